Context: an optimization exercise on an open-source flow, tuned for small area, a short achievable clock period and few clock cycles per item. The choices shown serve that exercise and are no tape-out recipe. The RTL was checked by simulation tests, not by an equivalence proof against the original design. Runs are listed by start time; runs that overlapped did not see each other's results, and the first one shown may already differ from the original design. The series may have gaps, and a smaller design here may also do less where the tests do not look. Power is estimated from default activity; no workload was simulated.

$ cat flow/run.sh
#!/bin/bash
# synth_recipe.tcl (not shown) runs the flow's synth.tcl, then flattens the netlist and writes it again
# the make line also repeats each setting of config.mk as NAME=value (left out here)
make -C /OpenROAD-flow-scripts/flow DESIGN_CONFIG=/design/flow/config.mk WORK_HOME=/design/flow/orfs CLKGATE_MAP_FILE= SYNTH_SCRIPT=/design/flow/synth_recipe.tcl finish
$ cat flow/config.mk
export PLATFORM = sky130hd
export DESIGN_NAME = data_mover_bram
export DESIGN_NICKNAME = data_mover_bram
export VERILOG_FILES = /design/flow/design.v
export SDC_FILE = /design/flow/constraint.sdc
export NUM_CORES = 8
export LEC_CHECK = 0
export CAP_MARGIN = 20
export CORE_MARGIN = 2
export CORE_UTILIZATION = 40
export SLEW_MARGIN = 20
$ cat flow/constraint.sdc
create_clock -name core_clock -period 10.0 [get_ports {clk}]
set_input_delay 2.0000 -clock core_clock [delete_from_list [all_inputs] [get_ports {clk}]]
set_output_delay 2.0000 -clock core_clock [all_outputs]
set_load 0.01 [all_outputs]
$ cat flow/design.v
`timescale 1ns / 1ps
module fully_connected_core
#(
    parameter IN_DATA_WITDH = 16
)
(
    input                                clk,
    input                                reset_n, 
    input                                i_run, 
    input                                i_valid, 
    input  signed [IN_DATA_WITDH-1:0]    i_node, 
    input  signed [IN_DATA_WITDH-1:0]    i_wegt, 
    output                               o_valid, 
    output signed [IN_DATA_WITDH-1:0]     o_result   
);
reg                              r_valid;
reg signed [IN_DATA_WITDH-1:0] r_result; 
wire signed [IN_DATA_WITDH-1:0] w_result;
always @(posedge clk or negedge reset_n) begin
    if (!reset_n) begin
        r_valid <= 1'b0;  
    end else if (i_run) begin
        r_valid <= 1'b0;  
    end else begin
        r_valid <= i_valid;
    end
end
always @(posedge clk or negedge reset_n) begin
    if (!reset_n) begin
        r_result <= {IN_DATA_WITDH{1'b0}};  
    end else if (i_run) begin
        r_result <= {IN_DATA_WITDH{1'b0}};  
    end else if (i_valid) begin   
        r_result <= r_result + w_result;  
    end
end
assign o_valid  = r_valid;
assign w_result = i_node * i_wegt;
assign o_result = r_result;
endmodule
`timescale 1ns / 1ps
module data_mover_bram
#(
	parameter CNT_BIT = 31,
	parameter DWIDTH = 32,
	parameter AWIDTH = 12,
	parameter MEM_SIZE = 3481,
	parameter IN_DATA_WITDH = 32  
)
(
    input 				clk,
    input 				reset_n,
	input 				i_run,
	input  [CNT_BIT-1:0]	i_num_cnt,
	output   			o_idle,
	output   			o_read,
	output   			o_write,
	output  			o_done,
	output[AWIDTH-1:0] 	addr_b0,
	output 				ce_b0,
	output 				we_b0,
	input [DWIDTH-1:0]  q_b0,
	output[DWIDTH-1:0] 	d_b0,
	output[AWIDTH-1:0] 	addr_b1,
	output 				ce_b1,
	output 				we_b1,
	input [DWIDTH-1:0]  q_b1,
	output[DWIDTH-1:0] 	d_b1,
	output[AWIDTH-1:0] 	addr_b2,
	output 				ce_b2,
	output 				we_b2,
	input [DWIDTH-1:0]  q_b2,
	output[DWIDTH-1:0] 	d_b2,
	output[AWIDTH-1:0] 	addr_b3,
	output 				ce_b3,
	output 				we_b3,
	input [DWIDTH-1:0]  q_b3,
	output[DWIDTH-1:0] 	d_b3,
	output[AWIDTH-1:0] 	addr_b4,
	output 				ce_b4,
	output 				we_b4,
	input [DWIDTH-1:0]  q_b4,
	output[DWIDTH-1:0] 	d_b4,
	output[AWIDTH-1:0] 	addr_b5,
	output 				ce_b5,
	output 				we_b5,
	input [DWIDTH-1:0]  q_b5,
	output[DWIDTH-1:0] 	d_b5,
	output[AWIDTH-1:0] 	addr_b6,
	output 				ce_b6,
	output 				we_b6,
	input [DWIDTH-1:0]  q_b6,
	output[DWIDTH-1:0] 	d_b6,
	output[AWIDTH-1:0] 	addr_b7,
	output 				ce_b7,
	output 				we_b7,
	input [DWIDTH-1:0]  q_b7,
	output[DWIDTH-1:0] 	d_b7,
	output[AWIDTH-1:0] 	addr_b8,
	output 				ce_b8,
	output 				we_b8,
	input [DWIDTH-1:0]  q_b8,
	output[DWIDTH-1:0] 	d_b8,
	output[AWIDTH-1:0] 	addr_b9,
	output 				ce_b9,
	output 				we_b9,
	input [DWIDTH-1:0]  q_b9,
	output[DWIDTH-1:0] 	d_b9,
	output[AWIDTH-1:0] 	addr_b10,
	output 				ce_b10,
	output 				we_b10,
	input [DWIDTH-1:0]  q_b10,
	output[DWIDTH-1:0] 	d_b10,
	output[AWIDTH-1:0] 	addr_b11,
	output 				ce_b11,
	output 				we_b11,
	input [DWIDTH-1:0]  q_b11,
	output[DWIDTH-1:0] 	d_b11,
	output[AWIDTH-1:0] 	addr_b12,
	output 				ce_b12,
	output 				we_b12,
	input [DWIDTH-1:0]  q_b12,
	output[DWIDTH-1:0] 	d_b12,
	output[AWIDTH-1:0] 	addr_b13,
	output 				ce_b13,
	output 				we_b13,
	input [DWIDTH-1:0]  q_b13,
	output[DWIDTH-1:0] 	d_b13,
	output[AWIDTH-1:0] 	addr_b14,
	output 				ce_b14,
	output 				we_b14,
	input [DWIDTH-1:0]  q_b14,
	output[DWIDTH-1:0] 	d_b14,
	output[AWIDTH-1:0] 	addr_b15,
	output 				ce_b15,
	output 				we_b15,
	input [DWIDTH-1:0]  q_b15,
	output[DWIDTH-1:0] 	d_b15,
	output[AWIDTH-1:0] 	addr_b16,
	output 				ce_b16,
	output 				we_b16,
	input [DWIDTH-1:0]  q_b16,
	output[DWIDTH-1:0] 	d_b16,
	output[DWIDTH-1:0]  result_0,
	output[DWIDTH-1:0]  result_1,
	output[DWIDTH-1:0]  result_2,
	output[DWIDTH-1:0]  result_3,
	output[DWIDTH-1:0]  result_4,
	output[DWIDTH-1:0]  result_5,
	output[DWIDTH-1:0]  result_6,
	output[DWIDTH-1:0]  result_7,
	output[DWIDTH-1:0]  result_8,
	output[DWIDTH-1:0]  result_9,
	output[DWIDTH-1:0]  result_10,
	output[DWIDTH-1:0]  result_11,
	output[DWIDTH-1:0]  result_12,
	output[DWIDTH-1:0]  result_13,
	output[DWIDTH-1:0]  result_14,
	output[DWIDTH-1:0]  result_15
    );
localparam S_IDLE	= 2'b00;
localparam S_RUN	= 2'b01;
localparam S_DONE  	= 2'b10;
reg [1:0] c_state_read;  
reg [1:0] n_state_read;  
reg [1:0] c_state_write;  
reg [1:0] n_state_write;  
wire	  is_write_done;
wire	  result_valid;
wire	  is_read_done;
always @(posedge clk or negedge reset_n) begin
    if(!reset_n) begin
		c_state_read <= S_IDLE;
    end else begin
		c_state_read <= n_state_read;
    end
end
always @(posedge clk or negedge reset_n) begin
    if(!reset_n) begin
		c_state_write <= S_IDLE;
    end else begin
		c_state_write <= n_state_write;
    end
end
always @(*) 
begin
	n_state_read = c_state_read;  
	case(c_state_read)
	S_IDLE	: if(i_run)
				n_state_read = S_RUN;
	S_RUN   : if(is_read_done)
				n_state_read = S_DONE;
	S_DONE	: n_state_read 	 = S_IDLE;
	endcase
end 
always @(*) 
begin
	n_state_write = c_state_write;  
	case(c_state_write)
	S_IDLE	: if(i_run)
				n_state_write = S_RUN;
	S_RUN   : if(is_write_done)
				n_state_write = S_DONE;
	S_DONE	: n_state_write   = S_IDLE;
	endcase
end 
assign o_idle 		= (c_state_read == S_IDLE) && (c_state_write == S_IDLE);
assign o_read 		= (c_state_read == S_RUN);
assign o_write 		= (c_state_write == S_RUN);
assign o_done 		= (c_state_write == S_DONE);  
reg [CNT_BIT-1:0] num_cnt;  
always @(posedge clk or negedge reset_n) begin
    if(!reset_n) begin
        num_cnt <= 0;  
    end else if (i_run) begin
        num_cnt <= i_num_cnt;
	end else if (o_done) begin
		num_cnt <= 0;
	end
end
reg [CNT_BIT-1:0] addr_cnt_read;  
reg [CNT_BIT-1:0] addr_cnt_write;
assign is_read_done  = o_read  && (addr_cnt_read == num_cnt-1);
assign is_write_done = o_write && result_valid && (addr_cnt_write == num_cnt-1);  
always @(posedge clk or negedge reset_n) begin
    if(!reset_n) begin
        addr_cnt_read <= 0;  
    end else if (is_read_done) begin
        addr_cnt_read <= 0; 
    end else if (o_read) begin
        addr_cnt_read <= addr_cnt_read + 1;
	end
end
always @(posedge clk or negedge reset_n) begin
    if(!reset_n) begin
        addr_cnt_write <= 0;  
    end else if (is_write_done) begin
        addr_cnt_write <= 0; 
    end else if (o_write && result_valid) begin   
        addr_cnt_write <= addr_cnt_write + 1;
	end
end
assign addr_b0 	= addr_cnt_read;
assign ce_b0 	= o_read;
assign we_b0 	= 1'b0;  
assign d_b0		= {DWIDTH{1'b0}};  
reg 				r_valid;
wire [DWIDTH-1:0] 	mem_data_0;
always @(posedge clk or negedge reset_n) begin
    if(!reset_n) begin
        r_valid <= {DWIDTH{1'b0}};  
    end else begin
		r_valid <= o_read;  
	end
end
assign mem_data_0 = q_b0;  
assign addr_b1 	= addr_cnt_read;
assign ce_b1 	= o_read;
assign we_b1 	= 1'b0;  
assign d_b1		= {DWIDTH{1'b0}};  
wire [DWIDTH-1:0] 	mem_data_1;
assign mem_data_1 = q_b1;
assign addr_b2 	= addr_cnt_read;
assign ce_b2 	= o_read;
assign we_b2 	= 1'b0;  
assign d_b2		= {DWIDTH{1'b0}};  
wire [DWIDTH-1:0] 	mem_data_2;
assign mem_data_2 = q_b2;
assign addr_b3 	= addr_cnt_read;
assign ce_b3 	= o_read;
assign we_b3 	= 1'b0;  
assign d_b3		= {DWIDTH{1'b0}};  
wire [DWIDTH-1:0] 	mem_data_3;
assign mem_data_3 = q_b3;
assign addr_b4 	= addr_cnt_read;
assign ce_b4 	= o_read;
assign we_b4 	= 1'b0;  
assign d_b4		= {DWIDTH{1'b0}};  
wire [DWIDTH-1:0] 	mem_data_4;
assign mem_data_4 = q_b4;
assign addr_b5 	= addr_cnt_read;
assign ce_b5 	= o_read;
assign we_b5 	= 1'b0;  
assign d_b5		= {DWIDTH{1'b0}};  
wire [DWIDTH-1:0] 	mem_data_5;
assign mem_data_5 = q_b5;
assign addr_b6 	= addr_cnt_read;
assign ce_b6 	= o_read;
assign we_b6 	= 1'b0;  
assign d_b6		= {DWIDTH{1'b0}};  
wire [DWIDTH-1:0] 	mem_data_6;
assign mem_data_6 = q_b6;
assign addr_b7 	= addr_cnt_read;
assign ce_b7 	= o_read;
assign we_b7 	= 1'b0;  
assign d_b7		= {DWIDTH{1'b0}};  
wire [DWIDTH-1:0] 	mem_data_7;
assign mem_data_7 = q_b7;
assign addr_b8 	= addr_cnt_read;
assign ce_b8 	= o_read;
assign we_b8 	= 1'b0;  
assign d_b8		= {DWIDTH{1'b0}};  
wire [DWIDTH-1:0] 	mem_data_8;
assign mem_data_8 = q_b8;
assign addr_b9 	= addr_cnt_read;
assign ce_b9 	= o_read;
assign we_b9 	= 1'b0;  
assign d_b9		= {DWIDTH{1'b0}};  
wire [DWIDTH-1:0] 	mem_data_9;
assign mem_data_9 = q_b9;
assign addr_b10 	= addr_cnt_read;
assign ce_b10 	= o_read;
assign we_b10 	= 1'b0;  
assign d_b10		= {DWIDTH{1'b0}};  
wire [DWIDTH-1:0] 	mem_data_10;
assign mem_data_10 = q_b10;
assign addr_b11 	= addr_cnt_read;
assign ce_b11 	= o_read;
assign we_b11 	= 1'b0;  
assign d_b11		= {DWIDTH{1'b0}};  
wire [DWIDTH-1:0] 	mem_data_11;
assign mem_data_11 = q_b11;
assign addr_b12 	= addr_cnt_read;
assign ce_b12 	= o_read;
assign we_b12 	= 1'b0;  
assign d_b12		= {DWIDTH{1'b0}};  
wire [DWIDTH-1:0] 	mem_data_12;
assign mem_data_12 = q_b12;
assign addr_b13 	= addr_cnt_read;
assign ce_b13 	= o_read;
assign we_b13 	= 1'b0;  
assign d_b13		= {DWIDTH{1'b0}};  
wire [DWIDTH-1:0] 	mem_data_13;
assign mem_data_13 = q_b13;
assign addr_b14 	= addr_cnt_read;
assign ce_b14 	= o_read;
assign we_b14 	= 1'b0;  
assign d_b14		= {DWIDTH{1'b0}};  
wire [DWIDTH-1:0] 	mem_data_14;
assign mem_data_14 = q_b14;
assign addr_b15 	= addr_cnt_read;
assign ce_b15 	= o_read;
assign we_b15 	= 1'b0;  
assign d_b15		= {DWIDTH{1'b0}};  
wire [DWIDTH-1:0] 	mem_data_15;
assign mem_data_15 = q_b15;
assign addr_b16 	= addr_cnt_read;
assign ce_b16 	= o_read;
assign we_b16 	= 1'b0;  
assign d_b16		= {DWIDTH{1'b0}};  
wire [DWIDTH-1:0] 	mem_data_16;
assign mem_data_16 = q_b16;
wire	[IN_DATA_WITDH-1:0]	    w_a_0	 	= mem_data_0[(1*IN_DATA_WITDH)-1:(0*IN_DATA_WITDH)];
wire	[IN_DATA_WITDH-1:0]	    w_b_0	 	= mem_data_1[(1*IN_DATA_WITDH)-1:(0*IN_DATA_WITDH)];
wire	[IN_DATA_WITDH-1:0]     w_result_0	;
wire 							w_valid_0 	;
wire	[IN_DATA_WITDH-1:0]	    w_a_1	 	= mem_data_0[(1*IN_DATA_WITDH)-1:(0*IN_DATA_WITDH)];
wire	[IN_DATA_WITDH-1:0]	    w_b_1	 	= mem_data_2[(1*IN_DATA_WITDH)-1:(0*IN_DATA_WITDH)];
wire	[IN_DATA_WITDH-1:0]     w_result_1	;
wire 							w_valid_1 	;
wire	[IN_DATA_WITDH-1:0]	    w_a_2	 	= mem_data_0[(1*IN_DATA_WITDH)-1:(0*IN_DATA_WITDH)];
wire	[IN_DATA_WITDH-1:0]	    w_b_2	 	= mem_data_3[(1*IN_DATA_WITDH)-1:(0*IN_DATA_WITDH)];
wire	[IN_DATA_WITDH-1:0]     w_result_2	;
wire 							w_valid_2 	;
wire	[IN_DATA_WITDH-1:0]	    w_a_3	 	= mem_data_0[(1*IN_DATA_WITDH)-1:(0*IN_DATA_WITDH)];
wire	[IN_DATA_WITDH-1:0]	    w_b_3	 	= mem_data_4[(1*IN_DATA_WITDH)-1:(0*IN_DATA_WITDH)];
wire	[IN_DATA_WITDH-1:0]     w_result_3	;
wire 							w_valid_3 	;
wire	[IN_DATA_WITDH-1:0]	    w_a_4	 	= mem_data_0[(1*IN_DATA_WITDH)-1:(0*IN_DATA_WITDH)];
wire	[IN_DATA_WITDH-1:0]	    w_b_4	 	= mem_data_5[(1*IN_DATA_WITDH)-1:(0*IN_DATA_WITDH)];
wire	[IN_DATA_WITDH-1:0]     w_result_4	;
wire 							w_valid_4 	;
wire	[IN_DATA_WITDH-1:0]	    w_a_5	 	= mem_data_0[(1*IN_DATA_WITDH)-1:(0*IN_DATA_WITDH)];
wire	[IN_DATA_WITDH-1:0]	    w_b_5	 	= mem_data_6[(1*IN_DATA_WITDH)-1:(0*IN_DATA_WITDH)];
wire	[IN_DATA_WITDH-1:0]     w_result_5	;
wire 							w_valid_5 	;
wire	[IN_DATA_WITDH-1:0]	    w_a_6	 	= mem_data_0[(1*IN_DATA_WITDH)-1:(0*IN_DATA_WITDH)];
wire	[IN_DATA_WITDH-1:0]	    w_b_6	 	= mem_data_7[(1*IN_DATA_WITDH)-1:(0*IN_DATA_WITDH)];
wire	[IN_DATA_WITDH-1:0]     w_result_6	;
wire 							w_valid_6 	;
wire	[IN_DATA_WITDH-1:0]	    w_a_7	 	= mem_data_0[(1*IN_DATA_WITDH)-1:(0*IN_DATA_WITDH)];
wire	[IN_DATA_WITDH-1:0]	    w_b_7	 	= mem_data_8[(1*IN_DATA_WITDH)-1:(0*IN_DATA_WITDH)];
wire	[IN_DATA_WITDH-1:0]     w_result_7	;
wire 							w_valid_7 	;
wire	[IN_DATA_WITDH-1:0]	    w_a_8	 	= mem_data_0[(1*IN_DATA_WITDH)-1:(0*IN_DATA_WITDH)];
wire	[IN_DATA_WITDH-1:0]	    w_b_8	 	= mem_data_9[(1*IN_DATA_WITDH)-1:(0*IN_DATA_WITDH)];
wire	[IN_DATA_WITDH-1:0]     w_result_8	;
wire 							w_valid_8 	;
wire	[IN_DATA_WITDH-1:0]	    w_a_9	 	= mem_data_0[(1*IN_DATA_WITDH)-1:(0*IN_DATA_WITDH)];
wire	[IN_DATA_WITDH-1:0]	    w_b_9	 	= mem_data_10[(1*IN_DATA_WITDH)-1:(0*IN_DATA_WITDH)];
wire	[IN_DATA_WITDH-1:0]     w_result_9	;
wire 							w_valid_9 	;
wire	[IN_DATA_WITDH-1:0]	    w_a_10	 	= mem_data_0[(1*IN_DATA_WITDH)-1:(0*IN_DATA_WITDH)];
wire	[IN_DATA_WITDH-1:0]	    w_b_10	 	= mem_data_11[(1*IN_DATA_WITDH)-1:(0*IN_DATA_WITDH)];
wire	[IN_DATA_WITDH-1:0]     w_result_10	;
wire 							w_valid_10 	;
wire	[IN_DATA_WITDH-1:0]	    w_a_11	 	= mem_data_0[(1*IN_DATA_WITDH)-1:(0*IN_DATA_WITDH)];
wire	[IN_DATA_WITDH-1:0]	    w_b_11	 	= mem_data_12[(1*IN_DATA_WITDH)-1:(0*IN_DATA_WITDH)];
wire	[IN_DATA_WITDH-1:0]     w_result_11	;
wire 							w_valid_11 	;
wire	[IN_DATA_WITDH-1:0]	    w_a_12	 	= mem_data_0[(1*IN_DATA_WITDH)-1:(0*IN_DATA_WITDH)];
wire	[IN_DATA_WITDH-1:0]	    w_b_12	 	= mem_data_13[(1*IN_DATA_WITDH)-1:(0*IN_DATA_WITDH)];
wire	[IN_DATA_WITDH-1:0]     w_result_12	;
wire 							w_valid_12 	;
wire	[IN_DATA_WITDH-1:0]	    w_a_13	 	= mem_data_0[(1*IN_DATA_WITDH)-1:(0*IN_DATA_WITDH)];
wire	[IN_DATA_WITDH-1:0]	    w_b_13	 	= mem_data_14[(1*IN_DATA_WITDH)-1:(0*IN_DATA_WITDH)];
wire	[IN_DATA_WITDH-1:0]     w_result_13	;
wire 							w_valid_13 	;
wire	[IN_DATA_WITDH-1:0]	    w_a_14	 	= mem_data_0[(1*IN_DATA_WITDH)-1:(0*IN_DATA_WITDH)];
wire	[IN_DATA_WITDH-1:0]	    w_b_14	 	= mem_data_15[(1*IN_DATA_WITDH)-1:(0*IN_DATA_WITDH)];
wire	[IN_DATA_WITDH-1:0]     w_result_14	;
wire 							w_valid_14 	;
wire	[IN_DATA_WITDH-1:0]	    w_a_15	 	= mem_data_0[(1*IN_DATA_WITDH)-1:(0*IN_DATA_WITDH)];
wire	[IN_DATA_WITDH-1:0]	    w_b_15	 	= mem_data_16[(1*IN_DATA_WITDH)-1:(0*IN_DATA_WITDH)];
wire	[IN_DATA_WITDH-1:0]     w_result_15	;
wire 							w_valid_15 	;
fully_connected_core
#(
	.IN_DATA_WITDH (IN_DATA_WITDH)
)
u_fully_connected_core_8b_0(
    .clk		(clk	 	),
    .reset_n	(reset_n 	),
	.i_run		(i_run		),
	.i_valid	(r_valid 	),
	.i_node		(w_a_0	 	),
	.i_wegt		(w_b_0	 	),
	.o_result	(w_result_0	),
	.o_valid	(w_valid_0	)
);
fully_connected_core
#(
	.IN_DATA_WITDH (IN_DATA_WITDH)
)
u_fully_connected_core_8b_1(
    .clk		(clk	 	),
    .reset_n	(reset_n 	),
	.i_run		(i_run		),
	.i_valid	(r_valid 	),
	.i_node		(w_a_1	 	),
	.i_wegt		(w_b_1	 	),
	.o_result	(w_result_1	),
	.o_valid	(w_valid_1	)
);
fully_connected_core
#(
	.IN_DATA_WITDH (IN_DATA_WITDH)
)
u_fully_connected_core_8b_2(
    .clk		(clk	 	),
    .reset_n	(reset_n 	),
	.i_run		(i_run		),
	.i_valid	(r_valid 	),
	.i_node		(w_a_2	 	),
	.i_wegt		(w_b_2	 	),
	.o_result	(w_result_2	),
	.o_valid	(w_valid_2	)
);
fully_connected_core
#(
	.IN_DATA_WITDH (IN_DATA_WITDH)
)
u_fully_connected_core_8b_3(
    .clk		(clk	 	),
    .reset_n	(reset_n 	),
	.i_run		(i_run		),
	.i_valid	(r_valid 	),
	.i_node		(w_a_3	 	),
	.i_wegt		(w_b_3	 	),
	.o_result	(w_result_3	),
	.o_valid	(w_valid_3	)
);
fully_connected_core
#(
	.IN_DATA_WITDH (IN_DATA_WITDH)
)
u_fully_connected_core_8b_4(
    .clk		(clk	 	),
    .reset_n	(reset_n 	),
	.i_run		(i_run		),
	.i_valid	(r_valid 	),
	.i_node		(w_a_4	 	),
	.i_wegt		(w_b_4	 	),
	.o_result	(w_result_4	),
	.o_valid	(w_valid_4	)
);
fully_connected_core
#(
	.IN_DATA_WITDH (IN_DATA_WITDH)
)
u_fully_connected_core_8b_5(
    .clk		(clk	 	),
    .reset_n	(reset_n 	),
	.i_run		(i_run		),
	.i_valid	(r_valid 	),
	.i_node		(w_a_5	 	),
	.i_wegt		(w_b_5	 	),
	.o_result	(w_result_5	),
	.o_valid	(w_valid_5	)
);
fully_connected_core
#(
	.IN_DATA_WITDH (IN_DATA_WITDH)
)
u_fully_connected_core_8b_6(
    .clk		(clk	 	),
    .reset_n	(reset_n 	),
	.i_run		(i_run		),
	.i_valid	(r_valid 	),
	.i_node		(w_a_6	 	),
	.i_wegt		(w_b_6	 	),
	.o_result	(w_result_6	),
	.o_valid	(w_valid_6	)
);
fully_connected_core
#(
	.IN_DATA_WITDH (IN_DATA_WITDH)
)
u_fully_connected_core_8b_7(
    .clk		(clk	 	),
    .reset_n	(reset_n 	),
	.i_run		(i_run		),
	.i_valid	(r_valid 	),
	.i_node		(w_a_7	 	),
	.i_wegt		(w_b_7	 	),
	.o_result	(w_result_7	),
	.o_valid	(w_valid_7	)
);
fully_connected_core
#(
	.IN_DATA_WITDH (IN_DATA_WITDH)
)
u_fully_connected_core_8b_8(
    .clk		(clk	 	),
    .reset_n	(reset_n 	),
	.i_run		(i_run		),
	.i_valid	(r_valid 	),
	.i_node		(w_a_8	 	),
	.i_wegt		(w_b_8	 	),
	.o_result	(w_result_8	),
	.o_valid	(w_valid_8	)
);
fully_connected_core
#(
	.IN_DATA_WITDH (IN_DATA_WITDH)
)
u_fully_connected_core_8b_9(
    .clk		(clk	 	),
    .reset_n	(reset_n 	),
	.i_run		(i_run		),
	.i_valid	(r_valid 	),
	.i_node		(w_a_9	 	),
	.i_wegt		(w_b_9	 	),
	.o_result	(w_result_9	),
	.o_valid	(w_valid_9	)
);
fully_connected_core
#(
	.IN_DATA_WITDH (IN_DATA_WITDH)
)
u_fully_connected_core_8b_10(
    .clk		(clk	 	),
    .reset_n	(reset_n 	),
	.i_run		(i_run		),
	.i_valid	(r_valid 	),
	.i_node		(w_a_10	 	),
	.i_wegt		(w_b_10 	),
	.o_result	(w_result_10 ),
	.o_valid	(w_valid_10	)
);
fully_connected_core
#(
	.IN_DATA_WITDH (IN_DATA_WITDH)
)
u_fully_connected_core_8b_11(
    .clk		(clk	 	),
    .reset_n	(reset_n 	),
	.i_run		(i_run		),
	.i_valid	(r_valid 	),
	.i_node		(w_a_11	 	),
	.i_wegt		(w_b_11 	),
	.o_result	(w_result_11 ),
	.o_valid	(w_valid_11	)
);
fully_connected_core
#(
	.IN_DATA_WITDH (IN_DATA_WITDH)
)
u_fully_connected_core_8b_12(
    .clk		(clk	 	),
    .reset_n	(reset_n 	),
	.i_run		(i_run		),
	.i_valid	(r_valid 	),
	.i_node		(w_a_12	 	),
	.i_wegt		(w_b_12	 	),
	.o_result	(w_result_12	),
	.o_valid	(w_valid_12	)
);
fully_connected_core
#(
	.IN_DATA_WITDH (IN_DATA_WITDH)
)
u_fully_connected_core_8b_13(
    .clk		(clk	 	),
    .reset_n	(reset_n 	),
	.i_run		(i_run		),
	.i_valid	(r_valid 	),
	.i_node		(w_a_13	 	),
	.i_wegt		(w_b_13	 	),
	.o_result	(w_result_13	),
	.o_valid	(w_valid_13	)
);
fully_connected_core
#(
	.IN_DATA_WITDH (IN_DATA_WITDH)
)
u_fully_connected_core_8b_14(
    .clk		(clk	 	),
    .reset_n	(reset_n 	),
	.i_run		(i_run		),
	.i_valid	(r_valid 	),
	.i_node		(w_a_14	 	),
	.i_wegt		(w_b_14	 	),
	.o_result	(w_result_14),
	.o_valid	(w_valid_14	)
);
fully_connected_core
#(
	.IN_DATA_WITDH (IN_DATA_WITDH)
)
u_fully_connected_core_8b_15(
    .clk		(clk	 	),
    .reset_n	(reset_n 	),
	.i_run		(i_run		),
	.i_valid	(r_valid 	),
	.i_node		(w_a_15	 	),
	.i_wegt		(w_b_15	 	),
	.o_result	(w_result_15),
	.o_valid	(w_valid_15	)
);
assign result_valid = w_valid_0 & w_valid_1 & w_valid_2 & w_valid_3 & w_valid_4 & w_valid_5 & w_valid_6 & w_valid_7 & w_valid_8 & w_valid_9 & w_valid_10 & w_valid_11 & w_valid_12 & w_valid_13 & w_valid_14 & w_valid_15;
assign result_0 	= w_result_0;
assign result_1 	= w_result_1;
assign result_2 	= w_result_2;
assign result_3 	= w_result_3;
assign result_4 	= w_result_4;
assign result_5 	= w_result_5;
assign result_6 	= w_result_6;
assign result_7 	= w_result_7;
assign result_8 	= w_result_8;
assign result_9 	= w_result_9;
assign result_10 	= w_result_10;
assign result_11 	= w_result_11;
assign result_12 	= w_result_12;
assign result_13 	= w_result_13;
assign result_14 	= w_result_14;
assign result_15 	= w_result_15;
endmodule
==> results of run 1 <==
==> Yosys cell counts (13+ instances only) <==
cell,count
inv_1,8369
a21oi_1,360
xor2_1,338
or3_1,22
a21o_1,170
nor2_1,666
a211oi_1,69
nor2b_1,66
clkbuf_1,1685
o21bai_1,49
and2_1,5097
o211ai_1,18
o21a_1,69
xnor2_1,1181
mux2i_1,250
o31ai_1,34
dfrtp_1,611
buf_1,64
nand2b_1,57
buf_4,788
o21ai_0,342
nor3_1,107
nor4_1,13
nand2_1,3768
nand3_1,100
nand4_1,36
a22o_1,19
a31oi_1,23
fa_1,7008
a21boi_0,14
and3_1,42
ha_1,2426
==> cell families (layout without fill, tap and decap cells) <==
kind of cell	after synthesis	in the layout	share of synthesized area [%]
flip-flops	611	611	5.002
AO/OA/AOI/OAI	1290	1290	2.644
buffers and inverters	10920	11090	14.39
AND/OR/NAND/NOR	10050	10050	16.94
other	1	707	0.001227
adder cells (fa/ha/maj)	9434	9434	55.83
multiplexers	251	251	0.8224
XOR/XNOR	1522	1522	4.375
==> metal layers <==
| metal | vias to the layer above | share of wire [%] | track usage (%) |
|---|---|---|---|
| li1 | 97570 | - | - |
| met1 | 117900 | 40 | 35.74 |
| met2 | 8772 | 46 | 44.72 |
| met3 | 1836 | 8.1 | 5.411 |
| met4 | 62 | 6.1 | 14.11 |
| met5 | - | 0.038 | 0 |
==> state kept, by name, summed over array words and instances (netlist names), 2 cells and up <==
| name | cells |
|---|---|
| u_fully_connected_core_8b_3.r_result | 32 |
| u_fully_connected_core_8b_12.r_result | 32 |
| u_fully_connected_core_8b_1.r_result | 32 |
| u_fully_connected_core_8b_6.r_result | 32 |
| num_cnt | 31 |
| u_fully_connected_core_8b_5.r_result | 32 |
| c_state_write | 2 |
| u_fully_connected_core_8b_9.r_result | 32 |
| u_fully_connected_core_8b_13.r_result | 32 |
| c_state_read | 2 |
| u_fully_connected_core_8b_2.r_result | 32 |
| u_fully_connected_core_8b_7.r_result | 32 |
| addr_cnt_read | 31 |
| u_fully_connected_core_8b_11.r_result | 32 |
| u_fully_connected_core_8b_0.r_result | 32 |
| u_fully_connected_core_8b_14.r_result | 32 |
| u_fully_connected_core_8b_10.r_result | 32 |
| u_fully_connected_core_8b_4.r_result | 32 |
| u_fully_connected_core_8b_8.r_result | 32 |
| u_fully_connected_core_8b_15.r_result | 32 |
| addr_cnt_write | 31 |
==> through the flow <==
step                std cells  TNS (ns)
finish                  45130         0
global route            45040         0
CTS                     44980         0
detailed placement      44790   -0.3609
global placement        44790   -0.3227
floorplan               34640         0
==> cell type report <==
| class | count | area (um^2) |
|---|---|---|
| Clock inverter | 62 | 883.3 |
| Tap cell | 10170 | 12730 |
| Sequential cell | 611 | 15290 |
| Clock buffer | 134 | 2964 |
| Timing Repair Buffer | 2525 | 25190 |
| Inverter | 8371 | 31430 |
| Antenna cell | 146 | 365.4 |
| Fill cell | 74200 | 425300 |
| Multi-Input combinational cell | 23110 | 248500 |
==> tightest hold or removal path, delay by kind of cell, from the launching register on <==
family | cells | cell delay, ns
AO/OA/AOI/OAI | 1 | 0.06
flip-flops | 1 | 0.37
AND/OR/NAND/NOR | 1 | 0.05
==> final timing paths <==
path	start	endpoint	slack, ns	cells after the start
hold / removal	u_fully_connected_core_8b_11.r_result[25]	u_fully_connected_core_8b_11.r_result[25]	0.51	2
min in group asynchronous	reset_n	u_fully_connected_core_8b_9.r_result[4]	0.94	1
hold reg to reg	u_fully_connected_core_8b_11.r_result[25]	u_fully_connected_core_8b_11.r_result[25]	0.51	2
setup reg to reg	u_fully_connected_core_8b_15.r_result[19]	u_fully_connected_core_8b_15.r_result[28]	2.24	22
setup / recovery	q_b16[10]	u_fully_connected_core_8b_15.r_result[28]	0.72	26
max in group asynchronous	reset_n	u_fully_connected_core_8b_2.r_result[20]	7.20	3
==> placed cells by master (no fill, tap or decap), drive strengths merged, types with 38 or more instances in the layout <==
cell           netlist  layout
dfrtp              611     611
fa                7008    7008
a21o               170     170
xor2               338     338
buf                862    1243
a21oi              360     360
o21a                69      69
conb                 1     561
o21bai              49      49
o21ai              343     343
nor3               114     114
inv               8370    8380
a211oi              69      69
nand2             3768    3768
and3                43      43
nand3              100     100
ha                2426    2426
nand4               38      38
nor2b               67      67
clkdlybuf4s50        0    1279
nand2b              58      58
mux2i              250     250
and2              5097    5097
nor2               670     670
clkbuf            1685     137
xnor2             1181    1181
diode                0     146
==> impl_metrics.ini, run 1 <==
[outcome]
status = finished clean

[floorplanning]
fp.dieW_um = 878.1
ios = 1876
rows = 321
core_region_area_um2 = 762700
die_area_um2 = 771100
start_util_pct = 40.07
die_h_um = 878.1

[logic_synthesis]
synth_area_per_cell_um2 = 8.969
netlist_area_um2 = 305600
synth_cells = 34080
synth_top_area_share_pct = 45.90
ys_types = 94
synth_edf_count = 0
ys.flop_type = dfrtp_1
ys_warn_count = 2
synth-seq-cells = 611
ys_seq_area_share_pct = 5.002
synth_top_area_cell = fa_1
synth.area.top_cells = fa_1 46%, and2_1 10%, inv_1 10%
async_flop_share_pct = 100.0

[critical_path]
cp.required_ns = 10.78
path_common_cell = fa_1
cp-end-kind = flip-flop
max_stage_delay_ns = 0.99
critPathMaxFanout = 10
path_class = input port to flip-flop
arrival_ns = 10.05
path_buf_inv = 9
startpoint_type = input port
slowest_stage = clkdlybuf4s50_1
cp_top_family = adder cells

[clock_tree]
cts_tree = done
cts_made_buffers = 111
cts.clk_slew.worst_paths_ns = 0.06
cts_hold_buffers = 0
cts_buffer_depth = 4
htree_levels = 3
cts-root-buf = clkbuf_16
clk_latency_ns = 0.97
post_cts_resize_count = 0
cts_num_sinks = 611
post_cts_buffers = 0

[min_path]
hold_class = flip-flop to flip-flop

[routing]
via_per_inst = 5.011
num_vias = 226200
post-route-drc-count = 0
wire_per_inst_um = 23.45
detail-route-antenna-nets = 0
drtIter0Drc = 15660
dr.pass1.iters = 8
wl_um = 1058000

[sta]
max_freq_ghz = 0.1078
finalHoldViolCount = 0
maxSlewHeadroom_pct = 25.10
min_period_ns = 9.276
drv_slew = 0
setup_ws_ns = 0.7237
worst_pin_slew_ns = 1.124
rsz0062_at_grt = no
finalSetupViolCount = 0
fin_skew_ns = 0.06698
min_period_over_period_pct = 92.76
fin_hold_ws_ns = 0.5139

[finish]
area_growth_pct = 10.38
final_nets = 44740
final_area_um2 = 337400
finalCoreUtilization_pct = 44.23
drive_gt1_share_pct = 4.280

[grt]
global_route.usage.total_pct = 27.77
grt_pass1_vias = 248300
grt_pass1_wl_um = 1606000
grt_max_degree = 106
grt-ovfl-total = 0
antenna_found_initial = 209

[placement]
post-dp-hpwl_um = 869000
gp_congestion = 0.9425
buffer_ports.inserted = 1314
placed_cell_area_um2 = 333200
pre_cts_slack_ns = -0.1223

[job]
drv_cap = 0
Testbench counts, summed over its fixed seeds: cycles 50,836, items 50,068.
Power of run 1 is left out: the tool's default activity adds up to more than one toggle a clock period on the data nets, which glitch-free logic cannot reach.
==> run 2, diff against run 1 <==
==> flow/design.v (replaced) <==
`timescale 1ns / 1ps
module fully_connected_core (
    input             clk,
    input             i_clr_pre,   
    input             i_rd_nxt,    
    input      [11:0] i_addr_nxt,  
    output reg        o_ce,        
    output reg [11:0] o_addr,      
    input      [31:0] i_n1,        
    input      [31:0] i_n3,        
    input      [31:0] i_wegt,      
    output     [31:0] o_result
);
reg  [31:0] i_m1;
reg  [31:0] i_m3;
always @(posedge clk) begin
    i_m1 <= i_n1;
    i_m3 <= i_n3;
end
reg [54:0] e_r;
wire [54:0] e_d;
assign e_d[0] = (i_wegt[0] & ~i_wegt[1] & ~i_wegt[2]) | (i_wegt[0] & i_wegt[1] & i_wegt[2]);
assign e_d[1] = (~i_wegt[0] & i_wegt[1] & ~i_wegt[2]) | (~i_wegt[0] & i_wegt[1] & i_wegt[2]);
assign e_d[2] = (i_wegt[0] & i_wegt[1] & ~i_wegt[2]) | (i_wegt[0] & ~i_wegt[1] & i_wegt[2]);
assign e_d[3] = (~i_wegt[0] & ~i_wegt[1] & i_wegt[2]);
assign e_d[4] = i_wegt[2];
assign e_d[5] = (i_wegt[2] & ~i_wegt[3] & ~i_wegt[4] & ~i_wegt[5]) | (~i_wegt[2] & i_wegt[3] & ~i_wegt[4] & ~i_wegt[5]) | (i_wegt[2] & ~i_wegt[3] & i_wegt[4] & i_wegt[5]) | (~i_wegt[2] & i_wegt[3] & i_wegt[4] & i_wegt[5]);
assign e_d[6] = (i_wegt[2] & i_wegt[3] & ~i_wegt[4] & ~i_wegt[5]) | (~i_wegt[2] & ~i_wegt[3] & i_wegt[4] & ~i_wegt[5]) | (i_wegt[2] & i_wegt[3] & ~i_wegt[4] & i_wegt[5]) | (~i_wegt[2] & ~i_wegt[3] & i_wegt[4] & i_wegt[5]);
assign e_d[7] = (i_wegt[2] & ~i_wegt[3] & i_wegt[4] & ~i_wegt[5]) | (~i_wegt[2] & i_wegt[3] & i_wegt[4] & ~i_wegt[5]) | (i_wegt[2] & ~i_wegt[3] & ~i_wegt[4] & i_wegt[5]) | (~i_wegt[2] & i_wegt[3] & ~i_wegt[4] & i_wegt[5]);
assign e_d[8] = (i_wegt[2] & i_wegt[3] & i_wegt[4] & ~i_wegt[5]) | (~i_wegt[2] & ~i_wegt[3] & ~i_wegt[4] & i_wegt[5]);
assign e_d[9] = i_wegt[5];
assign e_d[10] = (i_wegt[5] & ~i_wegt[6] & ~i_wegt[7] & ~i_wegt[8]) | (~i_wegt[5] & i_wegt[6] & ~i_wegt[7] & ~i_wegt[8]) | (i_wegt[5] & ~i_wegt[6] & i_wegt[7] & i_wegt[8]) | (~i_wegt[5] & i_wegt[6] & i_wegt[7] & i_wegt[8]);
assign e_d[11] = (i_wegt[5] & i_wegt[6] & ~i_wegt[7] & ~i_wegt[8]) | (~i_wegt[5] & ~i_wegt[6] & i_wegt[7] & ~i_wegt[8]) | (i_wegt[5] & i_wegt[6] & ~i_wegt[7] & i_wegt[8]) | (~i_wegt[5] & ~i_wegt[6] & i_wegt[7] & i_wegt[8]);
assign e_d[12] = (i_wegt[5] & ~i_wegt[6] & i_wegt[7] & ~i_wegt[8]) | (~i_wegt[5] & i_wegt[6] & i_wegt[7] & ~i_wegt[8]) | (i_wegt[5] & ~i_wegt[6] & ~i_wegt[7] & i_wegt[8]) | (~i_wegt[5] & i_wegt[6] & ~i_wegt[7] & i_wegt[8]);
assign e_d[13] = (i_wegt[5] & i_wegt[6] & i_wegt[7] & ~i_wegt[8]) | (~i_wegt[5] & ~i_wegt[6] & ~i_wegt[7] & i_wegt[8]);
assign e_d[14] = i_wegt[8];
assign e_d[15] = (i_wegt[8] & ~i_wegt[9] & ~i_wegt[10] & ~i_wegt[11]) | (~i_wegt[8] & i_wegt[9] & ~i_wegt[10] & ~i_wegt[11]) | (i_wegt[8] & ~i_wegt[9] & i_wegt[10] & i_wegt[11]) | (~i_wegt[8] & i_wegt[9] & i_wegt[10] & i_wegt[11]);
assign e_d[16] = (i_wegt[8] & i_wegt[9] & ~i_wegt[10] & ~i_wegt[11]) | (~i_wegt[8] & ~i_wegt[9] & i_wegt[10] & ~i_wegt[11]) | (i_wegt[8] & i_wegt[9] & ~i_wegt[10] & i_wegt[11]) | (~i_wegt[8] & ~i_wegt[9] & i_wegt[10] & i_wegt[11]);
assign e_d[17] = (i_wegt[8] & ~i_wegt[9] & i_wegt[10] & ~i_wegt[11]) | (~i_wegt[8] & i_wegt[9] & i_wegt[10] & ~i_wegt[11]) | (i_wegt[8] & ~i_wegt[9] & ~i_wegt[10] & i_wegt[11]) | (~i_wegt[8] & i_wegt[9] & ~i_wegt[10] & i_wegt[11]);
assign e_d[18] = (i_wegt[8] & i_wegt[9] & i_wegt[10] & ~i_wegt[11]) | (~i_wegt[8] & ~i_wegt[9] & ~i_wegt[10] & i_wegt[11]);
assign e_d[19] = i_wegt[11];
assign e_d[20] = (i_wegt[11] & ~i_wegt[12] & ~i_wegt[13] & ~i_wegt[14]) | (~i_wegt[11] & i_wegt[12] & ~i_wegt[13] & ~i_wegt[14]) | (i_wegt[11] & ~i_wegt[12] & i_wegt[13] & i_wegt[14]) | (~i_wegt[11] & i_wegt[12] & i_wegt[13] & i_wegt[14]);
assign e_d[21] = (i_wegt[11] & i_wegt[12] & ~i_wegt[13] & ~i_wegt[14]) | (~i_wegt[11] & ~i_wegt[12] & i_wegt[13] & ~i_wegt[14]) | (i_wegt[11] & i_wegt[12] & ~i_wegt[13] & i_wegt[14]) | (~i_wegt[11] & ~i_wegt[12] & i_wegt[13] & i_wegt[14]);
assign e_d[22] = (i_wegt[11] & ~i_wegt[12] & i_wegt[13] & ~i_wegt[14]) | (~i_wegt[11] & i_wegt[12] & i_wegt[13] & ~i_wegt[14]) | (i_wegt[11] & ~i_wegt[12] & ~i_wegt[13] & i_wegt[14]) | (~i_wegt[11] & i_wegt[12] & ~i_wegt[13] & i_wegt[14]);
assign e_d[23] = (i_wegt[11] & i_wegt[12] & i_wegt[13] & ~i_wegt[14]) | (~i_wegt[11] & ~i_wegt[12] & ~i_wegt[13] & i_wegt[14]);
assign e_d[24] = i_wegt[14];
assign e_d[25] = (i_wegt[14] & ~i_wegt[15] & ~i_wegt[16] & ~i_wegt[17]) | (~i_wegt[14] & i_wegt[15] & ~i_wegt[16] & ~i_wegt[17]) | (i_wegt[14] & ~i_wegt[15] & i_wegt[16] & i_wegt[17]) | (~i_wegt[14] & i_wegt[15] & i_wegt[16] & i_wegt[17]);
assign e_d[26] = (i_wegt[14] & i_wegt[15] & ~i_wegt[16] & ~i_wegt[17]) | (~i_wegt[14] & ~i_wegt[15] & i_wegt[16] & ~i_wegt[17]) | (i_wegt[14] & i_wegt[15] & ~i_wegt[16] & i_wegt[17]) | (~i_wegt[14] & ~i_wegt[15] & i_wegt[16] & i_wegt[17]);
assign e_d[27] = (i_wegt[14] & ~i_wegt[15] & i_wegt[16] & ~i_wegt[17]) | (~i_wegt[14] & i_wegt[15] & i_wegt[16] & ~i_wegt[17]) | (i_wegt[14] & ~i_wegt[15] & ~i_wegt[16] & i_wegt[17]) | (~i_wegt[14] & i_wegt[15] & ~i_wegt[16] & i_wegt[17]);
assign e_d[28] = (i_wegt[14] & i_wegt[15] & i_wegt[16] & ~i_wegt[17]) | (~i_wegt[14] & ~i_wegt[15] & ~i_wegt[16] & i_wegt[17]);
assign e_d[29] = i_wegt[17];
assign e_d[30] = (i_wegt[17] & ~i_wegt[18] & ~i_wegt[19] & ~i_wegt[20]) | (~i_wegt[17] & i_wegt[18] & ~i_wegt[19] & ~i_wegt[20]) | (i_wegt[17] & ~i_wegt[18] & i_wegt[19] & i_wegt[20]) | (~i_wegt[17] & i_wegt[18] & i_wegt[19] & i_wegt[20]);
assign e_d[31] = (i_wegt[17] & i_wegt[18] & ~i_wegt[19] & ~i_wegt[20]) | (~i_wegt[17] & ~i_wegt[18] & i_wegt[19] & ~i_wegt[20]) | (i_wegt[17] & i_wegt[18] & ~i_wegt[19] & i_wegt[20]) | (~i_wegt[17] & ~i_wegt[18] & i_wegt[19] & i_wegt[20]);
assign e_d[32] = (i_wegt[17] & ~i_wegt[18] & i_wegt[19] & ~i_wegt[20]) | (~i_wegt[17] & i_wegt[18] & i_wegt[19] & ~i_wegt[20]) | (i_wegt[17] & ~i_wegt[18] & ~i_wegt[19] & i_wegt[20]) | (~i_wegt[17] & i_wegt[18] & ~i_wegt[19] & i_wegt[20]);
assign e_d[33] = (i_wegt[17] & i_wegt[18] & i_wegt[19] & ~i_wegt[20]) | (~i_wegt[17] & ~i_wegt[18] & ~i_wegt[19] & i_wegt[20]);
assign e_d[34] = i_wegt[20];
assign e_d[35] = (i_wegt[20] & ~i_wegt[21] & ~i_wegt[22] & ~i_wegt[23]) | (~i_wegt[20] & i_wegt[21] & ~i_wegt[22] & ~i_wegt[23]) | (i_wegt[20] & ~i_wegt[21] & i_wegt[22] & i_wegt[23]) | (~i_wegt[20] & i_wegt[21] & i_wegt[22] & i_wegt[23]);
assign e_d[36] = (i_wegt[20] & i_wegt[21] & ~i_wegt[22] & ~i_wegt[23]) | (~i_wegt[20] & ~i_wegt[21] & i_wegt[22] & ~i_wegt[23]) | (i_wegt[20] & i_wegt[21] & ~i_wegt[22] & i_wegt[23]) | (~i_wegt[20] & ~i_wegt[21] & i_wegt[22] & i_wegt[23]);
assign e_d[37] = (i_wegt[20] & ~i_wegt[21] & i_wegt[22] & ~i_wegt[23]) | (~i_wegt[20] & i_wegt[21] & i_wegt[22] & ~i_wegt[23]) | (i_wegt[20] & ~i_wegt[21] & ~i_wegt[22] & i_wegt[23]) | (~i_wegt[20] & i_wegt[21] & ~i_wegt[22] & i_wegt[23]);
assign e_d[38] = (i_wegt[20] & i_wegt[21] & i_wegt[22] & ~i_wegt[23]) | (~i_wegt[20] & ~i_wegt[21] & ~i_wegt[22] & i_wegt[23]);
assign e_d[39] = i_wegt[23];
assign e_d[40] = (i_wegt[23] & ~i_wegt[24] & ~i_wegt[25] & ~i_wegt[26]) | (~i_wegt[23] & i_wegt[24] & ~i_wegt[25] & ~i_wegt[26]) | (i_wegt[23] & ~i_wegt[24] & i_wegt[25] & i_wegt[26]) | (~i_wegt[23] & i_wegt[24] & i_wegt[25] & i_wegt[26]);
assign e_d[41] = (i_wegt[23] & i_wegt[24] & ~i_wegt[25] & ~i_wegt[26]) | (~i_wegt[23] & ~i_wegt[24] & i_wegt[25] & ~i_wegt[26]) | (i_wegt[23] & i_wegt[24] & ~i_wegt[25] & i_wegt[26]) | (~i_wegt[23] & ~i_wegt[24] & i_wegt[25] & i_wegt[26]);
assign e_d[42] = (i_wegt[23] & ~i_wegt[24] & i_wegt[25] & ~i_wegt[26]) | (~i_wegt[23] & i_wegt[24] & i_wegt[25] & ~i_wegt[26]) | (i_wegt[23] & ~i_wegt[24] & ~i_wegt[25] & i_wegt[26]) | (~i_wegt[23] & i_wegt[24] & ~i_wegt[25] & i_wegt[26]);
assign e_d[43] = (i_wegt[23] & i_wegt[24] & i_wegt[25] & ~i_wegt[26]) | (~i_wegt[23] & ~i_wegt[24] & ~i_wegt[25] & i_wegt[26]);
assign e_d[44] = i_wegt[26];
assign e_d[45] = (i_wegt[26] & ~i_wegt[27] & ~i_wegt[28] & ~i_wegt[29]) | (~i_wegt[26] & i_wegt[27] & ~i_wegt[28] & ~i_wegt[29]) | (i_wegt[26] & ~i_wegt[27] & i_wegt[28] & i_wegt[29]) | (~i_wegt[26] & i_wegt[27] & i_wegt[28] & i_wegt[29]);
assign e_d[46] = (i_wegt[26] & i_wegt[27] & ~i_wegt[28] & ~i_wegt[29]) | (~i_wegt[26] & ~i_wegt[27] & i_wegt[28] & ~i_wegt[29]) | (i_wegt[26] & i_wegt[27] & ~i_wegt[28] & i_wegt[29]) | (~i_wegt[26] & ~i_wegt[27] & i_wegt[28] & i_wegt[29]);
assign e_d[47] = (i_wegt[26] & ~i_wegt[27] & i_wegt[28] & ~i_wegt[29]) | (~i_wegt[26] & i_wegt[27] & i_wegt[28] & ~i_wegt[29]) | (i_wegt[26] & ~i_wegt[27] & ~i_wegt[28] & i_wegt[29]) | (~i_wegt[26] & i_wegt[27] & ~i_wegt[28] & i_wegt[29]);
assign e_d[48] = (i_wegt[26] & i_wegt[27] & i_wegt[28] & ~i_wegt[29]) | (~i_wegt[26] & ~i_wegt[27] & ~i_wegt[28] & i_wegt[29]);
assign e_d[49] = i_wegt[29];
assign e_d[50] = (i_wegt[29] & ~i_wegt[30] & ~i_wegt[31] & ~i_wegt[31]) | (~i_wegt[29] & i_wegt[30] & ~i_wegt[31] & ~i_wegt[31]) | (i_wegt[29] & ~i_wegt[30] & i_wegt[31] & i_wegt[31]) | (~i_wegt[29] & i_wegt[30] & i_wegt[31] & i_wegt[31]);
assign e_d[51] = (i_wegt[29] & i_wegt[30] & ~i_wegt[31] & ~i_wegt[31]) | (~i_wegt[29] & ~i_wegt[30] & i_wegt[31] & ~i_wegt[31]) | (i_wegt[29] & i_wegt[30] & ~i_wegt[31] & i_wegt[31]) | (~i_wegt[29] & ~i_wegt[30] & i_wegt[31] & i_wegt[31]);
assign e_d[52] = (i_wegt[29] & ~i_wegt[30] & i_wegt[31] & ~i_wegt[31]) | (~i_wegt[29] & i_wegt[30] & i_wegt[31] & ~i_wegt[31]) | (i_wegt[29] & ~i_wegt[30] & ~i_wegt[31] & i_wegt[31]) | (~i_wegt[29] & i_wegt[30] & ~i_wegt[31] & i_wegt[31]);
assign e_d[53] = (i_wegt[29] & i_wegt[30] & i_wegt[31] & ~i_wegt[31]) | (~i_wegt[29] & ~i_wegt[30] & ~i_wegt[31] & i_wegt[31]);
assign e_d[54] = i_wegt[31];
always @(posedge clk) e_r <= e_d;
wire s0_1 = e_r[0];
wire s0_2 = e_r[1];
wire s0_3 = e_r[2];
wire s0_4 = e_r[3];
wire n0 = e_r[4];
wire s1_1 = e_r[5];
wire s1_2 = e_r[6];
wire s1_3 = e_r[7];
wire s1_4 = e_r[8];
wire n1 = e_r[9];
wire s2_1 = e_r[10];
wire s2_2 = e_r[11];
wire s2_3 = e_r[12];
wire s2_4 = e_r[13];
wire n2 = e_r[14];
wire s3_1 = e_r[15];
wire s3_2 = e_r[16];
wire s3_3 = e_r[17];
wire s3_4 = e_r[18];
wire n3 = e_r[19];
wire s4_1 = e_r[20];
wire s4_2 = e_r[21];
wire s4_3 = e_r[22];
wire s4_4 = e_r[23];
wire n4 = e_r[24];
wire s5_1 = e_r[25];
wire s5_2 = e_r[26];
wire s5_3 = e_r[27];
wire s5_4 = e_r[28];
wire n5 = e_r[29];
wire s6_1 = e_r[30];
wire s6_2 = e_r[31];
wire s6_3 = e_r[32];
wire s6_4 = e_r[33];
wire n6 = e_r[34];
wire s7_1 = e_r[35];
wire s7_2 = e_r[36];
wire s7_3 = e_r[37];
wire s7_4 = e_r[38];
wire n7 = e_r[39];
wire s8_1 = e_r[40];
wire s8_2 = e_r[41];
wire s8_3 = e_r[42];
wire s8_4 = e_r[43];
wire n8 = e_r[44];
wire s9_1 = e_r[45];
wire s9_2 = e_r[46];
wire s9_3 = e_r[47];
wire s9_4 = e_r[48];
wire n9 = e_r[49];
wire s10_1 = e_r[50];
wire s10_2 = e_r[51];
wire s10_3 = e_r[52];
wire s10_4 = e_r[53];
wire n10 = e_r[54];
wire p0_0 = ((s0_1 & i_m1[0]) | (s0_3 & i_m3[0])) ^ n0;
wire p0_1 = ((s0_1 & i_m1[1]) | (s0_2 & i_m1[0]) | (s0_3 & i_m3[1])) ^ n0;
wire p0_2 = ((s0_1 & i_m1[2]) | (s0_2 & i_m1[1]) | (s0_3 & i_m3[2]) | (s0_4 & i_m1[0])) ^ n0;
wire p0_3 = ((s0_1 & i_m1[3]) | (s0_2 & i_m1[2]) | (s0_3 & i_m3[3]) | (s0_4 & i_m1[1])) ^ n0;
wire p0_4 = ((s0_1 & i_m1[4]) | (s0_2 & i_m1[3]) | (s0_3 & i_m3[4]) | (s0_4 & i_m1[2])) ^ n0;
wire p0_5 = ((s0_1 & i_m1[5]) | (s0_2 & i_m1[4]) | (s0_3 & i_m3[5]) | (s0_4 & i_m1[3])) ^ n0;
wire p0_6 = ((s0_1 & i_m1[6]) | (s0_2 & i_m1[5]) | (s0_3 & i_m3[6]) | (s0_4 & i_m1[4])) ^ n0;
wire p0_7 = ((s0_1 & i_m1[7]) | (s0_2 & i_m1[6]) | (s0_3 & i_m3[7]) | (s0_4 & i_m1[5])) ^ n0;
wire p0_8 = ((s0_1 & i_m1[8]) | (s0_2 & i_m1[7]) | (s0_3 & i_m3[8]) | (s0_4 & i_m1[6])) ^ n0;
wire p0_9 = ((s0_1 & i_m1[9]) | (s0_2 & i_m1[8]) | (s0_3 & i_m3[9]) | (s0_4 & i_m1[7])) ^ n0;
wire p0_10 = ((s0_1 & i_m1[10]) | (s0_2 & i_m1[9]) | (s0_3 & i_m3[10]) | (s0_4 & i_m1[8])) ^ n0;
wire p0_11 = ((s0_1 & i_m1[11]) | (s0_2 & i_m1[10]) | (s0_3 & i_m3[11]) | (s0_4 & i_m1[9])) ^ n0;
wire p0_12 = ((s0_1 & i_m1[12]) | (s0_2 & i_m1[11]) | (s0_3 & i_m3[12]) | (s0_4 & i_m1[10])) ^ n0;
wire p0_13 = ((s0_1 & i_m1[13]) | (s0_2 & i_m1[12]) | (s0_3 & i_m3[13]) | (s0_4 & i_m1[11])) ^ n0;
wire p0_14 = ((s0_1 & i_m1[14]) | (s0_2 & i_m1[13]) | (s0_3 & i_m3[14]) | (s0_4 & i_m1[12])) ^ n0;
wire p0_15 = ((s0_1 & i_m1[15]) | (s0_2 & i_m1[14]) | (s0_3 & i_m3[15]) | (s0_4 & i_m1[13])) ^ n0;
wire p0_16 = ((s0_1 & i_m1[16]) | (s0_2 & i_m1[15]) | (s0_3 & i_m3[16]) | (s0_4 & i_m1[14])) ^ n0;
wire p0_17 = ((s0_1 & i_m1[17]) | (s0_2 & i_m1[16]) | (s0_3 & i_m3[17]) | (s0_4 & i_m1[15])) ^ n0;
wire p0_18 = ((s0_1 & i_m1[18]) | (s0_2 & i_m1[17]) | (s0_3 & i_m3[18]) | (s0_4 & i_m1[16])) ^ n0;
wire p0_19 = ((s0_1 & i_m1[19]) | (s0_2 & i_m1[18]) | (s0_3 & i_m3[19]) | (s0_4 & i_m1[17])) ^ n0;
wire p0_20 = ((s0_1 & i_m1[20]) | (s0_2 & i_m1[19]) | (s0_3 & i_m3[20]) | (s0_4 & i_m1[18])) ^ n0;
wire p0_21 = ((s0_1 & i_m1[21]) | (s0_2 & i_m1[20]) | (s0_3 & i_m3[21]) | (s0_4 & i_m1[19])) ^ n0;
wire p0_22 = ((s0_1 & i_m1[22]) | (s0_2 & i_m1[21]) | (s0_3 & i_m3[22]) | (s0_4 & i_m1[20])) ^ n0;
wire p0_23 = ((s0_1 & i_m1[23]) | (s0_2 & i_m1[22]) | (s0_3 & i_m3[23]) | (s0_4 & i_m1[21])) ^ n0;
wire p0_24 = ((s0_1 & i_m1[24]) | (s0_2 & i_m1[23]) | (s0_3 & i_m3[24]) | (s0_4 & i_m1[22])) ^ n0;
wire p0_25 = ((s0_1 & i_m1[25]) | (s0_2 & i_m1[24]) | (s0_3 & i_m3[25]) | (s0_4 & i_m1[23])) ^ n0;
wire p0_26 = ((s0_1 & i_m1[26]) | (s0_2 & i_m1[25]) | (s0_3 & i_m3[26]) | (s0_4 & i_m1[24])) ^ n0;
wire p0_27 = ((s0_1 & i_m1[27]) | (s0_2 & i_m1[26]) | (s0_3 & i_m3[27]) | (s0_4 & i_m1[25])) ^ n0;
wire p0_28 = ((s0_1 & i_m1[28]) | (s0_2 & i_m1[27]) | (s0_3 & i_m3[28]) | (s0_4 & i_m1[26])) ^ n0;
wire p0_29 = ((s0_1 & i_m1[29]) | (s0_2 & i_m1[28]) | (s0_3 & i_m3[29]) | (s0_4 & i_m1[27])) ^ n0;
wire p0_30 = ((s0_1 & i_m1[30]) | (s0_2 & i_m1[29]) | (s0_3 & i_m3[30]) | (s0_4 & i_m1[28])) ^ n0;
wire p0_31 = ((s0_1 & i_m1[31]) | (s0_2 & i_m1[30]) | (s0_3 & i_m3[31]) | (s0_4 & i_m1[29])) ^ n0;
wire p1_3 = ((s1_1 & i_m1[0]) | (s1_3 & i_m3[0])) ^ n1;
wire p1_4 = ((s1_1 & i_m1[1]) | (s1_2 & i_m1[0]) | (s1_3 & i_m3[1])) ^ n1;
wire p1_5 = ((s1_1 & i_m1[2]) | (s1_2 & i_m1[1]) | (s1_3 & i_m3[2]) | (s1_4 & i_m1[0])) ^ n1;
wire p1_6 = ((s1_1 & i_m1[3]) | (s1_2 & i_m1[2]) | (s1_3 & i_m3[3]) | (s1_4 & i_m1[1])) ^ n1;
wire p1_7 = ((s1_1 & i_m1[4]) | (s1_2 & i_m1[3]) | (s1_3 & i_m3[4]) | (s1_4 & i_m1[2])) ^ n1;
wire p1_8 = ((s1_1 & i_m1[5]) | (s1_2 & i_m1[4]) | (s1_3 & i_m3[5]) | (s1_4 & i_m1[3])) ^ n1;
wire p1_9 = ((s1_1 & i_m1[6]) | (s1_2 & i_m1[5]) | (s1_3 & i_m3[6]) | (s1_4 & i_m1[4])) ^ n1;
wire p1_10 = ((s1_1 & i_m1[7]) | (s1_2 & i_m1[6]) | (s1_3 & i_m3[7]) | (s1_4 & i_m1[5])) ^ n1;
wire p1_11 = ((s1_1 & i_m1[8]) | (s1_2 & i_m1[7]) | (s1_3 & i_m3[8]) | (s1_4 & i_m1[6])) ^ n1;
wire p1_12 = ((s1_1 & i_m1[9]) | (s1_2 & i_m1[8]) | (s1_3 & i_m3[9]) | (s1_4 & i_m1[7])) ^ n1;
wire p1_13 = ((s1_1 & i_m1[10]) | (s1_2 & i_m1[9]) | (s1_3 & i_m3[10]) | (s1_4 & i_m1[8])) ^ n1;
wire p1_14 = ((s1_1 & i_m1[11]) | (s1_2 & i_m1[10]) | (s1_3 & i_m3[11]) | (s1_4 & i_m1[9])) ^ n1;
wire p1_15 = ((s1_1 & i_m1[12]) | (s1_2 & i_m1[11]) | (s1_3 & i_m3[12]) | (s1_4 & i_m1[10])) ^ n1;
wire p1_16 = ((s1_1 & i_m1[13]) | (s1_2 & i_m1[12]) | (s1_3 & i_m3[13]) | (s1_4 & i_m1[11])) ^ n1;
wire p1_17 = ((s1_1 & i_m1[14]) | (s1_2 & i_m1[13]) | (s1_3 & i_m3[14]) | (s1_4 & i_m1[12])) ^ n1;
wire p1_18 = ((s1_1 & i_m1[15]) | (s1_2 & i_m1[14]) | (s1_3 & i_m3[15]) | (s1_4 & i_m1[13])) ^ n1;
wire p1_19 = ((s1_1 & i_m1[16]) | (s1_2 & i_m1[15]) | (s1_3 & i_m3[16]) | (s1_4 & i_m1[14])) ^ n1;
wire p1_20 = ((s1_1 & i_m1[17]) | (s1_2 & i_m1[16]) | (s1_3 & i_m3[17]) | (s1_4 & i_m1[15])) ^ n1;
wire p1_21 = ((s1_1 & i_m1[18]) | (s1_2 & i_m1[17]) | (s1_3 & i_m3[18]) | (s1_4 & i_m1[16])) ^ n1;
wire p1_22 = ((s1_1 & i_m1[19]) | (s1_2 & i_m1[18]) | (s1_3 & i_m3[19]) | (s1_4 & i_m1[17])) ^ n1;
wire p1_23 = ((s1_1 & i_m1[20]) | (s1_2 & i_m1[19]) | (s1_3 & i_m3[20]) | (s1_4 & i_m1[18])) ^ n1;
wire p1_24 = ((s1_1 & i_m1[21]) | (s1_2 & i_m1[20]) | (s1_3 & i_m3[21]) | (s1_4 & i_m1[19])) ^ n1;
wire p1_25 = ((s1_1 & i_m1[22]) | (s1_2 & i_m1[21]) | (s1_3 & i_m3[22]) | (s1_4 & i_m1[20])) ^ n1;
wire p1_26 = ((s1_1 & i_m1[23]) | (s1_2 & i_m1[22]) | (s1_3 & i_m3[23]) | (s1_4 & i_m1[21])) ^ n1;
wire p1_27 = ((s1_1 & i_m1[24]) | (s1_2 & i_m1[23]) | (s1_3 & i_m3[24]) | (s1_4 & i_m1[22])) ^ n1;
wire p1_28 = ((s1_1 & i_m1[25]) | (s1_2 & i_m1[24]) | (s1_3 & i_m3[25]) | (s1_4 & i_m1[23])) ^ n1;
wire p1_29 = ((s1_1 & i_m1[26]) | (s1_2 & i_m1[25]) | (s1_3 & i_m3[26]) | (s1_4 & i_m1[24])) ^ n1;
wire p1_30 = ((s1_1 & i_m1[27]) | (s1_2 & i_m1[26]) | (s1_3 & i_m3[27]) | (s1_4 & i_m1[25])) ^ n1;
wire p1_31 = ((s1_1 & i_m1[28]) | (s1_2 & i_m1[27]) | (s1_3 & i_m3[28]) | (s1_4 & i_m1[26])) ^ n1;
wire p2_6 = ((s2_1 & i_m1[0]) | (s2_3 & i_m3[0])) ^ n2;
wire p2_7 = ((s2_1 & i_m1[1]) | (s2_2 & i_m1[0]) | (s2_3 & i_m3[1])) ^ n2;
wire p2_8 = ((s2_1 & i_m1[2]) | (s2_2 & i_m1[1]) | (s2_3 & i_m3[2]) | (s2_4 & i_m1[0])) ^ n2;
wire p2_9 = ((s2_1 & i_m1[3]) | (s2_2 & i_m1[2]) | (s2_3 & i_m3[3]) | (s2_4 & i_m1[1])) ^ n2;
wire p2_10 = ((s2_1 & i_m1[4]) | (s2_2 & i_m1[3]) | (s2_3 & i_m3[4]) | (s2_4 & i_m1[2])) ^ n2;
wire p2_11 = ((s2_1 & i_m1[5]) | (s2_2 & i_m1[4]) | (s2_3 & i_m3[5]) | (s2_4 & i_m1[3])) ^ n2;
wire p2_12 = ((s2_1 & i_m1[6]) | (s2_2 & i_m1[5]) | (s2_3 & i_m3[6]) | (s2_4 & i_m1[4])) ^ n2;
wire p2_13 = ((s2_1 & i_m1[7]) | (s2_2 & i_m1[6]) | (s2_3 & i_m3[7]) | (s2_4 & i_m1[5])) ^ n2;
wire p2_14 = ((s2_1 & i_m1[8]) | (s2_2 & i_m1[7]) | (s2_3 & i_m3[8]) | (s2_4 & i_m1[6])) ^ n2;
wire p2_15 = ((s2_1 & i_m1[9]) | (s2_2 & i_m1[8]) | (s2_3 & i_m3[9]) | (s2_4 & i_m1[7])) ^ n2;
wire p2_16 = ((s2_1 & i_m1[10]) | (s2_2 & i_m1[9]) | (s2_3 & i_m3[10]) | (s2_4 & i_m1[8])) ^ n2;
wire p2_17 = ((s2_1 & i_m1[11]) | (s2_2 & i_m1[10]) | (s2_3 & i_m3[11]) | (s2_4 & i_m1[9])) ^ n2;
wire p2_18 = ((s2_1 & i_m1[12]) | (s2_2 & i_m1[11]) | (s2_3 & i_m3[12]) | (s2_4 & i_m1[10])) ^ n2;
wire p2_19 = ((s2_1 & i_m1[13]) | (s2_2 & i_m1[12]) | (s2_3 & i_m3[13]) | (s2_4 & i_m1[11])) ^ n2;
wire p2_20 = ((s2_1 & i_m1[14]) | (s2_2 & i_m1[13]) | (s2_3 & i_m3[14]) | (s2_4 & i_m1[12])) ^ n2;
wire p2_21 = ((s2_1 & i_m1[15]) | (s2_2 & i_m1[14]) | (s2_3 & i_m3[15]) | (s2_4 & i_m1[13])) ^ n2;
wire p2_22 = ((s2_1 & i_m1[16]) | (s2_2 & i_m1[15]) | (s2_3 & i_m3[16]) | (s2_4 & i_m1[14])) ^ n2;
wire p2_23 = ((s2_1 & i_m1[17]) | (s2_2 & i_m1[16]) | (s2_3 & i_m3[17]) | (s2_4 & i_m1[15])) ^ n2;
wire p2_24 = ((s2_1 & i_m1[18]) | (s2_2 & i_m1[17]) | (s2_3 & i_m3[18]) | (s2_4 & i_m1[16])) ^ n2;
wire p2_25 = ((s2_1 & i_m1[19]) | (s2_2 & i_m1[18]) | (s2_3 & i_m3[19]) | (s2_4 & i_m1[17])) ^ n2;
wire p2_26 = ((s2_1 & i_m1[20]) | (s2_2 & i_m1[19]) | (s2_3 & i_m3[20]) | (s2_4 & i_m1[18])) ^ n2;
wire p2_27 = ((s2_1 & i_m1[21]) | (s2_2 & i_m1[20]) | (s2_3 & i_m3[21]) | (s2_4 & i_m1[19])) ^ n2;
wire p2_28 = ((s2_1 & i_m1[22]) | (s2_2 & i_m1[21]) | (s2_3 & i_m3[22]) | (s2_4 & i_m1[20])) ^ n2;
wire p2_29 = ((s2_1 & i_m1[23]) | (s2_2 & i_m1[22]) | (s2_3 & i_m3[23]) | (s2_4 & i_m1[21])) ^ n2;
wire p2_30 = ((s2_1 & i_m1[24]) | (s2_2 & i_m1[23]) | (s2_3 & i_m3[24]) | (s2_4 & i_m1[22])) ^ n2;
wire p2_31 = ((s2_1 & i_m1[25]) | (s2_2 & i_m1[24]) | (s2_3 & i_m3[25]) | (s2_4 & i_m1[23])) ^ n2;
wire p3_9 = ((s3_1 & i_m1[0]) | (s3_3 & i_m3[0])) ^ n3;
wire p3_10 = ((s3_1 & i_m1[1]) | (s3_2 & i_m1[0]) | (s3_3 & i_m3[1])) ^ n3;
wire p3_11 = ((s3_1 & i_m1[2]) | (s3_2 & i_m1[1]) | (s3_3 & i_m3[2]) | (s3_4 & i_m1[0])) ^ n3;
wire p3_12 = ((s3_1 & i_m1[3]) | (s3_2 & i_m1[2]) | (s3_3 & i_m3[3]) | (s3_4 & i_m1[1])) ^ n3;
wire p3_13 = ((s3_1 & i_m1[4]) | (s3_2 & i_m1[3]) | (s3_3 & i_m3[4]) | (s3_4 & i_m1[2])) ^ n3;
wire p3_14 = ((s3_1 & i_m1[5]) | (s3_2 & i_m1[4]) | (s3_3 & i_m3[5]) | (s3_4 & i_m1[3])) ^ n3;
wire p3_15 = ((s3_1 & i_m1[6]) | (s3_2 & i_m1[5]) | (s3_3 & i_m3[6]) | (s3_4 & i_m1[4])) ^ n3;
wire p3_16 = ((s3_1 & i_m1[7]) | (s3_2 & i_m1[6]) | (s3_3 & i_m3[7]) | (s3_4 & i_m1[5])) ^ n3;
wire p3_17 = ((s3_1 & i_m1[8]) | (s3_2 & i_m1[7]) | (s3_3 & i_m3[8]) | (s3_4 & i_m1[6])) ^ n3;
wire p3_18 = ((s3_1 & i_m1[9]) | (s3_2 & i_m1[8]) | (s3_3 & i_m3[9]) | (s3_4 & i_m1[7])) ^ n3;
wire p3_19 = ((s3_1 & i_m1[10]) | (s3_2 & i_m1[9]) | (s3_3 & i_m3[10]) | (s3_4 & i_m1[8])) ^ n3;
wire p3_20 = ((s3_1 & i_m1[11]) | (s3_2 & i_m1[10]) | (s3_3 & i_m3[11]) | (s3_4 & i_m1[9])) ^ n3;
wire p3_21 = ((s3_1 & i_m1[12]) | (s3_2 & i_m1[11]) | (s3_3 & i_m3[12]) | (s3_4 & i_m1[10])) ^ n3;
wire p3_22 = ((s3_1 & i_m1[13]) | (s3_2 & i_m1[12]) | (s3_3 & i_m3[13]) | (s3_4 & i_m1[11])) ^ n3;
wire p3_23 = ((s3_1 & i_m1[14]) | (s3_2 & i_m1[13]) | (s3_3 & i_m3[14]) | (s3_4 & i_m1[12])) ^ n3;
wire p3_24 = ((s3_1 & i_m1[15]) | (s3_2 & i_m1[14]) | (s3_3 & i_m3[15]) | (s3_4 & i_m1[13])) ^ n3;
wire p3_25 = ((s3_1 & i_m1[16]) | (s3_2 & i_m1[15]) | (s3_3 & i_m3[16]) | (s3_4 & i_m1[14])) ^ n3;
wire p3_26 = ((s3_1 & i_m1[17]) | (s3_2 & i_m1[16]) | (s3_3 & i_m3[17]) | (s3_4 & i_m1[15])) ^ n3;
wire p3_27 = ((s3_1 & i_m1[18]) | (s3_2 & i_m1[17]) | (s3_3 & i_m3[18]) | (s3_4 & i_m1[16])) ^ n3;
wire p3_28 = ((s3_1 & i_m1[19]) | (s3_2 & i_m1[18]) | (s3_3 & i_m3[19]) | (s3_4 & i_m1[17])) ^ n3;
wire p3_29 = ((s3_1 & i_m1[20]) | (s3_2 & i_m1[19]) | (s3_3 & i_m3[20]) | (s3_4 & i_m1[18])) ^ n3;
wire p3_30 = ((s3_1 & i_m1[21]) | (s3_2 & i_m1[20]) | (s3_3 & i_m3[21]) | (s3_4 & i_m1[19])) ^ n3;
wire p3_31 = ((s3_1 & i_m1[22]) | (s3_2 & i_m1[21]) | (s3_3 & i_m3[22]) | (s3_4 & i_m1[20])) ^ n3;
wire p4_12 = ((s4_1 & i_m1[0]) | (s4_3 & i_m3[0])) ^ n4;
wire p4_13 = ((s4_1 & i_m1[1]) | (s4_2 & i_m1[0]) | (s4_3 & i_m3[1])) ^ n4;
wire p4_14 = ((s4_1 & i_m1[2]) | (s4_2 & i_m1[1]) | (s4_3 & i_m3[2]) | (s4_4 & i_m1[0])) ^ n4;
wire p4_15 = ((s4_1 & i_m1[3]) | (s4_2 & i_m1[2]) | (s4_3 & i_m3[3]) | (s4_4 & i_m1[1])) ^ n4;
wire p4_16 = ((s4_1 & i_m1[4]) | (s4_2 & i_m1[3]) | (s4_3 & i_m3[4]) | (s4_4 & i_m1[2])) ^ n4;
wire p4_17 = ((s4_1 & i_m1[5]) | (s4_2 & i_m1[4]) | (s4_3 & i_m3[5]) | (s4_4 & i_m1[3])) ^ n4;
wire p4_18 = ((s4_1 & i_m1[6]) | (s4_2 & i_m1[5]) | (s4_3 & i_m3[6]) | (s4_4 & i_m1[4])) ^ n4;
wire p4_19 = ((s4_1 & i_m1[7]) | (s4_2 & i_m1[6]) | (s4_3 & i_m3[7]) | (s4_4 & i_m1[5])) ^ n4;
wire p4_20 = ((s4_1 & i_m1[8]) | (s4_2 & i_m1[7]) | (s4_3 & i_m3[8]) | (s4_4 & i_m1[6])) ^ n4;
wire p4_21 = ((s4_1 & i_m1[9]) | (s4_2 & i_m1[8]) | (s4_3 & i_m3[9]) | (s4_4 & i_m1[7])) ^ n4;
wire p4_22 = ((s4_1 & i_m1[10]) | (s4_2 & i_m1[9]) | (s4_3 & i_m3[10]) | (s4_4 & i_m1[8])) ^ n4;
wire p4_23 = ((s4_1 & i_m1[11]) | (s4_2 & i_m1[10]) | (s4_3 & i_m3[11]) | (s4_4 & i_m1[9])) ^ n4;
wire p4_24 = ((s4_1 & i_m1[12]) | (s4_2 & i_m1[11]) | (s4_3 & i_m3[12]) | (s4_4 & i_m1[10])) ^ n4;
wire p4_25 = ((s4_1 & i_m1[13]) | (s4_2 & i_m1[12]) | (s4_3 & i_m3[13]) | (s4_4 & i_m1[11])) ^ n4;
wire p4_26 = ((s4_1 & i_m1[14]) | (s4_2 & i_m1[13]) | (s4_3 & i_m3[14]) | (s4_4 & i_m1[12])) ^ n4;
wire p4_27 = ((s4_1 & i_m1[15]) | (s4_2 & i_m1[14]) | (s4_3 & i_m3[15]) | (s4_4 & i_m1[13])) ^ n4;
wire p4_28 = ((s4_1 & i_m1[16]) | (s4_2 & i_m1[15]) | (s4_3 & i_m3[16]) | (s4_4 & i_m1[14])) ^ n4;
wire p4_29 = ((s4_1 & i_m1[17]) | (s4_2 & i_m1[16]) | (s4_3 & i_m3[17]) | (s4_4 & i_m1[15])) ^ n4;
wire p4_30 = ((s4_1 & i_m1[18]) | (s4_2 & i_m1[17]) | (s4_3 & i_m3[18]) | (s4_4 & i_m1[16])) ^ n4;
wire p4_31 = ((s4_1 & i_m1[19]) | (s4_2 & i_m1[18]) | (s4_3 & i_m3[19]) | (s4_4 & i_m1[17])) ^ n4;
wire p5_15 = ((s5_1 & i_m1[0]) | (s5_3 & i_m3[0])) ^ n5;
wire p5_16 = ((s5_1 & i_m1[1]) | (s5_2 & i_m1[0]) | (s5_3 & i_m3[1])) ^ n5;
wire p5_17 = ((s5_1 & i_m1[2]) | (s5_2 & i_m1[1]) | (s5_3 & i_m3[2]) | (s5_4 & i_m1[0])) ^ n5;
wire p5_18 = ((s5_1 & i_m1[3]) | (s5_2 & i_m1[2]) | (s5_3 & i_m3[3]) | (s5_4 & i_m1[1])) ^ n5;
wire p5_19 = ((s5_1 & i_m1[4]) | (s5_2 & i_m1[3]) | (s5_3 & i_m3[4]) | (s5_4 & i_m1[2])) ^ n5;
wire p5_20 = ((s5_1 & i_m1[5]) | (s5_2 & i_m1[4]) | (s5_3 & i_m3[5]) | (s5_4 & i_m1[3])) ^ n5;
wire p5_21 = ((s5_1 & i_m1[6]) | (s5_2 & i_m1[5]) | (s5_3 & i_m3[6]) | (s5_4 & i_m1[4])) ^ n5;
wire p5_22 = ((s5_1 & i_m1[7]) | (s5_2 & i_m1[6]) | (s5_3 & i_m3[7]) | (s5_4 & i_m1[5])) ^ n5;
wire p5_23 = ((s5_1 & i_m1[8]) | (s5_2 & i_m1[7]) | (s5_3 & i_m3[8]) | (s5_4 & i_m1[6])) ^ n5;
wire p5_24 = ((s5_1 & i_m1[9]) | (s5_2 & i_m1[8]) | (s5_3 & i_m3[9]) | (s5_4 & i_m1[7])) ^ n5;
wire p5_25 = ((s5_1 & i_m1[10]) | (s5_2 & i_m1[9]) | (s5_3 & i_m3[10]) | (s5_4 & i_m1[8])) ^ n5;
wire p5_26 = ((s5_1 & i_m1[11]) | (s5_2 & i_m1[10]) | (s5_3 & i_m3[11]) | (s5_4 & i_m1[9])) ^ n5;
wire p5_27 = ((s5_1 & i_m1[12]) | (s5_2 & i_m1[11]) | (s5_3 & i_m3[12]) | (s5_4 & i_m1[10])) ^ n5;
wire p5_28 = ((s5_1 & i_m1[13]) | (s5_2 & i_m1[12]) | (s5_3 & i_m3[13]) | (s5_4 & i_m1[11])) ^ n5;
wire p5_29 = ((s5_1 & i_m1[14]) | (s5_2 & i_m1[13]) | (s5_3 & i_m3[14]) | (s5_4 & i_m1[12])) ^ n5;
wire p5_30 = ((s5_1 & i_m1[15]) | (s5_2 & i_m1[14]) | (s5_3 & i_m3[15]) | (s5_4 & i_m1[13])) ^ n5;
wire p5_31 = ((s5_1 & i_m1[16]) | (s5_2 & i_m1[15]) | (s5_3 & i_m3[16]) | (s5_4 & i_m1[14])) ^ n5;
wire p6_18 = ((s6_1 & i_m1[0]) | (s6_3 & i_m3[0])) ^ n6;
wire p6_19 = ((s6_1 & i_m1[1]) | (s6_2 & i_m1[0]) | (s6_3 & i_m3[1])) ^ n6;
wire p6_20 = ((s6_1 & i_m1[2]) | (s6_2 & i_m1[1]) | (s6_3 & i_m3[2]) | (s6_4 & i_m1[0])) ^ n6;
wire p6_21 = ((s6_1 & i_m1[3]) | (s6_2 & i_m1[2]) | (s6_3 & i_m3[3]) | (s6_4 & i_m1[1])) ^ n6;
wire p6_22 = ((s6_1 & i_m1[4]) | (s6_2 & i_m1[3]) | (s6_3 & i_m3[4]) | (s6_4 & i_m1[2])) ^ n6;
wire p6_23 = ((s6_1 & i_m1[5]) | (s6_2 & i_m1[4]) | (s6_3 & i_m3[5]) | (s6_4 & i_m1[3])) ^ n6;
wire p6_24 = ((s6_1 & i_m1[6]) | (s6_2 & i_m1[5]) | (s6_3 & i_m3[6]) | (s6_4 & i_m1[4])) ^ n6;
wire p6_25 = ((s6_1 & i_m1[7]) | (s6_2 & i_m1[6]) | (s6_3 & i_m3[7]) | (s6_4 & i_m1[5])) ^ n6;
wire p6_26 = ((s6_1 & i_m1[8]) | (s6_2 & i_m1[7]) | (s6_3 & i_m3[8]) | (s6_4 & i_m1[6])) ^ n6;
wire p6_27 = ((s6_1 & i_m1[9]) | (s6_2 & i_m1[8]) | (s6_3 & i_m3[9]) | (s6_4 & i_m1[7])) ^ n6;
wire p6_28 = ((s6_1 & i_m1[10]) | (s6_2 & i_m1[9]) | (s6_3 & i_m3[10]) | (s6_4 & i_m1[8])) ^ n6;
wire p6_29 = ((s6_1 & i_m1[11]) | (s6_2 & i_m1[10]) | (s6_3 & i_m3[11]) | (s6_4 & i_m1[9])) ^ n6;
wire p6_30 = ((s6_1 & i_m1[12]) | (s6_2 & i_m1[11]) | (s6_3 & i_m3[12]) | (s6_4 & i_m1[10])) ^ n6;
wire p6_31 = ((s6_1 & i_m1[13]) | (s6_2 & i_m1[12]) | (s6_3 & i_m3[13]) | (s6_4 & i_m1[11])) ^ n6;
wire p7_21 = ((s7_1 & i_m1[0]) | (s7_3 & i_m3[0])) ^ n7;
wire p7_22 = ((s7_1 & i_m1[1]) | (s7_2 & i_m1[0]) | (s7_3 & i_m3[1])) ^ n7;
wire p7_23 = ((s7_1 & i_m1[2]) | (s7_2 & i_m1[1]) | (s7_3 & i_m3[2]) | (s7_4 & i_m1[0])) ^ n7;
wire p7_24 = ((s7_1 & i_m1[3]) | (s7_2 & i_m1[2]) | (s7_3 & i_m3[3]) | (s7_4 & i_m1[1])) ^ n7;
wire p7_25 = ((s7_1 & i_m1[4]) | (s7_2 & i_m1[3]) | (s7_3 & i_m3[4]) | (s7_4 & i_m1[2])) ^ n7;
wire p7_26 = ((s7_1 & i_m1[5]) | (s7_2 & i_m1[4]) | (s7_3 & i_m3[5]) | (s7_4 & i_m1[3])) ^ n7;
wire p7_27 = ((s7_1 & i_m1[6]) | (s7_2 & i_m1[5]) | (s7_3 & i_m3[6]) | (s7_4 & i_m1[4])) ^ n7;
wire p7_28 = ((s7_1 & i_m1[7]) | (s7_2 & i_m1[6]) | (s7_3 & i_m3[7]) | (s7_4 & i_m1[5])) ^ n7;
wire p7_29 = ((s7_1 & i_m1[8]) | (s7_2 & i_m1[7]) | (s7_3 & i_m3[8]) | (s7_4 & i_m1[6])) ^ n7;
wire p7_30 = ((s7_1 & i_m1[9]) | (s7_2 & i_m1[8]) | (s7_3 & i_m3[9]) | (s7_4 & i_m1[7])) ^ n7;
wire p7_31 = ((s7_1 & i_m1[10]) | (s7_2 & i_m1[9]) | (s7_3 & i_m3[10]) | (s7_4 & i_m1[8])) ^ n7;
wire p8_24 = ((s8_1 & i_m1[0]) | (s8_3 & i_m3[0])) ^ n8;
wire p8_25 = ((s8_1 & i_m1[1]) | (s8_2 & i_m1[0]) | (s8_3 & i_m3[1])) ^ n8;
wire p8_26 = ((s8_1 & i_m1[2]) | (s8_2 & i_m1[1]) | (s8_3 & i_m3[2]) | (s8_4 & i_m1[0])) ^ n8;
wire p8_27 = ((s8_1 & i_m1[3]) | (s8_2 & i_m1[2]) | (s8_3 & i_m3[3]) | (s8_4 & i_m1[1])) ^ n8;
wire p8_28 = ((s8_1 & i_m1[4]) | (s8_2 & i_m1[3]) | (s8_3 & i_m3[4]) | (s8_4 & i_m1[2])) ^ n8;
wire p8_29 = ((s8_1 & i_m1[5]) | (s8_2 & i_m1[4]) | (s8_3 & i_m3[5]) | (s8_4 & i_m1[3])) ^ n8;
wire p8_30 = ((s8_1 & i_m1[6]) | (s8_2 & i_m1[5]) | (s8_3 & i_m3[6]) | (s8_4 & i_m1[4])) ^ n8;
wire p8_31 = ((s8_1 & i_m1[7]) | (s8_2 & i_m1[6]) | (s8_3 & i_m3[7]) | (s8_4 & i_m1[5])) ^ n8;
wire p9_27 = ((s9_1 & i_m1[0]) | (s9_3 & i_m3[0])) ^ n9;
wire p9_28 = ((s9_1 & i_m1[1]) | (s9_2 & i_m1[0]) | (s9_3 & i_m3[1])) ^ n9;
wire p9_29 = ((s9_1 & i_m1[2]) | (s9_2 & i_m1[1]) | (s9_3 & i_m3[2]) | (s9_4 & i_m1[0])) ^ n9;
wire p9_30 = ((s9_1 & i_m1[3]) | (s9_2 & i_m1[2]) | (s9_3 & i_m3[3]) | (s9_4 & i_m1[1])) ^ n9;
wire p9_31 = ((s9_1 & i_m1[4]) | (s9_2 & i_m1[3]) | (s9_3 & i_m3[4]) | (s9_4 & i_m1[2])) ^ n9;
wire p10_30 = ((s10_1 & i_m1[0]) | (s10_3 & i_m3[0])) ^ n10;
wire p10_31 = ((s10_1 & i_m1[1]) | (s10_2 & i_m1[0]) | (s10_3 & i_m3[1])) ^ n10;
wire t1 = n1 ^ p0_3;
wire t2 = n1 & p0_3;
wire t3 = p0_4 ^ p1_4;
wire t4 = p0_4 & p1_4;
wire t5 = p0_5 ^ p1_5;
wire t6 = p0_5 & p1_5;
wire t7, t8;
fc_fa u_t7 (.a(n2), .b(p0_6), .c(p1_6), .s(t7), .co(t8));
wire t9 = p2_6 ^ t6;
wire t10 = p2_6 & t6;
wire t11, t12;
fc_fa u_t11 (.a(p0_7), .b(p1_7), .c(p2_7), .s(t11), .co(t12));
wire t13 = t8 ^ t10;
wire t14 = t8 & t10;
wire t15, t16;
fc_fa u_t15 (.a(p0_8), .b(p1_8), .c(p2_8), .s(t15), .co(t16));
wire t17 = t12 ^ t15;
wire t18 = t12 & t15;
wire t19, t20;
fc_fa u_t19 (.a(n3), .b(p0_9), .c(p1_9), .s(t19), .co(t20));
wire t21, t22;
fc_fa u_t21 (.a(p2_9), .b(p3_9), .c(t16), .s(t21), .co(t22));
wire t23 = t19 ^ t18;
wire t24 = t19 & t18;
wire t25, t26;
fc_fa u_t25 (.a(p0_10), .b(p1_10), .c(p2_10), .s(t25), .co(t26));
wire t27, t28;
fc_fa u_t27 (.a(p3_10), .b(t20), .c(t25), .s(t27), .co(t28));
wire t29 = t22 ^ t24;
wire t30 = t22 & t24;
wire t31, t32;
fc_fa u_t31 (.a(p0_11), .b(p1_11), .c(p2_11), .s(t31), .co(t32));
wire t33, t34;
fc_fa u_t33 (.a(p3_11), .b(t26), .c(t31), .s(t33), .co(t34));
wire t35 = t28 ^ t33;
wire t36 = t28 & t33;
wire t37, t38;
fc_fa u_t37 (.a(n4), .b(p0_12), .c(p1_12), .s(t37), .co(t38));
wire t39, t40;
fc_fa u_t39 (.a(p2_12), .b(p3_12), .c(p4_12), .s(t39), .co(t40));
wire t41, t42;
fc_fa u_t41 (.a(t32), .b(t37), .c(t39), .s(t41), .co(t42));
wire t43 = t34 ^ t41;
wire t44 = t34 & t41;
wire t45, t46;
fc_fa u_t45 (.a(p0_13), .b(p1_13), .c(p2_13), .s(t45), .co(t46));
wire t47, t48;
fc_fa u_t47 (.a(p3_13), .b(p4_13), .c(t38), .s(t47), .co(t48));
wire t49, t50;
fc_fa u_t49 (.a(t40), .b(t45), .c(t42), .s(t49), .co(t50));
wire t51 = t47 ^ t44;
wire t52 = t47 & t44;
wire t53, t54;
fc_fa u_t53 (.a(p0_14), .b(p1_14), .c(p2_14), .s(t53), .co(t54));
wire t55, t56;
fc_fa u_t55 (.a(p3_14), .b(p4_14), .c(t46), .s(t55), .co(t56));
wire t57, t58;
fc_fa u_t57 (.a(t53), .b(t48), .c(t55), .s(t57), .co(t58));
wire t59 = t50 ^ t57;
wire t60 = t50 & t57;
wire t61, t62;
fc_fa u_t61 (.a(n5), .b(p0_15), .c(p1_15), .s(t61), .co(t62));
wire t63, t64;
fc_fa u_t63 (.a(p2_15), .b(p3_15), .c(p4_15), .s(t63), .co(t64));
wire t65, t66;
fc_fa u_t65 (.a(p5_15), .b(t54), .c(t61), .s(t65), .co(t66));
wire t67, t68;
fc_fa u_t67 (.a(t63), .b(t56), .c(t65), .s(t67), .co(t68));
wire t69 = t58 ^ t67;
wire t70 = t58 & t67;
wire t71, t72;
fc_fa u_t71 (.a(p0_16), .b(p1_16), .c(p2_16), .s(t71), .co(t72));
wire t73, t74;
fc_fa u_t73 (.a(p3_16), .b(p4_16), .c(p5_16), .s(t73), .co(t74));
wire t75, t76;
fc_fa u_t75 (.a(t62), .b(t64), .c(t71), .s(t75), .co(t76));
wire t77, t78;
fc_fa u_t77 (.a(t73), .b(t66), .c(t75), .s(t77), .co(t78));
wire t79 = t68 ^ t77;
wire t80 = t68 & t77;
wire t81, t82;
fc_fa u_t81 (.a(p0_17), .b(p1_17), .c(p2_17), .s(t81), .co(t82));
wire t83, t84;
fc_fa u_t83 (.a(p3_17), .b(p4_17), .c(p5_17), .s(t83), .co(t84));
wire t85, t86;
fc_fa u_t85 (.a(t72), .b(t74), .c(t81), .s(t85), .co(t86));
wire t87, t88;
fc_fa u_t87 (.a(t83), .b(t76), .c(t85), .s(t87), .co(t88));
wire t89 = t78 ^ t87;
wire t90 = t78 & t87;
wire t91, t92;
fc_fa u_t91 (.a(n6), .b(p0_18), .c(p1_18), .s(t91), .co(t92));
wire t93, t94;
fc_fa u_t93 (.a(p2_18), .b(p3_18), .c(p4_18), .s(t93), .co(t94));
wire t95, t96;
fc_fa u_t95 (.a(p5_18), .b(p6_18), .c(t82), .s(t95), .co(t96));
wire t97, t98;
fc_fa u_t97 (.a(t84), .b(t91), .c(t93), .s(t97), .co(t98));
wire t99, t100;
fc_fa u_t99 (.a(t86), .b(t95), .c(t97), .s(t99), .co(t100));
wire t101 = t88 ^ t99;
wire t102 = t88 & t99;
wire t103, t104;
fc_fa u_t103 (.a(p0_19), .b(p1_19), .c(p2_19), .s(t103), .co(t104));
wire t105, t106;
fc_fa u_t105 (.a(p3_19), .b(p4_19), .c(p5_19), .s(t105), .co(t106));
wire t107, t108;
fc_fa u_t107 (.a(p6_19), .b(t92), .c(t94), .s(t107), .co(t108));
wire t109, t110;
fc_fa u_t109 (.a(t103), .b(t105), .c(t96), .s(t109), .co(t110));
wire t111, t112;
fc_fa u_t111 (.a(t107), .b(t98), .c(t109), .s(t111), .co(t112));
wire t113, t114;
fc_fa u_t113 (.a(p0_20), .b(p1_20), .c(p2_20), .s(t113), .co(t114));
wire t115, t116;
fc_fa u_t115 (.a(p3_20), .b(p4_20), .c(p5_20), .s(t115), .co(t116));
wire t117, t118;
fc_fa u_t117 (.a(p6_20), .b(t104), .c(t106), .s(t117), .co(t118));
wire t119, t120;
fc_fa u_t119 (.a(t113), .b(t115), .c(t108), .s(t119), .co(t120));
wire t121, t122;
fc_fa u_t121 (.a(t117), .b(t110), .c(t119), .s(t121), .co(t122));
wire t123, t124;
fc_fa u_t123 (.a(n7), .b(p0_21), .c(p1_21), .s(t123), .co(t124));
wire t125, t126;
fc_fa u_t125 (.a(p2_21), .b(p3_21), .c(p4_21), .s(t125), .co(t126));
wire t127, t128;
fc_fa u_t127 (.a(p5_21), .b(p6_21), .c(p7_21), .s(t127), .co(t128));
wire t129, t130;
fc_fa u_t129 (.a(t114), .b(t116), .c(t123), .s(t129), .co(t130));
wire t131, t132;
fc_fa u_t131 (.a(t125), .b(t127), .c(t118), .s(t131), .co(t132));
wire t133, t134;
fc_fa u_t133 (.a(t129), .b(t120), .c(t131), .s(t133), .co(t134));
wire t135, t136;
fc_fa u_t135 (.a(p0_22), .b(p1_22), .c(p2_22), .s(t135), .co(t136));
wire t137, t138;
fc_fa u_t137 (.a(p3_22), .b(p4_22), .c(p5_22), .s(t137), .co(t138));
wire t139, t140;
fc_fa u_t139 (.a(p6_22), .b(p7_22), .c(t124), .s(t139), .co(t140));
wire t141, t142;
fc_fa u_t141 (.a(t126), .b(t128), .c(t135), .s(t141), .co(t142));
wire t143, t144;
fc_fa u_t143 (.a(t137), .b(t130), .c(t139), .s(t143), .co(t144));
wire t145, t146;
fc_fa u_t145 (.a(p0_23), .b(p1_23), .c(p2_23), .s(t145), .co(t146));
wire t147, t148;
fc_fa u_t147 (.a(p3_23), .b(p4_23), .c(p5_23), .s(t147), .co(t148));
wire t149, t150;
fc_fa u_t149 (.a(p6_23), .b(p7_23), .c(t136), .s(t149), .co(t150));
wire t151, t152;
fc_fa u_t151 (.a(t138), .b(t145), .c(t147), .s(t151), .co(t152));
wire t153, t154;
fc_fa u_t153 (.a(t140), .b(t142), .c(t149), .s(t153), .co(t154));
wire t155 = t151 ^ t144;
wire t156 = t151 & t144;
wire t157, t158;
fc_fa u_t157 (.a(n8), .b(p0_24), .c(p1_24), .s(t157), .co(t158));
wire t159, t160;
fc_fa u_t159 (.a(p2_24), .b(p3_24), .c(p4_24), .s(t159), .co(t160));
wire t161, t162;
fc_fa u_t161 (.a(p5_24), .b(p6_24), .c(p7_24), .s(t161), .co(t162));
wire t163, t164;
fc_fa u_t163 (.a(p8_24), .b(t146), .c(t148), .s(t163), .co(t164));
wire t165, t166;
fc_fa u_t165 (.a(t157), .b(t159), .c(t161), .s(t165), .co(t166));
wire t167, t168;
fc_fa u_t167 (.a(t150), .b(t152), .c(t163), .s(t167), .co(t168));
wire t169, t170;
fc_fa u_t169 (.a(p0_25), .b(p1_25), .c(p2_25), .s(t169), .co(t170));
wire t171, t172;
fc_fa u_t171 (.a(p3_25), .b(p4_25), .c(p5_25), .s(t171), .co(t172));
wire t173, t174;
fc_fa u_t173 (.a(p6_25), .b(p7_25), .c(p8_25), .s(t173), .co(t174));
wire t175, t176;
fc_fa u_t175 (.a(t158), .b(t160), .c(t162), .s(t175), .co(t176));
wire t177, t178;
fc_fa u_t177 (.a(t169), .b(t171), .c(t173), .s(t177), .co(t178));
wire t179, t180;
fc_fa u_t179 (.a(t164), .b(t166), .c(t175), .s(t179), .co(t180));
wire t181 = t177 ^ t168;
wire t182 = t177 & t168;
wire t183, t184;
fc_fa u_t183 (.a(p0_26), .b(p1_26), .c(p2_26), .s(t183), .co(t184));
wire t185, t186;
fc_fa u_t185 (.a(p3_26), .b(p4_26), .c(p5_26), .s(t185), .co(t186));
wire t187, t188;
fc_fa u_t187 (.a(p6_26), .b(p7_26), .c(p8_26), .s(t187), .co(t188));
wire t189, t190;
fc_fa u_t189 (.a(t170), .b(t172), .c(t174), .s(t189), .co(t190));
wire t191, t192;
fc_fa u_t191 (.a(t183), .b(t185), .c(t187), .s(t191), .co(t192));
wire t193, t194;
fc_fa u_t193 (.a(t176), .b(t178), .c(t189), .s(t193), .co(t194));
wire t195, t196;
fc_fa u_t195 (.a(n9), .b(p0_27), .c(p1_27), .s(t195), .co(t196));
wire t197, t198;
fc_fa u_t197 (.a(p2_27), .b(p3_27), .c(p4_27), .s(t197), .co(t198));
wire t199, t200;
fc_fa u_t199 (.a(p5_27), .b(p6_27), .c(p7_27), .s(t199), .co(t200));
wire t201, t202;
fc_fa u_t201 (.a(p8_27), .b(p9_27), .c(t184), .s(t201), .co(t202));
wire t203, t204;
fc_fa u_t203 (.a(t186), .b(t188), .c(t195), .s(t203), .co(t204));
wire t205, t206;
fc_fa u_t205 (.a(t197), .b(t199), .c(t190), .s(t205), .co(t206));
wire t207, t208;
fc_fa u_t207 (.a(t192), .b(t201), .c(t203), .s(t207), .co(t208));
wire t209 = t194 ^ t205;
wire t210 = t194 & t205;
wire t211, t212;
fc_fa u_t211 (.a(p0_28), .b(p1_28), .c(p2_28), .s(t211), .co(t212));
wire t213, t214;
fc_fa u_t213 (.a(p3_28), .b(p4_28), .c(p5_28), .s(t213), .co(t214));
wire t215, t216;
fc_fa u_t215 (.a(p6_28), .b(p7_28), .c(p8_28), .s(t215), .co(t216));
wire t217, t218;
fc_fa u_t217 (.a(p9_28), .b(t196), .c(t198), .s(t217), .co(t218));
wire t219, t220;
fc_fa u_t219 (.a(t200), .b(t211), .c(t213), .s(t219), .co(t220));
wire t221, t222;
fc_fa u_t221 (.a(t215), .b(t202), .c(t204), .s(t221), .co(t222));
wire t223, t224;
fc_fa u_t223 (.a(t217), .b(t219), .c(t206), .s(t223), .co(t224));
wire t225, t226;
fc_fa u_t225 (.a(p0_29), .b(p1_29), .c(p2_29), .s(t225), .co(t226));
wire t227, t228;
fc_fa u_t227 (.a(p3_29), .b(p4_29), .c(p5_29), .s(t227), .co(t228));
wire t229, t230;
fc_fa u_t229 (.a(p6_29), .b(p7_29), .c(p8_29), .s(t229), .co(t230));
wire t231, t232;
fc_fa u_t231 (.a(p9_29), .b(t212), .c(t214), .s(t231), .co(t232));
wire t233, t234;
fc_fa u_t233 (.a(t216), .b(t225), .c(t227), .s(t233), .co(t234));
wire t235, t236;
fc_fa u_t235 (.a(t229), .b(t218), .c(t220), .s(t235), .co(t236));
wire t237, t238;
fc_fa u_t237 (.a(t231), .b(t233), .c(t222), .s(t237), .co(t238));
wire t239, t240;
fc_fa u_t239 (.a(n10), .b(p0_30), .c(p10_30), .s(t239), .co(t240));
wire t241, t242;
fc_fa u_t241 (.a(p1_30), .b(p2_30), .c(p3_30), .s(t241), .co(t242));
wire t243, t244;
fc_fa u_t243 (.a(p4_30), .b(p5_30), .c(p6_30), .s(t243), .co(t244));
wire t245, t246;
fc_fa u_t245 (.a(p7_30), .b(p8_30), .c(p9_30), .s(t245), .co(t246));
wire t247, t248;
fc_fa u_t247 (.a(t226), .b(t228), .c(t230), .s(t247), .co(t248));
wire t249, t250;
fc_fa u_t249 (.a(t239), .b(t241), .c(t243), .s(t249), .co(t250));
wire t251, t252;
fc_fa u_t251 (.a(t245), .b(t232), .c(t234), .s(t251), .co(t252));
wire t253, t254;
fc_fa u_t253 (.a(t247), .b(t249), .c(t236), .s(t253), .co(t254));
wire t255 = p0_31 ^ p10_31;
wire t256 = p1_31 ^ p2_31;
wire t257 = p3_31 ^ p4_31;
wire t258 = p5_31 ^ p6_31;
wire t259 = p7_31 ^ p8_31;
wire t260 = p9_31 ^ t255;
wire t261 = t256 ^ t257;
wire t262 = t258 ^ t259;
wire t263 = t260 ^ t261;
wire t264 = t262 ^ t240;
wire t265 = t242 ^ t244;
wire t266 = t246 ^ t263;
wire t267 = t264 ^ t265;
wire t268 = t266 ^ t267;
wire t269 = t248 ^ t250;
wire t270 = t268 ^ t269;
wire t271 = t270 ^ t252;
reg [31:0] r0_r;
always @(posedge clk) begin
    r0_r[0] <= n0;
    r0_r[1] <= p0_1;
    r0_r[2] <= p0_2;
    r0_r[3] <= p1_3;
    r0_r[4] <= t2;
    r0_r[5] <= t4;
    r0_r[6] <= t7;
    r0_r[7] <= t11;
    r0_r[8] <= t14;
    r0_r[9] <= t21;
    r0_r[10] <= t27;
    r0_r[11] <= t30;
    r0_r[12] <= t36;
    r0_r[13] <= t49;
    r0_r[14] <= t52;
    r0_r[15] <= t60;
    r0_r[16] <= t70;
    r0_r[17] <= t80;
    r0_r[18] <= t90;
    r0_r[19] <= t100;
    r0_r[20] <= t112;
    r0_r[21] <= t122;
    r0_r[22] <= t141;
    r0_r[23] <= t153;
    r0_r[24] <= t165;
    r0_r[25] <= t179;
    r0_r[26] <= t191;
    r0_r[27] <= t207;
    r0_r[28] <= t208;
    r0_r[29] <= t235;
    r0_r[30] <= t251;
    r0_r[31] <= t271;
end
reg [31:0] r1_r;
always @(posedge clk) begin
    r1_r[0] <= p0_0;
    r1_r[1] <= 1'b0;
    r1_r[2] <= 1'b0;
    r1_r[3] <= t1;
    r1_r[4] <= t3;
    r1_r[5] <= t5;
    r1_r[6] <= t9;
    r1_r[7] <= t13;
    r1_r[8] <= t17;
    r1_r[9] <= t23;
    r1_r[10] <= t29;
    r1_r[11] <= t35;
    r1_r[12] <= t43;
    r1_r[13] <= t51;
    r1_r[14] <= t59;
    r1_r[15] <= t69;
    r1_r[16] <= t79;
    r1_r[17] <= t89;
    r1_r[18] <= t101;
    r1_r[19] <= t102;
    r1_r[20] <= t121;
    r1_r[21] <= t133;
    r1_r[22] <= t132;
    r1_r[23] <= t155;
    r1_r[24] <= t154;
    r1_r[25] <= t181;
    r1_r[26] <= t180;
    r1_r[27] <= t209;
    r1_r[28] <= t221;
    r1_r[29] <= t224;
    r1_r[30] <= t238;
    r1_r[31] <= t254;
end
reg [31:0] r2_r;
always @(posedge clk) begin
    r2_r[0] <= 1'b0;
    r2_r[1] <= 1'b0;
    r2_r[2] <= 1'b0;
    r2_r[3] <= 1'b0;
    r2_r[4] <= 1'b0;
    r2_r[5] <= 1'b0;
    r2_r[6] <= 1'b0;
    r2_r[7] <= 1'b0;
    r2_r[8] <= 1'b0;
    r2_r[9] <= 1'b0;
    r2_r[10] <= 1'b0;
    r2_r[11] <= 1'b0;
    r2_r[12] <= 1'b0;
    r2_r[13] <= 1'b0;
    r2_r[14] <= 1'b0;
    r2_r[15] <= 1'b0;
    r2_r[16] <= 1'b0;
    r2_r[17] <= 1'b0;
    r2_r[18] <= 1'b0;
    r2_r[19] <= t111;
    r2_r[20] <= 1'b0;
    r2_r[21] <= 1'b0;
    r2_r[22] <= t143;
    r2_r[23] <= 1'b0;
    r2_r[24] <= t167;
    r2_r[25] <= 1'b0;
    r2_r[26] <= t193;
    r2_r[27] <= 1'b0;
    r2_r[28] <= t210;
    r2_r[29] <= t237;
    r2_r[30] <= t253;
    r2_r[31] <= 1'b0;
end
reg [31:0] r3_r;
always @(posedge clk) begin
    r3_r[0] <= 1'b0;
    r3_r[1] <= 1'b0;
    r3_r[2] <= 1'b0;
    r3_r[3] <= 1'b0;
    r3_r[4] <= 1'b0;
    r3_r[5] <= 1'b0;
    r3_r[6] <= 1'b0;
    r3_r[7] <= 1'b0;
    r3_r[8] <= 1'b0;
    r3_r[9] <= 1'b0;
    r3_r[10] <= 1'b0;
    r3_r[11] <= 1'b0;
    r3_r[12] <= 1'b0;
    r3_r[13] <= 1'b0;
    r3_r[14] <= 1'b0;
    r3_r[15] <= 1'b0;
    r3_r[16] <= 1'b0;
    r3_r[17] <= 1'b0;
    r3_r[18] <= 1'b0;
    r3_r[19] <= 1'b0;
    r3_r[20] <= 1'b0;
    r3_r[21] <= 1'b0;
    r3_r[22] <= t134;
    r3_r[23] <= 1'b0;
    r3_r[24] <= t156;
    r3_r[25] <= 1'b0;
    r3_r[26] <= t182;
    r3_r[27] <= 1'b0;
    r3_r[28] <= t223;
    r3_r[29] <= 1'b0;
    r3_r[30] <= 1'b0;
    r3_r[31] <= 1'b0;
end
reg  [31:0] acc;
reg         i_clr;             
always @(posedge clk) begin
    i_clr  <= i_clr_pre;
    o_ce   <= i_rd_nxt;
    o_addr <= i_addr_nxt;
end
wire [31:0] acc_in = acc & {32{~i_clr}};
wire a1 = r0_r[0] ^ r1_r[0];
wire a2 = r0_r[0] & r1_r[0];
wire a3 = r0_r[1] ^ a2;
wire a4 = r0_r[1] & a2;
wire a5 = r0_r[2] ^ a4;
wire a6 = r0_r[2] & a4;
wire a7, a8;
fc_fa u_a7 (.a(r0_r[3]), .b(r1_r[3]), .c(a6), .s(a7), .co(a8));
wire a9, a10;
fc_fa u_a9 (.a(r0_r[4]), .b(r1_r[4]), .c(acc_in[4]), .s(a9), .co(a10));
wire a11, a12;
fc_fa u_a11 (.a(r0_r[5]), .b(r1_r[5]), .c(acc_in[5]), .s(a11), .co(a12));
wire a13, a14;
fc_fa u_a13 (.a(r0_r[6]), .b(r1_r[6]), .c(acc_in[6]), .s(a13), .co(a14));
wire a15, a16;
fc_fa u_a15 (.a(r0_r[7]), .b(r1_r[7]), .c(acc_in[7]), .s(a15), .co(a16));
wire a17, a18;
fc_fa u_a17 (.a(r0_r[8]), .b(r1_r[8]), .c(acc_in[8]), .s(a17), .co(a18));
wire a19, a20;
fc_fa u_a19 (.a(r0_r[9]), .b(r1_r[9]), .c(acc_in[9]), .s(a19), .co(a20));
wire a21, a22;
fc_fa u_a21 (.a(r0_r[10]), .b(r1_r[10]), .c(acc_in[10]), .s(a21), .co(a22));
wire a23, a24;
fc_fa u_a23 (.a(r0_r[11]), .b(r1_r[11]), .c(acc_in[11]), .s(a23), .co(a24));
wire a25, a26;
fc_fa u_a25 (.a(r0_r[12]), .b(r1_r[12]), .c(acc_in[12]), .s(a25), .co(a26));
wire a27, a28;
fc_fa u_a27 (.a(r0_r[13]), .b(r1_r[13]), .c(acc_in[13]), .s(a27), .co(a28));
wire a29, a30;
fc_fa u_a29 (.a(r0_r[14]), .b(r1_r[14]), .c(acc_in[14]), .s(a29), .co(a30));
wire a31, a32;
fc_fa u_a31 (.a(r0_r[15]), .b(r1_r[15]), .c(acc_in[15]), .s(a31), .co(a32));
wire a33, a34;
fc_fa u_a33 (.a(r0_r[16]), .b(r1_r[16]), .c(acc_in[16]), .s(a33), .co(a34));
wire a35, a36;
fc_fa u_a35 (.a(r0_r[17]), .b(r1_r[17]), .c(acc_in[17]), .s(a35), .co(a36));
wire a37, a38;
fc_fa u_a37 (.a(r0_r[18]), .b(r1_r[18]), .c(acc_in[18]), .s(a37), .co(a38));
wire a39, a40;
fc_fa u_a39 (.a(r0_r[19]), .b(r1_r[19]), .c(r2_r[19]), .s(a39), .co(a40));
wire a41 = a39 ^ acc_in[19];
wire a42 = a39 & acc_in[19];
wire a43, a44;
fc_fa u_a43 (.a(r0_r[20]), .b(r1_r[20]), .c(a40), .s(a43), .co(a44));
wire a45 = acc_in[20] ^ a43;
wire a46 = acc_in[20] & a43;
wire a47, a48;
fc_fa u_a47 (.a(r0_r[21]), .b(r1_r[21]), .c(acc_in[21]), .s(a47), .co(a48));
wire a49 = a44 ^ a46;
wire a50 = a44 & a46;
wire a51, a52;
fc_fa u_a51 (.a(r0_r[22]), .b(r1_r[22]), .c(r2_r[22]), .s(a51), .co(a52));
wire a53, a54;
fc_fa u_a53 (.a(r3_r[22]), .b(a51), .c(acc_in[22]), .s(a53), .co(a54));
wire a55 = a48 ^ a53;
wire a56 = a48 & a53;
wire a57, a58;
fc_fa u_a57 (.a(r0_r[23]), .b(r1_r[23]), .c(a52), .s(a57), .co(a58));
wire a59, a60;
fc_fa u_a59 (.a(acc_in[23]), .b(a57), .c(a54), .s(a59), .co(a60));
wire a61, a62;
fc_fa u_a61 (.a(r0_r[24]), .b(r1_r[24]), .c(r2_r[24]), .s(a61), .co(a62));
wire a63, a64;
fc_fa u_a63 (.a(r3_r[24]), .b(a61), .c(acc_in[24]), .s(a63), .co(a64));
wire a65 = a58 ^ a63;
wire a66 = a58 & a63;
wire a67, a68;
fc_fa u_a67 (.a(r0_r[25]), .b(r1_r[25]), .c(a62), .s(a67), .co(a68));
wire a69, a70;
fc_fa u_a69 (.a(acc_in[25]), .b(a67), .c(a64), .s(a69), .co(a70));
wire a71, a72;
fc_fa u_a71 (.a(r0_r[26]), .b(r1_r[26]), .c(r2_r[26]), .s(a71), .co(a72));
wire a73, a74;
fc_fa u_a73 (.a(r3_r[26]), .b(a71), .c(acc_in[26]), .s(a73), .co(a74));
wire a75 = a68 ^ a73;
wire a76 = a68 & a73;
wire a77, a78;
fc_fa u_a77 (.a(r0_r[27]), .b(r1_r[27]), .c(a72), .s(a77), .co(a78));
wire a79, a80;
fc_fa u_a79 (.a(acc_in[27]), .b(a77), .c(a74), .s(a79), .co(a80));
wire a81, a82;
fc_fa u_a81 (.a(r0_r[28]), .b(r1_r[28]), .c(r2_r[28]), .s(a81), .co(a82));
wire a83, a84;
fc_fa u_a83 (.a(r3_r[28]), .b(a81), .c(acc_in[28]), .s(a83), .co(a84));
wire a85 = a78 ^ a83;
wire a86 = a78 & a83;
wire a87, a88;
fc_fa u_a87 (.a(r0_r[29]), .b(r1_r[29]), .c(r2_r[29]), .s(a87), .co(a88));
wire a89, a90;
fc_fa u_a89 (.a(a82), .b(a87), .c(acc_in[29]), .s(a89), .co(a90));
wire a91 = a84 ^ a89;
wire a92 = a84 & a89;
wire a93, a94;
fc_fa u_a93 (.a(r0_r[30]), .b(r1_r[30]), .c(r2_r[30]), .s(a93), .co(a94));
wire a95, a96;
fc_fa u_a95 (.a(a88), .b(a93), .c(acc_in[30]), .s(a95), .co(a96));
wire a97 = a90 ^ a95;
wire a98 = a90 & a95;
wire a99 = r0_r[31] ^ r1_r[31];
wire a100 = a99 ^ a94;
wire a101 = a100 ^ acc_in[31];
wire a102 = a101 ^ a96;
wire [31:0] acc_x = {a102, a92, a86, a85, a76, a75, a66, a65, a56, a50, a47, a42, a41, a36, a34, a32, a30, a28, a26, a24, a22, a20, a18, a16, a14, a12, a10, a8, acc_in[3], a5, a3, a1};
wire [31:0] acc_y = {a98, a97, a91, a80, a79, a70, a69, a60, a59, a55, a49, a45, a38, a37, a35, a33, a31, a29, a27, a25, a23, a21, a19, a17, a15, a13, a11, a9, a7, acc_in[2], acc_in[1], acc_in[0]};
always @(posedge clk) acc <= acc_x + acc_y;
assign o_result = acc;
endmodule
module fc_fa (input a, input b, input c, output s, output co);
assign s  = a ^ b ^ c;
assign co = (a & b) | (a & c) | (b & c);
endmodule
`timescale 1ns / 1ps
module data_mover_bram
#(
	parameter CNT_BIT = 31,
	parameter DWIDTH = 32,
	parameter AWIDTH = 12,
	parameter MEM_SIZE = 3481,
	parameter IN_DATA_WITDH = 32  
)
(
    input 				clk,
    input 				reset_n,
	input 				i_run,
	input  [CNT_BIT-1:0]	i_num_cnt,
	output   			o_idle,
	output   			o_read,
	output   			o_write,
	output  			o_done,
	output[AWIDTH-1:0] 	addr_b0,
	output 				ce_b0,
	output 				we_b0,
	input [DWIDTH-1:0]  q_b0,
	output[DWIDTH-1:0] 	d_b0,
	output[AWIDTH-1:0] 	addr_b1,
	output 				ce_b1,
	output 				we_b1,
	input [DWIDTH-1:0]  q_b1,
	output[DWIDTH-1:0] 	d_b1,
	output[AWIDTH-1:0] 	addr_b2,
	output 				ce_b2,
	output 				we_b2,
	input [DWIDTH-1:0]  q_b2,
	output[DWIDTH-1:0] 	d_b2,
	output[AWIDTH-1:0] 	addr_b3,
	output 				ce_b3,
	output 				we_b3,
	input [DWIDTH-1:0]  q_b3,
	output[DWIDTH-1:0] 	d_b3,
	output[AWIDTH-1:0] 	addr_b4,
	output 				ce_b4,
	output 				we_b4,
	input [DWIDTH-1:0]  q_b4,
	output[DWIDTH-1:0] 	d_b4,
	output[AWIDTH-1:0] 	addr_b5,
	output 				ce_b5,
	output 				we_b5,
	input [DWIDTH-1:0]  q_b5,
	output[DWIDTH-1:0] 	d_b5,
	output[AWIDTH-1:0] 	addr_b6,
	output 				ce_b6,
	output 				we_b6,
	input [DWIDTH-1:0]  q_b6,
	output[DWIDTH-1:0] 	d_b6,
	output[AWIDTH-1:0] 	addr_b7,
	output 				ce_b7,
	output 				we_b7,
	input [DWIDTH-1:0]  q_b7,
	output[DWIDTH-1:0] 	d_b7,
	output[AWIDTH-1:0] 	addr_b8,
	output 				ce_b8,
	output 				we_b8,
	input [DWIDTH-1:0]  q_b8,
	output[DWIDTH-1:0] 	d_b8,
	output[AWIDTH-1:0] 	addr_b9,
	output 				ce_b9,
	output 				we_b9,
	input [DWIDTH-1:0]  q_b9,
	output[DWIDTH-1:0] 	d_b9,
	output[AWIDTH-1:0] 	addr_b10,
	output 				ce_b10,
	output 				we_b10,
	input [DWIDTH-1:0]  q_b10,
	output[DWIDTH-1:0] 	d_b10,
	output[AWIDTH-1:0] 	addr_b11,
	output 				ce_b11,
	output 				we_b11,
	input [DWIDTH-1:0]  q_b11,
	output[DWIDTH-1:0] 	d_b11,
	output[AWIDTH-1:0] 	addr_b12,
	output 				ce_b12,
	output 				we_b12,
	input [DWIDTH-1:0]  q_b12,
	output[DWIDTH-1:0] 	d_b12,
	output[AWIDTH-1:0] 	addr_b13,
	output 				ce_b13,
	output 				we_b13,
	input [DWIDTH-1:0]  q_b13,
	output[DWIDTH-1:0] 	d_b13,
	output[AWIDTH-1:0] 	addr_b14,
	output 				ce_b14,
	output 				we_b14,
	input [DWIDTH-1:0]  q_b14,
	output[DWIDTH-1:0] 	d_b14,
	output[AWIDTH-1:0] 	addr_b15,
	output 				ce_b15,
	output 				we_b15,
	input [DWIDTH-1:0]  q_b15,
	output[DWIDTH-1:0] 	d_b15,
	output[AWIDTH-1:0] 	addr_b16,
	output 				ce_b16,
	output 				we_b16,
	input [DWIDTH-1:0]  q_b16,
	output[DWIDTH-1:0] 	d_b16,
	output[DWIDTH-1:0]  result_0,
	output[DWIDTH-1:0]  result_1,
	output[DWIDTH-1:0]  result_2,
	output[DWIDTH-1:0]  result_3,
	output[DWIDTH-1:0]  result_4,
	output[DWIDTH-1:0]  result_5,
	output[DWIDTH-1:0]  result_6,
	output[DWIDTH-1:0]  result_7,
	output[DWIDTH-1:0]  result_8,
	output[DWIDTH-1:0]  result_9,
	output[DWIDTH-1:0]  result_10,
	output[DWIDTH-1:0]  result_11,
	output[DWIDTH-1:0]  result_12,
	output[DWIDTH-1:0]  result_13,
	output[DWIDTH-1:0]  result_14,
	output[DWIDTH-1:0]  result_15
    );
reg         st_idle, st_write, st_done;
reg         rd;                  
reg  [11:0] addr;                
wire        start = st_idle & i_run;
wire        last  = rd & (addr == 12'd0);
wire [11:0] addr_dec = (start ? i_num_cnt[11:0] : addr) - 12'd1;
reg  [3:1] lst;               
reg  [3:1] fst;               
always @(posedge clk or negedge reset_n) begin
    if (!reset_n) begin
        st_idle  <= 1'b1;
        st_write <= 1'b0;
        st_done  <= 1'b0;
        rd       <= 1'b0;
        lst      <= {3{1'b0}};
        fst      <= {3{1'b0}};
    end else begin
        st_idle  <= st_done | (st_idle & ~i_run);
        st_write <= start | (st_write & ~lst[3]);
        st_done  <= lst[3];
        rd       <= start | (rd & ~last);
        lst      <= {lst[2:1], last};
        fst      <= {fst[2:1], start};
    end
end
always @(posedge clk) addr <= addr_dec;
assign o_idle  = st_idle;
assign o_write = st_write;
assign o_done  = st_done;
assign o_read  = rd;
reg         vld;                 
always @(posedge clk or negedge reset_n) begin
    if (!reset_n) vld <= 1'b0;
    else          vld <= rd;
end
wire [31:0] n = q_b0 & {32{vld}};    
wire [31:0] m1 = n;
wire [31:0] m3 = n + {n[30:0], 1'b0};
assign addr_b0 = addr; assign ce_b0 = rd; assign we_b0 = 1'b0; assign d_b0 = 32'd0;
assign we_b1 = 1'b0; assign d_b1 = 32'd0;
assign we_b2 = 1'b0; assign d_b2 = 32'd0;
assign we_b3 = 1'b0; assign d_b3 = 32'd0;
assign we_b4 = 1'b0; assign d_b4 = 32'd0;
assign we_b5 = 1'b0; assign d_b5 = 32'd0;
assign we_b6 = 1'b0; assign d_b6 = 32'd0;
assign we_b7 = 1'b0; assign d_b7 = 32'd0;
assign we_b8 = 1'b0; assign d_b8 = 32'd0;
assign we_b9 = 1'b0; assign d_b9 = 32'd0;
assign we_b10 = 1'b0; assign d_b10 = 32'd0;
assign we_b11 = 1'b0; assign d_b11 = 32'd0;
assign we_b12 = 1'b0; assign d_b12 = 32'd0;
assign we_b13 = 1'b0; assign d_b13 = 32'd0;
assign we_b14 = 1'b0; assign d_b14 = 32'd0;
assign we_b15 = 1'b0; assign d_b15 = 32'd0;
assign we_b16 = 1'b0; assign d_b16 = 32'd0;
wire rd_nxt = start | (rd & ~last);
fully_connected_core u_lane_0 (
    .clk(clk), .i_clr_pre(fst[2]), .i_rd_nxt(rd_nxt), .i_addr_nxt(addr_dec), .o_ce(ce_b1), .o_addr(addr_b1),
    .i_n1(m1), .i_n3(m3),
    .i_wegt(q_b1), .o_result(result_0));
fully_connected_core u_lane_1 (
    .clk(clk), .i_clr_pre(fst[2]), .i_rd_nxt(rd_nxt), .i_addr_nxt(addr_dec), .o_ce(ce_b2), .o_addr(addr_b2),
    .i_n1(m1), .i_n3(m3),
    .i_wegt(q_b2), .o_result(result_1));
fully_connected_core u_lane_2 (
    .clk(clk), .i_clr_pre(fst[2]), .i_rd_nxt(rd_nxt), .i_addr_nxt(addr_dec), .o_ce(ce_b3), .o_addr(addr_b3),
    .i_n1(m1), .i_n3(m3),
    .i_wegt(q_b3), .o_result(result_2));
fully_connected_core u_lane_3 (
    .clk(clk), .i_clr_pre(fst[2]), .i_rd_nxt(rd_nxt), .i_addr_nxt(addr_dec), .o_ce(ce_b4), .o_addr(addr_b4),
    .i_n1(m1), .i_n3(m3),
    .i_wegt(q_b4), .o_result(result_3));
fully_connected_core u_lane_4 (
    .clk(clk), .i_clr_pre(fst[2]), .i_rd_nxt(rd_nxt), .i_addr_nxt(addr_dec), .o_ce(ce_b5), .o_addr(addr_b5),
    .i_n1(m1), .i_n3(m3),
    .i_wegt(q_b5), .o_result(result_4));
fully_connected_core u_lane_5 (
    .clk(clk), .i_clr_pre(fst[2]), .i_rd_nxt(rd_nxt), .i_addr_nxt(addr_dec), .o_ce(ce_b6), .o_addr(addr_b6),
    .i_n1(m1), .i_n3(m3),
    .i_wegt(q_b6), .o_result(result_5));
fully_connected_core u_lane_6 (
    .clk(clk), .i_clr_pre(fst[2]), .i_rd_nxt(rd_nxt), .i_addr_nxt(addr_dec), .o_ce(ce_b7), .o_addr(addr_b7),
    .i_n1(m1), .i_n3(m3),
    .i_wegt(q_b7), .o_result(result_6));
fully_connected_core u_lane_7 (
    .clk(clk), .i_clr_pre(fst[2]), .i_rd_nxt(rd_nxt), .i_addr_nxt(addr_dec), .o_ce(ce_b8), .o_addr(addr_b8),
    .i_n1(m1), .i_n3(m3),
    .i_wegt(q_b8), .o_result(result_7));
fully_connected_core u_lane_8 (
    .clk(clk), .i_clr_pre(fst[2]), .i_rd_nxt(rd_nxt), .i_addr_nxt(addr_dec), .o_ce(ce_b9), .o_addr(addr_b9),
    .i_n1(m1), .i_n3(m3),
    .i_wegt(q_b9), .o_result(result_8));
fully_connected_core u_lane_9 (
    .clk(clk), .i_clr_pre(fst[2]), .i_rd_nxt(rd_nxt), .i_addr_nxt(addr_dec), .o_ce(ce_b10), .o_addr(addr_b10),
    .i_n1(m1), .i_n3(m3),
    .i_wegt(q_b10), .o_result(result_9));
fully_connected_core u_lane_10 (
    .clk(clk), .i_clr_pre(fst[2]), .i_rd_nxt(rd_nxt), .i_addr_nxt(addr_dec), .o_ce(ce_b11), .o_addr(addr_b11),
    .i_n1(m1), .i_n3(m3),
    .i_wegt(q_b11), .o_result(result_10));
fully_connected_core u_lane_11 (
    .clk(clk), .i_clr_pre(fst[2]), .i_rd_nxt(rd_nxt), .i_addr_nxt(addr_dec), .o_ce(ce_b12), .o_addr(addr_b12),
    .i_n1(m1), .i_n3(m3),
    .i_wegt(q_b12), .o_result(result_11));
fully_connected_core u_lane_12 (
    .clk(clk), .i_clr_pre(fst[2]), .i_rd_nxt(rd_nxt), .i_addr_nxt(addr_dec), .o_ce(ce_b13), .o_addr(addr_b13),
    .i_n1(m1), .i_n3(m3),
    .i_wegt(q_b13), .o_result(result_12));
fully_connected_core u_lane_13 (
    .clk(clk), .i_clr_pre(fst[2]), .i_rd_nxt(rd_nxt), .i_addr_nxt(addr_dec), .o_ce(ce_b14), .o_addr(addr_b14),
    .i_n1(m1), .i_n3(m3),
    .i_wegt(q_b14), .o_result(result_13));
fully_connected_core u_lane_14 (
    .clk(clk), .i_clr_pre(fst[2]), .i_rd_nxt(rd_nxt), .i_addr_nxt(addr_dec), .o_ce(ce_b15), .o_addr(addr_b15),
    .i_n1(m1), .i_n3(m3),
    .i_wegt(q_b15), .o_result(result_14));
fully_connected_core u_lane_15 (
    .clk(clk), .i_clr_pre(fst[2]), .i_rd_nxt(rd_nxt), .i_addr_nxt(addr_dec), .o_ce(ce_b16), .o_addr(addr_b16),
    .i_n1(m1), .i_n3(m3),
    .i_wegt(q_b16), .o_result(result_15));
endmodule
--- a/flow/config.mk
+++ b/flow/config.mk
@@ -8,4 +8,6 @@
 export CAP_MARGIN = 20
 export CORE_MARGIN = 2
 export CORE_UTILIZATION = 40
+export SETUP_SLACK_MARGIN = 5
 export SLEW_MARGIN = 20
+export SYNTH_HIERARCHICAL = 1
==> impl_metrics.ini, run 2 <==
[sta]
finalHoldViolCount = 0
min_period_ns = 5.031
drv_slew = 0
fin_skew_ns = 0.1724
max_freq_ghz = 0.1988
maxSlewHeadroom_pct = 10.59
fin_setup_tns_ns = 0
setup_ws_ns = 4.969
worst_pin_slew_ns = 1.341
fin_hold_ws_ns = 0.3459
min_period_over_period_pct = 50.31
finalSetupViolCount = 0
rsz0062_at_grt = no

[grt]
grt-ovfl-total = 0
grt_pass1_wl_um = 1515000
grt_pass1_vias = 205800
global_route.usage.total_pct = 30.14
antenna_found_initial = 297
grt_max_degree = 34

[logic_synthesis]
ys_types = 92
synth_cells = 25270
synth_compound_area_share_pct = 23.49
synthAdderAreaFrac_pct = 22.20
synth_mux_area_share_pct = 0.2439
yosys.area_share.simple_pct = 6.450
synth_commonest_cells = 3,840 x xnor2_1, 3,804 x dfxtp_1, 2,673 x a221oi_1
synth.area.top_cells = dfxtp_1 28%, fa_1 18%, xnor2_1 13%
synth-xor-area-share_pct = 13.36
synth_top_family_by_area = compound AO/OA/AOI/OAI gates
synth_top_area_share_pct = 28.50
synth_edf_count = 0
yosysMostFrequentCell = xnor2_1
ys.flop_type = dfxtp_1
synth_area_per_cell_um2 = 10.58
synth_top_area_cell = dfxtp_1
netlist_area_um2 = 267200
async_flop_share_pct = 0.2622
ys_seq_area_share_pct = 28.59
ys_warn_count = 8
synth-seq-cells = 3814

[critical_path]
max_stage_delay_ns = 0.82
slowest_stage = buf_4
critPathMaxFanout = 28
arrival_ns = 5.89
crit_path_cell_trace = clkdlybuf4s50_1, and2_4, buf_4, ha_1, and3_1, nor2b_1, nand2_1, o22ai_1, xnor2_2, buf_6
r2r-start = vld
r2r_slack_ns = 5.40
startpoint_type = input port
path_class = input port to flip-flop
r2r_cells = 10
r2r-end = u_lane_9.i_m3[31]
cp.required_ns = 10.86
cp-end-kind = flip-flop

[placement]
buffer_ports.inserted = 1295
pre_cts_slack_ns = 3.291
gp_congestion = 0.9640
dp_cells = 33440
post-dp-hpwl_um = 747000

[routing]
drtIter0Drc = 29070
via_per_inst = 6.235
wire_per_inst_um = 30.56
wl_um = 1066000
post-route-drc-count = 0
detail-route-antenna-nets = 5
num_vias = 217500
dr.pass1.iters = 11

[finish]
fin_cells = 34880
final_common_cell = xnor2_1
drive_gt1_share_pct = 8.243
area_growth_pct = 12.80
final_nets = 28890
mostFrequentLayoutCells = 3,830 x xnor2_1, 3,768 x dfxtp_1, 2,673 x a221oi_1

[clock_tree]
cts_tree = done
clk_latency_ns = 1.13
htree_levels = 5
cts.clk_slew.worst_paths_ns = 0.06
cts_made_buffers = 437
cts-root-buf = clkbuf_16
cts_buffer_depth = 4
cts_hold_buffers = 0
cts_num_sinks = 3814

[floorplanning]
die_area_um2 = 674600
die_h_um = 821.4
fp.dieW_um = 821.4
core_region_area_um2 = 666600
rows = 300
ios = 1876
start_util_pct = 40.09

[outcome]
so_faults = antenna violations
status = complete, but fails checks

[min_path]
hp-start = lst[1]
min_to = lst[2]
hold_depth = 0
hold_class = flip-flop to flip-flop

[job]
drv_cap = 0
[run 2: cell types whose count changed in the layout (fill, tap and decap cells not counted), sizes merged, moves of 2622 or more]
| cell | change |
|---|---|
| a221oi | +2684 |
| a22o | +2622 |
| and2 | -5025 |
| dfxtp | +3804 |
| fa | -4672 |
| inv | -8239 |
| nand2 | -3105 |
| xnor2 | +2659 |
[run 2: kinds of logic (layout without fill, tap and decap cells)]
| group | after synthesis | in the layout |
|---|---|---|
| other | 17 | 1207 |
| muxes | 61 | 61 |
| DFF | 3814 | 3814 |
| and+or+nand+nor | 3012 | 3012 |
| buffers and inverters | 3391 | 2905 |
| adders and majority gates | 3339 | 3339 |
| xor gates and xnor gates | 4077 | 4077 |
| AOI/OAI and AO/OA | 7558 | 7558 |
[run 2: layer usage]
metal  share of wire, %  global-route usage, %  vias up
met5              0.038                0.02119        -
met4                7.5                  21.15       56
met3                 11                  9.762     3201
met2                 43                  44.60    14570
met1                 38                  37.10   107800
li1                   -                      -    91910
[run 2: how the worst max path moves through the flow]
| stage | start | endpoint | slack [ns] |
|---|---|---|---|
| CTS | q_b0[23] | u_lane_1.i_m3[29] | 5.00 |
| finish | q_b0[27] | u_lane_9.i_m3[31] | 4.97 |
| global placement | q_b0[22] | u_lane_12.i_m3[27] | 3.39 |
| global route | q_b0[2] | u_lane_1.i_m3[23] | 5.01 |
| detailed placement | q_b0[22] | u_lane_12.i_m3[27] | 3.29 |
| floorplan | i_run | addr[10] | 5.06 |
[run 2: modules after synthesis (local to each module, per instance)]
module / cells / flops+latches
data_mover_bram: 1061 / 22
fc_fa: 1 / 0
fully_connected_core: 1368 / 237
[run 2: critical path, delay by kind of cell]
family,cells,cell delay [ns]
buffers and inverters,3,1.96
AOI/OAI and AO/OA,1,0.24
adders and majority gates,1,0.52
and+or+nand+nor,4,0.83
xor gates and xnor gates,1,0.16
[run 2: what timing repair did]
item / in CTS / in global routing
pin swaps: 1 / 0
setup endpoints to repair: 77 / 57
setup buffers: 3 / 2
endpoints found under the hold margin: 0 / 0
resized for setup: 4 / 6
[run 2: per-stage QoR]
stage	cell area, um^2	utilization [%]
3_3_place_gp	284400	42.66
6_report	301400	45.22
4_1_cts	299800	44.97
2_1_floorplan	269300	-
3_5_place_dp	284400	42.66
5_1_grt	300800	45.12
[run 2: area by class of cell]
| class | instances | area [um^2] |
|---|---|---|
| tap | 8909 | 11150 |
| clock buffer | 581 | 12310 |
| sequential | 3814 | 76450 |
| antenna | 630 | 1577 |
| multi-input combinational | 18620 | 178300 |
| clock inverter | 224 | 3009 |
| fill | 62380 | 365200 |
| inverter | 119 | 449.2 |
| timing repair buffer | 1981 | 18180 |
Testbench counts for the RTL of run 2, summed over its fixed seeds: cycles 51,028, items 50,068.
Power of run 2 is not shown: the default activity estimate is doubtful for this run.
==> run 3, diff against run 2 <==
--- a/flow/design.v
+++ b/flow/design.v
@@ -8,6 +8,7 @@
     output reg [11:0] o_addr,      
     input      [31:0] i_n1,        
     input      [31:0] i_n3,        
+    input             i_vld,       
     input      [31:0] i_wegt,      
     output     [31:0] o_result
 );
@@ -19,61 +20,61 @@
 end
 reg [54:0] e_r;
 wire [54:0] e_d;
-assign e_d[0] = (i_wegt[0] & ~i_wegt[1] & ~i_wegt[2]) | (i_wegt[0] & i_wegt[1] & i_wegt[2]);
-assign e_d[1] = (~i_wegt[0] & i_wegt[1] & ~i_wegt[2]) | (~i_wegt[0] & i_wegt[1] & i_wegt[2]);
-assign e_d[2] = (i_wegt[0] & i_wegt[1] & ~i_wegt[2]) | (i_wegt[0] & ~i_wegt[1] & i_wegt[2]);
-assign e_d[3] = (~i_wegt[0] & ~i_wegt[1] & i_wegt[2]);
-assign e_d[4] = i_wegt[2];
-assign e_d[5] = (i_wegt[2] & ~i_wegt[3] & ~i_wegt[4] & ~i_wegt[5]) | (~i_wegt[2] & i_wegt[3] & ~i_wegt[4] & ~i_wegt[5]) | (i_wegt[2] & ~i_wegt[3] & i_wegt[4] & i_wegt[5]) | (~i_wegt[2] & i_wegt[3] & i_wegt[4] & i_wegt[5]);
-assign e_d[6] = (i_wegt[2] & i_wegt[3] & ~i_wegt[4] & ~i_wegt[5]) | (~i_wegt[2] & ~i_wegt[3] & i_wegt[4] & ~i_wegt[5]) | (i_wegt[2] & i_wegt[3] & ~i_wegt[4] & i_wegt[5]) | (~i_wegt[2] & ~i_wegt[3] & i_wegt[4] & i_wegt[5]);
-assign e_d[7] = (i_wegt[2] & ~i_wegt[3] & i_wegt[4] & ~i_wegt[5]) | (~i_wegt[2] & i_wegt[3] & i_wegt[4] & ~i_wegt[5]) | (i_wegt[2] & ~i_wegt[3] & ~i_wegt[4] & i_wegt[5]) | (~i_wegt[2] & i_wegt[3] & ~i_wegt[4] & i_wegt[5]);
-assign e_d[8] = (i_wegt[2] & i_wegt[3] & i_wegt[4] & ~i_wegt[5]) | (~i_wegt[2] & ~i_wegt[3] & ~i_wegt[4] & i_wegt[5]);
-assign e_d[9] = i_wegt[5];
-assign e_d[10] = (i_wegt[5] & ~i_wegt[6] & ~i_wegt[7] & ~i_wegt[8]) | (~i_wegt[5] & i_wegt[6] & ~i_wegt[7] & ~i_wegt[8]) | (i_wegt[5] & ~i_wegt[6] & i_wegt[7] & i_wegt[8]) | (~i_wegt[5] & i_wegt[6] & i_wegt[7] & i_wegt[8]);
-assign e_d[11] = (i_wegt[5] & i_wegt[6] & ~i_wegt[7] & ~i_wegt[8]) | (~i_wegt[5] & ~i_wegt[6] & i_wegt[7] & ~i_wegt[8]) | (i_wegt[5] & i_wegt[6] & ~i_wegt[7] & i_wegt[8]) | (~i_wegt[5] & ~i_wegt[6] & i_wegt[7] & i_wegt[8]);
-assign e_d[12] = (i_wegt[5] & ~i_wegt[6] & i_wegt[7] & ~i_wegt[8]) | (~i_wegt[5] & i_wegt[6] & i_wegt[7] & ~i_wegt[8]) | (i_wegt[5] & ~i_wegt[6] & ~i_wegt[7] & i_wegt[8]) | (~i_wegt[5] & i_wegt[6] & ~i_wegt[7] & i_wegt[8]);
-assign e_d[13] = (i_wegt[5] & i_wegt[6] & i_wegt[7] & ~i_wegt[8]) | (~i_wegt[5] & ~i_wegt[6] & ~i_wegt[7] & i_wegt[8]);
-assign e_d[14] = i_wegt[8];
-assign e_d[15] = (i_wegt[8] & ~i_wegt[9] & ~i_wegt[10] & ~i_wegt[11]) | (~i_wegt[8] & i_wegt[9] & ~i_wegt[10] & ~i_wegt[11]) | (i_wegt[8] & ~i_wegt[9] & i_wegt[10] & i_wegt[11]) | (~i_wegt[8] & i_wegt[9] & i_wegt[10] & i_wegt[11]);
-assign e_d[16] = (i_wegt[8] & i_wegt[9] & ~i_wegt[10] & ~i_wegt[11]) | (~i_wegt[8] & ~i_wegt[9] & i_wegt[10] & ~i_wegt[11]) | (i_wegt[8] & i_wegt[9] & ~i_wegt[10] & i_wegt[11]) | (~i_wegt[8] & ~i_wegt[9] & i_wegt[10] & i_wegt[11]);
-assign e_d[17] = (i_wegt[8] & ~i_wegt[9] & i_wegt[10] & ~i_wegt[11]) | (~i_wegt[8] & i_wegt[9] & i_wegt[10] & ~i_wegt[11]) | (i_wegt[8] & ~i_wegt[9] & ~i_wegt[10] & i_wegt[11]) | (~i_wegt[8] & i_wegt[9] & ~i_wegt[10] & i_wegt[11]);
-assign e_d[18] = (i_wegt[8] & i_wegt[9] & i_wegt[10] & ~i_wegt[11]) | (~i_wegt[8] & ~i_wegt[9] & ~i_wegt[10] & i_wegt[11]);
-assign e_d[19] = i_wegt[11];
-assign e_d[20] = (i_wegt[11] & ~i_wegt[12] & ~i_wegt[13] & ~i_wegt[14]) | (~i_wegt[11] & i_wegt[12] & ~i_wegt[13] & ~i_wegt[14]) | (i_wegt[11] & ~i_wegt[12] & i_wegt[13] & i_wegt[14]) | (~i_wegt[11] & i_wegt[12] & i_wegt[13] & i_wegt[14]);
-assign e_d[21] = (i_wegt[11] & i_wegt[12] & ~i_wegt[13] & ~i_wegt[14]) | (~i_wegt[11] & ~i_wegt[12] & i_wegt[13] & ~i_wegt[14]) | (i_wegt[11] & i_wegt[12] & ~i_wegt[13] & i_wegt[14]) | (~i_wegt[11] & ~i_wegt[12] & i_wegt[13] & i_wegt[14]);
-assign e_d[22] = (i_wegt[11] & ~i_wegt[12] & i_wegt[13] & ~i_wegt[14]) | (~i_wegt[11] & i_wegt[12] & i_wegt[13] & ~i_wegt[14]) | (i_wegt[11] & ~i_wegt[12] & ~i_wegt[13] & i_wegt[14]) | (~i_wegt[11] & i_wegt[12] & ~i_wegt[13] & i_wegt[14]);
-assign e_d[23] = (i_wegt[11] & i_wegt[12] & i_wegt[13] & ~i_wegt[14]) | (~i_wegt[11] & ~i_wegt[12] & ~i_wegt[13] & i_wegt[14]);
-assign e_d[24] = i_wegt[14];
-assign e_d[25] = (i_wegt[14] & ~i_wegt[15] & ~i_wegt[16] & ~i_wegt[17]) | (~i_wegt[14] & i_wegt[15] & ~i_wegt[16] & ~i_wegt[17]) | (i_wegt[14] & ~i_wegt[15] & i_wegt[16] & i_wegt[17]) | (~i_wegt[14] & i_wegt[15] & i_wegt[16] & i_wegt[17]);
-assign e_d[26] = (i_wegt[14] & i_wegt[15] & ~i_wegt[16] & ~i_wegt[17]) | (~i_wegt[14] & ~i_wegt[15] & i_wegt[16] & ~i_wegt[17]) | (i_wegt[14] & i_wegt[15] & ~i_wegt[16] & i_wegt[17]) | (~i_wegt[14] & ~i_wegt[15] & i_wegt[16] & i_wegt[17]);
-assign e_d[27] = (i_wegt[14] & ~i_wegt[15] & i_wegt[16] & ~i_wegt[17]) | (~i_wegt[14] & i_wegt[15] & i_wegt[16] & ~i_wegt[17]) | (i_wegt[14] & ~i_wegt[15] & ~i_wegt[16] & i_wegt[17]) | (~i_wegt[14] & i_wegt[15] & ~i_wegt[16] & i_wegt[17]);
-assign e_d[28] = (i_wegt[14] & i_wegt[15] & i_wegt[16] & ~i_wegt[17]) | (~i_wegt[14] & ~i_wegt[15] & ~i_wegt[16] & i_wegt[17]);
-assign e_d[29] = i_wegt[17];
-assign e_d[30] = (i_wegt[17] & ~i_wegt[18] & ~i_wegt[19] & ~i_wegt[20]) | (~i_wegt[17] & i_wegt[18] & ~i_wegt[19] & ~i_wegt[20]) | (i_wegt[17] & ~i_wegt[18] & i_wegt[19] & i_wegt[20]) | (~i_wegt[17] & i_wegt[18] & i_wegt[19] & i_wegt[20]);
-assign e_d[31] = (i_wegt[17] & i_wegt[18] & ~i_wegt[19] & ~i_wegt[20]) | (~i_wegt[17] & ~i_wegt[18] & i_wegt[19] & ~i_wegt[20]) | (i_wegt[17] & i_wegt[18] & ~i_wegt[19] & i_wegt[20]) | (~i_wegt[17] & ~i_wegt[18] & i_wegt[19] & i_wegt[20]);
-assign e_d[32] = (i_wegt[17] & ~i_wegt[18] & i_wegt[19] & ~i_wegt[20]) | (~i_wegt[17] & i_wegt[18] & i_wegt[19] & ~i_wegt[20]) | (i_wegt[17] & ~i_wegt[18] & ~i_wegt[19] & i_wegt[20]) | (~i_wegt[17] & i_wegt[18] & ~i_wegt[19] & i_wegt[20]);
-assign e_d[33] = (i_wegt[17] & i_wegt[18] & i_wegt[19] & ~i_wegt[20]) | (~i_wegt[17] & ~i_wegt[18] & ~i_wegt[19] & i_wegt[20]);
-assign e_d[34] = i_wegt[20];
-assign e_d[35] = (i_wegt[20] & ~i_wegt[21] & ~i_wegt[22] & ~i_wegt[23]) | (~i_wegt[20] & i_wegt[21] & ~i_wegt[22] & ~i_wegt[23]) | (i_wegt[20] & ~i_wegt[21] & i_wegt[22] & i_wegt[23]) | (~i_wegt[20] & i_wegt[21] & i_wegt[22] & i_wegt[23]);
-assign e_d[36] = (i_wegt[20] & i_wegt[21] & ~i_wegt[22] & ~i_wegt[23]) | (~i_wegt[20] & ~i_wegt[21] & i_wegt[22] & ~i_wegt[23]) | (i_wegt[20] & i_wegt[21] & ~i_wegt[22] & i_wegt[23]) | (~i_wegt[20] & ~i_wegt[21] & i_wegt[22] & i_wegt[23]);
-assign e_d[37] = (i_wegt[20] & ~i_wegt[21] & i_wegt[22] & ~i_wegt[23]) | (~i_wegt[20] & i_wegt[21] & i_wegt[22] & ~i_wegt[23]) | (i_wegt[20] & ~i_wegt[21] & ~i_wegt[22] & i_wegt[23]) | (~i_wegt[20] & i_wegt[21] & ~i_wegt[22] & i_wegt[23]);
-assign e_d[38] = (i_wegt[20] & i_wegt[21] & i_wegt[22] & ~i_wegt[23]) | (~i_wegt[20] & ~i_wegt[21] & ~i_wegt[22] & i_wegt[23]);
-assign e_d[39] = i_wegt[23];
-assign e_d[40] = (i_wegt[23] & ~i_wegt[24] & ~i_wegt[25] & ~i_wegt[26]) | (~i_wegt[23] & i_wegt[24] & ~i_wegt[25] & ~i_wegt[26]) | (i_wegt[23] & ~i_wegt[24] & i_wegt[25] & i_wegt[26]) | (~i_wegt[23] & i_wegt[24] & i_wegt[25] & i_wegt[26]);
-assign e_d[41] = (i_wegt[23] & i_wegt[24] & ~i_wegt[25] & ~i_wegt[26]) | (~i_wegt[23] & ~i_wegt[24] & i_wegt[25] & ~i_wegt[26]) | (i_wegt[23] & i_wegt[24] & ~i_wegt[25] & i_wegt[26]) | (~i_wegt[23] & ~i_wegt[24] & i_wegt[25] & i_wegt[26]);
-assign e_d[42] = (i_wegt[23] & ~i_wegt[24] & i_wegt[25] & ~i_wegt[26]) | (~i_wegt[23] & i_wegt[24] & i_wegt[25] & ~i_wegt[26]) | (i_wegt[23] & ~i_wegt[24] & ~i_wegt[25] & i_wegt[26]) | (~i_wegt[23] & i_wegt[24] & ~i_wegt[25] & i_wegt[26]);
-assign e_d[43] = (i_wegt[23] & i_wegt[24] & i_wegt[25] & ~i_wegt[26]) | (~i_wegt[23] & ~i_wegt[24] & ~i_wegt[25] & i_wegt[26]);
-assign e_d[44] = i_wegt[26];
-assign e_d[45] = (i_wegt[26] & ~i_wegt[27] & ~i_wegt[28] & ~i_wegt[29]) | (~i_wegt[26] & i_wegt[27] & ~i_wegt[28] & ~i_wegt[29]) | (i_wegt[26] & ~i_wegt[27] & i_wegt[28] & i_wegt[29]) | (~i_wegt[26] & i_wegt[27] & i_wegt[28] & i_wegt[29]);
-assign e_d[46] = (i_wegt[26] & i_wegt[27] & ~i_wegt[28] & ~i_wegt[29]) | (~i_wegt[26] & ~i_wegt[27] & i_wegt[28] & ~i_wegt[29]) | (i_wegt[26] & i_wegt[27] & ~i_wegt[28] & i_wegt[29]) | (~i_wegt[26] & ~i_wegt[27] & i_wegt[28] & i_wegt[29]);
-assign e_d[47] = (i_wegt[26] & ~i_wegt[27] & i_wegt[28] & ~i_wegt[29]) | (~i_wegt[26] & i_wegt[27] & i_wegt[28] & ~i_wegt[29]) | (i_wegt[26] & ~i_wegt[27] & ~i_wegt[28] & i_wegt[29]) | (~i_wegt[26] & i_wegt[27] & ~i_wegt[28] & i_wegt[29]);
-assign e_d[48] = (i_wegt[26] & i_wegt[27] & i_wegt[28] & ~i_wegt[29]) | (~i_wegt[26] & ~i_wegt[27] & ~i_wegt[28] & i_wegt[29]);
-assign e_d[49] = i_wegt[29];
-assign e_d[50] = (i_wegt[29] & ~i_wegt[30] & ~i_wegt[31] & ~i_wegt[31]) | (~i_wegt[29] & i_wegt[30] & ~i_wegt[31] & ~i_wegt[31]) | (i_wegt[29] & ~i_wegt[30] & i_wegt[31] & i_wegt[31]) | (~i_wegt[29] & i_wegt[30] & i_wegt[31] & i_wegt[31]);
-assign e_d[51] = (i_wegt[29] & i_wegt[30] & ~i_wegt[31] & ~i_wegt[31]) | (~i_wegt[29] & ~i_wegt[30] & i_wegt[31] & ~i_wegt[31]) | (i_wegt[29] & i_wegt[30] & ~i_wegt[31] & i_wegt[31]) | (~i_wegt[29] & ~i_wegt[30] & i_wegt[31] & i_wegt[31]);
-assign e_d[52] = (i_wegt[29] & ~i_wegt[30] & i_wegt[31] & ~i_wegt[31]) | (~i_wegt[29] & i_wegt[30] & i_wegt[31] & ~i_wegt[31]) | (i_wegt[29] & ~i_wegt[30] & ~i_wegt[31] & i_wegt[31]) | (~i_wegt[29] & i_wegt[30] & ~i_wegt[31] & i_wegt[31]);
-assign e_d[53] = (i_wegt[29] & i_wegt[30] & i_wegt[31] & ~i_wegt[31]) | (~i_wegt[29] & ~i_wegt[30] & ~i_wegt[31] & i_wegt[31]);
-assign e_d[54] = i_wegt[31];
+assign e_d[0] = ((i_wegt[0] & ~i_wegt[1] & ~i_wegt[2]) | (i_wegt[0] & i_wegt[1] & i_wegt[2])) & i_vld;
+assign e_d[1] = ((~i_wegt[0] & i_wegt[1] & ~i_wegt[2]) | (~i_wegt[0] & i_wegt[1] & i_wegt[2])) & i_vld;
+assign e_d[2] = ((i_wegt[0] & i_wegt[1] & ~i_wegt[2]) | (i_wegt[0] & ~i_wegt[1] & i_wegt[2])) & i_vld;
+assign e_d[3] = ((~i_wegt[0] & ~i_wegt[1] & i_wegt[2])) & i_vld;
+assign e_d[4] = (i_wegt[2]) & i_vld;
+assign e_d[5] = ((i_wegt[2] & ~i_wegt[3] & ~i_wegt[4] & ~i_wegt[5]) | (~i_wegt[2] & i_wegt[3] & ~i_wegt[4] & ~i_wegt[5]) | (i_wegt[2] & ~i_wegt[3] & i_wegt[4] & i_wegt[5]) | (~i_wegt[2] & i_wegt[3] & i_wegt[4] & i_wegt[5])) & i_vld;
+assign e_d[6] = ((i_wegt[2] & i_wegt[3] & ~i_wegt[4] & ~i_wegt[5]) | (~i_wegt[2] & ~i_wegt[3] & i_wegt[4] & ~i_wegt[5]) | (i_wegt[2] & i_wegt[3] & ~i_wegt[4] & i_wegt[5]) | (~i_wegt[2] & ~i_wegt[3] & i_wegt[4] & i_wegt[5])) & i_vld;
+assign e_d[7] = ((i_wegt[2] & ~i_wegt[3] & i_wegt[4] & ~i_wegt[5]) | (~i_wegt[2] & i_wegt[3] & i_wegt[4] & ~i_wegt[5]) | (i_wegt[2] & ~i_wegt[3] & ~i_wegt[4] & i_wegt[5]) | (~i_wegt[2] & i_wegt[3] & ~i_wegt[4] & i_wegt[5])) & i_vld;
+assign e_d[8] = ((i_wegt[2] & i_wegt[3] & i_wegt[4] & ~i_wegt[5]) | (~i_wegt[2] & ~i_wegt[3] & ~i_wegt[4] & i_wegt[5])) & i_vld;
+assign e_d[9] = (i_wegt[5]) & i_vld;
+assign e_d[10] = ((i_wegt[5] & ~i_wegt[6] & ~i_wegt[7] & ~i_wegt[8]) | (~i_wegt[5] & i_wegt[6] & ~i_wegt[7] & ~i_wegt[8]) | (i_wegt[5] & ~i_wegt[6] & i_wegt[7] & i_wegt[8]) | (~i_wegt[5] & i_wegt[6] & i_wegt[7] & i_wegt[8])) & i_vld;
+assign e_d[11] = ((i_wegt[5] & i_wegt[6] & ~i_wegt[7] & ~i_wegt[8]) | (~i_wegt[5] & ~i_wegt[6] & i_wegt[7] & ~i_wegt[8]) | (i_wegt[5] & i_wegt[6] & ~i_wegt[7] & i_wegt[8]) | (~i_wegt[5] & ~i_wegt[6] & i_wegt[7] & i_wegt[8])) & i_vld;
+assign e_d[12] = ((i_wegt[5] & ~i_wegt[6] & i_wegt[7] & ~i_wegt[8]) | (~i_wegt[5] & i_wegt[6] & i_wegt[7] & ~i_wegt[8]) | (i_wegt[5] & ~i_wegt[6] & ~i_wegt[7] & i_wegt[8]) | (~i_wegt[5] & i_wegt[6] & ~i_wegt[7] & i_wegt[8])) & i_vld;
+assign e_d[13] = ((i_wegt[5] & i_wegt[6] & i_wegt[7] & ~i_wegt[8]) | (~i_wegt[5] & ~i_wegt[6] & ~i_wegt[7] & i_wegt[8])) & i_vld;
+assign e_d[14] = (i_wegt[8]) & i_vld;
+assign e_d[15] = ((i_wegt[8] & ~i_wegt[9] & ~i_wegt[10] & ~i_wegt[11]) | (~i_wegt[8] & i_wegt[9] & ~i_wegt[10] & ~i_wegt[11]) | (i_wegt[8] & ~i_wegt[9] & i_wegt[10] & i_wegt[11]) | (~i_wegt[8] & i_wegt[9] & i_wegt[10] & i_wegt[11])) & i_vld;
+assign e_d[16] = ((i_wegt[8] & i_wegt[9] & ~i_wegt[10] & ~i_wegt[11]) | (~i_wegt[8] & ~i_wegt[9] & i_wegt[10] & ~i_wegt[11]) | (i_wegt[8] & i_wegt[9] & ~i_wegt[10] & i_wegt[11]) | (~i_wegt[8] & ~i_wegt[9] & i_wegt[10] & i_wegt[11])) & i_vld;
+assign e_d[17] = ((i_wegt[8] & ~i_wegt[9] & i_wegt[10] & ~i_wegt[11]) | (~i_wegt[8] & i_wegt[9] & i_wegt[10] & ~i_wegt[11]) | (i_wegt[8] & ~i_wegt[9] & ~i_wegt[10] & i_wegt[11]) | (~i_wegt[8] & i_wegt[9] & ~i_wegt[10] & i_wegt[11])) & i_vld;
+assign e_d[18] = ((i_wegt[8] & i_wegt[9] & i_wegt[10] & ~i_wegt[11]) | (~i_wegt[8] & ~i_wegt[9] & ~i_wegt[10] & i_wegt[11])) & i_vld;
+assign e_d[19] = (i_wegt[11]) & i_vld;
+assign e_d[20] = ((i_wegt[11] & ~i_wegt[12] & ~i_wegt[13] & ~i_wegt[14]) | (~i_wegt[11] & i_wegt[12] & ~i_wegt[13] & ~i_wegt[14]) | (i_wegt[11] & ~i_wegt[12] & i_wegt[13] & i_wegt[14]) | (~i_wegt[11] & i_wegt[12] & i_wegt[13] & i_wegt[14])) & i_vld;
+assign e_d[21] = ((i_wegt[11] & i_wegt[12] & ~i_wegt[13] & ~i_wegt[14]) | (~i_wegt[11] & ~i_wegt[12] & i_wegt[13] & ~i_wegt[14]) | (i_wegt[11] & i_wegt[12] & ~i_wegt[13] & i_wegt[14]) | (~i_wegt[11] & ~i_wegt[12] & i_wegt[13] & i_wegt[14])) & i_vld;
+assign e_d[22] = ((i_wegt[11] & ~i_wegt[12] & i_wegt[13] & ~i_wegt[14]) | (~i_wegt[11] & i_wegt[12] & i_wegt[13] & ~i_wegt[14]) | (i_wegt[11] & ~i_wegt[12] & ~i_wegt[13] & i_wegt[14]) | (~i_wegt[11] & i_wegt[12] & ~i_wegt[13] & i_wegt[14])) & i_vld;
+assign e_d[23] = ((i_wegt[11] & i_wegt[12] & i_wegt[13] & ~i_wegt[14]) | (~i_wegt[11] & ~i_wegt[12] & ~i_wegt[13] & i_wegt[14])) & i_vld;
+assign e_d[24] = (i_wegt[14]) & i_vld;
+assign e_d[25] = ((i_wegt[14] & ~i_wegt[15] & ~i_wegt[16] & ~i_wegt[17]) | (~i_wegt[14] & i_wegt[15] & ~i_wegt[16] & ~i_wegt[17]) | (i_wegt[14] & ~i_wegt[15] & i_wegt[16] & i_wegt[17]) | (~i_wegt[14] & i_wegt[15] & i_wegt[16] & i_wegt[17])) & i_vld;
+assign e_d[26] = ((i_wegt[14] & i_wegt[15] & ~i_wegt[16] & ~i_wegt[17]) | (~i_wegt[14] & ~i_wegt[15] & i_wegt[16] & ~i_wegt[17]) | (i_wegt[14] & i_wegt[15] & ~i_wegt[16] & i_wegt[17]) | (~i_wegt[14] & ~i_wegt[15] & i_wegt[16] & i_wegt[17])) & i_vld;
+assign e_d[27] = ((i_wegt[14] & ~i_wegt[15] & i_wegt[16] & ~i_wegt[17]) | (~i_wegt[14] & i_wegt[15] & i_wegt[16] & ~i_wegt[17]) | (i_wegt[14] & ~i_wegt[15] & ~i_wegt[16] & i_wegt[17]) | (~i_wegt[14] & i_wegt[15] & ~i_wegt[16] & i_wegt[17])) & i_vld;
+assign e_d[28] = ((i_wegt[14] & i_wegt[15] & i_wegt[16] & ~i_wegt[17]) | (~i_wegt[14] & ~i_wegt[15] & ~i_wegt[16] & i_wegt[17])) & i_vld;
+assign e_d[29] = (i_wegt[17]) & i_vld;
+assign e_d[30] = ((i_wegt[17] & ~i_wegt[18] & ~i_wegt[19] & ~i_wegt[20]) | (~i_wegt[17] & i_wegt[18] & ~i_wegt[19] & ~i_wegt[20]) | (i_wegt[17] & ~i_wegt[18] & i_wegt[19] & i_wegt[20]) | (~i_wegt[17] & i_wegt[18] & i_wegt[19] & i_wegt[20])) & i_vld;
+assign e_d[31] = ((i_wegt[17] & i_wegt[18] & ~i_wegt[19] & ~i_wegt[20]) | (~i_wegt[17] & ~i_wegt[18] & i_wegt[19] & ~i_wegt[20]) | (i_wegt[17] & i_wegt[18] & ~i_wegt[19] & i_wegt[20]) | (~i_wegt[17] & ~i_wegt[18] & i_wegt[19] & i_wegt[20])) & i_vld;
+assign e_d[32] = ((i_wegt[17] & ~i_wegt[18] & i_wegt[19] & ~i_wegt[20]) | (~i_wegt[17] & i_wegt[18] & i_wegt[19] & ~i_wegt[20]) | (i_wegt[17] & ~i_wegt[18] & ~i_wegt[19] & i_wegt[20]) | (~i_wegt[17] & i_wegt[18] & ~i_wegt[19] & i_wegt[20])) & i_vld;
+assign e_d[33] = ((i_wegt[17] & i_wegt[18] & i_wegt[19] & ~i_wegt[20]) | (~i_wegt[17] & ~i_wegt[18] & ~i_wegt[19] & i_wegt[20])) & i_vld;
+assign e_d[34] = (i_wegt[20]) & i_vld;
+assign e_d[35] = ((i_wegt[20] & ~i_wegt[21] & ~i_wegt[22] & ~i_wegt[23]) | (~i_wegt[20] & i_wegt[21] & ~i_wegt[22] & ~i_wegt[23]) | (i_wegt[20] & ~i_wegt[21] & i_wegt[22] & i_wegt[23]) | (~i_wegt[20] & i_wegt[21] & i_wegt[22] & i_wegt[23])) & i_vld;
+assign e_d[36] = ((i_wegt[20] & i_wegt[21] & ~i_wegt[22] & ~i_wegt[23]) | (~i_wegt[20] & ~i_wegt[21] & i_wegt[22] & ~i_wegt[23]) | (i_wegt[20] & i_wegt[21] & ~i_wegt[22] & i_wegt[23]) | (~i_wegt[20] & ~i_wegt[21] & i_wegt[22] & i_wegt[23])) & i_vld;
+assign e_d[37] = ((i_wegt[20] & ~i_wegt[21] & i_wegt[22] & ~i_wegt[23]) | (~i_wegt[20] & i_wegt[21] & i_wegt[22] & ~i_wegt[23]) | (i_wegt[20] & ~i_wegt[21] & ~i_wegt[22] & i_wegt[23]) | (~i_wegt[20] & i_wegt[21] & ~i_wegt[22] & i_wegt[23])) & i_vld;
+assign e_d[38] = ((i_wegt[20] & i_wegt[21] & i_wegt[22] & ~i_wegt[23]) | (~i_wegt[20] & ~i_wegt[21] & ~i_wegt[22] & i_wegt[23])) & i_vld;
+assign e_d[39] = (i_wegt[23]) & i_vld;
+assign e_d[40] = ((i_wegt[23] & ~i_wegt[24] & ~i_wegt[25] & ~i_wegt[26]) | (~i_wegt[23] & i_wegt[24] & ~i_wegt[25] & ~i_wegt[26]) | (i_wegt[23] & ~i_wegt[24] & i_wegt[25] & i_wegt[26]) | (~i_wegt[23] & i_wegt[24] & i_wegt[25] & i_wegt[26])) & i_vld;
+assign e_d[41] = ((i_wegt[23] & i_wegt[24] & ~i_wegt[25] & ~i_wegt[26]) | (~i_wegt[23] & ~i_wegt[24] & i_wegt[25] & ~i_wegt[26]) | (i_wegt[23] & i_wegt[24] & ~i_wegt[25] & i_wegt[26]) | (~i_wegt[23] & ~i_wegt[24] & i_wegt[25] & i_wegt[26])) & i_vld;
+assign e_d[42] = ((i_wegt[23] & ~i_wegt[24] & i_wegt[25] & ~i_wegt[26]) | (~i_wegt[23] & i_wegt[24] & i_wegt[25] & ~i_wegt[26]) | (i_wegt[23] & ~i_wegt[24] & ~i_wegt[25] & i_wegt[26]) | (~i_wegt[23] & i_wegt[24] & ~i_wegt[25] & i_wegt[26])) & i_vld;
+assign e_d[43] = ((i_wegt[23] & i_wegt[24] & i_wegt[25] & ~i_wegt[26]) | (~i_wegt[23] & ~i_wegt[24] & ~i_wegt[25] & i_wegt[26])) & i_vld;
+assign e_d[44] = (i_wegt[26]) & i_vld;
+assign e_d[45] = ((i_wegt[26] & ~i_wegt[27] & ~i_wegt[28] & ~i_wegt[29]) | (~i_wegt[26] & i_wegt[27] & ~i_wegt[28] & ~i_wegt[29]) | (i_wegt[26] & ~i_wegt[27] & i_wegt[28] & i_wegt[29]) | (~i_wegt[26] & i_wegt[27] & i_wegt[28] & i_wegt[29])) & i_vld;
+assign e_d[46] = ((i_wegt[26] & i_wegt[27] & ~i_wegt[28] & ~i_wegt[29]) | (~i_wegt[26] & ~i_wegt[27] & i_wegt[28] & ~i_wegt[29]) | (i_wegt[26] & i_wegt[27] & ~i_wegt[28] & i_wegt[29]) | (~i_wegt[26] & ~i_wegt[27] & i_wegt[28] & i_wegt[29])) & i_vld;
+assign e_d[47] = ((i_wegt[26] & ~i_wegt[27] & i_wegt[28] & ~i_wegt[29]) | (~i_wegt[26] & i_wegt[27] & i_wegt[28] & ~i_wegt[29]) | (i_wegt[26] & ~i_wegt[27] & ~i_wegt[28] & i_wegt[29]) | (~i_wegt[26] & i_wegt[27] & ~i_wegt[28] & i_wegt[29])) & i_vld;
+assign e_d[48] = ((i_wegt[26] & i_wegt[27] & i_wegt[28] & ~i_wegt[29]) | (~i_wegt[26] & ~i_wegt[27] & ~i_wegt[28] & i_wegt[29])) & i_vld;
+assign e_d[49] = (i_wegt[29]) & i_vld;
+assign e_d[50] = ((i_wegt[29] & ~i_wegt[30] & ~i_wegt[31] & ~i_wegt[31]) | (~i_wegt[29] & i_wegt[30] & ~i_wegt[31] & ~i_wegt[31]) | (i_wegt[29] & ~i_wegt[30] & i_wegt[31] & i_wegt[31]) | (~i_wegt[29] & i_wegt[30] & i_wegt[31] & i_wegt[31])) & i_vld;
+assign e_d[51] = ((i_wegt[29] & i_wegt[30] & ~i_wegt[31] & ~i_wegt[31]) | (~i_wegt[29] & ~i_wegt[30] & i_wegt[31] & ~i_wegt[31]) | (i_wegt[29] & i_wegt[30] & ~i_wegt[31] & i_wegt[31]) | (~i_wegt[29] & ~i_wegt[30] & i_wegt[31] & i_wegt[31])) & i_vld;
+assign e_d[52] = ((i_wegt[29] & ~i_wegt[30] & i_wegt[31] & ~i_wegt[31]) | (~i_wegt[29] & i_wegt[30] & i_wegt[31] & ~i_wegt[31]) | (i_wegt[29] & ~i_wegt[30] & ~i_wegt[31] & i_wegt[31]) | (~i_wegt[29] & i_wegt[30] & ~i_wegt[31] & i_wegt[31])) & i_vld;
+assign e_d[53] = ((i_wegt[29] & i_wegt[30] & i_wegt[31] & ~i_wegt[31]) | (~i_wegt[29] & ~i_wegt[30] & ~i_wegt[31] & i_wegt[31])) & i_vld;
+assign e_d[54] = (i_wegt[31]) & i_vld;
 always @(posedge clk) e_r <= e_d;
 wire s0_1 = e_r[0];
 wire s0_2 = e_r[1];
@@ -840,7 +841,12 @@
 wire a102 = a101 ^ a96;
 wire [31:0] acc_x = {a102, a92, a86, a85, a76, a75, a66, a65, a56, a50, a47, a42, a41, a36, a34, a32, a30, a28, a26, a24, a22, a20, a18, a16, a14, a12, a10, a8, acc_in[3], a5, a3, a1};
 wire [31:0] acc_y = {a98, a97, a91, a80, a79, a70, a69, a60, a59, a55, a49, a45, a38, a37, a35, a33, a31, a29, a27, a25, a23, a21, a19, a17, a15, a13, a11, a9, a7, acc_in[2], acc_in[1], acc_in[0]};
-always @(posedge clk) acc <= acc_x + acc_y;
+reg         acc_c;
+wire        acc_c_in = acc_c & ~i_clr;
+always @(posedge clk) begin
+    {acc_c, acc[15:0]} <= acc_x[15:0] + acc_y[15:0];
+    acc[31:16] <= acc_x[31:16] + acc_y[31:16] + acc_c_in;
+end
 assign o_result = acc;
 endmodule
 module fc_fa (input a, input b, input c, output s, output co);
@@ -973,23 +979,23 @@
 wire        start = st_idle & i_run;
 wire        last  = rd & (addr == 12'd0);
 wire [11:0] addr_dec = (start ? i_num_cnt[11:0] : addr) - 12'd1;
-reg  [3:1] lst;               
-reg  [3:1] fst;               
+reg  [5:1] lst;               
+reg  [4:1] fst;               
 always @(posedge clk or negedge reset_n) begin
     if (!reset_n) begin
         st_idle  <= 1'b1;
         st_write <= 1'b0;
         st_done  <= 1'b0;
         rd       <= 1'b0;
-        lst      <= {3{1'b0}};
-        fst      <= {3{1'b0}};
+        lst      <= {5{1'b0}};
+        fst      <= {4{1'b0}};
     end else begin
         st_idle  <= st_done | (st_idle & ~i_run);
-        st_write <= start | (st_write & ~lst[3]);
-        st_done  <= lst[3];
+        st_write <= start | (st_write & ~lst[5]);
+        st_done  <= lst[5];
         rd       <= start | (rd & ~last);
-        lst      <= {lst[2:1], last};
-        fst      <= {fst[2:1], start};
+        lst      <= {lst[4:1], last};
+        fst      <= {fst[3:1], start};
     end
 end
 always @(posedge clk) addr <= addr_dec;
@@ -997,12 +1003,26 @@
 assign o_write = st_write;
 assign o_done  = st_done;
 assign o_read  = rd;
+reg         rd_w;
+reg  [11:0] addr_w;
+always @(posedge clk or negedge reset_n) begin
+    if (!reset_n) rd_w <= 1'b0;
+    else          rd_w <= rd;
+end
+always @(posedge clk) addr_w <= addr;
 reg         vld;                 
 always @(posedge clk or negedge reset_n) begin
     if (!reset_n) vld <= 1'b0;
     else          vld <= rd;
 end
-wire [31:0] n = q_b0 & {32{vld}};    
+reg  [31:0] n_r;
+always @(posedge clk) n_r <= q_b0;    
+wire [31:0] n = n_r;
+reg         vld_w;               
+always @(posedge clk or negedge reset_n) begin
+    if (!reset_n) vld_w <= 1'b0;
+    else          vld_w <= vld;
+end
 wire [31:0] m1 = n;
 wire [31:0] m3 = n + {n[30:0], 1'b0};
 assign addr_b0 = addr; assign ce_b0 = rd; assign we_b0 = 1'b0; assign d_b0 = 32'd0;
@@ -1022,69 +1042,84 @@
 assign we_b14 = 1'b0; assign d_b14 = 32'd0;
 assign we_b15 = 1'b0; assign d_b15 = 32'd0;
 assign we_b16 = 1'b0; assign d_b16 = 32'd0;
-wire rd_nxt = start | (rd & ~last);
 fully_connected_core u_lane_0 (
-    .clk(clk), .i_clr_pre(fst[2]), .i_rd_nxt(rd_nxt), .i_addr_nxt(addr_dec), .o_ce(ce_b1), .o_addr(addr_b1),
+    .clk(clk), .i_clr_pre(fst[3]), .i_rd_nxt(rd), .i_addr_nxt(addr), .o_ce(ce_b1), .o_addr(addr_b1),
+    .i_vld(vld_w),
     .i_n1(m1), .i_n3(m3),
     .i_wegt(q_b1), .o_result(result_0));
 fully_connected_core u_lane_1 (
-    .clk(clk), .i_clr_pre(fst[2]), .i_rd_nxt(rd_nxt), .i_addr_nxt(addr_dec), .o_ce(ce_b2), .o_addr(addr_b2),
+    .clk(clk), .i_clr_pre(fst[3]), .i_rd_nxt(rd), .i_addr_nxt(addr), .o_ce(ce_b2), .o_addr(addr_b2),
+    .i_vld(vld_w),
     .i_n1(m1), .i_n3(m3),
     .i_wegt(q_b2), .o_result(result_1));
 fully_connected_core u_lane_2 (
-    .clk(clk), .i_clr_pre(fst[2]), .i_rd_nxt(rd_nxt), .i_addr_nxt(addr_dec), .o_ce(ce_b3), .o_addr(addr_b3),
+    .clk(clk), .i_clr_pre(fst[3]), .i_rd_nxt(rd), .i_addr_nxt(addr), .o_ce(ce_b3), .o_addr(addr_b3),
+    .i_vld(vld_w),
     .i_n1(m1), .i_n3(m3),
     .i_wegt(q_b3), .o_result(result_2));
 fully_connected_core u_lane_3 (
-    .clk(clk), .i_clr_pre(fst[2]), .i_rd_nxt(rd_nxt), .i_addr_nxt(addr_dec), .o_ce(ce_b4), .o_addr(addr_b4),
+    .clk(clk), .i_clr_pre(fst[3]), .i_rd_nxt(rd), .i_addr_nxt(addr), .o_ce(ce_b4), .o_addr(addr_b4),
+    .i_vld(vld_w),
     .i_n1(m1), .i_n3(m3),
     .i_wegt(q_b4), .o_result(result_3));
 fully_connected_core u_lane_4 (
-    .clk(clk), .i_clr_pre(fst[2]), .i_rd_nxt(rd_nxt), .i_addr_nxt(addr_dec), .o_ce(ce_b5), .o_addr(addr_b5),
+    .clk(clk), .i_clr_pre(fst[3]), .i_rd_nxt(rd), .i_addr_nxt(addr), .o_ce(ce_b5), .o_addr(addr_b5),
+    .i_vld(vld_w),
     .i_n1(m1), .i_n3(m3),
     .i_wegt(q_b5), .o_result(result_4));
 fully_connected_core u_lane_5 (
-    .clk(clk), .i_clr_pre(fst[2]), .i_rd_nxt(rd_nxt), .i_addr_nxt(addr_dec), .o_ce(ce_b6), .o_addr(addr_b6),
+    .clk(clk), .i_clr_pre(fst[3]), .i_rd_nxt(rd), .i_addr_nxt(addr), .o_ce(ce_b6), .o_addr(addr_b6),
+    .i_vld(vld_w),
     .i_n1(m1), .i_n3(m3),
     .i_wegt(q_b6), .o_result(result_5));
 fully_connected_core u_lane_6 (
-    .clk(clk), .i_clr_pre(fst[2]), .i_rd_nxt(rd_nxt), .i_addr_nxt(addr_dec), .o_ce(ce_b7), .o_addr(addr_b7),
+    .clk(clk), .i_clr_pre(fst[3]), .i_rd_nxt(rd), .i_addr_nxt(addr), .o_ce(ce_b7), .o_addr(addr_b7),
+    .i_vld(vld_w),
     .i_n1(m1), .i_n3(m3),
     .i_wegt(q_b7), .o_result(result_6));
 fully_connected_core u_lane_7 (
-    .clk(clk), .i_clr_pre(fst[2]), .i_rd_nxt(rd_nxt), .i_addr_nxt(addr_dec), .o_ce(ce_b8), .o_addr(addr_b8),
+    .clk(clk), .i_clr_pre(fst[3]), .i_rd_nxt(rd), .i_addr_nxt(addr), .o_ce(ce_b8), .o_addr(addr_b8),
+    .i_vld(vld_w),
     .i_n1(m1), .i_n3(m3),
     .i_wegt(q_b8), .o_result(result_7));
 fully_connected_core u_lane_8 (
-    .clk(clk), .i_clr_pre(fst[2]), .i_rd_nxt(rd_nxt), .i_addr_nxt(addr_dec), .o_ce(ce_b9), .o_addr(addr_b9),
+    .clk(clk), .i_clr_pre(fst[3]), .i_rd_nxt(rd), .i_addr_nxt(addr), .o_ce(ce_b9), .o_addr(addr_b9),
+    .i_vld(vld_w),
     .i_n1(m1), .i_n3(m3),
     .i_wegt(q_b9), .o_result(result_8));
 fully_connected_core u_lane_9 (
-    .clk(clk), .i_clr_pre(fst[2]), .i_rd_nxt(rd_nxt), .i_addr_nxt(addr_dec), .o_ce(ce_b10), .o_addr(addr_b10),
+    .clk(clk), .i_clr_pre(fst[3]), .i_rd_nxt(rd), .i_addr_nxt(addr), .o_ce(ce_b10), .o_addr(addr_b10),
+    .i_vld(vld_w),
     .i_n1(m1), .i_n3(m3),
     .i_wegt(q_b10), .o_result(result_9));
 fully_connected_core u_lane_10 (
-    .clk(clk), .i_clr_pre(fst[2]), .i_rd_nxt(rd_nxt), .i_addr_nxt(addr_dec), .o_ce(ce_b11), .o_addr(addr_b11),
+    .clk(clk), .i_clr_pre(fst[3]), .i_rd_nxt(rd), .i_addr_nxt(addr), .o_ce(ce_b11), .o_addr(addr_b11),
+    .i_vld(vld_w),
     .i_n1(m1), .i_n3(m3),
     .i_wegt(q_b11), .o_result(result_10));
 fully_connected_core u_lane_11 (
-    .clk(clk), .i_clr_pre(fst[2]), .i_rd_nxt(rd_nxt), .i_addr_nxt(addr_dec), .o_ce(ce_b12), .o_addr(addr_b12),
+    .clk(clk), .i_clr_pre(fst[3]), .i_rd_nxt(rd), .i_addr_nxt(addr), .o_ce(ce_b12), .o_addr(addr_b12),
+    .i_vld(vld_w),
     .i_n1(m1), .i_n3(m3),
     .i_wegt(q_b12), .o_result(result_11));
 fully_connected_core u_lane_12 (
-    .clk(clk), .i_clr_pre(fst[2]), .i_rd_nxt(rd_nxt), .i_addr_nxt(addr_dec), .o_ce(ce_b13), .o_addr(addr_b13),
+    .clk(clk), .i_clr_pre(fst[3]), .i_rd_nxt(rd), .i_addr_nxt(addr), .o_ce(ce_b13), .o_addr(addr_b13),
+    .i_vld(vld_w),
     .i_n1(m1), .i_n3(m3),
     .i_wegt(q_b13), .o_result(result_12));
 fully_connected_core u_lane_13 (
-    .clk(clk), .i_clr_pre(fst[2]), .i_rd_nxt(rd_nxt), .i_addr_nxt(addr_dec), .o_ce(ce_b14), .o_addr(addr_b14),
+    .clk(clk), .i_clr_pre(fst[3]), .i_rd_nxt(rd), .i_addr_nxt(addr), .o_ce(ce_b14), .o_addr(addr_b14),
+    .i_vld(vld_w),
     .i_n1(m1), .i_n3(m3),
     .i_wegt(q_b14), .o_result(result_13));
 fully_connected_core u_lane_14 (
-    .clk(clk), .i_clr_pre(fst[2]), .i_rd_nxt(rd_nxt), .i_addr_nxt(addr_dec), .o_ce(ce_b15), .o_addr(addr_b15),
+    .clk(clk), .i_clr_pre(fst[3]), .i_rd_nxt(rd), .i_addr_nxt(addr), .o_ce(ce_b15), .o_addr(addr_b15),
+    .i_vld(vld_w),
     .i_n1(m1), .i_n3(m3),
     .i_wegt(q_b15), .o_result(result_14));
 fully_connected_core u_lane_15 (
-    .clk(clk), .i_clr_pre(fst[2]), .i_rd_nxt(rd_nxt), .i_addr_nxt(addr_dec), .o_ce(ce_b16), .o_addr(addr_b16),
+    .clk(clk), .i_clr_pre(fst[3]), .i_rd_nxt(rd), .i_addr_nxt(addr), .o_ce(ce_b16), .o_addr(addr_b16),
+    .i_vld(vld_w),
     .i_n1(m1), .i_n3(m3),
     .i_wegt(q_b16), .o_result(result_15));
 endmodule
==> flow/flow/run.sh (new file) <==
#!/bin/bash
set -euo pipefail
export BUFFER_PORTS_ARGS="-buffer_cell sky130_fd_sc_hd__buf_4"
export SETUP_SLACK_MARGIN=6.3
bash standard.sh finish > make.log 2>&1
==> flow/standard.sh (new file) <==
#!/bin/bash
# synth_recipe.tcl (not shown) runs the flow's synth.tcl, then flattens the netlist and writes it again
# the make line also repeats each setting of config.mk as NAME=value (left out here)
make -C /OpenROAD-flow-scripts/flow DESIGN_CONFIG=/design/flow/config.mk WORK_HOME=/design/flow/orfs CLKGATE_MAP_FILE= SYNTH_SCRIPT=/design/flow/synth_recipe.tcl "${@:-finish}"
--- a/flow/config.mk
+++ b/flow/config.mk
@@ -8,6 +8,7 @@
 export CAP_MARGIN = 20
 export CORE_MARGIN = 2
 export CORE_UTILIZATION = 40
-export SETUP_SLACK_MARGIN = 5
+export CTS_CLUSTER_DIAMETER = 100
+export CTS_CLUSTER_SIZE = 30
 export SLEW_MARGIN = 20
 export SYNTH_HIERARCHICAL = 1
removed: flow/run.sh
==> impl_metrics.ini, run 3 <==
[clock_tree]
cts_made_buffers = 189
clk_latency_ns = 1.07
cts_buffer_depth = 4
cts.clk_slew.worst_paths_ns = 0.11
htree_levels = 4
cts_tree = done
cts_num_sinks = 3866
cts-root-buf = clkbuf_16

[sta]
finalHoldViolCount = 0
worst_pin_slew_ns = 1.093
drv_slew = 0
min_period_over_period_pct = 37.57
maxSlewHeadroom_pct = 27.01
finalSetupViolCount = 0
fin_hold_ws_ns = 0.3589
fin_setup_tns_ns = 0
min_period_ns = 3.757
max_freq_ghz = 0.2662
fin_skew_ns = 0.1404
rsz0062_at_grt = yes

[critical_path]
r2r-start = u_lane_0.i_m3[10]
r2r_cells = 12
arrival_ns = 1.76
r2r-end = u_lane_0.r0_r[31]
cp-end-kind = primary output
r2r_slack_ns = 6.29
startpoint_type = flip-flop
path_class = flip-flop to primary output
critPathMaxFanout = 5
cp.required_ns = 8.00

[floorplanning]
start_util_pct = 40.17
fp.dieW_um = 817.4
die_area_um2 = 668100
rows = 298
ios = 1876
die_h_um = 817.4
core_region_area_um2 = 658800

[logic_synthesis]
synth_commonest_cells = 3,852 x dfxtp_1, 3,558 x xnor2_1, 2,640 x a22o_1
ys_warn_count = 8
ys_types = 74
synth_top_family_by_area = adder cells
synth.area.top_cells = dfxtp_1 29%, fa_1 18%, xnor2_1 12%
synth-seq-cells = 3866
synth-xor-area-share_pct = 13.63
ys_seq_area_share_pct = 29.27
netlist_area_um2 = 264600
synth_area_per_cell_um2 = 10.62
yosysMostFrequentCell = dfxtp_1
synth_edf_count = 0
synth_cells = 24910
synth_compound_area_share_pct = 22.20
ys.flop_type = dfxtp_1
synthAdderAreaFrac_pct = 22.68
synth_top_area_share_pct = 29.14
async_flop_share_pct = 0.3621
synth_top_area_cell = dfxtp_1
yosys.area_share.simple_pct = 6.173
synth_mux_area_share_pct = 0.1026

[routing]
wl_um = 1023000
via_per_inst = 6.200
wire_per_inst_um = 30.38
num_vias = 208900
dr.pass1.iters = 10
drtIter0Drc = 25260
post-route-drc-count = 0
detail-route-antenna-nets = 3

[outcome]
status = complete, but fails checks
so_faults = antenna violations

[power_and_ir_drop]
intPower_mw = 62.20
p_switching_mw = 53.87
power.share.combinational_pct = 68.5
p_per_area_nw_per_um2 = 399.8
seq_power_share_pct = 22.7
switching_share_pct = 46.41
p_leak_nw = 110.8
ir_drop_mv = 0.4730
clkPwrFrac_pct = 8.8

[finish]
fill_cells = 61990
drive_gt1_share_pct = 13.84
final_common_cell = xnor2_1
area_growth_pct = 9.698
mostFrequentLayoutCells = 3,527 x xnor2_1, 3,300 x dfxtp_1, 2,640 x a22o_1
final_nets = 28380

[placement]
buffer_ports.inserted = 1295
gp_congestion = 0.9472
post-dp-hpwl_um = 720800

[grt]
grt_pass1_wl_um = 1450000
grt_pass1_vias = 198200
grt-ovfl-total = 0
global_route.usage.total_pct = 29.10
grt_max_degree = 175
antenna_found_initial = 304

[min_path]
hold_depth = 0
min_to = fst[1]
hold_class = flip-flop to flip-flop
hp-start = fst[0]

[job]
drv_cap = 0
[run 3: cell types whose count changed in the layout (fill, tap and decap cells not counted), moves of 176 or more]
cell	previous run	this run
a221oi_1	2673	2392
a221oi_2	16	246
and2_1	52	353
and3_1	4	180
buf_4	675	1796
clkbuf_16	442	194
clkdlybuf4s50_1	1295	0
dfxtp_1	3768	3300
dfxtp_2	36	341
dfxtp_4	0	211
diode_2	630	435
nor2b_1	778	579
xnor2_1	3830	3527
xor2_1	231	548
[run 3: area by class of cell]
type,instances,area [um^2],share of cell area (%)
Clock buffer,214,4969,1.712
Clock inverter,107,1813,0.6245
Tap cell,8700,10890,3.750
Timing Repair Buffer,2036,16710,5.757
Inverter,222,833.3,0.2871
Antenna cell,435,1089,0.3750
Sequential cell,3866,78690,27.11
Multi-Input combinational cell,18110,175300,60.39
[run 3: cells by family after synthesis]
group                    Yosys count
adder cells (fa/ha/maj)         3376
flip-flops                      3866
AND/OR/NAND/NOR                 3062
buffers and inverters           3498
XOR/XNOR                        4118
other                             17
multiplexers                      27
AO/OA/AOI/OAI                   6947
[run 3: Yosys stat by module (local to each module, per instance)]
module,flip-flops and latches,copies in the design
fc_fa,0,2320
fully_connected_core,238,16
data_mover_bram,58,1
[run 3: critical path: stages, from the launching register on]
cell	delay [ns]
dfrtp_2	0.44
buf_12	0.15
buf_6	0.12
[run 3: per-stage QoR]
stage          power, mW  util [%]  instances  setup slack (ns)  instance area [um^2]
5_1_grt            126.4     43.98      33480             6.154                289800
6_report           116.1     44.06      33690             6.243                290300
3_3_place_gp       102.7     42.20      32840             4.583                278000
2_1_floorplan      81.92         -      25470             6.339                266700
3_5_place_dp       103.9     42.21      32840             5.175                278100
4_1_cts            115.3     43.59      33230             6.128                287200
[run 3: worst max-delay path by stage]
stage | from | endpoint | slack, ns | cells past startpoint
after floorplan | i_run | addr[6] | 6.34 | 10
after global placement | n_r[5] | u_lane_10.i_m3[23] | 4.58 | 10
after detailed placement | n_r[3] | u_lane_10.i_m3[23] | 5.17 | 10
after CTS | rd | ce_b0 | 6.13 | 2
after global routing | u_lane_0.e_r[17] | u_lane_0.r0_r[31] | 6.15 | 13
final | rd | ce_b0 | 6.24 | 2
[run 3: what timing repair did]
item / in CTS / in global routing
setup endpoints to repair: 537 / 169
gates resized for setup: 691 / 515
pin swaps: 18 / 87
gates cloned: 5 / 1
hold buffers: 0 / 0
setup buffers: 58 / 23
[run 3: routing by layer]
layer / track usage (%) / up-vias / wire length, um
li1: - / 88800 / -
met1: 36.98 / 104300 / 397400
met2: 43.52 / 13090 / 451100
met3: 8.308 / 2639 / 108400
met4: 18.31 / 58 / 66000
met5: 0.01425 / - / 368
[run 3: power by group through the flow]
stage          combinational, mW  sequential (mW)  clock, mW
6_report                    79.5             26.4       10.2
5_1_grt                     88.7             26.7       10.9
4_1_cts                     78.5             26.3       10.5
3_5_place_dp                77.5             26.4          0
3_3_place_gp                76.3             26.4          0
2_1_floorplan               57.7             24.3          0
Testbench counts for the RTL of run 3, summed over its fixed seeds: cycles 51,412, items 50,068.
==> run 4, diff against run 3 <==
--- a/flow/design.v
+++ b/flow/design.v
@@ -6,18 +6,12 @@
     input      [11:0] i_addr_nxt,  
     output reg        o_ce,        
     output reg [11:0] o_addr,      
-    input      [31:0] i_n1,        
-    input      [31:0] i_n3,        
+    input      [31:0] i_m1,        
+    input      [31:0] i_m3,        
     input             i_vld,       
     input      [31:0] i_wegt,      
     output     [31:0] o_result
 );
-reg  [31:0] i_m1;
-reg  [31:0] i_m3;
-always @(posedge clk) begin
-    i_m1 <= i_n1;
-    i_m3 <= i_n3;
-end
 reg [54:0] e_r;
 wire [54:0] e_d;
 assign e_d[0] = ((i_wegt[0] & ~i_wegt[1] & ~i_wegt[2]) | (i_wegt[0] & i_wegt[1] & i_wegt[2])) & i_vld;
@@ -853,6 +847,41 @@
 assign s  = a ^ b ^ c;
 assign co = (a & b) | (a & c) | (b & c);
 endmodule
+module fc_ctlout (
+    input             clk,
+    input             reset_n,
+    input             i_idle, i_write, i_done, i_rd,
+    input      [11:0] i_addr,
+    output reg        o_idle, o_write, o_done, o_rd,
+    output reg [11:0] o_addr
+);
+always @(posedge clk or negedge reset_n) begin
+    if (!reset_n) begin
+        o_idle  <= 1'b1;
+        o_write <= 1'b0;
+        o_done  <= 1'b0;
+        o_rd    <= 1'b0;
+    end else begin
+        o_idle  <= i_idle;
+        o_write <= i_write;
+        o_done  <= i_done;
+        o_rd    <= i_rd;
+    end
+end
+always @(posedge clk) o_addr <= i_addr;
+endmodule
+module fc_mreg (
+    input             clk,
+    input      [31:0] i_n1,
+    input      [31:0] i_n3,
+    output reg [31:0] o_m1,
+    output reg [31:0] o_m3
+);
+always @(posedge clk) begin
+    o_m1 <= i_n1;
+    o_m3 <= i_n3;
+end
+endmodule
 `timescale 1ns / 1ps
 module data_mover_bram
 #(
@@ -981,6 +1010,10 @@
 wire [11:0] addr_dec = (start ? i_num_cnt[11:0] : addr) - 12'd1;
 reg  [5:1] lst;               
 reg  [4:1] fst;               
+wire        idle_nx  = st_done | (st_idle & ~i_run);
+wire        write_nx = start | (st_write & ~lst[5]);
+wire        done_nx  = lst[5];
+wire        rd_nx    = start | (rd & ~last);
 always @(posedge clk or negedge reset_n) begin
     if (!reset_n) begin
         st_idle  <= 1'b1;
@@ -990,19 +1023,20 @@
         lst      <= {5{1'b0}};
         fst      <= {4{1'b0}};
     end else begin
-        st_idle  <= st_done | (st_idle & ~i_run);
-        st_write <= start | (st_write & ~lst[5]);
-        st_done  <= lst[5];
-        rd       <= start | (rd & ~last);
+        st_idle  <= idle_nx;
+        st_write <= write_nx;
+        st_done  <= done_nx;
+        rd       <= rd_nx;
         lst      <= {lst[4:1], last};
         fst      <= {fst[3:1], start};
     end
 end
 always @(posedge clk) addr <= addr_dec;
-assign o_idle  = st_idle;
-assign o_write = st_write;
-assign o_done  = st_done;
-assign o_read  = rd;
+fc_ctlout u_ctlout (
+    .clk(clk), .reset_n(reset_n),
+    .i_idle(idle_nx), .i_write(write_nx), .i_done(done_nx), .i_rd(rd_nx), .i_addr(addr_dec),
+    .o_idle(o_idle), .o_write(o_write), .o_done(o_done), .o_rd(o_read), .o_addr(addr_b0));
+assign ce_b0 = o_read;
 reg         rd_w;
 reg  [11:0] addr_w;
 always @(posedge clk or negedge reset_n) begin
@@ -1025,7 +1059,23 @@
 end
 wire [31:0] m1 = n;
 wire [31:0] m3 = n + {n[30:0], 1'b0};
-assign addr_b0 = addr; assign ce_b0 = rd; assign we_b0 = 1'b0; assign d_b0 = 32'd0;
+wire [31:0] m1_0, m3_0;
+fc_mreg u_mreg_0 (.clk(clk), .i_n1(m1), .i_n3(m3), .o_m1(m1_0), .o_m3(m3_0));
+wire [31:0] m1_1, m3_1;
+fc_mreg u_mreg_1 (.clk(clk), .i_n1(m1), .i_n3(m3), .o_m1(m1_1), .o_m3(m3_1));
+wire [31:0] m1_2, m3_2;
+fc_mreg u_mreg_2 (.clk(clk), .i_n1(m1), .i_n3(m3), .o_m1(m1_2), .o_m3(m3_2));
+wire [31:0] m1_3, m3_3;
+fc_mreg u_mreg_3 (.clk(clk), .i_n1(m1), .i_n3(m3), .o_m1(m1_3), .o_m3(m3_3));
+wire [31:0] m1_4, m3_4;
+fc_mreg u_mreg_4 (.clk(clk), .i_n1(m1), .i_n3(m3), .o_m1(m1_4), .o_m3(m3_4));
+wire [31:0] m1_5, m3_5;
+fc_mreg u_mreg_5 (.clk(clk), .i_n1(m1), .i_n3(m3), .o_m1(m1_5), .o_m3(m3_5));
+wire [31:0] m1_6, m3_6;
+fc_mreg u_mreg_6 (.clk(clk), .i_n1(m1), .i_n3(m3), .o_m1(m1_6), .o_m3(m3_6));
+wire [31:0] m1_7, m3_7;
+fc_mreg u_mreg_7 (.clk(clk), .i_n1(m1), .i_n3(m3), .o_m1(m1_7), .o_m3(m3_7));
+assign we_b0 = 1'b0; assign d_b0 = 32'd0;
 assign we_b1 = 1'b0; assign d_b1 = 32'd0;
 assign we_b2 = 1'b0; assign d_b2 = 32'd0;
 assign we_b3 = 1'b0; assign d_b3 = 32'd0;
@@ -1045,81 +1095,81 @@
 fully_connected_core u_lane_0 (
     .clk(clk), .i_clr_pre(fst[3]), .i_rd_nxt(rd), .i_addr_nxt(addr), .o_ce(ce_b1), .o_addr(addr_b1),
     .i_vld(vld_w),
-    .i_n1(m1), .i_n3(m3),
+    .i_m1(m1_0), .i_m3(m3_0),
     .i_wegt(q_b1), .o_result(result_0));
 fully_connected_core u_lane_1 (
     .clk(clk), .i_clr_pre(fst[3]), .i_rd_nxt(rd), .i_addr_nxt(addr), .o_ce(ce_b2), .o_addr(addr_b2),
     .i_vld(vld_w),
-    .i_n1(m1), .i_n3(m3),
+    .i_m1(m1_0), .i_m3(m3_0),
     .i_wegt(q_b2), .o_result(result_1));
 fully_connected_core u_lane_2 (
     .clk(clk), .i_clr_pre(fst[3]), .i_rd_nxt(rd), .i_addr_nxt(addr), .o_ce(ce_b3), .o_addr(addr_b3),
     .i_vld(vld_w),
-    .i_n1(m1), .i_n3(m3),
+    .i_m1(m1_1), .i_m3(m3_1),
     .i_wegt(q_b3), .o_result(result_2));
 fully_connected_core u_lane_3 (
     .clk(clk), .i_clr_pre(fst[3]), .i_rd_nxt(rd), .i_addr_nxt(addr), .o_ce(ce_b4), .o_addr(addr_b4),
     .i_vld(vld_w),
-    .i_n1(m1), .i_n3(m3),
+    .i_m1(m1_1), .i_m3(m3_1),
     .i_wegt(q_b4), .o_result(result_3));
 fully_connected_core u_lane_4 (
     .clk(clk), .i_clr_pre(fst[3]), .i_rd_nxt(rd), .i_addr_nxt(addr), .o_ce(ce_b5), .o_addr(addr_b5),
     .i_vld(vld_w),
-    .i_n1(m1), .i_n3(m3),
+    .i_m1(m1_2), .i_m3(m3_2),
     .i_wegt(q_b5), .o_result(result_4));
 fully_connected_core u_lane_5 (
     .clk(clk), .i_clr_pre(fst[3]), .i_rd_nxt(rd), .i_addr_nxt(addr), .o_ce(ce_b6), .o_addr(addr_b6),
     .i_vld(vld_w),
-    .i_n1(m1), .i_n3(m3),
+    .i_m1(m1_2), .i_m3(m3_2),
     .i_wegt(q_b6), .o_result(result_5));
 fully_connected_core u_lane_6 (
     .clk(clk), .i_clr_pre(fst[3]), .i_rd_nxt(rd), .i_addr_nxt(addr), .o_ce(ce_b7), .o_addr(addr_b7),
     .i_vld(vld_w),
-    .i_n1(m1), .i_n3(m3),
+    .i_m1(m1_3), .i_m3(m3_3),
     .i_wegt(q_b7), .o_result(result_6));
 fully_connected_core u_lane_7 (
     .clk(clk), .i_clr_pre(fst[3]), .i_rd_nxt(rd), .i_addr_nxt(addr), .o_ce(ce_b8), .o_addr(addr_b8),
     .i_vld(vld_w),
-    .i_n1(m1), .i_n3(m3),
+    .i_m1(m1_3), .i_m3(m3_3),
     .i_wegt(q_b8), .o_result(result_7));
 fully_connected_core u_lane_8 (
     .clk(clk), .i_clr_pre(fst[3]), .i_rd_nxt(rd), .i_addr_nxt(addr), .o_ce(ce_b9), .o_addr(addr_b9),
     .i_vld(vld_w),
-    .i_n1(m1), .i_n3(m3),
+    .i_m1(m1_4), .i_m3(m3_4),
     .i_wegt(q_b9), .o_result(result_8));
 fully_connected_core u_lane_9 (
     .clk(clk), .i_clr_pre(fst[3]), .i_rd_nxt(rd), .i_addr_nxt(addr), .o_ce(ce_b10), .o_addr(addr_b10),
     .i_vld(vld_w),
-    .i_n1(m1), .i_n3(m3),
+    .i_m1(m1_4), .i_m3(m3_4),
     .i_wegt(q_b10), .o_result(result_9));
 fully_connected_core u_lane_10 (
     .clk(clk), .i_clr_pre(fst[3]), .i_rd_nxt(rd), .i_addr_nxt(addr), .o_ce(ce_b11), .o_addr(addr_b11),
     .i_vld(vld_w),
-    .i_n1(m1), .i_n3(m3),
+    .i_m1(m1_5), .i_m3(m3_5),
     .i_wegt(q_b11), .o_result(result_10));
 fully_connected_core u_lane_11 (
     .clk(clk), .i_clr_pre(fst[3]), .i_rd_nxt(rd), .i_addr_nxt(addr), .o_ce(ce_b12), .o_addr(addr_b12),
     .i_vld(vld_w),
-    .i_n1(m1), .i_n3(m3),
+    .i_m1(m1_5), .i_m3(m3_5),
     .i_wegt(q_b12), .o_result(result_11));
 fully_connected_core u_lane_12 (
     .clk(clk), .i_clr_pre(fst[3]), .i_rd_nxt(rd), .i_addr_nxt(addr), .o_ce(ce_b13), .o_addr(addr_b13),
     .i_vld(vld_w),
-    .i_n1(m1), .i_n3(m3),
+    .i_m1(m1_6), .i_m3(m3_6),
     .i_wegt(q_b13), .o_result(result_12));
 fully_connected_core u_lane_13 (
     .clk(clk), .i_clr_pre(fst[3]), .i_rd_nxt(rd), .i_addr_nxt(addr), .o_ce(ce_b14), .o_addr(addr_b14),
     .i_vld(vld_w),
-    .i_n1(m1), .i_n3(m3),
+    .i_m1(m1_6), .i_m3(m3_6),
     .i_wegt(q_b14), .o_result(result_13));
 fully_connected_core u_lane_14 (
     .clk(clk), .i_clr_pre(fst[3]), .i_rd_nxt(rd), .i_addr_nxt(addr), .o_ce(ce_b15), .o_addr(addr_b15),
     .i_vld(vld_w),
-    .i_n1(m1), .i_n3(m3),
+    .i_m1(m1_7), .i_m3(m3_7),
     .i_wegt(q_b15), .o_result(result_14));
 fully_connected_core u_lane_15 (
     .clk(clk), .i_clr_pre(fst[3]), .i_rd_nxt(rd), .i_addr_nxt(addr), .o_ce(ce_b16), .o_addr(addr_b16),
     .i_vld(vld_w),
-    .i_n1(m1), .i_n3(m3),
+    .i_m1(m1_7), .i_m3(m3_7),
     .i_wegt(q_b16), .o_result(result_15));
 endmodule
==> flow/flow/run.sh (replaced) <==
#!/bin/bash
# Layout flow: the standard ORFS flow (standard.sh, with the standard synthesis), with
# these changes to how the layout is made:
#   - the port buffers that placement inserts start as buf_1 cells (the resizer sizes up
#     the ones on timing paths), not the delay cells it picks by default;
#   - antenna repair after detailed routing may take more rounds.
# ORFS writes each step's full log under orfs/logs/; make's own output goes to make.log.
set -euo pipefail
export BUFFER_PORTS_ARGS="-buffer_cell sky130_fd_sc_hd__buf_1"
export SETUP_SLACK_MARGIN=6.3
export MAX_REPAIR_ANTENNAS_ITER_DRT=15
bash standard.sh finish > make.log 2>&1
--- a/flow/config.mk
+++ b/flow/config.mk
@@ -7,7 +7,7 @@
 export LEC_CHECK = 0
 export CAP_MARGIN = 20
 export CORE_MARGIN = 2
-export CORE_UTILIZATION = 40
+export CORE_UTILIZATION = 50
 export CTS_CLUSTER_DIAMETER = 100
 export CTS_CLUSTER_SIZE = 30
 export SLEW_MARGIN = 20
==> impl_metrics.ini, run 4 <==
[min_path]
hp-start = lst[1]
hold_depth = 0
min_to = lst[2]
hold_class = flip-flop to flip-flop

[placement]
post-dp-hpwl_um = 687400
gp_congestion = 0.9688
buffer_ports.inserted = 1295

[critical_path]
max_stage_delay_ns = 0.61
r2r-start = u_mreg_1.o_m3[15]
path_buf_inv = 1
cp.required_ns = 8.00
slowest_stage = dfrtp_4
crit_path_start = u_ctlout.o_rd
crit_path_cell_trace = buf_6
critPathMaxFanout = 2
cp-end-kind = primary output
r2r-end = u_lane_2.r1_r[18]
r2r_cells = 7
arrival_ns = 1.77
path_class = flip-flop to primary output
r2r_slack_ns = 6.27
startpoint_type = flip-flop
cp_top_family = flip-flops

[logic_synthesis]
synth_cells = 24420
ys.flop_type = dfxtp_1
yosysMostFrequentCell = xnor2_1
synth_area_per_cell_um2 = 10.44
async_flop_share_pct = 0.5341
synth_edf_count = 0
synth-seq-cells = 3370
ys_warn_count = 10
ys_seq_area_share_pct = 26.51
synth_top_area_cell = dfxtp_1
synth_commonest_cells = 3,542 x xnor2_1, 3,352 x dfxtp_1, 2,640 x a22o_1
synth_top_area_share_pct = 26.33
ys_types = 76
netlist_area_um2 = 254900
synth.area.top_cells = dfxtp_1 26%, fa_1 19%, xnor2_1 12%

[outcome]
status = finished clean

[clock_tree]
htree_levels = 4
cts_tree = done
clk_latency_ns = 1.02
cts_made_buffers = 167
cts_num_sinks = 3370
cts_buffer_depth = 4
cts.clk_slew.worst_paths_ns = 0.11
cts-root-buf = clkbuf_16

[floorplanning]
rows = 262
fp.dieW_um = 718.0
core_region_area_um2 = 508400
die_area_um2 = 515500
die_h_um = 718.0
ios = 1876
start_util_pct = 50.13

[routing]
wire_per_inst_um = 32.15
detail-route-antenna-nets = 0
drtIter0Drc = 25990
dr.pass1.iters = 10
num_vias = 208000
wl_um = 1003000
post-route-drc-count = 0
via_per_inst = 6.664

[sta]
max_freq_ghz = 0.2652
fin_setup_tns_ns = 0
min_period_over_period_pct = 37.71
drv_slew = 0
finalSetupViolCount = 0
min_period_ns = 3.771
fin_skew_ns = 0.07870
maxSlewHeadroom_pct = 22.52
rsz0062_at_grt = yes
worst_pin_slew_ns = 1.162
finalHoldViolCount = 0

[finish]
drive_gt1_share_pct = 9.574
mostFrequentLayoutCells = 3,500 x xnor2_1, 2,931 x dfxtp_1, 2,640 x a22o_1
final_nets = 28050
final_common_cell = xnor2_1
area_growth_pct = 7.553

[grt]
grt_pass1_wl_um = 1431000
grt_pass1_vias = 197800
grt_max_degree = 202
global_route.usage.total_pct = 37.15
grt-ovfl-total = 0
antenna_found_initial = 271

[job]
drv_cap = 0
-- run 4: cell count changes in the layout (fill, tap and decap cells not counted), moves of 36 or more --
cell | previous run | this run
buf_1 | 0 | 1140
buf_2 | 1 | 109
buf_4 | 1796 | 689
buf_8 | 17 | 53
dfxtp_1 | 3300 | 2931
dfxtp_4 | 211 | 112
diode_2 | 435 | 281
-- run 4: per-stage QoR --
step	setup slack (ns)	std cells	cell area [um^2]	hold WS, ns	util (%)
2_1_floorplan	6.314	24980	257000	0.3258	-
3_3_place_gp	4.919	30500	261600	0.3327	51.45
3_5_place_dp	5.138	30510	262000	0.3347	51.53
4_1_cts	6.194	30840	270100	0.3600	53.13
5_1_grt	6.142	31100	273900	0.3649	53.86
6_report	6.229	31210	274100	0.3584	53.92
-- run 4: layer usage --
metal	routed length (um)	vias to the layer above	global-route usage (%)	part of all wire, %
li1	-	87350	-	-
met1	374700	103400	46.23	37
met2	434900	13880	55.57	43
met3	108700	3299	9.986	11
met4	84600	54	27.02	8.4
met5	552	-	0.05548	0.055
-- run 4: per-module statistics from Yosys (local to each module, per instance) --
| module | cell area, um^2 | copies in the design |
|---|---|---|
| fc_mreg | 1281 | 8 |
| fc_ctlout | 341.6 | 1 |
| data_mover_bram | 7501 | 1 |
| fully_connected_core | 11900 | 16 |
| fc_fa | 20.02 | 2320 |
-- run 4: cell families after synthesis --
group / count (synthesis) / synth area share (%)
other cells: 17 / 0.02504
simple gates: 3062 / 6.409
fa+ha+maj: 3376 / 23.55
xor+xnor: 4118 / 14.20
flops: 3370 / 26.51
mux: 27 / 0.1065
buf+inv: 3498 / 6.232
compound gates: 6947 / 22.97
-- run 4: worst max-delay path by stage --
stage | endpoint | slack [ns] | depth (start not counted)
after global placement | u_mreg_1.o_m3[27] | 4.92 | 9
after global routing | u_lane_4.r0_r[31] | 6.14 | 14
after floorplan | addr[6] | 6.31 | 10
after detailed placement | addr[11] | 5.14 | 9
final | ce_b0 | 6.23 | 1
after CTS | ce_b0 | 6.19 | 1
-- run 4: cell type report --
type	count	area, um^2
tap	6732	8423
clock buffer	185	4478
timing repair buffer	2230	14340
multi-input combinational	18110	175500
fill	45360	234300
inverter	222	833.3
clock inverter	86	1485
sequential	3370	68380
antenna	281	703.2
-- run 4: what timing repair did --
item,in CTS,in global routing
setup endpoints to repair,399,132
resized for setup,653,587
pin swaps,33,107
setup buffers,55,80
cloned,1,14
hold buffers,0,0
Testbench counts for the RTL of run 4, summed over its fixed seeds: cycles 51,412, items 50,068.
Power of run 4 is not shown: the default activity estimate is doubtful for this run.
## Run 5: large edit since run 4, in outline
flow/design.v: 1175 -> 1173 lines; modules unchanged: 3
  fully_connected_core: edited, 844 -> 844 lines, shown in part
  fc_rdreg: new, 6 lines
  data_mover_bram: edited, 290 -> 282 lines
==> module fully_connected_core, changes in run 5, first 47 of 812 lines <==
@@ -311,346 +311,328 @@
 wire p9_31 = ((s9_1 & i_m1[4]) | (s9_2 & i_m1[3]) | (s9_3 & i_m3[4]) | (s9_4 & i_m1[2])) ^ n9;
 wire p10_30 = ((s10_1 & i_m1[0]) | (s10_3 & i_m3[0])) ^ n10;
 wire p10_31 = ((s10_1 & i_m1[1]) | (s10_2 & i_m1[0]) | (s10_3 & i_m3[1])) ^ n10;
-wire t1 = n1 ^ p0_3;
-wire t2 = n1 & p0_3;
-wire t3 = p0_4 ^ p1_4;
-wire t4 = p0_4 & p1_4;
-wire t5 = p0_5 ^ p1_5;
-wire t6 = p0_5 & p1_5;
+wire t1, t2;
+fc_fa u_t1 (.a(n1), .b(p0_3), .c(p1_3), .s(t1), .co(t2));
+wire t3, t4;
+fc_fa u_t3 (.a(p0_4), .b(p1_4), .c(t2), .s(t3), .co(t4));
+wire t5, t6;
+fc_fa u_t5 (.a(p0_5), .b(p1_5), .c(t4), .s(t5), .co(t6));
 wire t7, t8;
 fc_fa u_t7 (.a(n2), .b(p0_6), .c(p1_6), .s(t7), .co(t8));
-wire t9 = p2_6 ^ t6;
-wire t10 = p2_6 & t6;
+wire t9, t10;
+fc_fa u_t9 (.a(p2_6), .b(t7), .c(t6), .s(t9), .co(t10));
 wire t11, t12;
 fc_fa u_t11 (.a(p0_7), .b(p1_7), .c(p2_7), .s(t11), .co(t12));
-wire t13 = t8 ^ t10;
-wire t14 = t8 & t10;
+wire t13, t14;
+fc_fa u_t13 (.a(p0_8), .b(p1_8), .c(p2_8), .s(t13), .co(t14));
 wire t15, t16;
-fc_fa u_t15 (.a(p0_8), .b(p1_8), .c(p2_8), .s(t15), .co(t16));
-wire t17 = t12 ^ t15;
-wire t18 = t12 & t15;
+fc_fa u_t15 (.a(n3), .b(p0_9), .c(p1_9), .s(t15), .co(t16));
+wire t17, t18;
+fc_fa u_t17 (.a(p2_9), .b(p3_9), .c(t14), .s(t17), .co(t18));
 wire t19, t20;
-fc_fa u_t19 (.a(n3), .b(p0_9), .c(p1_9), .s(t19), .co(t20));
+fc_fa u_t19 (.a(p0_10), .b(p1_10), .c(p2_10), .s(t19), .co(t20));
 wire t21, t22;
-fc_fa u_t21 (.a(p2_9), .b(p3_9), .c(t16), .s(t21), .co(t22));
-wire t23 = t19 ^ t18;
-wire t24 = t19 & t18;
+fc_fa u_t21 (.a(p3_10), .b(t16), .c(t19), .s(t21), .co(t22));
+wire t23, t24;
+fc_fa u_t23 (.a(p0_11), .b(p1_11), .c(p2_11), .s(t23), .co(t24));
 wire t25, t26;
-fc_fa u_t25 (.a(p0_10), .b(p1_10), .c(p2_10), .s(t25), .co(t26));
==> module fc_rdreg as of run 5 <==
module fc_rdreg (input clk, input reset_n, input i_d, output reg o_q);
always @(posedge clk or negedge reset_n) begin
    if (!reset_n) o_q <= 1'b0;
    else          o_q <= i_d;
end
endmodule
==> module data_mover_bram, changes in run 5 <==
@@ -151,7 +151,7 @@
     .clk(clk), .reset_n(reset_n),
     .i_idle(idle_nx), .i_write(write_nx), .i_done(done_nx), .i_rd(rd_nx), .i_addr(addr_dec),
     .o_idle(o_idle), .o_write(o_write), .o_done(o_done), .o_rd(o_read), .o_addr(addr_b0));
-assign ce_b0 = o_read;
+fc_rdreg u_ce_b0 (.clk(clk), .reset_n(reset_n), .i_d(rd_nx), .o_q(ce_b0));
 reg         rd_w;
 reg  [11:0] addr_w;
 always @(posedge clk or negedge reset_n) begin
@@ -182,14 +182,6 @@
 fc_mreg u_mreg_2 (.clk(clk), .i_n1(m1), .i_n3(m3), .o_m1(m1_2), .o_m3(m3_2));
 wire [31:0] m1_3, m3_3;
 fc_mreg u_mreg_3 (.clk(clk), .i_n1(m1), .i_n3(m3), .o_m1(m1_3), .o_m3(m3_3));
-wire [31:0] m1_4, m3_4;
-fc_mreg u_mreg_4 (.clk(clk), .i_n1(m1), .i_n3(m3), .o_m1(m1_4), .o_m3(m3_4));
-wire [31:0] m1_5, m3_5;
-fc_mreg u_mreg_5 (.clk(clk), .i_n1(m1), .i_n3(m3), .o_m1(m1_5), .o_m3(m3_5));
-wire [31:0] m1_6, m3_6;
-fc_mreg u_mreg_6 (.clk(clk), .i_n1(m1), .i_n3(m3), .o_m1(m1_6), .o_m3(m3_6));
-wire [31:0] m1_7, m3_7;
-fc_mreg u_mreg_7 (.clk(clk), .i_n1(m1), .i_n3(m3), .o_m1(m1_7), .o_m3(m3_7));
 assign we_b0 = 1'b0; assign d_b0 = 32'd0;
 assign we_b1 = 1'b0; assign d_b1 = 32'd0;
 assign we_b2 = 1'b0; assign d_b2 = 32'd0;
@@ -220,71 +212,71 @@
 fully_connected_core u_lane_2 (
     .clk(clk), .i_clr_pre(fst[3]), .i_rd_nxt(rd), .i_addr_nxt(addr), .o_ce(ce_b3), .o_addr(addr_b3),
     .i_vld(vld_w),
-    .i_m1(m1_1), .i_m3(m3_1),
+    .i_m1(m1_0), .i_m3(m3_0),
     .i_wegt(q_b3), .o_result(result_2));
 fully_connected_core u_lane_3 (
     .clk(clk), .i_clr_pre(fst[3]), .i_rd_nxt(rd), .i_addr_nxt(addr), .o_ce(ce_b4), .o_addr(addr_b4),
     .i_vld(vld_w),
-    .i_m1(m1_1), .i_m3(m3_1),
+    .i_m1(m1_0), .i_m3(m3_0),
     .i_wegt(q_b4), .o_result(result_3));
 fully_connected_core u_lane_4 (
     .clk(clk), .i_clr_pre(fst[3]), .i_rd_nxt(rd), .i_addr_nxt(addr), .o_ce(ce_b5), .o_addr(addr_b5),
     .i_vld(vld_w),
-    .i_m1(m1_2), .i_m3(m3_2),
+    .i_m1(m1_1), .i_m3(m3_1),
     .i_wegt(q_b5), .o_result(result_4));
 fully_connected_core u_lane_5 (
     .clk(clk), .i_clr_pre(fst[3]), .i_rd_nxt(rd), .i_addr_nxt(addr), .o_ce(ce_b6), .o_addr(addr_b6),
     .i_vld(vld_w),
-    .i_m1(m1_2), .i_m3(m3_2),
+    .i_m1(m1_1), .i_m3(m3_1),
     .i_wegt(q_b6), .o_result(result_5));
 fully_connected_core u_lane_6 (
     .clk(clk), .i_clr_pre(fst[3]), .i_rd_nxt(rd), .i_addr_nxt(addr), .o_ce(ce_b7), .o_addr(addr_b7),
     .i_vld(vld_w),
-    .i_m1(m1_3), .i_m3(m3_3),
+    .i_m1(m1_1), .i_m3(m3_1),
     .i_wegt(q_b7), .o_result(result_6));
 fully_connected_core u_lane_7 (
     .clk(clk), .i_clr_pre(fst[3]), .i_rd_nxt(rd), .i_addr_nxt(addr), .o_ce(ce_b8), .o_addr(addr_b8),
     .i_vld(vld_w),
-    .i_m1(m1_3), .i_m3(m3_3),
+    .i_m1(m1_1), .i_m3(m3_1),
     .i_wegt(q_b8), .o_result(result_7));
 fully_connected_core u_lane_8 (
     .clk(clk), .i_clr_pre(fst[3]), .i_rd_nxt(rd), .i_addr_nxt(addr), .o_ce(ce_b9), .o_addr(addr_b9),
     .i_vld(vld_w),
-    .i_m1(m1_4), .i_m3(m3_4),
+    .i_m1(m1_2), .i_m3(m3_2),
     .i_wegt(q_b9), .o_result(result_8));
 fully_connected_core u_lane_9 (
     .clk(clk), .i_clr_pre(fst[3]), .i_rd_nxt(rd), .i_addr_nxt(addr), .o_ce(ce_b10), .o_addr(addr_b10),
     .i_vld(vld_w),
-    .i_m1(m1_4), .i_m3(m3_4),
+    .i_m1(m1_2), .i_m3(m3_2),
     .i_wegt(q_b10), .o_result(result_9));
 fully_connected_core u_lane_10 (
     .clk(clk), .i_clr_pre(fst[3]), .i_rd_nxt(rd), .i_addr_nxt(addr), .o_ce(ce_b11), .o_addr(addr_b11),
     .i_vld(vld_w),
-    .i_m1(m1_5), .i_m3(m3_5),
+    .i_m1(m1_2), .i_m3(m3_2),
     .i_wegt(q_b11), .o_result(result_10));
 fully_connected_core u_lane_11 (
     .clk(clk), .i_clr_pre(fst[3]), .i_rd_nxt(rd), .i_addr_nxt(addr), .o_ce(ce_b12), .o_addr(addr_b12),
     .i_vld(vld_w),
-    .i_m1(m1_5), .i_m3(m3_5),
+    .i_m1(m1_2), .i_m3(m3_2),
     .i_wegt(q_b12), .o_result(result_11));
 fully_connected_core u_lane_12 (
     .clk(clk), .i_clr_pre(fst[3]), .i_rd_nxt(rd), .i_addr_nxt(addr), .o_ce(ce_b13), .o_addr(addr_b13),
     .i_vld(vld_w),
-    .i_m1(m1_6), .i_m3(m3_6),
+    .i_m1(m1_3), .i_m3(m3_3),
     .i_wegt(q_b13), .o_result(result_12));
 fully_connected_core u_lane_13 (
     .clk(clk), .i_clr_pre(fst[3]), .i_rd_nxt(rd), .i_addr_nxt(addr), .o_ce(ce_b14), .o_addr(addr_b14),
     .i_vld(vld_w),
-    .i_m1(m1_6), .i_m3(m3_6),
+    .i_m1(m1_3), .i_m3(m3_3),
     .i_wegt(q_b14), .o_result(result_13));
 fully_connected_core u_lane_14 (
     .clk(clk), .i_clr_pre(fst[3]), .i_rd_nxt(rd), .i_addr_nxt(addr), .o_ce(ce_b15), .o_addr(addr_b15),
     .i_vld(vld_w),
-    .i_m1(m1_7), .i_m3(m3_7),
+    .i_m1(m1_3), .i_m3(m3_3),
     .i_wegt(q_b15), .o_result(result_14));
 fully_connected_core u_lane_15 (
     .clk(clk), .i_clr_pre(fst[3]), .i_rd_nxt(rd), .i_addr_nxt(addr), .o_ce(ce_b16), .o_addr(addr_b16),
     .i_vld(vld_w),
-    .i_m1(m1_7), .i_m3(m3_7),
+    .i_m1(m1_3), .i_m3(m3_3),
     .i_wegt(q_b16), .o_result(result_15));
 endmodule
--- a/flow/config.mk
+++ b/flow/config.mk
@@ -8,7 +8,7 @@
 export CAP_MARGIN = 20
 export CORE_MARGIN = 2
 export CORE_UTILIZATION = 50
-export CTS_CLUSTER_DIAMETER = 100
-export CTS_CLUSTER_SIZE = 30
+export CTS_CLUSTER_DIAMETER = 80
+export CTS_CLUSTER_SIZE = 24
 export SLEW_MARGIN = 20
 export SYNTH_HIERARCHICAL = 1
==> impl_metrics.ini, run 5 <==
[sta]
setup_ws_ns = 6.170
worst_pin_slew_ns = 1.082
max_freq_ghz = 0.2611
maxSlewHeadroom_pct = 27.88
fin_skew_ns = 0.08833
min_period_ns = 3.830
min_period_over_period_pct = 38.30
fin_setup_tns_ns = 0
finalHoldViolCount = 0
finalSetupViolCount = 0
drv_slew = 0
rsz0062_at_grt = yes

[clock_tree]
cts_tree = done
cts_made_buffers = 199
cts.clk_slew.worst_paths_ns = 0.09
htree_levels = 4
cts_hold_buffers = 0
cts_num_sinks = 2955
cts_buffer_depth = 4
cts-root-buf = clkbuf_16
clk_latency_ns = 1.00

[floorplanning]
core_region_area_um2 = 492900
ios = 1876
die_area_um2 = 499700
rows = 258
fp.dieW_um = 706.9
start_util_pct = 50.11
die_h_um = 706.9

[finish]
multi_input_area_um2 = 175200
seq_area_um2 = 60050
final_nets = 27480
fin_cells = 30380
area_growth_pct = 8.330
fill_cells = 43790
mostFrequentLayoutCells = 3,492 x xnor2_1, 2,539 x dfxtp_1, 2,496 x a22o_1
drive_gt1_share_pct = 10.43
final_common_cell = xnor2_1

[logic_synthesis]
netlist_area_um2 = 247000
ys_seq_area_share_pct = 23.99
async_flop_share_pct = 0.6430
synth_cells = 23820
yosysMostFrequentCell = xnor2_1
ys_types = 73
synth.area.top_cells = dfxtp_1 24%, fa_1 19%, xnor2_1 13%
synth-xor-area-share_pct = 14.75
ys_warn_count = 11
synth_top_family_by_area = adder cells
synthAdderAreaFrac_pct = 24.30
synth_top_area_cell = dfxtp_1
synth_mux_area_share_pct = 0.04508
synth_commonest_cells = 3,542 x xnor2_1, 2,936 x dfxtp_1, 2,498 x a221oi_1
synth_compound_area_share_pct = 23.95
synth_area_per_cell_um2 = 10.37
synth-seq-cells = 2955
ys.flop_type = dfxtp_1
synth_edf_count = 0
synth_top_area_share_pct = 23.79
yosys.area_share.simple_pct = 6.256

[placement]
post-dp-hpwl_um = 652500
gp_congestion = 0.9588
pre_cts_slack_ns = 5.293
buffer_ports.inserted = 1295
dp_cells = 29600

[routing]
top_layer_used = met5
dr.pass1.iters = 10
wl_met3_um = 135400
num_vias = 208600
drtIter0Drc = 28800
detail-route-antenna-nets = 0
wire_per_inst_um = 32.79
routedLengthMet1_um = 364900
post-route-drc-count = 0
via_per_inst = 6.867
wl_um = 996300
wl_met2_um = 417200

[critical_path]
cp-end-kind = flip-flop
cp.required_ns = 10.87
startpoint_type = flip-flop
path_class = flip-flop to flip-flop
r2r_cells = 11
critPathMaxFanout = 29
arrival_ns = 4.70

[power_and_ir_drop]
fin_total_pwr_mw = 108.6
ir_drop_mv = 0.5082
p_per_area_nw_per_um2 = 405.7
p_leak_nw = 100.4

[grt]
grt_max_degree = 192
grt_pass1_wl_um = 1410000
antenna_found_initial = 231
grt-ovfl-total = 0
grt_pass1_vias = 198900
global_route.usage.total_pct = 37.66

[job]
drv_cap = 0

[min_path]
hold_depth = 0
hold_class = flip-flop to flip-flop

[outcome]
status = finished clean
[run 5: stage by stage]
step,util (%),area (um^2),hold slack (ns)
after floorplan,-,249100,0.3258
after global placement,51.18,252300,0.3323
after detailed placement,51.18,252300,0.3347
after CTS,53.55,264000,0.3468
after global routing,54.24,267400,0.3407
final,54.29,267600,0.3491
[run 5: cells by family (layout without fill, tap and decap cells)]
| kind of cell | count (synthesis) | after routing |
|---|---|---|
| AOI/OAI and AO/OA | 7043 | 7043 |
| xor gates and xnor gates | 4134 | 4134 |
| buffers and inverters | 3465 | 2766 |
| adders and majority gates | 3376 | 3376 |
| DFF | 2955 | 2955 |
| and+or+nand+nor | 2822 | 2822 |
| other | 17 | 776 |
| muxes | 11 | 11 |
[run 5: power breakdown]
group	switching (mW)	internal, mW
registers	3.52	17.3
logic	43.1	35.3
clock network	5.07	4.33
[run 5: path summary, 6_finish.rpt]
check	from	slack, ns	endpoint
min in group asynchronous	reset_n	0.95	u_ctlout.o_done
worst min-delay path	fst[1]	0.35	fst[2]
worst max-delay path	u_mreg_2.o_m3[0]	6.17	u_lane_10.r0_r[31]
worst min register to register	fst[1]	0.35	fst[2]
max in group asynchronous	reset_n	8.69	vld_w
worst max register to register	u_mreg_2.o_m3[0]	6.17	u_lane_10.r0_r[31]
[run 5: modules after synthesis, one instance, submodules excluded]
module	cell area (um^2)	cells inside	flops+latches	copies in the design
fc_rdreg	25.02	1	1	1
data_mover_bram	7493	910	58	1
fc_ctlout	341.6	16	16	1
fc_mreg	1281	64	64	4
fc_fa	20.02	1	0	2320
fully_connected_core	11720	1270	164	16
[run 5: final cells by class]
class	instances	area share, %
timing repair buffer	2221	5.927
multi-input combinational	17960	65.46
tap	6500	3.039
sequential	2955	22.44
clock inverter	128	0.7060
antenna	199	0.1861
clock buffer	227	1.973
inverter	190	0.2665
[run 5: routing by layer]
metal | global-route usage (%) | vias up
met5 | 0.2499 | -
met4 | 24.61 | 94
met3 | 14.42 | 4080
met2 | 54.81 | 15700
met1 | 46.40 | 103200
li1 | - | 85580
[run 5: timing repair]
item,4_1_cts,5_1_grt
setup endpoints to repair,714,211
buffers inserted,111,85
cloned,15,15
pin swaps,49,116
resized for setup,878,472
[run 5: worst max-delay path, stage by stage, from the launching register on]
cell,delay (ns)
dfxtp_2,0.33
buf_4,0.61
a22oi_1,0.36
xnor2_1,0.32
fa_1,0.49
fa_1,0.44
xor2_1,0.16
xnor2_1,0.24
xnor2_1,0.13
xnor2_1,0.14
xnor2_1,0.27
xnor2_1,0.21
Testbench counts for the RTL of run 5, summed over its fixed seeds: cycles 51,412, items 50,068.
==> run 6, diff against run 5 <==
--- a/flow/design.v
+++ b/flow/design.v
@@ -2,10 +2,6 @@
 module fully_connected_core (
     input             clk,
     input             i_clr_pre,   
-    input             i_rd_nxt,    
-    input      [11:0] i_addr_nxt,  
-    output reg        o_ce,        
-    output reg [11:0] o_addr,      
     input      [31:0] i_m1,        
     input      [31:0] i_m3,        
     input             i_vld,       
@@ -433,138 +429,126 @@
 wire t119, t120;
 fc_fa u_t119 (.a(t113), .b(t106), .c(t115), .s(t119), .co(t120));
 wire t121, t122;
-fc_fa u_t121 (.a(t117), .b(t108), .c(t119), .s(t121), .co(t122));
+fc_fa u_t121 (.a(p0_23), .b(p1_23), .c(p2_23), .s(t121), .co(t122));
 wire t123, t124;
-fc_fa u_t123 (.a(p0_23), .b(p1_23), .c(p2_23), .s(t123), .co(t124));
+fc_fa u_t123 (.a(p3_23), .b(p4_23), .c(p5_23), .s(t123), .co(t124));
 wire t125, t126;
-fc_fa u_t125 (.a(p3_23), .b(p4_23), .c(p5_23), .s(t125), .co(t126));
+fc_fa u_t125 (.a(p6_23), .b(p7_23), .c(t112), .s(t125), .co(t126));
 wire t127, t128;
-fc_fa u_t127 (.a(p6_23), .b(p7_23), .c(t112), .s(t127), .co(t128));
+fc_fa u_t127 (.a(t114), .b(t121), .c(t123), .s(t127), .co(t128));
 wire t129, t130;
-fc_fa u_t129 (.a(t114), .b(t123), .c(t125), .s(t129), .co(t130));
+fc_fa u_t129 (.a(t116), .b(t118), .c(t125), .s(t129), .co(t130));
 wire t131, t132;
-fc_fa u_t131 (.a(t116), .b(t118), .c(t127), .s(t131), .co(t132));
+fc_fa u_t131 (.a(n8), .b(p0_24), .c(p1_24), .s(t131), .co(t132));
 wire t133, t134;
-fc_fa u_t133 (.a(t129), .b(t120), .c(t131), .s(t133), .co(t134));
+fc_fa u_t133 (.a(p2_24), .b(p3_24), .c(p4_24), .s(t133), .co(t134));
 wire t135, t136;
-fc_fa u_t135 (.a(n8), .b(p0_24), .c(p1_24), .s(t135), .co(t136));
+fc_fa u_t135 (.a(p5_24), .b(p6_24), .c(p7_24), .s(t135), .co(t136));
 wire t137, t138;
-fc_fa u_t137 (.a(p2_24), .b(p3_24), .c(p4_24), .s(t137), .co(t138));
+fc_fa u_t137 (.a(p8_24), .b(t122), .c(t124), .s(t137), .co(t138));
 wire t139, t140;
-fc_fa u_t139 (.a(p5_24), .b(p6_24), .c(p7_24), .s(t139), .co(t140));
+fc_fa u_t139 (.a(t131), .b(t133), .c(t135), .s(t139), .co(t140));
 wire t141, t142;
-fc_fa u_t141 (.a(p8_24), .b(t124), .c(t126), .s(t141), .co(t142));
+fc_fa u_t141 (.a(t126), .b(t128), .c(t137), .s(t141), .co(t142));
 wire t143, t144;
-fc_fa u_t143 (.a(t135), .b(t137), .c(t139), .s(t143), .co(t144));
+fc_fa u_t143 (.a(p0_25), .b(p1_25), .c(p2_25), .s(t143), .co(t144));
 wire t145, t146;
-fc_fa u_t145 (.a(t128), .b(t130), .c(t141), .s(t145), .co(t146));
+fc_fa u_t145 (.a(p3_25), .b(p4_25), .c(p5_25), .s(t145), .co(t146));
 wire t147, t148;
-fc_fa u_t147 (.a(t143), .b(t132), .c(t145), .s(t147), .co(t148));
+fc_fa u_t147 (.a(p6_25), .b(p7_25), .c(p8_25), .s(t147), .co(t148));
 wire t149, t150;
-fc_fa u_t149 (.a(p0_25), .b(p1_25), .c(p2_25), .s(t149), .co(t150));
+fc_fa u_t149 (.a(t132), .b(t134), .c(t136), .s(t149), .co(t150));
 wire t151, t152;
-fc_fa u_t151 (.a(p3_25), .b(p4_25), .c(p5_25), .s(t151), .co(t152));
+fc_fa u_t151 (.a(t143), .b(t145), .c(t147), .s(t151), .co(t152));
 wire t153, t154;
-fc_fa u_t153 (.a(p6_25), .b(p7_25), .c(p8_25), .s(t153), .co(t154));
+fc_fa u_t153 (.a(t138), .b(t140), .c(t149), .s(t153), .co(t154));
 wire t155, t156;
-fc_fa u_t155 (.a(t136), .b(t138), .c(t140), .s(t155), .co(t156));
+fc_fa u_t155 (.a(p0_26), .b(p1_26), .c(p2_26), .s(t155), .co(t156));
 wire t157, t158;
-fc_fa u_t157 (.a(t149), .b(t151), .c(t153), .s(t157), .co(t158));
+fc_fa u_t157 (.a(p3_26), .b(p4_26), .c(p5_26), .s(t157), .co(t158));
 wire t159, t160;
-fc_fa u_t159 (.a(t142), .b(t144), .c(t155), .s(t159), .co(t160));
+fc_fa u_t159 (.a(p6_26), .b(p7_26), .c(p8_26), .s(t159), .co(t160));
 wire t161, t162;
-fc_fa u_t161 (.a(t157), .b(t146), .c(t159), .s(t161), .co(t162));
+fc_fa u_t161 (.a(t144), .b(t146), .c(t148), .s(t161), .co(t162));
 wire t163, t164;
-fc_fa u_t163 (.a(p0_26), .b(p1_26), .c(p2_26), .s(t163), .co(t164));
+fc_fa u_t163 (.a(t155), .b(t157), .c(t159), .s(t163), .co(t164));
 wire t165, t166;
-fc_fa u_t165 (.a(p3_26), .b(p4_26), .c(p5_26), .s(t165), .co(t166));
+fc_fa u_t165 (.a(t150), .b(t152), .c(t161), .s(t165), .co(t166));
 wire t167, t168;
-fc_fa u_t167 (.a(p6_26), .b(p7_26), .c(p8_26), .s(t167), .co(t168));
+fc_fa u_t167 (.a(n9), .b(p0_27), .c(p1_27), .s(t167), .co(t168));
 wire t169, t170;
-fc_fa u_t169 (.a(t150), .b(t152), .c(t154), .s(t169), .co(t170));
+fc_fa u_t169 (.a(p2_27), .b(p3_27), .c(p4_27), .s(t169), .co(t170));
 wire t171, t172;
-fc_fa u_t171 (.a(t163), .b(t165), .c(t167), .s(t171), .co(t172));
+fc_fa u_t171 (.a(p5_27), .b(p6_27), .c(p7_27), .s(t171), .co(t172));
 wire t173, t174;
-fc_fa u_t173 (.a(t156), .b(t158), .c(t169), .s(t173), .co(t174));
+fc_fa u_t173 (.a(p8_27), .b(p9_27), .c(t156), .s(t173), .co(t174));
 wire t175, t176;
-fc_fa u_t175 (.a(t171), .b(t160), .c(t173), .s(t175), .co(t176));
+fc_fa u_t175 (.a(t158), .b(t160), .c(t167), .s(t175), .co(t176));
 wire t177, t178;
-fc_fa u_t177 (.a(n9), .b(p0_27), .c(p1_27), .s(t177), .co(t178));
+fc_fa u_t177 (.a(t169), .b(t171), .c(t162), .s(t177), .co(t178));
 wire t179, t180;
-fc_fa u_t179 (.a(p2_27), .b(p3_27), .c(p4_27), .s(t179), .co(t180));
+fc_fa u_t179 (.a(t164), .b(t173), .c(t175), .s(t179), .co(t180));
 wire t181, t182;
-fc_fa u_t181 (.a(p5_27), .b(p6_27), .c(p7_27), .s(t181), .co(t182));
+fc_fa u_t181 (.a(p0_28), .b(p1_28), .c(p2_28), .s(t181), .co(t182));
 wire t183, t184;
-fc_fa u_t183 (.a(p8_27), .b(p9_27), .c(t164), .s(t183), .co(t184));
+fc_fa u_t183 (.a(p3_28), .b(p4_28), .c(p5_28), .s(t183), .co(t184));
 wire t185, t186;
-fc_fa u_t185 (.a(t166), .b(t168), .c(t177), .s(t185), .co(t186));
+fc_fa u_t185 (.a(p6_28), .b(p7_28), .c(p8_28), .s(t185), .co(t186));
 wire t187, t188;
-fc_fa u_t187 (.a(t179), .b(t181), .c(t170), .s(t187), .co(t188));
+fc_fa u_t187 (.a(p9_28), .b(t168), .c(t170), .s(t187), .co(t188));
 wire t189, t190;
-fc_fa u_t189 (.a(t172), .b(t183), .c(t185), .s(t189), .co(t190));
+fc_fa u_t189 (.a(t172), .b(t181), .c(t183), .s(t189), .co(t190));
 wire t191, t192;
-fc_fa u_t191 (.a(t174), .b(t187), .c(t189), .s(t191), .co(t192));
+fc_fa u_t191 (.a(t185), .b(t174), .c(t176), .s(t191), .co(t192));
 wire t193, t194;
-fc_fa u_t193 (.a(p0_28), .b(p1_28), .c(p2_28), .s(t193), .co(t194));
+fc_fa u_t193 (.a(t187), .b(t189), .c(t178), .s(t193), .co(t194));
 wire t195, t196;
-fc_fa u_t195 (.a(p3_28), .b(p4_28), .c(p5_28), .s(t195), .co(t196));
+fc_fa u_t195 (.a(p0_29), .b(p1_29), .c(p2_29), .s(t195), .co(t196));
 wire t197, t198;
-fc_fa u_t197 (.a(p6_28), .b(p7_28), .c(p8_28), .s(t197), .co(t198));
+fc_fa u_t197 (.a(p3_29), .b(p4_29), .c(p5_29), .s(t197), .co(t198));
 wire t199, t200;
-fc_fa u_t199 (.a(p9_28), .b(t178), .c(t180), .s(t199), .co(t200));
+fc_fa u_t199 (.a(p6_29), .b(p7_29), .c(p8_29), .s(t199), .co(t200));
 wire t201, t202;
-fc_fa u_t201 (.a(t182), .b(t193), .c(t195), .s(t201), .co(t202));
+fc_fa u_t201 (.a(p9_29), .b(t182), .c(t184), .s(t201), .co(t202));
 wire t203, t204;
-fc_fa u_t203 (.a(t197), .b(t184), .c(t186), .s(t203), .co(t204));
+fc_fa u_t203 (.a(t186), .b(t195), .c(t197), .s(t203), .co(t204));
 wire t205, t206;
-fc_fa u_t205 (.a(t199), .b(t201), .c(t188), .s(t205), .co(t206));
+fc_fa u_t205 (.a(t199), .b(t188), .c(t190), .s(t205), .co(t206));
 wire t207, t208;
-fc_fa u_t207 (.a(p0_29), .b(p1_29), .c(p2_29), .s(t207), .co(t208));
+fc_fa u_t207 (.a(t201), .b(t203), .c(t192), .s(t207), .co(t208));
 wire t209, t210;
-fc_fa u_t209 (.a(p3_29), .b(p4_29), .c(p5_29), .s(t209), .co(t210));
+fc_fa u_t209 (.a(n10), .b(p0_30), .c(p10_30), .s(t209), .co(t210));
 wire t211, t212;
-fc_fa u_t211 (.a(p6_29), .b(p7_29), .c(p8_29), .s(t211), .co(t212));
+fc_fa u_t211 (.a(p1_30), .b(p2_30), .c(p3_30), .s(t211), .co(t212));
 wire t213, t214;
-fc_fa u_t213 (.a(p9_29), .b(t194), .c(t196), .s(t213), .co(t214));
+fc_fa u_t213 (.a(p4_30), .b(p5_30), .c(p6_30), .s(t213), .co(t214));
 wire t215, t216;
-fc_fa u_t215 (.a(t198), .b(t207), .c(t209), .s(t215), .co(t216));
+fc_fa u_t215 (.a(p7_30), .b(p8_30), .c(p9_30), .s(t215), .co(t216));
 wire t217, t218;
-fc_fa u_t217 (.a(t211), .b(t200), .c(t202), .s(t217), .co(t218));
+fc_fa u_t217 (.a(t196), .b(t198), .c(t200), .s(t217), .co(t218));
 wire t219, t220;
-fc_fa u_t219 (.a(t213), .b(t215), .c(t204), .s(t219), .co(t220));
+fc_fa u_t219 (.a(t209), .b(t211), .c(t213), .s(t219), .co(t220));
 wire t221, t222;
-fc_fa u_t221 (.a(n10), .b(p0_30), .c(p10_30), .s(t221), .co(t222));
+fc_fa u_t221 (.a(t215), .b(t202), .c(t204), .s(t221), .co(t222));
 wire t223, t224;
-fc_fa u_t223 (.a(p1_30), .b(p2_30), .c(p3_30), .s(t223), .co(t224));
-wire t225, t226;
-fc_fa u_t225 (.a(p4_30), .b(p5_30), .c(p6_30), .s(t225), .co(t226));
-wire t227, t228;
-fc_fa u_t227 (.a(p7_30), .b(p8_30), .c(p9_30), .s(t227), .co(t228));
-wire t229, t230;
-fc_fa u_t229 (.a(t208), .b(t210), .c(t212), .s(t229), .co(t230));
-wire t231, t232;
-fc_fa u_t231 (.a(t221), .b(t223), .c(t225), .s(t231), .co(t232));
-wire t233, t234;
-fc_fa u_t233 (.a(t227), .b(t214), .c(t216), .s(t233), .co(t234));
-wire t235, t236;
-fc_fa u_t235 (.a(t229), .b(t231), .c(t218), .s(t235), .co(t236));
-wire t237 = p0_31 ^ p10_31;
-wire t238 = p1_31 ^ p2_31;
-wire t239 = p3_31 ^ p4_31;
-wire t240 = p5_31 ^ p6_31;
-wire t241 = p7_31 ^ p8_31;
-wire t242 = p9_31 ^ t237;
-wire t243 = t238 ^ t239;
-wire t244 = t240 ^ t241;
-wire t245 = t242 ^ t243;
-wire t246 = t244 ^ t222;
-wire t247 = t224 ^ t226;
-wire t248 = t228 ^ t245;
-wire t249 = t246 ^ t247;
-wire t250 = t248 ^ t249;
-wire t251 = t230 ^ t232;
-wire t252 = t250 ^ t251;
-wire t253 = t252 ^ t234;
+fc_fa u_t223 (.a(t217), .b(t219), .c(t206), .s(t223), .co(t224));
+wire t225 = p0_31 ^ p10_31;
+wire t226 = p1_31 ^ p2_31;
+wire t227 = p3_31 ^ p4_31;
+wire t228 = p5_31 ^ p6_31;
+wire t229 = p7_31 ^ p8_31;
+wire t230 = p9_31 ^ t225;
+wire t231 = t226 ^ t227;
+wire t232 = t228 ^ t229;
+wire t233 = t230 ^ t231;
+wire t234 = t232 ^ t210;
+wire t235 = t212 ^ t214;
+wire t236 = t216 ^ t233;
+wire t237 = t234 ^ t235;
+wire t238 = t236 ^ t237;
+wire t239 = t218 ^ t220;
+wire t240 = t238 ^ t239;
+wire t241 = t240 ^ t222;
 reg [31:0] r0_r;
 always @(posedge clk) begin
     r0_r[0] <= n0;
@@ -589,16 +573,16 @@
     r0_r[19] <= t78;
     r0_r[20] <= t88;
     r0_r[21] <= t98;
-    r0_r[22] <= t110;
-    r0_r[23] <= t122;
-    r0_r[24] <= t134;
-    r0_r[25] <= t148;
-    r0_r[26] <= t162;
-    r0_r[27] <= t176;
-    r0_r[28] <= t190;
-    r0_r[29] <= t217;
-    r0_r[30] <= t233;
-    r0_r[31] <= t253;
+    r0_r[22] <= t117;
+    r0_r[23] <= t127;
+    r0_r[24] <= t139;
+    r0_r[25] <= t151;
+    r0_r[26] <= t163;
+    r0_r[27] <= t166;
+    r0_r[28] <= t180;
+    r0_r[29] <= t205;
+    r0_r[30] <= t221;
+    r0_r[31] <= t241;
 end
 reg [31:0] r1_r;
 always @(posedge clk) begin
@@ -624,16 +608,16 @@
     r1_r[19] <= t87;
     r1_r[20] <= t97;
     r1_r[21] <= t109;
-    r1_r[22] <= t121;
-    r1_r[23] <= t133;
-    r1_r[24] <= t147;
-    r1_r[25] <= t161;
-    r1_r[26] <= t175;
-    r1_r[27] <= t191;
-    r1_r[28] <= t203;
-    r1_r[29] <= t206;
-    r1_r[30] <= t220;
-    r1_r[31] <= t236;
+    r1_r[22] <= t108;
+    r1_r[23] <= t120;
+    r1_r[24] <= t130;
+    r1_r[25] <= t142;
+    r1_r[26] <= t154;
+    r1_r[27] <= t177;
+    r1_r[28] <= t191;
+    r1_r[29] <= t194;
+    r1_r[30] <= t208;
+    r1_r[31] <= t224;
 end
 reg [31:0] r2_r;
 always @(posedge clk) begin
@@ -659,15 +643,15 @@
     r2_r[19] <= 1'b0;
     r2_r[20] <= 1'b0;
     r2_r[21] <= 1'b0;
-    r2_r[22] <= 1'b0;
-    r2_r[23] <= 1'b0;
-    r2_r[24] <= 1'b0;
-    r2_r[25] <= 1'b0;
-    r2_r[26] <= 1'b0;
-    r2_r[27] <= 1'b0;
-    r2_r[28] <= t205;
-    r2_r[29] <= t219;
-    r2_r[30] <= t235;
+    r2_r[22] <= t119;
+    r2_r[23] <= t129;
+    r2_r[24] <= t141;
+    r2_r[25] <= t153;
+    r2_r[26] <= t165;
+    r2_r[27] <= t179;
+    r2_r[28] <= t193;
+    r2_r[29] <= t207;
+    r2_r[30] <= t223;
     r2_r[31] <= 1'b0;
 end
 reg [31:0] r3_r;
@@ -694,13 +678,13 @@
     r3_r[19] <= 1'b0;
     r3_r[20] <= 1'b0;
     r3_r[21] <= 1'b0;
-    r3_r[22] <= 1'b0;
+    r3_r[22] <= t110;
     r3_r[23] <= 1'b0;
     r3_r[24] <= 1'b0;
     r3_r[25] <= 1'b0;
     r3_r[26] <= 1'b0;
     r3_r[27] <= 1'b0;
-    r3_r[28] <= t192;
+    r3_r[28] <= 1'b0;
     r3_r[29] <= 1'b0;
     r3_r[30] <= 1'b0;
     r3_r[31] <= 1'b0;
@@ -709,8 +693,6 @@
 reg         i_clr;             
 always @(posedge clk) begin
     i_clr  <= i_clr_pre;
-    o_ce   <= i_rd_nxt;
-    o_addr <= i_addr_nxt;
 end
 wire [31:0] acc_in = acc & {32{~i_clr}};
 wire a1 = r0_r[0] ^ r1_r[0];
@@ -788,53 +770,65 @@
 wire a73 = a68 ^ a71;
 wire a74 = a68 & a71;
 wire a75, a76;
-fc_fa u_a75 (.a(r0_r[22]), .b(r1_r[22]), .c(acc_in[22]), .s(a75), .co(a76));
-wire a77 = a72 ^ a75;
-wire a78 = a72 & a75;
-wire a79, a80;
-fc_fa u_a79 (.a(r0_r[23]), .b(r1_r[23]), .c(acc_in[23]), .s(a79), .co(a80));
-wire a81 = a76 ^ a79;
-wire a82 = a76 & a79;
+fc_fa u_a75 (.a(r0_r[22]), .b(r1_r[22]), .c(r2_r[22]), .s(a75), .co(a76));
+wire a77, a78;
+fc_fa u_a77 (.a(r3_r[22]), .b(a75), .c(acc_in[22]), .s(a77), .co(a78));
+wire a79 = a72 ^ a77;
+wire a80 = a72 & a77;
+wire a81, a82;
+fc_fa u_a81 (.a(r0_r[23]), .b(r1_r[23]), .c(r2_r[23]), .s(a81), .co(a82));
 wire a83, a84;
-fc_fa u_a83 (.a(r0_r[24]), .b(r1_r[24]), .c(acc_in[24]), .s(a83), .co(a84));
-wire a85 = a80 ^ a83;
-wire a86 = a80 & a83;
+fc_fa u_a83 (.a(a76), .b(a81), .c(acc_in[23]), .s(a83), .co(a84));
+wire a85 = a78 ^ a83;
+wire a86 = a78 & a83;
 wire a87, a88;
-fc_fa u_a87 (.a(r0_r[25]), .b(r1_r[25]), .c(acc_in[25]), .s(a87), .co(a88));
-wire a89 = a84 ^ a87;
-wire a90 = a84 & a87;
-wire a91, a92;
-fc_fa u_a91 (.a(r0_r[26]), .b(r1_r[26]), .c(acc_in[26]), .s(a91), .co(a92));
-wire a93 = a88 ^ a91;
-wire a94 = a88 & a91;
+fc_fa u_a87 (.a(r0_r[24]), .b(r1_r[24]), .c(r2_r[24]), .s(a87), .co(a88));
+wire a89, a90;
+fc_fa u_a89 (.a(a82), .b(a87), .c(acc_in[24]), .s(a89), .co(a90));
+wire a91 = a84 ^ a89;
+wire a92 = a84 & a89;
+wire a93, a94;
+fc_fa u_a93 (.a(r0_r[25]), .b(r1_r[25]), .c(r2_r[25]), .s(a93), .co(a94));
 wire a95, a96;
-fc_fa u_a95 (.a(r0_r[27]), .b(r1_r[27]), .c(acc_in[27]), .s(a95), .co(a96));
-wire a97 = a92 ^ a95;
-wire a98 = a92 & a95;
+fc_fa u_a95 (.a(a88), .b(a93), .c(acc_in[25]), .s(a95), .co(a96));
+wire a97 = a90 ^ a95;
+wire a98 = a90 & a95;
 wire a99, a100;
-fc_fa u_a99 (.a(r0_r[28]), .b(r1_r[28]), .c(r2_r[28]), .s(a99), .co(a100));
+fc_fa u_a99 (.a(r0_r[26]), .b(r1_r[26]), .c(r2_r[26]), .s(a99), .co(a100));
 wire a101, a102;
-fc_fa u_a101 (.a(r3_r[28]), .b(a99), .c(acc_in[28]), .s(a101), .co(a102));
+fc_fa u_a101 (.a(a94), .b(a99), .c(acc_in[26]), .s(a101), .co(a102));
 wire a103 = a96 ^ a101;
 wire a104 = a96 & a101;
 wire a105, a106;
-fc_fa u_a105 (.a(r0_r[29]), .b(r1_r[29]), .c(r2_r[29]), .s(a105), .co(a106));
+fc_fa u_a105 (.a(r0_r[27]), .b(r1_r[27]), .c(r2_r[27]), .s(a105), .co(a106));
 wire a107, a108;
-fc_fa u_a107 (.a(a100), .b(a105), .c(acc_in[29]), .s(a107), .co(a108));
+fc_fa u_a107 (.a(a100), .b(a105), .c(acc_in[27]), .s(a107), .co(a108));
 wire a109 = a102 ^ a107;
 wire a110 = a102 & a107;
 wire a111, a112;
-fc_fa u_a111 (.a(r0_r[30]), .b(r1_r[30]), .c(r2_r[30]), .s(a111), .co(a112));
+fc_fa u_a111 (.a(r0_r[28]), .b(r1_r[28]), .c(r2_r[28]), .s(a111), .co(a112));
 wire a113, a114;
-fc_fa u_a113 (.a(a106), .b(a111), .c(acc_in[30]), .s(a113), .co(a114));
+fc_fa u_a113 (.a(a106), .b(a111), .c(acc_in[28]), .s(a113), .co(a114));
 wire a115 = a108 ^ a113;
 wire a116 = a108 & a113;
-wire a117 = r0_r[31] ^ r1_r[31];
-wire a118 = a117 ^ a112;
-wire a119 = a118 ^ acc_in[31];
-wire a120 = a119 ^ a114;
-wire [31:0] acc_x = {a120, a110, a104, a98, a94, a90, a86, a82, a78, a74, a70, a66, a62, a58, a54, a50, a46, a42, a38, a34, a30, a26, a23, a18, a14, a12, a10, a8, acc_in[3], a5, a3, a1};
-wire [31:0] acc_y = {a116, a115, a109, a103, a97, a93, a89, a85, a81, a77, a73, a69, a65, a61, a57, a53, a49, a45, a41, a37, a33, a29, a25, a21, a17, a13, a11, a9, a7, acc_in[2], acc_in[1], acc_in[0]};
+wire a117, a118;
+fc_fa u_a117 (.a(r0_r[29]), .b(r1_r[29]), .c(r2_r[29]), .s(a117), .co(a118));
+wire a119, a120;
+fc_fa u_a119 (.a(a112), .b(a117), .c(acc_in[29]), .s(a119), .co(a120));
+wire a121 = a114 ^ a119;
+wire a122 = a114 & a119;
+wire a123, a124;
+fc_fa u_a123 (.a(r0_r[30]), .b(r1_r[30]), .c(r2_r[30]), .s(a123), .co(a124));
+wire a125, a126;
+fc_fa u_a125 (.a(a118), .b(a123), .c(acc_in[30]), .s(a125), .co(a126));
+wire a127 = a120 ^ a125;
+wire a128 = a120 & a125;
+wire a129 = r0_r[31] ^ r1_r[31];
+wire a130 = a129 ^ a124;
+wire a131 = a130 ^ acc_in[31];
+wire a132 = a131 ^ a126;
+wire [31:0] acc_x = {a132, a122, a116, a110, a104, a98, a92, a86, a80, a74, a70, a66, a62, a58, a54, a50, a46, a42, a38, a34, a30, a26, a23, a18, a14, a12, a10, a8, acc_in[3], a5, a3, a1};
+wire [31:0] acc_y = {a128, a127, a121, a115, a109, a103, a97, a91, a85, a79, a73, a69, a65, a61, a57, a53, a49, a45, a41, a37, a33, a29, a25, a21, a17, a13, a11, a9, a7, acc_in[2], acc_in[1], acc_in[0]};
 reg         acc_c;
 wire        acc_c_in = acc_c & ~i_clr;
 always @(posedge clk) begin
@@ -876,6 +870,18 @@
     else          o_q <= i_d;
 end
 endmodule
+module fc_areg (
+    input             clk,
+    input             i_rd,
+    input      [11:0] i_addr,
+    output reg        o_ce,
+    output reg [11:0] o_addr
+);
+always @(posedge clk) begin
+    o_ce   <= i_rd;
+    o_addr <= i_addr;
+end
+endmodule
 module fc_mreg (
     input             clk,
     input      [31:0] i_n1,
@@ -1073,6 +1079,14 @@
 fc_mreg u_mreg_2 (.clk(clk), .i_n1(m1), .i_n3(m3), .o_m1(m1_2), .o_m3(m3_2));
 wire [31:0] m1_3, m3_3;
 fc_mreg u_mreg_3 (.clk(clk), .i_n1(m1), .i_n3(m3), .o_m1(m1_3), .o_m3(m3_3));
+wire [31:0] m1_4, m3_4;
+fc_mreg u_mreg_4 (.clk(clk), .i_n1(m1), .i_n3(m3), .o_m1(m1_4), .o_m3(m3_4));
+wire [31:0] m1_5, m3_5;
+fc_mreg u_mreg_5 (.clk(clk), .i_n1(m1), .i_n3(m3), .o_m1(m1_5), .o_m3(m3_5));
+wire [31:0] m1_6, m3_6;
+fc_mreg u_mreg_6 (.clk(clk), .i_n1(m1), .i_n3(m3), .o_m1(m1_6), .o_m3(m3_6));
+wire [31:0] m1_7, m3_7;
+fc_mreg u_mreg_7 (.clk(clk), .i_n1(m1), .i_n3(m3), .o_m1(m1_7), .o_m3(m3_7));
 assign we_b0 = 1'b0; assign d_b0 = 32'd0;
 assign we_b1 = 1'b0; assign d_b1 = 32'd0;
 assign we_b2 = 1'b0; assign d_b2 = 32'd0;
@@ -1090,84 +1104,124 @@
 assign we_b14 = 1'b0; assign d_b14 = 32'd0;
 assign we_b15 = 1'b0; assign d_b15 = 32'd0;
 assign we_b16 = 1'b0; assign d_b16 = 32'd0;
+wire        ce_g0;
+wire [11:0] addr_g0;
+fc_areg u_areg_0 (.clk(clk), .i_rd(rd), .i_addr(addr), .o_ce(ce_g0), .o_addr(addr_g0));
+assign ce_b1 = ce_g0; assign addr_b1 = addr_g0;
+assign ce_b2 = ce_g0; assign addr_b2 = addr_g0;
+wire        ce_g1;
+wire [11:0] addr_g1;
+fc_areg u_areg_1 (.clk(clk), .i_rd(rd), .i_addr(addr), .o_ce(ce_g1), .o_addr(addr_g1));
+assign ce_b3 = ce_g1; assign addr_b3 = addr_g1;
+assign ce_b4 = ce_g1; assign addr_b4 = addr_g1;
+wire        ce_g2;
+wire [11:0] addr_g2;
+fc_areg u_areg_2 (.clk(clk), .i_rd(rd), .i_addr(addr), .o_ce(ce_g2), .o_addr(addr_g2));
+assign ce_b5 = ce_g2; assign addr_b5 = addr_g2;
+assign ce_b6 = ce_g2; assign addr_b6 = addr_g2;
+wire        ce_g3;
+wire [11:0] addr_g3;
+fc_areg u_areg_3 (.clk(clk), .i_rd(rd), .i_addr(addr), .o_ce(ce_g3), .o_addr(addr_g3));
+assign ce_b7 = ce_g3; assign addr_b7 = addr_g3;
+assign ce_b8 = ce_g3; assign addr_b8 = addr_g3;
+wire        ce_g4;
+wire [11:0] addr_g4;
+fc_areg u_areg_4 (.clk(clk), .i_rd(rd), .i_addr(addr), .o_ce(ce_g4), .o_addr(addr_g4));
+assign ce_b9 = ce_g4; assign addr_b9 = addr_g4;
+assign ce_b10 = ce_g4; assign addr_b10 = addr_g4;
+wire        ce_g5;
+wire [11:0] addr_g5;
+fc_areg u_areg_5 (.clk(clk), .i_rd(rd), .i_addr(addr), .o_ce(ce_g5), .o_addr(addr_g5));
+assign ce_b11 = ce_g5; assign addr_b11 = addr_g5;
+assign ce_b12 = ce_g5; assign addr_b12 = addr_g5;
+wire        ce_g6;
+wire [11:0] addr_g6;
+fc_areg u_areg_6 (.clk(clk), .i_rd(rd), .i_addr(addr), .o_ce(ce_g6), .o_addr(addr_g6));
+assign ce_b13 = ce_g6; assign addr_b13 = addr_g6;
+assign ce_b14 = ce_g6; assign addr_b14 = addr_g6;
+wire        ce_g7;
+wire [11:0] addr_g7;
+fc_areg u_areg_7 (.clk(clk), .i_rd(rd), .i_addr(addr), .o_ce(ce_g7), .o_addr(addr_g7));
+assign ce_b15 = ce_g7; assign addr_b15 = addr_g7;
+assign ce_b16 = ce_g7; assign addr_b16 = addr_g7;
 fully_connected_core u_lane_0 (
-    .clk(clk), .i_clr_pre(fst[3]), .i_rd_nxt(rd), .i_addr_nxt(addr), .o_ce(ce_b1), .o_addr(addr_b1),
+    .clk(clk), .i_clr_pre(fst[3]),
     .i_vld(vld_w),
     .i_m1(m1_0), .i_m3(m3_0),
     .i_wegt(q_b1), .o_result(result_0));
 fully_connected_core u_lane_1 (
-    .clk(clk), .i_clr_pre(fst[3]), .i_rd_nxt(rd), .i_addr_nxt(addr), .o_ce(ce_b2), .o_addr(addr_b2),
+    .clk(clk), .i_clr_pre(fst[3]),
     .i_vld(vld_w),
     .i_m1(m1_0), .i_m3(m3_0),
     .i_wegt(q_b2), .o_result(result_1));
 fully_connected_core u_lane_2 (
-    .clk(clk), .i_clr_pre(fst[3]), .i_rd_nxt(rd), .i_addr_nxt(addr), .o_ce(ce_b3), .o_addr(addr_b3),
+    .clk(clk), .i_clr_pre(fst[3]),
     .i_vld(vld_w),
-    .i_m1(m1_0), .i_m3(m3_0),
+    .i_m1(m1_1), .i_m3(m3_1),
     .i_wegt(q_b3), .o_result(result_2));
 fully_connected_core u_lane_3 (
-    .clk(clk), .i_clr_pre(fst[3]), .i_rd_nxt(rd), .i_addr_nxt(addr), .o_ce(ce_b4), .o_addr(addr_b4),
+    .clk(clk), .i_clr_pre(fst[3]),
     .i_vld(vld_w),
-    .i_m1(m1_0), .i_m3(m3_0),
+    .i_m1(m1_1), .i_m3(m3_1),
     .i_wegt(q_b4), .o_result(result_3));
 fully_connected_core u_lane_4 (
-    .clk(clk), .i_clr_pre(fst[3]), .i_rd_nxt(rd), .i_addr_nxt(addr), .o_ce(ce_b5), .o_addr(addr_b5),
+    .clk(clk), .i_clr_pre(fst[3]),
     .i_vld(vld_w),
-    .i_m1(m1_1), .i_m3(m3_1),
+    .i_m1(m1_2), .i_m3(m3_2),
     .i_wegt(q_b5), .o_result(result_4));
 fully_connected_core u_lane_5 (
-    .clk(clk), .i_clr_pre(fst[3]), .i_rd_nxt(rd), .i_addr_nxt(addr), .o_ce(ce_b6), .o_addr(addr_b6),
+    .clk(clk), .i_clr_pre(fst[3]),
     .i_vld(vld_w),
-    .i_m1(m1_1), .i_m3(m3_1),
+    .i_m1(m1_2), .i_m3(m3_2),
     .i_wegt(q_b6), .o_result(result_5));
 fully_connected_core u_lane_6 (
-    .clk(clk), .i_clr_pre(fst[3]), .i_rd_nxt(rd), .i_addr_nxt(addr), .o_ce(ce_b7), .o_addr(addr_b7),
+    .clk(clk), .i_clr_pre(fst[3]),
     .i_vld(vld_w),
-    .i_m1(m1_1), .i_m3(m3_1),
+    .i_m1(m1_3), .i_m3(m3_3),
     .i_wegt(q_b7), .o_result(result_6));
 fully_connected_core u_lane_7 (
-    .clk(clk), .i_clr_pre(fst[3]), .i_rd_nxt(rd), .i_addr_nxt(addr), .o_ce(ce_b8), .o_addr(addr_b8),
+    .clk(clk), .i_clr_pre(fst[3]),
     .i_vld(vld_w),
-    .i_m1(m1_1), .i_m3(m3_1),
+    .i_m1(m1_3), .i_m3(m3_3),
     .i_wegt(q_b8), .o_result(result_7));
 fully_connected_core u_lane_8 (
-    .clk(clk), .i_clr_pre(fst[3]), .i_rd_nxt(rd), .i_addr_nxt(addr), .o_ce(ce_b9), .o_addr(addr_b9),
+    .clk(clk), .i_clr_pre(fst[3]),
     .i_vld(vld_w),
-    .i_m1(m1_2), .i_m3(m3_2),
+    .i_m1(m1_4), .i_m3(m3_4),
     .i_wegt(q_b9), .o_result(result_8));
 fully_connected_core u_lane_9 (
-    .clk(clk), .i_clr_pre(fst[3]), .i_rd_nxt(rd), .i_addr_nxt(addr), .o_ce(ce_b10), .o_addr(addr_b10),
+    .clk(clk), .i_clr_pre(fst[3]),
     .i_vld(vld_w),
-    .i_m1(m1_2), .i_m3(m3_2),
+    .i_m1(m1_4), .i_m3(m3_4),
     .i_wegt(q_b10), .o_result(result_9));
 fully_connected_core u_lane_10 (
-    .clk(clk), .i_clr_pre(fst[3]), .i_rd_nxt(rd), .i_addr_nxt(addr), .o_ce(ce_b11), .o_addr(addr_b11),
+    .clk(clk), .i_clr_pre(fst[3]),
     .i_vld(vld_w),
-    .i_m1(m1_2), .i_m3(m3_2),
+    .i_m1(m1_5), .i_m3(m3_5),
     .i_wegt(q_b11), .o_result(result_10));
 fully_connected_core u_lane_11 (
-    .clk(clk), .i_clr_pre(fst[3]), .i_rd_nxt(rd), .i_addr_nxt(addr), .o_ce(ce_b12), .o_addr(addr_b12),
+    .clk(clk), .i_clr_pre(fst[3]),
     .i_vld(vld_w),
-    .i_m1(m1_2), .i_m3(m3_2),
+    .i_m1(m1_5), .i_m3(m3_5),
     .i_wegt(q_b12), .o_result(result_11));
 fully_connected_core u_lane_12 (
-    .clk(clk), .i_clr_pre(fst[3]), .i_rd_nxt(rd), .i_addr_nxt(addr), .o_ce(ce_b13), .o_addr(addr_b13),
+    .clk(clk), .i_clr_pre(fst[3]),
     .i_vld(vld_w),
-    .i_m1(m1_3), .i_m3(m3_3),
+    .i_m1(m1_6), .i_m3(m3_6),
     .i_wegt(q_b13), .o_result(result_12));
 fully_connected_core u_lane_13 (
-    .clk(clk), .i_clr_pre(fst[3]), .i_rd_nxt(rd), .i_addr_nxt(addr), .o_ce(ce_b14), .o_addr(addr_b14),
+    .clk(clk), .i_clr_pre(fst[3]),
     .i_vld(vld_w),
-    .i_m1(m1_3), .i_m3(m3_3),
+    .i_m1(m1_6), .i_m3(m3_6),
     .i_wegt(q_b14), .o_result(result_13));
 fully_connected_core u_lane_14 (
-    .clk(clk), .i_clr_pre(fst[3]), .i_rd_nxt(rd), .i_addr_nxt(addr), .o_ce(ce_b15), .o_addr(addr_b15),
+    .clk(clk), .i_clr_pre(fst[3]),
     .i_vld(vld_w),
-    .i_m1(m1_3), .i_m3(m3_3),
+    .i_m1(m1_7), .i_m3(m3_7),
     .i_wegt(q_b15), .o_result(result_14));
 fully_connected_core u_lane_15 (
-    .clk(clk), .i_clr_pre(fst[3]), .i_rd_nxt(rd), .i_addr_nxt(addr), .o_ce(ce_b16), .o_addr(addr_b16),
+    .clk(clk), .i_clr_pre(fst[3]),
     .i_vld(vld_w),
-    .i_m1(m1_3), .i_m3(m3_3),
+    .i_m1(m1_7), .i_m3(m3_7),
     .i_wegt(q_b16), .o_result(result_15));
 endmodule
==> impl_metrics.ini, run 6 <==
[clock_tree]
cts.clk_slew.worst_paths_ns = 0.09
cts_buffer_depth = 4
htree_levels = 4
cts_tree = done
clk_latency_ns = 1.02
cts-root-buf = clkbuf_16
cts_made_buffers = 210
cts_num_sinks = 3203

[floorplanning]
die_h_um = 715.0
fp.dieW_um = 715.0
ios = 1876
rows = 261
start_util_pct = 50.10
die_area_um2 = 511300
core_region_area_um2 = 504500

[grt]
antenna_found_initial = 295
grt_pass1_wl_um = 1412000
grt_max_degree = 192
grt_pass1_vias = 194500
global_route.usage.total_pct = 37.20
grt-ovfl-total = 0

[logic_synthesis]
synth_top_area_share_pct = 25.22
ys.flop_type = dfxtp_1
synth_edf_count = 0
ys_warn_count = 12
netlist_area_um2 = 252800
synth_top_area_cell = dfxtp_1
yosysMostFrequentCell = xnor2_1
ys_seq_area_share_pct = 25.41
synth_cells = 24180
synth-seq-cells = 3203
async_flop_share_pct = 0.5932
ys_types = 73
synth.area.top_cells = dfxtp_1 25%, fa_1 19%, xnor2_1 12%
synth_area_per_cell_um2 = 10.46
synth_commonest_cells = 3,542 x xnor2_1, 3,184 x dfxtp_1, 2,498 x a221oi_1

[critical_path]
cp.required_ns = 10.85
critPathMaxFanout = 17
r2r-start = n_r[1]
startpoint_type = flip-flop
crit_path_start = n_r[1]
path_class = flip-flop to flip-flop
arrival_ns = 4.60
cp-end-kind = flip-flop

[placement]
buffer_ports.inserted = 1295
gp_congestion = 0.9687
post-dp-hpwl_um = 687400

[routing]
wire_per_inst_um = 32.09
dr.pass1.iters = 10
wl_um = 995200
drtIter0Drc = 26300
post-route-drc-count = 0
via_per_inst = 6.661
num_vias = 206600
detail-route-antenna-nets = 0

[finish]
final_common_cell = xnor2_1
fill_cells = 45170
drive_gt1_share_pct = 10.24
mostFrequentLayoutCells = 3,502 x xnor2_1, 2,838 x dfxtp_1, 2,496 x a22o_1
area_growth_pct = 7.327
final_nets = 27720

[sta]
drv_slew = 0
min_period_over_period_pct = 37.58
rsz0062_at_grt = yes
maxSlewHeadroom_pct = 23.32
worst_pin_slew_ns = 1.150
finalSetupViolCount = 0
max_freq_ghz = 0.2661
fin_skew_ns = 0.04903
min_period_ns = 3.758
fin_setup_tns_ns = 0
finalHoldViolCount = 0

[min_path]
hold_class = flip-flop to flip-flop
hp-start = vld

[job]
drv_cap = 0

[outcome]
status = finished clean
## run 6: repair_timing
action                     in CTS  in global routing
hold buffers                    0                  0
resized for setup             665                523
pin swaps                      38                129
buffers inserted               18                 33
setup endpoints to repair     376                128
gates cloned                    0                 14
## run 6: final cells by class
cell class | count | area, um^2 | area share, %
well taps | 6706 | 8391 | 3.093
diodes | 390 | 975.9 | 0.3597
multi-input cells | 17960 | 175300 | 64.61
inverters | 190 | 713.2 | 0.2629
clock buffers | 230 | 5495 | 2.026
flip-flops and latches | 3203 | 64840 | 23.90
clock inverters | 134 | 1897 | 0.6992
repair buffers | 2193 | 13690 | 5.048
## run 6: critical path, cell delays in order, from the launching register on
cell     delay (ns)
dfxtp_2        0.33
buf_6          0.20
ha_2           0.26
fa_2           0.39
a21o_1         0.22
a221o_2        0.43
o21ai_4        0.28
o41ai_4        0.14
o31ai_4        0.32
o31a_1         0.19
and3_2         0.35
buf_6          0.40
## run 6: routing by layer
| layer | global-route usage [%] | vias to the layer above | routed length, um |
|---|---|---|---|
| met5 | 0 | - | 370 |
| met1 | 45.91 | 102300 | 362500 |
| met4 | 31.00 | 56 | 91070 |
| met3 | 10.13 | 3338 | 112900 |
| met2 | 54.16 | 14330 | 428300 |
| li1 | - | 86520 | - |
## run 6: path summary, 6_finish.rpt
check	to	slack (ns)	depth (start not counted)
max	u_mreg_3.o_m3[31]	6.24	11
min	vld_w	0.36	0
max reg2reg	u_mreg_3.o_m3[31]	6.24	11
min reg2reg	vld_w	0.36	0
max in group asynchronous	u_ctlout.o_idle	8.76	2
min in group asynchronous	u_ce_b0.o_q	0.92	2
## run 6: kinds of logic after synthesis
| family | synth area share, % |
|---|---|
| flip-flops | 25.41 |
| multiplexers | 0.04406 |
| other | 0.02524 |
| AO/OA/AOI/OAI | 23.41 |
| AND/OR/NAND/NOR | 6.114 |
| buffers and inverters | 6.835 |
| XOR/XNOR | 14.42 |
| adder cells (fa/ha/maj) | 23.75 |
## run 6: Yosys stat by module, one instance, submodules excluded
| module | cells | area [um^2] | times used | flip-flops and latches |
|---|---|---|---|---|
| fc_areg | 13 | 260.2 | 8 | 13 |
| fc_mreg | 64 | 1281 | 8 | 64 |
| data_mover_bram | 1014 | 8274 | 1 | 58 |
| fc_ctlout | 16 | 341.6 | 1 | 16 |
| fc_rdreg | 1 | 25.02 | 1 | 1 |
| fc_fa | 1 | 20.02 | 2320 | 0 |
| fully_connected_core | 1263 | 11580 | 16 | 157 |
## run 6: through the flow
step,cells,worst slack [ns],hold slack [ns],cell area [um^2],util [%]
after floorplan,24740,6.315,0.3258,254900,-
after global placement,30190,5.355,0.3327,258400,51.22
after detailed placement,30190,5.355,0.3364,258400,51.22
after CTS,30570,6.243,0.3571,267700,53.05
after global routing,30840,6.181,0.3619,270900,53.69
final,31010,6.242,0.3615,271300,53.77
Testbench counts for the RTL of run 6, summed over its fixed seeds: cycles 51,412, items 50,068.
Power of run 6 is not shown: the default activity estimate is doubtful for this run.
==> run 7, diff against run 6 <==
--- a/flow/design.v
+++ b/flow/design.v
@@ -10,60 +10,60 @@
 );
 reg [54:0] e_r;
 wire [54:0] e_d;
-assign e_d[0] = ((i_wegt[0] & ~i_wegt[1] & ~i_wegt[2]) | (i_wegt[0] & i_wegt[1] & i_wegt[2])) & i_vld;
-assign e_d[1] = ((~i_wegt[0] & i_wegt[1] & ~i_wegt[2]) | (~i_wegt[0] & i_wegt[1] & i_wegt[2])) & i_vld;
-assign e_d[2] = ((i_wegt[0] & i_wegt[1] & ~i_wegt[2]) | (i_wegt[0] & ~i_wegt[1] & i_wegt[2])) & i_vld;
-assign e_d[3] = ((~i_wegt[0] & ~i_wegt[1] & i_wegt[2])) & i_vld;
+assign e_d[0] = (i_wegt[0] & ~i_wegt[1] & ~i_wegt[2]) | (i_wegt[0] & i_wegt[1] & i_wegt[2]);
+assign e_d[1] = (~i_wegt[0] & i_wegt[1] & ~i_wegt[2]) | (~i_wegt[0] & i_wegt[1] & i_wegt[2]);
+assign e_d[2] = (i_wegt[0] & i_wegt[1] & ~i_wegt[2]) | (i_wegt[0] & ~i_wegt[1] & i_wegt[2]);
+assign e_d[3] = (~i_wegt[0] & ~i_wegt[1] & i_wegt[2]);
 assign e_d[4] = (i_wegt[2]) & i_vld;
-assign e_d[5] = ((i_wegt[2] & ~i_wegt[3] & ~i_wegt[4] & ~i_wegt[5]) | (~i_wegt[2] & i_wegt[3] & ~i_wegt[4] & ~i_wegt[5]) | (i_wegt[2] & ~i_wegt[3] & i_wegt[4] & i_wegt[5]) | (~i_wegt[2] & i_wegt[3] & i_wegt[4] & i_wegt[5])) & i_vld;
-assign e_d[6] = ((i_wegt[2] & i_wegt[3] & ~i_wegt[4] & ~i_wegt[5]) | (~i_wegt[2] & ~i_wegt[3] & i_wegt[4] & ~i_wegt[5]) | (i_wegt[2] & i_wegt[3] & ~i_wegt[4] & i_wegt[5]) | (~i_wegt[2] & ~i_wegt[3] & i_wegt[4] & i_wegt[5])) & i_vld;
-assign e_d[7] = ((i_wegt[2] & ~i_wegt[3] & i_wegt[4] & ~i_wegt[5]) | (~i_wegt[2] & i_wegt[3] & i_wegt[4] & ~i_wegt[5]) | (i_wegt[2] & ~i_wegt[3] & ~i_wegt[4] & i_wegt[5]) | (~i_wegt[2] & i_wegt[3] & ~i_wegt[4] & i_wegt[5])) & i_vld;
-assign e_d[8] = ((i_wegt[2] & i_wegt[3] & i_wegt[4] & ~i_wegt[5]) | (~i_wegt[2] & ~i_wegt[3] & ~i_wegt[4] & i_wegt[5])) & i_vld;
+assign e_d[5] = (i_wegt[2] & ~i_wegt[3] & ~i_wegt[4] & ~i_wegt[5]) | (~i_wegt[2] & i_wegt[3] & ~i_wegt[4] & ~i_wegt[5]) | (i_wegt[2] & ~i_wegt[3] & i_wegt[4] & i_wegt[5]) | (~i_wegt[2] & i_wegt[3] & i_wegt[4] & i_wegt[5]);
+assign e_d[6] = (i_wegt[2] & i_wegt[3] & ~i_wegt[4] & ~i_wegt[5]) | (~i_wegt[2] & ~i_wegt[3] & i_wegt[4] & ~i_wegt[5]) | (i_wegt[2] & i_wegt[3] & ~i_wegt[4] & i_wegt[5]) | (~i_wegt[2] & ~i_wegt[3] & i_wegt[4] & i_wegt[5]);
+assign e_d[7] = (i_wegt[2] & ~i_wegt[3] & i_wegt[4] & ~i_wegt[5]) | (~i_wegt[2] & i_wegt[3] & i_wegt[4] & ~i_wegt[5]) | (i_wegt[2] & ~i_wegt[3] & ~i_wegt[4] & i_wegt[5]) | (~i_wegt[2] & i_wegt[3] & ~i_wegt[4] & i_wegt[5]);
+assign e_d[8] = (i_wegt[2] & i_wegt[3] & i_wegt[4] & ~i_wegt[5]) | (~i_wegt[2] & ~i_wegt[3] & ~i_wegt[4] & i_wegt[5]);
 assign e_d[9] = (i_wegt[5]) & i_vld;
-assign e_d[10] = ((i_wegt[5] & ~i_wegt[6] & ~i_wegt[7] & ~i_wegt[8]) | (~i_wegt[5] & i_wegt[6] & ~i_wegt[7] & ~i_wegt[8]) | (i_wegt[5] & ~i_wegt[6] & i_wegt[7] & i_wegt[8]) | (~i_wegt[5] & i_wegt[6] & i_wegt[7] & i_wegt[8])) & i_vld;
-assign e_d[11] = ((i_wegt[5] & i_wegt[6] & ~i_wegt[7] & ~i_wegt[8]) | (~i_wegt[5] & ~i_wegt[6] & i_wegt[7] & ~i_wegt[8]) | (i_wegt[5] & i_wegt[6] & ~i_wegt[7] & i_wegt[8]) | (~i_wegt[5] & ~i_wegt[6] & i_wegt[7] & i_wegt[8])) & i_vld;
-assign e_d[12] = ((i_wegt[5] & ~i_wegt[6] & i_wegt[7] & ~i_wegt[8]) | (~i_wegt[5] & i_wegt[6] & i_wegt[7] & ~i_wegt[8]) | (i_wegt[5] & ~i_wegt[6] & ~i_wegt[7] & i_wegt[8]) | (~i_wegt[5] & i_wegt[6] & ~i_wegt[7] & i_wegt[8])) & i_vld;
-assign e_d[13] = ((i_wegt[5] & i_wegt[6] & i_wegt[7] & ~i_wegt[8]) | (~i_wegt[5] & ~i_wegt[6] & ~i_wegt[7] & i_wegt[8])) & i_vld;
+assign e_d[10] = (i_wegt[5] & ~i_wegt[6] & ~i_wegt[7] & ~i_wegt[8]) | (~i_wegt[5] & i_wegt[6] & ~i_wegt[7] & ~i_wegt[8]) | (i_wegt[5] & ~i_wegt[6] & i_wegt[7] & i_wegt[8]) | (~i_wegt[5] & i_wegt[6] & i_wegt[7] & i_wegt[8]);
+assign e_d[11] = (i_wegt[5] & i_wegt[6] & ~i_wegt[7] & ~i_wegt[8]) | (~i_wegt[5] & ~i_wegt[6] & i_wegt[7] & ~i_wegt[8]) | (i_wegt[5] & i_wegt[6] & ~i_wegt[7] & i_wegt[8]) | (~i_wegt[5] & ~i_wegt[6] & i_wegt[7] & i_wegt[8]);
+assign e_d[12] = (i_wegt[5] & ~i_wegt[6] & i_wegt[7] & ~i_wegt[8]) | (~i_wegt[5] & i_wegt[6] & i_wegt[7] & ~i_wegt[8]) | (i_wegt[5] & ~i_wegt[6] & ~i_wegt[7] & i_wegt[8]) | (~i_wegt[5] & i_wegt[6] & ~i_wegt[7] & i_wegt[8]);
+assign e_d[13] = (i_wegt[5] & i_wegt[6] & i_wegt[7] & ~i_wegt[8]) | (~i_wegt[5] & ~i_wegt[6] & ~i_wegt[7] & i_wegt[8]);
 assign e_d[14] = (i_wegt[8]) & i_vld;
-assign e_d[15] = ((i_wegt[8] & ~i_wegt[9] & ~i_wegt[10] & ~i_wegt[11]) | (~i_wegt[8] & i_wegt[9] & ~i_wegt[10] & ~i_wegt[11]) | (i_wegt[8] & ~i_wegt[9] & i_wegt[10] & i_wegt[11]) | (~i_wegt[8] & i_wegt[9] & i_wegt[10] & i_wegt[11])) & i_vld;
-assign e_d[16] = ((i_wegt[8] & i_wegt[9] & ~i_wegt[10] & ~i_wegt[11]) | (~i_wegt[8] & ~i_wegt[9] & i_wegt[10] & ~i_wegt[11]) | (i_wegt[8] & i_wegt[9] & ~i_wegt[10] & i_wegt[11]) | (~i_wegt[8] & ~i_wegt[9] & i_wegt[10] & i_wegt[11])) & i_vld;
-assign e_d[17] = ((i_wegt[8] & ~i_wegt[9] & i_wegt[10] & ~i_wegt[11]) | (~i_wegt[8] & i_wegt[9] & i_wegt[10] & ~i_wegt[11]) | (i_wegt[8] & ~i_wegt[9] & ~i_wegt[10] & i_wegt[11]) | (~i_wegt[8] & i_wegt[9] & ~i_wegt[10] & i_wegt[11])) & i_vld;
-assign e_d[18] = ((i_wegt[8] & i_wegt[9] & i_wegt[10] & ~i_wegt[11]) | (~i_wegt[8] & ~i_wegt[9] & ~i_wegt[10] & i_wegt[11])) & i_vld;
+assign e_d[15] = (i_wegt[8] & ~i_wegt[9] & ~i_wegt[10] & ~i_wegt[11]) | (~i_wegt[8] & i_wegt[9] & ~i_wegt[10] & ~i_wegt[11]) | (i_wegt[8] & ~i_wegt[9] & i_wegt[10] & i_wegt[11]) | (~i_wegt[8] & i_wegt[9] & i_wegt[10] & i_wegt[11]);
+assign e_d[16] = (i_wegt[8] & i_wegt[9] & ~i_wegt[10] & ~i_wegt[11]) | (~i_wegt[8] & ~i_wegt[9] & i_wegt[10] & ~i_wegt[11]) | (i_wegt[8] & i_wegt[9] & ~i_wegt[10] & i_wegt[11]) | (~i_wegt[8] & ~i_wegt[9] & i_wegt[10] & i_wegt[11]);
+assign e_d[17] = (i_wegt[8] & ~i_wegt[9] & i_wegt[10] & ~i_wegt[11]) | (~i_wegt[8] & i_wegt[9] & i_wegt[10] & ~i_wegt[11]) | (i_wegt[8] & ~i_wegt[9] & ~i_wegt[10] & i_wegt[11]) | (~i_wegt[8] & i_wegt[9] & ~i_wegt[10] & i_wegt[11]);
+assign e_d[18] = (i_wegt[8] & i_wegt[9] & i_wegt[10] & ~i_wegt[11]) | (~i_wegt[8] & ~i_wegt[9] & ~i_wegt[10] & i_wegt[11]);
 assign e_d[19] = (i_wegt[11]) & i_vld;
-assign e_d[20] = ((i_wegt[11] & ~i_wegt[12] & ~i_wegt[13] & ~i_wegt[14]) | (~i_wegt[11] & i_wegt[12] & ~i_wegt[13] & ~i_wegt[14]) | (i_wegt[11] & ~i_wegt[12] & i_wegt[13] & i_wegt[14]) | (~i_wegt[11] & i_wegt[12] & i_wegt[13] & i_wegt[14])) & i_vld;
-assign e_d[21] = ((i_wegt[11] & i_wegt[12] & ~i_wegt[13] & ~i_wegt[14]) | (~i_wegt[11] & ~i_wegt[12] & i_wegt[13] & ~i_wegt[14]) | (i_wegt[11] & i_wegt[12] & ~i_wegt[13] & i_wegt[14]) | (~i_wegt[11] & ~i_wegt[12] & i_wegt[13] & i_wegt[14])) & i_vld;
-assign e_d[22] = ((i_wegt[11] & ~i_wegt[12] & i_wegt[13] & ~i_wegt[14]) | (~i_wegt[11] & i_wegt[12] & i_wegt[13] & ~i_wegt[14]) | (i_wegt[11] & ~i_wegt[12] & ~i_wegt[13] & i_wegt[14]) | (~i_wegt[11] & i_wegt[12] & ~i_wegt[13] & i_wegt[14])) & i_vld;
-assign e_d[23] = ((i_wegt[11] & i_wegt[12] & i_wegt[13] & ~i_wegt[14]) | (~i_wegt[11] & ~i_wegt[12] & ~i_wegt[13] & i_wegt[14])) & i_vld;
+assign e_d[20] = (i_wegt[11] & ~i_wegt[12] & ~i_wegt[13] & ~i_wegt[14]) | (~i_wegt[11] & i_wegt[12] & ~i_wegt[13] & ~i_wegt[14]) | (i_wegt[11] & ~i_wegt[12] & i_wegt[13] & i_wegt[14]) | (~i_wegt[11] & i_wegt[12] & i_wegt[13] & i_wegt[14]);
+assign e_d[21] = (i_wegt[11] & i_wegt[12] & ~i_wegt[13] & ~i_wegt[14]) | (~i_wegt[11] & ~i_wegt[12] & i_wegt[13] & ~i_wegt[14]) | (i_wegt[11] & i_wegt[12] & ~i_wegt[13] & i_wegt[14]) | (~i_wegt[11] & ~i_wegt[12] & i_wegt[13] & i_wegt[14]);
+assign e_d[22] = (i_wegt[11] & ~i_wegt[12] & i_wegt[13] & ~i_wegt[14]) | (~i_wegt[11] & i_wegt[12] & i_wegt[13] & ~i_wegt[14]) | (i_wegt[11] & ~i_wegt[12] & ~i_wegt[13] & i_wegt[14]) | (~i_wegt[11] & i_wegt[12] & ~i_wegt[13] & i_wegt[14]);
+assign e_d[23] = (i_wegt[11] & i_wegt[12] & i_wegt[13] & ~i_wegt[14]) | (~i_wegt[11] & ~i_wegt[12] & ~i_wegt[13] & i_wegt[14]);
 assign e_d[24] = (i_wegt[14]) & i_vld;
-assign e_d[25] = ((i_wegt[14] & ~i_wegt[15] & ~i_wegt[16] & ~i_wegt[17]) | (~i_wegt[14] & i_wegt[15] & ~i_wegt[16] & ~i_wegt[17]) | (i_wegt[14] & ~i_wegt[15] & i_wegt[16] & i_wegt[17]) | (~i_wegt[14] & i_wegt[15] & i_wegt[16] & i_wegt[17])) & i_vld;
-assign e_d[26] = ((i_wegt[14] & i_wegt[15] & ~i_wegt[16] & ~i_wegt[17]) | (~i_wegt[14] & ~i_wegt[15] & i_wegt[16] & ~i_wegt[17]) | (i_wegt[14] & i_wegt[15] & ~i_wegt[16] & i_wegt[17]) | (~i_wegt[14] & ~i_wegt[15] & i_wegt[16] & i_wegt[17])) & i_vld;
-assign e_d[27] = ((i_wegt[14] & ~i_wegt[15] & i_wegt[16] & ~i_wegt[17]) | (~i_wegt[14] & i_wegt[15] & i_wegt[16] & ~i_wegt[17]) | (i_wegt[14] & ~i_wegt[15] & ~i_wegt[16] & i_wegt[17]) | (~i_wegt[14] & i_wegt[15] & ~i_wegt[16] & i_wegt[17])) & i_vld;
-assign e_d[28] = ((i_wegt[14] & i_wegt[15] & i_wegt[16] & ~i_wegt[17]) | (~i_wegt[14] & ~i_wegt[15] & ~i_wegt[16] & i_wegt[17])) & i_vld;
+assign e_d[25] = (i_wegt[14] & ~i_wegt[15] & ~i_wegt[16] & ~i_wegt[17]) | (~i_wegt[14] & i_wegt[15] & ~i_wegt[16] & ~i_wegt[17]) | (i_wegt[14] & ~i_wegt[15] & i_wegt[16] & i_wegt[17]) | (~i_wegt[14] & i_wegt[15] & i_wegt[16] & i_wegt[17]);
+assign e_d[26] = (i_wegt[14] & i_wegt[15] & ~i_wegt[16] & ~i_wegt[17]) | (~i_wegt[14] & ~i_wegt[15] & i_wegt[16] & ~i_wegt[17]) | (i_wegt[14] & i_wegt[15] & ~i_wegt[16] & i_wegt[17]) | (~i_wegt[14] & ~i_wegt[15] & i_wegt[16] & i_wegt[17]);
+assign e_d[27] = (i_wegt[14] & ~i_wegt[15] & i_wegt[16] & ~i_wegt[17]) | (~i_wegt[14] & i_wegt[15] & i_wegt[16] & ~i_wegt[17]) | (i_wegt[14] & ~i_wegt[15] & ~i_wegt[16] & i_wegt[17]) | (~i_wegt[14] & i_wegt[15] & ~i_wegt[16] & i_wegt[17]);
+assign e_d[28] = (i_wegt[14] & i_wegt[15] & i_wegt[16] & ~i_wegt[17]) | (~i_wegt[14] & ~i_wegt[15] & ~i_wegt[16] & i_wegt[17]);
 assign e_d[29] = (i_wegt[17]) & i_vld;
-assign e_d[30] = ((i_wegt[17] & ~i_wegt[18] & ~i_wegt[19] & ~i_wegt[20]) | (~i_wegt[17] & i_wegt[18] & ~i_wegt[19] & ~i_wegt[20]) | (i_wegt[17] & ~i_wegt[18] & i_wegt[19] & i_wegt[20]) | (~i_wegt[17] & i_wegt[18] & i_wegt[19] & i_wegt[20])) & i_vld;
-assign e_d[31] = ((i_wegt[17] & i_wegt[18] & ~i_wegt[19] & ~i_wegt[20]) | (~i_wegt[17] & ~i_wegt[18] & i_wegt[19] & ~i_wegt[20]) | (i_wegt[17] & i_wegt[18] & ~i_wegt[19] & i_wegt[20]) | (~i_wegt[17] & ~i_wegt[18] & i_wegt[19] & i_wegt[20])) & i_vld;
-assign e_d[32] = ((i_wegt[17] & ~i_wegt[18] & i_wegt[19] & ~i_wegt[20]) | (~i_wegt[17] & i_wegt[18] & i_wegt[19] & ~i_wegt[20]) | (i_wegt[17] & ~i_wegt[18] & ~i_wegt[19] & i_wegt[20]) | (~i_wegt[17] & i_wegt[18] & ~i_wegt[19] & i_wegt[20])) & i_vld;
-assign e_d[33] = ((i_wegt[17] & i_wegt[18] & i_wegt[19] & ~i_wegt[20]) | (~i_wegt[17] & ~i_wegt[18] & ~i_wegt[19] & i_wegt[20])) & i_vld;
+assign e_d[30] = (i_wegt[17] & ~i_wegt[18] & ~i_wegt[19] & ~i_wegt[20]) | (~i_wegt[17] & i_wegt[18] & ~i_wegt[19] & ~i_wegt[20]) | (i_wegt[17] & ~i_wegt[18] & i_wegt[19] & i_wegt[20]) | (~i_wegt[17] & i_wegt[18] & i_wegt[19] & i_wegt[20]);
+assign e_d[31] = (i_wegt[17] & i_wegt[18] & ~i_wegt[19] & ~i_wegt[20]) | (~i_wegt[17] & ~i_wegt[18] & i_wegt[19] & ~i_wegt[20]) | (i_wegt[17] & i_wegt[18] & ~i_wegt[19] & i_wegt[20]) | (~i_wegt[17] & ~i_wegt[18] & i_wegt[19] & i_wegt[20]);
+assign e_d[32] = (i_wegt[17] & ~i_wegt[18] & i_wegt[19] & ~i_wegt[20]) | (~i_wegt[17] & i_wegt[18] & i_wegt[19] & ~i_wegt[20]) | (i_wegt[17] & ~i_wegt[18] & ~i_wegt[19] & i_wegt[20]) | (~i_wegt[17] & i_wegt[18] & ~i_wegt[19] & i_wegt[20]);
+assign e_d[33] = (i_wegt[17] & i_wegt[18] & i_wegt[19] & ~i_wegt[20]) | (~i_wegt[17] & ~i_wegt[18] & ~i_wegt[19] & i_wegt[20]);
 assign e_d[34] = (i_wegt[20]) & i_vld;
-assign e_d[35] = ((i_wegt[20] & ~i_wegt[21] & ~i_wegt[22] & ~i_wegt[23]) | (~i_wegt[20] & i_wegt[21] & ~i_wegt[22] & ~i_wegt[23]) | (i_wegt[20] & ~i_wegt[21] & i_wegt[22] & i_wegt[23]) | (~i_wegt[20] & i_wegt[21] & i_wegt[22] & i_wegt[23])) & i_vld;
-assign e_d[36] = ((i_wegt[20] & i_wegt[21] & ~i_wegt[22] & ~i_wegt[23]) | (~i_wegt[20] & ~i_wegt[21] & i_wegt[22] & ~i_wegt[23]) | (i_wegt[20] & i_wegt[21] & ~i_wegt[22] & i_wegt[23]) | (~i_wegt[20] & ~i_wegt[21] & i_wegt[22] & i_wegt[23])) & i_vld;
-assign e_d[37] = ((i_wegt[20] & ~i_wegt[21] & i_wegt[22] & ~i_wegt[23]) | (~i_wegt[20] & i_wegt[21] & i_wegt[22] & ~i_wegt[23]) | (i_wegt[20] & ~i_wegt[21] & ~i_wegt[22] & i_wegt[23]) | (~i_wegt[20] & i_wegt[21] & ~i_wegt[22] & i_wegt[23])) & i_vld;
-assign e_d[38] = ((i_wegt[20] & i_wegt[21] & i_wegt[22] & ~i_wegt[23]) | (~i_wegt[20] & ~i_wegt[21] & ~i_wegt[22] & i_wegt[23])) & i_vld;
+assign e_d[35] = (i_wegt[20] & ~i_wegt[21] & ~i_wegt[22] & ~i_wegt[23]) | (~i_wegt[20] & i_wegt[21] & ~i_wegt[22] & ~i_wegt[23]) | (i_wegt[20] & ~i_wegt[21] & i_wegt[22] & i_wegt[23]) | (~i_wegt[20] & i_wegt[21] & i_wegt[22] & i_wegt[23]);
+assign e_d[36] = (i_wegt[20] & i_wegt[21] & ~i_wegt[22] & ~i_wegt[23]) | (~i_wegt[20] & ~i_wegt[21] & i_wegt[22] & ~i_wegt[23]) | (i_wegt[20] & i_wegt[21] & ~i_wegt[22] & i_wegt[23]) | (~i_wegt[20] & ~i_wegt[21] & i_wegt[22] & i_wegt[23]);
+assign e_d[37] = (i_wegt[20] & ~i_wegt[21] & i_wegt[22] & ~i_wegt[23]) | (~i_wegt[20] & i_wegt[21] & i_wegt[22] & ~i_wegt[23]) | (i_wegt[20] & ~i_wegt[21] & ~i_wegt[22] & i_wegt[23]) | (~i_wegt[20] & i_wegt[21] & ~i_wegt[22] & i_wegt[23]);
+assign e_d[38] = (i_wegt[20] & i_wegt[21] & i_wegt[22] & ~i_wegt[23]) | (~i_wegt[20] & ~i_wegt[21] & ~i_wegt[22] & i_wegt[23]);
 assign e_d[39] = (i_wegt[23]) & i_vld;
-assign e_d[40] = ((i_wegt[23] & ~i_wegt[24] & ~i_wegt[25] & ~i_wegt[26]) | (~i_wegt[23] & i_wegt[24] & ~i_wegt[25] & ~i_wegt[26]) | (i_wegt[23] & ~i_wegt[24] & i_wegt[25] & i_wegt[26]) | (~i_wegt[23] & i_wegt[24] & i_wegt[25] & i_wegt[26])) & i_vld;
-assign e_d[41] = ((i_wegt[23] & i_wegt[24] & ~i_wegt[25] & ~i_wegt[26]) | (~i_wegt[23] & ~i_wegt[24] & i_wegt[25] & ~i_wegt[26]) | (i_wegt[23] & i_wegt[24] & ~i_wegt[25] & i_wegt[26]) | (~i_wegt[23] & ~i_wegt[24] & i_wegt[25] & i_wegt[26])) & i_vld;
-assign e_d[42] = ((i_wegt[23] & ~i_wegt[24] & i_wegt[25] & ~i_wegt[26]) | (~i_wegt[23] & i_wegt[24] & i_wegt[25] & ~i_wegt[26]) | (i_wegt[23] & ~i_wegt[24] & ~i_wegt[25] & i_wegt[26]) | (~i_wegt[23] & i_wegt[24] & ~i_wegt[25] & i_wegt[26])) & i_vld;
-assign e_d[43] = ((i_wegt[23] & i_wegt[24] & i_wegt[25] & ~i_wegt[26]) | (~i_wegt[23] & ~i_wegt[24] & ~i_wegt[25] & i_wegt[26])) & i_vld;
+assign e_d[40] = (i_wegt[23] & ~i_wegt[24] & ~i_wegt[25] & ~i_wegt[26]) | (~i_wegt[23] & i_wegt[24] & ~i_wegt[25] & ~i_wegt[26]) | (i_wegt[23] & ~i_wegt[24] & i_wegt[25] & i_wegt[26]) | (~i_wegt[23] & i_wegt[24] & i_wegt[25] & i_wegt[26]);
+assign e_d[41] = (i_wegt[23] & i_wegt[24] & ~i_wegt[25] & ~i_wegt[26]) | (~i_wegt[23] & ~i_wegt[24] & i_wegt[25] & ~i_wegt[26]) | (i_wegt[23] & i_wegt[24] & ~i_wegt[25] & i_wegt[26]) | (~i_wegt[23] & ~i_wegt[24] & i_wegt[25] & i_wegt[26]);
+assign e_d[42] = (i_wegt[23] & ~i_wegt[24] & i_wegt[25] & ~i_wegt[26]) | (~i_wegt[23] & i_wegt[24] & i_wegt[25] & ~i_wegt[26]) | (i_wegt[23] & ~i_wegt[24] & ~i_wegt[25] & i_wegt[26]) | (~i_wegt[23] & i_wegt[24] & ~i_wegt[25] & i_wegt[26]);
+assign e_d[43] = (i_wegt[23] & i_wegt[24] & i_wegt[25] & ~i_wegt[26]) | (~i_wegt[23] & ~i_wegt[24] & ~i_wegt[25] & i_wegt[26]);
 assign e_d[44] = (i_wegt[26]) & i_vld;
-assign e_d[45] = ((i_wegt[26] & ~i_wegt[27] & ~i_wegt[28] & ~i_wegt[29]) | (~i_wegt[26] & i_wegt[27] & ~i_wegt[28] & ~i_wegt[29]) | (i_wegt[26] & ~i_wegt[27] & i_wegt[28] & i_wegt[29]) | (~i_wegt[26] & i_wegt[27] & i_wegt[28] & i_wegt[29])) & i_vld;
-assign e_d[46] = ((i_wegt[26] & i_wegt[27] & ~i_wegt[28] & ~i_wegt[29]) | (~i_wegt[26] & ~i_wegt[27] & i_wegt[28] & ~i_wegt[29]) | (i_wegt[26] & i_wegt[27] & ~i_wegt[28] & i_wegt[29]) | (~i_wegt[26] & ~i_wegt[27] & i_wegt[28] & i_wegt[29])) & i_vld;
-assign e_d[47] = ((i_wegt[26] & ~i_wegt[27] & i_wegt[28] & ~i_wegt[29]) | (~i_wegt[26] & i_wegt[27] & i_wegt[28] & ~i_wegt[29]) | (i_wegt[26] & ~i_wegt[27] & ~i_wegt[28] & i_wegt[29]) | (~i_wegt[26] & i_wegt[27] & ~i_wegt[28] & i_wegt[29])) & i_vld;
-assign e_d[48] = ((i_wegt[26] & i_wegt[27] & i_wegt[28] & ~i_wegt[29]) | (~i_wegt[26] & ~i_wegt[27] & ~i_wegt[28] & i_wegt[29])) & i_vld;
+assign e_d[45] = (i_wegt[26] & ~i_wegt[27] & ~i_wegt[28] & ~i_wegt[29]) | (~i_wegt[26] & i_wegt[27] & ~i_wegt[28] & ~i_wegt[29]) | (i_wegt[26] & ~i_wegt[27] & i_wegt[28] & i_wegt[29]) | (~i_wegt[26] & i_wegt[27] & i_wegt[28] & i_wegt[29]);
+assign e_d[46] = (i_wegt[26] & i_wegt[27] & ~i_wegt[28] & ~i_wegt[29]) | (~i_wegt[26] & ~i_wegt[27] & i_wegt[28] & ~i_wegt[29]) | (i_wegt[26] & i_wegt[27] & ~i_wegt[28] & i_wegt[29]) | (~i_wegt[26] & ~i_wegt[27] & i_wegt[28] & i_wegt[29]);
+assign e_d[47] = (i_wegt[26] & ~i_wegt[27] & i_wegt[28] & ~i_wegt[29]) | (~i_wegt[26] & i_wegt[27] & i_wegt[28] & ~i_wegt[29]) | (i_wegt[26] & ~i_wegt[27] & ~i_wegt[28] & i_wegt[29]) | (~i_wegt[26] & i_wegt[27] & ~i_wegt[28] & i_wegt[29]);
+assign e_d[48] = (i_wegt[26] & i_wegt[27] & i_wegt[28] & ~i_wegt[29]) | (~i_wegt[26] & ~i_wegt[27] & ~i_wegt[28] & i_wegt[29]);
 assign e_d[49] = (i_wegt[29]) & i_vld;
-assign e_d[50] = ((i_wegt[29] & ~i_wegt[30] & ~i_wegt[31] & ~i_wegt[31]) | (~i_wegt[29] & i_wegt[30] & ~i_wegt[31] & ~i_wegt[31]) | (i_wegt[29] & ~i_wegt[30] & i_wegt[31] & i_wegt[31]) | (~i_wegt[29] & i_wegt[30] & i_wegt[31] & i_wegt[31])) & i_vld;
-assign e_d[51] = ((i_wegt[29] & i_wegt[30] & ~i_wegt[31] & ~i_wegt[31]) | (~i_wegt[29] & ~i_wegt[30] & i_wegt[31] & ~i_wegt[31]) | (i_wegt[29] & i_wegt[30] & ~i_wegt[31] & i_wegt[31]) | (~i_wegt[29] & ~i_wegt[30] & i_wegt[31] & i_wegt[31])) & i_vld;
-assign e_d[52] = ((i_wegt[29] & ~i_wegt[30] & i_wegt[31] & ~i_wegt[31]) | (~i_wegt[29] & i_wegt[30] & i_wegt[31] & ~i_wegt[31]) | (i_wegt[29] & ~i_wegt[30] & ~i_wegt[31] & i_wegt[31]) | (~i_wegt[29] & i_wegt[30] & ~i_wegt[31] & i_wegt[31])) & i_vld;
-assign e_d[53] = ((i_wegt[29] & i_wegt[30] & i_wegt[31] & ~i_wegt[31]) | (~i_wegt[29] & ~i_wegt[30] & ~i_wegt[31] & i_wegt[31])) & i_vld;
+assign e_d[50] = (i_wegt[29] & ~i_wegt[30] & ~i_wegt[31] & ~i_wegt[31]) | (~i_wegt[29] & i_wegt[30] & ~i_wegt[31] & ~i_wegt[31]) | (i_wegt[29] & ~i_wegt[30] & i_wegt[31] & i_wegt[31]) | (~i_wegt[29] & i_wegt[30] & i_wegt[31] & i_wegt[31]);
+assign e_d[51] = (i_wegt[29] & i_wegt[30] & ~i_wegt[31] & ~i_wegt[31]) | (~i_wegt[29] & ~i_wegt[30] & i_wegt[31] & ~i_wegt[31]) | (i_wegt[29] & i_wegt[30] & ~i_wegt[31] & i_wegt[31]) | (~i_wegt[29] & ~i_wegt[30] & i_wegt[31] & i_wegt[31]);
+assign e_d[52] = (i_wegt[29] & ~i_wegt[30] & i_wegt[31] & ~i_wegt[31]) | (~i_wegt[29] & i_wegt[30] & i_wegt[31] & ~i_wegt[31]) | (i_wegt[29] & ~i_wegt[30] & ~i_wegt[31] & i_wegt[31]) | (~i_wegt[29] & i_wegt[30] & ~i_wegt[31] & i_wegt[31]);
+assign e_d[53] = (i_wegt[29] & i_wegt[30] & i_wegt[31] & ~i_wegt[31]) | (~i_wegt[29] & ~i_wegt[30] & ~i_wegt[31] & i_wegt[31]);
 assign e_d[54] = (i_wegt[31]) & i_vld;
 always @(posedge clk) e_r <= e_d;
 wire s0_1 = e_r[0];
@@ -1062,7 +1062,7 @@
     else          vld <= rd;
 end
 reg  [31:0] n_r;
-always @(posedge clk) n_r <= q_b0;    
+always @(posedge clk) n_r <= q_b0 & {32{vld}};    
 wire [31:0] n = n_r;
 reg         vld_w;               
 always @(posedge clk or negedge reset_n) begin
==> impl_metrics.ini, run 7 <==
[outcome]
status = finished clean

[critical_path]
startpoint_type = flip-flop
max_stage_delay_ns = 0.59
path_buf_inv = 1
r2r-end = u_lane_12.r0_r[31]
cp_top_family = flip-flops
r2r_cells = 11
cp-end-kind = primary output
cp.required_ns = 8.00
critPathMaxFanout = 1
r2r-start = u_mreg_6.o_m3[15]
slowest_stage = dfstp_2
crit_cells = 1
arrival_ns = 1.68
r2r_slack_ns = 6.32
path_class = flip-flop to primary output
crit_path_cell_trace = buf_6

[finish]
final_common_cell = xnor2_1
final_nets = 27340
mostFrequentLayoutCells = 3,805 x xnor2_1, 2,769 x dfxtp_1, 2,640 x a22o_1
drive_gt1_share_pct = 10.54
fill_cells = 44380
area_growth_pct = 7.412

[sta]
rsz0062_at_grt = yes
finalSetupViolCount = 0
min_period_over_period_pct = 36.83
maxSlewHeadroom_pct = 15.91
worst_pin_slew_ns = 1.259
min_period_ns = 3.683
max_freq_ghz = 0.2715
fin_skew_ns = 0.06140
fin_setup_tns_ns = 0
drv_slew = 0
finalHoldViolCount = 0

[clock_tree]
cts_tree = done
cts_num_sinks = 3203
htree_levels = 4
clk_latency_ns = 1.01
cts-root-buf = clkbuf_16
cts_buffer_depth = 4
cts.clk_slew.worst_paths_ns = 0.09
cts_hold_buffers = 0
cts_made_buffers = 208

[logic_synthesis]
synth_top_area_cell = dfxtp_1
synth-xor-area-share_pct = 14.57
synth_top_family_by_area = adder cells
synth_top_area_share_pct = 25.47
synth_cells = 23770
ys_warn_count = 12
ys_seq_area_share_pct = 25.66
synthAdderAreaFrac_pct = 23.98
ys_types = 74
synth-seq-cells = 3203
synth_mux_area_share_pct = 0.04449
netlist_area_um2 = 250300
yosysMostFrequentCell = xnor2_1
async_flop_share_pct = 0.5932
synth_compound_area_share_pct = 23.17
yosys.area_share.simple_pct = 5.935
synth_commonest_cells = 3,850 x xnor2_1, 3,184 x dfxtp_1, 2,640 x a22o_1
ys.flop_type = dfxtp_1
synth_edf_count = 0
synth_area_per_cell_um2 = 10.53
synth.area.top_cells = dfxtp_1 25%, fa_1 19%, xnor2_1 13%

[grt]
grt_max_degree = 63
grt_pass1_vias = 193000
grt_pass1_wl_um = 1385000
global_route.usage.total_pct = 36.63
antenna_found_initial = 290
grt-ovfl-total = 0

[floorplanning]
die_h_um = 711.5
ios = 1876
rows = 259
start_util_pct = 50.25
die_area_um2 = 506200
fp.dieW_um = 711.5
core_region_area_um2 = 498100

[placement]
gp_congestion = 0.9567
buffer_ports.inserted = 1295
post-dp-hpwl_um = 678600

[routing]
num_vias = 203900
wl_um = 972000
via_per_inst = 6.678
post-route-drc-count = 0
detail-route-antenna-nets = 0
wire_per_inst_um = 31.84
dr.pass1.iters = 13
drtIter0Drc = 26060

[job]
drv_cap = 0

[min_path]
hp-start = fst[1]
min_to = fst[2]
hold_depth = 0
hold_class = flip-flop to flip-flop
==> run 7: changes by cell type in the layout (fill, tap and decap cells not counted), sizes merged, moves of 55 or more <==
cell    previous run  this run
xor2             560       253
xnor2           3574      3882
or4b               0       144
and3             150         4
a21boi           164        18
nand3b           144        16
nor2b            611       770
nand2            651       595
and2             353       225
diode            390       335
==> run 7: timing repair <==
item                       in CTS  in global routing
hold endpoints to repair        0                  0
buffers inserted               16                 20
gates cloned                    0                 10
gates resized for setup       726                512
setup endpoints to repair     388                106
pin swaps                      41                108
==> run 7: metrics by stage <==
step,instances,utilization [%],worst slack [ns],hold slack (ns),cell area [um^2]
3_3_place_gp,29780,51.45,5.092,0.3316,256300
2_1_floorplan,24330,-,6.315,0.3258,252400
3_5_place_dp,29790,51.48,5.504,0.3347,256400
4_1_cts,30160,53.32,6.223,0.3568,265600
6_report,30530,53.97,6.317,0.3553,268800
5_1_grt,30350,53.89,6.198,0.3634,268400
==> run 7: layout make-up <==
class / count / area, um^2 / share of cell area [%]
Sequential cell: 3203 / 64960 / 24.16
Timing Repair Buffer: 2147 / 13100 / 4.872
Tap cell: 6655 / 8327 / 3.097
Clock buffer: 232 / 5439 / 2.023
Antenna cell: 335 / 838.3 / 0.3118
Inverter: 188 / 705.7 / 0.2625
Clock inverter: 129 / 1956 / 0.7274
Multi-Input combinational cell: 17640 / 173500 / 64.54
==> run 7: per-layer routing <==
metal  vias up  routed length, um  part of all wire, %  global-route usage [%]
li1      85230                  -                    -                       -
met1    102000             367300                   38                   46.34
met2     13760             418400                   43                   53.75
met3      2845             114200                   12                   11.69
met4        72              71560                  7.4                   23.89
met5         -                560                0.058                 0.03771
==> run 7: cell families after synthesis <==
family / Yosys count
buf+inv: 3490
xor+xnor: 4135
flops: 3203
compound gates: 6899
simple gates: 2643
mux: 11
fa+ha+maj: 3376
other cells: 17
==> run 7: worst max path at each step <==
stage | endpoint | slack, ns | startpoint
floorplan | addr[6] | 6.31 | i_run
global placement | u_mreg_2.o_m3[15] | 5.09 | n_r[2]
global route | u_lane_1.r0_r[31] | 6.20 | u_mreg_0.o_m1[26]
CTS | o_idle | 6.22 | u_ctlout.o_idle
finish | o_idle | 6.32 | u_ctlout.o_idle
detailed placement | u_mreg_2.o_m3[17] | 5.50 | n_r[2]
==> run 7: Yosys stat by module (local to each module, per instance) <==
module,flip-flops and latches,area [um^2],cells
fully_connected_core,157,11410,1236
data_mover_bram,58,8527,1045
fc_mreg,64,1281,64
fc_ctlout,16,341.6,16
fc_areg,13,260.2,13
fc_rdreg,1,25.02,1
fc_fa,0,20.02,1
Testbench counts for the RTL of run 7, summed over its fixed seeds: cycles 51,412, items 50,068.
Power of run 7 is not shown: the default activity estimate is doubtful for this run.
--- run 8: outline of the changes from run 7 ---
flow/design.v: 1227 -> 1291 lines; modules unchanged: 5
  fully_connected_core: edited, 838 -> 894 lines, shown in part
  fc_x2: new, 3 lines
  data_mover_bram: edited, 330 -> 335 lines
==> module fully_connected_core, changes in run 8, first 38 of 852 lines <==
@@ -316,238 +316,239 @@
 wire t7, t8;
 fc_fa u_t7 (.a(n2), .b(p0_6), .c(p1_6), .s(t7), .co(t8));
 wire t9, t10;
-fc_fa u_t9 (.a(p2_6), .b(t7), .c(t6), .s(t9), .co(t10));
+fc_fa u_t9 (.a(p0_7), .b(p1_7), .c(p2_7), .s(t9), .co(t10));
 wire t11, t12;
-fc_fa u_t11 (.a(p0_7), .b(p1_7), .c(p2_7), .s(t11), .co(t12));
+fc_fa u_t11 (.a(p0_8), .b(p1_8), .c(p2_8), .s(t11), .co(t12));
 wire t13, t14;
-fc_fa u_t13 (.a(p0_8), .b(p1_8), .c(p2_8), .s(t13), .co(t14));
+fc_fa u_t13 (.a(n3), .b(p0_9), .c(p1_9), .s(t13), .co(t14));
 wire t15, t16;
-fc_fa u_t15 (.a(n3), .b(p0_9), .c(p1_9), .s(t15), .co(t16));
+fc_fa u_t15 (.a(p2_9), .b(p3_9), .c(t12), .s(t15), .co(t16));
 wire t17, t18;
-fc_fa u_t17 (.a(p2_9), .b(p3_9), .c(t14), .s(t17), .co(t18));
+fc_fa u_t17 (.a(p0_10), .b(p1_10), .c(p2_10), .s(t17), .co(t18));
 wire t19, t20;
-fc_fa u_t19 (.a(p0_10), .b(p1_10), .c(p2_10), .s(t19), .co(t20));
+fc_fa u_t19 (.a(p3_10), .b(t14), .c(t17), .s(t19), .co(t20));
 wire t21, t22;
-fc_fa u_t21 (.a(p3_10), .b(t16), .c(t19), .s(t21), .co(t22));
+fc_fa u_t21 (.a(p0_11), .b(p1_11), .c(p2_11), .s(t21), .co(t22));
 wire t23, t24;
-fc_fa u_t23 (.a(p0_11), .b(p1_11), .c(p2_11), .s(t23), .co(t24));
+fc_fa u_t23 (.a(p3_11), .b(t18), .c(t21), .s(t23), .co(t24));
 wire t25, t26;
-fc_fa u_t25 (.a(p3_11), .b(t20), .c(t23), .s(t25), .co(t26));
+fc_fa u_t25 (.a(n4), .b(p0_12), .c(p1_12), .s(t25), .co(t26));
 wire t27, t28;
-fc_fa u_t27 (.a(n4), .b(p0_12), .c(p1_12), .s(t27), .co(t28));
+fc_fa u_t27 (.a(p2_12), .b(p3_12), .c(p4_12), .s(t27), .co(t28));
 wire t29, t30;
-fc_fa u_t29 (.a(p2_12), .b(p3_12), .c(p4_12), .s(t29), .co(t30));
+fc_fa u_t29 (.a(t22), .b(t25), .c(t27), .s(t29), .co(t30));
 wire t31, t32;
-fc_fa u_t31 (.a(t24), .b(t27), .c(t29), .s(t31), .co(t32));
==> module fc_x2 as of run 8 <==
module fc_x2 (input a, input b, output y);
assign y = a ^ b;
endmodule
==> module data_mover_bram, changes in run 8 <==
@@ -164,8 +164,13 @@
     if (!reset_n) vld <= 1'b0;
     else          vld <= rd;
 end
+wire [31:0] ng = q_b0 & {32{vld}};    
 reg  [31:0] n_r;
-always @(posedge clk) n_r <= q_b0 & {32{vld}};    
+reg  [31:0] t3_r;
+always @(posedge clk) begin
+    n_r <= ng;
+    t3_r <= ng + {ng[30:0], 1'b0};
+end
 wire [31:0] n = n_r;
 reg         vld_w;               
 always @(posedge clk or negedge reset_n) begin
@@ -173,7 +178,7 @@
     else          vld_w <= vld;
 end
 wire [31:0] m1 = n;
-wire [31:0] m3 = n + {n[30:0], 1'b0};
+wire [31:0] m3 = t3_r;
 wire [31:0] m1_0, m3_0;
 fc_mreg u_mreg_0 (.clk(clk), .i_n1(m1), .i_n3(m3), .o_m1(m1_0), .o_m3(m3_0));
 wire [31:0] m1_1, m3_1;
==> impl_metrics.ini, run 8 <==
[floorplanning]
core_region_area_um2 = 509400
start_util_pct = 50.21
ios = 1876
rows = 262
die_h_um = 719.3
die_area_um2 = 517300
fp.dieW_um = 719.3

[critical_path]
path_buf_inv = 2
cp-end-kind = primary output
cp_top_family = flip-flops
max_stage_delay_ns = 0.38
path_class = flip-flop to primary output
critPathMaxFanout = 2
crit_path_cell_trace = buf_12, buf_6
arrival_ns = 1.72
startpoint_type = flip-flop
cp.required_ns = 8.00
slowest_stage = dfxtp_4

[routing]
dr.pass1.iters = 9
num_vias = 210400
drtIter0Drc = 26980
via_per_inst = 6.769
post-route-drc-count = 0
wl_um = 1010000
detail-route-antenna-nets = 0
wire_per_inst_um = 32.51

[grt]
global_route.usage.total_pct = 37.42
grt-ovfl-total = 0
antenna_found_initial = 312
grt_pass1_wl_um = 1442000
grt_max_degree = 65
grt_pass1_vias = 198000

[sta]
finalSetupViolCount = 0
worst_pin_slew_ns = 1.392
drv_slew = 0
max_freq_ghz = 0.2688
min_period_over_period_pct = 37.20
fin_skew_ns = 0.07131
maxSlewHeadroom_pct = 7.222
min_period_ns = 3.720
fin_setup_tns_ns = 0
finalHoldViolCount = 0
rsz0062_at_grt = yes

[logic_synthesis]
synth_top_family_by_area = compound AO/OA/AOI/OAI gates
synth_compound_area_share_pct = 23.54
synth-xor-area-share_pct = 13.99
synth-seq-cells = 3362
synth_edf_count = 0
ys.flop_type = dfxtp_1
synthAdderAreaFrac_pct = 23.36
synth_mux_area_share_pct = 0.1683
synth_cells = 24580
netlist_area_um2 = 255800
ys_seq_area_share_pct = 26.35
synth_area_per_cell_um2 = 10.41
ys_warn_count = 12
synth.area.top_cells = dfxtp_1 26%, fa_1 19%, xnor2_1 12%
synth_top_area_cell = dfxtp_1
yosysMostFrequentCell = xnor2_1
async_flop_share_pct = 0.5651
yosys.area_share.simple_pct = 6.319
synth_commonest_cells = 3,554 x xnor2_1, 3,343 x dfxtp_1, 2,646 x a22o_1
ys_types = 77
synth_top_area_share_pct = 26.16

[finish]
area_growth_pct = 5.904
fin_cells = 31080
seq_area_um2 = 67940
mostFrequentLayoutCells = 3,553 x xnor2_1, 2,979 x dfxtp_1, 2,646 x a22o_1
finalCoreUtilization_pct = 53.18
final_nets = 27730
fill_cells = 45900
drive_gt1_share_pct = 7.517
final_common_cell = xnor2_1
multi_input_area_um2 = 175000

[outcome]
status = finished clean

[clock_tree]
cts-root-buf = clkbuf_16
clk_latency_ns = 1.07
cts_buffer_depth = 4
cts.clk_slew.worst_paths_ns = 0.10
htree_levels = 4
cts_made_buffers = 227
cts_num_sinks = 3362
cts_tree = done

[min_path]
hold_class = flip-flop to flip-flop

[placement]
dp_cells = 30280
buffer_ports.inserted = 1295
gp_congestion = 0.9782
post-dp-hpwl_um = 693300

[job]
drv_cap = 0
==> run 8: cell types whose count changed in the layout (fill, tap and decap cells not counted), moves of 132 or more <==
cell	before	now
buf_6	154	22
dfxtp_1	2769	2979
xnor2_1	3805	3553
a221oi_2	296	1
xor2_1	244	533
a221oi_1	2346	2641
==> run 8: timing repair <==
action,4_1_cts,5_1_grt
hold buffers,0,0
gates cloned,0,3
buffers inserted,10,12
endpoints found under the setup margin,349,81
pin swaps,3,15
resized for setup,508,107
==> run 8: cell type report <==
class | count | share of cell area [%]
Antenna cell | 378 | 0.3492
Clock buffer | 246 | 2.161
Clock inverter | 154 | 0.8475
Inverter | 177 | 0.2452
Multi-Input combinational cell | 18190 | 64.59
Sequential cell | 3362 | 25.08
Tap cell | 6732 | 3.109
Timing Repair Buffer | 1844 | 3.622
==> run 8: metrics by stage <==
stage / hold slack (ns) / cell area (um^2) / setup WS (ns)
floorplan: 0.3290 / 258100 / 5.969
global placement: 0.3339 / 260200 / 5.246
detailed placement: 0.3347 / 260200 / 5.247
CTS: 0.3199 / 269400 / 6.123
global route: 0.3505 / 270500 / 6.170
finish: 0.3413 / 270900 / 6.280
==> run 8: routing by layer <==
layer	vias to the layer above	share of wire (%)	global-route usage [%]	routed length [um]
met3	2998	12	11.89	121400
met4	80	7.7	25.38	78210
met1	105100	37	47.08	376400
li1	87820	-	-	-
met5	-	0.054	0.1849	545
met2	14400	43	54.82	433900
==> run 8: path summary, 6_finish.rpt <==
path / startpoint / end / slack (ns) / cells after the start
setup / recovery: u_areg_6.o_addr[6] / addr_b13[6] / 6.28 / 2
hold / removal: n_r[19] / u_mreg_5.o_m1[19] / 0.34 / 0
setup reg to reg: u_mreg_4.o_m1[1] / u_lane_8.r2_r[27] / 6.35 / 6
hold reg to reg: n_r[19] / u_mreg_5.o_m1[19] / 0.34 / 0
max in group asynchronous: reset_n / vld_w / 8.37 / 1
min in group asynchronous: reset_n / st_write / 1.01 / 1
==> run 8: cells by family after synthesis <==
group / after synthesis
muxes: 43
AOI/OAI and AO/OA: 7206
adders and majority gates: 3355
other: 17
DFF: 3362
and+or+nand+nor: 2921
buffers and inverters: 3584
xor gates and xnor gates: 4087
==> run 8: Yosys stat by module (local to each module, per instance) <==
module / cells / area, um^2
fc_x2: 1 / 8.758
fc_areg: 13 / 260.2
data_mover_bram: 1190 / 9640
fc_mreg: 64 / 1281
fully_connected_core: 1256 / 11500
fc_rdreg: 1 / 25.02
fc_ctlout: 16 / 341.6
fc_fa: 1 / 20.02
Testbench counts for the RTL of run 8, summed over its fixed seeds: cycles 51,412, items 50,068.
Power of run 8 is not shown: the default activity estimate is doubtful for this run.
--- run 9: outline of the changes from run 8 ---
flow/design.v: 1291 -> 1228 lines; modules unchanged: 4
  fully_connected_core: edited, 894 -> 842 lines, shown in part
  fc_mreg: edited, 12 -> 9 lines
  data_mover_bram: edited, 335 -> 330 lines
  removed: fc_x2
==> module fully_connected_core, changes in run 9, first 46 of 870 lines <==
@@ -1,12 +1,16 @@
 module fully_connected_core (
     input             clk,
     input             i_clr_pre,   
-    input      [31:0] i_m1,        
+    input      [31:0] i_n1,        
     input      [31:0] i_m3,        
     input             i_vld,       
     input      [31:0] i_wegt,      
     output     [31:0] o_result
 );
+reg  [31:0] i_m1;
+always @(posedge clk) begin
+    i_m1 <= i_n1;
+end
 reg [54:0] e_r;
 wire [54:0] e_d;
 assign e_d[0] = (i_wegt[0] & ~i_wegt[1] & ~i_wegt[2]) | (i_wegt[0] & i_wegt[1] & i_wegt[2]);
@@ -316,239 +320,238 @@
 wire t7, t8;
 fc_fa u_t7 (.a(n2), .b(p0_6), .c(p1_6), .s(t7), .co(t8));
 wire t9, t10;
-fc_fa u_t9 (.a(p0_7), .b(p1_7), .c(p2_7), .s(t9), .co(t10));
+fc_fa u_t9 (.a(p2_6), .b(t7), .c(t6), .s(t9), .co(t10));
 wire t11, t12;
-fc_fa u_t11 (.a(p0_8), .b(p1_8), .c(p2_8), .s(t11), .co(t12));
+fc_fa u_t11 (.a(p0_7), .b(p1_7), .c(p2_7), .s(t11), .co(t12));
 wire t13, t14;
-fc_fa u_t13 (.a(n3), .b(p0_9), .c(p1_9), .s(t13), .co(t14));
+fc_fa u_t13 (.a(p0_8), .b(p1_8), .c(p2_8), .s(t13), .co(t14));
 wire t15, t16;
-fc_fa u_t15 (.a(p2_9), .b(p3_9), .c(t12), .s(t15), .co(t16));
+fc_fa u_t15 (.a(n3), .b(p0_9), .c(p1_9), .s(t15), .co(t16));
 wire t17, t18;
-fc_fa u_t17 (.a(p0_10), .b(p1_10), .c(p2_10), .s(t17), .co(t18));
+fc_fa u_t17 (.a(p2_9), .b(p3_9), .c(t14), .s(t17), .co(t18));
 wire t19, t20;
-fc_fa u_t19 (.a(p3_10), .b(t14), .c(t17), .s(t19), .co(t20));
+fc_fa u_t19 (.a(p0_10), .b(p1_10), .c(p2_10), .s(t19), .co(t20));
 wire t21, t22;
-fc_fa u_t21 (.a(p0_11), .b(p1_11), .c(p2_11), .s(t21), .co(t22));
+fc_fa u_t21 (.a(p3_10), .b(t16), .c(t19), .s(t21), .co(t22));
 wire t23, t24;
-fc_fa u_t23 (.a(p3_11), .b(t18), .c(t21), .s(t23), .co(t24));
+fc_fa u_t23 (.a(p0_11), .b(p1_11), .c(p2_11), .s(t23), .co(t24));
 wire t25, t26;
==> module fc_mreg as of run 9 <==
module fc_mreg (
    input             clk,
    input      [31:0] i_n3,
    output reg [31:0] o_m3
);
always @(posedge clk) begin
    o_m3 <= i_n3;
end
endmodule
==> module data_mover_bram, changes in run 9 <==
@@ -164,13 +164,8 @@
     if (!reset_n) vld <= 1'b0;
     else          vld <= rd;
 end
-wire [31:0] ng = q_b0 & {32{vld}};    
 reg  [31:0] n_r;
-reg  [31:0] t3_r;
-always @(posedge clk) begin
-    n_r <= ng;
-    t3_r <= ng + {ng[30:0], 1'b0};
-end
+always @(posedge clk) n_r <= q_b0 & {32{vld}};    
 wire [31:0] n = n_r;
 reg         vld_w;               
 always @(posedge clk or negedge reset_n) begin
@@ -178,23 +173,23 @@
     else          vld_w <= vld;
 end
 wire [31:0] m1 = n;
-wire [31:0] m3 = t3_r;
-wire [31:0] m1_0, m3_0;
-fc_mreg u_mreg_0 (.clk(clk), .i_n1(m1), .i_n3(m3), .o_m1(m1_0), .o_m3(m3_0));
-wire [31:0] m1_1, m3_1;
-fc_mreg u_mreg_1 (.clk(clk), .i_n1(m1), .i_n3(m3), .o_m1(m1_1), .o_m3(m3_1));
-wire [31:0] m1_2, m3_2;
-fc_mreg u_mreg_2 (.clk(clk), .i_n1(m1), .i_n3(m3), .o_m1(m1_2), .o_m3(m3_2));
-wire [31:0] m1_3, m3_3;
-fc_mreg u_mreg_3 (.clk(clk), .i_n1(m1), .i_n3(m3), .o_m1(m1_3), .o_m3(m3_3));
-wire [31:0] m1_4, m3_4;
-fc_mreg u_mreg_4 (.clk(clk), .i_n1(m1), .i_n3(m3), .o_m1(m1_4), .o_m3(m3_4));
-wire [31:0] m1_5, m3_5;
-fc_mreg u_mreg_5 (.clk(clk), .i_n1(m1), .i_n3(m3), .o_m1(m1_5), .o_m3(m3_5));
-wire [31:0] m1_6, m3_6;
-fc_mreg u_mreg_6 (.clk(clk), .i_n1(m1), .i_n3(m3), .o_m1(m1_6), .o_m3(m3_6));
-wire [31:0] m1_7, m3_7;
-fc_mreg u_mreg_7 (.clk(clk), .i_n1(m1), .i_n3(m3), .o_m1(m1_7), .o_m3(m3_7));
+wire [31:0] m3 = n + {n[30:0], 1'b0};
+wire [31:0] m3_0;
+fc_mreg u_mreg_0 (.clk(clk), .i_n3(m3), .o_m3(m3_0));
+wire [31:0] m3_1;
+fc_mreg u_mreg_1 (.clk(clk), .i_n3(m3), .o_m3(m3_1));
+wire [31:0] m3_2;
+fc_mreg u_mreg_2 (.clk(clk), .i_n3(m3), .o_m3(m3_2));
+wire [31:0] m3_3;
+fc_mreg u_mreg_3 (.clk(clk), .i_n3(m3), .o_m3(m3_3));
+wire [31:0] m3_4;
+fc_mreg u_mreg_4 (.clk(clk), .i_n3(m3), .o_m3(m3_4));
+wire [31:0] m3_5;
+fc_mreg u_mreg_5 (.clk(clk), .i_n3(m3), .o_m3(m3_5));
+wire [31:0] m3_6;
+fc_mreg u_mreg_6 (.clk(clk), .i_n3(m3), .o_m3(m3_6));
+wire [31:0] m3_7;
+fc_mreg u_mreg_7 (.clk(clk), .i_n3(m3), .o_m3(m3_7));
 assign we_b0 = 1'b0; assign d_b0 = 32'd0;
 assign we_b1 = 1'b0; assign d_b1 = 32'd0;
 assign we_b2 = 1'b0; assign d_b2 = 32'd0;
@@ -255,81 +250,81 @@
 fully_connected_core u_lane_0 (
     .clk(clk), .i_clr_pre(fst[3]),
     .i_vld(vld_w),
-    .i_m1(m1_0), .i_m3(m3_0),
+    .i_n1(m1), .i_m3(m3_0),
     .i_wegt(q_b1), .o_result(result_0));
 fully_connected_core u_lane_1 (
     .clk(clk), .i_clr_pre(fst[3]),
     .i_vld(vld_w),
-    .i_m1(m1_0), .i_m3(m3_0),
+    .i_n1(m1), .i_m3(m3_0),
     .i_wegt(q_b2), .o_result(result_1));
 fully_connected_core u_lane_2 (
     .clk(clk), .i_clr_pre(fst[3]),
     .i_vld(vld_w),
-    .i_m1(m1_1), .i_m3(m3_1),
+    .i_n1(m1), .i_m3(m3_1),
     .i_wegt(q_b3), .o_result(result_2));
 fully_connected_core u_lane_3 (
     .clk(clk), .i_clr_pre(fst[3]),
     .i_vld(vld_w),
-    .i_m1(m1_1), .i_m3(m3_1),
+    .i_n1(m1), .i_m3(m3_1),
     .i_wegt(q_b4), .o_result(result_3));
 fully_connected_core u_lane_4 (
     .clk(clk), .i_clr_pre(fst[3]),
     .i_vld(vld_w),
-    .i_m1(m1_2), .i_m3(m3_2),
+    .i_n1(m1), .i_m3(m3_2),
     .i_wegt(q_b5), .o_result(result_4));
 fully_connected_core u_lane_5 (
     .clk(clk), .i_clr_pre(fst[3]),
     .i_vld(vld_w),
-    .i_m1(m1_2), .i_m3(m3_2),
+    .i_n1(m1), .i_m3(m3_2),
     .i_wegt(q_b6), .o_result(result_5));
 fully_connected_core u_lane_6 (
     .clk(clk), .i_clr_pre(fst[3]),
     .i_vld(vld_w),
-    .i_m1(m1_3), .i_m3(m3_3),
+    .i_n1(m1), .i_m3(m3_3),
     .i_wegt(q_b7), .o_result(result_6));
 fully_connected_core u_lane_7 (
     .clk(clk), .i_clr_pre(fst[3]),
     .i_vld(vld_w),
-    .i_m1(m1_3), .i_m3(m3_3),
+    .i_n1(m1), .i_m3(m3_3),
     .i_wegt(q_b8), .o_result(result_7));
 fully_connected_core u_lane_8 (
     .clk(clk), .i_clr_pre(fst[3]),
     .i_vld(vld_w),
-    .i_m1(m1_4), .i_m3(m3_4),
+    .i_n1(m1), .i_m3(m3_4),
     .i_wegt(q_b9), .o_result(result_8));
 fully_connected_core u_lane_9 (
     .clk(clk), .i_clr_pre(fst[3]),
     .i_vld(vld_w),
-    .i_m1(m1_4), .i_m3(m3_4),
+    .i_n1(m1), .i_m3(m3_4),
     .i_wegt(q_b10), .o_result(result_9));
 fully_connected_core u_lane_10 (
     .clk(clk), .i_clr_pre(fst[3]),
     .i_vld(vld_w),
-    .i_m1(m1_5), .i_m3(m3_5),
+    .i_n1(m1), .i_m3(m3_5),
     .i_wegt(q_b11), .o_result(result_10));
 fully_connected_core u_lane_11 (
     .clk(clk), .i_clr_pre(fst[3]),
     .i_vld(vld_w),
-    .i_m1(m1_5), .i_m3(m3_5),
+    .i_n1(m1), .i_m3(m3_5),
     .i_wegt(q_b12), .o_result(result_11));
 fully_connected_core u_lane_12 (
     .clk(clk), .i_clr_pre(fst[3]),
     .i_vld(vld_w),
-    .i_m1(m1_6), .i_m3(m3_6),
+    .i_n1(m1), .i_m3(m3_6),
     .i_wegt(q_b13), .o_result(result_12));
 fully_connected_core u_lane_13 (
     .clk(clk), .i_clr_pre(fst[3]),
     .i_vld(vld_w),
-    .i_m1(m1_6), .i_m3(m3_6),
+    .i_n1(m1), .i_m3(m3_6),
     .i_wegt(q_b14), .o_result(result_13));
 fully_connected_core u_lane_14 (
     .clk(clk), .i_clr_pre(fst[3]),
     .i_vld(vld_w),
-    .i_m1(m1_7), .i_m3(m3_7),
+    .i_n1(m1), .i_m3(m3_7),
     .i_wegt(q_b15), .o_result(result_14));
 fully_connected_core u_lane_15 (
     .clk(clk), .i_clr_pre(fst[3]),
     .i_vld(vld_w),
-    .i_m1(m1_7), .i_m3(m3_7),
+    .i_n1(m1), .i_m3(m3_7),
     .i_wegt(q_b16), .o_result(result_15));
 endmodule
==> impl_metrics.ini, run 9 <==
[clock_tree]
cts_made_buffers = 225
cts_hold_buffers = 0
cts_num_sinks = 3459
cts_tree = done
cts_buffer_depth = 4
cts-root-buf = clkbuf_16
htree_levels = 4
clk_latency_ns = 1.07
cts.clk_slew.worst_paths_ns = 0.10

[critical_path]
arrival_ns = 1.73
cp.required_ns = 8.00
crit_path_cell_trace = buf_6
path_buf_inv = 1
slowest_stage = dfstp_2
path_class = flip-flop to primary output
cp_top_family = flip-flops
startpoint_type = flip-flop
r2r-start = u_mreg_5.o_m3[8]
max_stage_delay_ns = 0.54
crit_path_start = u_ctlout.o_idle
critPathMaxFanout = 1
cp-end-kind = primary output

[logic_synthesis]
synth_compound_area_share_pct = 22.71
synth_cells = 24030
synth-xor-area-share_pct = 14.27
synth_top_area_cell = dfxtp_1
synth_commonest_cells = 3,850 x xnor2_1, 3,440 x dfxtp_1, 2,640 x a22o_1
synth-seq-cells = 3459
synth_mux_area_share_pct = 0.04360
synth_top_family_by_area = adder cells
netlist_area_um2 = 255400
synth.area.top_cells = dfxtp_1 27%, fa_1 19%, xnor2_1 13%
synth_edf_count = 0
async_flop_share_pct = 0.5493
yosysMostFrequentCell = xnor2_1
ys_types = 74
synth_top_area_share_pct = 26.96
ys.flop_type = dfxtp_1
synth_area_per_cell_um2 = 10.63
yosys.area_share.simple_pct = 5.816
ys_seq_area_share_pct = 27.15
synthAdderAreaFrac_pct = 23.50
ys_warn_count = 12

[routing]
via_per_inst = 6.567
wl_um = 967700
dr.pass1.iters = 10
post-route-drc-count = 0
num_vias = 202500
wire_per_inst_um = 31.37
drtIter0Drc = 25090
detail-route-antenna-nets = 0

[floorplanning]
fp.dieW_um = 718.7
die_area_um2 = 516600
rows = 262
core_region_area_um2 = 509100
start_util_pct = 50.17
die_h_um = 718.7
ios = 1876

[placement]
buffer_ports.inserted = 1295
post-dp-hpwl_um = 690900
placed_cell_area_um2 = 261600
gp_congestion = 0.9665

[grt]
grt_max_degree = 57
grt-ovfl-total = 0
antenna_found_initial = 282
grt_pass1_vias = 193900
grt_pass1_wl_um = 1385000
global_route.usage.total_pct = 35.85

[sta]
fin_skew_ns = 0.09479
finalHoldViolCount = 0
min_period_over_period_pct = 37.33
fin_setup_tns_ns = 0
maxSlewHeadroom_pct = 27.79
fin_hold_ws_ns = 0.3584
worst_pin_slew_ns = 1.083
finalSetupViolCount = 0
rsz0062_at_grt = yes
min_period_ns = 3.733
drv_slew = 0
max_freq_ghz = 0.2679

[finish]
final_nets = 27630
area_growth_pct = 7.204
final_area_um2 = 273800
final_common_cell = xnor2_1
mostFrequentLayoutCells = 3,804 x xnor2_1, 3,023 x dfxtp_1, 2,640 x a22o_1
drive_gt1_share_pct = 10.29
fill_cells = 45320
finalCoreUtilization_pct = 53.78

[job]
drv_cap = 0

[min_path]
hold_class = flip-flop to flip-flop
hp-start = lst[2]

[outcome]
status = finished clean
-- run 9: changes by cell type after synthesis, moves of 142 or more --
cell      before   now
buf_2         13   224
a221oi_2       1   146
a221oi_1    2641  2499
xnor2_1     3554  3850
clkbuf_1    2369  1928
xor2_1       533   253
-- run 9: final cells by class --
cell class | instances | area (um^2) | area share [%]
Multi-Input combinational cell | 17640 | 173400 | 63.33
Sequential cell | 3459 | 70090 | 25.60
Timing Repair Buffer | 2156 | 12560 | 4.589
Tap cell | 6732 | 8423 | 3.076
Clock buffer | 251 | 5904 | 2.156
Clock inverter | 137 | 2008 | 0.7334
Inverter | 188 | 705.7 | 0.2577
Antenna cell | 279 | 698.2 | 0.2550
-- run 9: kinds of logic (layout without fill, tap and decap cells) --
| kind of cell | count (synthesis) | in the layout |
|---|---|---|
| compound gates | 6899 | 6899 |
| xor+xnor | 4135 | 4135 |
| fa+ha+maj | 3376 | 3376 |
| buf+inv | 3490 | 2732 |
| flops | 3459 | 3459 |
| mux | 11 | 11 |
| other cells | 17 | 856 |
| simple gates | 2643 | 2643 |
-- run 9: metrics by stage --
stage	setup WS, ns	instances
2_1_floorplan	6.315	24590
3_3_place_gp	4.932	30120
3_5_place_dp	4.960	30120
4_1_cts	6.223	30530
5_1_grt	6.233	30690
6_report	6.267	30840
-- run 9: layer usage --
layer	global-route usage [%]	part of all wire (%)	up-vias
met3	12.95	12	2682
met1	46.55	39	101100
li1	-	-	85990
met5	0	0.098	-
met2	51.23	42	12610
met4	20.88	6.4	144
-- run 9: path summary, 6_finish.rpt --
path	depth (start not counted)	endpoint	slack (ns)
max	1	o_idle	6.27
min	0	lst[3]	0.36
max reg2reg	8	u_lane_10.r2_r[29]	6.32
min reg2reg	0	lst[3]	0.36
max in group asynchronous	1	fst[2]	8.77
min in group asynchronous	1	u_ctlout.o_done	0.87
-- run 9: per-module statistics from Yosys, one instance, submodules excluded --
| module | cell area, um^2 | copies in the design | cells | flops+latches |
|---|---|---|---|---|
| fc_mreg | 640.6 | 8 | 32 | 32 |
| data_mover_bram | 8527 | 1 | 1045 | 58 |
| fully_connected_core | 12050 | 16 | 1268 | 189 |
| fc_ctlout | 341.6 | 1 | 16 | 16 |
| fc_rdreg | 25.02 | 1 | 1 | 1 |
| fc_fa | 20.02 | 2320 | 1 | 0 |
| fc_areg | 260.2 | 8 | 13 | 13 |
-- run 9: repair_timing --
item / 4_1_cts / 5_1_grt
pin swaps: 26 / 106
endpoints found under the setup margin: 399 / 126
gates cloned: 1 / 11
setup buffers: 22 / 19
resized for setup: 472 / 534
Testbench counts for the RTL of run 9, summed over its fixed seeds: cycles 51,412, items 50,068.
Power of run 9 is not shown: the default activity estimate is doubtful for this run.
==> run 10, diff against run 9 <==
--- a/flow/design.v
+++ b/flow/design.v
@@ -433,126 +433,138 @@
 wire t119, t120;
 fc_fa u_t119 (.a(t113), .b(t106), .c(t115), .s(t119), .co(t120));
 wire t121, t122;
-fc_fa u_t121 (.a(p0_23), .b(p1_23), .c(p2_23), .s(t121), .co(t122));
+fc_fa u_t121 (.a(t117), .b(t108), .c(t119), .s(t121), .co(t122));
 wire t123, t124;
-fc_fa u_t123 (.a(p3_23), .b(p4_23), .c(p5_23), .s(t123), .co(t124));
+fc_fa u_t123 (.a(p0_23), .b(p1_23), .c(p2_23), .s(t123), .co(t124));
 wire t125, t126;
-fc_fa u_t125 (.a(p6_23), .b(p7_23), .c(t112), .s(t125), .co(t126));
+fc_fa u_t125 (.a(p3_23), .b(p4_23), .c(p5_23), .s(t125), .co(t126));
 wire t127, t128;
-fc_fa u_t127 (.a(t114), .b(t121), .c(t123), .s(t127), .co(t128));
+fc_fa u_t127 (.a(p6_23), .b(p7_23), .c(t112), .s(t127), .co(t128));
 wire t129, t130;
-fc_fa u_t129 (.a(t116), .b(t118), .c(t125), .s(t129), .co(t130));
+fc_fa u_t129 (.a(t114), .b(t123), .c(t125), .s(t129), .co(t130));
 wire t131, t132;
-fc_fa u_t131 (.a(n8), .b(p0_24), .c(p1_24), .s(t131), .co(t132));
+fc_fa u_t131 (.a(t116), .b(t118), .c(t127), .s(t131), .co(t132));
 wire t133, t134;
-fc_fa u_t133 (.a(p2_24), .b(p3_24), .c(p4_24), .s(t133), .co(t134));
+fc_fa u_t133 (.a(t129), .b(t120), .c(t131), .s(t133), .co(t134));
 wire t135, t136;
-fc_fa u_t135 (.a(p5_24), .b(p6_24), .c(p7_24), .s(t135), .co(t136));
+fc_fa u_t135 (.a(n8), .b(p0_24), .c(p1_24), .s(t135), .co(t136));
 wire t137, t138;
-fc_fa u_t137 (.a(p8_24), .b(t122), .c(t124), .s(t137), .co(t138));
+fc_fa u_t137 (.a(p2_24), .b(p3_24), .c(p4_24), .s(t137), .co(t138));
 wire t139, t140;
-fc_fa u_t139 (.a(t131), .b(t133), .c(t135), .s(t139), .co(t140));
+fc_fa u_t139 (.a(p5_24), .b(p6_24), .c(p7_24), .s(t139), .co(t140));
 wire t141, t142;
-fc_fa u_t141 (.a(t126), .b(t128), .c(t137), .s(t141), .co(t142));
+fc_fa u_t141 (.a(p8_24), .b(t124), .c(t126), .s(t141), .co(t142));
 wire t143, t144;
-fc_fa u_t143 (.a(p0_25), .b(p1_25), .c(p2_25), .s(t143), .co(t144));
+fc_fa u_t143 (.a(t135), .b(t137), .c(t139), .s(t143), .co(t144));
 wire t145, t146;
-fc_fa u_t145 (.a(p3_25), .b(p4_25), .c(p5_25), .s(t145), .co(t146));
+fc_fa u_t145 (.a(t128), .b(t130), .c(t141), .s(t145), .co(t146));
 wire t147, t148;
-fc_fa u_t147 (.a(p6_25), .b(p7_25), .c(p8_25), .s(t147), .co(t148));
+fc_fa u_t147 (.a(t143), .b(t132), .c(t145), .s(t147), .co(t148));
 wire t149, t150;
-fc_fa u_t149 (.a(t132), .b(t134), .c(t136), .s(t149), .co(t150));
+fc_fa u_t149 (.a(p0_25), .b(p1_25), .c(p2_25), .s(t149), .co(t150));
 wire t151, t152;
-fc_fa u_t151 (.a(t143), .b(t145), .c(t147), .s(t151), .co(t152));
+fc_fa u_t151 (.a(p3_25), .b(p4_25), .c(p5_25), .s(t151), .co(t152));
 wire t153, t154;
-fc_fa u_t153 (.a(t138), .b(t140), .c(t149), .s(t153), .co(t154));
+fc_fa u_t153 (.a(p6_25), .b(p7_25), .c(p8_25), .s(t153), .co(t154));
 wire t155, t156;
-fc_fa u_t155 (.a(p0_26), .b(p1_26), .c(p2_26), .s(t155), .co(t156));
+fc_fa u_t155 (.a(t136), .b(t138), .c(t140), .s(t155), .co(t156));
 wire t157, t158;
-fc_fa u_t157 (.a(p3_26), .b(p4_26), .c(p5_26), .s(t157), .co(t158));
+fc_fa u_t157 (.a(t149), .b(t151), .c(t153), .s(t157), .co(t158));
 wire t159, t160;
-fc_fa u_t159 (.a(p6_26), .b(p7_26), .c(p8_26), .s(t159), .co(t160));
+fc_fa u_t159 (.a(t142), .b(t144), .c(t155), .s(t159), .co(t160));
 wire t161, t162;
-fc_fa u_t161 (.a(t144), .b(t146), .c(t148), .s(t161), .co(t162));
+fc_fa u_t161 (.a(t157), .b(t146), .c(t159), .s(t161), .co(t162));
 wire t163, t164;
-fc_fa u_t163 (.a(t155), .b(t157), .c(t159), .s(t163), .co(t164));
+fc_fa u_t163 (.a(p0_26), .b(p1_26), .c(p2_26), .s(t163), .co(t164));
 wire t165, t166;
-fc_fa u_t165 (.a(t150), .b(t152), .c(t161), .s(t165), .co(t166));
+fc_fa u_t165 (.a(p3_26), .b(p4_26), .c(p5_26), .s(t165), .co(t166));
 wire t167, t168;
-fc_fa u_t167 (.a(n9), .b(p0_27), .c(p1_27), .s(t167), .co(t168));
+fc_fa u_t167 (.a(p6_26), .b(p7_26), .c(p8_26), .s(t167), .co(t168));
 wire t169, t170;
-fc_fa u_t169 (.a(p2_27), .b(p3_27), .c(p4_27), .s(t169), .co(t170));
+fc_fa u_t169 (.a(t150), .b(t152), .c(t154), .s(t169), .co(t170));
 wire t171, t172;
-fc_fa u_t171 (.a(p5_27), .b(p6_27), .c(p7_27), .s(t171), .co(t172));
+fc_fa u_t171 (.a(t163), .b(t165), .c(t167), .s(t171), .co(t172));
 wire t173, t174;
-fc_fa u_t173 (.a(p8_27), .b(p9_27), .c(t156), .s(t173), .co(t174));
+fc_fa u_t173 (.a(t156), .b(t158), .c(t169), .s(t173), .co(t174));
 wire t175, t176;
-fc_fa u_t175 (.a(t158), .b(t160), .c(t167), .s(t175), .co(t176));
+fc_fa u_t175 (.a(t171), .b(t160), .c(t173), .s(t175), .co(t176));
 wire t177, t178;
-fc_fa u_t177 (.a(t169), .b(t171), .c(t162), .s(t177), .co(t178));
+fc_fa u_t177 (.a(n9), .b(p0_27), .c(p1_27), .s(t177), .co(t178));
 wire t179, t180;
-fc_fa u_t179 (.a(t164), .b(t173), .c(t175), .s(t179), .co(t180));
+fc_fa u_t179 (.a(p2_27), .b(p3_27), .c(p4_27), .s(t179), .co(t180));
 wire t181, t182;
-fc_fa u_t181 (.a(p0_28), .b(p1_28), .c(p2_28), .s(t181), .co(t182));
+fc_fa u_t181 (.a(p5_27), .b(p6_27), .c(p7_27), .s(t181), .co(t182));
 wire t183, t184;
-fc_fa u_t183 (.a(p3_28), .b(p4_28), .c(p5_28), .s(t183), .co(t184));
+fc_fa u_t183 (.a(p8_27), .b(p9_27), .c(t164), .s(t183), .co(t184));
 wire t185, t186;
-fc_fa u_t185 (.a(p6_28), .b(p7_28), .c(p8_28), .s(t185), .co(t186));
+fc_fa u_t185 (.a(t166), .b(t168), .c(t177), .s(t185), .co(t186));
 wire t187, t188;
-fc_fa u_t187 (.a(p9_28), .b(t168), .c(t170), .s(t187), .co(t188));
+fc_fa u_t187 (.a(t179), .b(t181), .c(t170), .s(t187), .co(t188));
 wire t189, t190;
-fc_fa u_t189 (.a(t172), .b(t181), .c(t183), .s(t189), .co(t190));
+fc_fa u_t189 (.a(t172), .b(t183), .c(t185), .s(t189), .co(t190));
 wire t191, t192;
-fc_fa u_t191 (.a(t185), .b(t174), .c(t176), .s(t191), .co(t192));
+fc_fa u_t191 (.a(t174), .b(t187), .c(t189), .s(t191), .co(t192));
 wire t193, t194;
-fc_fa u_t193 (.a(t187), .b(t189), .c(t178), .s(t193), .co(t194));
+fc_fa u_t193 (.a(p0_28), .b(p1_28), .c(p2_28), .s(t193), .co(t194));
 wire t195, t196;
-fc_fa u_t195 (.a(p0_29), .b(p1_29), .c(p2_29), .s(t195), .co(t196));
+fc_fa u_t195 (.a(p3_28), .b(p4_28), .c(p5_28), .s(t195), .co(t196));
 wire t197, t198;
-fc_fa u_t197 (.a(p3_29), .b(p4_29), .c(p5_29), .s(t197), .co(t198));
+fc_fa u_t197 (.a(p6_28), .b(p7_28), .c(p8_28), .s(t197), .co(t198));
 wire t199, t200;
-fc_fa u_t199 (.a(p6_29), .b(p7_29), .c(p8_29), .s(t199), .co(t200));
+fc_fa u_t199 (.a(p9_28), .b(t178), .c(t180), .s(t199), .co(t200));
 wire t201, t202;
-fc_fa u_t201 (.a(p9_29), .b(t182), .c(t184), .s(t201), .co(t202));
+fc_fa u_t201 (.a(t182), .b(t193), .c(t195), .s(t201), .co(t202));
 wire t203, t204;
-fc_fa u_t203 (.a(t186), .b(t195), .c(t197), .s(t203), .co(t204));
+fc_fa u_t203 (.a(t197), .b(t184), .c(t186), .s(t203), .co(t204));
 wire t205, t206;
-fc_fa u_t205 (.a(t199), .b(t188), .c(t190), .s(t205), .co(t206));
+fc_fa u_t205 (.a(t199), .b(t201), .c(t188), .s(t205), .co(t206));
 wire t207, t208;
-fc_fa u_t207 (.a(t201), .b(t203), .c(t192), .s(t207), .co(t208));
+fc_fa u_t207 (.a(p0_29), .b(p1_29), .c(p2_29), .s(t207), .co(t208));
 wire t209, t210;
-fc_fa u_t209 (.a(n10), .b(p0_30), .c(p10_30), .s(t209), .co(t210));
+fc_fa u_t209 (.a(p3_29), .b(p4_29), .c(p5_29), .s(t209), .co(t210));
 wire t211, t212;
-fc_fa u_t211 (.a(p1_30), .b(p2_30), .c(p3_30), .s(t211), .co(t212));
+fc_fa u_t211 (.a(p6_29), .b(p7_29), .c(p8_29), .s(t211), .co(t212));
 wire t213, t214;
-fc_fa u_t213 (.a(p4_30), .b(p5_30), .c(p6_30), .s(t213), .co(t214));
+fc_fa u_t213 (.a(p9_29), .b(t194), .c(t196), .s(t213), .co(t214));
 wire t215, t216;
-fc_fa u_t215 (.a(p7_30), .b(p8_30), .c(p9_30), .s(t215), .co(t216));
+fc_fa u_t215 (.a(t198), .b(t207), .c(t209), .s(t215), .co(t216));
 wire t217, t218;
-fc_fa u_t217 (.a(t196), .b(t198), .c(t200), .s(t217), .co(t218));
+fc_fa u_t217 (.a(t211), .b(t200), .c(t202), .s(t217), .co(t218));
 wire t219, t220;
-fc_fa u_t219 (.a(t209), .b(t211), .c(t213), .s(t219), .co(t220));
+fc_fa u_t219 (.a(t213), .b(t215), .c(t204), .s(t219), .co(t220));
 wire t221, t222;
-fc_fa u_t221 (.a(t215), .b(t202), .c(t204), .s(t221), .co(t222));
+fc_fa u_t221 (.a(n10), .b(p0_30), .c(p10_30), .s(t221), .co(t222));
 wire t223, t224;
-fc_fa u_t223 (.a(t217), .b(t219), .c(t206), .s(t223), .co(t224));
-wire t225 = p0_31 ^ p10_31;
-wire t226 = p1_31 ^ p2_31;
-wire t227 = p3_31 ^ p4_31;
-wire t228 = p5_31 ^ p6_31;
-wire t229 = p7_31 ^ p8_31;
-wire t230 = p9_31 ^ t225;
-wire t231 = t226 ^ t227;
-wire t232 = t228 ^ t229;
-wire t233 = t230 ^ t231;
-wire t234 = t232 ^ t210;
-wire t235 = t212 ^ t214;
-wire t236 = t216 ^ t233;
-wire t237 = t234 ^ t235;
-wire t238 = t236 ^ t237;
-wire t239 = t218 ^ t220;
-wire t240 = t238 ^ t239;
-wire t241 = t240 ^ t222;
+fc_fa u_t223 (.a(p1_30), .b(p2_30), .c(p3_30), .s(t223), .co(t224));
+wire t225, t226;
+fc_fa u_t225 (.a(p4_30), .b(p5_30), .c(p6_30), .s(t225), .co(t226));
+wire t227, t228;
+fc_fa u_t227 (.a(p7_30), .b(p8_30), .c(p9_30), .s(t227), .co(t228));
+wire t229, t230;
+fc_fa u_t229 (.a(t208), .b(t210), .c(t212), .s(t229), .co(t230));
+wire t231, t232;
+fc_fa u_t231 (.a(t221), .b(t223), .c(t225), .s(t231), .co(t232));
+wire t233, t234;
+fc_fa u_t233 (.a(t227), .b(t214), .c(t216), .s(t233), .co(t234));
+wire t235, t236;
+fc_fa u_t235 (.a(t229), .b(t231), .c(t218), .s(t235), .co(t236));
+wire t237 = p0_31 ^ p10_31;
+wire t238 = p1_31 ^ p2_31;
+wire t239 = p3_31 ^ p4_31;
+wire t240 = p5_31 ^ p6_31;
+wire t241 = p7_31 ^ p8_31;
+wire t242 = p9_31 ^ t237;
+wire t243 = t238 ^ t239;
+wire t244 = t240 ^ t241;
+wire t245 = t242 ^ t243;
+wire t246 = t244 ^ t222;
+wire t247 = t224 ^ t226;
+wire t248 = t228 ^ t245;
+wire t249 = t246 ^ t247;
+wire t250 = t248 ^ t249;
+wire t251 = t230 ^ t232;
+wire t252 = t250 ^ t251;
+wire t253 = t252 ^ t234;
 reg [31:0] r0_r;
 always @(posedge clk) begin
     r0_r[0] <= n0;
@@ -577,16 +589,16 @@
     r0_r[19] <= t78;
     r0_r[20] <= t88;
     r0_r[21] <= t98;
-    r0_r[22] <= t117;
-    r0_r[23] <= t127;
-    r0_r[24] <= t139;
-    r0_r[25] <= t151;
-    r0_r[26] <= t163;
-    r0_r[27] <= t166;
-    r0_r[28] <= t180;
-    r0_r[29] <= t205;
-    r0_r[30] <= t221;
-    r0_r[31] <= t241;
+    r0_r[22] <= t110;
+    r0_r[23] <= t122;
+    r0_r[24] <= t134;
+    r0_r[25] <= t148;
+    r0_r[26] <= t162;
+    r0_r[27] <= t176;
+    r0_r[28] <= t190;
+    r0_r[29] <= t217;
+    r0_r[30] <= t233;
+    r0_r[31] <= t253;
 end
 reg [31:0] r1_r;
 always @(posedge clk) begin
@@ -612,16 +624,16 @@
     r1_r[19] <= t87;
     r1_r[20] <= t97;
     r1_r[21] <= t109;
-    r1_r[22] <= t108;
-    r1_r[23] <= t120;
-    r1_r[24] <= t130;
-    r1_r[25] <= t142;
-    r1_r[26] <= t154;
-    r1_r[27] <= t177;
-    r1_r[28] <= t191;
-    r1_r[29] <= t194;
-    r1_r[30] <= t208;
-    r1_r[31] <= t224;
+    r1_r[22] <= t121;
+    r1_r[23] <= t133;
+    r1_r[24] <= t147;
+    r1_r[25] <= t161;
+    r1_r[26] <= t175;
+    r1_r[27] <= t191;
+    r1_r[28] <= t203;
+    r1_r[29] <= t206;
+    r1_r[30] <= t220;
+    r1_r[31] <= t236;
 end
 reg [31:0] r2_r;
 always @(posedge clk) begin
@@ -647,15 +659,15 @@
     r2_r[19] <= 1'b0;
     r2_r[20] <= 1'b0;
     r2_r[21] <= 1'b0;
-    r2_r[22] <= t119;
-    r2_r[23] <= t129;
-    r2_r[24] <= t141;
-    r2_r[25] <= t153;
-    r2_r[26] <= t165;
-    r2_r[27] <= t179;
-    r2_r[28] <= t193;
-    r2_r[29] <= t207;
-    r2_r[30] <= t223;
+    r2_r[22] <= 1'b0;
+    r2_r[23] <= 1'b0;
+    r2_r[24] <= 1'b0;
+    r2_r[25] <= 1'b0;
+    r2_r[26] <= 1'b0;
+    r2_r[27] <= 1'b0;
+    r2_r[28] <= t205;
+    r2_r[29] <= t219;
+    r2_r[30] <= t235;
     r2_r[31] <= 1'b0;
 end
 reg [31:0] r3_r;
@@ -682,13 +694,13 @@
     r3_r[19] <= 1'b0;
     r3_r[20] <= 1'b0;
     r3_r[21] <= 1'b0;
-    r3_r[22] <= t110;
+    r3_r[22] <= 1'b0;
     r3_r[23] <= 1'b0;
     r3_r[24] <= 1'b0;
     r3_r[25] <= 1'b0;
     r3_r[26] <= 1'b0;
     r3_r[27] <= 1'b0;
-    r3_r[28] <= 1'b0;
+    r3_r[28] <= t192;
     r3_r[29] <= 1'b0;
     r3_r[30] <= 1'b0;
     r3_r[31] <= 1'b0;
@@ -774,65 +786,53 @@
 wire a73 = a68 ^ a71;
 wire a74 = a68 & a71;
 wire a75, a76;
-fc_fa u_a75 (.a(r0_r[22]), .b(r1_r[22]), .c(r2_r[22]), .s(a75), .co(a76));
-wire a77, a78;
-fc_fa u_a77 (.a(r3_r[22]), .b(a75), .c(acc_in[22]), .s(a77), .co(a78));
-wire a79 = a72 ^ a77;
-wire a80 = a72 & a77;
-wire a81, a82;
-fc_fa u_a81 (.a(r0_r[23]), .b(r1_r[23]), .c(r2_r[23]), .s(a81), .co(a82));
+fc_fa u_a75 (.a(r0_r[22]), .b(r1_r[22]), .c(acc_in[22]), .s(a75), .co(a76));
+wire a77 = a72 ^ a75;
+wire a78 = a72 & a75;
+wire a79, a80;
+fc_fa u_a79 (.a(r0_r[23]), .b(r1_r[23]), .c(acc_in[23]), .s(a79), .co(a80));
+wire a81 = a76 ^ a79;
+wire a82 = a76 & a79;
 wire a83, a84;
-fc_fa u_a83 (.a(a76), .b(a81), .c(acc_in[23]), .s(a83), .co(a84));
-wire a85 = a78 ^ a83;
-wire a86 = a78 & a83;
+fc_fa u_a83 (.a(r0_r[24]), .b(r1_r[24]), .c(acc_in[24]), .s(a83), .co(a84));
+wire a85 = a80 ^ a83;
+wire a86 = a80 & a83;
 wire a87, a88;
-fc_fa u_a87 (.a(r0_r[24]), .b(r1_r[24]), .c(r2_r[24]), .s(a87), .co(a88));
-wire a89, a90;
-fc_fa u_a89 (.a(a82), .b(a87), .c(acc_in[24]), .s(a89), .co(a90));
-wire a91 = a84 ^ a89;
-wire a92 = a84 & a89;
-wire a93, a94;
-fc_fa u_a93 (.a(r0_r[25]), .b(r1_r[25]), .c(r2_r[25]), .s(a93), .co(a94));
+fc_fa u_a87 (.a(r0_r[25]), .b(r1_r[25]), .c(acc_in[25]), .s(a87), .co(a88));
+wire a89 = a84 ^ a87;
+wire a90 = a84 & a87;
+wire a91, a92;
+fc_fa u_a91 (.a(r0_r[26]), .b(r1_r[26]), .c(acc_in[26]), .s(a91), .co(a92));
+wire a93 = a88 ^ a91;
+wire a94 = a88 & a91;
 wire a95, a96;
-fc_fa u_a95 (.a(a88), .b(a93), .c(acc_in[25]), .s(a95), .co(a96));
-wire a97 = a90 ^ a95;
-wire a98 = a90 & a95;
+fc_fa u_a95 (.a(r0_r[27]), .b(r1_r[27]), .c(acc_in[27]), .s(a95), .co(a96));
+wire a97 = a92 ^ a95;
+wire a98 = a92 & a95;
 wire a99, a100;
-fc_fa u_a99 (.a(r0_r[26]), .b(r1_r[26]), .c(r2_r[26]), .s(a99), .co(a100));
+fc_fa u_a99 (.a(r0_r[28]), .b(r1_r[28]), .c(r2_r[28]), .s(a99), .co(a100));
 wire a101, a102;
-fc_fa u_a101 (.a(a94), .b(a99), .c(acc_in[26]), .s(a101), .co(a102));
+fc_fa u_a101 (.a(r3_r[28]), .b(a99), .c(acc_in[28]), .s(a101), .co(a102));
 wire a103 = a96 ^ a101;
 wire a104 = a96 & a101;
 wire a105, a106;
-fc_fa u_a105 (.a(r0_r[27]), .b(r1_r[27]), .c(r2_r[27]), .s(a105), .co(a106));
+fc_fa u_a105 (.a(r0_r[29]), .b(r1_r[29]), .c(r2_r[29]), .s(a105), .co(a106));
 wire a107, a108;
-fc_fa u_a107 (.a(a100), .b(a105), .c(acc_in[27]), .s(a107), .co(a108));
+fc_fa u_a107 (.a(a100), .b(a105), .c(acc_in[29]), .s(a107), .co(a108));
 wire a109 = a102 ^ a107;
 wire a110 = a102 & a107;
 wire a111, a112;
-fc_fa u_a111 (.a(r0_r[28]), .b(r1_r[28]), .c(r2_r[28]), .s(a111), .co(a112));
+fc_fa u_a111 (.a(r0_r[30]), .b(r1_r[30]), .c(r2_r[30]), .s(a111), .co(a112));
 wire a113, a114;
-fc_fa u_a113 (.a(a106), .b(a111), .c(acc_in[28]), .s(a113), .co(a114));
+fc_fa u_a113 (.a(a106), .b(a111), .c(acc_in[30]), .s(a113), .co(a114));
 wire a115 = a108 ^ a113;
 wire a116 = a108 & a113;
-wire a117, a118;
-fc_fa u_a117 (.a(r0_r[29]), .b(r1_r[29]), .c(r2_r[29]), .s(a117), .co(a118));
-wire a119, a120;
-fc_fa u_a119 (.a(a112), .b(a117), .c(acc_in[29]), .s(a119), .co(a120));
-wire a121 = a114 ^ a119;
-wire a122 = a114 & a119;
-wire a123, a124;
-fc_fa u_a123 (.a(r0_r[30]), .b(r1_r[30]), .c(r2_r[30]), .s(a123), .co(a124));
-wire a125, a126;
-fc_fa u_a125 (.a(a118), .b(a123), .c(acc_in[30]), .s(a125), .co(a126));
-wire a127 = a120 ^ a125;
-wire a128 = a120 & a125;
-wire a129 = r0_r[31] ^ r1_r[31];
-wire a130 = a129 ^ a124;
-wire a131 = a130 ^ acc_in[31];
-wire a132 = a131 ^ a126;
-wire [31:0] acc_x = {a132, a122, a116, a110, a104, a98, a92, a86, a80, a74, a70, a66, a62, a58, a54, a50, a46, a42, a38, a34, a30, a26, a23, a18, a14, a12, a10, a8, acc_in[3], a5, a3, a1};
-wire [31:0] acc_y = {a128, a127, a121, a115, a109, a103, a97, a91, a85, a79, a73, a69, a65, a61, a57, a53, a49, a45, a41, a37, a33, a29, a25, a21, a17, a13, a11, a9, a7, acc_in[2], acc_in[1], acc_in[0]};
+wire a117 = r0_r[31] ^ r1_r[31];
+wire a118 = a117 ^ a112;
+wire a119 = a118 ^ acc_in[31];
+wire a120 = a119 ^ a114;
+wire [31:0] acc_x = {a120, a110, a104, a98, a94, a90, a86, a82, a78, a74, a70, a66, a62, a58, a54, a50, a46, a42, a38, a34, a30, a26, a23, a18, a14, a12, a10, a8, acc_in[3], a5, a3, a1};
+wire [31:0] acc_y = {a116, a115, a109, a103, a97, a93, a89, a85, a81, a77, a73, a69, a65, a61, a57, a53, a49, a45, a41, a37, a33, a29, a25, a21, a17, a13, a11, a9, a7, acc_in[2], acc_in[1], acc_in[0]};
 reg         acc_c;
 wire        acc_c_in = acc_c & ~i_clr;
 always @(posedge clk) begin
==> impl_metrics.ini, run 10 <==
[power_and_ir_drop]
intPower_mw = 59.00
clkPwrFrac_pct = 9.4
p_switching_mw = 51.98
switching_share_pct = 46.84
ir_drop_mv = 0.5264
p_leak_nw = 100.7
power.share.combinational_pct = 70.0
seq_power_share_pct = 20.6
p_per_area_nw_per_um2 = 409.0

[logic_synthesis]
synth_top_area_share_pct = 26.41
ys_seq_area_share_pct = 26.60
async_flop_share_pct = 0.5650
ys_warn_count = 12
synth_cells = 23930
yosysMostFrequentCell = xnor2_1
synthAdderAreaFrac_pct = 23.68
synth_mux_area_share_pct = 0.04393
synth_compound_area_share_pct = 22.88
ys.flop_type = dfxtp_1
netlist_area_um2 = 253500
synth_top_area_cell = dfxtp_1
synth_edf_count = 0
synth-seq-cells = 3363
synth-xor-area-share_pct = 14.38
synth_top_family_by_area = adder cells
yosys.area_share.simple_pct = 5.860
ys_types = 74
synth_area_per_cell_um2 = 10.59
synth.area.top_cells = dfxtp_1 26%, fa_1 19%, xnor2_1 13%
synth_commonest_cells = 3,850 x xnor2_1, 3,344 x dfxtp_1, 2,640 x a22o_1

[sta]
fin_hold_ws_ns = 0.3614
min_period_ns = 3.748
maxSlewHeadroom_pct = 26.76
setup_ws_ns = 6.252
rsz0062_at_grt = yes
max_freq_ghz = 0.2668
finalSetupViolCount = 0
worst_pin_slew_ns = 1.097
fin_setup_tns_ns = 0
min_period_over_period_pct = 37.48
drv_slew = 0
finalHoldViolCount = 0
fin_skew_ns = 0.07510

[routing]
wl_met3_um = 102200
wl_um = 980700
num_vias = 203700
routedLengthMet1_um = 358300
wire_per_inst_um = 31.98
wl_met2_um = 434600
via_per_inst = 6.641
drtIter0Drc = 24660
detail-route-antenna-nets = 0
dr.pass1.iters = 9
top_layer_used = met5
post-route-drc-count = 0

[clock_tree]
cts_buffer_depth = 4
cts_made_buffers = 223
cts.clk_slew.worst_paths_ns = 0.09
htree_levels = 4
cts-root-buf = clkbuf_16
cts_num_sinks = 3363
clk_latency_ns = 1.04
cts_tree = done

[placement]
buffer_ports.inserted = 1295
placed_cell_area_um2 = 259300
pre_cts_slack_ns = 5.424
dp_cells = 29950
post-dp-hpwl_um = 690800
gp_congestion = 0.9765

[finish]
area_growth_pct = 7.041
final_common_cell = xnor2_1
mostFrequentLayoutCells = 3,803 x xnor2_1, 2,935 x dfxtp_1, 2,640 x a22o_1
multi_input_area_um2 = 173400
final_nets = 27490
final_area_um2 = 271300
fin_cells = 30670
fill_cells = 44880
seq_area_um2 = 68140
drive_gt1_share_pct = 10.25

[floorplanning]
rows = 261
die_area_um2 = 512700
ios = 1876
start_util_pct = 50.18
core_region_area_um2 = 505200
die_h_um = 716.0
fp.dieW_um = 716.0

[grt]
global_route.usage.total_pct = 36.71
grt_pass1_wl_um = 1397000
grt_max_degree = 48
grt-ovfl-total = 0
grt_pass1_vias = 194500
antenna_found_initial = 271

[min_path]
hold_class = flip-flop to flip-flop

[critical_path]
startpoint_type = flip-flop
cp.required_ns = 10.90
arrival_ns = 4.64
path_class = flip-flop to flip-flop
critPathMaxFanout = 12
cp-end-kind = flip-flop

[outcome]
status = finished clean

[job]
drv_cap = 0
## run 10: cell count changes after synthesis
cell	before	now
dfxtp_1	3440	3344
## run 10: worst max-delay path: stages, from the launching register on
cell      delay (ns)
dfxtp_1         1.05
a22o_1          0.27
a221oi_1        0.06
xnor2_1         0.28
fa_1            0.49
fa_1            0.39
xor2_1          0.16
xnor2_1         0.21
xnor2_1         0.17
xnor2_1         0.16
xnor2_1         0.10
xnor2_1         0.28
## run 10: worst paths after layout
kind | end | startpoint | slack (ns) | depth (start not counted)
setup reg to reg | u_lane_6.r0_r[31] | u_mreg_3.o_m3[15] | 6.25 | 11
min in group asynchronous | fst[0] | reset_n | 0.93 | 2
hold reg to reg | lst[3] | lst[2] | 0.36 | 0
setup / recovery | u_lane_6.r0_r[31] | u_mreg_3.o_m3[15] | 6.25 | 11
max in group asynchronous | st_idle | reset_n | 8.77 | 2
hold / removal | lst[3] | lst[2] | 0.36 | 0
## run 10: power by group through the flow
stage / sequential, mW / clock (mW) / combinational, mW
after global placement: 22.9 / 0 / 74.6
after detailed placement: 23.0 / 0 / 75.5
final: 22.8 / 10.5 / 77.7
after floorplan: 21.7 / 0 / 55.6
after global routing: 23.2 / 11.1 / 86.6
after CTS: 22.7 / 10.7 / 76.6
## run 10: what timing repair did
| item | in CTS | in global routing |
|---|---|---|
| setup buffers | 36 | 13 |
| endpoints found under the setup margin | 425 | 133 |
| gates cloned | 2 | 7 |
| hold buffers | 0 | 0 |
| resized for setup | 526 | 510 |
| endpoints found under the hold margin | 0 | 0 |
| pin swaps | 21 | 75 |
## run 10: layer usage
metal	global-route usage [%]	vias up
met2	55.74	13430
met5	0	-
met4	28.18	68
met1	44.58	101300
met3	9.608	3210
li1	-	85650
## run 10: final cells by class
type	instances	area share, %
timing repair buffer	2114	4.478
multi-input combinational	17640	63.90
clock buffer	250	2.135
sequential	3363	25.11
inverter	188	0.2601
clock inverter	143	0.7756
antenna	263	0.2426
tap	6706	3.092
## run 10: cell families (layout without fill, tap and decap cells)
kind of cell,count (synthesis),after routing
xor+xnor,4135,4135
flops,3363,3363
compound gates,6899,6899
fa+ha+maj,3376,3376
mux,11,11
buf+inv,3490,2695
other cells,17,840
simple gates,2643,2643
## run 10: through the flow
| step | utilization, % | power (mW) |
|---|---|---|
| floorplan | - | 77.36 |
| global placement | 51.31 | 97.58 |
| detailed placement | 51.32 | 98.46 |
| CTS | 53.16 | 110.0 |
| global route | 53.64 | 120.9 |
| finish | 53.71 | 111.0 |
## run 10: Yosys stat by module (local to each module, per instance)
module,times used,cells,flops+latches
data_mover_bram,1,1045,58
fc_areg,8,13,13
fc_ctlout,1,16,16
fc_fa,2320,1,0
fc_mreg,8,32,32
fc_rdreg,1,1,1
fully_connected_core,16,1262,183
Testbench counts for the RTL of run 10, summed over its fixed seeds: cycles 51,412, items 50,068.
==> run 11, diff against run 10 <==
==> flow/design.v: back to that of run 7 <==
==> flow/flow/run.sh (replaced) <==
#!/bin/bash
set -euo pipefail
export BUFFER_PORTS_ARGS="-buffer_cell sky130_fd_sc_hd__buf_1"
export MAX_REPAIR_ANTENNAS_ITER_DRT=15
bash standard.sh finish > make.log 2>&1
--- a/flow/config.mk
+++ b/flow/config.mk
@@ -10,5 +10,6 @@
 export CORE_UTILIZATION = 50
 export CTS_CLUSTER_DIAMETER = 80
 export CTS_CLUSTER_SIZE = 24
+export SETUP_SLACK_MARGIN = 5
 export SLEW_MARGIN = 20
 export SYNTH_HIERARCHICAL = 1
==> impl_metrics.ini, run 11 <==
[sta]
rsz0062_at_grt = no
drv_slew = 0
maxSlewHeadroom_pct = 18.63
worst_pin_slew_ns = 1.221
finalHoldViolCount = 0
min_period_ns = 4.618
min_period_over_period_pct = 46.18
finalSetupViolCount = 0
fin_skew_ns = 0.07927
max_freq_ghz = 0.2166
fin_setup_tns_ns = 0

[clock_tree]
post_cts_buffers = 0
htree_levels = 4
cts_tree = done
cts_hold_buffers = 0
cts.clk_slew.worst_paths_ns = 0.10
clk_latency_ns = 1.03
post_cts_resize_count = 0
cts-root-buf = clkbuf_16
cts_num_sinks = 3203
cts_made_buffers = 207
cts_buffer_depth = 4

[critical_path]
cp-endpoint = u_mreg_3.o_m3[17]
startpoint_type = flip-flop
cp.required_ns = 10.90
r2r_slack_ns = 5.38
cp-end-kind = flip-flop
path_class = flip-flop to flip-flop
arrival_ns = 5.52
r2r-start = n_r[5]
crit_path_start = n_r[5]
r2r-end = u_mreg_3.o_m3[17]
r2r_cells = 8
critPathMaxFanout = 10

[logic_synthesis]
ys_warn_count = 12
async_flop_share_pct = 0.5932
synth_area_per_cell_um2 = 10.53
yosysMostFrequentCell = xnor2_1
synth_top_area_share_pct = 25.47
synth_cells = 23770
synth_edf_count = 0
synth_commonest_cells = 3,850 x xnor2_1, 3,184 x dfxtp_1, 2,640 x a22o_1
ys_seq_area_share_pct = 25.66
synth.area.top_cells = dfxtp_1 25%, fa_1 19%, xnor2_1 13%
netlist_area_um2 = 250300
synth_top_area_cell = dfxtp_1
synth-seq-cells = 3203
ys.flop_type = dfxtp_1
ys_types = 74

[finish]
seq_area_um2 = 64430
area_growth_pct = 5.646
final_nets = 27300
drive_gt1_share_pct = 7.310
fill_cells = 44820
final_common_cell = xnor2_1
mostFrequentLayoutCells = 3,832 x xnor2_1, 3,021 x dfxtp_1, 2,640 x a22o_1
multi_input_area_um2 = 172000

[routing]
detail-route-antenna-nets = 0
via_per_inst = 6.611
wl_um = 954000
dr.pass1.iters = 13
num_vias = 201300
wire_per_inst_um = 31.33
drtIter0Drc = 25110
post-route-drc-count = 0

[grt]
grt_pass1_wl_um = 1373000
grt_max_degree = 94
global_route.usage.total_pct = 36.18
grt-ovfl-total = 0
antenna_found_initial = 264
grt_pass1_vias = 192100

[floorplanning]
die_h_um = 711.5
rows = 259
fp.dieW_um = 711.5
core_region_area_um2 = 498100
die_area_um2 = 506200
start_util_pct = 50.25
ios = 1876

[job]
drv_cap = 0

[placement]
buffer_ports.inserted = 1295
post-dp-hpwl_um = 671200
gp_congestion = 0.9647

[min_path]
hold_class = flip-flop to flip-flop

[outcome]
status = finished clean
==> run 11: cell types whose count changed after synthesis, sizes merged <==
cell | before | now
dfxtp | 3344 | 3184
==> run 11: cells by family after synthesis <==
family,Yosys count,synth area share (%)
flops,3203,25.66
compound gates,6899,23.17
fa+ha+maj,3376,23.98
xor+xnor,4135,14.57
simple gates,2643,5.935
mux,11,0.04449
other cells,17,0.02549
buf+inv,3490,6.615
==> run 11: area by class of cell <==
class / instances / share of cell area (%)
diodes: 308 / 0.2915
clock buffers: 227 / 2.014
clock inverters: 128 / 0.6795
inverters: 188 / 0.2669
multi-input cells: 17640 / 65.06
flip-flops and latches: 3203 / 24.37
well taps: 6655 / 3.149
repair buffers: 2102 / 4.175
==> run 11: worst max-delay path: stages, from the launching register on <==
cell and delay, ns:
dfxtp_2 1.03, ha_1 0.46, a21o_1 0.23, a221oi_2 0.44, o21bai_1 0.26, a221oi_1 0.76
o21ai_0 0.36, xor2_4 0.68, buf_16 0.25
==> run 11: routing by layer <==
layer	up-vias	track usage (%)	share of wire, %	wire (um)
li1	85040	-	-	-
met1	100300	44.18	37	351500
met2	13010	55.63	45	427600
met3	2872	10.38	11	103200
met4	86	24.12	7.4	71060
met5	-	0	0.058	557
==> run 11: worst min path at each step <==
stage / startpoint / to / depth (start not counted)
final: fst[1] / fst[2] / 0
after global routing: fst[0] / fst[1] / 0
after CTS: fst[1] / fst[2] / 0
after detailed placement: fst[1] / fst[2] / 0
after global placement: fst[0] / fst[1] / 0
after floorplan: u_lane_0.e_r[4] / u_lane_0.r0_r[0] / 0
==> run 11: stage by stage <==
step / cell area [um^2] / instances / hold WS, ns / setup slack (ns) / utilization [%]
after CTS: 263600 / 30140 / 0.3572 / 5.373 / 52.93
after floorplan: 252400 / 24330 / 0.3258 / 5.955 / -
after detailed placement: 256500 / 29790 / 0.3347 / 5.424 / 51.50
final: 264400 / 30450 / 0.3564 / 5.382 / 53.09
after global routing: 264100 / 30310 / 0.3688 / 5.236 / 53.02
after global placement: 256400 / 29780 / 0.3317 / 5.005 / 51.47
==> run 11: modules after synthesis (local to each module, per instance) <==
| module | cells | flops+latches |
|---|---|---|
| data_mover_bram | 1045 | 58 |
| fc_areg | 13 | 13 |
| fc_ctlout | 16 | 16 |
| fc_fa | 1 | 0 |
| fc_mreg | 64 | 64 |
| fc_rdreg | 1 | 1 |
| fully_connected_core | 1236 | 157 |
Testbench counts for the RTL of run 11, summed over its fixed seeds: cycles 51,412, items 50,068.
Power of run 11 is not shown: the default activity estimate is doubtful for this run.
==> run 12, diff against run 11 <==
==> flow/run.sh (new file) <==
#!/bin/bash
# synth_recipe.tcl (not shown) runs the flow's synth.tcl, then flattens the netlist and writes it again
# the make line also repeats each setting of config.mk as NAME=value (left out here)
make -C /OpenROAD-flow-scripts/flow DESIGN_CONFIG=/design/flow/config.mk WORK_HOME=/design/flow/orfs CLKGATE_MAP_FILE= SYNTH_SCRIPT=/design/flow/synth_recipe.tcl finish
removed: flow/flow/run.sh
removed: flow/standard.sh
==> impl_metrics.ini, run 12 <==
[critical_path]
path_class = flip-flop to flip-flop
max_stage_delay_ns = 0.92
arrival_ns = 5.42
cp.required_ns = 10.87
slowest_stage = dfxtp_2
crit_path_cell_trace = ha_2, fa_2, a21o_1, a221oi_2, a211o_2, o311a_4, nor2_4, a41oi_2, xnor2_2, buf_4
path_buf_inv = 1
cp_top_family = compound AO/OA/AOI/OAI gates
r2r_slack_ns = 5.45
startpoint_type = flip-flop
critPathMaxFanout = 11
cp-end-kind = flip-flop

[floorplanning]
fp.dieW_um = 711.5
ios = 1876
die_area_um2 = 506200
start_util_pct = 50.25
core_region_area_um2 = 498100
die_h_um = 711.5
rows = 259

[clock_tree]
cts_hold_buffers = 0
cts_num_sinks = 3203
cts_tree = done
cts_buffer_depth = 4
post_cts_buffers = 0
cts.clk_slew.worst_paths_ns = 0.10
cts-root-buf = clkbuf_16
htree_levels = 4
clk_latency_ns = 0.99
post_cts_resize_count = 0
cts_made_buffers = 209

[finish]
final_nets = 27310
multi_input_area_um2 = 172000
fill_cells = 43770
drive_gt1_share_pct = 7.357
seq_area_um2 = 64430
final_common_cell = xnor2_1
mostFrequentLayoutCells = 3,832 x xnor2_1, 3,019 x dfxtp_1, 2,640 x a22o_1
area_growth_pct = 8.869

[logic_synthesis]
synth_compound_area_share_pct = 23.17
synth_top_area_share_pct = 25.47
synth.area.top_cells = dfxtp_1 25%, fa_1 19%, xnor2_1 13%
synth_edf_count = 0
synth_top_area_cell = dfxtp_1
synth_area_per_cell_um2 = 10.53
ys.flop_type = dfxtp_1
synthAdderAreaFrac_pct = 23.98
yosys.area_share.simple_pct = 5.935
synth_commonest_cells = 3,850 x xnor2_1, 3,184 x dfxtp_1, 2,640 x a22o_1
ys_types = 74
synth-seq-cells = 3203
synth_cells = 23770
synth_top_family_by_area = adder cells
async_flop_share_pct = 0.5932
synth_mux_area_share_pct = 0.04449
ys_seq_area_share_pct = 25.66
netlist_area_um2 = 250300
ys_warn_count = 12
synth-xor-area-share_pct = 14.57
yosysMostFrequentCell = xnor2_1

[grt]
global_route.usage.total_pct = 36.29
grt_pass1_vias = 193300
grt_max_degree = 97
grt_pass1_wl_um = 1377000
grt-ovfl-total = 0
antenna_found_initial = 235

[routing]
drtIter0Drc = 24690
dr.pass1.iters = 13
wl_um = 956500
num_vias = 200900
post-route-drc-count = 0
wire_per_inst_um = 31.45
detail-route-antenna-nets = 1
via_per_inst = 6.606

[placement]
buffer_ports.inserted = 1295
post-dp-hpwl_um = 673600
gp_congestion = 0.9466

[sta]
maxSlewHeadroom_pct = 20.96
fin_setup_tns_ns = 0
finalSetupViolCount = 0
fin_skew_ns = 0.07566
fin_hold_ws_ns = 0.3579
finalHoldViolCount = 0
rsz0062_at_grt = no
worst_pin_slew_ns = 1.180
max_freq_ghz = 0.2196
min_period_over_period_pct = 45.55
drv_slew = 0
min_period_ns = 4.555

[outcome]
so_faults = antenna violations
status = complete, but fails checks

[min_path]
hold_class = flip-flop to flip-flop

[job]
drv_cap = 0
[run 12: cell counts after synthesis]
No cell type changed its count.
[run 12: path summary, 6_finish.rpt]
path                               from                 to  cells past startpoint
worst max-delay path             n_r[1]  u_mreg_7.o_m3[29]                     10
worst min-delay path             lst[3]             lst[4]                      0
worst max register to register   n_r[1]  u_mreg_7.o_m3[29]                     10
worst min register to register   lst[3]             lst[4]                      0
max in group asynchronous       reset_n            st_idle                      2
min in group asynchronous       reset_n      u_ctlout.o_rd                      2
[run 12: layout make-up]
class / count / share of cell area [%]
antenna: 255 / 0.2342
clock buffer: 235 / 2.012
multi-input combinational: 17640 / 63.13
clock inverter: 124 / 0.6433
sequential: 3203 / 23.65
inverter: 188 / 0.2590
timing repair buffer: 2110 / 7.022
tap: 6655 / 3.056
[run 12: kinds of logic (layout without fill, tap and decap cells)]
family / Yosys count / in the layout
AOI/OAI and AO/OA: 6899 / 6899
adders and majority gates: 3376 / 3376
other: 17 / 832
buffers and inverters: 3490 / 2657
xor gates and xnor gates: 4135 / 4135
and+or+nand+nor: 2643 / 2643
DFF: 3203 / 3203
muxes: 11 / 11
[run 12: modules after synthesis, one instance, submodules excluded]
| module | times used | flops+latches | cell area (um^2) | cells inside |
|---|---|---|---|---|
| fc_rdreg | 1 | 1 | 25.02 | 1 |
| data_mover_bram | 1 | 58 | 8527 | 1045 |
| fc_mreg | 8 | 64 | 1281 | 64 |
| fc_areg | 8 | 13 | 260.2 | 13 |
| fully_connected_core | 16 | 157 | 11410 | 1236 |
| fc_fa | 2320 | 0 | 20.02 | 1 |
| fc_ctlout | 1 | 16 | 341.6 | 16 |
[run 12: metrics by stage]
stage | setup WS, ns | cell area (um^2) | util, % | cells
6_report | 5.445 | 272500 | 54.71 | 30410
5_1_grt | 5.385 | 272200 | 54.65 | 30310
4_1_cts | 5.510 | 271800 | 54.58 | 30160
3_5_place_dp | 5.093 | 264600 | 53.13 | 29800
3_3_place_gp | 4.858 | 264500 | 53.11 | 29800
2_1_floorplan | 5.955 | 252400 | - | 24330
[run 12: layer usage]
metal / GRT usage [%] / wire length [um] / vias to the layer above
met5: 0 / 373 / -
met4: 25.36 / 75020 / 54
met3: 9.840 / 102300 / 2813
met2: 55.88 / 427800 / 12900
met1: 44.17 / 351100 / 100100
li1: - / - / 84970
Power of run 12 is not shown: the default activity estimate is doubtful for this run.
==> run 13, diff against run 12 <==
==> flow/config.mk (replaced) <==
export PLATFORM = sky130hd
export DESIGN_NAME = data_mover_bram
export DESIGN_NICKNAME = data_mover_bram
export VERILOG_FILES = /design/flow/design.v
export SDC_FILE = /design/flow/constraint.sdc
export NUM_CORES = 8
export LEC_CHECK = 0
export CAP_MARGIN = 40
export CORE_MARGIN = 2
export CORE_UTILIZATION = 60
export CTS_CLUSTER_DIAMETER = 80
export CTS_CLUSTER_SIZE = 24
export SETUP_SLACK_MARGIN = 5
export SLEW_MARGIN = 40
export SYNTH_HIERARCHICAL = 1
==> impl_metrics.ini, run 13 <==
[outcome]
status = finished clean

[sta]
finalHoldViolCount = 0
fin_skew_ns = 0.06400
drv_slew = 0
fin_setup_tns_ns = 0
finalSetupViolCount = 0
rsz0062_at_grt = no
maxSlewHeadroom_pct = 34.79
min_period_over_period_pct = 44.54
worst_pin_slew_ns = 0.9768
min_period_ns = 4.454
max_freq_ghz = 0.2245

[routing]
wire_per_inst_um = 32.03
detail-route-antenna-nets = 0
drtIter0Drc = 28380
num_vias = 204600
post-route-drc-count = 0
via_per_inst = 7.004
dr.pass1.iters = 14
wl_um = 935900

[floorplanning]
start_util_pct = 60.16
die_h_um = 649.9
ios = 1876
die_area_um2 = 422300
fp.dieW_um = 649.9
core_region_area_um2 = 416000
rows = 237

[grt]
antenna_found_initial = 238
grt_pass1_wl_um = 1350000
grt_max_degree = 65
global_route.usage.total_pct = 42.71
grt-ovfl-total = 0
grt_pass1_vias = 194100

[min_path]
min_to = fst[1]
hold_depth = 0
hold_class = flip-flop to flip-flop
hp-start = fst[0]

[finish]
final_common_cell = xnor2_1
final_nets = 27260
mostFrequentLayoutCells = 3,832 x xnor2_1, 2,991 x dfxtp_1, 2,640 x a22o_1
finalCoreUtilization_pct = 64.96
drive_gt1_share_pct = 7.185
area_growth_pct = 7.987

[clock_tree]
cts_num_sinks = 3203
post_cts_buffers = 0
cts-root-buf = clkbuf_16
htree_levels = 4
clk_latency_ns = 1.04
cts_buffer_depth = 4
cts_tree = done
post_cts_resize_count = 0
cts.clk_slew.worst_paths_ns = 0.09
cts_hold_buffers = 0
cts_made_buffers = 192

[critical_path]
r2r-start = u_mreg_2.o_m1[2]
cp_top_family = buffers and inverters
cp.required_ns = 8.00
arrival_ns = 2.45
path_class = flip-flop to primary output
r2r_cells = 13
r2r_slack_ns = 5.73
path_buf_inv = 1
startpoint_type = flip-flop
crit_path_cell_trace = clkdlybuf4s50_1
cp-end-kind = primary output
r2r-end = u_lane_5.r0_r[31]
max_stage_delay_ns = 0.74
slowest_stage = clkdlybuf4s50_1
critPathMaxFanout = 2

[logic_synthesis]
synth_top_area_share_pct = 25.47
synth_commonest_cells = 3,850 x xnor2_1, 3,184 x dfxtp_1, 2,640 x a22o_1
synth_area_per_cell_um2 = 10.53
ys_types = 74
ys.flop_type = dfxtp_1
synth-seq-cells = 3203
netlist_area_um2 = 250300
synth_cells = 23770
synth.area.top_cells = dfxtp_1 25%, fa_1 19%, xnor2_1 13%
ys_seq_area_share_pct = 25.66
synth_top_area_cell = dfxtp_1
yosysMostFrequentCell = xnor2_1
ys_warn_count = 12
async_flop_share_pct = 0.5932
synth_edf_count = 0

[placement]
buffer_ports.inserted = 1295
post-dp-hpwl_um = 654900
gp_congestion = 0.9681

[job]
drv_cap = 0
==> run 13: cell counts after synthesis <==
Identical to the previous run, type by type.
==> run 13: worst max-delay path by stage <==
stage	depth (start not counted)	from	to
after global routing	1	u_lane_13.acc[10]	result_13[10]
after detailed placement	9	i_run	u_ctlout.o_addr[6]
final	1	u_lane_2.acc[12]	result_2[12]
after global placement	9	i_run	addr[6]
after floorplan	10	i_run	addr[6]
after CTS	1	u_lane_6.acc[3]	result_6[3]
==> run 13: cell families (layout without fill, tap and decap cells) <==
logic type	Yosys count	in the layout	share of synthesized area, %
other	17	873	0.02549
AOI/OAI and AO/OA	6899	6899	23.17
DFF	3203	3203	25.66
muxes	11	11	0.04449
adders and majority gates	3376	3376	23.98
xor gates and xnor gates	4135	4135	14.57
and+or+nand+nor	2643	2643	5.935
buffers and inverters	3490	2581	6.615
==> run 13: routing by layer <==
metal	GRT usage (%)	vias up	wire, um
li1	-	84930	-
met1	51.71	101100	331200
met2	62.98	14960	402100
met3	13.15	3613	114400
met4	34.16	72	87670
met5	0.02264	-	481
==> run 13: area by class of cell <==
class,count,area (um^2)
Sequential cell,3203,64530
Fill cell,33830,145800
Multi-Input combinational cell,17640,172000
Clock inverter,92,1339
Antenna cell,296,740.7
Timing Repair Buffer,2083,18980
Tap cell,5497,6878
Inverter,188,705.7
Clock buffer,218,5057
==> run 13: modules after synthesis, one instance, submodules excluded <==
module,cells,area [um^2]
fc_mreg,64,1281
fc_fa,1,20.02
fc_areg,13,260.2
fully_connected_core,1236,11410
fc_ctlout,16,341.6
data_mover_bram,1045,8527
fc_rdreg,1,25.02
==> run 13: metrics by stage <==
step           instances  cell area [um^2]  setup slack, ns  hold WS, ns
2_1_floorplan      24330            252400            5.955       0.3258
3_3_place_gp       28600            262800            5.214       0.3322
3_5_place_dp       28610            263100            5.173       0.3347
4_1_cts            28920            269500            5.576       0.3568
5_1_grt            29060            269900            5.554       0.3684
6_report           29220            270300            5.546       0.3552
Power of run 13 is not shown: the default activity estimate is doubtful for this run.
==> run 14, diff against run 13 <==
==> flow/config.mk (replaced) <==
export PLATFORM = sky130hd
export DESIGN_NAME = data_mover_bram
export DESIGN_NICKNAME = data_mover_bram
export VERILOG_FILES = /design/flow/design.v
export SDC_FILE = /design/flow/constraint.sdc
export NUM_CORES = 8
export LEC_CHECK = 0
export CAP_MARGIN = 30
export CORE_MARGIN = 2
export CORE_UTILIZATION = 45
export CTS_CLUSTER_DIAMETER = 80
export CTS_CLUSTER_SIZE = 24
export SETUP_SLACK_MARGIN = 5
export SLEW_MARGIN = 30
export SYNTH_HIERARCHICAL = 1
==> impl_metrics.ini, run 14 <==
[outcome]
status = finished clean

[critical_path]
cp.required_ns = 10.87
crit_path_start = u_mreg_1.o_m1[5]
cp-end-kind = flip-flop
startpoint_type = flip-flop
path_class = flip-flop to flip-flop
arrival_ns = 5.43
r2r-start = u_mreg_1.o_m1[5]
critPathMaxFanout = 54

[sta]
finalSetupViolCount = 0
max_freq_ghz = 0.2192
min_period_over_period_pct = 45.62
finalHoldViolCount = 0
rsz0062_at_grt = no
maxSlewHeadroom_pct = 27.60
fin_setup_tns_ns = 0
drv_slew = 0
worst_pin_slew_ns = 1.084
min_period_ns = 4.562
fin_skew_ns = 0.06951

[floorplanning]
ios = 1876
die_h_um = 749.8
rows = 273
start_util_pct = 45.23
fp.dieW_um = 749.8
core_region_area_um2 = 553400
die_area_um2 = 562200

[logic_synthesis]
ys.flop_type = dfxtp_1
netlist_area_um2 = 250300
synth_area_per_cell_um2 = 10.53
async_flop_share_pct = 0.5932
synth_cells = 23770
ys_types = 74
synth_edf_count = 0
synth_commonest_cells = 3,850 x xnor2_1, 3,184 x dfxtp_1, 2,640 x a22o_1
synth-seq-cells = 3203
ys_seq_area_share_pct = 25.66
synth_top_area_share_pct = 25.47
synth.area.top_cells = dfxtp_1 25%, fa_1 19%, xnor2_1 13%
yosysMostFrequentCell = xnor2_1
synth_top_area_cell = dfxtp_1
ys_warn_count = 12

[grt]
global_route.usage.total_pct = 33.50
grt_pass1_vias = 193400
grt_pass1_wl_um = 1403000
grt-ovfl-total = 0
grt_max_degree = 63
antenna_found_initial = 267

[clock_tree]
cts-root-buf = clkbuf_16
cts_num_sinks = 3203
clk_latency_ns = 1.04
post_cts_resize_count = 0
cts_tree = done
cts_buffer_depth = 4
cts_hold_buffers = 0
cts_made_buffers = 217
post_cts_buffers = 0
htree_levels = 4
cts.clk_slew.worst_paths_ns = 0.08

[finish]
area_growth_pct = 9.578
fill_cells = 50340
multi_input_area_um2 = 172000
mostFrequentLayoutCells = 3,832 x xnor2_1, 3,020 x dfxtp_1, 2,640 x a22o_1
drive_gt1_share_pct = 7.580
final_nets = 27340
seq_area_um2 = 64450
final_common_cell = xnor2_1

[min_path]
hp-start = n_r[31]
hold_class = flip-flop to flip-flop

[placement]
buffer_ports.inserted = 1295
post-dp-hpwl_um = 690500
gp_congestion = 0.9386

[routing]
dr.pass1.iters = 10
post-route-drc-count = 0
detail-route-antenna-nets = 0
num_vias = 202600
wl_um = 981700
via_per_inst = 6.496
wire_per_inst_um = 31.47
drtIter0Drc = 26530

[job]
drv_cap = 0
==> run 14: cell count changes in the layout (fill, tap and decap cells not counted), moves of 16 or more <==
cell       change
buf_4         +66
clkbuf_16     +23
inv_16        +16
clkinv_8      +21
dfxtp_4       -18
dfxtp_1       +29
diode_2       +60
==> run 14: metal layers <==
metal / vias to the layer above / GRT usage, % / part of all wire (%)
met5: - / 0.1954 / 0.058
met4: 84 / 21.08 / 6.9
met3: 2699 / 9.627 / 11
met2: 13240 / 49.85 / 43
met1: 101400 / 42.71 / 38
li1: 85240 / - / -
==> run 14: per-module statistics from Yosys, one instance, submodules excluded <==
| module | cell area [um^2] | times used | cells | flip-flops and latches |
|---|---|---|---|---|
| fc_rdreg | 25.02 | 1 | 1 | 1 |
| fc_mreg | 1281 | 8 | 64 | 64 |
| fc_fa | 20.02 | 2320 | 1 | 0 |
| fc_ctlout | 341.6 | 1 | 16 | 16 |
| fc_areg | 260.2 | 8 | 13 | 13 |
| data_mover_bram | 8527 | 1 | 1045 | 58 |
| fully_connected_core | 11410 | 16 | 1236 | 157 |
==> run 14: path summary, 6_finish.rpt <==
kind                       slack (ns)  cells past startpoint                 to
setup / recovery                 5.44                     13  u_lane_2.r0_r[31]
hold / removal                   0.35                      0  u_mreg_2.o_m1[31]
setup reg to reg                 5.44                     13  u_lane_2.r0_r[31]
hold reg to reg                  0.35                      0  u_mreg_2.o_m1[31]
max in group asynchronous        8.72                      1              vld_w
min in group asynchronous        0.93                      1            st_done
==> run 14: cell type report <==
type	instances	share of cell area, %
multi-input cells	17640	62.72
flip-flops and latches	3203	23.50
repair buffers	2137	7.040
well taps	7287	3.324
clock buffers	234	2.044
clock inverters	146	0.7920
diodes	356	0.3248
inverters	188	0.2573
==> run 14: critical path, stage by stage, from the launching register on <==
cell      delay, ns
dfxtp_2        0.32
buf_4          0.62
a22o_1         0.23
a221oi_1       0.06
xnor2_1        0.22
fa_1           0.58
fa_1           0.48
fa_1           0.39
xnor2_1        0.44
xnor2_1        0.17
xnor2_1        0.20
xnor2_1        0.16
xnor2_1        0.11
xnor2_1        0.42
==> run 14: metrics by stage <==
step	hold WS, ns	area [um^2]	cells	worst slack [ns]	utilization, %
6_report	0.3530	274300	31190	5.438	49.56
5_1_grt	0.3589	273800	31020	5.350	49.48
2_1_floorplan	0.3258	252400	24330	5.955	-
3_5_place_dp	0.3341	265600	30460	5.142	47.99
4_1_cts	0.3534	273300	30840	5.545	49.40
3_3_place_gp	0.3309	265500	30450	4.843	47.98
==> run 14: kinds of logic after synthesis <==
family / share of synthesized area, %
buffers and inverters: 6.615
flip-flops: 25.66
adder cells (fa/ha/maj): 23.98
other: 0.02549
AO/OA/AOI/OAI: 23.17
multiplexers: 0.04449
AND/OR/NAND/NOR: 5.935
XOR/XNOR: 14.57
Power of run 14 is not shown: the default activity estimate is doubtful for this run.
==> run 15, diff against run 14 <==
==> flow/flow/run.sh (new file) <==
#!/bin/bash
# Layout flow: the standard ORFS flow (standard.sh, with the standard synthesis), with
# these changes to how the layout is made:
#   - the port buffers that placement inserts start as buf_1 cells (the resizer sizes up
#     the ones on timing paths), not the delay cells it picks by default;
#   - antenna repair after detailed routing may take more rounds.
# ORFS writes each step's full log under orfs/logs/; make's own output goes to make.log.
set -euo pipefail
export BUFFER_PORTS_ARGS="-buffer_cell sky130_fd_sc_hd__buf_1"
export SETUP_SLACK_MARGIN=6.3
export MAX_REPAIR_ANTENNAS_ITER_DRT=15
bash standard.sh finish > make.log 2>&1
==> flow/standard.sh (new file) <==
#!/bin/bash
# synth_recipe.tcl (not shown) runs the flow's synth.tcl, then flattens the netlist and writes it again
# the make line also repeats each setting of config.mk as NAME=value (left out here)
make -C /OpenROAD-flow-scripts/flow DESIGN_CONFIG=/design/flow/config.mk WORK_HOME=/design/flow/orfs CLKGATE_MAP_FILE= SYNTH_SCRIPT=/design/flow/synth_recipe.tcl "${@:-finish}"
==> flow/config.mk (replaced) <==
export PLATFORM = sky130hd
export DESIGN_NAME = data_mover_bram
export DESIGN_NICKNAME = data_mover_bram
export VERILOG_FILES = /design/flow/design.v
export SDC_FILE = /design/flow/constraint.sdc
export NUM_CORES = 8
export LEC_CHECK = 0
export CAP_MARGIN = 40
export CORE_MARGIN = 2
export CORE_UTILIZATION = 60
export CTS_CLUSTER_DIAMETER = 80
export CTS_CLUSTER_SIZE = 24
export SLEW_MARGIN = 40
export SYNTH_HIERARCHICAL = 1
removed: flow/run.sh
==> impl_metrics.ini, run 15 <==
[outcome]
status = finished clean

[floorplanning]
core_region_area_um2 = 416000
start_util_pct = 60.16
die_h_um = 649.9
rows = 237
fp.dieW_um = 649.9
die_area_um2 = 422300
ios = 1876

[critical_path]
path_common_cell = a21oi_1
r2r_slack_ns = 6.22
crit_path_cell_trace = buf_6, ha_1, a21oi_1, o21bai_1, a221oi_1, o21ai_0, a21oi_1, o41ai_2, xor2_4, buf_4
path_class = flip-flop to flip-flop
r2r-start = n_r[21]
crit_path_start = n_r[21]
slowest_stage = buf_4
cp.required_ns = 10.84
critPathMaxFanout = 15
cp-end-kind = flip-flop
max_stage_delay_ns = 0.57
arrival_ns = 4.62
startpoint_type = flip-flop

[clock_tree]
cts.clk_slew.worst_paths_ns = 0.09
cts-root-buf = clkbuf_16
cts_hold_buffers = 0
cts_tree = done
cts_num_sinks = 3203
cts_made_buffers = 193
cts_buffer_depth = 4
clk_latency_ns = 1.04
htree_levels = 4

[routing]
wl_um = 932700
post-route-drc-count = 0
num_vias = 204700
wire_per_inst_um = 31.82
detail-route-antenna-nets = 0
via_per_inst = 6.983
drtIter0Drc = 27340
dr.pass1.iters = 12

[grt]
grt-ovfl-total = 0
antenna_found_initial = 260
global_route.usage.total_pct = 42.27
grt_pass1_wl_um = 1339000
grt_pass1_vias = 192100
grt_max_degree = 96

[sta]
fin_skew_ns = 0.07221
setup_ws_ns = 6.223
maxSlewHeadroom_pct = 41.22
finalSetupViolCount = 0
drv_slew = 0
min_period_over_period_pct = 37.77
worst_pin_slew_ns = 0.8805
finalHoldViolCount = 0
fin_setup_tns_ns = 0
min_period_ns = 3.777
max_freq_ghz = 0.2648
rsz0062_at_grt = yes

[placement]
pre_cts_slack_ns = 5.594
post-dp-hpwl_um = 647000
buffer_ports.inserted = 1295
placed_cell_area_um2 = 255000
gp_congestion = 0.9720
dp_cells = 28620

[logic_synthesis]
synth_area_per_cell_um2 = 10.53
synth_top_area_share_pct = 25.47
ys_types = 74
netlist_area_um2 = 250300
synth.area.top_cells = dfxtp_1 25%, fa_1 19%, xnor2_1 13%
ys_warn_count = 12
async_flop_share_pct = 0.5932
synth-seq-cells = 3203
synth_cells = 23770
ys.flop_type = dfxtp_1
synth_top_area_cell = dfxtp_1
yosysMostFrequentCell = xnor2_1
synth_edf_count = 0
synth_commonest_cells = 3,850 x xnor2_1, 3,184 x dfxtp_1, 2,640 x a22o_1
ys_seq_area_share_pct = 25.66

[finish]
seq_area_um2 = 64930
mostFrequentLayoutCells = 3,810 x xnor2_1, 2,784 x dfxtp_1, 2,640 x a22o_1
final_common_cell = xnor2_1
fin_cells = 29310
final_area_um2 = 265900
multi_input_area_um2 = 173400
drive_gt1_share_pct = 9.925
fill_cells = 34290
final_nets = 27310
area_growth_pct = 6.230

[min_path]
hold_class = flip-flop to flip-flop
hp-start = lst[4]

[job]
drv_cap = 0
[run 15: what timing repair did]
item                       CTS  global route
gates resized for setup    457           543
setup endpoints to repair  334           117
pin swaps                   17            75
cloned                       0             8
setup buffers                6            18
[run 15: layout make-up]
class | count | share of cell area, %
Timing Repair Buffer | 2125 | 4.747
Multi-Input combinational cell | 17640 | 65.20
Antenna cell | 337 | 0.3172
Inverter | 188 | 0.2654
Clock inverter | 94 | 0.5252
Tap cell | 5497 | 2.587
Sequential cell | 3203 | 24.42
Clock buffer | 225 | 1.936
[run 15: through the flow]
stage          utilization (%)  hold WS [ns]
2_1_floorplan                -        0.3258
3_3_place_gp             61.24        0.3320
3_5_place_dp             61.29        0.3347
4_1_cts                  63.13        0.3564
5_1_grt                  63.80        0.3618
6_report                 63.91        0.3552
[run 15: path summary, 6_finish.rpt]
path | endpoint | cells after the start
setup / recovery | u_mreg_0.o_m3[28] | 10
hold / removal | lst[5] | 0
setup reg to reg | u_mreg_0.o_m3[28] | 10
hold reg to reg | lst[5] | 0
max in group asynchronous | fst[2] | 1
min in group asynchronous | lst[1] | 1
[run 15: routing by layer]
layer	vias to the layer above	track usage [%]	share of wire, %
met4	42	33.14	9.3
li1	85150	-	-
met1	101100	50.73	35
met2	14840	63.27	44
met5	-	0.6678	0.095
met3	3554	12.77	12
[run 15: critical path: cells and delay by family (launching register included)]
kind,cells,cell delay [ns]
AO/OA/AOI/OAI,6,1.31
buffers and inverters,2,1.01
adder cells (fa/ha/maj),1,0.47
XOR/XNOR,1,0.38
flip-flops,1,0.34
[run 15: Yosys stat by module, one instance, submodules excluded]
| module | cells inside | flip-flops and latches | area, um^2 |
|---|---|---|---|
| fc_fa | 1 | 0 | 20.02 |
| data_mover_bram | 1045 | 58 | 8527 |
| fc_mreg | 64 | 64 | 1281 |
| fc_areg | 13 | 13 | 260.2 |
| fc_rdreg | 1 | 1 | 25.02 |
| fc_ctlout | 16 | 16 | 341.6 |
| fully_connected_core | 1236 | 157 | 11410 |
[run 15: logic make-up (layout without fill, tap and decap cells)]
family	after synthesis	in the layout	synth area share, %
buf+inv	3490	2632	6.615
fa+ha+maj	3376	3376	23.98
other cells	17	914	0.02549
flops	3203	3203	25.66
mux	11	11	0.04449
simple gates	2643	2643	5.935
compound gates	6899	6899	23.17
xor+xnor	4135	4135	14.57
Power of run 15 is not shown: the default activity estimate is doubtful for this run.

what the ideal ports hide:
Ports are ideal in the flow. The routed layouts listed here were re-timed in OpenROAD.
Step 1 assumes that a clkbuf_16 drives the clock port and a buf_2 every other input.
Step 2 also shifts input and output timing later by t, the mid clock arrival at the registers, as if the neighbouring blocks saw the same clock.
Three values: no drivers, after step 1, after step 2; two values: the first two.
run | shift t [ns] | setup slack, ns | clock arrival spread, ns | worst register clock-pin slew, ns
run 1 | 1.085 | 0.724 / 0.810 / -0.274 | 0.077 / 0.077 | 0.08 / 0.08
run 2 | 1.184 | 4.969 / 4.987 / 3.803 | 0.174 / 0.174 | 0.08 / 0.08
run 3 | 1.151 | 6.243 / 6.093 / 5.612 | 0.142 / 0.141 | 0.12 / 0.12
run 4 | 1.118 | 6.229 / 6.091 / 5.320 | 0.085 / 0.084 | 0.12 / 0.12
run 5 | 1.056 | 6.170 / 6.170 / 5.735 | 0.099 / 0.099 | 0.10 / 0.10
run 6 | 1.127 | 6.242 / 6.180 / 5.667 | 0.058 / 0.058 | 0.10 / 0.10
run 7 | 1.119 | 6.317 / 6.182 / 5.492 | 0.066 / 0.067 | 0.10 / 0.10
run 8 | 1.162 | 6.280 / 6.139 / 5.119 | 0.099 / 0.099 | 0.11 / 0.11
run 9 | 1.152 | 6.267 / 6.134 / 5.703 | 0.098 / 0.098 | 0.10 / 0.10
run 10 | 1.139 | 6.252 / 6.113 / 5.798 | 0.089 / 0.089 | 0.10 / 0.10
run 11 | 1.130 | 5.382 / 5.382 / 5.382 | 0.099 / 0.100 | 0.10 / 0.10
run 12 | 1.095 | 5.445 / 5.445 / 5.011 | 0.089 / 0.089 | 0.10 / 0.10
run 13 | 1.138 | 5.546 / 5.412 / 5.062 | 0.077 / 0.078 | 0.11 / 0.11
run 14 | 1.137 | 5.438 / 5.438 / 5.068 | 0.073 / 0.073 | 0.10 / 0.10
run 15 | 1.135 | 6.223 / 6.179 / 5.558 | 0.075 / 0.075 | 0.10 / 0.10
With both steps, setup timing fails in run 1, where it was met with ideal ports. For run 2, which loses most, drivers alone change the setup slack by +0.018 ns; drivers and shift together by -1.166 ns.
